From an optimization exercise on the open Yosys and OpenROAD flow, aimed at small area; shortcuts taken in it are not production practice.
At most, simulation tests tie the RTL to the original design; equivalence was not proved.
Runs are listed by start time; runs that overlapped did not see each other's results, and the first one shown may already differ from the original design.
The series may have gaps, and a smaller design here may also do less where the tests do not look.
Function not checked in runs 3 to 7, 13, 15 and 16: the RTL went through the layout flow alone.
Power is estimated from default activity; no workload was simulated.

--- run.sh ---
#!/bin/bash
# synth_recipe.tcl (not shown) runs the flow's synth.tcl, then flattens the netlist and writes it again
# the make line also repeats each setting of config.mk as NAME=value (left out here)
make -C /OpenROAD-flow-scripts/flow DESIGN_CONFIG=/design/flow/config.mk WORK_HOME=/design/flow/orfs CLKGATE_MAP_FILE= SYNTH_SCRIPT=/design/flow/synth_recipe.tcl finish
--- design.v ---
module Mul_Add #(parameter K = 0) (
  input  [7:0] x0, x1, x2, x3, x4, x5, x6, x7, x8,
  output [15:0] S
);
generate
if (K == 0) begin : k0
    wire s1;
    assign s1 = x1[0] ^ ~x3[0] ^ x5[0];
    wire c2;
    assign c2 = (x1[0] & ~x3[0]) | (x1[0] & x5[0]) | (~x3[0] & x5[0]);
    wire s3;
    assign s3 = x0[0] ^ x1[1] ^ x2[0];
    wire c4;
    assign c4 = (x0[0] & x1[1]) | (x0[0] & x2[0]) | (x1[1] & x2[0]);
    wire s5;
    assign s5 = ~x3[1] ^ x5[1] ^ ~x7[1];
    wire c6;
    assign c6 = (~x3[1] & x5[1]) | (~x3[1] & ~x7[1]) | (x5[1] & ~x7[1]);
    wire s7;
    assign s7 = 1'b1 ^ c2 ^ s3;
    wire c8;
    assign c8 = (1'b1 & c2) | (1'b1 & s3) | (c2 & s3);
    wire s9;
    assign s9 = x0[1] ^ x1[2] ^ x1[0];
    wire c10;
    assign c10 = (x0[1] & x1[2]) | (x0[1] & x1[0]) | (x1[2] & x1[0]);
    wire s11;
    assign s11 = x2[1] ^ ~x3[2] ^ ~x3[0];
    wire c12;
    assign c12 = (x2[1] & ~x3[2]) | (x2[1] & ~x3[0]) | (~x3[2] & ~x3[0]);
    wire s13;
    assign s13 = ~x4[0] ^ x5[2] ^ x6[0];
    wire c14;
    assign c14 = (~x4[0] & x5[2]) | (~x4[0] & x6[0]) | (x5[2] & x6[0]);
    wire s15;
    assign s15 = ~x7[2] ^ x8[0] ^ c4;
    wire c16;
    assign c16 = (~x7[2] & x8[0]) | (~x7[2] & c4) | (x8[0] & c4);
    wire s17;
    assign s17 = c6 ^ s9 ^ s11;
    wire c18;
    assign c18 = (c6 & s9) | (c6 & s11) | (s9 & s11);
    wire s19;
    assign s19 = s13 ^ c8 ^ s15;
    wire c20;
    assign c20 = (s13 & c8) | (s13 & s15) | (c8 & s15);
    wire s21;
    assign s21 = x0[2] ^ ~x0[0] ^ x1[3];
    wire c22;
    assign c22 = (x0[2] & ~x0[0]) | (x0[2] & x1[3]) | (~x0[0] & x1[3]);
    wire s23;
    assign s23 = x1[1] ^ x2[2] ^ ~x3[3];
    wire c24;
    assign c24 = (x1[1] & x2[2]) | (x1[1] & ~x3[3]) | (x2[2] & ~x3[3]);
    wire s25;
    assign s25 = ~x3[1] ^ ~x4[1] ^ x5[3];
    wire c26;
    assign c26 = (~x3[1] & ~x4[1]) | (~x3[1] & x5[3]) | (~x4[1] & x5[3]);
    wire s27;
    assign s27 = ~x5[0] ^ x6[1] ^ ~x7[3];
    wire c28;
    assign c28 = (~x5[0] & x6[1]) | (~x5[0] & ~x7[3]) | (x6[1] & ~x7[3]);
    wire s29;
    assign s29 = x8[1] ^ 1'b1 ^ c10;
    wire c30;
    assign c30 = (x8[1] & 1'b1) | (x8[1] & c10) | (1'b1 & c10);
    wire s31;
    assign s31 = c12 ^ c14 ^ s21;
    wire c32;
    assign c32 = (c12 & c14) | (c12 & s21) | (c14 & s21);
    wire s33;
    assign s33 = s23 ^ s25 ^ s27;
    wire c34;
    assign c34 = (s23 & s25) | (s23 & s27) | (s25 & s27);
    wire s35;
    assign s35 = c16 ^ c18 ^ s29;
    wire c36;
    assign c36 = (c16 & c18) | (c16 & s29) | (c18 & s29);
    wire s37;
    assign s37 = s31 ^ s33 ^ c20;
    wire c38;
    assign c38 = (s31 & s33) | (s31 & c20) | (s33 & c20);
    wire s39;
    assign s39 = x0[3] ^ ~x0[1] ^ x1[4];
    wire c40;
    assign c40 = (x0[3] & ~x0[1]) | (x0[3] & x1[4]) | (~x0[1] & x1[4]);
    wire s41;
    assign s41 = x1[2] ^ ~x1[0] ^ x2[3];
    wire c42;
    assign c42 = (x1[2] & ~x1[0]) | (x1[2] & x2[3]) | (~x1[0] & x2[3]);
    wire s43;
    assign s43 = x2[0] ^ ~x3[4] ^ ~x3[2];
    wire c44;
    assign c44 = (x2[0] & ~x3[4]) | (x2[0] & ~x3[2]) | (~x3[4] & ~x3[2]);
    wire s45;
    assign s45 = ~x4[2] ^ ~x4[0] ^ x5[4];
    wire c46;
    assign c46 = (~x4[2] & ~x4[0]) | (~x4[2] & x5[4]) | (~x4[0] & x5[4]);
    wire s47;
    assign s47 = ~x5[1] ^ x6[2] ^ ~x7[4];
    wire c48;
    assign c48 = (~x5[1] & x6[2]) | (~x5[1] & ~x7[4]) | (x6[2] & ~x7[4]);
    wire s49;
    assign s49 = x8[2] ^ ~x8[0] ^ c22;
    wire c50;
    assign c50 = (x8[2] & ~x8[0]) | (x8[2] & c22) | (~x8[0] & c22);
    wire s51;
    assign s51 = c24 ^ c26 ^ c28;
    wire c52;
    assign c52 = (c24 & c26) | (c24 & c28) | (c26 & c28);
    wire s53;
    assign s53 = s39 ^ s41 ^ s43;
    wire c54;
    assign c54 = (s39 & s41) | (s39 & s43) | (s41 & s43);
    wire s55;
    assign s55 = s45 ^ s47 ^ c30;
    wire c56;
    assign c56 = (s45 & s47) | (s45 & c30) | (s47 & c30);
    wire s57;
    assign s57 = c32 ^ c34 ^ s49;
    wire c58;
    assign c58 = (c32 & c34) | (c32 & s49) | (c34 & s49);
    wire s59;
    assign s59 = s51 ^ s53 ^ c36;
    wire c60;
    assign c60 = (s51 & s53) | (s51 & c36) | (s53 & c36);
    wire s61;
    assign s61 = s55 ^ s57 ^ c38;
    wire c62;
    assign c62 = (s55 & s57) | (s55 & c38) | (s57 & c38);
    wire s63;
    assign s63 = x0[4] ^ ~x0[2] ^ x0[0];
    wire c64;
    assign c64 = (x0[4] & ~x0[2]) | (x0[4] & x0[0]) | (~x0[2] & x0[0]);
    wire s65;
    assign s65 = x1[5] ^ x1[3] ^ ~x1[1];
    wire c66;
    assign c66 = (x1[5] & x1[3]) | (x1[5] & ~x1[1]) | (x1[3] & ~x1[1]);
    wire s67;
    assign s67 = x2[4] ^ x2[1] ^ ~x3[5];
    wire c68;
    assign c68 = (x2[4] & x2[1]) | (x2[4] & ~x3[5]) | (x2[1] & ~x3[5]);
    wire s69;
    assign s69 = ~x3[3] ^ ~x4[3] ^ ~x4[1];
    wire c70;
    assign c70 = (~x3[3] & ~x4[3]) | (~x3[3] & ~x4[1]) | (~x4[3] & ~x4[1]);
    wire s71;
    assign s71 = x5[5] ^ ~x5[2] ^ x6[3];
    wire c72;
    assign c72 = (x5[5] & ~x5[2]) | (x5[5] & x6[3]) | (~x5[2] & x6[3]);
    wire s73;
    assign s73 = ~x7[5] ^ x7[0] ^ x8[3];
    wire c74;
    assign c74 = (~x7[5] & x7[0]) | (~x7[5] & x8[3]) | (x7[0] & x8[3]);
    wire s75;
    assign s75 = ~x8[1] ^ c40 ^ c42;
    wire c76;
    assign c76 = (~x8[1] & c40) | (~x8[1] & c42) | (c40 & c42);
    wire s77;
    assign s77 = c44 ^ c46 ^ c48;
    wire c78;
    assign c78 = (c44 & c46) | (c44 & c48) | (c46 & c48);
    wire s79;
    assign s79 = s63 ^ s65 ^ s67;
    wire c80;
    assign c80 = (s63 & s65) | (s63 & s67) | (s65 & s67);
    wire s81;
    assign s81 = s69 ^ s71 ^ s73;
    wire c82;
    assign c82 = (s69 & s71) | (s69 & s73) | (s71 & s73);
    wire s83;
    assign s83 = c50 ^ c52 ^ c54;
    wire c84;
    assign c84 = (c50 & c52) | (c50 & c54) | (c52 & c54);
    wire s85;
    assign s85 = s75 ^ s77 ^ s79;
    wire c86;
    assign c86 = (s75 & s77) | (s75 & s79) | (s77 & s79);
    wire s87;
    assign s87 = s81 ^ c56 ^ c58;
    wire c88;
    assign c88 = (s81 & c56) | (s81 & c58) | (c56 & c58);
    wire s89;
    assign s89 = s83 ^ s85 ^ c60;
    wire c90;
    assign c90 = (s83 & s85) | (s83 & c60) | (s85 & c60);
    wire s91;
    assign s91 = s87 ^ c62 ^ s89;
    wire c92;
    assign c92 = (s87 & c62) | (s87 & s89) | (c62 & s89);
    wire s93;
    assign s93 = x0[5] ^ ~x0[3] ^ x0[1];
    wire c94;
    assign c94 = (x0[5] & ~x0[3]) | (x0[5] & x0[1]) | (~x0[3] & x0[1]);
    wire s95;
    assign s95 = x1[6] ^ x1[4] ^ ~x1[2];
    wire c96;
    assign c96 = (x1[6] & x1[4]) | (x1[6] & ~x1[2]) | (x1[4] & ~x1[2]);
    wire s97;
    assign s97 = x1[0] ^ x2[5] ^ x2[2];
    wire c98;
    assign c98 = (x1[0] & x2[5]) | (x1[0] & x2[2]) | (x2[5] & x2[2]);
    wire s99;
    assign s99 = ~x3[6] ^ ~x3[4] ^ ~x4[4];
    wire c100;
    assign c100 = (~x3[6] & ~x3[4]) | (~x3[6] & ~x4[4]) | (~x3[4] & ~x4[4]);
    wire s101;
    assign s101 = ~x4[2] ^ x4[0] ^ x5[6];
    wire c102;
    assign c102 = (~x4[2] & x4[0]) | (~x4[2] & x5[6]) | (x4[0] & x5[6]);
    wire s103;
    assign s103 = ~x5[3] ^ x5[0] ^ x6[4];
    wire c104;
    assign c104 = (~x5[3] & x5[0]) | (~x5[3] & x6[4]) | (x5[0] & x6[4]);
    wire s105;
    assign s105 = ~x6[0] ^ ~x7[6] ^ x7[1];
    wire c106;
    assign c106 = (~x6[0] & ~x7[6]) | (~x6[0] & x7[1]) | (~x7[6] & x7[1]);
    wire s107;
    assign s107 = x8[4] ^ ~x8[2] ^ x8[0];
    wire c108;
    assign c108 = (x8[4] & ~x8[2]) | (x8[4] & x8[0]) | (~x8[2] & x8[0]);
    wire s109;
    assign s109 = c64 ^ c66 ^ c68;
    wire c110;
    assign c110 = (c64 & c66) | (c64 & c68) | (c66 & c68);
    wire s111;
    assign s111 = c70 ^ c72 ^ c74;
    wire c112;
    assign c112 = (c70 & c72) | (c70 & c74) | (c72 & c74);
    wire s113;
    assign s113 = s93 ^ s95 ^ s97;
    wire c114;
    assign c114 = (s93 & s95) | (s93 & s97) | (s95 & s97);
    wire s115;
    assign s115 = s99 ^ s101 ^ s103;
    wire c116;
    assign c116 = (s99 & s101) | (s99 & s103) | (s101 & s103);
    wire s117;
    assign s117 = s105 ^ s107 ^ c76;
    wire c118;
    assign c118 = (s105 & s107) | (s105 & c76) | (s107 & c76);
    wire s119;
    assign s119 = c78 ^ c80 ^ c82;
    wire c120;
    assign c120 = (c78 & c80) | (c78 & c82) | (c80 & c82);
    wire s121;
    assign s121 = s109 ^ s111 ^ s113;
    wire c122;
    assign c122 = (s109 & s111) | (s109 & s113) | (s111 & s113);
    wire s123;
    assign s123 = s115 ^ c84 ^ s117;
    wire c124;
    assign c124 = (s115 & c84) | (s115 & s117) | (c84 & s117);
    wire s125;
    assign s125 = c86 ^ s119 ^ s121;
    wire c126;
    assign c126 = (c86 & s119) | (c86 & s121) | (s119 & s121);
    wire s127;
    assign s127 = c88 ^ s123 ^ s125;
    wire c128;
    assign c128 = (c88 & s123) | (c88 & s125) | (s123 & s125);
    wire s129;
    assign s129 = c90 ^ s127 ^ c92;
    wire c130;
    assign c130 = (c90 & s127) | (c90 & c92) | (s127 & c92);
    wire s131;
    assign s131 = x0[6] ^ ~x0[4] ^ x0[2];
    wire c132;
    assign c132 = (x0[6] & ~x0[4]) | (x0[6] & x0[2]) | (~x0[4] & x0[2]);
    wire s133;
    assign s133 = ~x1[7] ^ x1[5] ^ ~x1[3];
    wire c134;
    assign c134 = (~x1[7] & x1[5]) | (~x1[7] & ~x1[3]) | (x1[5] & ~x1[3]);
    wire s135;
    assign s135 = x1[1] ^ x2[6] ^ x2[3];
    wire c136;
    assign c136 = (x1[1] & x2[6]) | (x1[1] & x2[3]) | (x2[6] & x2[3]);
    wire s137;
    assign s137 = x3[7] ^ ~x3[5] ^ ~x4[5];
    wire c138;
    assign c138 = (x3[7] & ~x3[5]) | (x3[7] & ~x4[5]) | (~x3[5] & ~x4[5]);
    wire s139;
    assign s139 = ~x4[3] ^ x4[1] ^ ~x5[7];
    wire c140;
    assign c140 = (~x4[3] & x4[1]) | (~x4[3] & ~x5[7]) | (x4[1] & ~x5[7]);
    wire s141;
    assign s141 = ~x5[4] ^ x5[1] ^ x6[5];
    wire c142;
    assign c142 = (~x5[4] & x5[1]) | (~x5[4] & x6[5]) | (x5[1] & x6[5]);
    wire s143;
    assign s143 = ~x6[1] ^ x7[7] ^ x7[2];
    wire c144;
    assign c144 = (~x6[1] & x7[7]) | (~x6[1] & x7[2]) | (x7[7] & x7[2]);
    wire s145;
    assign s145 = x8[5] ^ ~x8[3] ^ x8[1];
    wire c146;
    assign c146 = (x8[5] & ~x8[3]) | (x8[5] & x8[1]) | (~x8[3] & x8[1]);
    wire s147;
    assign s147 = 1'b1 ^ c94 ^ c96;
    wire c148;
    assign c148 = (1'b1 & c94) | (1'b1 & c96) | (c94 & c96);
    wire s149;
    assign s149 = c98 ^ c100 ^ c102;
    wire c150;
    assign c150 = (c98 & c100) | (c98 & c102) | (c100 & c102);
    wire s151;
    assign s151 = c104 ^ c106 ^ c108;
    wire c152;
    assign c152 = (c104 & c106) | (c104 & c108) | (c106 & c108);
    wire s153;
    assign s153 = s131 ^ s133 ^ s135;
    wire c154;
    assign c154 = (s131 & s133) | (s131 & s135) | (s133 & s135);
    wire s155;
    assign s155 = s137 ^ s139 ^ s141;
    wire c156;
    assign c156 = (s137 & s139) | (s137 & s141) | (s139 & s141);
    wire s157;
    assign s157 = s143 ^ s145 ^ c110;
    wire c158;
    assign c158 = (s143 & s145) | (s143 & c110) | (s145 & c110);
    wire s159;
    assign s159 = c112 ^ c114 ^ c116;
    wire c160;
    assign c160 = (c112 & c114) | (c112 & c116) | (c114 & c116);
    wire s161;
    assign s161 = s147 ^ s149 ^ s151;
    wire c162;
    assign c162 = (s147 & s149) | (s147 & s151) | (s149 & s151);
    wire s163;
    assign s163 = s153 ^ s155 ^ c118;
    wire c164;
    assign c164 = (s153 & s155) | (s153 & c118) | (s155 & c118);
    wire s165;
    assign s165 = c120 ^ s157 ^ c122;
    wire c166;
    assign c166 = (c120 & s157) | (c120 & c122) | (s157 & c122);
    wire s167;
    assign s167 = s159 ^ s161 ^ c124;
    wire c168;
    assign c168 = (s159 & s161) | (s159 & c124) | (s161 & c124);
    wire s169;
    assign s169 = s163 ^ c126 ^ s165;
    wire c170;
    assign c170 = (s163 & c126) | (s163 & s165) | (c126 & s165);
    wire s171;
    assign s171 = s167 ^ c128 ^ s169;
    wire c172;
    assign c172 = (s167 & c128) | (s167 & s169) | (c128 & s169);
    wire s173;
    assign s173 = ~x0[7] ^ ~x0[5] ^ x0[3];
    wire c174;
    assign c174 = (~x0[7] & ~x0[5]) | (~x0[7] & x0[3]) | (~x0[5] & x0[3]);
    wire s175;
    assign s175 = x1[6] ^ ~x1[4] ^ x1[2];
    wire c176;
    assign c176 = (x1[6] & ~x1[4]) | (x1[6] & x1[2]) | (~x1[4] & x1[2]);
    wire s177;
    assign s177 = ~x2[7] ^ x2[4] ^ ~x3[6];
    wire c178;
    assign c178 = (~x2[7] & x2[4]) | (~x2[7] & ~x3[6]) | (x2[4] & ~x3[6]);
    wire s179;
    assign s179 = ~x4[6] ^ ~x4[4] ^ x4[2];
    wire c180;
    assign c180 = (~x4[6] & ~x4[4]) | (~x4[6] & x4[2]) | (~x4[4] & x4[2]);
    wire s181;
    assign s181 = ~x5[5] ^ x5[2] ^ x6[6];
    wire c182;
    assign c182 = (~x5[5] & x5[2]) | (~x5[5] & x6[6]) | (x5[2] & x6[6]);
    wire s183;
    assign s183 = ~x6[2] ^ x7[3] ^ x8[6];
    wire c184;
    assign c184 = (~x6[2] & x7[3]) | (~x6[2] & x8[6]) | (x7[3] & x8[6]);
    wire s185;
    assign s185 = ~x8[4] ^ x8[2] ^ c132;
    wire c186;
    assign c186 = (~x8[4] & x8[2]) | (~x8[4] & c132) | (x8[2] & c132);
    wire s187;
    assign s187 = c134 ^ c136 ^ c138;
    wire c188;
    assign c188 = (c134 & c136) | (c134 & c138) | (c136 & c138);
    wire s189;
    assign s189 = c140 ^ c142 ^ c144;
    wire c190;
    assign c190 = (c140 & c142) | (c140 & c144) | (c142 & c144);
    wire s191;
    assign s191 = c146 ^ s173 ^ s175;
    wire c192;
    assign c192 = (c146 & s173) | (c146 & s175) | (s173 & s175);
    wire s193;
    assign s193 = s177 ^ s179 ^ s181;
    wire c194;
    assign c194 = (s177 & s179) | (s177 & s181) | (s179 & s181);
    wire s195;
    assign s195 = s183 ^ c148 ^ c150;
    wire c196;
    assign c196 = (s183 & c148) | (s183 & c150) | (c148 & c150);
    wire s197;
    assign s197 = c152 ^ c154 ^ c156;
    wire c198;
    assign c198 = (c152 & c154) | (c152 & c156) | (c154 & c156);
    wire s199;
    assign s199 = s185 ^ s187 ^ s189;
    wire c200;
    assign c200 = (s185 & s187) | (s185 & s189) | (s187 & s189);
    wire s201;
    assign s201 = s191 ^ s193 ^ c158;
    wire c202;
    assign c202 = (s191 & s193) | (s191 & c158) | (s193 & c158);
    wire s203;
    assign s203 = c160 ^ c162 ^ s195;
    wire c204;
    assign c204 = (c160 & c162) | (c160 & s195) | (c162 & s195);
    wire s205;
    assign s205 = s197 ^ s199 ^ c164;
    wire c206;
    assign c206 = (s197 & s199) | (s197 & c164) | (s199 & c164);
    wire s207;
    assign s207 = s201 ^ c166 ^ s203;
    wire c208;
    assign c208 = (s201 & c166) | (s201 & s203) | (c166 & s203);
    wire s209;
    assign s209 = c168 ^ s205 ^ c170;
    wire c210;
    assign c210 = (c168 & s205) | (c168 & c170) | (s205 & c170);
    wire s211;
    assign s211 = s207 ^ c172 ^ s209;
    wire c212;
    assign c212 = (s207 & c172) | (s207 & s209) | (c172 & s209);
    wire s213;
    assign s213 = ~x0[6] ^ x0[4] ^ ~x1[7];
    wire c214;
    assign c214 = (~x0[6] & x0[4]) | (~x0[6] & ~x1[7]) | (x0[4] & ~x1[7]);
    wire s215;
    assign s215 = ~x1[5] ^ x1[3] ^ x2[5];
    wire c216;
    assign c216 = (~x1[5] & x1[3]) | (~x1[5] & x2[5]) | (x1[3] & x2[5]);
    wire s217;
    assign s217 = x3[7] ^ x4[7] ^ ~x4[5];
    wire c218;
    assign c218 = (x3[7] & x4[7]) | (x3[7] & ~x4[5]) | (x4[7] & ~x4[5]);
    wire s219;
    assign s219 = x4[3] ^ ~x5[6] ^ x5[3];
    wire c220;
    assign c220 = (x4[3] & ~x5[6]) | (x4[3] & x5[3]) | (~x5[6] & x5[3]);
    wire s221;
    assign s221 = ~x6[7] ^ ~x6[3] ^ x7[4];
    wire c222;
    assign c222 = (~x6[7] & ~x6[3]) | (~x6[7] & x7[4]) | (~x6[3] & x7[4]);
    wire s223;
    assign s223 = ~x8[7] ^ ~x8[5] ^ x8[3];
    wire c224;
    assign c224 = (~x8[7] & ~x8[5]) | (~x8[7] & x8[3]) | (~x8[5] & x8[3]);
    wire s225;
    assign s225 = 1'b1 ^ c174 ^ c176;
    wire c226;
    assign c226 = (1'b1 & c174) | (1'b1 & c176) | (c174 & c176);
    wire s227;
    assign s227 = c178 ^ c180 ^ c182;
    wire c228;
    assign c228 = (c178 & c180) | (c178 & c182) | (c180 & c182);
    wire s229;
    assign s229 = c184 ^ s213 ^ s215;
    wire c230;
    assign c230 = (c184 & s213) | (c184 & s215) | (s213 & s215);
    wire s231;
    assign s231 = s217 ^ s219 ^ s221;
    wire c232;
    assign c232 = (s217 & s219) | (s217 & s221) | (s219 & s221);
    wire s233;
    assign s233 = s223 ^ c186 ^ c188;
    wire c234;
    assign c234 = (s223 & c186) | (s223 & c188) | (c186 & c188);
    wire s235;
    assign s235 = c190 ^ c192 ^ c194;
    wire c236;
    assign c236 = (c190 & c192) | (c190 & c194) | (c192 & c194);
    wire s237;
    assign s237 = s225 ^ s227 ^ s229;
    wire c238;
    assign c238 = (s225 & s227) | (s225 & s229) | (s227 & s229);
    wire s239;
    assign s239 = s231 ^ c196 ^ c198;
    wire c240;
    assign c240 = (s231 & c196) | (s231 & c198) | (c196 & c198);
    wire s241;
    assign s241 = c200 ^ s233 ^ s235;
    wire c242;
    assign c242 = (c200 & s233) | (c200 & s235) | (s233 & s235);
    wire s243;
    assign s243 = s237 ^ c202 ^ c204;
    wire c244;
    assign c244 = (s237 & c202) | (s237 & c204) | (c202 & c204);
    wire s245;
    assign s245 = s239 ^ s241 ^ c206;
    wire c246;
    assign c246 = (s239 & s241) | (s239 & c206) | (s241 & c206);
    wire s247;
    assign s247 = c208 ^ s243 ^ s245;
    wire c248;
    assign c248 = (c208 & s243) | (c208 & s245) | (s243 & s245);
    wire s249;
    assign s249 = c210 ^ s247 ^ c212;
    wire c250;
    assign c250 = (c210 & s247) | (c210 & c212) | (s247 & c212);
    wire s251;
    assign s251 = x0[7] ^ x0[5] ^ ~x1[6];
    wire c252;
    assign c252 = (x0[7] & x0[5]) | (x0[7] & ~x1[6]) | (x0[5] & ~x1[6]);
    wire s253;
    assign s253 = x1[4] ^ x2[6] ^ ~x4[6];
    wire c254;
    assign c254 = (x1[4] & x2[6]) | (x1[4] & ~x4[6]) | (x2[6] & ~x4[6]);
    wire s255;
    assign s255 = x4[4] ^ x5[7] ^ x5[4];
    wire c256;
    assign c256 = (x4[4] & x5[7]) | (x4[4] & x5[4]) | (x5[7] & x5[4]);
    wire s257;
    assign s257 = ~x6[4] ^ x7[5] ^ ~x8[6];
    wire c258;
    assign c258 = (~x6[4] & x7[5]) | (~x6[4] & ~x8[6]) | (x7[5] & ~x8[6]);
    wire s259;
    assign s259 = x8[4] ^ c214 ^ c216;
    wire c260;
    assign c260 = (x8[4] & c214) | (x8[4] & c216) | (c214 & c216);
    wire s261;
    assign s261 = c218 ^ c220 ^ c222;
    wire c262;
    assign c262 = (c218 & c220) | (c218 & c222) | (c220 & c222);
    wire s263;
    assign s263 = c224 ^ s251 ^ s253;
    wire c264;
    assign c264 = (c224 & s251) | (c224 & s253) | (s251 & s253);
    wire s265;
    assign s265 = s255 ^ s257 ^ c226;
    wire c266;
    assign c266 = (s255 & s257) | (s255 & c226) | (s257 & c226);
    wire s267;
    assign s267 = c228 ^ c230 ^ c232;
    wire c268;
    assign c268 = (c228 & c230) | (c228 & c232) | (c230 & c232);
    wire s269;
    assign s269 = s259 ^ s261 ^ s263;
    wire c270;
    assign c270 = (s259 & s261) | (s259 & s263) | (s261 & s263);
    wire s271;
    assign s271 = c234 ^ c236 ^ s265;
    wire c272;
    assign c272 = (c234 & c236) | (c234 & s265) | (c236 & s265);
    wire s273;
    assign s273 = c238 ^ s267 ^ s269;
    wire c274;
    assign c274 = (c238 & s267) | (c238 & s269) | (s267 & s269);
    wire s275;
    assign s275 = c240 ^ c242 ^ s271;
    wire c276;
    assign c276 = (c240 & c242) | (c240 & s271) | (c242 & s271);
    wire s277;
    assign s277 = s273 ^ c244 ^ s275;
    wire c278;
    assign c278 = (s273 & c244) | (s273 & s275) | (c244 & s275);
    wire s279;
    assign s279 = c246 ^ s277 ^ c248;
    wire c280;
    assign c280 = (c246 & s277) | (c246 & c248) | (s277 & c248);
    wire s281;
    assign s281 = x0[6] ^ x1[7] ^ x1[5];
    wire c282;
    assign c282 = (x0[6] & x1[7]) | (x0[6] & x1[5]) | (x1[7] & x1[5]);
    wire s283;
    assign s283 = ~x2[7] ^ x4[7] ^ x4[5];
    wire c284;
    assign c284 = (~x2[7] & x4[7]) | (~x2[7] & x4[5]) | (x4[7] & x4[5]);
    wire s285;
    assign s285 = x5[5] ^ ~x6[5] ^ x7[6];
    wire c286;
    assign c286 = (x5[5] & ~x6[5]) | (x5[5] & x7[6]) | (~x6[5] & x7[6]);
    wire s287;
    assign s287 = x8[7] ^ x8[5] ^ 1'b1;
    wire c288;
    assign c288 = (x8[7] & x8[5]) | (x8[7] & 1'b1) | (x8[5] & 1'b1);
    wire s289;
    assign s289 = c252 ^ c254 ^ c256;
    wire c290;
    assign c290 = (c252 & c254) | (c252 & c256) | (c254 & c256);
    wire s291;
    assign s291 = c258 ^ s281 ^ s283;
    wire c292;
    assign c292 = (c258 & s281) | (c258 & s283) | (s281 & s283);
    wire s293;
    assign s293 = s285 ^ s287 ^ c260;
    wire c294;
    assign c294 = (s285 & s287) | (s285 & c260) | (s287 & c260);
    wire s295;
    assign s295 = c262 ^ c264 ^ s289;
    wire c296;
    assign c296 = (c262 & c264) | (c262 & s289) | (c264 & s289);
    wire s297;
    assign s297 = s291 ^ c266 ^ c268;
    wire c298;
    assign c298 = (s291 & c266) | (s291 & c268) | (c266 & c268);
    wire s299;
    assign s299 = s293 ^ c270 ^ s295;
    wire c300;
    assign c300 = (s293 & c270) | (s293 & s295) | (c270 & s295);
    wire s301;
    assign s301 = c272 ^ s297 ^ c274;
    wire c302;
    assign c302 = (c272 & s297) | (c272 & c274) | (s297 & c274);
    wire s303;
    assign s303 = s299 ^ c276 ^ s301;
    wire c304;
    assign c304 = (s299 & c276) | (s299 & s301) | (c276 & s301);
    wire s305;
    assign s305 = c278 ^ s303 ^ c280;
    wire c306;
    assign c306 = (c278 & s303) | (c278 & c280) | (s303 & c280);
    wire s307;
    assign s307 = ~x0[7] ^ x1[6] ^ x4[6];
    wire c308;
    assign c308 = (~x0[7] & x1[6]) | (~x0[7] & x4[6]) | (x1[6] & x4[6]);
    wire s309;
    assign s309 = x5[6] ^ ~x6[6] ^ ~x7[7];
    wire c310;
    assign c310 = (x5[6] & ~x6[6]) | (x5[6] & ~x7[7]) | (~x6[6] & ~x7[7]);
    wire s311;
    assign s311 = x8[6] ^ c282 ^ c284;
    wire c312;
    assign c312 = (x8[6] & c282) | (x8[6] & c284) | (c282 & c284);
    wire s313;
    assign s313 = c286 ^ c288 ^ s307;
    wire c314;
    assign c314 = (c286 & c288) | (c286 & s307) | (c288 & s307);
    wire s315;
    assign s315 = s309 ^ c290 ^ c292;
    wire c316;
    assign c316 = (s309 & c290) | (s309 & c292) | (c290 & c292);
    wire s317;
    assign s317 = s311 ^ s313 ^ c294;
    wire c318;
    assign c318 = (s311 & s313) | (s311 & c294) | (s313 & c294);
    wire s319;
    assign s319 = c296 ^ s315 ^ c298;
    wire c320;
    assign c320 = (c296 & s315) | (c296 & c298) | (s315 & c298);
    wire s321;
    assign s321 = s317 ^ c300 ^ s319;
    wire c322;
    assign c322 = (s317 & c300) | (s317 & s319) | (c300 & s319);
    wire s323;
    assign s323 = c302 ^ s321 ^ c304;
    wire c324;
    assign c324 = (c302 & s321) | (c302 & c304) | (s321 & c304);
    wire s325;
    assign s325 = ~x1[7] ^ ~x4[7] ^ ~x5[7];
    wire c326;
    assign c326 = (~x1[7] & ~x4[7]) | (~x1[7] & ~x5[7]) | (~x4[7] & ~x5[7]);
    wire s327;
    assign s327 = x6[7] ^ ~x8[7] ^ c308;
    wire c328;
    assign c328 = (x6[7] & ~x8[7]) | (x6[7] & c308) | (~x8[7] & c308);
    wire s329;
    assign s329 = c310 ^ s325 ^ c312;
    wire c330;
    assign c330 = (c310 & s325) | (c310 & c312) | (s325 & c312);
    wire s331;
    assign s331 = c314 ^ s327 ^ c316;
    wire c332;
    assign c332 = (c314 & s327) | (c314 & c316) | (s327 & c316);
    wire s333;
    assign s333 = s329 ^ c318 ^ s331;
    wire c334;
    assign c334 = (s329 & c318) | (s329 & s331) | (c318 & s331);
    wire s335;
    assign s335 = c320 ^ s333 ^ c322;
    wire c336;
    assign c336 = (c320 & s333) | (c320 & c322) | (s333 & c322);
    wire s337;
    assign s337 = c326 ^ c328 ^ c330;
    wire c338;
    assign c338 = (c326 & c328) | (c326 & c330) | (c328 & c330);
    wire s339;
    assign s339 = c332 ^ s337 ^ c334;
    wire c340;
    assign c340 = (c332 & s337) | (c332 & c334) | (s337 & c334);
    wire [15:0] ra = {c338, c336, c324, c306, s305, c250, s249, s211, c130, s129, s91, s59, s35, s17, s5, ~x7[0]};
    wire [15:0] rb = {c340, s339, s335, s323, 1'b0, s279, 1'b0, 1'b0, s171, 1'b0, 1'b0, s61, s37, s19, s7, s1};
    assign S = ra + rb;
end
if (K == 1) begin : k1
    wire s1;
    assign s1 = ~x0[0] ^ x4[0] ^ ~x5[0];
    wire c2;
    assign c2 = (~x0[0] & x4[0]) | (~x0[0] & ~x5[0]) | (x4[0] & ~x5[0]);
    wire s3;
    assign s3 = x6[0] ^ ~x8[0] ^ 1'b1;
    wire c4;
    assign c4 = (x6[0] & ~x8[0]) | (x6[0] & 1'b1) | (~x8[0] & 1'b1);
    wire s5;
    assign s5 = ~x0[1] ^ ~x1[0] ^ x2[0];
    wire c6;
    assign c6 = (~x0[1] & ~x1[0]) | (~x0[1] & x2[0]) | (~x1[0] & x2[0]);
    wire s7;
    assign s7 = x4[1] ^ ~x5[1] ^ x6[1];
    wire c8;
    assign c8 = (x4[1] & ~x5[1]) | (x4[1] & x6[1]) | (~x5[1] & x6[1]);
    wire s9;
    assign s9 = ~x8[1] ^ c2 ^ c4;
    wire c10;
    assign c10 = (~x8[1] & c2) | (~x8[1] & c4) | (c2 & c4);
    wire s11;
    assign s11 = s5 ^ s7 ^ s9;
    wire c12;
    assign c12 = (s5 & s7) | (s5 & s9) | (s7 & s9);
    wire s13;
    assign s13 = ~x0[2] ^ ~x1[1] ^ x2[1];
    wire c14;
    assign c14 = (~x0[2] & ~x1[1]) | (~x0[2] & x2[1]) | (~x1[1] & x2[1]);
    wire s15;
    assign s15 = x4[2] ^ ~x5[2] ^ x6[2];
    wire c16;
    assign c16 = (x4[2] & ~x5[2]) | (x4[2] & x6[2]) | (~x5[2] & x6[2]);
    wire s17;
    assign s17 = ~x8[2] ^ ~x8[0] ^ c6;
    wire c18;
    assign c18 = (~x8[2] & ~x8[0]) | (~x8[2] & c6) | (~x8[0] & c6);
    wire s19;
    assign s19 = c8 ^ s13 ^ s15;
    wire c20;
    assign c20 = (c8 & s13) | (c8 & s15) | (s13 & s15);
    wire s21;
    assign s21 = c10 ^ s17 ^ s19;
    wire c22;
    assign c22 = (c10 & s17) | (c10 & s19) | (s17 & s19);
    wire s23;
    assign s23 = ~x0[3] ^ ~x0[0] ^ ~x1[2];
    wire c24;
    assign c24 = (~x0[3] & ~x0[0]) | (~x0[3] & ~x1[2]) | (~x0[0] & ~x1[2]);
    wire s25;
    assign s25 = ~x1[0] ^ x2[2] ^ ~x3[0];
    wire c26;
    assign c26 = (~x1[0] & x2[2]) | (~x1[0] & ~x3[0]) | (x2[2] & ~x3[0]);
    wire s27;
    assign s27 = x4[3] ^ x4[0] ^ ~x5[3];
    wire c28;
    assign c28 = (x4[3] & x4[0]) | (x4[3] & ~x5[3]) | (x4[0] & ~x5[3]);
    wire s29;
    assign s29 = x5[0] ^ x6[3] ^ ~x6[0];
    wire c30;
    assign c30 = (x5[0] & x6[3]) | (x5[0] & ~x6[0]) | (x6[3] & ~x6[0]);
    wire s31;
    assign s31 = ~x8[3] ^ ~x8[1] ^ 1'b1;
    wire c32;
    assign c32 = (~x8[3] & ~x8[1]) | (~x8[3] & 1'b1) | (~x8[1] & 1'b1);
    wire s33;
    assign s33 = c14 ^ c16 ^ s23;
    wire c34;
    assign c34 = (c14 & c16) | (c14 & s23) | (c16 & s23);
    wire s35;
    assign s35 = s25 ^ s27 ^ s29;
    wire c36;
    assign c36 = (s25 & s27) | (s25 & s29) | (s27 & s29);
    wire s37;
    assign s37 = s31 ^ c18 ^ c20;
    wire c38;
    assign c38 = (s31 & c18) | (s31 & c20) | (c18 & c20);
    wire s39;
    assign s39 = s33 ^ s35 ^ c22;
    wire c40;
    assign c40 = (s33 & s35) | (s33 & c22) | (s35 & c22);
    wire s41;
    assign s41 = ~x0[4] ^ ~x0[1] ^ ~x1[3];
    wire c42;
    assign c42 = (~x0[4] & ~x0[1]) | (~x0[4] & ~x1[3]) | (~x0[1] & ~x1[3]);
    wire s43;
    assign s43 = ~x1[1] ^ x2[3] ^ ~x2[0];
    wire c44;
    assign c44 = (~x1[1] & x2[3]) | (~x1[1] & ~x2[0]) | (x2[3] & ~x2[0]);
    wire s45;
    assign s45 = ~x3[1] ^ x4[4] ^ x4[1];
    wire c46;
    assign c46 = (~x3[1] & x4[4]) | (~x3[1] & x4[1]) | (x4[4] & x4[1]);
    wire s47;
    assign s47 = ~x5[4] ^ x5[1] ^ x6[4];
    wire c48;
    assign c48 = (~x5[4] & x5[1]) | (~x5[4] & x6[4]) | (x5[1] & x6[4]);
    wire s49;
    assign s49 = ~x6[1] ^ ~x8[4] ^ ~x8[2];
    wire c50;
    assign c50 = (~x6[1] & ~x8[4]) | (~x6[1] & ~x8[2]) | (~x8[4] & ~x8[2]);
    wire s51;
    assign s51 = ~x8[0] ^ c24 ^ c26;
    wire c52;
    assign c52 = (~x8[0] & c24) | (~x8[0] & c26) | (c24 & c26);
    wire s53;
    assign s53 = c28 ^ c30 ^ c32;
    wire c54;
    assign c54 = (c28 & c30) | (c28 & c32) | (c30 & c32);
    wire s55;
    assign s55 = s41 ^ s43 ^ s45;
    wire c56;
    assign c56 = (s41 & s43) | (s41 & s45) | (s43 & s45);
    wire s57;
    assign s57 = s47 ^ s49 ^ c34;
    wire c58;
    assign c58 = (s47 & s49) | (s47 & c34) | (s49 & c34);
    wire s59;
    assign s59 = c36 ^ s51 ^ s53;
    wire c60;
    assign c60 = (c36 & s51) | (c36 & s53) | (s51 & s53);
    wire s61;
    assign s61 = s55 ^ c38 ^ s57;
    wire c62;
    assign c62 = (s55 & c38) | (s55 & s57) | (c38 & s57);
    wire s63;
    assign s63 = s59 ^ c40 ^ s61;
    wire c64;
    assign c64 = (s59 & c40) | (s59 & s61) | (c40 & s61);
    wire s65;
    assign s65 = ~x0[5] ^ ~x0[2] ^ ~x1[4];
    wire c66;
    assign c66 = (~x0[5] & ~x0[2]) | (~x0[5] & ~x1[4]) | (~x0[2] & ~x1[4]);
    wire s67;
    assign s67 = ~x1[2] ^ x2[4] ^ ~x2[1];
    wire c68;
    assign c68 = (~x1[2] & x2[4]) | (~x1[2] & ~x2[1]) | (x2[4] & ~x2[1]);
    wire s69;
    assign s69 = ~x3[2] ^ x3[0] ^ x4[5];
    wire c70;
    assign c70 = (~x3[2] & x3[0]) | (~x3[2] & x4[5]) | (x3[0] & x4[5]);
    wire s71;
    assign s71 = x4[2] ^ ~x5[5] ^ x5[2];
    wire c72;
    assign c72 = (x4[2] & ~x5[5]) | (x4[2] & x5[2]) | (~x5[5] & x5[2]);
    wire s73;
    assign s73 = x6[5] ^ ~x6[2] ^ ~x8[5];
    wire c74;
    assign c74 = (x6[5] & ~x6[2]) | (x6[5] & ~x8[5]) | (~x6[2] & ~x8[5]);
    wire s75;
    assign s75 = ~x8[3] ^ ~x8[1] ^ c42;
    wire c76;
    assign c76 = (~x8[3] & ~x8[1]) | (~x8[3] & c42) | (~x8[1] & c42);
    wire s77;
    assign s77 = c44 ^ c46 ^ c48;
    wire c78;
    assign c78 = (c44 & c46) | (c44 & c48) | (c46 & c48);
    wire s79;
    assign s79 = c50 ^ s65 ^ s67;
    wire c80;
    assign c80 = (c50 & s65) | (c50 & s67) | (s65 & s67);
    wire s81;
    assign s81 = s69 ^ s71 ^ s73;
    wire c82;
    assign c82 = (s69 & s71) | (s69 & s73) | (s71 & s73);
    wire s83;
    assign s83 = c52 ^ c54 ^ c56;
    wire c84;
    assign c84 = (c52 & c54) | (c52 & c56) | (c54 & c56);
    wire s85;
    assign s85 = s75 ^ s77 ^ s79;
    wire c86;
    assign c86 = (s75 & s77) | (s75 & s79) | (s77 & s79);
    wire s87;
    assign s87 = s81 ^ c58 ^ c60;
    wire c88;
    assign c88 = (s81 & c58) | (s81 & c60) | (c58 & c60);
    wire s89;
    assign s89 = s83 ^ s85 ^ c62;
    wire c90;
    assign c90 = (s83 & s85) | (s83 & c62) | (s85 & c62);
    wire s91;
    assign s91 = s87 ^ c64 ^ s89;
    wire c92;
    assign c92 = (s87 & c64) | (s87 & s89) | (c64 & s89);
    wire s93;
    assign s93 = ~x0[6] ^ ~x0[3] ^ x0[0];
    wire c94;
    assign c94 = (~x0[6] & ~x0[3]) | (~x0[6] & x0[0]) | (~x0[3] & x0[0]);
    wire s95;
    assign s95 = ~x1[5] ^ ~x1[3] ^ x2[5];
    wire c96;
    assign c96 = (~x1[5] & ~x1[3]) | (~x1[5] & x2[5]) | (~x1[3] & x2[5]);
    wire s97;
    assign s97 = ~x2[2] ^ ~x2[0] ^ ~x3[3];
    wire c98;
    assign c98 = (~x2[2] & ~x2[0]) | (~x2[2] & ~x3[3]) | (~x2[0] & ~x3[3]);
    wire s99;
    assign s99 = x3[1] ^ x4[6] ^ x4[3];
    wire c100;
    assign c100 = (x3[1] & x4[6]) | (x3[1] & x4[3]) | (x4[6] & x4[3]);
    wire s101;
    assign s101 = ~x5[6] ^ x5[3] ^ ~x5[0];
    wire c102;
    assign c102 = (~x5[6] & x5[3]) | (~x5[6] & ~x5[0]) | (x5[3] & ~x5[0]);
    wire s103;
    assign s103 = x6[6] ^ ~x6[3] ^ ~x8[6];
    wire c104;
    assign c104 = (x6[6] & ~x6[3]) | (x6[6] & ~x8[6]) | (~x6[3] & ~x8[6]);
    wire s105;
    assign s105 = ~x8[4] ^ ~x8[2] ^ 1'b1;
    wire c106;
    assign c106 = (~x8[4] & ~x8[2]) | (~x8[4] & 1'b1) | (~x8[2] & 1'b1);
    wire s107;
    assign s107 = c66 ^ c68 ^ c70;
    wire c108;
    assign c108 = (c66 & c68) | (c66 & c70) | (c68 & c70);
    wire s109;
    assign s109 = c72 ^ c74 ^ s93;
    wire c110;
    assign c110 = (c72 & c74) | (c72 & s93) | (c74 & s93);
    wire s111;
    assign s111 = s95 ^ s97 ^ s99;
    wire c112;
    assign c112 = (s95 & s97) | (s95 & s99) | (s97 & s99);
    wire s113;
    assign s113 = s101 ^ s103 ^ s105;
    wire c114;
    assign c114 = (s101 & s103) | (s101 & s105) | (s103 & s105);
    wire s115;
    assign s115 = c76 ^ c78 ^ c80;
    wire c116;
    assign c116 = (c76 & c78) | (c76 & c80) | (c78 & c80);
    wire s117;
    assign s117 = c82 ^ s107 ^ s109;
    wire c118;
    assign c118 = (c82 & s107) | (c82 & s109) | (s107 & s109);
    wire s119;
    assign s119 = s111 ^ s113 ^ c84;
    wire c120;
    assign c120 = (s111 & s113) | (s111 & c84) | (s113 & c84);
    wire s121;
    assign s121 = c86 ^ s115 ^ s117;
    wire c122;
    assign c122 = (c86 & s115) | (c86 & s117) | (s115 & s117);
    wire s123;
    assign s123 = c88 ^ s119 ^ s121;
    wire c124;
    assign c124 = (c88 & s119) | (c88 & s121) | (s119 & s121);
    wire s125;
    assign s125 = c90 ^ s123 ^ c92;
    wire c126;
    assign c126 = (c90 & s123) | (c90 & c92) | (s123 & c92);
    wire s127;
    assign s127 = x0[7] ^ ~x0[4] ^ x0[1];
    wire c128;
    assign c128 = (x0[7] & ~x0[4]) | (x0[7] & x0[1]) | (~x0[4] & x0[1]);
    wire s129;
    assign s129 = ~x1[6] ^ ~x1[4] ^ x2[6];
    wire c130;
    assign c130 = (~x1[6] & ~x1[4]) | (~x1[6] & x2[6]) | (~x1[4] & x2[6]);
    wire s131;
    assign s131 = ~x2[3] ^ ~x2[1] ^ ~x3[4];
    wire c132;
    assign c132 = (~x2[3] & ~x2[1]) | (~x2[3] & ~x3[4]) | (~x2[1] & ~x3[4]);
    wire s133;
    assign s133 = x3[2] ^ ~x4[7] ^ x4[4];
    wire c134;
    assign c134 = (x3[2] & ~x4[7]) | (x3[2] & x4[4]) | (~x4[7] & x4[4]);
    wire s135;
    assign s135 = x5[7] ^ x5[4] ^ ~x5[1];
    wire c136;
    assign c136 = (x5[7] & x5[4]) | (x5[7] & ~x5[1]) | (x5[4] & ~x5[1]);
    wire s137;
    assign s137 = ~x6[7] ^ ~x6[4] ^ x8[7];
    wire c138;
    assign c138 = (~x6[7] & ~x6[4]) | (~x6[7] & x8[7]) | (~x6[4] & x8[7]);
    wire s139;
    assign s139 = ~x8[5] ^ ~x8[3] ^ c94;
    wire c140;
    assign c140 = (~x8[5] & ~x8[3]) | (~x8[5] & c94) | (~x8[3] & c94);
    wire s141;
    assign s141 = c96 ^ c98 ^ c100;
    wire c142;
    assign c142 = (c96 & c98) | (c96 & c100) | (c98 & c100);
    wire s143;
    assign s143 = c102 ^ c104 ^ c106;
    wire c144;
    assign c144 = (c102 & c104) | (c102 & c106) | (c104 & c106);
    wire s145;
    assign s145 = s127 ^ s129 ^ s131;
    wire c146;
    assign c146 = (s127 & s129) | (s127 & s131) | (s129 & s131);
    wire s147;
    assign s147 = s133 ^ s135 ^ s137;
    wire c148;
    assign c148 = (s133 & s135) | (s133 & s137) | (s135 & s137);
    wire s149;
    assign s149 = c108 ^ c110 ^ c112;
    wire c150;
    assign c150 = (c108 & c110) | (c108 & c112) | (c110 & c112);
    wire s151;
    assign s151 = c114 ^ s139 ^ s141;
    wire c152;
    assign c152 = (c114 & s139) | (c114 & s141) | (s139 & s141);
    wire s153;
    assign s153 = s143 ^ s145 ^ s147;
    wire c154;
    assign c154 = (s143 & s145) | (s143 & s147) | (s145 & s147);
    wire s155;
    assign s155 = c116 ^ c118 ^ s149;
    wire c156;
    assign c156 = (c116 & c118) | (c116 & s149) | (c118 & s149);
    wire s157;
    assign s157 = s151 ^ s153 ^ c120;
    wire c158;
    assign c158 = (s151 & s153) | (s151 & c120) | (s153 & c120);
    wire s159;
    assign s159 = c122 ^ s155 ^ s157;
    wire c160;
    assign c160 = (c122 & s155) | (c122 & s157) | (s155 & s157);
    wire s161;
    assign s161 = c124 ^ s159 ^ c126;
    wire c162;
    assign c162 = (c124 & s159) | (c124 & c126) | (s159 & c126);
    wire s163;
    assign s163 = ~x0[5] ^ x0[2] ^ x1[7];
    wire c164;
    assign c164 = (~x0[5] & x0[2]) | (~x0[5] & x1[7]) | (x0[2] & x1[7]);
    wire s165;
    assign s165 = ~x1[5] ^ ~x2[7] ^ ~x2[4];
    wire c166;
    assign c166 = (~x1[5] & ~x2[7]) | (~x1[5] & ~x2[4]) | (~x2[7] & ~x2[4]);
    wire s167;
    assign s167 = ~x2[2] ^ ~x3[5] ^ x3[3];
    wire c168;
    assign c168 = (~x2[2] & ~x3[5]) | (~x2[2] & x3[3]) | (~x3[5] & x3[3]);
    wire s169;
    assign s169 = x4[5] ^ x5[5] ^ ~x5[2];
    wire c170;
    assign c170 = (x4[5] & x5[5]) | (x4[5] & ~x5[2]) | (x5[5] & ~x5[2]);
    wire s171;
    assign s171 = ~x6[5] ^ ~x8[6] ^ ~x8[4];
    wire c172;
    assign c172 = (~x6[5] & ~x8[6]) | (~x6[5] & ~x8[4]) | (~x8[6] & ~x8[4]);
    wire s173;
    assign s173 = c128 ^ c130 ^ c132;
    wire c174;
    assign c174 = (c128 & c130) | (c128 & c132) | (c130 & c132);
    wire s175;
    assign s175 = c134 ^ c136 ^ c138;
    wire c176;
    assign c176 = (c134 & c136) | (c134 & c138) | (c136 & c138);
    wire s177;
    assign s177 = s163 ^ s165 ^ s167;
    wire c178;
    assign c178 = (s163 & s165) | (s163 & s167) | (s165 & s167);
    wire s179;
    assign s179 = s169 ^ s171 ^ c140;
    wire c180;
    assign c180 = (s169 & s171) | (s169 & c140) | (s171 & c140);
    wire s181;
    assign s181 = c142 ^ c144 ^ c146;
    wire c182;
    assign c182 = (c142 & c144) | (c142 & c146) | (c144 & c146);
    wire s183;
    assign s183 = c148 ^ s173 ^ s175;
    wire c184;
    assign c184 = (c148 & s173) | (c148 & s175) | (s173 & s175);
    wire s185;
    assign s185 = s177 ^ c150 ^ c152;
    wire c186;
    assign c186 = (s177 & c150) | (s177 & c152) | (c150 & c152);
    wire s187;
    assign s187 = s179 ^ c154 ^ s181;
    wire c188;
    assign c188 = (s179 & c154) | (s179 & s181) | (c154 & s181);
    wire s189;
    assign s189 = s183 ^ c156 ^ s185;
    wire c190;
    assign c190 = (s183 & c156) | (s183 & s185) | (c156 & s185);
    wire s191;
    assign s191 = s187 ^ c158 ^ s189;
    wire c192;
    assign c192 = (s187 & c158) | (s187 & s189) | (c158 & s189);
    wire s193;
    assign s193 = c160 ^ s191 ^ c162;
    wire c194;
    assign c194 = (c160 & s191) | (c160 & c162) | (s191 & c162);
    wire s195;
    assign s195 = ~x0[6] ^ x0[3] ^ ~x1[6];
    wire c196;
    assign c196 = (~x0[6] & x0[3]) | (~x0[6] & ~x1[6]) | (x0[3] & ~x1[6]);
    wire s197;
    assign s197 = ~x2[5] ^ ~x2[3] ^ ~x3[6];
    wire c198;
    assign c198 = (~x2[5] & ~x2[3]) | (~x2[5] & ~x3[6]) | (~x2[3] & ~x3[6]);
    wire s199;
    assign s199 = x3[4] ^ x4[6] ^ x5[6];
    wire c200;
    assign c200 = (x3[4] & x4[6]) | (x3[4] & x5[6]) | (x4[6] & x5[6]);
    wire s201;
    assign s201 = ~x5[3] ^ ~x6[6] ^ x8[7];
    wire c202;
    assign c202 = (~x5[3] & ~x6[6]) | (~x5[3] & x8[7]) | (~x6[6] & x8[7]);
    wire s203;
    assign s203 = ~x8[5] ^ 1'b1 ^ c164;
    wire c204;
    assign c204 = (~x8[5] & 1'b1) | (~x8[5] & c164) | (1'b1 & c164);
    wire s205;
    assign s205 = c166 ^ c168 ^ c170;
    wire c206;
    assign c206 = (c166 & c168) | (c166 & c170) | (c168 & c170);
    wire s207;
    assign s207 = c172 ^ s195 ^ s197;
    wire c208;
    assign c208 = (c172 & s195) | (c172 & s197) | (s195 & s197);
    wire s209;
    assign s209 = s199 ^ s201 ^ c174;
    wire c210;
    assign c210 = (s199 & s201) | (s199 & c174) | (s201 & c174);
    wire s211;
    assign s211 = c176 ^ c178 ^ s203;
    wire c212;
    assign c212 = (c176 & c178) | (c176 & s203) | (c178 & s203);
    wire s213;
    assign s213 = s205 ^ s207 ^ c180;
    wire c214;
    assign c214 = (s205 & s207) | (s205 & c180) | (s207 & c180);
    wire s215;
    assign s215 = c182 ^ c184 ^ s209;
    wire c216;
    assign c216 = (c182 & c184) | (c182 & s209) | (c184 & s209);
    wire s217;
    assign s217 = s211 ^ c186 ^ s213;
    wire c218;
    assign c218 = (s211 & c186) | (s211 & s213) | (c186 & s213);
    wire s219;
    assign s219 = c188 ^ s215 ^ c190;
    wire c220;
    assign c220 = (c188 & s215) | (c188 & c190) | (s215 & c190);
    wire s221;
    assign s221 = s217 ^ c192 ^ s219;
    wire c222;
    assign c222 = (s217 & c192) | (s217 & s219) | (c192 & s219);
    wire s223;
    assign s223 = x0[7] ^ x0[4] ^ x1[7];
    wire c224;
    assign c224 = (x0[7] & x0[4]) | (x0[7] & x1[7]) | (x0[4] & x1[7]);
    wire s225;
    assign s225 = ~x2[6] ^ ~x2[4] ^ x3[7];
    wire c226;
    assign c226 = (~x2[6] & ~x2[4]) | (~x2[6] & x3[7]) | (~x2[4] & x3[7]);
    wire s227;
    assign s227 = x3[5] ^ ~x4[7] ^ ~x5[7];
    wire c228;
    assign c228 = (x3[5] & ~x4[7]) | (x3[5] & ~x5[7]) | (~x4[7] & ~x5[7]);
    wire s229;
    assign s229 = ~x5[4] ^ x6[7] ^ ~x8[6];
    wire c230;
    assign c230 = (~x5[4] & x6[7]) | (~x5[4] & ~x8[6]) | (x6[7] & ~x8[6]);
    wire s231;
    assign s231 = c196 ^ c198 ^ c200;
    wire c232;
    assign c232 = (c196 & c198) | (c196 & c200) | (c198 & c200);
    wire s233;
    assign s233 = c202 ^ s223 ^ s225;
    wire c234;
    assign c234 = (c202 & s223) | (c202 & s225) | (s223 & s225);
    wire s235;
    assign s235 = s227 ^ s229 ^ c204;
    wire c236;
    assign c236 = (s227 & s229) | (s227 & c204) | (s229 & c204);
    wire s237;
    assign s237 = c206 ^ c208 ^ s231;
    wire c238;
    assign c238 = (c206 & c208) | (c206 & s231) | (c208 & s231);
    wire s239;
    assign s239 = s233 ^ c210 ^ c212;
    wire c240;
    assign c240 = (s233 & c210) | (s233 & c212) | (c210 & c212);
    wire s241;
    assign s241 = s235 ^ s237 ^ c214;
    wire c242;
    assign c242 = (s235 & s237) | (s235 & c214) | (s237 & c214);
    wire s243;
    assign s243 = c216 ^ s239 ^ c218;
    wire c244;
    assign c244 = (c216 & s239) | (c216 & c218) | (s239 & c218);
    wire s245;
    assign s245 = s241 ^ c220 ^ s243;
    wire c246;
    assign c246 = (s241 & c220) | (s241 & s243) | (c220 & s243);
    wire s247;
    assign s247 = x0[5] ^ x2[7] ^ ~x2[5];
    wire c248;
    assign c248 = (x0[5] & x2[7]) | (x0[5] & ~x2[5]) | (x2[7] & ~x2[5]);
    wire s249;
    assign s249 = x3[6] ^ ~x5[5] ^ x8[7];
    wire c250;
    assign c250 = (x3[6] & ~x5[5]) | (x3[6] & x8[7]) | (~x5[5] & x8[7]);
    wire s251;
    assign s251 = c224 ^ c226 ^ c228;
    wire c252;
    assign c252 = (c224 & c226) | (c224 & c228) | (c226 & c228);
    wire s253;
    assign s253 = c230 ^ s247 ^ s249;
    wire c254;
    assign c254 = (c230 & s247) | (c230 & s249) | (s247 & s249);
    wire s255;
    assign s255 = c232 ^ c234 ^ s251;
    wire c256;
    assign c256 = (c232 & c234) | (c232 & s251) | (c234 & s251);
    wire s257;
    assign s257 = s253 ^ c236 ^ c238;
    wire c258;
    assign c258 = (s253 & c236) | (s253 & c238) | (c236 & c238);
    wire s259;
    assign s259 = s255 ^ c240 ^ s257;
    wire c260;
    assign c260 = (s255 & c240) | (s255 & s257) | (c240 & s257);
    wire s261;
    assign s261 = c242 ^ s259 ^ c244;
    wire c262;
    assign c262 = (c242 & s259) | (c242 & c244) | (s259 & c244);
    wire s263;
    assign s263 = x0[6] ^ ~x2[6] ^ ~x3[7];
    wire c264;
    assign c264 = (x0[6] & ~x2[6]) | (x0[6] & ~x3[7]) | (~x2[6] & ~x3[7]);
    wire s265;
    assign s265 = ~x5[6] ^ c248 ^ c250;
    wire c266;
    assign c266 = (~x5[6] & c248) | (~x5[6] & c250) | (c248 & c250);
    wire s267;
    assign s267 = s263 ^ c252 ^ c254;
    wire c268;
    assign c268 = (s263 & c252) | (s263 & c254) | (c252 & c254);
    wire s269;
    assign s269 = s265 ^ c256 ^ s267;
    wire c270;
    assign c270 = (s265 & c256) | (s265 & s267) | (c256 & s267);
    wire s271;
    assign s271 = c258 ^ s269 ^ c260;
    wire c272;
    assign c272 = (c258 & s269) | (c258 & c260) | (s269 & c260);
    wire s273;
    assign s273 = ~x0[7] ^ x2[7] ^ x5[7];
    wire c274;
    assign c274 = (~x0[7] & x2[7]) | (~x0[7] & x5[7]) | (x2[7] & x5[7]);
    wire s275;
    assign s275 = 1'b1 ^ c264 ^ s273;
    wire c276;
    assign c276 = (1'b1 & c264) | (1'b1 & s273) | (c264 & s273);
    wire s277;
    assign s277 = c266 ^ s275 ^ c268;
    wire c278;
    assign c278 = (c266 & s275) | (c266 & c268) | (s275 & c268);
    wire s279;
    assign s279 = c270 ^ s277 ^ c272;
    wire c280;
    assign c280 = (c270 & s277) | (c270 & c272) | (s277 & c272);
    wire s281;
    assign s281 = 1'b1 ^ c274 ^ c276;
    wire c282;
    assign c282 = (1'b1 & c274) | (1'b1 & c276) | (c274 & c276);
    wire s283;
    assign s283 = s281 ^ c278 ^ c280;
    wire c284;
    assign c284 = (s281 & c278) | (s281 & c280) | (c278 & c280);
    wire [15:0] ra = {c282, s283, s279, c262, c246, c222, c194, s193, s161, s125, s91, s63, s37, c12, s11, s1};
    wire [15:0] rb = {c284, 1'b0, 1'b0, s271, s261, s245, s221, 1'b0, 1'b0, 1'b0, 1'b0, 1'b0, s39, s21, 1'b0, s3};
    assign S = ra + rb;
end
if (K == 2) begin : k2
    wire s1;
    assign s1 = x0[0] ^ x3[0] ^ ~x7[0];
    wire c2;
    assign c2 = (x0[0] & x3[0]) | (x0[0] & ~x7[0]) | (x3[0] & ~x7[0]);
    wire s3;
    assign s3 = x0[1] ^ ~x1[0] ^ x3[1];
    wire c4;
    assign c4 = (x0[1] & ~x1[0]) | (x0[1] & x3[1]) | (~x1[0] & x3[1]);
    wire s5;
    assign s5 = x5[0] ^ ~x6[0] ^ ~x7[1];
    wire c6;
    assign c6 = (x5[0] & ~x6[0]) | (x5[0] & ~x7[1]) | (~x6[0] & ~x7[1]);
    wire s7;
    assign s7 = ~x8[1] ^ 1'b1 ^ c2;
    wire c8;
    assign c8 = (~x8[1] & 1'b1) | (~x8[1] & c2) | (1'b1 & c2);
    wire s9;
    assign s9 = s3 ^ s5 ^ s7;
    wire c10;
    assign c10 = (s3 & s5) | (s3 & s7) | (s5 & s7);
    wire s11;
    assign s11 = x0[2] ^ ~x1[1] ^ x2[0];
    wire c12;
    assign c12 = (x0[2] & ~x1[1]) | (x0[2] & x2[0]) | (~x1[1] & x2[0]);
    wire s13;
    assign s13 = x3[2] ^ x4[0] ^ x5[1];
    wire c14;
    assign c14 = (x3[2] & x4[0]) | (x3[2] & x5[1]) | (x4[0] & x5[1]);
    wire s15;
    assign s15 = ~x6[1] ^ ~x7[2] ^ ~x7[0];
    wire c16;
    assign c16 = (~x6[1] & ~x7[2]) | (~x6[1] & ~x7[0]) | (~x7[2] & ~x7[0]);
    wire s17;
    assign s17 = ~x8[2] ^ x8[0] ^ c4;
    wire c18;
    assign c18 = (~x8[2] & x8[0]) | (~x8[2] & c4) | (x8[0] & c4);
    wire s19;
    assign s19 = c6 ^ s11 ^ s13;
    wire c20;
    assign c20 = (c6 & s11) | (c6 & s13) | (s11 & s13);
    wire s21;
    assign s21 = s15 ^ c8 ^ s17;
    wire c22;
    assign c22 = (s15 & c8) | (s15 & s17) | (c8 & s17);
    wire s23;
    assign s23 = s19 ^ c10 ^ s21;
    wire c24;
    assign c24 = (s19 & c10) | (s19 & s21) | (c10 & s21);
    wire s25;
    assign s25 = x0[3] ^ ~x1[2] ^ x1[0];
    wire c26;
    assign c26 = (x0[3] & ~x1[2]) | (x0[3] & x1[0]) | (~x1[2] & x1[0]);
    wire s27;
    assign s27 = x2[1] ^ x3[3] ^ x3[0];
    wire c28;
    assign c28 = (x2[1] & x3[3]) | (x2[1] & x3[0]) | (x3[3] & x3[0]);
    wire s29;
    assign s29 = x4[1] ^ x5[2] ^ ~x6[2];
    wire c30;
    assign c30 = (x4[1] & x5[2]) | (x4[1] & ~x6[2]) | (x5[2] & ~x6[2]);
    wire s31;
    assign s31 = ~x6[0] ^ ~x7[3] ^ ~x7[1];
    wire c32;
    assign c32 = (~x6[0] & ~x7[3]) | (~x6[0] & ~x7[1]) | (~x7[3] & ~x7[1]);
    wire s33;
    assign s33 = ~x8[3] ^ x8[1] ^ c12;
    wire c34;
    assign c34 = (~x8[3] & x8[1]) | (~x8[3] & c12) | (x8[1] & c12);
    wire s35;
    assign s35 = c14 ^ c16 ^ s25;
    wire c36;
    assign c36 = (c14 & c16) | (c14 & s25) | (c16 & s25);
    wire s37;
    assign s37 = s27 ^ s29 ^ s31;
    wire c38;
    assign c38 = (s27 & s29) | (s27 & s31) | (s29 & s31);
    wire s39;
    assign s39 = c18 ^ c20 ^ s33;
    wire c40;
    assign c40 = (c18 & c20) | (c18 & s33) | (c20 & s33);
    wire s41;
    assign s41 = s35 ^ s37 ^ c22;
    wire c42;
    assign c42 = (s35 & s37) | (s35 & c22) | (s37 & c22);
    wire s43;
    assign s43 = s39 ^ c24 ^ s41;
    wire c44;
    assign c44 = (s39 & c24) | (s39 & s41) | (c24 & s41);
    wire s45;
    assign s45 = x0[4] ^ ~x1[3] ^ x1[1];
    wire c46;
    assign c46 = (x0[4] & ~x1[3]) | (x0[4] & x1[1]) | (~x1[3] & x1[1]);
    wire s47;
    assign s47 = x2[2] ^ x3[4] ^ x3[1];
    wire c48;
    assign c48 = (x2[2] & x3[4]) | (x2[2] & x3[1]) | (x3[4] & x3[1]);
    wire s49;
    assign s49 = x4[2] ^ x5[3] ^ ~x6[3];
    wire c50;
    assign c50 = (x4[2] & x5[3]) | (x4[2] & ~x6[3]) | (x5[3] & ~x6[3]);
    wire s51;
    assign s51 = ~x6[1] ^ ~x7[4] ^ ~x7[2];
    wire c52;
    assign c52 = (~x6[1] & ~x7[4]) | (~x6[1] & ~x7[2]) | (~x7[4] & ~x7[2]);
    wire s53;
    assign s53 = ~x8[4] ^ x8[2] ^ ~x8[0];
    wire c54;
    assign c54 = (~x8[4] & x8[2]) | (~x8[4] & ~x8[0]) | (x8[2] & ~x8[0]);
    wire s55;
    assign s55 = c26 ^ c28 ^ c30;
    wire c56;
    assign c56 = (c26 & c28) | (c26 & c30) | (c28 & c30);
    wire s57;
    assign s57 = c32 ^ s45 ^ s47;
    wire c58;
    assign c58 = (c32 & s45) | (c32 & s47) | (s45 & s47);
    wire s59;
    assign s59 = s49 ^ s51 ^ s53;
    wire c60;
    assign c60 = (s49 & s51) | (s49 & s53) | (s51 & s53);
    wire s61;
    assign s61 = c34 ^ c36 ^ c38;
    wire c62;
    assign c62 = (c34 & c36) | (c34 & c38) | (c36 & c38);
    wire s63;
    assign s63 = s55 ^ s57 ^ s59;
    wire c64;
    assign c64 = (s55 & s57) | (s55 & s59) | (s57 & s59);
    wire s65;
    assign s65 = c40 ^ s61 ^ s63;
    wire c66;
    assign c66 = (c40 & s61) | (c40 & s63) | (s61 & s63);
    wire s67;
    assign s67 = c42 ^ s65 ^ c44;
    wire c68;
    assign c68 = (c42 & s65) | (c42 & c44) | (s65 & c44);
    wire s69;
    assign s69 = x0[5] ^ x0[0] ^ ~x1[4];
    wire c70;
    assign c70 = (x0[5] & x0[0]) | (x0[5] & ~x1[4]) | (x0[0] & ~x1[4]);
    wire s71;
    assign s71 = x1[2] ^ x1[0] ^ x2[3];
    wire c72;
    assign c72 = (x1[2] & x1[0]) | (x1[2] & x2[3]) | (x1[0] & x2[3]);
    wire s73;
    assign s73 = ~x2[0] ^ x3[5] ^ x3[2];
    wire c74;
    assign c74 = (~x2[0] & x3[5]) | (~x2[0] & x3[2]) | (x3[5] & x3[2]);
    wire s75;
    assign s75 = x4[3] ^ x4[0] ^ x5[4];
    wire c76;
    assign c76 = (x4[3] & x4[0]) | (x4[3] & x5[4]) | (x4[0] & x5[4]);
    wire s77;
    assign s77 = ~x6[4] ^ ~x6[2] ^ ~x7[5];
    wire c78;
    assign c78 = (~x6[4] & ~x6[2]) | (~x6[4] & ~x7[5]) | (~x6[2] & ~x7[5]);
    wire s79;
    assign s79 = ~x7[3] ^ x7[0] ^ ~x8[5];
    wire c80;
    assign c80 = (~x7[3] & x7[0]) | (~x7[3] & ~x8[5]) | (x7[0] & ~x8[5]);
    wire s81;
    assign s81 = x8[3] ^ ~x8[1] ^ c46;
    wire c82;
    assign c82 = (x8[3] & ~x8[1]) | (x8[3] & c46) | (~x8[1] & c46);
    wire s83;
    assign s83 = c48 ^ c50 ^ c52;
    wire c84;
    assign c84 = (c48 & c50) | (c48 & c52) | (c50 & c52);
    wire s85;
    assign s85 = c54 ^ s69 ^ s71;
    wire c86;
    assign c86 = (c54 & s69) | (c54 & s71) | (s69 & s71);
    wire s87;
    assign s87 = s73 ^ s75 ^ s77;
    wire c88;
    assign c88 = (s73 & s75) | (s73 & s77) | (s75 & s77);
    wire s89;
    assign s89 = s79 ^ c56 ^ c58;
    wire c90;
    assign c90 = (s79 & c56) | (s79 & c58) | (c56 & c58);
    wire s91;
    assign s91 = c60 ^ s81 ^ s83;
    wire c92;
    assign c92 = (c60 & s81) | (c60 & s83) | (s81 & s83);
    wire s93;
    assign s93 = s85 ^ s87 ^ c62;
    wire c94;
    assign c94 = (s85 & s87) | (s85 & c62) | (s87 & c62);
    wire s95;
    assign s95 = c64 ^ s89 ^ s91;
    wire c96;
    assign c96 = (c64 & s89) | (c64 & s91) | (s89 & s91);
    wire s97;
    assign s97 = s93 ^ c66 ^ s95;
    wire c98;
    assign c98 = (s93 & c66) | (s93 & s95) | (c66 & s95);
    wire s99;
    assign s99 = x0[6] ^ x0[1] ^ ~x1[5];
    wire c100;
    assign c100 = (x0[6] & x0[1]) | (x0[6] & ~x1[5]) | (x0[1] & ~x1[5]);
    wire s101;
    assign s101 = x1[3] ^ x1[1] ^ x2[4];
    wire c102;
    assign c102 = (x1[3] & x1[1]) | (x1[3] & x2[4]) | (x1[1] & x2[4]);
    wire s103;
    assign s103 = ~x2[1] ^ x3[6] ^ x3[3];
    wire c104;
    assign c104 = (~x2[1] & x3[6]) | (~x2[1] & x3[3]) | (x3[6] & x3[3]);
    wire s105;
    assign s105 = x4[4] ^ x4[1] ^ x5[5];
    wire c106;
    assign c106 = (x4[4] & x4[1]) | (x4[4] & x5[5]) | (x4[1] & x5[5]);
    wire s107;
    assign s107 = ~x6[5] ^ ~x6[3] ^ ~x7[6];
    wire c108;
    assign c108 = (~x6[5] & ~x6[3]) | (~x6[5] & ~x7[6]) | (~x6[3] & ~x7[6]);
    wire s109;
    assign s109 = ~x7[4] ^ x7[1] ^ ~x8[6];
    wire c110;
    assign c110 = (~x7[4] & x7[1]) | (~x7[4] & ~x8[6]) | (x7[1] & ~x8[6]);
    wire s111;
    assign s111 = x8[4] ^ ~x8[2] ^ x8[0];
    wire c112;
    assign c112 = (x8[4] & ~x8[2]) | (x8[4] & x8[0]) | (~x8[2] & x8[0]);
    wire s113;
    assign s113 = 1'b1 ^ c70 ^ c72;
    wire c114;
    assign c114 = (1'b1 & c70) | (1'b1 & c72) | (c70 & c72);
    wire s115;
    assign s115 = c74 ^ c76 ^ c78;
    wire c116;
    assign c116 = (c74 & c76) | (c74 & c78) | (c76 & c78);
    wire s117;
    assign s117 = c80 ^ s99 ^ s101;
    wire c118;
    assign c118 = (c80 & s99) | (c80 & s101) | (s99 & s101);
    wire s119;
    assign s119 = s103 ^ s105 ^ s107;
    wire c120;
    assign c120 = (s103 & s105) | (s103 & s107) | (s105 & s107);
    wire s121;
    assign s121 = s109 ^ s111 ^ c82;
    wire c122;
    assign c122 = (s109 & s111) | (s109 & c82) | (s111 & c82);
    wire s123;
    assign s123 = c84 ^ c86 ^ c88;
    wire c124;
    assign c124 = (c84 & c86) | (c84 & c88) | (c86 & c88);
    wire s125;
    assign s125 = s113 ^ s115 ^ s117;
    wire c126;
    assign c126 = (s113 & s115) | (s113 & s117) | (s115 & s117);
    wire s127;
    assign s127 = s119 ^ c90 ^ c92;
    wire c128;
    assign c128 = (s119 & c90) | (s119 & c92) | (c90 & c92);
    wire s129;
    assign s129 = s121 ^ s123 ^ s125;
    wire c130;
    assign c130 = (s121 & s123) | (s121 & s125) | (s123 & s125);
    wire s131;
    assign s131 = c94 ^ c96 ^ s127;
    wire c132;
    assign c132 = (c94 & c96) | (c94 & s127) | (c96 & s127);
    wire s133;
    assign s133 = s129 ^ c98 ^ s131;
    wire c134;
    assign c134 = (s129 & c98) | (s129 & s131) | (c98 & s131);
    wire s135;
    assign s135 = ~x0[7] ^ x0[2] ^ ~x1[6];
    wire c136;
    assign c136 = (~x0[7] & x0[2]) | (~x0[7] & ~x1[6]) | (x0[2] & ~x1[6]);
    wire s137;
    assign s137 = x1[4] ^ x1[2] ^ x2[5];
    wire c138;
    assign c138 = (x1[4] & x1[2]) | (x1[4] & x2[5]) | (x1[2] & x2[5]);
    wire s139;
    assign s139 = ~x2[2] ^ ~x3[7] ^ x3[4];
    wire c140;
    assign c140 = (~x2[2] & ~x3[7]) | (~x2[2] & x3[4]) | (~x3[7] & x3[4]);
    wire s141;
    assign s141 = x4[5] ^ x4[2] ^ x5[6];
    wire c142;
    assign c142 = (x4[5] & x4[2]) | (x4[5] & x5[6]) | (x4[2] & x5[6]);
    wire s143;
    assign s143 = ~x6[6] ^ ~x6[4] ^ x7[7];
    wire c144;
    assign c144 = (~x6[6] & ~x6[4]) | (~x6[6] & x7[7]) | (~x6[4] & x7[7]);
    wire s145;
    assign s145 = ~x7[5] ^ x7[2] ^ x8[7];
    wire c146;
    assign c146 = (~x7[5] & x7[2]) | (~x7[5] & x8[7]) | (x7[2] & x8[7]);
    wire s147;
    assign s147 = x8[5] ^ ~x8[3] ^ x8[1];
    wire c148;
    assign c148 = (x8[5] & ~x8[3]) | (x8[5] & x8[1]) | (~x8[3] & x8[1]);
    wire s149;
    assign s149 = c100 ^ c102 ^ c104;
    wire c150;
    assign c150 = (c100 & c102) | (c100 & c104) | (c102 & c104);
    wire s151;
    assign s151 = c106 ^ c108 ^ c110;
    wire c152;
    assign c152 = (c106 & c108) | (c106 & c110) | (c108 & c110);
    wire s153;
    assign s153 = c112 ^ s135 ^ s137;
    wire c154;
    assign c154 = (c112 & s135) | (c112 & s137) | (s135 & s137);
    wire s155;
    assign s155 = s139 ^ s141 ^ s143;
    wire c156;
    assign c156 = (s139 & s141) | (s139 & s143) | (s141 & s143);
    wire s157;
    assign s157 = s145 ^ s147 ^ c114;
    wire c158;
    assign c158 = (s145 & s147) | (s145 & c114) | (s147 & c114);
    wire s159;
    assign s159 = c116 ^ c118 ^ c120;
    wire c160;
    assign c160 = (c116 & c118) | (c116 & c120) | (c118 & c120);
    wire s161;
    assign s161 = s149 ^ s151 ^ s153;
    wire c162;
    assign c162 = (s149 & s151) | (s149 & s153) | (s151 & s153);
    wire s163;
    assign s163 = s155 ^ c122 ^ c124;
    wire c164;
    assign c164 = (s155 & c122) | (s155 & c124) | (c122 & c124);
    wire s165;
    assign s165 = s157 ^ c126 ^ s159;
    wire c166;
    assign c166 = (s157 & c126) | (s157 & s159) | (c126 & s159);
    wire s167;
    assign s167 = s161 ^ c128 ^ s163;
    wire c168;
    assign c168 = (s161 & c128) | (s161 & s163) | (c128 & s163);
    wire s169;
    assign s169 = c130 ^ s165 ^ c132;
    wire c170;
    assign c170 = (c130 & s165) | (c130 & c132) | (s165 & c132);
    wire s171;
    assign s171 = s167 ^ c134 ^ s169;
    wire c172;
    assign c172 = (s167 & c134) | (s167 & s169) | (c134 & s169);
    wire s173;
    assign s173 = x0[3] ^ x1[7] ^ x1[5];
    wire c174;
    assign c174 = (x0[3] & x1[7]) | (x0[3] & x1[5]) | (x1[7] & x1[5]);
    wire s175;
    assign s175 = x1[3] ^ x2[6] ^ ~x2[3];
    wire c176;
    assign c176 = (x1[3] & x2[6]) | (x1[3] & ~x2[3]) | (x2[6] & ~x2[3]);
    wire s177;
    assign s177 = x3[5] ^ x4[6] ^ x4[3];
    wire c178;
    assign c178 = (x3[5] & x4[6]) | (x3[5] & x4[3]) | (x4[6] & x4[3]);
    wire s179;
    assign s179 = ~x5[7] ^ x6[7] ^ ~x6[5];
    wire c180;
    assign c180 = (~x5[7] & x6[7]) | (~x5[7] & ~x6[5]) | (x6[7] & ~x6[5]);
    wire s181;
    assign s181 = ~x7[6] ^ x7[3] ^ x8[6];
    wire c182;
    assign c182 = (~x7[6] & x7[3]) | (~x7[6] & x8[6]) | (x7[3] & x8[6]);
    wire s183;
    assign s183 = ~x8[4] ^ x8[2] ^ 1'b1;
    wire c184;
    assign c184 = (~x8[4] & x8[2]) | (~x8[4] & 1'b1) | (x8[2] & 1'b1);
    wire s185;
    assign s185 = c136 ^ c138 ^ c140;
    wire c186;
    assign c186 = (c136 & c138) | (c136 & c140) | (c138 & c140);
    wire s187;
    assign s187 = c142 ^ c144 ^ c146;
    wire c188;
    assign c188 = (c142 & c144) | (c142 & c146) | (c144 & c146);
    wire s189;
    assign s189 = c148 ^ s173 ^ s175;
    wire c190;
    assign c190 = (c148 & s173) | (c148 & s175) | (s173 & s175);
    wire s191;
    assign s191 = s177 ^ s179 ^ s181;
    wire c192;
    assign c192 = (s177 & s179) | (s177 & s181) | (s179 & s181);
    wire s193;
    assign s193 = s183 ^ c150 ^ c152;
    wire c194;
    assign c194 = (s183 & c150) | (s183 & c152) | (c150 & c152);
    wire s195;
    assign s195 = c154 ^ c156 ^ s185;
    wire c196;
    assign c196 = (c154 & c156) | (c154 & s185) | (c156 & s185);
    wire s197;
    assign s197 = s187 ^ s189 ^ s191;
    wire c198;
    assign c198 = (s187 & s189) | (s187 & s191) | (s189 & s191);
    wire s199;
    assign s199 = c158 ^ c160 ^ s193;
    wire c200;
    assign c200 = (c158 & c160) | (c158 & s193) | (c160 & s193);
    wire s201;
    assign s201 = c162 ^ s195 ^ s197;
    wire c202;
    assign c202 = (c162 & s195) | (c162 & s197) | (s195 & s197);
    wire s203;
    assign s203 = c164 ^ c166 ^ s199;
    wire c204;
    assign c204 = (c164 & c166) | (c164 & s199) | (c166 & s199);
    wire s205;
    assign s205 = s201 ^ c168 ^ s203;
    wire c206;
    assign c206 = (s201 & c168) | (s201 & s203) | (c168 & s203);
    wire s207;
    assign s207 = c170 ^ s205 ^ c172;
    wire c208;
    assign c208 = (c170 & s205) | (c170 & c172) | (s205 & c172);
    wire s209;
    assign s209 = x0[4] ^ x1[6] ^ x1[4];
    wire c210;
    assign c210 = (x0[4] & x1[6]) | (x0[4] & x1[4]) | (x1[6] & x1[4]);
    wire s211;
    assign s211 = ~x2[7] ^ ~x2[4] ^ x3[6];
    wire c212;
    assign c212 = (~x2[7] & ~x2[4]) | (~x2[7] & x3[6]) | (~x2[4] & x3[6]);
    wire s213;
    assign s213 = ~x4[7] ^ x4[4] ^ ~x6[6];
    wire c214;
    assign c214 = (~x4[7] & x4[4]) | (~x4[7] & ~x6[6]) | (x4[4] & ~x6[6]);
    wire s215;
    assign s215 = x7[7] ^ x7[4] ^ ~x8[7];
    wire c216;
    assign c216 = (x7[7] & x7[4]) | (x7[7] & ~x8[7]) | (x7[4] & ~x8[7]);
    wire s217;
    assign s217 = ~x8[5] ^ x8[3] ^ 1'b1;
    wire c218;
    assign c218 = (~x8[5] & x8[3]) | (~x8[5] & 1'b1) | (x8[3] & 1'b1);
    wire s219;
    assign s219 = c174 ^ c176 ^ c178;
    wire c220;
    assign c220 = (c174 & c176) | (c174 & c178) | (c176 & c178);
    wire s221;
    assign s221 = c180 ^ c182 ^ c184;
    wire c222;
    assign c222 = (c180 & c182) | (c180 & c184) | (c182 & c184);
    wire s223;
    assign s223 = s209 ^ s211 ^ s213;
    wire c224;
    assign c224 = (s209 & s211) | (s209 & s213) | (s211 & s213);
    wire s225;
    assign s225 = s215 ^ s217 ^ c186;
    wire c226;
    assign c226 = (s215 & s217) | (s215 & c186) | (s217 & c186);
    wire s227;
    assign s227 = c188 ^ c190 ^ c192;
    wire c228;
    assign c228 = (c188 & c190) | (c188 & c192) | (c190 & c192);
    wire s229;
    assign s229 = s219 ^ s221 ^ s223;
    wire c230;
    assign c230 = (s219 & s221) | (s219 & s223) | (s221 & s223);
    wire s231;
    assign s231 = c194 ^ c196 ^ s225;
    wire c232;
    assign c232 = (c194 & c196) | (c194 & s225) | (c196 & s225);
    wire s233;
    assign s233 = c198 ^ s227 ^ s229;
    wire c234;
    assign c234 = (c198 & s227) | (c198 & s229) | (s227 & s229);
    wire s235;
    assign s235 = c200 ^ s231 ^ c202;
    wire c236;
    assign c236 = (c200 & s231) | (c200 & c202) | (s231 & c202);
    wire s237;
    assign s237 = s233 ^ c204 ^ s235;
    wire c238;
    assign c238 = (s233 & c204) | (s233 & s235) | (c204 & s235);
    wire s239;
    assign s239 = c206 ^ s237 ^ c208;
    wire c240;
    assign c240 = (c206 & s237) | (c206 & c208) | (s237 & c208);
    wire s241;
    assign s241 = x0[5] ^ ~x1[7] ^ x1[5];
    wire c242;
    assign c242 = (x0[5] & ~x1[7]) | (x0[5] & x1[5]) | (~x1[7] & x1[5]);
    wire s243;
    assign s243 = ~x2[5] ^ ~x3[7] ^ x4[5];
    wire c244;
    assign c244 = (~x2[5] & ~x3[7]) | (~x2[5] & x4[5]) | (~x3[7] & x4[5]);
    wire s245;
    assign s245 = x6[7] ^ x7[5] ^ ~x8[6];
    wire c246;
    assign c246 = (x6[7] & x7[5]) | (x6[7] & ~x8[6]) | (x7[5] & ~x8[6]);
    wire s247;
    assign s247 = x8[4] ^ 1'b1 ^ c210;
    wire c248;
    assign c248 = (x8[4] & 1'b1) | (x8[4] & c210) | (1'b1 & c210);
    wire s249;
    assign s249 = c212 ^ c214 ^ c216;
    wire c250;
    assign c250 = (c212 & c214) | (c212 & c216) | (c214 & c216);
    wire s251;
    assign s251 = c218 ^ s241 ^ s243;
    wire c252;
    assign c252 = (c218 & s241) | (c218 & s243) | (s241 & s243);
    wire s253;
    assign s253 = s245 ^ c220 ^ c222;
    wire c254;
    assign c254 = (s245 & c220) | (s245 & c222) | (c220 & c222);
    wire s255;
    assign s255 = c224 ^ s247 ^ s249;
    wire c256;
    assign c256 = (c224 & s247) | (c224 & s249) | (s247 & s249);
    wire s257;
    assign s257 = s251 ^ c226 ^ c228;
    wire c258;
    assign c258 = (s251 & c226) | (s251 & c228) | (c226 & c228);
    wire s259;
    assign s259 = s253 ^ c230 ^ s255;
    wire c260;
    assign c260 = (s253 & c230) | (s253 & s255) | (c230 & s255);
    wire s261;
    assign s261 = c232 ^ s257 ^ c234;
    wire c262;
    assign c262 = (c232 & s257) | (c232 & c234) | (s257 & c234);
    wire s263;
    assign s263 = s259 ^ c236 ^ s261;
    wire c264;
    assign c264 = (s259 & c236) | (s259 & s261) | (c236 & s261);
    wire s265;
    assign s265 = c238 ^ s263 ^ c240;
    wire c266;
    assign c266 = (c238 & s263) | (c238 & c240) | (s263 & c240);
    wire s267;
    assign s267 = x0[6] ^ x1[6] ^ ~x2[6];
    wire c268;
    assign c268 = (x0[6] & x1[6]) | (x0[6] & ~x2[6]) | (x1[6] & ~x2[6]);
    wire s269;
    assign s269 = x4[6] ^ x7[6] ^ x8[7];
    wire c270;
    assign c270 = (x4[6] & x7[6]) | (x4[6] & x8[7]) | (x7[6] & x8[7]);
    wire s271;
    assign s271 = x8[5] ^ 1'b1 ^ c242;
    wire c272;
    assign c272 = (x8[5] & 1'b1) | (x8[5] & c242) | (1'b1 & c242);
    wire s273;
    assign s273 = c244 ^ c246 ^ s267;
    wire c274;
    assign c274 = (c244 & c246) | (c244 & s267) | (c246 & s267);
    wire s275;
    assign s275 = s269 ^ c248 ^ c250;
    wire c276;
    assign c276 = (s269 & c248) | (s269 & c250) | (c248 & c250);
    wire s277;
    assign s277 = c252 ^ s271 ^ s273;
    wire c278;
    assign c278 = (c252 & s271) | (c252 & s273) | (s271 & s273);
    wire s279;
    assign s279 = c254 ^ c256 ^ s275;
    wire c280;
    assign c280 = (c254 & c256) | (c254 & s275) | (c256 & s275);
    wire s281;
    assign s281 = s277 ^ c258 ^ c260;
    wire c282;
    assign c282 = (s277 & c258) | (s277 & c260) | (c258 & c260);
    wire s283;
    assign s283 = s279 ^ c262 ^ s281;
    wire c284;
    assign c284 = (s279 & c262) | (s279 & s281) | (c262 & s281);
    wire s285;
    assign s285 = c264 ^ s283 ^ c266;
    wire c286;
    assign c286 = (c264 & s283) | (c264 & c266) | (s283 & c266);
    wire s287;
    assign s287 = ~x0[7] ^ ~x1[7] ^ x2[7];
    wire c288;
    assign c288 = (~x0[7] & ~x1[7]) | (~x0[7] & x2[7]) | (~x1[7] & x2[7]);
    wire s289;
    assign s289 = ~x4[7] ^ ~x7[7] ^ x8[6];
    wire c290;
    assign c290 = (~x4[7] & ~x7[7]) | (~x4[7] & x8[6]) | (~x7[7] & x8[6]);
    wire s291;
    assign s291 = c268 ^ c270 ^ s287;
    wire c292;
    assign c292 = (c268 & c270) | (c268 & s287) | (c270 & s287);
    wire s293;
    assign s293 = s289 ^ c272 ^ c274;
    wire c294;
    assign c294 = (s289 & c272) | (s289 & c274) | (c272 & c274);
    wire s295;
    assign s295 = s291 ^ c276 ^ c278;
    wire c296;
    assign c296 = (s291 & c276) | (s291 & c278) | (c276 & c278);
    wire s297;
    assign s297 = s293 ^ c280 ^ s295;
    wire c298;
    assign c298 = (s293 & c280) | (s293 & s295) | (c280 & s295);
    wire s299;
    assign s299 = c282 ^ s297 ^ c284;
    wire c300;
    assign c300 = (c282 & s297) | (c282 & c284) | (s297 & c284);
    wire s301;
    assign s301 = ~x8[7] ^ 1'b1 ^ c288;
    wire c302;
    assign c302 = (~x8[7] & 1'b1) | (~x8[7] & c288) | (1'b1 & c288);
    wire s303;
    assign s303 = c290 ^ c292 ^ s301;
    wire c304;
    assign c304 = (c290 & c292) | (c290 & s301) | (c292 & s301);
    wire s305;
    assign s305 = c294 ^ s303 ^ c296;
    wire c306;
    assign c306 = (c294 & s303) | (c294 & c296) | (s303 & c296);
    wire s307;
    assign s307 = c298 ^ s305 ^ c300;
    wire c308;
    assign c308 = (c298 & s305) | (c298 & c300) | (s305 & c300);
    wire s309;
    assign s309 = 1'b1 ^ c302 ^ c304;
    wire c310;
    assign c310 = (1'b1 & c302) | (1'b1 & c304) | (c302 & c304);
    wire s311;
    assign s311 = s309 ^ c306 ^ c308;
    wire c312;
    assign c312 = (s309 & c306) | (s309 & c308) | (c306 & c308);
    wire [15:0] ra = {c310, s311, s307, c286, s285, s265, s239, s207, s171, s133, c68, s67, s43, s23, s9, ~x8[0]};
    wire [15:0] rb = {c312, 1'b0, 1'b0, s299, 1'b0, 1'b0, 1'b0, 1'b0, 1'b0, 1'b0, s97, 1'b0, 1'b0, 1'b0, 1'b0, s1};
    assign S = ra + rb;
end
if (K == 3) begin : k3
    wire s1;
    assign s1 = ~x2[0] ^ ~x4[0] ^ x5[0];
    wire c2;
    assign c2 = (~x2[0] & ~x4[0]) | (~x2[0] & x5[0]) | (~x4[0] & x5[0]);
    wire s3;
    assign s3 = ~x6[0] ^ 1'b1 ^ s1;
    wire c4;
    assign c4 = (~x6[0] & 1'b1) | (~x6[0] & s1) | (1'b1 & s1);
    wire s5;
    assign s5 = ~x2[1] ^ x3[0] ^ ~x4[1];
    wire c6;
    assign c6 = (~x2[1] & x3[0]) | (~x2[1] & ~x4[1]) | (x3[0] & ~x4[1]);
    wire s7;
    assign s7 = x5[1] ^ ~x6[1] ^ x7[0];
    wire c8;
    assign c8 = (x5[1] & ~x6[1]) | (x5[1] & x7[0]) | (~x6[1] & x7[0]);
    wire s9;
    assign s9 = 1'b1 ^ c2 ^ s5;
    wire c10;
    assign c10 = (1'b1 & c2) | (1'b1 & s5) | (c2 & s5);
    wire s11;
    assign s11 = s7 ^ c4 ^ s9;
    wire c12;
    assign c12 = (s7 & c4) | (s7 & s9) | (c4 & s9);
    wire s13;
    assign s13 = ~x1[0] ^ ~x2[2] ^ x3[1];
    wire c14;
    assign c14 = (~x1[0] & ~x2[2]) | (~x1[0] & x3[1]) | (~x2[2] & x3[1]);
    wire s15;
    assign s15 = ~x4[2] ^ x5[2] ^ ~x6[2];
    wire c16;
    assign c16 = (~x4[2] & x5[2]) | (~x4[2] & ~x6[2]) | (x5[2] & ~x6[2]);
    wire s17;
    assign s17 = x7[1] ^ 1'b1 ^ c6;
    wire c18;
    assign c18 = (x7[1] & 1'b1) | (x7[1] & c6) | (1'b1 & c6);
    wire s19;
    assign s19 = c8 ^ s13 ^ s15;
    wire c20;
    assign c20 = (c8 & s13) | (c8 & s15) | (s13 & s15);
    wire s21;
    assign s21 = c10 ^ s17 ^ s19;
    wire c22;
    assign c22 = (c10 & s17) | (c10 & s19) | (s17 & s19);
    wire s23;
    assign s23 = ~x1[1] ^ ~x2[3] ^ x3[2];
    wire c24;
    assign c24 = (~x1[1] & ~x2[3]) | (~x1[1] & x3[2]) | (~x2[3] & x3[2]);
    wire s25;
    assign s25 = ~x4[3] ^ ~x4[0] ^ x5[3];
    wire c26;
    assign c26 = (~x4[3] & ~x4[0]) | (~x4[3] & x5[3]) | (~x4[0] & x5[3]);
    wire s27;
    assign s27 = x5[0] ^ ~x6[3] ^ x7[2];
    wire c28;
    assign c28 = (x5[0] & ~x6[3]) | (x5[0] & x7[2]) | (~x6[3] & x7[2]);
    wire s29;
    assign s29 = ~x8[0] ^ c14 ^ c16;
    wire c30;
    assign c30 = (~x8[0] & c14) | (~x8[0] & c16) | (c14 & c16);
    wire s31;
    assign s31 = s23 ^ s25 ^ s27;
    wire c32;
    assign c32 = (s23 & s25) | (s23 & s27) | (s25 & s27);
    wire s33;
    assign s33 = c18 ^ c20 ^ s29;
    wire c34;
    assign c34 = (c18 & c20) | (c18 & s29) | (c20 & s29);
    wire s35;
    assign s35 = s31 ^ c22 ^ s33;
    wire c36;
    assign c36 = (s31 & c22) | (s31 & s33) | (c22 & s33);
    wire s37;
    assign s37 = ~x1[2] ^ ~x2[4] ^ x3[3];
    wire c38;
    assign c38 = (~x1[2] & ~x2[4]) | (~x1[2] & x3[3]) | (~x2[4] & x3[3]);
    wire s39;
    assign s39 = ~x4[4] ^ ~x4[1] ^ x5[4];
    wire c40;
    assign c40 = (~x4[4] & ~x4[1]) | (~x4[4] & x5[4]) | (~x4[1] & x5[4]);
    wire s41;
    assign s41 = x5[1] ^ ~x6[4] ^ x6[0];
    wire c42;
    assign c42 = (x5[1] & ~x6[4]) | (x5[1] & x6[0]) | (~x6[4] & x6[0]);
    wire s43;
    assign s43 = x7[3] ^ x7[0] ^ ~x8[1];
    wire c44;
    assign c44 = (x7[3] & x7[0]) | (x7[3] & ~x8[1]) | (x7[0] & ~x8[1]);
    wire s45;
    assign s45 = 1'b1 ^ c24 ^ c26;
    wire c46;
    assign c46 = (1'b1 & c24) | (1'b1 & c26) | (c24 & c26);
    wire s47;
    assign s47 = c28 ^ s37 ^ s39;
    wire c48;
    assign c48 = (c28 & s37) | (c28 & s39) | (s37 & s39);
    wire s49;
    assign s49 = s41 ^ s43 ^ c30;
    wire c50;
    assign c50 = (s41 & s43) | (s41 & c30) | (s43 & c30);
    wire s51;
    assign s51 = c32 ^ s45 ^ s47;
    wire c52;
    assign c52 = (c32 & s45) | (c32 & s47) | (s45 & s47);
    wire s53;
    assign s53 = c34 ^ s49 ^ s51;
    wire c54;
    assign c54 = (c34 & s49) | (c34 & s51) | (s49 & s51);
    wire s55;
    assign s55 = ~x1[3] ^ x1[0] ^ ~x2[5];
    wire c56;
    assign c56 = (~x1[3] & x1[0]) | (~x1[3] & ~x2[5]) | (x1[0] & ~x2[5]);
    wire s57;
    assign s57 = ~x2[0] ^ x3[4] ^ ~x4[5];
    wire c58;
    assign c58 = (~x2[0] & x3[4]) | (~x2[0] & ~x4[5]) | (x3[4] & ~x4[5]);
    wire s59;
    assign s59 = ~x4[2] ^ x5[5] ^ x5[2];
    wire c60;
    assign c60 = (~x4[2] & x5[5]) | (~x4[2] & x5[2]) | (x5[5] & x5[2]);
    wire s61;
    assign s61 = x5[0] ^ ~x6[5] ^ x6[1];
    wire c62;
    assign c62 = (x5[0] & ~x6[5]) | (x5[0] & x6[1]) | (~x6[5] & x6[1]);
    wire s63;
    assign s63 = x7[4] ^ x7[1] ^ ~x8[2];
    wire c64;
    assign c64 = (x7[4] & x7[1]) | (x7[4] & ~x8[2]) | (x7[1] & ~x8[2]);
    wire s65;
    assign s65 = 1'b1 ^ c38 ^ c40;
    wire c66;
    assign c66 = (1'b1 & c38) | (1'b1 & c40) | (c38 & c40);
    wire s67;
    assign s67 = c42 ^ c44 ^ s55;
    wire c68;
    assign c68 = (c42 & c44) | (c42 & s55) | (c44 & s55);
    wire s69;
    assign s69 = s57 ^ s59 ^ s61;
    wire c70;
    assign c70 = (s57 & s59) | (s57 & s61) | (s59 & s61);
    wire s71;
    assign s71 = s63 ^ c46 ^ c48;
    wire c72;
    assign c72 = (s63 & c46) | (s63 & c48) | (c46 & c48);
    wire s73;
    assign s73 = s65 ^ s67 ^ s69;
    wire c74;
    assign c74 = (s65 & s67) | (s65 & s69) | (s67 & s69);
    wire s75;
    assign s75 = c50 ^ c52 ^ s71;
    wire c76;
    assign c76 = (c50 & c52) | (c50 & s71) | (c52 & s71);
    wire s77;
    assign s77 = s73 ^ c54 ^ s75;
    wire c78;
    assign c78 = (s73 & c54) | (s73 & s75) | (c54 & s75);
    wire s79;
    assign s79 = ~x1[4] ^ x1[1] ^ ~x2[6];
    wire c80;
    assign c80 = (~x1[4] & x1[1]) | (~x1[4] & ~x2[6]) | (x1[1] & ~x2[6]);
    wire s81;
    assign s81 = ~x2[1] ^ x3[5] ^ ~x4[6];
    wire c82;
    assign c82 = (~x2[1] & x3[5]) | (~x2[1] & ~x4[6]) | (x3[5] & ~x4[6]);
    wire s83;
    assign s83 = ~x4[3] ^ ~x4[0] ^ x5[6];
    wire c84;
    assign c84 = (~x4[3] & ~x4[0]) | (~x4[3] & x5[6]) | (~x4[0] & x5[6]);
    wire s85;
    assign s85 = x5[3] ^ x5[1] ^ ~x6[6];
    wire c86;
    assign c86 = (x5[3] & x5[1]) | (x5[3] & ~x6[6]) | (x5[1] & ~x6[6]);
    wire s87;
    assign s87 = x6[2] ^ x7[5] ^ x7[2];
    wire c88;
    assign c88 = (x6[2] & x7[5]) | (x6[2] & x7[2]) | (x7[5] & x7[2]);
    wire s89;
    assign s89 = ~x7[0] ^ ~x8[3] ^ ~x8[0];
    wire c90;
    assign c90 = (~x7[0] & ~x8[3]) | (~x7[0] & ~x8[0]) | (~x8[3] & ~x8[0]);
    wire s91;
    assign s91 = 1'b1 ^ c56 ^ c58;
    wire c92;
    assign c92 = (1'b1 & c56) | (1'b1 & c58) | (c56 & c58);
    wire s93;
    assign s93 = c60 ^ c62 ^ c64;
    wire c94;
    assign c94 = (c60 & c62) | (c60 & c64) | (c62 & c64);
    wire s95;
    assign s95 = s79 ^ s81 ^ s83;
    wire c96;
    assign c96 = (s79 & s81) | (s79 & s83) | (s81 & s83);
    wire s97;
    assign s97 = s85 ^ s87 ^ s89;
    wire c98;
    assign c98 = (s85 & s87) | (s85 & s89) | (s87 & s89);
    wire s99;
    assign s99 = c66 ^ c68 ^ c70;
    wire c100;
    assign c100 = (c66 & c68) | (c66 & c70) | (c68 & c70);
    wire s101;
    assign s101 = s91 ^ s93 ^ s95;
    wire c102;
    assign c102 = (s91 & s93) | (s91 & s95) | (s93 & s95);
    wire s103;
    assign s103 = s97 ^ c72 ^ c74;
    wire c104;
    assign c104 = (s97 & c72) | (s97 & c74) | (c72 & c74);
    wire s105;
    assign s105 = s99 ^ s101 ^ c76;
    wire c106;
    assign c106 = (s99 & s101) | (s99 & c76) | (s101 & c76);
    wire s107;
    assign s107 = s103 ^ c78 ^ s105;
    wire c108;
    assign c108 = (s103 & c78) | (s103 & s105) | (c78 & s105);
    wire s109;
    assign s109 = ~x1[5] ^ x1[2] ^ ~x1[0];
    wire c110;
    assign c110 = (~x1[5] & x1[2]) | (~x1[5] & ~x1[0]) | (x1[2] & ~x1[0]);
    wire s111;
    assign s111 = x2[7] ^ ~x2[2] ^ x3[6];
    wire c112;
    assign c112 = (x2[7] & ~x2[2]) | (x2[7] & x3[6]) | (~x2[2] & x3[6]);
    wire s113;
    assign s113 = x4[7] ^ ~x4[4] ^ ~x4[1];
    wire c114;
    assign c114 = (x4[7] & ~x4[4]) | (x4[7] & ~x4[1]) | (~x4[4] & ~x4[1]);
    wire s115;
    assign s115 = ~x5[7] ^ x5[4] ^ x5[2];
    wire c116;
    assign c116 = (~x5[7] & x5[4]) | (~x5[7] & x5[2]) | (x5[4] & x5[2]);
    wire s117;
    assign s117 = ~x5[0] ^ x6[7] ^ x6[3];
    wire c118;
    assign c118 = (~x5[0] & x6[7]) | (~x5[0] & x6[3]) | (x6[7] & x6[3]);
    wire s119;
    assign s119 = x7[6] ^ x7[3] ^ ~x7[1];
    wire c120;
    assign c120 = (x7[6] & x7[3]) | (x7[6] & ~x7[1]) | (x7[3] & ~x7[1]);
    wire s121;
    assign s121 = ~x8[4] ^ ~x8[1] ^ 1'b1;
    wire c122;
    assign c122 = (~x8[4] & ~x8[1]) | (~x8[4] & 1'b1) | (~x8[1] & 1'b1);
    wire s123;
    assign s123 = c80 ^ c82 ^ c84;
    wire c124;
    assign c124 = (c80 & c82) | (c80 & c84) | (c82 & c84);
    wire s125;
    assign s125 = c86 ^ c88 ^ c90;
    wire c126;
    assign c126 = (c86 & c88) | (c86 & c90) | (c88 & c90);
    wire s127;
    assign s127 = s109 ^ s111 ^ s113;
    wire c128;
    assign c128 = (s109 & s111) | (s109 & s113) | (s111 & s113);
    wire s129;
    assign s129 = s115 ^ s117 ^ s119;
    wire c130;
    assign c130 = (s115 & s117) | (s115 & s119) | (s117 & s119);
    wire s131;
    assign s131 = s121 ^ c92 ^ c94;
    wire c132;
    assign c132 = (s121 & c92) | (s121 & c94) | (c92 & c94);
    wire s133;
    assign s133 = c96 ^ c98 ^ s123;
    wire c134;
    assign c134 = (c96 & c98) | (c96 & s123) | (c98 & s123);
    wire s135;
    assign s135 = s125 ^ s127 ^ s129;
    wire c136;
    assign c136 = (s125 & s127) | (s125 & s129) | (s127 & s129);
    wire s137;
    assign s137 = c100 ^ s131 ^ c102;
    wire c138;
    assign c138 = (c100 & s131) | (c100 & c102) | (s131 & c102);
    wire s139;
    assign s139 = s133 ^ s135 ^ c104;
    wire c140;
    assign c140 = (s133 & s135) | (s133 & c104) | (s135 & c104);
    wire s141;
    assign s141 = s137 ^ c106 ^ s139;
    wire c142;
    assign c142 = (s137 & c106) | (s137 & s139) | (c106 & s139);
    wire s143;
    assign s143 = ~x1[6] ^ x1[3] ^ ~x1[1];
    wire c144;
    assign c144 = (~x1[6] & x1[3]) | (~x1[6] & ~x1[1]) | (x1[3] & ~x1[1]);
    wire s145;
    assign s145 = ~x2[3] ^ ~x3[7] ^ ~x4[5];
    wire c146;
    assign c146 = (~x2[3] & ~x3[7]) | (~x2[3] & ~x4[5]) | (~x3[7] & ~x4[5]);
    wire s147;
    assign s147 = ~x4[2] ^ x5[5] ^ x5[3];
    wire c148;
    assign c148 = (~x4[2] & x5[5]) | (~x4[2] & x5[3]) | (x5[5] & x5[3]);
    wire s149;
    assign s149 = ~x5[1] ^ x6[4] ^ ~x7[7];
    wire c150;
    assign c150 = (~x5[1] & x6[4]) | (~x5[1] & ~x7[7]) | (x6[4] & ~x7[7]);
    wire s151;
    assign s151 = x7[4] ^ ~x7[2] ^ ~x8[5];
    wire c152;
    assign c152 = (x7[4] & ~x7[2]) | (x7[4] & ~x8[5]) | (~x7[2] & ~x8[5]);
    wire s153;
    assign s153 = ~x8[2] ^ 1'b1 ^ c110;
    wire c154;
    assign c154 = (~x8[2] & 1'b1) | (~x8[2] & c110) | (1'b1 & c110);
    wire s155;
    assign s155 = c112 ^ c114 ^ c116;
    wire c156;
    assign c156 = (c112 & c114) | (c112 & c116) | (c114 & c116);
    wire s157;
    assign s157 = c118 ^ c120 ^ c122;
    wire c158;
    assign c158 = (c118 & c120) | (c118 & c122) | (c120 & c122);
    wire s159;
    assign s159 = s143 ^ s145 ^ s147;
    wire c160;
    assign c160 = (s143 & s145) | (s143 & s147) | (s145 & s147);
    wire s161;
    assign s161 = s149 ^ s151 ^ c124;
    wire c162;
    assign c162 = (s149 & s151) | (s149 & c124) | (s151 & c124);
    wire s163;
    assign s163 = c126 ^ c128 ^ c130;
    wire c164;
    assign c164 = (c126 & c128) | (c126 & c130) | (c128 & c130);
    wire s165;
    assign s165 = s153 ^ s155 ^ s157;
    wire c166;
    assign c166 = (s153 & s155) | (s153 & s157) | (s155 & s157);
    wire s167;
    assign s167 = s159 ^ c132 ^ c134;
    wire c168;
    assign c168 = (s159 & c132) | (s159 & c134) | (c132 & c134);
    wire s169;
    assign s169 = s161 ^ c136 ^ s163;
    wire c170;
    assign c170 = (s161 & c136) | (s161 & s163) | (c136 & s163);
    wire s171;
    assign s171 = s165 ^ c138 ^ s167;
    wire c172;
    assign c172 = (s165 & c138) | (s165 & s167) | (c138 & s167);
    wire s173;
    assign s173 = s169 ^ c140 ^ s171;
    wire c174;
    assign c174 = (s169 & c140) | (s169 & s171) | (c140 & s171);
    wire s175;
    assign s175 = x1[7] ^ x1[4] ^ ~x1[2];
    wire c176;
    assign c176 = (x1[7] & x1[4]) | (x1[7] & ~x1[2]) | (x1[4] & ~x1[2]);
    wire s177;
    assign s177 = ~x2[4] ^ ~x4[6] ^ ~x4[3];
    wire c178;
    assign c178 = (~x2[4] & ~x4[6]) | (~x2[4] & ~x4[3]) | (~x4[6] & ~x4[3]);
    wire s179;
    assign s179 = x5[6] ^ x5[4] ^ ~x5[2];
    wire c180;
    assign c180 = (x5[6] & x5[4]) | (x5[6] & ~x5[2]) | (x5[4] & ~x5[2]);
    wire s181;
    assign s181 = x6[5] ^ x7[5] ^ ~x7[3];
    wire c182;
    assign c182 = (x6[5] & x7[5]) | (x6[5] & ~x7[3]) | (x7[5] & ~x7[3]);
    wire s183;
    assign s183 = ~x8[6] ^ ~x8[3] ^ 1'b1;
    wire c184;
    assign c184 = (~x8[6] & ~x8[3]) | (~x8[6] & 1'b1) | (~x8[3] & 1'b1);
    wire s185;
    assign s185 = c144 ^ c146 ^ c148;
    wire c186;
    assign c186 = (c144 & c146) | (c144 & c148) | (c146 & c148);
    wire s187;
    assign s187 = c150 ^ c152 ^ s175;
    wire c188;
    assign c188 = (c150 & c152) | (c150 & s175) | (c152 & s175);
    wire s189;
    assign s189 = s177 ^ s179 ^ s181;
    wire c190;
    assign c190 = (s177 & s179) | (s177 & s181) | (s179 & s181);
    wire s191;
    assign s191 = s183 ^ c154 ^ c156;
    wire c192;
    assign c192 = (s183 & c154) | (s183 & c156) | (c154 & c156);
    wire s193;
    assign s193 = c158 ^ c160 ^ s185;
    wire c194;
    assign c194 = (c158 & c160) | (c158 & s185) | (c160 & s185);
    wire s195;
    assign s195 = s187 ^ s189 ^ c162;
    wire c196;
    assign c196 = (s187 & s189) | (s187 & c162) | (s189 & c162);
    wire s197;
    assign s197 = c164 ^ c166 ^ s191;
    wire c198;
    assign c198 = (c164 & c166) | (c164 & s191) | (c166 & s191);
    wire s199;
    assign s199 = s193 ^ c168 ^ s195;
    wire c200;
    assign c200 = (s193 & c168) | (s193 & s195) | (c168 & s195);
    wire s201;
    assign s201 = c170 ^ s197 ^ c172;
    wire c202;
    assign c202 = (c170 & s197) | (c170 & c172) | (s197 & c172);
    wire s203;
    assign s203 = s199 ^ c174 ^ s201;
    wire c204;
    assign c204 = (s199 & c174) | (s199 & s201) | (c174 & s201);
    wire s205;
    assign s205 = x1[5] ^ ~x1[3] ^ ~x2[5];
    wire c206;
    assign c206 = (x1[5] & ~x1[3]) | (x1[5] & ~x2[5]) | (~x1[3] & ~x2[5]);
    wire s207;
    assign s207 = x4[7] ^ ~x4[4] ^ ~x5[7];
    wire c208;
    assign c208 = (x4[7] & ~x4[4]) | (x4[7] & ~x5[7]) | (~x4[4] & ~x5[7]);
    wire s209;
    assign s209 = x5[5] ^ ~x5[3] ^ x6[6];
    wire c210;
    assign c210 = (x5[5] & ~x5[3]) | (x5[5] & x6[6]) | (~x5[3] & x6[6]);
    wire s211;
    assign s211 = x7[6] ^ ~x7[4] ^ x8[7];
    wire c212;
    assign c212 = (x7[6] & ~x7[4]) | (x7[6] & x8[7]) | (~x7[4] & x8[7]);
    wire s213;
    assign s213 = ~x8[4] ^ 1'b1 ^ c176;
    wire c214;
    assign c214 = (~x8[4] & 1'b1) | (~x8[4] & c176) | (1'b1 & c176);
    wire s215;
    assign s215 = c178 ^ c180 ^ c182;
    wire c216;
    assign c216 = (c178 & c180) | (c178 & c182) | (c180 & c182);
    wire s217;
    assign s217 = c184 ^ s205 ^ s207;
    wire c218;
    assign c218 = (c184 & s205) | (c184 & s207) | (s205 & s207);
    wire s219;
    assign s219 = s209 ^ s211 ^ c186;
    wire c220;
    assign c220 = (s209 & s211) | (s209 & c186) | (s211 & c186);
    wire s221;
    assign s221 = c188 ^ c190 ^ s213;
    wire c222;
    assign c222 = (c188 & c190) | (c188 & s213) | (c190 & s213);
    wire s223;
    assign s223 = s215 ^ s217 ^ c192;
    wire c224;
    assign c224 = (s215 & s217) | (s215 & c192) | (s217 & c192);
    wire s225;
    assign s225 = c194 ^ s219 ^ s221;
    wire c226;
    assign c226 = (c194 & s219) | (c194 & s221) | (s219 & s221);
    wire s227;
    assign s227 = c196 ^ c198 ^ s223;
    wire c228;
    assign c228 = (c196 & c198) | (c196 & s223) | (c198 & s223);
    wire s229;
    assign s229 = s225 ^ c200 ^ s227;
    wire c230;
    assign c230 = (s225 & c200) | (s225 & s227) | (c200 & s227);
    wire s231;
    assign s231 = c202 ^ s229 ^ c204;
    wire c232;
    assign c232 = (c202 & s229) | (c202 & c204) | (s229 & c204);
    wire s233;
    assign s233 = x1[6] ^ ~x1[4] ^ ~x2[6];
    wire c234;
    assign c234 = (x1[6] & ~x1[4]) | (x1[6] & ~x2[6]) | (~x1[4] & ~x2[6]);
    wire s235;
    assign s235 = ~x4[5] ^ x5[6] ^ ~x5[4];
    wire c236;
    assign c236 = (~x4[5] & x5[6]) | (~x4[5] & ~x5[4]) | (x5[6] & ~x5[4]);
    wire s237;
    assign s237 = ~x6[7] ^ ~x7[7] ^ ~x7[5];
    wire c238;
    assign c238 = (~x6[7] & ~x7[7]) | (~x6[7] & ~x7[5]) | (~x7[7] & ~x7[5]);
    wire s239;
    assign s239 = ~x8[5] ^ 1'b1 ^ c206;
    wire c240;
    assign c240 = (~x8[5] & 1'b1) | (~x8[5] & c206) | (1'b1 & c206);
    wire s241;
    assign s241 = c208 ^ c210 ^ c212;
    wire c242;
    assign c242 = (c208 & c210) | (c208 & c212) | (c210 & c212);
    wire s243;
    assign s243 = s233 ^ s235 ^ s237;
    wire c244;
    assign c244 = (s233 & s235) | (s233 & s237) | (s235 & s237);
    wire s245;
    assign s245 = c214 ^ c216 ^ c218;
    wire c246;
    assign c246 = (c214 & c216) | (c214 & c218) | (c216 & c218);
    wire s247;
    assign s247 = s239 ^ s241 ^ s243;
    wire c248;
    assign c248 = (s239 & s241) | (s239 & s243) | (s241 & s243);
    wire s249;
    assign s249 = c220 ^ c222 ^ s245;
    wire c250;
    assign c250 = (c220 & c222) | (c220 & s245) | (c222 & s245);
    wire s251;
    assign s251 = s247 ^ c224 ^ c226;
    wire c252;
    assign c252 = (s247 & c224) | (s247 & c226) | (c224 & c226);
    wire s253;
    assign s253 = s249 ^ c228 ^ s251;
    wire c254;
    assign c254 = (s249 & c228) | (s249 & s251) | (c228 & s251);
    wire s255;
    assign s255 = c230 ^ s253 ^ c232;
    wire c256;
    assign c256 = (c230 & s253) | (c230 & c232) | (s253 & c232);
    wire s257;
    assign s257 = ~x1[7] ^ ~x1[5] ^ x2[7];
    wire c258;
    assign c258 = (~x1[7] & ~x1[5]) | (~x1[7] & x2[7]) | (~x1[5] & x2[7]);
    wire s259;
    assign s259 = ~x4[6] ^ ~x5[7] ^ ~x5[5];
    wire c260;
    assign c260 = (~x4[6] & ~x5[7]) | (~x4[6] & ~x5[5]) | (~x5[7] & ~x5[5]);
    wire s261;
    assign s261 = ~x7[6] ^ ~x8[6] ^ c234;
    wire c262;
    assign c262 = (~x7[6] & ~x8[6]) | (~x7[6] & c234) | (~x8[6] & c234);
    wire s263;
    assign s263 = c236 ^ c238 ^ s257;
    wire c264;
    assign c264 = (c236 & c238) | (c236 & s257) | (c238 & s257);
    wire s265;
    assign s265 = s259 ^ c240 ^ c242;
    wire c266;
    assign c266 = (s259 & c240) | (s259 & c242) | (c240 & c242);
    wire s267;
    assign s267 = c244 ^ s261 ^ s263;
    wire c268;
    assign c268 = (c244 & s261) | (c244 & s263) | (s261 & s263);
    wire s269;
    assign s269 = c246 ^ s265 ^ c248;
    wire c270;
    assign c270 = (c246 & s265) | (c246 & c248) | (s265 & c248);
    wire s271;
    assign s271 = s267 ^ c250 ^ s269;
    wire c272;
    assign c272 = (s267 & c250) | (s267 & s269) | (c250 & s269);
    wire s273;
    assign s273 = c252 ^ s271 ^ c254;
    wire c274;
    assign c274 = (c252 & s271) | (c252 & c254) | (s271 & c254);
    wire s275;
    assign s275 = ~x1[6] ^ x4[7] ^ ~x5[6];
    wire c276;
    assign c276 = (~x1[6] & x4[7]) | (~x1[6] & ~x5[6]) | (x4[7] & ~x5[6]);
    wire s277;
    assign s277 = x7[7] ^ x8[7] ^ c258;
    wire c278;
    assign c278 = (x7[7] & x8[7]) | (x7[7] & c258) | (x8[7] & c258);
    wire s279;
    assign s279 = c260 ^ s275 ^ c262;
    wire c280;
    assign c280 = (c260 & s275) | (c260 & c262) | (s275 & c262);
    wire s281;
    assign s281 = c264 ^ s277 ^ c266;
    wire c282;
    assign c282 = (c264 & s277) | (c264 & c266) | (s277 & c266);
    wire s283;
    assign s283 = s279 ^ c268 ^ s281;
    wire c284;
    assign c284 = (s279 & c268) | (s279 & s281) | (c268 & s281);
    wire s285;
    assign s285 = c270 ^ s283 ^ c272;
    wire c286;
    assign c286 = (c270 & s283) | (c270 & c272) | (s283 & c272);
    wire s287;
    assign s287 = x1[7] ^ x5[7] ^ 1'b1;
    wire c288;
    assign c288 = (x1[7] & x5[7]) | (x1[7] & 1'b1) | (x5[7] & 1'b1);
    wire s289;
    assign s289 = c276 ^ s287 ^ c278;
    wire c290;
    assign c290 = (c276 & s287) | (c276 & c278) | (s287 & c278);
    wire s291;
    assign s291 = c280 ^ s289 ^ c282;
    wire c292;
    assign c292 = (c280 & s289) | (c280 & c282) | (s289 & c282);
    wire s293;
    assign s293 = c284 ^ s291 ^ c286;
    wire c294;
    assign c294 = (c284 & s291) | (c284 & c286) | (s291 & c286);
    wire s295;
    assign s295 = 1'b1 ^ c288 ^ c290;
    wire s296;
    assign s296 = s295 ^ c292 ^ c294;
    wire [15:0] ra = {s296, s293, c274, c256, s255, s231, s203, c142, c108, s107, s77, c36, s35, c12, s11, s3};
    wire [15:0] rb = {1'b0, 1'b0, s285, s273, 1'b0, 1'b0, 1'b0, s173, s141, 1'b0, 1'b0, s53, 1'b0, s21, 1'b0, 1'b0};
    assign S = ra + rb;
end
if (K == 4) begin : k4
    wire s1;
    assign s1 = ~x2[0] ^ ~x3[0] ^ x4[0];
    wire c2;
    assign c2 = (~x2[0] & ~x3[0]) | (~x2[0] & x4[0]) | (~x3[0] & x4[0]);
    wire s3;
    assign s3 = ~x6[0] ^ ~x8[0] ^ s1;
    wire c4;
    assign c4 = (~x6[0] & ~x8[0]) | (~x6[0] & s1) | (~x8[0] & s1);
    wire s5;
    assign s5 = ~x0[0] ^ ~x2[1] ^ ~x3[1];
    wire c6;
    assign c6 = (~x0[0] & ~x2[1]) | (~x0[0] & ~x3[1]) | (~x2[1] & ~x3[1]);
    wire s7;
    assign s7 = x4[1] ^ x5[0] ^ ~x6[1];
    wire c8;
    assign c8 = (x4[1] & x5[0]) | (x4[1] & ~x6[1]) | (x5[0] & ~x6[1]);
    wire s9;
    assign s9 = ~x7[0] ^ ~x8[1] ^ c2;
    wire c10;
    assign c10 = (~x7[0] & ~x8[1]) | (~x7[0] & c2) | (~x8[1] & c2);
    wire s11;
    assign s11 = s5 ^ s7 ^ c4;
    wire c12;
    assign c12 = (s5 & s7) | (s5 & c4) | (s7 & c4);
    wire s13;
    assign s13 = ~x0[1] ^ ~x2[2] ^ x2[0];
    wire c14;
    assign c14 = (~x0[1] & ~x2[2]) | (~x0[1] & x2[0]) | (~x2[2] & x2[0]);
    wire s15;
    assign s15 = ~x3[2] ^ x3[0] ^ x4[2];
    wire c16;
    assign c16 = (~x3[2] & x3[0]) | (~x3[2] & x4[2]) | (x3[0] & x4[2]);
    wire s17;
    assign s17 = x4[0] ^ x5[1] ^ ~x6[2];
    wire c18;
    assign c18 = (x4[0] & x5[1]) | (x4[0] & ~x6[2]) | (x5[1] & ~x6[2]);
    wire s19;
    assign s19 = ~x7[1] ^ ~x8[2] ^ c6;
    wire c20;
    assign c20 = (~x7[1] & ~x8[2]) | (~x7[1] & c6) | (~x8[2] & c6);
    wire s21;
    assign s21 = c8 ^ s13 ^ s15;
    wire c22;
    assign c22 = (c8 & s13) | (c8 & s15) | (s13 & s15);
    wire s23;
    assign s23 = s17 ^ c10 ^ s19;
    wire c24;
    assign c24 = (s17 & c10) | (s17 & s19) | (c10 & s19);
    wire s25;
    assign s25 = s21 ^ c12 ^ s23;
    wire c26;
    assign c26 = (s21 & c12) | (s21 & s23) | (c12 & s23);
    wire s27;
    assign s27 = ~x0[2] ^ x1[0] ^ ~x2[3];
    wire c28;
    assign c28 = (~x0[2] & x1[0]) | (~x0[2] & ~x2[3]) | (x1[0] & ~x2[3]);
    wire s29;
    assign s29 = x2[1] ^ ~x3[3] ^ x3[1];
    wire c30;
    assign c30 = (x2[1] & ~x3[3]) | (x2[1] & x3[1]) | (~x3[3] & x3[1]);
    wire s31;
    assign s31 = x4[3] ^ x4[1] ^ x5[2];
    wire c32;
    assign c32 = (x4[3] & x4[1]) | (x4[3] & x5[2]) | (x4[1] & x5[2]);
    wire s33;
    assign s33 = x5[0] ^ ~x6[3] ^ ~x6[0];
    wire c34;
    assign c34 = (x5[0] & ~x6[3]) | (x5[0] & ~x6[0]) | (~x6[3] & ~x6[0]);
    wire s35;
    assign s35 = ~x7[2] ^ ~x8[3] ^ c14;
    wire c36;
    assign c36 = (~x7[2] & ~x8[3]) | (~x7[2] & c14) | (~x8[3] & c14);
    wire s37;
    assign s37 = c16 ^ c18 ^ s27;
    wire c38;
    assign c38 = (c16 & c18) | (c16 & s27) | (c18 & s27);
    wire s39;
    assign s39 = s29 ^ s31 ^ s33;
    wire c40;
    assign c40 = (s29 & s31) | (s29 & s33) | (s31 & s33);
    wire s41;
    assign s41 = c20 ^ c22 ^ s35;
    wire c42;
    assign c42 = (c20 & c22) | (c20 & s35) | (c22 & s35);
    wire s43;
    assign s43 = s37 ^ s39 ^ c24;
    wire c44;
    assign c44 = (s37 & s39) | (s37 & c24) | (s39 & c24);
    wire s45;
    assign s45 = s41 ^ c26 ^ s43;
    wire c46;
    assign c46 = (s41 & c26) | (s41 & s43) | (c26 & s43);
    wire s47;
    assign s47 = ~x0[3] ^ ~x0[0] ^ x1[1];
    wire c48;
    assign c48 = (~x0[3] & ~x0[0]) | (~x0[3] & x1[1]) | (~x0[0] & x1[1]);
    wire s49;
    assign s49 = ~x2[4] ^ x2[2] ^ ~x3[4];
    wire c50;
    assign c50 = (~x2[4] & x2[2]) | (~x2[4] & ~x3[4]) | (x2[2] & ~x3[4]);
    wire s51;
    assign s51 = x3[2] ^ x3[0] ^ x4[4];
    wire c52;
    assign c52 = (x3[2] & x3[0]) | (x3[2] & x4[4]) | (x3[0] & x4[4]);
    wire s53;
    assign s53 = x4[2] ^ x5[3] ^ x5[1];
    wire c54;
    assign c54 = (x4[2] & x5[3]) | (x4[2] & x5[1]) | (x5[3] & x5[1]);
    wire s55;
    assign s55 = ~x6[4] ^ ~x6[1] ^ ~x7[3];
    wire c56;
    assign c56 = (~x6[4] & ~x6[1]) | (~x6[4] & ~x7[3]) | (~x6[1] & ~x7[3]);
    wire s57;
    assign s57 = ~x7[0] ^ ~x8[4] ^ x8[0];
    wire c58;
    assign c58 = (~x7[0] & ~x8[4]) | (~x7[0] & x8[0]) | (~x8[4] & x8[0]);
    wire s59;
    assign s59 = 1'b1 ^ c28 ^ c30;
    wire c60;
    assign c60 = (1'b1 & c28) | (1'b1 & c30) | (c28 & c30);
    wire s61;
    assign s61 = c32 ^ c34 ^ s47;
    wire c62;
    assign c62 = (c32 & c34) | (c32 & s47) | (c34 & s47);
    wire s63;
    assign s63 = s49 ^ s51 ^ s53;
    wire c64;
    assign c64 = (s49 & s51) | (s49 & s53) | (s51 & s53);
    wire s65;
    assign s65 = s55 ^ s57 ^ c36;
    wire c66;
    assign c66 = (s55 & s57) | (s55 & c36) | (s57 & c36);
    wire s67;
    assign s67 = c38 ^ c40 ^ s59;
    wire c68;
    assign c68 = (c38 & c40) | (c38 & s59) | (c40 & s59);
    wire s69;
    assign s69 = s61 ^ s63 ^ c42;
    wire c70;
    assign c70 = (s61 & s63) | (s61 & c42) | (s63 & c42);
    wire s71;
    assign s71 = s65 ^ s67 ^ c44;
    wire c72;
    assign c72 = (s65 & s67) | (s65 & c44) | (s67 & c44);
    wire s73;
    assign s73 = s69 ^ c46 ^ s71;
    wire c74;
    assign c74 = (s69 & c46) | (s69 & s71) | (c46 & s71);
    wire s75;
    assign s75 = ~x0[4] ^ ~x0[1] ^ x1[2];
    wire c76;
    assign c76 = (~x0[4] & ~x0[1]) | (~x0[4] & x1[2]) | (~x0[1] & x1[2]);
    wire s77;
    assign s77 = ~x1[0] ^ ~x2[5] ^ x2[3];
    wire c78;
    assign c78 = (~x1[0] & ~x2[5]) | (~x1[0] & x2[3]) | (~x2[5] & x2[3]);
    wire s79;
    assign s79 = ~x2[0] ^ ~x3[5] ^ x3[3];
    wire c80;
    assign c80 = (~x2[0] & ~x3[5]) | (~x2[0] & x3[3]) | (~x3[5] & x3[3]);
    wire s81;
    assign s81 = x3[1] ^ x4[5] ^ x4[3];
    wire c82;
    assign c82 = (x3[1] & x4[5]) | (x3[1] & x4[3]) | (x4[5] & x4[3]);
    wire s83;
    assign s83 = x4[0] ^ x5[4] ^ x5[2];
    wire c84;
    assign c84 = (x4[0] & x5[4]) | (x4[0] & x5[2]) | (x5[4] & x5[2]);
    wire s85;
    assign s85 = ~x6[5] ^ ~x6[2] ^ x6[0];
    wire c86;
    assign c86 = (~x6[5] & ~x6[2]) | (~x6[5] & x6[0]) | (~x6[2] & x6[0]);
    wire s87;
    assign s87 = ~x7[4] ^ ~x7[1] ^ ~x8[5];
    wire c88;
    assign c88 = (~x7[4] & ~x7[1]) | (~x7[4] & ~x8[5]) | (~x7[1] & ~x8[5]);
    wire s89;
    assign s89 = x8[1] ^ 1'b1 ^ c48;
    wire c90;
    assign c90 = (x8[1] & 1'b1) | (x8[1] & c48) | (1'b1 & c48);
    wire s91;
    assign s91 = c50 ^ c52 ^ c54;
    wire c92;
    assign c92 = (c50 & c52) | (c50 & c54) | (c52 & c54);
    wire s93;
    assign s93 = c56 ^ c58 ^ s75;
    wire c94;
    assign c94 = (c56 & c58) | (c56 & s75) | (c58 & s75);
    wire s95;
    assign s95 = s77 ^ s79 ^ s81;
    wire c96;
    assign c96 = (s77 & s79) | (s77 & s81) | (s79 & s81);
    wire s97;
    assign s97 = s83 ^ s85 ^ s87;
    wire c98;
    assign c98 = (s83 & s85) | (s83 & s87) | (s85 & s87);
    wire s99;
    assign s99 = c60 ^ c62 ^ c64;
    wire c100;
    assign c100 = (c60 & c62) | (c60 & c64) | (c62 & c64);
    wire s101;
    assign s101 = s89 ^ s91 ^ s93;
    wire c102;
    assign c102 = (s89 & s91) | (s89 & s93) | (s91 & s93);
    wire s103;
    assign s103 = s95 ^ s97 ^ c66;
    wire c104;
    assign c104 = (s95 & s97) | (s95 & c66) | (s97 & c66);
    wire s105;
    assign s105 = c68 ^ s99 ^ s101;
    wire c106;
    assign c106 = (c68 & s99) | (c68 & s101) | (s99 & s101);
    wire s107;
    assign s107 = c70 ^ s103 ^ s105;
    wire c108;
    assign c108 = (c70 & s103) | (c70 & s105) | (s103 & s105);
    wire s109;
    assign s109 = c72 ^ s107 ^ c74;
    wire c110;
    assign c110 = (c72 & s107) | (c72 & c74) | (s107 & c74);
    wire s111;
    assign s111 = ~x0[5] ^ ~x0[2] ^ x1[3];
    wire c112;
    assign c112 = (~x0[5] & ~x0[2]) | (~x0[5] & x1[3]) | (~x0[2] & x1[3]);
    wire s113;
    assign s113 = ~x1[1] ^ ~x2[6] ^ x2[4];
    wire c114;
    assign c114 = (~x1[1] & ~x2[6]) | (~x1[1] & x2[4]) | (~x2[6] & x2[4]);
    wire s115;
    assign s115 = ~x2[1] ^ ~x3[6] ^ x3[4];
    wire c116;
    assign c116 = (~x2[1] & ~x3[6]) | (~x2[1] & x3[4]) | (~x3[6] & x3[4]);
    wire s117;
    assign s117 = x3[2] ^ ~x3[0] ^ x4[6];
    wire c118;
    assign c118 = (x3[2] & ~x3[0]) | (x3[2] & x4[6]) | (~x3[0] & x4[6]);
    wire s119;
    assign s119 = x4[4] ^ x4[1] ^ x5[5];
    wire c120;
    assign c120 = (x4[4] & x4[1]) | (x4[4] & x5[5]) | (x4[1] & x5[5]);
    wire s121;
    assign s121 = x5[3] ^ ~x5[0] ^ ~x6[6];
    wire c122;
    assign c122 = (x5[3] & ~x5[0]) | (x5[3] & ~x6[6]) | (~x5[0] & ~x6[6]);
    wire s123;
    assign s123 = ~x6[3] ^ x6[1] ^ ~x7[5];
    wire c124;
    assign c124 = (~x6[3] & x6[1]) | (~x6[3] & ~x7[5]) | (x6[1] & ~x7[5]);
    wire s125;
    assign s125 = ~x7[2] ^ ~x8[6] ^ x8[2];
    wire c126;
    assign c126 = (~x7[2] & ~x8[6]) | (~x7[2] & x8[2]) | (~x8[6] & x8[2]);
    wire s127;
    assign s127 = ~x8[0] ^ c76 ^ c78;
    wire c128;
    assign c128 = (~x8[0] & c76) | (~x8[0] & c78) | (c76 & c78);
    wire s129;
    assign s129 = c80 ^ c82 ^ c84;
    wire c130;
    assign c130 = (c80 & c82) | (c80 & c84) | (c82 & c84);
    wire s131;
    assign s131 = c86 ^ c88 ^ s111;
    wire c132;
    assign c132 = (c86 & c88) | (c86 & s111) | (c88 & s111);
    wire s133;
    assign s133 = s113 ^ s115 ^ s117;
    wire c134;
    assign c134 = (s113 & s115) | (s113 & s117) | (s115 & s117);
    wire s135;
    assign s135 = s119 ^ s121 ^ s123;
    wire c136;
    assign c136 = (s119 & s121) | (s119 & s123) | (s121 & s123);
    wire s137;
    assign s137 = s125 ^ c90 ^ c92;
    wire c138;
    assign c138 = (s125 & c90) | (s125 & c92) | (c90 & c92);
    wire s139;
    assign s139 = c94 ^ c96 ^ c98;
    wire c140;
    assign c140 = (c94 & c96) | (c94 & c98) | (c96 & c98);
    wire s141;
    assign s141 = s127 ^ s129 ^ s131;
    wire c142;
    assign c142 = (s127 & s129) | (s127 & s131) | (s129 & s131);
    wire s143;
    assign s143 = s133 ^ s135 ^ c100;
    wire c144;
    assign c144 = (s133 & s135) | (s133 & c100) | (s135 & c100);
    wire s145;
    assign s145 = s137 ^ c102 ^ s139;
    wire c146;
    assign c146 = (s137 & c102) | (s137 & s139) | (c102 & s139);
    wire s147;
    assign s147 = s141 ^ c104 ^ s143;
    wire c148;
    assign c148 = (s141 & c104) | (s141 & s143) | (c104 & s143);
    wire s149;
    assign s149 = c106 ^ s145 ^ s147;
    wire c150;
    assign c150 = (c106 & s145) | (c106 & s147) | (s145 & s147);
    wire s151;
    assign s151 = c108 ^ s149 ^ c110;
    wire c152;
    assign c152 = (c108 & s149) | (c108 & c110) | (s149 & c110);
    wire s153;
    assign s153 = ~x0[6] ^ ~x0[3] ^ x1[4];
    wire c154;
    assign c154 = (~x0[6] & ~x0[3]) | (~x0[6] & x1[4]) | (~x0[3] & x1[4]);
    wire s155;
    assign s155 = ~x1[2] ^ x2[7] ^ x2[5];
    wire c156;
    assign c156 = (~x1[2] & x2[7]) | (~x1[2] & x2[5]) | (x2[7] & x2[5]);
    wire s157;
    assign s157 = ~x2[2] ^ x3[7] ^ x3[5];
    wire c158;
    assign c158 = (~x2[2] & x3[7]) | (~x2[2] & x3[5]) | (x3[7] & x3[5]);
    wire s159;
    assign s159 = x3[3] ^ ~x3[1] ^ ~x4[7];
    wire c160;
    assign c160 = (x3[3] & ~x3[1]) | (x3[3] & ~x4[7]) | (~x3[1] & ~x4[7]);
    wire s161;
    assign s161 = x4[5] ^ x4[2] ^ ~x4[0];
    wire c162;
    assign c162 = (x4[5] & x4[2]) | (x4[5] & ~x4[0]) | (x4[2] & ~x4[0]);
    wire s163;
    assign s163 = x5[6] ^ x5[4] ^ ~x5[1];
    wire c164;
    assign c164 = (x5[6] & x5[4]) | (x5[6] & ~x5[1]) | (x5[4] & ~x5[1]);
    wire s165;
    assign s165 = x6[7] ^ ~x6[4] ^ x6[2];
    wire c166;
    assign c166 = (x6[7] & ~x6[4]) | (x6[7] & x6[2]) | (~x6[4] & x6[2]);
    wire s167;
    assign s167 = ~x7[6] ^ ~x7[3] ^ x8[7];
    wire c168;
    assign c168 = (~x7[6] & ~x7[3]) | (~x7[6] & x8[7]) | (~x7[3] & x8[7]);
    wire s169;
    assign s169 = x8[3] ^ ~x8[1] ^ c112;
    wire c170;
    assign c170 = (x8[3] & ~x8[1]) | (x8[3] & c112) | (~x8[1] & c112);
    wire s171;
    assign s171 = c114 ^ c116 ^ c118;
    wire c172;
    assign c172 = (c114 & c116) | (c114 & c118) | (c116 & c118);
    wire s173;
    assign s173 = c120 ^ c122 ^ c124;
    wire c174;
    assign c174 = (c120 & c122) | (c120 & c124) | (c122 & c124);
    wire s175;
    assign s175 = c126 ^ s153 ^ s155;
    wire c176;
    assign c176 = (c126 & s153) | (c126 & s155) | (s153 & s155);
    wire s177;
    assign s177 = s157 ^ s159 ^ s161;
    wire c178;
    assign c178 = (s157 & s159) | (s157 & s161) | (s159 & s161);
    wire s179;
    assign s179 = s163 ^ s165 ^ s167;
    wire c180;
    assign c180 = (s163 & s165) | (s163 & s167) | (s165 & s167);
    wire s181;
    assign s181 = c128 ^ c130 ^ c132;
    wire c182;
    assign c182 = (c128 & c130) | (c128 & c132) | (c130 & c132);
    wire s183;
    assign s183 = c134 ^ c136 ^ s169;
    wire c184;
    assign c184 = (c134 & c136) | (c134 & s169) | (c136 & s169);
    wire s185;
    assign s185 = s171 ^ s173 ^ s175;
    wire c186;
    assign c186 = (s171 & s173) | (s171 & s175) | (s173 & s175);
    wire s187;
    assign s187 = s177 ^ s179 ^ c138;
    wire c188;
    assign c188 = (s177 & s179) | (s177 & c138) | (s179 & c138);
    wire s189;
    assign s189 = c140 ^ c142 ^ s181;
    wire c190;
    assign c190 = (c140 & c142) | (c140 & s181) | (c142 & s181);
    wire s191;
    assign s191 = s183 ^ s185 ^ c144;
    wire c192;
    assign c192 = (s183 & s185) | (s183 & c144) | (s185 & c144);
    wire s193;
    assign s193 = s187 ^ c146 ^ s189;
    wire c194;
    assign c194 = (s187 & c146) | (s187 & s189) | (c146 & s189);
    wire s195;
    assign s195 = c148 ^ s191 ^ s193;
    wire c196;
    assign c196 = (c148 & s191) | (c148 & s193) | (s191 & s193);
    wire s197;
    assign s197 = c150 ^ s195 ^ c152;
    wire c198;
    assign c198 = (c150 & s195) | (c150 & c152) | (s195 & c152);
    wire s199;
    assign s199 = x0[7] ^ ~x0[4] ^ x1[5];
    wire c200;
    assign c200 = (x0[7] & ~x0[4]) | (x0[7] & x1[5]) | (~x0[4] & x1[5]);
    wire s201;
    assign s201 = ~x1[3] ^ x2[6] ^ ~x2[3];
    wire c202;
    assign c202 = (~x1[3] & x2[6]) | (~x1[3] & ~x2[3]) | (x2[6] & ~x2[3]);
    wire s203;
    assign s203 = x3[6] ^ x3[4] ^ ~x3[2];
    wire c204;
    assign c204 = (x3[6] & x3[4]) | (x3[6] & ~x3[2]) | (x3[4] & ~x3[2]);
    wire s205;
    assign s205 = x4[6] ^ x4[3] ^ ~x4[1];
    wire c206;
    assign c206 = (x4[6] & x4[3]) | (x4[6] & ~x4[1]) | (x4[3] & ~x4[1]);
    wire s207;
    assign s207 = ~x5[7] ^ x5[5] ^ ~x5[2];
    wire c208;
    assign c208 = (~x5[7] & x5[5]) | (~x5[7] & ~x5[2]) | (x5[5] & ~x5[2]);
    wire s209;
    assign s209 = ~x6[5] ^ x6[3] ^ x7[7];
    wire c210;
    assign c210 = (~x6[5] & x6[3]) | (~x6[5] & x7[7]) | (x6[3] & x7[7]);
    wire s211;
    assign s211 = ~x7[4] ^ x8[4] ^ ~x8[2];
    wire c212;
    assign c212 = (~x7[4] & x8[4]) | (~x7[4] & ~x8[2]) | (x8[4] & ~x8[2]);
    wire s213;
    assign s213 = c154 ^ c156 ^ c158;
    wire c214;
    assign c214 = (c154 & c156) | (c154 & c158) | (c156 & c158);
    wire s215;
    assign s215 = c160 ^ c162 ^ c164;
    wire c216;
    assign c216 = (c160 & c162) | (c160 & c164) | (c162 & c164);
    wire s217;
    assign s217 = c166 ^ c168 ^ s199;
    wire c218;
    assign c218 = (c166 & c168) | (c166 & s199) | (c168 & s199);
    wire s219;
    assign s219 = s201 ^ s203 ^ s205;
    wire c220;
    assign c220 = (s201 & s203) | (s201 & s205) | (s203 & s205);
    wire s221;
    assign s221 = s207 ^ s209 ^ s211;
    wire c222;
    assign c222 = (s207 & s209) | (s207 & s211) | (s209 & s211);
    wire s223;
    assign s223 = c170 ^ c172 ^ c174;
    wire c224;
    assign c224 = (c170 & c172) | (c170 & c174) | (c172 & c174);
    wire s225;
    assign s225 = c176 ^ c178 ^ c180;
    wire c226;
    assign c226 = (c176 & c178) | (c176 & c180) | (c178 & c180);
    wire s227;
    assign s227 = s213 ^ s215 ^ s217;
    wire c228;
    assign c228 = (s213 & s215) | (s213 & s217) | (s215 & s217);
    wire s229;
    assign s229 = s219 ^ s221 ^ c182;
    wire c230;
    assign c230 = (s219 & s221) | (s219 & c182) | (s221 & c182);
    wire s231;
    assign s231 = c184 ^ s223 ^ c186;
    wire c232;
    assign c232 = (c184 & s223) | (c184 & c186) | (s223 & c186);
    wire s233;
    assign s233 = s225 ^ s227 ^ c188;
    wire c234;
    assign c234 = (s225 & s227) | (s225 & c188) | (s227 & c188);
    wire s235;
    assign s235 = c190 ^ s229 ^ s231;
    wire c236;
    assign c236 = (c190 & s229) | (c190 & s231) | (s229 & s231);
    wire s237;
    assign s237 = c192 ^ s233 ^ c194;
    wire c238;
    assign c238 = (c192 & s233) | (c192 & c194) | (s233 & c194);
    wire s239;
    assign s239 = s235 ^ c196 ^ s237;
    wire c240;
    assign c240 = (s235 & c196) | (s235 & s237) | (c196 & s237);
    wire s241;
    assign s241 = ~x0[5] ^ x1[6] ^ ~x1[4];
    wire c242;
    assign c242 = (~x0[5] & x1[6]) | (~x0[5] & ~x1[4]) | (x1[6] & ~x1[4]);
    wire s243;
    assign s243 = ~x2[7] ^ ~x2[4] ^ ~x3[7];
    wire c244;
    assign c244 = (~x2[7] & ~x2[4]) | (~x2[7] & ~x3[7]) | (~x2[4] & ~x3[7]);
    wire s245;
    assign s245 = x3[5] ^ ~x3[3] ^ ~x4[7];
    wire c246;
    assign c246 = (x3[5] & ~x3[3]) | (x3[5] & ~x4[7]) | (~x3[3] & ~x4[7]);
    wire s247;
    assign s247 = x4[4] ^ ~x4[2] ^ x5[6];
    wire c248;
    assign c248 = (x4[4] & ~x4[2]) | (x4[4] & x5[6]) | (~x4[2] & x5[6]);
    wire s249;
    assign s249 = ~x5[3] ^ ~x6[6] ^ x6[4];
    wire c250;
    assign c250 = (~x5[3] & ~x6[6]) | (~x5[3] & x6[4]) | (~x6[6] & x6[4]);
    wire s251;
    assign s251 = ~x7[5] ^ x8[5] ^ ~x8[3];
    wire c252;
    assign c252 = (~x7[5] & x8[5]) | (~x7[5] & ~x8[3]) | (x8[5] & ~x8[3]);
    wire s253;
    assign s253 = 1'b1 ^ c200 ^ c202;
    wire c254;
    assign c254 = (1'b1 & c200) | (1'b1 & c202) | (c200 & c202);
    wire s255;
    assign s255 = c204 ^ c206 ^ c208;
    wire c256;
    assign c256 = (c204 & c206) | (c204 & c208) | (c206 & c208);
    wire s257;
    assign s257 = c210 ^ c212 ^ s241;
    wire c258;
    assign c258 = (c210 & c212) | (c210 & s241) | (c212 & s241);
    wire s259;
    assign s259 = s243 ^ s245 ^ s247;
    wire c260;
    assign c260 = (s243 & s245) | (s243 & s247) | (s245 & s247);
    wire s261;
    assign s261 = s249 ^ s251 ^ c214;
    wire c262;
    assign c262 = (s249 & s251) | (s249 & c214) | (s251 & c214);
    wire s263;
    assign s263 = c216 ^ c218 ^ c220;
    wire c264;
    assign c264 = (c216 & c218) | (c216 & c220) | (c218 & c220);
    wire s265;
    assign s265 = c222 ^ s253 ^ s255;
    wire c266;
    assign c266 = (c222 & s253) | (c222 & s255) | (s253 & s255);
    wire s267;
    assign s267 = s257 ^ s259 ^ c224;
    wire c268;
    assign c268 = (s257 & s259) | (s257 & c224) | (s259 & c224);
    wire s269;
    assign s269 = c226 ^ s261 ^ c228;
    wire c270;
    assign c270 = (c226 & s261) | (c226 & c228) | (s261 & c228);
    wire s271;
    assign s271 = s263 ^ s265 ^ c230;
    wire c272;
    assign c272 = (s263 & s265) | (s263 & c230) | (s265 & c230);
    wire s273;
    assign s273 = s267 ^ c232 ^ s269;
    wire c274;
    assign c274 = (s267 & c232) | (s267 & s269) | (c232 & s269);
    wire s275;
    assign s275 = c234 ^ s271 ^ c236;
    wire c276;
    assign c276 = (c234 & s271) | (c234 & c236) | (s271 & c236);
    wire s277;
    assign s277 = s273 ^ c238 ^ s275;
    wire c278;
    assign c278 = (s273 & c238) | (s273 & s275) | (c238 & s275);
    wire s279;
    assign s279 = ~x0[6] ^ ~x1[7] ^ ~x1[5];
    wire c280;
    assign c280 = (~x0[6] & ~x1[7]) | (~x0[6] & ~x1[5]) | (~x1[7] & ~x1[5]);
    wire s281;
    assign s281 = ~x2[5] ^ x3[6] ^ ~x3[4];
    wire c282;
    assign c282 = (~x2[5] & x3[6]) | (~x2[5] & ~x3[4]) | (x3[6] & ~x3[4]);
    wire s283;
    assign s283 = x4[5] ^ ~x4[3] ^ ~x5[7];
    wire c284;
    assign c284 = (x4[5] & ~x4[3]) | (x4[5] & ~x5[7]) | (~x4[3] & ~x5[7]);
    wire s285;
    assign s285 = ~x5[4] ^ x6[7] ^ x6[5];
    wire c286;
    assign c286 = (~x5[4] & x6[7]) | (~x5[4] & x6[5]) | (x6[7] & x6[5]);
    wire s287;
    assign s287 = ~x7[6] ^ x8[6] ^ ~x8[4];
    wire c288;
    assign c288 = (~x7[6] & x8[6]) | (~x7[6] & ~x8[4]) | (x8[6] & ~x8[4]);
    wire s289;
    assign s289 = c242 ^ c244 ^ c246;
    wire c290;
    assign c290 = (c242 & c244) | (c242 & c246) | (c244 & c246);
    wire s291;
    assign s291 = c248 ^ c250 ^ c252;
    wire c292;
    assign c292 = (c248 & c250) | (c248 & c252) | (c250 & c252);
    wire s293;
    assign s293 = s279 ^ s281 ^ s283;
    wire c294;
    assign c294 = (s279 & s281) | (s279 & s283) | (s281 & s283);
    wire s295;
    assign s295 = s285 ^ s287 ^ c254;
    wire c296;
    assign c296 = (s285 & s287) | (s285 & c254) | (s287 & c254);
    wire s297;
    assign s297 = c256 ^ c258 ^ c260;
    wire c298;
    assign c298 = (c256 & c258) | (c256 & c260) | (c258 & c260);
    wire s299;
    assign s299 = s289 ^ s291 ^ s293;
    wire c300;
    assign c300 = (s289 & s291) | (s289 & s293) | (s291 & s293);
    wire s301;
    assign s301 = c262 ^ c264 ^ c266;
    wire c302;
    assign c302 = (c262 & c264) | (c262 & c266) | (c264 & c266);
    wire s303;
    assign s303 = s295 ^ s297 ^ s299;
    wire c304;
    assign c304 = (s295 & s297) | (s295 & s299) | (s297 & s299);
    wire s305;
    assign s305 = c268 ^ c270 ^ s301;
    wire c306;
    assign c306 = (c268 & c270) | (c268 & s301) | (c270 & s301);
    wire s307;
    assign s307 = s303 ^ c272 ^ c274;
    wire c308;
    assign c308 = (s303 & c272) | (s303 & c274) | (c272 & c274);
    wire s309;
    assign s309 = s305 ^ c276 ^ s307;
    wire c310;
    assign c310 = (s305 & c276) | (s305 & s307) | (c276 & s307);
    wire s311;
    assign s311 = x0[7] ^ ~x1[6] ^ ~x2[6];
    wire c312;
    assign c312 = (x0[7] & ~x1[6]) | (x0[7] & ~x2[6]) | (~x1[6] & ~x2[6]);
    wire s313;
    assign s313 = ~x3[7] ^ ~x3[5] ^ x4[6];
    wire c314;
    assign c314 = (~x3[7] & ~x3[5]) | (~x3[7] & x4[6]) | (~x3[5] & x4[6]);
    wire s315;
    assign s315 = ~x4[4] ^ ~x5[5] ^ x6[6];
    wire c316;
    assign c316 = (~x4[4] & ~x5[5]) | (~x4[4] & x6[6]) | (~x5[5] & x6[6]);
    wire s317;
    assign s317 = x7[7] ^ ~x8[7] ^ ~x8[5];
    wire c318;
    assign c318 = (x7[7] & ~x8[7]) | (x7[7] & ~x8[5]) | (~x8[7] & ~x8[5]);
    wire s319;
    assign s319 = 1'b1 ^ c280 ^ c282;
    wire c320;
    assign c320 = (1'b1 & c280) | (1'b1 & c282) | (c280 & c282);
    wire s321;
    assign s321 = c284 ^ c286 ^ c288;
    wire c322;
    assign c322 = (c284 & c286) | (c284 & c288) | (c286 & c288);
    wire s323;
    assign s323 = s311 ^ s313 ^ s315;
    wire c324;
    assign c324 = (s311 & s313) | (s311 & s315) | (s313 & s315);
    wire s325;
    assign s325 = s317 ^ c290 ^ c292;
    wire c326;
    assign c326 = (s317 & c290) | (s317 & c292) | (c290 & c292);
    wire s327;
    assign s327 = c294 ^ s319 ^ s321;
    wire c328;
    assign c328 = (c294 & s319) | (c294 & s321) | (s319 & s321);
    wire s329;
    assign s329 = s323 ^ c296 ^ c298;
    wire c330;
    assign c330 = (s323 & c296) | (s323 & c298) | (c296 & c298);
    wire s331;
    assign s331 = s325 ^ c300 ^ s327;
    wire c332;
    assign c332 = (s325 & c300) | (s325 & s327) | (c300 & s327);
    wire s333;
    assign s333 = c302 ^ s329 ^ c304;
    wire c334;
    assign c334 = (c302 & s329) | (c302 & c304) | (s329 & c304);
    wire s335;
    assign s335 = s331 ^ c306 ^ s333;
    wire c336;
    assign c336 = (s331 & c306) | (s331 & s333) | (c306 & s333);
    wire s337;
    assign s337 = c308 ^ s335 ^ c310;
    wire c338;
    assign c338 = (c308 & s335) | (c308 & c310) | (s335 & c310);
    wire s339;
    assign s339 = x1[7] ^ x2[7] ^ ~x3[6];
    wire c340;
    assign c340 = (x1[7] & x2[7]) | (x1[7] & ~x3[6]) | (x2[7] & ~x3[6]);
    wire s341;
    assign s341 = ~x4[7] ^ ~x4[5] ^ ~x5[6];
    wire c342;
    assign c342 = (~x4[7] & ~x4[5]) | (~x4[7] & ~x5[6]) | (~x4[5] & ~x5[6]);
    wire s343;
    assign s343 = ~x6[7] ^ ~x8[6] ^ c312;
    wire c344;
    assign c344 = (~x6[7] & ~x8[6]) | (~x6[7] & c312) | (~x8[6] & c312);
    wire s345;
    assign s345 = c314 ^ c316 ^ c318;
    wire c346;
    assign c346 = (c314 & c316) | (c314 & c318) | (c316 & c318);
    wire s347;
    assign s347 = s339 ^ s341 ^ c320;
    wire c348;
    assign c348 = (s339 & s341) | (s339 & c320) | (s341 & c320);
    wire s349;
    assign s349 = c322 ^ c324 ^ s343;
    wire c350;
    assign c350 = (c322 & c324) | (c322 & s343) | (c324 & s343);
    wire s351;
    assign s351 = s345 ^ c326 ^ c328;
    wire c352;
    assign c352 = (s345 & c326) | (s345 & c328) | (c326 & c328);
    wire s353;
    assign s353 = s347 ^ s349 ^ c330;
    wire c354;
    assign c354 = (s347 & s349) | (s347 & c330) | (s349 & c330);
    wire s355;
    assign s355 = c332 ^ s351 ^ s353;
    wire c356;
    assign c356 = (c332 & s351) | (c332 & s353) | (s351 & s353);
    wire s357;
    assign s357 = c334 ^ s355 ^ c336;
    wire c358;
    assign c358 = (c334 & s355) | (c334 & c336) | (s355 & c336);
    wire s359;
    assign s359 = x3[7] ^ ~x4[6] ^ x5[7];
    wire c360;
    assign c360 = (x3[7] & ~x4[6]) | (x3[7] & x5[7]) | (~x4[6] & x5[7]);
    wire s361;
    assign s361 = x8[7] ^ 1'b1 ^ c340;
    wire c362;
    assign c362 = (x8[7] & 1'b1) | (x8[7] & c340) | (1'b1 & c340);
    wire s363;
    assign s363 = c342 ^ s359 ^ c344;
    wire c364;
    assign c364 = (c342 & s359) | (c342 & c344) | (s359 & c344);
    wire s365;
    assign s365 = c346 ^ s361 ^ c348;
    wire c366;
    assign c366 = (c346 & s361) | (c346 & c348) | (s361 & c348);
    wire s367;
    assign s367 = c350 ^ s363 ^ c352;
    wire c368;
    assign c368 = (c350 & s363) | (c350 & c352) | (s363 & c352);
    wire s369;
    assign s369 = s365 ^ c354 ^ s367;
    wire c370;
    assign c370 = (s365 & c354) | (s365 & s367) | (c354 & s367);
    wire s371;
    assign s371 = c356 ^ s369 ^ c358;
    wire c372;
    assign c372 = (c356 & s369) | (c356 & c358) | (s369 & c358);
    wire s373;
    assign s373 = x4[7] ^ 1'b1 ^ c360;
    wire c374;
    assign c374 = (x4[7] & 1'b1) | (x4[7] & c360) | (1'b1 & c360);
    wire s375;
    assign s375 = c362 ^ s373 ^ c364;
    wire c376;
    assign c376 = (c362 & s373) | (c362 & c364) | (s373 & c364);
    wire s377;
    assign s377 = c366 ^ s375 ^ c368;
    wire c378;
    assign c378 = (c366 & s375) | (c366 & c368) | (s375 & c368);
    wire s379;
    assign s379 = c370 ^ s377 ^ c372;
    wire c380;
    assign c380 = (c370 & s377) | (c370 & c372) | (s377 & c372);
    wire s381;
    assign s381 = 1'b1 ^ c374 ^ c376;
    wire s382;
    assign s382 = s381 ^ c378 ^ c380;
    wire [15:0] ra = {s382, s379, s371, c338, s337, c278, c240, c198, s197, s151, s109, s73, s45, s25, s9, s3};
    wire [15:0] rb = {1'b0, 1'b0, 1'b0, s357, 1'b0, s309, s277, s239, 1'b0, 1'b0, 1'b0, 1'b0, 1'b0, 1'b0, s11, 1'b0};
    assign S = ra + rb;
end
if (K == 5) begin : k5
    wire s1;
    assign s1 = x0[0] ^ ~x1[0] ^ x4[0];
    wire c2;
    assign c2 = (x0[0] & ~x1[0]) | (x0[0] & x4[0]) | (~x1[0] & x4[0]);
    wire s3;
    assign s3 = x8[0] ^ 1'b1 ^ s1;
    wire c4;
    assign c4 = (x8[0] & 1'b1) | (x8[0] & s1) | (1'b1 & s1);
    wire s5;
    assign s5 = x0[1] ^ ~x1[1] ^ x2[0];
    wire c6;
    assign c6 = (x0[1] & ~x1[1]) | (x0[1] & x2[0]) | (~x1[1] & x2[0]);
    wire s7;
    assign s7 = ~x3[0] ^ x4[1] ^ ~x5[0];
    wire c8;
    assign c8 = (~x3[0] & x4[1]) | (~x3[0] & ~x5[0]) | (x4[1] & ~x5[0]);
    wire s9;
    assign s9 = x8[1] ^ c2 ^ s5;
    wire c10;
    assign c10 = (x8[1] & c2) | (x8[1] & s5) | (c2 & s5);
    wire s11;
    assign s11 = s7 ^ c4 ^ s9;
    wire c12;
    assign c12 = (s7 & c4) | (s7 & s9) | (c4 & s9);
    wire s13;
    assign s13 = x0[2] ^ ~x0[0] ^ ~x1[2];
    wire c14;
    assign c14 = (x0[2] & ~x0[0]) | (x0[2] & ~x1[2]) | (~x0[0] & ~x1[2]);
    wire s15;
    assign s15 = x2[1] ^ ~x3[1] ^ x4[2];
    wire c16;
    assign c16 = (x2[1] & ~x3[1]) | (x2[1] & x4[2]) | (~x3[1] & x4[2]);
    wire s17;
    assign s17 = x4[0] ^ ~x5[1] ^ ~x7[0];
    wire c18;
    assign c18 = (x4[0] & ~x5[1]) | (x4[0] & ~x7[0]) | (~x5[1] & ~x7[0]);
    wire s19;
    assign s19 = x8[2] ^ 1'b1 ^ c6;
    wire c20;
    assign c20 = (x8[2] & 1'b1) | (x8[2] & c6) | (1'b1 & c6);
    wire s21;
    assign s21 = c8 ^ s13 ^ s15;
    wire c22;
    assign c22 = (c8 & s13) | (c8 & s15) | (s13 & s15);
    wire s23;
    assign s23 = s17 ^ c10 ^ s19;
    wire c24;
    assign c24 = (s17 & c10) | (s17 & s19) | (c10 & s19);
    wire s25;
    assign s25 = s21 ^ c12 ^ s23;
    wire c26;
    assign c26 = (s21 & c12) | (s21 & s23) | (c12 & s23);
    wire s27;
    assign s27 = x0[3] ^ ~x0[1] ^ ~x1[3];
    wire c28;
    assign c28 = (x0[3] & ~x0[1]) | (x0[3] & ~x1[3]) | (~x0[1] & ~x1[3]);
    wire s29;
    assign s29 = x2[2] ^ ~x3[2] ^ x3[0];
    wire c30;
    assign c30 = (x2[2] & ~x3[2]) | (x2[2] & x3[0]) | (~x3[2] & x3[0]);
    wire s31;
    assign s31 = x4[3] ^ x4[1] ^ ~x5[2];
    wire c32;
    assign c32 = (x4[3] & x4[1]) | (x4[3] & ~x5[2]) | (x4[1] & ~x5[2]);
    wire s33;
    assign s33 = ~x6[0] ^ ~x7[1] ^ x8[3];
    wire c34;
    assign c34 = (~x6[0] & ~x7[1]) | (~x6[0] & x8[3]) | (~x7[1] & x8[3]);
    wire s35;
    assign s35 = x8[0] ^ c14 ^ c16;
    wire c36;
    assign c36 = (x8[0] & c14) | (x8[0] & c16) | (c14 & c16);
    wire s37;
    assign s37 = c18 ^ s27 ^ s29;
    wire c38;
    assign c38 = (c18 & s27) | (c18 & s29) | (s27 & s29);
    wire s39;
    assign s39 = s31 ^ s33 ^ c20;
    wire c40;
    assign c40 = (s31 & s33) | (s31 & c20) | (s33 & c20);
    wire s41;
    assign s41 = c22 ^ s35 ^ s37;
    wire c42;
    assign c42 = (c22 & s35) | (c22 & s37) | (s35 & s37);
    wire s43;
    assign s43 = c24 ^ s39 ^ s41;
    wire c44;
    assign c44 = (c24 & s39) | (c24 & s41) | (s39 & s41);
    wire s45;
    assign s45 = x0[4] ^ ~x0[2] ^ ~x1[4];
    wire c46;
    assign c46 = (x0[4] & ~x0[2]) | (x0[4] & ~x1[4]) | (~x0[2] & ~x1[4]);
    wire s47;
    assign s47 = x2[3] ^ x2[0] ^ ~x3[3];
    wire c48;
    assign c48 = (x2[3] & x2[0]) | (x2[3] & ~x3[3]) | (x2[0] & ~x3[3]);
    wire s49;
    assign s49 = x3[1] ^ x4[4] ^ x4[2];
    wire c50;
    assign c50 = (x3[1] & x4[4]) | (x3[1] & x4[2]) | (x4[4] & x4[2]);
    wire s51;
    assign s51 = ~x5[3] ^ ~x6[1] ^ ~x7[2];
    wire c52;
    assign c52 = (~x5[3] & ~x6[1]) | (~x5[3] & ~x7[2]) | (~x6[1] & ~x7[2]);
    wire s53;
    assign s53 = ~x7[0] ^ x8[4] ^ x8[1];
    wire c54;
    assign c54 = (~x7[0] & x8[4]) | (~x7[0] & x8[1]) | (x8[4] & x8[1]);
    wire s55;
    assign s55 = c28 ^ c30 ^ c32;
    wire c56;
    assign c56 = (c28 & c30) | (c28 & c32) | (c30 & c32);
    wire s57;
    assign s57 = c34 ^ s45 ^ s47;
    wire c58;
    assign c58 = (c34 & s45) | (c34 & s47) | (s45 & s47);
    wire s59;
    assign s59 = s49 ^ s51 ^ s53;
    wire c60;
    assign c60 = (s49 & s51) | (s49 & s53) | (s51 & s53);
    wire s61;
    assign s61 = c36 ^ c38 ^ s55;
    wire c62;
    assign c62 = (c36 & c38) | (c36 & s55) | (c38 & s55);
    wire s63;
    assign s63 = s57 ^ s59 ^ c40;
    wire c64;
    assign c64 = (s57 & s59) | (s57 & c40) | (s59 & c40);
    wire s65;
    assign s65 = c42 ^ s61 ^ s63;
    wire c66;
    assign c66 = (c42 & s61) | (c42 & s63) | (s61 & s63);
    wire s67;
    assign s67 = x0[5] ^ ~x0[3] ^ ~x1[5];
    wire c68;
    assign c68 = (x0[5] & ~x0[3]) | (x0[5] & ~x1[5]) | (~x0[3] & ~x1[5]);
    wire s69;
    assign s69 = x2[4] ^ x2[1] ^ ~x3[4];
    wire c70;
    assign c70 = (x2[4] & x2[1]) | (x2[4] & ~x3[4]) | (x2[1] & ~x3[4]);
    wire s71;
    assign s71 = x3[2] ^ x4[5] ^ x4[3];
    wire c72;
    assign c72 = (x3[2] & x4[5]) | (x3[2] & x4[3]) | (x4[5] & x4[3]);
    wire s73;
    assign s73 = ~x5[4] ^ ~x5[0] ^ ~x6[2];
    wire c74;
    assign c74 = (~x5[4] & ~x5[0]) | (~x5[4] & ~x6[2]) | (~x5[0] & ~x6[2]);
    wire s75;
    assign s75 = x6[0] ^ ~x7[3] ^ ~x7[1];
    wire c76;
    assign c76 = (x6[0] & ~x7[3]) | (x6[0] & ~x7[1]) | (~x7[3] & ~x7[1]);
    wire s77;
    assign s77 = x8[5] ^ x8[2] ^ c46;
    wire c78;
    assign c78 = (x8[5] & x8[2]) | (x8[5] & c46) | (x8[2] & c46);
    wire s79;
    assign s79 = c48 ^ c50 ^ c52;
    wire c80;
    assign c80 = (c48 & c50) | (c48 & c52) | (c50 & c52);
    wire s81;
    assign s81 = c54 ^ s67 ^ s69;
    wire c82;
    assign c82 = (c54 & s67) | (c54 & s69) | (s67 & s69);
    wire s83;
    assign s83 = s71 ^ s73 ^ s75;
    wire c84;
    assign c84 = (s71 & s73) | (s71 & s75) | (s73 & s75);
    wire s85;
    assign s85 = c56 ^ c58 ^ c60;
    wire c86;
    assign c86 = (c56 & c58) | (c56 & c60) | (c58 & c60);
    wire s87;
    assign s87 = s77 ^ s79 ^ s81;
    wire c88;
    assign c88 = (s77 & s79) | (s77 & s81) | (s79 & s81);
    wire s89;
    assign s89 = s83 ^ c62 ^ s85;
    wire c90;
    assign c90 = (s83 & c62) | (s83 & s85) | (c62 & s85);
    wire s91;
    assign s91 = s87 ^ c64 ^ s89;
    wire c92;
    assign c92 = (s87 & c64) | (s87 & s89) | (c64 & s89);
    wire s93;
    assign s93 = x0[6] ^ ~x0[4] ^ ~x1[6];
    wire c94;
    assign c94 = (x0[6] & ~x0[4]) | (x0[6] & ~x1[6]) | (~x0[4] & ~x1[6]);
    wire s95;
    assign s95 = x2[5] ^ x2[2] ^ ~x2[0];
    wire c96;
    assign c96 = (x2[5] & x2[2]) | (x2[5] & ~x2[0]) | (x2[2] & ~x2[0]);
    wire s97;
    assign s97 = ~x3[5] ^ x3[3] ^ x4[6];
    wire c98;
    assign c98 = (~x3[5] & x3[3]) | (~x3[5] & x4[6]) | (x3[3] & x4[6]);
    wire s99;
    assign s99 = x4[4] ^ ~x5[5] ^ ~x5[1];
    wire c100;
    assign c100 = (x4[4] & ~x5[5]) | (x4[4] & ~x5[1]) | (~x5[5] & ~x5[1]);
    wire s101;
    assign s101 = ~x6[3] ^ x6[1] ^ ~x7[4];
    wire c102;
    assign c102 = (~x6[3] & x6[1]) | (~x6[3] & ~x7[4]) | (x6[1] & ~x7[4]);
    wire s103;
    assign s103 = ~x7[2] ^ x7[0] ^ x8[6];
    wire c104;
    assign c104 = (~x7[2] & x7[0]) | (~x7[2] & x8[6]) | (x7[0] & x8[6]);
    wire s105;
    assign s105 = x8[3] ^ c68 ^ c70;
    wire c106;
    assign c106 = (x8[3] & c68) | (x8[3] & c70) | (c68 & c70);
    wire s107;
    assign s107 = c72 ^ c74 ^ c76;
    wire c108;
    assign c108 = (c72 & c74) | (c72 & c76) | (c74 & c76);
    wire s109;
    assign s109 = s93 ^ s95 ^ s97;
    wire c110;
    assign c110 = (s93 & s95) | (s93 & s97) | (s95 & s97);
    wire s111;
    assign s111 = s99 ^ s101 ^ s103;
    wire c112;
    assign c112 = (s99 & s101) | (s99 & s103) | (s101 & s103);
    wire s113;
    assign s113 = c78 ^ c80 ^ c82;
    wire c114;
    assign c114 = (c78 & c80) | (c78 & c82) | (c80 & c82);
    wire s115;
    assign s115 = c84 ^ s105 ^ s107;
    wire c116;
    assign c116 = (c84 & s105) | (c84 & s107) | (s105 & s107);
    wire s117;
    assign s117 = s109 ^ s111 ^ c86;
    wire c118;
    assign c118 = (s109 & s111) | (s109 & c86) | (s111 & c86);
    wire s119;
    assign s119 = c88 ^ s113 ^ s115;
    wire c120;
    assign c120 = (c88 & s113) | (c88 & s115) | (s113 & s115);
    wire s121;
    assign s121 = c90 ^ s117 ^ s119;
    wire c122;
    assign c122 = (c90 & s117) | (c90 & s119) | (s117 & s119);
    wire s123;
    assign s123 = ~x0[7] ^ ~x0[5] ^ x1[7];
    wire c124;
    assign c124 = (~x0[7] & ~x0[5]) | (~x0[7] & x1[7]) | (~x0[5] & x1[7]);
    wire s125;
    assign s125 = x2[6] ^ x2[3] ^ ~x2[1];
    wire c126;
    assign c126 = (x2[6] & x2[3]) | (x2[6] & ~x2[1]) | (x2[3] & ~x2[1]);
    wire s127;
    assign s127 = ~x3[6] ^ x3[4] ^ ~x4[7];
    wire c128;
    assign c128 = (~x3[6] & x3[4]) | (~x3[6] & ~x4[7]) | (x3[4] & ~x4[7]);
    wire s129;
    assign s129 = x4[5] ^ ~x5[6] ^ ~x5[2];
    wire c130;
    assign c130 = (x4[5] & ~x5[6]) | (x4[5] & ~x5[2]) | (~x5[6] & ~x5[2]);
    wire s131;
    assign s131 = ~x6[4] ^ x6[2] ^ ~x7[5];
    wire c132;
    assign c132 = (~x6[4] & x6[2]) | (~x6[4] & ~x7[5]) | (x6[2] & ~x7[5]);
    wire s133;
    assign s133 = ~x7[3] ^ x7[1] ^ ~x8[7];
    wire c134;
    assign c134 = (~x7[3] & x7[1]) | (~x7[3] & ~x8[7]) | (x7[1] & ~x8[7]);
    wire s135;
    assign s135 = x8[4] ^ 1'b1 ^ c94;
    wire c136;
    assign c136 = (x8[4] & 1'b1) | (x8[4] & c94) | (1'b1 & c94);
    wire s137;
    assign s137 = c96 ^ c98 ^ c100;
    wire c138;
    assign c138 = (c96 & c98) | (c96 & c100) | (c98 & c100);
    wire s139;
    assign s139 = c102 ^ c104 ^ s123;
    wire c140;
    assign c140 = (c102 & c104) | (c102 & s123) | (c104 & s123);
    wire s141;
    assign s141 = s125 ^ s127 ^ s129;
    wire c142;
    assign c142 = (s125 & s127) | (s125 & s129) | (s127 & s129);
    wire s143;
    assign s143 = s131 ^ s133 ^ c106;
    wire c144;
    assign c144 = (s131 & s133) | (s131 & c106) | (s133 & c106);
    wire s145;
    assign s145 = c108 ^ c110 ^ c112;
    wire c146;
    assign c146 = (c108 & c110) | (c108 & c112) | (c110 & c112);
    wire s147;
    assign s147 = s135 ^ s137 ^ s139;
    wire c148;
    assign c148 = (s135 & s137) | (s135 & s139) | (s137 & s139);
    wire s149;
    assign s149 = s141 ^ c114 ^ c116;
    wire c150;
    assign c150 = (s141 & c114) | (s141 & c116) | (c114 & c116);
    wire s151;
    assign s151 = s143 ^ s145 ^ s147;
    wire c152;
    assign c152 = (s143 & s145) | (s143 & s147) | (s145 & s147);
    wire s153;
    assign s153 = c118 ^ c120 ^ s149;
    wire c154;
    assign c154 = (c118 & c120) | (c118 & s149) | (c120 & s149);
    wire s155;
    assign s155 = s151 ^ c122 ^ s153;
    wire c156;
    assign c156 = (s151 & c122) | (s151 & s153) | (c122 & s153);
    wire s157;
    assign s157 = ~x0[6] ^ ~x2[7] ^ x2[4];
    wire c158;
    assign c158 = (~x0[6] & ~x2[7]) | (~x0[6] & x2[4]) | (~x2[7] & x2[4]);
    wire s159;
    assign s159 = ~x2[2] ^ x3[7] ^ x3[5];
    wire c160;
    assign c160 = (~x2[2] & x3[7]) | (~x2[2] & x3[5]) | (x3[7] & x3[5]);
    wire s161;
    assign s161 = x4[6] ^ x5[7] ^ ~x5[3];
    wire c162;
    assign c162 = (x4[6] & x5[7]) | (x4[6] & ~x5[3]) | (x5[7] & ~x5[3]);
    wire s163;
    assign s163 = ~x6[5] ^ x6[3] ^ ~x7[6];
    wire c164;
    assign c164 = (~x6[5] & x6[3]) | (~x6[5] & ~x7[6]) | (x6[3] & ~x7[6]);
    wire s165;
    assign s165 = ~x7[4] ^ x7[2] ^ x8[5];
    wire c166;
    assign c166 = (~x7[4] & x7[2]) | (~x7[4] & x8[5]) | (x7[2] & x8[5]);
    wire s167;
    assign s167 = 1'b1 ^ c124 ^ c126;
    wire c168;
    assign c168 = (1'b1 & c124) | (1'b1 & c126) | (c124 & c126);
    wire s169;
    assign s169 = c128 ^ c130 ^ c132;
    wire c170;
    assign c170 = (c128 & c130) | (c128 & c132) | (c130 & c132);
    wire s171;
    assign s171 = c134 ^ s157 ^ s159;
    wire c172;
    assign c172 = (c134 & s157) | (c134 & s159) | (s157 & s159);
    wire s173;
    assign s173 = s161 ^ s163 ^ s165;
    wire c174;
    assign c174 = (s161 & s163) | (s161 & s165) | (s163 & s165);
    wire s175;
    assign s175 = c136 ^ c138 ^ c140;
    wire c176;
    assign c176 = (c136 & c138) | (c136 & c140) | (c138 & c140);
    wire s177;
    assign s177 = c142 ^ s167 ^ s169;
    wire c178;
    assign c178 = (c142 & s167) | (c142 & s169) | (s167 & s169);
    wire s179;
    assign s179 = s171 ^ s173 ^ c144;
    wire c180;
    assign c180 = (s171 & s173) | (s171 & c144) | (s173 & c144);
    wire s181;
    assign s181 = c146 ^ c148 ^ s175;
    wire c182;
    assign c182 = (c146 & c148) | (c146 & s175) | (c148 & s175);
    wire s183;
    assign s183 = s177 ^ c150 ^ s179;
    wire c184;
    assign c184 = (s177 & c150) | (s177 & s179) | (c150 & s179);
    wire s185;
    assign s185 = c152 ^ s181 ^ c154;
    wire c186;
    assign c186 = (c152 & s181) | (c152 & c154) | (s181 & c154);
    wire s187;
    assign s187 = s183 ^ c156 ^ s185;
    wire c188;
    assign c188 = (s183 & c156) | (s183 & s185) | (c156 & s185);
    wire s189;
    assign s189 = x0[7] ^ x2[5] ^ ~x2[3];
    wire c190;
    assign c190 = (x0[7] & x2[5]) | (x0[7] & ~x2[3]) | (x2[5] & ~x2[3]);
    wire s191;
    assign s191 = x3[6] ^ ~x4[7] ^ ~x5[4];
    wire c192;
    assign c192 = (x3[6] & ~x4[7]) | (x3[6] & ~x5[4]) | (~x4[7] & ~x5[4]);
    wire s193;
    assign s193 = ~x6[6] ^ x6[4] ^ x7[7];
    wire c194;
    assign c194 = (~x6[6] & x6[4]) | (~x6[6] & x7[7]) | (x6[4] & x7[7]);
    wire s195;
    assign s195 = ~x7[5] ^ x7[3] ^ x8[6];
    wire c196;
    assign c196 = (~x7[5] & x7[3]) | (~x7[5] & x8[6]) | (x7[3] & x8[6]);
    wire s197;
    assign s197 = c158 ^ c160 ^ c162;
    wire c198;
    assign c198 = (c158 & c160) | (c158 & c162) | (c160 & c162);
    wire s199;
    assign s199 = c164 ^ c166 ^ s189;
    wire c200;
    assign c200 = (c164 & c166) | (c164 & s189) | (c166 & s189);
    wire s201;
    assign s201 = s191 ^ s193 ^ s195;
    wire c202;
    assign c202 = (s191 & s193) | (s191 & s195) | (s193 & s195);
    wire s203;
    assign s203 = c168 ^ c170 ^ c172;
    wire c204;
    assign c204 = (c168 & c170) | (c168 & c172) | (c170 & c172);
    wire s205;
    assign s205 = c174 ^ s197 ^ s199;
    wire c206;
    assign c206 = (c174 & s197) | (c174 & s199) | (s197 & s199);
    wire s207;
    assign s207 = s201 ^ c176 ^ c178;
    wire c208;
    assign c208 = (s201 & c176) | (s201 & c178) | (c176 & c178);
    wire s209;
    assign s209 = s203 ^ s205 ^ c180;
    wire c210;
    assign c210 = (s203 & s205) | (s203 & c180) | (s205 & c180);
    wire s211;
    assign s211 = c182 ^ s207 ^ c184;
    wire c212;
    assign c212 = (c182 & s207) | (c182 & c184) | (s207 & c184);
    wire s213;
    assign s213 = s209 ^ c186 ^ s211;
    wire c214;
    assign c214 = (s209 & c186) | (s209 & s211) | (c186 & s211);
    wire s215;
    assign s215 = x2[6] ^ ~x2[4] ^ ~x3[7];
    wire c216;
    assign c216 = (x2[6] & ~x2[4]) | (x2[6] & ~x3[7]) | (~x2[4] & ~x3[7]);
    wire s217;
    assign s217 = ~x5[5] ^ x6[7] ^ x6[5];
    wire c218;
    assign c218 = (~x5[5] & x6[7]) | (~x5[5] & x6[5]) | (x6[7] & x6[5]);
    wire s219;
    assign s219 = ~x7[6] ^ x7[4] ^ ~x8[7];
    wire c220;
    assign c220 = (~x7[6] & x7[4]) | (~x7[6] & ~x8[7]) | (x7[4] & ~x8[7]);
    wire s221;
    assign s221 = c190 ^ c192 ^ c194;
    wire c222;
    assign c222 = (c190 & c192) | (c190 & c194) | (c192 & c194);
    wire s223;
    assign s223 = c196 ^ s215 ^ s217;
    wire c224;
    assign c224 = (c196 & s215) | (c196 & s217) | (s215 & s217);
    wire s225;
    assign s225 = s219 ^ c198 ^ c200;
    wire c226;
    assign c226 = (s219 & c198) | (s219 & c200) | (c198 & c200);
    wire s227;
    assign s227 = c202 ^ s221 ^ s223;
    wire c228;
    assign c228 = (c202 & s221) | (c202 & s223) | (s221 & s223);
    wire s229;
    assign s229 = c204 ^ c206 ^ s225;
    wire c230;
    assign c230 = (c204 & c206) | (c204 & s225) | (c206 & s225);
    wire s231;
    assign s231 = s227 ^ c208 ^ s229;
    wire c232;
    assign c232 = (s227 & c208) | (s227 & s229) | (c208 & s229);
    wire s233;
    assign s233 = c210 ^ s231 ^ c212;
    wire c234;
    assign c234 = (c210 & s231) | (c210 & c212) | (s231 & c212);
    wire s235;
    assign s235 = ~x2[7] ^ ~x2[5] ^ ~x5[6];
    wire c236;
    assign c236 = (~x2[7] & ~x2[5]) | (~x2[7] & ~x5[6]) | (~x2[5] & ~x5[6]);
    wire s237;
    assign s237 = x6[6] ^ x7[7] ^ x7[5];
    wire c238;
    assign c238 = (x6[6] & x7[7]) | (x6[6] & x7[5]) | (x7[7] & x7[5]);
    wire s239;
    assign s239 = 1'b1 ^ c216 ^ c218;
    wire c240;
    assign c240 = (1'b1 & c216) | (1'b1 & c218) | (c216 & c218);
    wire s241;
    assign s241 = c220 ^ s235 ^ s237;
    wire c242;
    assign c242 = (c220 & s235) | (c220 & s237) | (s235 & s237);
    wire s243;
    assign s243 = c222 ^ c224 ^ s239;
    wire c244;
    assign c244 = (c222 & c224) | (c222 & s239) | (c224 & s239);
    wire s245;
    assign s245 = s241 ^ c226 ^ c228;
    wire c246;
    assign c246 = (s241 & c226) | (s241 & c228) | (c226 & c228);
    wire s247;
    assign s247 = s243 ^ c230 ^ s245;
    wire c248;
    assign c248 = (s243 & c230) | (s243 & s245) | (c230 & s245);
    wire s249;
    assign s249 = c232 ^ s247 ^ c234;
    wire c250;
    assign c250 = (c232 & s247) | (c232 & c234) | (s247 & c234);
    wire s251;
    assign s251 = ~x2[6] ^ x5[7] ^ ~x6[7];
    wire c252;
    assign c252 = (~x2[6] & x5[7]) | (~x2[6] & ~x6[7]) | (x5[7] & ~x6[7]);
    wire s253;
    assign s253 = x7[6] ^ 1'b1 ^ c236;
    wire c254;
    assign c254 = (x7[6] & 1'b1) | (x7[6] & c236) | (1'b1 & c236);
    wire s255;
    assign s255 = c238 ^ s251 ^ c240;
    wire c256;
    assign c256 = (c238 & s251) | (c238 & c240) | (s251 & c240);
    wire s257;
    assign s257 = c242 ^ s253 ^ c244;
    wire c258;
    assign c258 = (c242 & s253) | (c242 & c244) | (s253 & c244);
    wire s259;
    assign s259 = s255 ^ c246 ^ s257;
    wire c260;
    assign c260 = (s255 & c246) | (s255 & s257) | (c246 & s257);
    wire s261;
    assign s261 = c248 ^ s259 ^ c250;
    wire c262;
    assign c262 = (c248 & s259) | (c248 & c250) | (s259 & c250);
    wire s263;
    assign s263 = x2[7] ^ ~x7[7] ^ 1'b1;
    wire c264;
    assign c264 = (x2[7] & ~x7[7]) | (x2[7] & 1'b1) | (~x7[7] & 1'b1);
    wire s265;
    assign s265 = c252 ^ s263 ^ c254;
    wire c266;
    assign c266 = (c252 & s263) | (c252 & c254) | (s263 & c254);
    wire s267;
    assign s267 = c256 ^ s265 ^ c258;
    wire c268;
    assign c268 = (c256 & s265) | (c256 & c258) | (s265 & c258);
    wire s269;
    assign s269 = c260 ^ s267 ^ c262;
    wire c270;
    assign c270 = (c260 & s267) | (c260 & c262) | (s267 & c262);
    wire s271;
    assign s271 = 1'b1 ^ c264 ^ c266;
    wire c272;
    assign c272 = (1'b1 & c264) | (1'b1 & c266) | (c264 & c266);
    wire s273;
    assign s273 = s271 ^ c268 ^ c270;
    wire c274;
    assign c274 = (s271 & c268) | (s271 & c270) | (c268 & c270);
    wire [15:0] ra = {c272, s273, s269, s261, s249, c214, c188, s187, s155, c92, c66, c44, c26, s25, s11, s3};
    wire [15:0] rb = {c274, 1'b0, 1'b0, 1'b0, 1'b0, s233, s213, 1'b0, 1'b0, s121, s91, s65, s43, 1'b0, 1'b0, 1'b0};
    assign S = ra + rb;
end
if (K == 6) begin : k6
    wire s1;
    assign s1 = x0[0] ^ ~x2[0] ^ ~x3[0];
    wire c2;
    assign c2 = (x0[0] & ~x2[0]) | (x0[0] & ~x3[0]) | (~x2[0] & ~x3[0]);
    wire s3;
    assign s3 = x6[0] ^ ~x7[0] ^ 1'b1;
    wire c4;
    assign c4 = (x6[0] & ~x7[0]) | (x6[0] & 1'b1) | (~x7[0] & 1'b1);
    wire s5;
    assign s5 = x0[1] ^ ~x2[1] ^ ~x3[1];
    wire c6;
    assign c6 = (x0[1] & ~x2[1]) | (x0[1] & ~x3[1]) | (~x2[1] & ~x3[1]);
    wire s7;
    assign s7 = x6[1] ^ ~x7[1] ^ 1'b1;
    wire c8;
    assign c8 = (x6[1] & ~x7[1]) | (x6[1] & 1'b1) | (~x7[1] & 1'b1);
    wire s9;
    assign s9 = c2 ^ c4 ^ s5;
    wire c10;
    assign c10 = (c2 & c4) | (c2 & s5) | (c4 & s5);
    wire s11;
    assign s11 = x0[2] ^ ~x0[0] ^ ~x1[0];
    wire c12;
    assign c12 = (x0[2] & ~x0[0]) | (x0[2] & ~x1[0]) | (~x0[0] & ~x1[0]);
    wire s13;
    assign s13 = ~x2[2] ^ x2[0] ^ ~x3[2];
    wire c14;
    assign c14 = (~x2[2] & x2[0]) | (~x2[2] & ~x3[2]) | (x2[0] & ~x3[2]);
    wire s15;
    assign s15 = x3[0] ^ ~x4[0] ^ ~x5[0];
    wire c16;
    assign c16 = (x3[0] & ~x4[0]) | (x3[0] & ~x5[0]) | (~x4[0] & ~x5[0]);
    wire s17;
    assign s17 = x6[2] ^ ~x7[2] ^ ~x7[0];
    wire c18;
    assign c18 = (x6[2] & ~x7[2]) | (x6[2] & ~x7[0]) | (~x7[2] & ~x7[0]);
    wire s19;
    assign s19 = ~x8[0] ^ c6 ^ c8;
    wire c20;
    assign c20 = (~x8[0] & c6) | (~x8[0] & c8) | (c6 & c8);
    wire s21;
    assign s21 = s11 ^ s13 ^ s15;
    wire c22;
    assign c22 = (s11 & s13) | (s11 & s15) | (s13 & s15);
    wire s23;
    assign s23 = s17 ^ c10 ^ s19;
    wire c24;
    assign c24 = (s17 & c10) | (s17 & s19) | (c10 & s19);
    wire s25;
    assign s25 = x0[3] ^ ~x0[1] ^ ~x1[1];
    wire c26;
    assign c26 = (x0[3] & ~x0[1]) | (x0[3] & ~x1[1]) | (~x0[1] & ~x1[1]);
    wire s27;
    assign s27 = ~x2[3] ^ x2[1] ^ ~x3[3];
    wire c28;
    assign c28 = (~x2[3] & x2[1]) | (~x2[3] & ~x3[3]) | (x2[1] & ~x3[3]);
    wire s29;
    assign s29 = x3[1] ^ ~x4[1] ^ ~x5[1];
    wire c30;
    assign c30 = (x3[1] & ~x4[1]) | (x3[1] & ~x5[1]) | (~x4[1] & ~x5[1]);
    wire s31;
    assign s31 = x6[3] ^ ~x7[3] ^ ~x7[1];
    wire c32;
    assign c32 = (x6[3] & ~x7[3]) | (x6[3] & ~x7[1]) | (~x7[3] & ~x7[1]);
    wire s33;
    assign s33 = ~x8[1] ^ 1'b1 ^ c12;
    wire c34;
    assign c34 = (~x8[1] & 1'b1) | (~x8[1] & c12) | (1'b1 & c12);
    wire s35;
    assign s35 = c14 ^ c16 ^ c18;
    wire c36;
    assign c36 = (c14 & c16) | (c14 & c18) | (c16 & c18);
    wire s37;
    assign s37 = s25 ^ s27 ^ s29;
    wire c38;
    assign c38 = (s25 & s27) | (s25 & s29) | (s27 & s29);
    wire s39;
    assign s39 = s31 ^ c20 ^ c22;
    wire c40;
    assign c40 = (s31 & c20) | (s31 & c22) | (c20 & c22);
    wire s41;
    assign s41 = s33 ^ s35 ^ s37;
    wire c42;
    assign c42 = (s33 & s35) | (s33 & s37) | (s35 & s37);
    wire s43;
    assign s43 = c24 ^ s39 ^ s41;
    wire c44;
    assign c44 = (c24 & s39) | (c24 & s41) | (s39 & s41);
    wire s45;
    assign s45 = x0[4] ^ ~x0[2] ^ ~x1[2];
    wire c46;
    assign c46 = (x0[4] & ~x0[2]) | (x0[4] & ~x1[2]) | (~x0[2] & ~x1[2]);
    wire s47;
    assign s47 = ~x2[4] ^ x2[2] ^ x2[0];
    wire c48;
    assign c48 = (~x2[4] & x2[2]) | (~x2[4] & x2[0]) | (x2[2] & x2[0]);
    wire s49;
    assign s49 = ~x3[4] ^ x3[2] ^ ~x4[2];
    wire c50;
    assign c50 = (~x3[4] & x3[2]) | (~x3[4] & ~x4[2]) | (x3[2] & ~x4[2]);
    wire s51;
    assign s51 = ~x5[2] ^ x6[4] ^ ~x7[4];
    wire c52;
    assign c52 = (~x5[2] & x6[4]) | (~x5[2] & ~x7[4]) | (x6[4] & ~x7[4]);
    wire s53;
    assign s53 = ~x7[2] ^ x7[0] ^ ~x8[2];
    wire c54;
    assign c54 = (~x7[2] & x7[0]) | (~x7[2] & ~x8[2]) | (x7[0] & ~x8[2]);
    wire s55;
    assign s55 = 1'b1 ^ c26 ^ c28;
    wire c56;
    assign c56 = (1'b1 & c26) | (1'b1 & c28) | (c26 & c28);
    wire s57;
    assign s57 = c30 ^ c32 ^ s45;
    wire c58;
    assign c58 = (c30 & c32) | (c30 & s45) | (c32 & s45);
    wire s59;
    assign s59 = s47 ^ s49 ^ s51;
    wire c60;
    assign c60 = (s47 & s49) | (s47 & s51) | (s49 & s51);
    wire s61;
    assign s61 = s53 ^ c34 ^ c36;
    wire c62;
    assign c62 = (s53 & c34) | (s53 & c36) | (c34 & c36);
    wire s63;
    assign s63 = c38 ^ s55 ^ s57;
    wire c64;
    assign c64 = (c38 & s55) | (c38 & s57) | (s55 & s57);
    wire s65;
    assign s65 = s59 ^ c40 ^ s61;
    wire c66;
    assign c66 = (s59 & c40) | (s59 & s61) | (c40 & s61);
    wire s67;
    assign s67 = c42 ^ s63 ^ s65;
    wire c68;
    assign c68 = (c42 & s63) | (c42 & s65) | (s63 & s65);
    wire s69;
    assign s69 = x0[5] ^ ~x0[3] ^ ~x0[0];
    wire c70;
    assign c70 = (x0[5] & ~x0[3]) | (x0[5] & ~x0[0]) | (~x0[3] & ~x0[0]);
    wire s71;
    assign s71 = ~x1[3] ^ x1[0] ^ ~x2[5];
    wire c72;
    assign c72 = (~x1[3] & x1[0]) | (~x1[3] & ~x2[5]) | (x1[0] & ~x2[5]);
    wire s73;
    assign s73 = x2[3] ^ x2[1] ^ ~x3[5];
    wire c74;
    assign c74 = (x2[3] & x2[1]) | (x2[3] & ~x3[5]) | (x2[1] & ~x3[5]);
    wire s75;
    assign s75 = x3[3] ^ ~x3[0] ^ ~x4[3];
    wire c76;
    assign c76 = (x3[3] & ~x3[0]) | (x3[3] & ~x4[3]) | (~x3[0] & ~x4[3]);
    wire s77;
    assign s77 = x4[0] ^ ~x5[3] ^ x5[0];
    wire c78;
    assign c78 = (x4[0] & ~x5[3]) | (x4[0] & x5[0]) | (~x5[3] & x5[0]);
    wire s79;
    assign s79 = x6[5] ^ x6[0] ^ ~x7[5];
    wire c80;
    assign c80 = (x6[5] & x6[0]) | (x6[5] & ~x7[5]) | (x6[0] & ~x7[5]);
    wire s81;
    assign s81 = ~x7[3] ^ x7[1] ^ ~x8[3];
    wire c82;
    assign c82 = (~x7[3] & x7[1]) | (~x7[3] & ~x8[3]) | (x7[1] & ~x8[3]);
    wire s83;
    assign s83 = x8[0] ^ c46 ^ c48;
    wire c84;
    assign c84 = (x8[0] & c46) | (x8[0] & c48) | (c46 & c48);
    wire s85;
    assign s85 = c50 ^ c52 ^ c54;
    wire c86;
    assign c86 = (c50 & c52) | (c50 & c54) | (c52 & c54);
    wire s87;
    assign s87 = s69 ^ s71 ^ s73;
    wire c88;
    assign c88 = (s69 & s71) | (s69 & s73) | (s71 & s73);
    wire s89;
    assign s89 = s75 ^ s77 ^ s79;
    wire c90;
    assign c90 = (s75 & s77) | (s75 & s79) | (s77 & s79);
    wire s91;
    assign s91 = s81 ^ c56 ^ c58;
    wire c92;
    assign c92 = (s81 & c56) | (s81 & c58) | (c56 & c58);
    wire s93;
    assign s93 = c60 ^ s83 ^ s85;
    wire c94;
    assign c94 = (c60 & s83) | (c60 & s85) | (s83 & s85);
    wire s95;
    assign s95 = s87 ^ s89 ^ c62;
    wire c96;
    assign c96 = (s87 & s89) | (s87 & c62) | (s89 & c62);
    wire s97;
    assign s97 = c64 ^ s91 ^ s93;
    wire c98;
    assign c98 = (c64 & s91) | (c64 & s93) | (s91 & s93);
    wire s99;
    assign s99 = c66 ^ s95 ^ s97;
    wire c100;
    assign c100 = (c66 & s95) | (c66 & s97) | (s95 & s97);
    wire s101;
    assign s101 = x0[6] ^ ~x0[4] ^ ~x0[1];
    wire c102;
    assign c102 = (x0[6] & ~x0[4]) | (x0[6] & ~x0[1]) | (~x0[4] & ~x0[1]);
    wire s103;
    assign s103 = ~x1[4] ^ x1[1] ^ ~x2[6];
    wire c104;
    assign c104 = (~x1[4] & x1[1]) | (~x1[4] & ~x2[6]) | (x1[1] & ~x2[6]);
    wire s105;
    assign s105 = x2[4] ^ x2[2] ^ ~x2[0];
    wire c106;
    assign c106 = (x2[4] & x2[2]) | (x2[4] & ~x2[0]) | (x2[2] & ~x2[0]);
    wire s107;
    assign s107 = ~x3[6] ^ x3[4] ^ ~x3[1];
    wire c108;
    assign c108 = (~x3[6] & x3[4]) | (~x3[6] & ~x3[1]) | (x3[4] & ~x3[1]);
    wire s109;
    assign s109 = ~x4[4] ^ x4[1] ^ ~x5[4];
    wire c110;
    assign c110 = (~x4[4] & x4[1]) | (~x4[4] & ~x5[4]) | (x4[1] & ~x5[4]);
    wire s111;
    assign s111 = x5[1] ^ x6[6] ^ x6[1];
    wire c112;
    assign c112 = (x5[1] & x6[6]) | (x5[1] & x6[1]) | (x6[6] & x6[1]);
    wire s113;
    assign s113 = ~x7[6] ^ ~x7[4] ^ x7[2];
    wire c114;
    assign c114 = (~x7[6] & ~x7[4]) | (~x7[6] & x7[2]) | (~x7[4] & x7[2]);
    wire s115;
    assign s115 = ~x7[0] ^ ~x8[4] ^ x8[1];
    wire c116;
    assign c116 = (~x7[0] & ~x8[4]) | (~x7[0] & x8[1]) | (~x8[4] & x8[1]);
    wire s117;
    assign s117 = 1'b1 ^ c70 ^ c72;
    wire c118;
    assign c118 = (1'b1 & c70) | (1'b1 & c72) | (c70 & c72);
    wire s119;
    assign s119 = c74 ^ c76 ^ c78;
    wire c120;
    assign c120 = (c74 & c76) | (c74 & c78) | (c76 & c78);
    wire s121;
    assign s121 = c80 ^ c82 ^ s101;
    wire c122;
    assign c122 = (c80 & c82) | (c80 & s101) | (c82 & s101);
    wire s123;
    assign s123 = s103 ^ s105 ^ s107;
    wire c124;
    assign c124 = (s103 & s105) | (s103 & s107) | (s105 & s107);
    wire s125;
    assign s125 = s109 ^ s111 ^ s113;
    wire c126;
    assign c126 = (s109 & s111) | (s109 & s113) | (s111 & s113);
    wire s127;
    assign s127 = s115 ^ c84 ^ c86;
    wire c128;
    assign c128 = (s115 & c84) | (s115 & c86) | (c84 & c86);
    wire s129;
    assign s129 = c88 ^ c90 ^ s117;
    wire c130;
    assign c130 = (c88 & c90) | (c88 & s117) | (c90 & s117);
    wire s131;
    assign s131 = s119 ^ s121 ^ s123;
    wire c132;
    assign c132 = (s119 & s121) | (s119 & s123) | (s121 & s123);
    wire s133;
    assign s133 = s125 ^ c92 ^ c94;
    wire c134;
    assign c134 = (s125 & c92) | (s125 & c94) | (c92 & c94);
    wire s135;
    assign s135 = s127 ^ s129 ^ s131;
    wire c136;
    assign c136 = (s127 & s129) | (s127 & s131) | (s129 & s131);
    wire s137;
    assign s137 = c96 ^ c98 ^ s133;
    wire c138;
    assign c138 = (c96 & c98) | (c96 & s133) | (c98 & s133);
    wire s139;
    assign s139 = s135 ^ c100 ^ s137;
    wire c140;
    assign c140 = (s135 & c100) | (s135 & s137) | (c100 & s137);
    wire s141;
    assign s141 = ~x0[7] ^ ~x0[5] ^ ~x0[2];
    wire c142;
    assign c142 = (~x0[7] & ~x0[5]) | (~x0[7] & ~x0[2]) | (~x0[5] & ~x0[2]);
    wire s143;
    assign s143 = ~x1[5] ^ x1[2] ^ ~x1[0];
    wire c144;
    assign c144 = (~x1[5] & x1[2]) | (~x1[5] & ~x1[0]) | (x1[2] & ~x1[0]);
    wire s145;
    assign s145 = x2[7] ^ x2[5] ^ x2[3];
    wire c146;
    assign c146 = (x2[7] & x2[5]) | (x2[7] & x2[3]) | (x2[5] & x2[3]);
    wire s147;
    assign s147 = ~x2[1] ^ x3[7] ^ x3[5];
    wire c148;
    assign c148 = (~x2[1] & x3[7]) | (~x2[1] & x3[5]) | (x3[7] & x3[5]);
    wire s149;
    assign s149 = ~x3[2] ^ ~x4[5] ^ x4[2];
    wire c150;
    assign c150 = (~x3[2] & ~x4[5]) | (~x3[2] & x4[2]) | (~x4[5] & x4[2]);
    wire s151;
    assign s151 = ~x4[0] ^ ~x5[5] ^ x5[2];
    wire c152;
    assign c152 = (~x4[0] & ~x5[5]) | (~x4[0] & x5[2]) | (~x5[5] & x5[2]);
    wire s153;
    assign s153 = ~x5[0] ^ ~x6[7] ^ x6[2];
    wire c154;
    assign c154 = (~x5[0] & ~x6[7]) | (~x5[0] & x6[2]) | (~x6[7] & x6[2]);
    wire s155;
    assign s155 = x7[7] ^ ~x7[5] ^ x7[3];
    wire c156;
    assign c156 = (x7[7] & ~x7[5]) | (x7[7] & x7[3]) | (~x7[5] & x7[3]);
    wire s157;
    assign s157 = ~x7[1] ^ ~x8[5] ^ x8[2];
    wire c158;
    assign c158 = (~x7[1] & ~x8[5]) | (~x7[1] & x8[2]) | (~x8[5] & x8[2]);
    wire s159;
    assign s159 = ~x8[0] ^ c102 ^ c104;
    wire c160;
    assign c160 = (~x8[0] & c102) | (~x8[0] & c104) | (c102 & c104);
    wire s161;
    assign s161 = c106 ^ c108 ^ c110;
    wire c162;
    assign c162 = (c106 & c108) | (c106 & c110) | (c108 & c110);
    wire s163;
    assign s163 = c112 ^ c114 ^ c116;
    wire c164;
    assign c164 = (c112 & c114) | (c112 & c116) | (c114 & c116);
    wire s165;
    assign s165 = s141 ^ s143 ^ s145;
    wire c166;
    assign c166 = (s141 & s143) | (s141 & s145) | (s143 & s145);
    wire s167;
    assign s167 = s147 ^ s149 ^ s151;
    wire c168;
    assign c168 = (s147 & s149) | (s147 & s151) | (s149 & s151);
    wire s169;
    assign s169 = s153 ^ s155 ^ s157;
    wire c170;
    assign c170 = (s153 & s155) | (s153 & s157) | (s155 & s157);
    wire s171;
    assign s171 = c118 ^ c120 ^ c122;
    wire c172;
    assign c172 = (c118 & c120) | (c118 & c122) | (c120 & c122);
    wire s173;
    assign s173 = c124 ^ c126 ^ s159;
    wire c174;
    assign c174 = (c124 & c126) | (c124 & s159) | (c126 & s159);
    wire s175;
    assign s175 = s161 ^ s163 ^ s165;
    wire c176;
    assign c176 = (s161 & s163) | (s161 & s165) | (s163 & s165);
    wire s177;
    assign s177 = s167 ^ s169 ^ c128;
    wire c178;
    assign c178 = (s167 & s169) | (s167 & c128) | (s169 & c128);
    wire s179;
    assign s179 = c130 ^ c132 ^ s171;
    wire c180;
    assign c180 = (c130 & c132) | (c130 & s171) | (c132 & s171);
    wire s181;
    assign s181 = s173 ^ s175 ^ c134;
    wire c182;
    assign c182 = (s173 & s175) | (s173 & c134) | (s175 & c134);
    wire s183;
    assign s183 = s177 ^ c136 ^ s179;
    wire c184;
    assign c184 = (s177 & c136) | (s177 & s179) | (c136 & s179);
    wire s185;
    assign s185 = c138 ^ s181 ^ s183;
    wire c186;
    assign c186 = (c138 & s181) | (c138 & s183) | (s181 & s183);
    wire s187;
    assign s187 = ~x0[6] ^ ~x0[3] ^ ~x1[6];
    wire c188;
    assign c188 = (~x0[6] & ~x0[3]) | (~x0[6] & ~x1[6]) | (~x0[3] & ~x1[6]);
    wire s189;
    assign s189 = x1[3] ^ ~x1[1] ^ x2[6];
    wire c190;
    assign c190 = (x1[3] & ~x1[1]) | (x1[3] & x2[6]) | (~x1[1] & x2[6]);
    wire s191;
    assign s191 = x2[4] ^ ~x2[2] ^ x3[6];
    wire c192;
    assign c192 = (x2[4] & ~x2[2]) | (x2[4] & x3[6]) | (~x2[2] & x3[6]);
    wire s193;
    assign s193 = ~x3[3] ^ ~x4[6] ^ x4[3];
    wire c194;
    assign c194 = (~x3[3] & ~x4[6]) | (~x3[3] & x4[3]) | (~x4[6] & x4[3]);
    wire s195;
    assign s195 = ~x4[1] ^ ~x5[6] ^ x5[3];
    wire c196;
    assign c196 = (~x4[1] & ~x5[6]) | (~x4[1] & x5[3]) | (~x5[6] & x5[3]);
    wire s197;
    assign s197 = ~x5[1] ^ x6[3] ^ ~x7[6];
    wire c198;
    assign c198 = (~x5[1] & x6[3]) | (~x5[1] & ~x7[6]) | (x6[3] & ~x7[6]);
    wire s199;
    assign s199 = x7[4] ^ ~x7[2] ^ ~x8[6];
    wire c200;
    assign c200 = (x7[4] & ~x7[2]) | (x7[4] & ~x8[6]) | (~x7[2] & ~x8[6]);
    wire s201;
    assign s201 = x8[3] ^ ~x8[1] ^ c142;
    wire c202;
    assign c202 = (x8[3] & ~x8[1]) | (x8[3] & c142) | (~x8[1] & c142);
    wire s203;
    assign s203 = c144 ^ c146 ^ c148;
    wire c204;
    assign c204 = (c144 & c146) | (c144 & c148) | (c146 & c148);
    wire s205;
    assign s205 = c150 ^ c152 ^ c154;
    wire c206;
    assign c206 = (c150 & c152) | (c150 & c154) | (c152 & c154);
    wire s207;
    assign s207 = c156 ^ c158 ^ s187;
    wire c208;
    assign c208 = (c156 & c158) | (c156 & s187) | (c158 & s187);
    wire s209;
    assign s209 = s189 ^ s191 ^ s193;
    wire c210;
    assign c210 = (s189 & s191) | (s189 & s193) | (s191 & s193);
    wire s211;
    assign s211 = s195 ^ s197 ^ s199;
    wire c212;
    assign c212 = (s195 & s197) | (s195 & s199) | (s197 & s199);
    wire s213;
    assign s213 = c160 ^ c162 ^ c164;
    wire c214;
    assign c214 = (c160 & c162) | (c160 & c164) | (c162 & c164);
    wire s215;
    assign s215 = c166 ^ c168 ^ c170;
    wire c216;
    assign c216 = (c166 & c168) | (c166 & c170) | (c168 & c170);
    wire s217;
    assign s217 = s201 ^ s203 ^ s205;
    wire c218;
    assign c218 = (s201 & s203) | (s201 & s205) | (s203 & s205);
    wire s219;
    assign s219 = s207 ^ s209 ^ s211;
    wire c220;
    assign c220 = (s207 & s209) | (s207 & s211) | (s209 & s211);
    wire s221;
    assign s221 = c172 ^ c174 ^ s213;
    wire c222;
    assign c222 = (c172 & c174) | (c172 & s213) | (c174 & s213);
    wire s223;
    assign s223 = c176 ^ s215 ^ s217;
    wire c224;
    assign c224 = (c176 & s215) | (c176 & s217) | (s215 & s217);
    wire s225;
    assign s225 = s219 ^ c178 ^ c180;
    wire c226;
    assign c226 = (s219 & c178) | (s219 & c180) | (c178 & c180);
    wire s227;
    assign s227 = s221 ^ s223 ^ c182;
    wire c228;
    assign c228 = (s221 & s223) | (s221 & c182) | (s223 & c182);
    wire s229;
    assign s229 = c184 ^ s225 ^ s227;
    wire c230;
    assign c230 = (c184 & s225) | (c184 & s227) | (s225 & s227);
    wire s231;
    assign s231 = x0[7] ^ ~x0[4] ^ x1[7];
    wire c232;
    assign c232 = (x0[7] & ~x0[4]) | (x0[7] & x1[7]) | (~x0[4] & x1[7]);
    wire s233;
    assign s233 = x1[4] ^ ~x1[2] ^ ~x2[7];
    wire c234;
    assign c234 = (x1[4] & ~x1[2]) | (x1[4] & ~x2[7]) | (~x1[2] & ~x2[7]);
    wire s235;
    assign s235 = x2[5] ^ ~x2[3] ^ ~x3[7];
    wire c236;
    assign c236 = (x2[5] & ~x2[3]) | (x2[5] & ~x3[7]) | (~x2[3] & ~x3[7]);
    wire s237;
    assign s237 = ~x3[4] ^ x4[7] ^ x4[4];
    wire c238;
    assign c238 = (~x3[4] & x4[7]) | (~x3[4] & x4[4]) | (x4[7] & x4[4]);
    wire s239;
    assign s239 = ~x4[2] ^ x5[7] ^ x5[4];
    wire c240;
    assign c240 = (~x4[2] & x5[7]) | (~x4[2] & x5[4]) | (x5[7] & x5[4]);
    wire s241;
    assign s241 = ~x5[2] ^ x6[4] ^ x7[7];
    wire c242;
    assign c242 = (~x5[2] & x6[4]) | (~x5[2] & x7[7]) | (x6[4] & x7[7]);
    wire s243;
    assign s243 = x7[5] ^ ~x7[3] ^ x8[7];
    wire c244;
    assign c244 = (x7[5] & ~x7[3]) | (x7[5] & x8[7]) | (~x7[3] & x8[7]);
    wire s245;
    assign s245 = x8[4] ^ ~x8[2] ^ c188;
    wire c246;
    assign c246 = (x8[4] & ~x8[2]) | (x8[4] & c188) | (~x8[2] & c188);
    wire s247;
    assign s247 = c190 ^ c192 ^ c194;
    wire c248;
    assign c248 = (c190 & c192) | (c190 & c194) | (c192 & c194);
    wire s249;
    assign s249 = c196 ^ c198 ^ c200;
    wire c250;
    assign c250 = (c196 & c198) | (c196 & c200) | (c198 & c200);
    wire s251;
    assign s251 = s231 ^ s233 ^ s235;
    wire c252;
    assign c252 = (s231 & s233) | (s231 & s235) | (s233 & s235);
    wire s253;
    assign s253 = s237 ^ s239 ^ s241;
    wire c254;
    assign c254 = (s237 & s239) | (s237 & s241) | (s239 & s241);
    wire s255;
    assign s255 = s243 ^ c202 ^ c204;
    wire c256;
    assign c256 = (s243 & c202) | (s243 & c204) | (c202 & c204);
    wire s257;
    assign s257 = c206 ^ c208 ^ c210;
    wire c258;
    assign c258 = (c206 & c208) | (c206 & c210) | (c208 & c210);
    wire s259;
    assign s259 = c212 ^ s245 ^ s247;
    wire c260;
    assign c260 = (c212 & s245) | (c212 & s247) | (s245 & s247);
    wire s261;
    assign s261 = s249 ^ s251 ^ s253;
    wire c262;
    assign c262 = (s249 & s251) | (s249 & s253) | (s251 & s253);
    wire s263;
    assign s263 = c214 ^ c216 ^ c218;
    wire c264;
    assign c264 = (c214 & c216) | (c214 & c218) | (c216 & c218);
    wire s265;
    assign s265 = s255 ^ c220 ^ s257;
    wire c266;
    assign c266 = (s255 & c220) | (s255 & s257) | (c220 & s257);
    wire s267;
    assign s267 = s259 ^ s261 ^ c222;
    wire c268;
    assign c268 = (s259 & s261) | (s259 & c222) | (s261 & c222);
    wire s269;
    assign s269 = c224 ^ s263 ^ s265;
    wire c270;
    assign c270 = (c224 & s263) | (c224 & s265) | (s263 & s265);
    wire s271;
    assign s271 = c226 ^ s267 ^ s269;
    wire c272;
    assign c272 = (c226 & s267) | (c226 & s269) | (s267 & s269);
    wire s273;
    assign s273 = c228 ^ s271 ^ c230;
    wire c274;
    assign c274 = (c228 & s271) | (c228 & c230) | (s271 & c230);
    wire s275;
    assign s275 = ~x0[5] ^ x1[5] ^ ~x1[3];
    wire c276;
    assign c276 = (~x0[5] & x1[5]) | (~x0[5] & ~x1[3]) | (x1[5] & ~x1[3]);
    wire s277;
    assign s277 = x2[6] ^ ~x2[4] ^ ~x3[5];
    wire c278;
    assign c278 = (x2[6] & ~x2[4]) | (x2[6] & ~x3[5]) | (~x2[4] & ~x3[5]);
    wire s279;
    assign s279 = x4[5] ^ ~x4[3] ^ x5[5];
    wire c280;
    assign c280 = (x4[5] & ~x4[3]) | (x4[5] & x5[5]) | (~x4[3] & x5[5]);
    wire s281;
    assign s281 = ~x5[3] ^ x6[5] ^ x7[6];
    wire c282;
    assign c282 = (~x5[3] & x6[5]) | (~x5[3] & x7[6]) | (x6[5] & x7[6]);
    wire s283;
    assign s283 = ~x7[4] ^ x8[5] ^ ~x8[3];
    wire c284;
    assign c284 = (~x7[4] & x8[5]) | (~x7[4] & ~x8[3]) | (x8[5] & ~x8[3]);
    wire s285;
    assign s285 = c232 ^ c234 ^ c236;
    wire c286;
    assign c286 = (c232 & c234) | (c232 & c236) | (c234 & c236);
    wire s287;
    assign s287 = c238 ^ c240 ^ c242;
    wire c288;
    assign c288 = (c238 & c240) | (c238 & c242) | (c240 & c242);
    wire s289;
    assign s289 = c244 ^ s275 ^ s277;
    wire c290;
    assign c290 = (c244 & s275) | (c244 & s277) | (s275 & s277);
    wire s291;
    assign s291 = s279 ^ s281 ^ s283;
    wire c292;
    assign c292 = (s279 & s281) | (s279 & s283) | (s281 & s283);
    wire s293;
    assign s293 = c246 ^ c248 ^ c250;
    wire c294;
    assign c294 = (c246 & c248) | (c246 & c250) | (c248 & c250);
    wire s295;
    assign s295 = c252 ^ c254 ^ s285;
    wire c296;
    assign c296 = (c252 & c254) | (c252 & s285) | (c254 & s285);
    wire s297;
    assign s297 = s287 ^ s289 ^ s291;
    wire c298;
    assign c298 = (s287 & s289) | (s287 & s291) | (s289 & s291);
    wire s299;
    assign s299 = c256 ^ c258 ^ c260;
    wire c300;
    assign c300 = (c256 & c258) | (c256 & c260) | (c258 & c260);
    wire s301;
    assign s301 = s293 ^ c262 ^ s295;
    wire c302;
    assign c302 = (s293 & c262) | (s293 & s295) | (c262 & s295);
    wire s303;
    assign s303 = s297 ^ c264 ^ c266;
    wire c304;
    assign c304 = (s297 & c264) | (s297 & c266) | (c264 & c266);
    wire s305;
    assign s305 = s299 ^ s301 ^ c268;
    wire c306;
    assign c306 = (s299 & s301) | (s299 & c268) | (s301 & c268);
    wire s307;
    assign s307 = c270 ^ s303 ^ s305;
    wire c308;
    assign c308 = (c270 & s303) | (c270 & s305) | (s303 & s305);
    wire s309;
    assign s309 = c272 ^ s307 ^ c274;
    wire c310;
    assign c310 = (c272 & s307) | (c272 & c274) | (s307 & c274);
    wire s311;
    assign s311 = ~x0[6] ^ x1[6] ^ ~x1[4];
    wire c312;
    assign c312 = (~x0[6] & x1[6]) | (~x0[6] & ~x1[4]) | (x1[6] & ~x1[4]);
    wire s313;
    assign s313 = ~x2[7] ^ ~x2[5] ^ ~x3[6];
    wire c314;
    assign c314 = (~x2[7] & ~x2[5]) | (~x2[7] & ~x3[6]) | (~x2[5] & ~x3[6]);
    wire s315;
    assign s315 = x4[6] ^ ~x4[4] ^ x5[6];
    wire c316;
    assign c316 = (x4[6] & ~x4[4]) | (x4[6] & x5[6]) | (~x4[4] & x5[6]);
    wire s317;
    assign s317 = ~x5[4] ^ x6[6] ^ ~x7[7];
    wire c318;
    assign c318 = (~x5[4] & x6[6]) | (~x5[4] & ~x7[7]) | (x6[6] & ~x7[7]);
    wire s319;
    assign s319 = ~x7[5] ^ x8[6] ^ ~x8[4];
    wire c320;
    assign c320 = (~x7[5] & x8[6]) | (~x7[5] & ~x8[4]) | (x8[6] & ~x8[4]);
    wire s321;
    assign s321 = c276 ^ c278 ^ c280;
    wire c322;
    assign c322 = (c276 & c278) | (c276 & c280) | (c278 & c280);
    wire s323;
    assign s323 = c282 ^ c284 ^ s311;
    wire c324;
    assign c324 = (c282 & c284) | (c282 & s311) | (c284 & s311);
    wire s325;
    assign s325 = s313 ^ s315 ^ s317;
    wire c326;
    assign c326 = (s313 & s315) | (s313 & s317) | (s315 & s317);
    wire s327;
    assign s327 = s319 ^ c286 ^ c288;
    wire c328;
    assign c328 = (s319 & c286) | (s319 & c288) | (c286 & c288);
    wire s329;
    assign s329 = c290 ^ c292 ^ s321;
    wire c330;
    assign c330 = (c290 & c292) | (c290 & s321) | (c292 & s321);
    wire s331;
    assign s331 = s323 ^ s325 ^ c294;
    wire c332;
    assign c332 = (s323 & s325) | (s323 & c294) | (s325 & c294);
    wire s333;
    assign s333 = c296 ^ s327 ^ c298;
    wire c334;
    assign c334 = (c296 & s327) | (c296 & c298) | (s327 & c298);
    wire s335;
    assign s335 = s329 ^ c300 ^ s331;
    wire c336;
    assign c336 = (s329 & c300) | (s329 & s331) | (c300 & s331);
    wire s337;
    assign s337 = c302 ^ s333 ^ c304;
    wire c338;
    assign c338 = (c302 & s333) | (c302 & c304) | (s333 & c304);
    wire s339;
    assign s339 = s335 ^ c306 ^ s337;
    wire c340;
    assign c340 = (s335 & c306) | (s335 & s337) | (c306 & s337);
    wire s341;
    assign s341 = c308 ^ s339 ^ c310;
    wire c342;
    assign c342 = (c308 & s339) | (c308 & c310) | (s339 & c310);
    wire s343;
    assign s343 = x0[7] ^ ~x1[7] ^ ~x1[5];
    wire c344;
    assign c344 = (x0[7] & ~x1[7]) | (x0[7] & ~x1[5]) | (~x1[7] & ~x1[5]);
    wire s345;
    assign s345 = ~x2[6] ^ x3[7] ^ ~x4[7];
    wire c346;
    assign c346 = (~x2[6] & x3[7]) | (~x2[6] & ~x4[7]) | (x3[7] & ~x4[7]);
    wire s347;
    assign s347 = ~x4[5] ^ ~x5[7] ^ ~x5[5];
    wire c348;
    assign c348 = (~x4[5] & ~x5[7]) | (~x4[5] & ~x5[5]) | (~x5[7] & ~x5[5]);
    wire s349;
    assign s349 = ~x6[7] ^ ~x7[6] ^ ~x8[7];
    wire c350;
    assign c350 = (~x6[7] & ~x7[6]) | (~x6[7] & ~x8[7]) | (~x7[6] & ~x8[7]);
    wire s351;
    assign s351 = ~x8[5] ^ 1'b1 ^ c312;
    wire c352;
    assign c352 = (~x8[5] & 1'b1) | (~x8[5] & c312) | (1'b1 & c312);
    wire s353;
    assign s353 = c314 ^ c316 ^ c318;
    wire c354;
    assign c354 = (c314 & c316) | (c314 & c318) | (c316 & c318);
    wire s355;
    assign s355 = c320 ^ s343 ^ s345;
    wire c356;
    assign c356 = (c320 & s343) | (c320 & s345) | (s343 & s345);
    wire s357;
    assign s357 = s347 ^ s349 ^ c322;
    wire c358;
    assign c358 = (s347 & s349) | (s347 & c322) | (s349 & c322);
    wire s359;
    assign s359 = c324 ^ c326 ^ s351;
    wire c360;
    assign c360 = (c324 & c326) | (c324 & s351) | (c326 & s351);
    wire s361;
    assign s361 = s353 ^ s355 ^ c328;
    wire c362;
    assign c362 = (s353 & s355) | (s353 & c328) | (s355 & c328);
    wire s363;
    assign s363 = c330 ^ s357 ^ s359;
    wire c364;
    assign c364 = (c330 & s357) | (c330 & s359) | (s357 & s359);
    wire s365;
    assign s365 = c332 ^ s361 ^ c334;
    wire c366;
    assign c366 = (c332 & s361) | (c332 & c334) | (s361 & c334);
    wire s367;
    assign s367 = s363 ^ c336 ^ s365;
    wire c368;
    assign c368 = (s363 & c336) | (s363 & s365) | (c336 & s365);
    wire s369;
    assign s369 = c338 ^ s367 ^ c340;
    wire c370;
    assign c370 = (c338 & s367) | (c338 & c340) | (s367 & c340);
    wire s371;
    assign s371 = ~x1[6] ^ x2[7] ^ ~x4[6];
    wire c372;
    assign c372 = (~x1[6] & x2[7]) | (~x1[6] & ~x4[6]) | (x2[7] & ~x4[6]);
    wire s373;
    assign s373 = ~x5[6] ^ x7[7] ^ ~x8[6];
    wire c374;
    assign c374 = (~x5[6] & x7[7]) | (~x5[6] & ~x8[6]) | (x7[7] & ~x8[6]);
    wire s375;
    assign s375 = 1'b1 ^ c344 ^ c346;
    wire c376;
    assign c376 = (1'b1 & c344) | (1'b1 & c346) | (c344 & c346);
    wire s377;
    assign s377 = c348 ^ c350 ^ s371;
    wire c378;
    assign c378 = (c348 & c350) | (c348 & s371) | (c350 & s371);
    wire s379;
    assign s379 = s373 ^ c352 ^ c354;
    wire c380;
    assign c380 = (s373 & c352) | (s373 & c354) | (c352 & c354);
    wire s381;
    assign s381 = c356 ^ s375 ^ s377;
    wire c382;
    assign c382 = (c356 & s375) | (c356 & s377) | (s375 & s377);
    wire s383;
    assign s383 = c358 ^ c360 ^ s379;
    wire c384;
    assign c384 = (c358 & c360) | (c358 & s379) | (c360 & s379);
    wire s385;
    assign s385 = s381 ^ c362 ^ c364;
    wire c386;
    assign c386 = (s381 & c362) | (s381 & c364) | (c362 & c364);
    wire s387;
    assign s387 = s383 ^ c366 ^ s385;
    wire c388;
    assign c388 = (s383 & c366) | (s383 & s385) | (c366 & s385);
    wire s389;
    assign s389 = c368 ^ s387 ^ c370;
    wire c390;
    assign c390 = (c368 & s387) | (c368 & c370) | (s387 & c370);
    wire s391;
    assign s391 = x1[7] ^ x4[7] ^ x5[7];
    wire c392;
    assign c392 = (x1[7] & x4[7]) | (x1[7] & x5[7]) | (x4[7] & x5[7]);
    wire s393;
    assign s393 = x8[7] ^ c372 ^ c374;
    wire c394;
    assign c394 = (x8[7] & c372) | (x8[7] & c374) | (c372 & c374);
    wire s395;
    assign s395 = s391 ^ c376 ^ c378;
    wire c396;
    assign c396 = (s391 & c376) | (s391 & c378) | (c376 & c378);
    wire s397;
    assign s397 = s393 ^ c380 ^ c382;
    wire c398;
    assign c398 = (s393 & c380) | (s393 & c382) | (c380 & c382);
    wire s399;
    assign s399 = s395 ^ c384 ^ s397;
    wire c400;
    assign c400 = (s395 & c384) | (s395 & s397) | (c384 & s397);
    wire s401;
    assign s401 = c386 ^ s399 ^ c388;
    wire c402;
    assign c402 = (c386 & s399) | (c386 & c388) | (s399 & c388);
    wire s403;
    assign s403 = c392 ^ c394 ^ c396;
    wire s404;
    assign s404 = c398 ^ s403 ^ c400;
    wire [15:0] ra = {c402, c390, s389, c342, s341, s309, s273, c186, c140, s139, c68, c44, s43, s21, s7, s1};
    wire [15:0] rb = {s404, s401, 1'b0, s369, 1'b0, 1'b0, 1'b0, s229, s185, 1'b0, s99, s67, 1'b0, s23, s9, s3};
    assign S = ra + rb;
end
if (K == 7) begin : k7
    wire s1;
    assign s1 = x0[0] ^ x2[0] ^ x4[0];
    wire c2;
    assign c2 = (x0[0] & x2[0]) | (x0[0] & x4[0]) | (x2[0] & x4[0]);
    wire s3;
    assign s3 = x0[1] ^ ~x1[0] ^ x2[1];
    wire c4;
    assign c4 = (x0[1] & ~x1[0]) | (x0[1] & x2[1]) | (~x1[0] & x2[1]);
    wire s5;
    assign s5 = x4[1] ^ x6[0] ^ x7[1];
    wire c6;
    assign c6 = (x4[1] & x6[0]) | (x4[1] & x7[1]) | (x6[0] & x7[1]);
    wire s7;
    assign s7 = x8[0] ^ 1'b1 ^ c2;
    wire c8;
    assign c8 = (x8[0] & 1'b1) | (x8[0] & c2) | (1'b1 & c2);
    wire s9;
    assign s9 = s3 ^ s5 ^ s7;
    wire c10;
    assign c10 = (s3 & s5) | (s3 & s7) | (s5 & s7);
    wire s11;
    assign s11 = x0[2] ^ x0[0] ^ ~x1[1];
    wire c12;
    assign c12 = (x0[2] & x0[0]) | (x0[2] & ~x1[1]) | (x0[0] & ~x1[1]);
    wire s13;
    assign s13 = x2[2] ^ ~x3[0] ^ x4[2];
    wire c14;
    assign c14 = (x2[2] & ~x3[0]) | (x2[2] & x4[2]) | (~x3[0] & x4[2]);
    wire s15;
    assign s15 = x4[0] ^ x6[1] ^ x7[2];
    wire c16;
    assign c16 = (x4[0] & x6[1]) | (x4[0] & x7[2]) | (x6[1] & x7[2]);
    wire s17;
    assign s17 = x8[1] ^ 1'b1 ^ c4;
    wire c18;
    assign c18 = (x8[1] & 1'b1) | (x8[1] & c4) | (1'b1 & c4);
    wire s19;
    assign s19 = c6 ^ s11 ^ s13;
    wire c20;
    assign c20 = (c6 & s11) | (c6 & s13) | (s11 & s13);
    wire s21;
    assign s21 = s15 ^ c8 ^ s17;
    wire c22;
    assign c22 = (s15 & c8) | (s15 & s17) | (c8 & s17);
    wire s23;
    assign s23 = s19 ^ c10 ^ s21;
    wire c24;
    assign c24 = (s19 & c10) | (s19 & s21) | (c10 & s21);
    wire s25;
    assign s25 = x0[3] ^ x0[1] ^ ~x1[2];
    wire c26;
    assign c26 = (x0[3] & x0[1]) | (x0[3] & ~x1[2]) | (x0[1] & ~x1[2]);
    wire s27;
    assign s27 = x1[0] ^ x2[3] ^ ~x2[0];
    wire c28;
    assign c28 = (x1[0] & x2[3]) | (x1[0] & ~x2[0]) | (x2[3] & ~x2[0]);
    wire s29;
    assign s29 = ~x3[1] ^ x4[3] ^ x4[1];
    wire c30;
    assign c30 = (~x3[1] & x4[3]) | (~x3[1] & x4[1]) | (x4[3] & x4[1]);
    wire s31;
    assign s31 = ~x5[0] ^ x6[2] ^ x7[3];
    wire c32;
    assign c32 = (~x5[0] & x6[2]) | (~x5[0] & x7[3]) | (x6[2] & x7[3]);
    wire s33;
    assign s33 = x7[0] ^ x8[2] ^ c12;
    wire c34;
    assign c34 = (x7[0] & x8[2]) | (x7[0] & c12) | (x8[2] & c12);
    wire s35;
    assign s35 = c14 ^ c16 ^ s25;
    wire c36;
    assign c36 = (c14 & c16) | (c14 & s25) | (c16 & s25);
    wire s37;
    assign s37 = s27 ^ s29 ^ s31;
    wire c38;
    assign c38 = (s27 & s29) | (s27 & s31) | (s29 & s31);
    wire s39;
    assign s39 = c18 ^ c20 ^ s33;
    wire c40;
    assign c40 = (c18 & c20) | (c18 & s33) | (c20 & s33);
    wire s41;
    assign s41 = s35 ^ s37 ^ c22;
    wire c42;
    assign c42 = (s35 & s37) | (s35 & c22) | (s37 & c22);
    wire s43;
    assign s43 = s39 ^ c24 ^ s41;
    wire c44;
    assign c44 = (s39 & c24) | (s39 & s41) | (c24 & s41);
    wire s45;
    assign s45 = x0[4] ^ x0[2] ^ ~x1[3];
    wire c46;
    assign c46 = (x0[4] & x0[2]) | (x0[4] & ~x1[3]) | (x0[2] & ~x1[3]);
    wire s47;
    assign s47 = x1[1] ^ x2[4] ^ ~x2[1];
    wire c48;
    assign c48 = (x1[1] & x2[4]) | (x1[1] & ~x2[1]) | (x2[4] & ~x2[1]);
    wire s49;
    assign s49 = ~x3[2] ^ x4[4] ^ x4[2];
    wire c50;
    assign c50 = (~x3[2] & x4[4]) | (~x3[2] & x4[2]) | (x4[4] & x4[2]);
    wire s51;
    assign s51 = x4[0] ^ ~x5[1] ^ x6[3];
    wire c52;
    assign c52 = (x4[0] & ~x5[1]) | (x4[0] & x6[3]) | (~x5[1] & x6[3]);
    wire s53;
    assign s53 = x7[4] ^ x7[1] ^ x8[3];
    wire c54;
    assign c54 = (x7[4] & x7[1]) | (x7[4] & x8[3]) | (x7[1] & x8[3]);
    wire s55;
    assign s55 = 1'b1 ^ c26 ^ c28;
    wire c56;
    assign c56 = (1'b1 & c26) | (1'b1 & c28) | (c26 & c28);
    wire s57;
    assign s57 = c30 ^ c32 ^ s45;
    wire c58;
    assign c58 = (c30 & c32) | (c30 & s45) | (c32 & s45);
    wire s59;
    assign s59 = s47 ^ s49 ^ s51;
    wire c60;
    assign c60 = (s47 & s49) | (s47 & s51) | (s49 & s51);
    wire s61;
    assign s61 = s53 ^ c34 ^ c36;
    wire c62;
    assign c62 = (s53 & c34) | (s53 & c36) | (c34 & c36);
    wire s63;
    assign s63 = c38 ^ s55 ^ s57;
    wire c64;
    assign c64 = (c38 & s55) | (c38 & s57) | (s55 & s57);
    wire s65;
    assign s65 = s59 ^ c40 ^ s61;
    wire c66;
    assign c66 = (s59 & c40) | (s59 & s61) | (c40 & s61);
    wire s67;
    assign s67 = s63 ^ c42 ^ s65;
    wire c68;
    assign c68 = (s63 & c42) | (s63 & s65) | (c42 & s65);
    wire s69;
    assign s69 = x0[5] ^ x0[3] ^ ~x1[4];
    wire c70;
    assign c70 = (x0[5] & x0[3]) | (x0[5] & ~x1[4]) | (x0[3] & ~x1[4]);
    wire s71;
    assign s71 = x1[2] ^ x2[5] ^ ~x2[2];
    wire c72;
    assign c72 = (x1[2] & x2[5]) | (x1[2] & ~x2[2]) | (x2[5] & ~x2[2]);
    wire s73;
    assign s73 = ~x2[0] ^ ~x3[3] ^ x4[5];
    wire c74;
    assign c74 = (~x2[0] & ~x3[3]) | (~x2[0] & x4[5]) | (~x3[3] & x4[5]);
    wire s75;
    assign s75 = x4[3] ^ x4[1] ^ ~x5[2];
    wire c76;
    assign c76 = (x4[3] & x4[1]) | (x4[3] & ~x5[2]) | (x4[1] & ~x5[2]);
    wire s77;
    assign s77 = x6[4] ^ x7[5] ^ x7[2];
    wire c78;
    assign c78 = (x6[4] & x7[5]) | (x6[4] & x7[2]) | (x7[5] & x7[2]);
    wire s79;
    assign s79 = x7[0] ^ x8[4] ^ x8[0];
    wire c80;
    assign c80 = (x7[0] & x8[4]) | (x7[0] & x8[0]) | (x8[4] & x8[0]);
    wire s81;
    assign s81 = 1'b1 ^ c46 ^ c48;
    wire c82;
    assign c82 = (1'b1 & c46) | (1'b1 & c48) | (c46 & c48);
    wire s83;
    assign s83 = c50 ^ c52 ^ c54;
    wire c84;
    assign c84 = (c50 & c52) | (c50 & c54) | (c52 & c54);
    wire s85;
    assign s85 = s69 ^ s71 ^ s73;
    wire c86;
    assign c86 = (s69 & s71) | (s69 & s73) | (s71 & s73);
    wire s87;
    assign s87 = s75 ^ s77 ^ s79;
    wire c88;
    assign c88 = (s75 & s77) | (s75 & s79) | (s77 & s79);
    wire s89;
    assign s89 = c56 ^ c58 ^ c60;
    wire c90;
    assign c90 = (c56 & c58) | (c56 & c60) | (c58 & c60);
    wire s91;
    assign s91 = s81 ^ s83 ^ s85;
    wire c92;
    assign c92 = (s81 & s83) | (s81 & s85) | (s83 & s85);
    wire s93;
    assign s93 = s87 ^ c62 ^ c64;
    wire c94;
    assign c94 = (s87 & c62) | (s87 & c64) | (c62 & c64);
    wire s95;
    assign s95 = s89 ^ s91 ^ c66;
    wire c96;
    assign c96 = (s89 & s91) | (s89 & c66) | (s91 & c66);
    wire s97;
    assign s97 = s93 ^ c68 ^ s95;
    wire c98;
    assign c98 = (s93 & c68) | (s93 & s95) | (c68 & s95);
    wire s99;
    assign s99 = x0[6] ^ x0[4] ^ ~x1[5];
    wire c100;
    assign c100 = (x0[6] & x0[4]) | (x0[6] & ~x1[5]) | (x0[4] & ~x1[5]);
    wire s101;
    assign s101 = x1[3] ^ x2[6] ^ ~x2[3];
    wire c102;
    assign c102 = (x1[3] & x2[6]) | (x1[3] & ~x2[3]) | (x2[6] & ~x2[3]);
    wire s103;
    assign s103 = ~x2[1] ^ ~x3[4] ^ x4[6];
    wire c104;
    assign c104 = (~x2[1] & ~x3[4]) | (~x2[1] & x4[6]) | (~x3[4] & x4[6]);
    wire s105;
    assign s105 = x4[4] ^ x4[2] ^ ~x5[3];
    wire c106;
    assign c106 = (x4[4] & x4[2]) | (x4[4] & ~x5[3]) | (x4[2] & ~x5[3]);
    wire s107;
    assign s107 = x6[5] ^ x7[6] ^ x7[3];
    wire c108;
    assign c108 = (x6[5] & x7[6]) | (x6[5] & x7[3]) | (x7[6] & x7[3]);
    wire s109;
    assign s109 = x7[1] ^ x8[5] ^ x8[1];
    wire c110;
    assign c110 = (x7[1] & x8[5]) | (x7[1] & x8[1]) | (x8[5] & x8[1]);
    wire s111;
    assign s111 = c70 ^ c72 ^ c74;
    wire c112;
    assign c112 = (c70 & c72) | (c70 & c74) | (c72 & c74);
    wire s113;
    assign s113 = c76 ^ c78 ^ c80;
    wire c114;
    assign c114 = (c76 & c78) | (c76 & c80) | (c78 & c80);
    wire s115;
    assign s115 = s99 ^ s101 ^ s103;
    wire c116;
    assign c116 = (s99 & s101) | (s99 & s103) | (s101 & s103);
    wire s117;
    assign s117 = s105 ^ s107 ^ s109;
    wire c118;
    assign c118 = (s105 & s107) | (s105 & s109) | (s107 & s109);
    wire s119;
    assign s119 = c82 ^ c84 ^ c86;
    wire c120;
    assign c120 = (c82 & c84) | (c82 & c86) | (c84 & c86);
    wire s121;
    assign s121 = c88 ^ s111 ^ s113;
    wire c122;
    assign c122 = (c88 & s111) | (c88 & s113) | (s111 & s113);
    wire s123;
    assign s123 = s115 ^ s117 ^ c90;
    wire c124;
    assign c124 = (s115 & s117) | (s115 & c90) | (s117 & c90);
    wire s125;
    assign s125 = c92 ^ s119 ^ s121;
    wire c126;
    assign c126 = (c92 & s119) | (c92 & s121) | (s119 & s121);
    wire s127;
    assign s127 = c94 ^ s123 ^ s125;
    wire c128;
    assign c128 = (c94 & s123) | (c94 & s125) | (s123 & s125);
    wire s129;
    assign s129 = c96 ^ s127 ^ c98;
    wire c130;
    assign c130 = (c96 & s127) | (c96 & c98) | (s127 & c98);
    wire s131;
    assign s131 = ~x0[7] ^ x0[5] ^ ~x1[6];
    wire c132;
    assign c132 = (~x0[7] & x0[5]) | (~x0[7] & ~x1[6]) | (x0[5] & ~x1[6]);
    wire s133;
    assign s133 = x1[4] ^ ~x2[7] ^ ~x2[4];
    wire c134;
    assign c134 = (x1[4] & ~x2[7]) | (x1[4] & ~x2[4]) | (~x2[7] & ~x2[4]);
    wire s135;
    assign s135 = ~x2[2] ^ ~x3[5] ^ ~x4[7];
    wire c136;
    assign c136 = (~x2[2] & ~x3[5]) | (~x2[2] & ~x4[7]) | (~x3[5] & ~x4[7]);
    wire s137;
    assign s137 = x4[5] ^ x4[3] ^ ~x5[4];
    wire c138;
    assign c138 = (x4[5] & x4[3]) | (x4[5] & ~x5[4]) | (x4[3] & ~x5[4]);
    wire s139;
    assign s139 = x6[6] ^ ~x7[7] ^ x7[4];
    wire c140;
    assign c140 = (x6[6] & ~x7[7]) | (x6[6] & x7[4]) | (~x7[7] & x7[4]);
    wire s141;
    assign s141 = x7[2] ^ x8[6] ^ x8[2];
    wire c142;
    assign c142 = (x7[2] & x8[6]) | (x7[2] & x8[2]) | (x8[6] & x8[2]);
    wire s143;
    assign s143 = c100 ^ c102 ^ c104;
    wire c144;
    assign c144 = (c100 & c102) | (c100 & c104) | (c102 & c104);
    wire s145;
    assign s145 = c106 ^ c108 ^ c110;
    wire c146;
    assign c146 = (c106 & c108) | (c106 & c110) | (c108 & c110);
    wire s147;
    assign s147 = s131 ^ s133 ^ s135;
    wire c148;
    assign c148 = (s131 & s133) | (s131 & s135) | (s133 & s135);
    wire s149;
    assign s149 = s137 ^ s139 ^ s141;
    wire c150;
    assign c150 = (s137 & s139) | (s137 & s141) | (s139 & s141);
    wire s151;
    assign s151 = c112 ^ c114 ^ c116;
    wire c152;
    assign c152 = (c112 & c114) | (c112 & c116) | (c114 & c116);
    wire s153;
    assign s153 = c118 ^ s143 ^ s145;
    wire c154;
    assign c154 = (c118 & s143) | (c118 & s145) | (s143 & s145);
    wire s155;
    assign s155 = s147 ^ s149 ^ c120;
    wire c156;
    assign c156 = (s147 & s149) | (s147 & c120) | (s149 & c120);
    wire s157;
    assign s157 = c122 ^ s151 ^ s153;
    wire c158;
    assign c158 = (c122 & s151) | (c122 & s153) | (s151 & s153);
    wire s159;
    assign s159 = c124 ^ c126 ^ s155;
    wire c160;
    assign c160 = (c124 & c126) | (c124 & s155) | (c126 & s155);
    wire s161;
    assign s161 = s157 ^ c128 ^ s159;
    wire c162;
    assign c162 = (s157 & c128) | (s157 & s159) | (c128 & s159);
    wire s163;
    assign s163 = x0[6] ^ x1[7] ^ x1[5];
    wire c164;
    assign c164 = (x0[6] & x1[7]) | (x0[6] & x1[5]) | (x1[7] & x1[5]);
    wire s165;
    assign s165 = ~x2[5] ^ ~x2[3] ^ ~x3[6];
    wire c166;
    assign c166 = (~x2[5] & ~x2[3]) | (~x2[5] & ~x3[6]) | (~x2[3] & ~x3[6]);
    wire s167;
    assign s167 = x4[6] ^ x4[4] ^ ~x5[5];
    wire c168;
    assign c168 = (x4[6] & x4[4]) | (x4[6] & ~x5[5]) | (x4[4] & ~x5[5]);
    wire s169;
    assign s169 = ~x6[7] ^ x7[5] ^ x7[3];
    wire c170;
    assign c170 = (~x6[7] & x7[5]) | (~x6[7] & x7[3]) | (x7[5] & x7[3]);
    wire s171;
    assign s171 = ~x8[7] ^ x8[3] ^ 1'b1;
    wire c172;
    assign c172 = (~x8[7] & x8[3]) | (~x8[7] & 1'b1) | (x8[3] & 1'b1);
    wire s173;
    assign s173 = c132 ^ c134 ^ c136;
    wire c174;
    assign c174 = (c132 & c134) | (c132 & c136) | (c134 & c136);
    wire s175;
    assign s175 = c138 ^ c140 ^ c142;
    wire c176;
    assign c176 = (c138 & c140) | (c138 & c142) | (c140 & c142);
    wire s177;
    assign s177 = s163 ^ s165 ^ s167;
    wire c178;
    assign c178 = (s163 & s165) | (s163 & s167) | (s165 & s167);
    wire s179;
    assign s179 = s169 ^ s171 ^ c144;
    wire c180;
    assign c180 = (s169 & s171) | (s169 & c144) | (s171 & c144);
    wire s181;
    assign s181 = c146 ^ c148 ^ c150;
    wire c182;
    assign c182 = (c146 & c148) | (c146 & c150) | (c148 & c150);
    wire s183;
    assign s183 = s173 ^ s175 ^ s177;
    wire c184;
    assign c184 = (s173 & s175) | (s173 & s177) | (s175 & s177);
    wire s185;
    assign s185 = c152 ^ c154 ^ s179;
    wire c186;
    assign c186 = (c152 & c154) | (c152 & s179) | (c154 & s179);
    wire s187;
    assign s187 = s181 ^ s183 ^ c156;
    wire c188;
    assign c188 = (s181 & s183) | (s181 & c156) | (s183 & c156);
    wire s189;
    assign s189 = c158 ^ s185 ^ c160;
    wire c190;
    assign c190 = (c158 & s185) | (c158 & c160) | (s185 & c160);
    wire s191;
    assign s191 = s187 ^ c162 ^ s189;
    wire c192;
    assign c192 = (s187 & c162) | (s187 & s189) | (c162 & s189);
    wire s193;
    assign s193 = ~x0[7] ^ x1[6] ^ ~x2[6];
    wire c194;
    assign c194 = (~x0[7] & x1[6]) | (~x0[7] & ~x2[6]) | (x1[6] & ~x2[6]);
    wire s195;
    assign s195 = ~x2[4] ^ x3[7] ^ ~x4[7];
    wire c196;
    assign c196 = (~x2[4] & x3[7]) | (~x2[4] & ~x4[7]) | (x3[7] & ~x4[7]);
    wire s197;
    assign s197 = x4[5] ^ ~x5[6] ^ x7[6];
    wire c198;
    assign c198 = (x4[5] & ~x5[6]) | (x4[5] & x7[6]) | (~x5[6] & x7[6]);
    wire s199;
    assign s199 = x7[4] ^ x8[4] ^ c164;
    wire c200;
    assign c200 = (x7[4] & x8[4]) | (x7[4] & c164) | (x8[4] & c164);
    wire s201;
    assign s201 = c166 ^ c168 ^ c170;
    wire c202;
    assign c202 = (c166 & c168) | (c166 & c170) | (c168 & c170);
    wire s203;
    assign s203 = c172 ^ s193 ^ s195;
    wire c204;
    assign c204 = (c172 & s193) | (c172 & s195) | (s193 & s195);
    wire s205;
    assign s205 = s197 ^ c174 ^ c176;
    wire c206;
    assign c206 = (s197 & c174) | (s197 & c176) | (c174 & c176);
    wire s207;
    assign s207 = c178 ^ s199 ^ s201;
    wire c208;
    assign c208 = (c178 & s199) | (c178 & s201) | (s199 & s201);
    wire s209;
    assign s209 = s203 ^ c180 ^ c182;
    wire c210;
    assign c210 = (s203 & c180) | (s203 & c182) | (c180 & c182);
    wire s211;
    assign s211 = s205 ^ c184 ^ s207;
    wire c212;
    assign c212 = (s205 & c184) | (s205 & s207) | (c184 & s207);
    wire s213;
    assign s213 = c186 ^ s209 ^ s211;
    wire c214;
    assign c214 = (c186 & s209) | (c186 & s211) | (s209 & s211);
    wire s215;
    assign s215 = c188 ^ s213 ^ c190;
    wire c216;
    assign c216 = (c188 & s213) | (c188 & c190) | (s213 & c190);
    wire s217;
    assign s217 = ~x1[7] ^ x2[7] ^ ~x2[5];
    wire c218;
    assign c218 = (~x1[7] & x2[7]) | (~x1[7] & ~x2[5]) | (x2[7] & ~x2[5]);
    wire s219;
    assign s219 = x4[6] ^ x5[7] ^ ~x7[7];
    wire c220;
    assign c220 = (x4[6] & x5[7]) | (x4[6] & ~x7[7]) | (x5[7] & ~x7[7]);
    wire s221;
    assign s221 = x7[5] ^ x8[5] ^ 1'b1;
    wire c222;
    assign c222 = (x7[5] & x8[5]) | (x7[5] & 1'b1) | (x8[5] & 1'b1);
    wire s223;
    assign s223 = c194 ^ c196 ^ c198;
    wire c224;
    assign c224 = (c194 & c196) | (c194 & c198) | (c196 & c198);
    wire s225;
    assign s225 = s217 ^ s219 ^ s221;
    wire c226;
    assign c226 = (s217 & s219) | (s217 & s221) | (s219 & s221);
    wire s227;
    assign s227 = c200 ^ c202 ^ c204;
    wire c228;
    assign c228 = (c200 & c202) | (c200 & c204) | (c202 & c204);
    wire s229;
    assign s229 = s223 ^ s225 ^ c206;
    wire c230;
    assign c230 = (s223 & s225) | (s223 & c206) | (s225 & c206);
    wire s231;
    assign s231 = c208 ^ s227 ^ c210;
    wire c232;
    assign c232 = (c208 & s227) | (c208 & c210) | (s227 & c210);
    wire s233;
    assign s233 = s229 ^ c212 ^ s231;
    wire c234;
    assign c234 = (s229 & c212) | (s229 & s231) | (c212 & s231);
    wire s235;
    assign s235 = c214 ^ s233 ^ c216;
    wire c236;
    assign c236 = (c214 & s233) | (c214 & c216) | (s233 & c216);
    wire s237;
    assign s237 = ~x2[6] ^ ~x4[7] ^ x7[6];
    wire c238;
    assign c238 = (~x2[6] & ~x4[7]) | (~x2[6] & x7[6]) | (~x4[7] & x7[6]);
    wire s239;
    assign s239 = x8[6] ^ 1'b1 ^ c218;
    wire c240;
    assign c240 = (x8[6] & 1'b1) | (x8[6] & c218) | (1'b1 & c218);
    wire s241;
    assign s241 = c220 ^ c222 ^ s237;
    wire c242;
    assign c242 = (c220 & c222) | (c220 & s237) | (c222 & s237);
    wire s243;
    assign s243 = c224 ^ c226 ^ s239;
    wire c244;
    assign c244 = (c224 & c226) | (c224 & s239) | (c226 & s239);
    wire s245;
    assign s245 = s241 ^ c228 ^ s243;
    wire c246;
    assign c246 = (s241 & c228) | (s241 & s243) | (c228 & s243);
    wire s247;
    assign s247 = c230 ^ s245 ^ c232;
    wire c248;
    assign c248 = (c230 & s245) | (c230 & c232) | (s245 & c232);
    wire s249;
    assign s249 = c234 ^ s247 ^ c236;
    wire c250;
    assign c250 = (c234 & s247) | (c234 & c236) | (s247 & c236);
    wire s251;
    assign s251 = x2[7] ^ ~x7[7] ^ ~x8[7];
    wire c252;
    assign c252 = (x2[7] & ~x7[7]) | (x2[7] & ~x8[7]) | (~x7[7] & ~x8[7]);
    wire s253;
    assign s253 = c238 ^ s251 ^ c240;
    wire c254;
    assign c254 = (c238 & s251) | (c238 & c240) | (s251 & c240);
    wire s255;
    assign s255 = c242 ^ c244 ^ s253;
    wire c256;
    assign c256 = (c242 & c244) | (c242 & s253) | (c244 & s253);
    wire s257;
    assign s257 = c246 ^ s255 ^ c248;
    wire c258;
    assign c258 = (c246 & s255) | (c246 & c248) | (s255 & c248);
    wire s259;
    assign s259 = 1'b1 ^ c252 ^ c254;
    wire c260;
    assign c260 = (1'b1 & c252) | (1'b1 & c254) | (c252 & c254);
    wire s261;
    assign s261 = c256 ^ s259 ^ c258;
    wire c262;
    assign c262 = (c256 & s259) | (c256 & c258) | (s259 & c258);
    wire [15:0] ra = {1'b1, c260, s261, c250, s249, s235, c192, s191, c130, s129, s97, c44, s43, s23, s9, x7[0]};
    wire [15:0] rb = {1'b0, c262, 1'b0, s257, 1'b0, 1'b0, s215, 1'b0, s161, 1'b0, 1'b0, s67, 1'b0, 1'b0, 1'b0, s1};
    assign S = ra + rb;
end
endgenerate
endmodule
module Second_CNN_Sub(
    input clk,
    input rst_n,
    input Din_Valid,
    input Cal_Valid,
    input signed [7:0] Din,
    output [71:0] win
);
    reg [7:0] d1, d2, d3, d4, d5;        
    reg [5:1] v;                         
    reg [319:0] lb;                      
    reg [5:0] cnt;                       
    reg [2:0] cc;                        
    always @(posedge clk) begin
        d1 <= Din; d2 <= d1; d3 <= d2; d4 <= d3; d5 <= d4;
    end
    always @(posedge clk or negedge rst_n) begin
        if (!rst_n) begin
            v   <= 5'd0;
            cnt <= 6'd0;
            cc  <= 3'd0;
        end else begin
            v <= {v[4:1], Din_Valid};
            if (v[5] && cnt != 6'd40) cnt <= cnt + 6'd1;
            if (!Cal_Valid) cc <= 3'd0;
            else if (cc != 3'd5) cc <= cc + 3'd1;
        end
    end
    always @(posedge clk) begin
        if (v[5]) lb <= {lb[311:0], d5};
    end
    wire ok = Cal_Valid && (cc == 3'd5);
    wire m0 = ok && (cnt >= 6'd2);
    assign win[7:0] = lb[15:8] & {8{m0}};
    wire m1 = ok && (cnt >= 6'd3);
    assign win[15:8] = lb[23:16] & {8{m1}};
    wire m2 = ok && (cnt >= 6'd4);
    assign win[23:16] = lb[31:24] & {8{m2}};
    wire m3 = ok && (cnt >= 6'd20);
    assign win[31:24] = lb[159:152] & {8{m3}};
    wire m4 = ok && (cnt >= 6'd21);
    assign win[39:32] = lb[167:160] & {8{m4}};
    wire m5 = ok && (cnt >= 6'd22);
    assign win[47:40] = lb[175:168] & {8{m5}};
    wire m6 = ok && (cnt >= 6'd38);
    assign win[55:48] = lb[303:296] & {8{m6}};
    wire m7 = ok && (cnt >= 6'd39);
    assign win[63:56] = lb[311:304] & {8{m7}};
    wire m8 = ok && (cnt >= 6'd40);
    assign win[71:64] = lb[319:312] & {8{m8}};
endmodule
module Second_CNN(
clk,
rst_n,
Din_Valid,
Cal_Valid,
Din,
Dout0,
Dout1,
Dout2,
Dout3,
Dout4,
Dout5,
Dout6,
Dout7
);
parameter WIDTH = 8;
input clk;
input rst_n;
input Din_Valid;
input Cal_Valid;
input signed [WIDTH-1:0] Din;
output reg signed [2*WIDTH-1:0] Dout0,Dout1,Dout2,Dout3,Dout4,Dout5,Dout6,Dout7;
wire [71:0] win;
wire [15:0] S0, S1, S2, S3, S4, S5, S6, S7;
Second_CNN_Sub Second_CNN_Sub(.clk(clk), .rst_n(rst_n), .Din_Valid(Din_Valid),
    .Cal_Valid(Cal_Valid), .Din(Din), .win(win));
Mul_Add #(.K(0)) Mul_Add0(.x0(win[7:0]), .x1(win[15:8]), .x2(win[23:16]), .x3(win[31:24]), .x4(win[39:32]), .x5(win[47:40]), .x6(win[55:48]), .x7(win[63:56]), .x8(win[71:64]), .S(S0));
Mul_Add #(.K(1)) Mul_Add1(.x0(win[7:0]), .x1(win[15:8]), .x2(win[23:16]), .x3(win[31:24]), .x4(win[39:32]), .x5(win[47:40]), .x6(win[55:48]), .x7(win[63:56]), .x8(win[71:64]), .S(S1));
Mul_Add #(.K(2)) Mul_Add2(.x0(win[7:0]), .x1(win[15:8]), .x2(win[23:16]), .x3(win[31:24]), .x4(win[39:32]), .x5(win[47:40]), .x6(win[55:48]), .x7(win[63:56]), .x8(win[71:64]), .S(S2));
Mul_Add #(.K(3)) Mul_Add3(.x0(win[7:0]), .x1(win[15:8]), .x2(win[23:16]), .x3(win[31:24]), .x4(win[39:32]), .x5(win[47:40]), .x6(win[55:48]), .x7(win[63:56]), .x8(win[71:64]), .S(S3));
Mul_Add #(.K(4)) Mul_Add4(.x0(win[7:0]), .x1(win[15:8]), .x2(win[23:16]), .x3(win[31:24]), .x4(win[39:32]), .x5(win[47:40]), .x6(win[55:48]), .x7(win[63:56]), .x8(win[71:64]), .S(S4));
Mul_Add #(.K(5)) Mul_Add5(.x0(win[7:0]), .x1(win[15:8]), .x2(win[23:16]), .x3(win[31:24]), .x4(win[39:32]), .x5(win[47:40]), .x6(win[55:48]), .x7(win[63:56]), .x8(win[71:64]), .S(S5));
Mul_Add #(.K(6)) Mul_Add6(.x0(win[7:0]), .x1(win[15:8]), .x2(win[23:16]), .x3(win[31:24]), .x4(win[39:32]), .x5(win[47:40]), .x6(win[55:48]), .x7(win[63:56]), .x8(win[71:64]), .S(S6));
Mul_Add #(.K(7)) Mul_Add7(.x0(win[7:0]), .x1(win[15:8]), .x2(win[23:16]), .x3(win[31:24]), .x4(win[39:32]), .x5(win[47:40]), .x6(win[55:48]), .x7(win[63:56]), .x8(win[71:64]), .S(S7));
always @(posedge clk or negedge rst_n) begin
    if (!rst_n) begin
        Dout0 <= 16'd0; Dout1 <= 16'd0; Dout2 <= 16'd0; Dout3 <= 16'd0;
        Dout4 <= 16'd0; Dout5 <= 16'd0; Dout6 <= 16'd0; Dout7 <= 16'd0;
    end else begin
        Dout0 <= S0; Dout1 <= S1; Dout2 <= S2; Dout3 <= S3;
        Dout4 <= S4; Dout5 <= S5; Dout6 <= S6; Dout7 <= S7;
    end
end
endmodule
--- constraint.sdc ---
create_clock -name core_clock -period 8.0 [get_ports {clk}]
set_input_delay 1.6000 -clock core_clock [delete_from_list [all_inputs] [get_ports {clk}]]
set_output_delay 1.6000 -clock core_clock [all_outputs]
set_load 0.01 [all_outputs]
--- config.mk ---
export PLATFORM = sky130hd
export DESIGN_NAME = Second_CNN
export DESIGN_NICKNAME = Second_CNN
export VERILOG_FILES = /design/flow/design.v
export SDC_FILE = /design/flow/constraint.sdc
export NUM_CORES = 4
export LEC_CHECK = 0
export CAP_MARGIN = 20
export CORE_MARGIN = 2
export CORE_UTILIZATION = 40
export SLEW_MARGIN = 20
==> impl_metrics.env, run 1 <==
export IMPL_synth_top_cells_by_count="inv_1, fa_1, edfxtp_1, dfrtp_1, ha_1"
export IMPL_power_share_sequential_pct=26.1
export IMPL_clkSlewWorstSetupHoldPaths_ps=60
export IMPL_track_usage_pct=29.2
export IMPL_wl_um=170000
export IMPL_wl_per_cell_um=27.9
export IMPL_drive_gt1_share_pct=17.4
export IMPL_setup_viol=0
export IMPL_cts_tree="done"
export IMPL_intPower_w=0.00792
export IMPL_syn_inst=3665
export IMPL_p_clk_share_pct=20.3
export IMPL_drt_iter0_markers=2783
export IMPL_cts_root_buf="clkbuf_16"
export IMPL_yosysMostFrequentCell="inv_1"
export IMPL_routabilityCongestion=1.05
export IMPL_antenna_found_initial=3
export IMPL_synth_area_leader_cell="fa_1"
export IMPL_setup_worst_path_end_class="flop"
export IMPL_synth_edff_count=320
export IMPL_drv_cap=0
export IMPL_grt_overflow_total=0
export IMPL_crit_type="input port to flop"
export IMPL_clock_latency_ps=690
export IMPL_switching_share_pct=36.6
export IMPL_p_per_area_nw_per_um2=214
export IMPL_hold_path_depth=0
export IMPL_fmax_mhz=130
export IMPL_worst_setup_path_start_kind="input port"
export IMPL_synthDistinctLibCells=70
export IMPL_min_period_over_period_pct=96.3
export IMPL_cts_max_path_buffers=3
export IMPL_worst_r2r_setup_slack_ps=620
export IMPL_critPathMaxStageDelay_ps=530
export IMPL_viasPerCell=4.87
export IMPL_worst_hold_startpoint="Second_CNN_Sub.d4[5]$_DFF_P_"
export IMPL_antenna_left=0
export IMPL_pwr_share_comb_pct=53.6
export IMPL_worst_pin_slew_ps=1040
export IMPL_vdd_drop_max_uv=217
export IMPL_outcome="complete, no violations"
export IMPL_leakage_nw=27.9
export IMPL_avgSynthCellArea_sq_um=13.0
export IMPL_yosysTopAreaCellShare_pct=49.8
export IMPL_whs_endpoint="Second_CNN_Sub.d5[5]$_DFF_P_"
export IMPL_ctsHoldBuffers=0
export IMPL_finalHoldViolations=0
export IMPL_yosys_top_cells_area="fa_1, edfxtp_1, inv_1"
export IMPL_die_height_um=350
export IMPL_ys_warn_count=2
export IMPL_cp_common_cell="fa_1"
export IMPL_syn2layout_area_growth_pct=22.2
export IMPL_p_sw_w=0.00457
export IMPL_syn_cell_area_sq_um=47800
export IMPL_grt_setup_unrepaired="false"
export IMPL_r2r_cells=23
export IMPL_synth_seq_area_share_pct=29.2
export IMPL_max_slew_margin_rel_pct=30.8
export IMPL_cts_made_buffers=54
export IMPL_slowest_stage="fa_1"
export IMPL_fin_nets=5824
export IMPL_worstPathMaxFanout=8
export IMPL_cts_sinks=502
export IMPL_die_w_um=350
export IMPL_io_pins=140
export IMPL_syn_nets=5005
export IMPL_h_tree_depth=2
export IMPL_dr_total_vias=29500
export IMPL_min_period_ps=7700
export IMPL_worst_ep_arrival_time_ps=8270
export IMPL_grt_pass1_vias=32500
export IMPL_holdWs_ps=318
export IMPL_row_count=126
export IMPL_post_dp_hpwl_um=146000
export IMPL_grt_pass1_wl_um=243000
export IMPL_synthFlopType="edfxtp_1"
export IMPL_start_util_pct=40.4
export IMPL_grt_max_degree=160
export IMPL_ys_ff_latch=502
export IMPL_hold_path_class="flop to flop"
export IMPL_portBuffers=139
export IMPL_drcViolationCount=0
export IMPL_firstDrtPassIters=5
export IMPL_crit_required_ps=8570
export IMPL_timing_rr_start="Second_CNN_Sub.cnt[3]$_DFFE_PN0P_"
export IMPL_fin_skew_ps=73.7
export IMPL_total_power_w=0.0125
export IMPL_dieArea_sq_um=122000
export IMPL_async_reset_ff_share_pct=28.3
export IMPL_final_max_slew_violation_count=0
export IMPL_core_sq_um=118000
export IMPL_rr_endpoint="Dout4[15]$_DFF_PN0_"
-- cells by family after synthesis --
group                      share of synthesized area [%]
AOI/OAI and AO/OA                                   1.86
muxes                                             0.0628
DFF                                                 29.2
xor gates and xnor gates                            2.27
buffers and inverters                               10.3
and+or+nand+nor                                     2.86
adders and majority gates                           53.4
-- power groups by stage --
stage,Combinational (W),Sequential [W],Clock (W)
final,0.00669,0.00326,0.00254
after global routing,0.00738,0.00329,0.00272
after CTS,0.00675,0.00327,0.00263
after detailed placement,0.00668,0.00332,0
after global placement,0.00664,0.00332,0
after floorplan,0.00354,0.00343,0
-- layer usage --
| layer | wire (um) | global-route usage, % | vias to the layer above | share of wire, % |
|---|---|---|---|---|
| met3 | 12100 | 4.93 | 339 | 7.1 |
| met1 | 70500 | 40.5 | 15900 | 42 |
| met5 | 11 | 0 | - | 0.0065 |
| met2 | 77600 | 45.3 | 1165 | 46 |
| met4 | 9310 | 13.1 | 2 | 5.5 |
| li1 | - | - | 12200 | - |
-- per-stage QoR --
stage / utilization [%] / setup slack [ps] / setup TNS, ps / instances / cell area [sq um]
3_3_place_gp: 47.8 / -737 / -19360 / 5964 / 56500
5_1_grt: 49.4 / 67.3 / 0 / 6066 / 58400
6_report: 49.4 / 299 / 0 / 6068 / 58400
2_1_floorplan: - / -11.6 / -11.6 / 3665 / 47900
4_1_cts: 49.4 / 18.8 / 0 / 6066 / 58400
3_5_place_dp: 47.8 / -822 / -23630 / 5964 / 56500
-- cell type report --
cell class / instances / area [sq um]
inverters: 1299 / 4920
clock inverters: 30 / 330
well taps: 1536 / 1920
flip-flops and latches: 502 / 14000
repair buffers: 769 / 6730
clock buffers: 72 / 1500
multi-input cells: 1858 / 29000
diodes: 2 / 5.00
fillers: 10500 / 59800
-- sequential cells by signal, indices dropped and copies added, names as in the netlist --
register	count
Second_CNN_Sub.lb	320
Dout0	16
Dout1	16
Dout2	16
Dout3	16
Dout4	16
Dout5	16
Dout6	16
Dout7	16
Second_CNN_Sub.d1	8
Second_CNN_Sub.d2	8
Second_CNN_Sub.d3	8
Second_CNN_Sub.d4	8
Second_CNN_Sub.d5	8
Second_CNN_Sub.cnt	6
Second_CNN_Sub.v	5
Second_CNN_Sub.cc	3
-- repair_timing --
item                       CTS  global route
setup endpoints to repair    5            27
buffers inserted             0             0
gates resized for setup      3             2
-- cell usage in the layout, fill, tap and decap left out, types with 13 or more instances in the layout --
master,n
clkbuf_16,54
edfxtp_1,320
dfxtp_1,40
a21oi_1,29
xor2_1,47
ha_1,138
nand2_2,16
nand2_1,95
nor2_1,36
clkdlybuf4s50_1,137
dfrtp_1,141
nand3_1,19
o21ai_0,28
buf_12,48
clkinvlp_4,13
fa_1,1182
xnor2_1,77
buf_4,582
inv_1,1285
-- worst max path at each step --
stage | start | endpoint | depth (start not counted)
global placement | Cal_Valid | Dout5[15]$_DFF_PN0_ | 24
finish | Cal_Valid | Dout6[14]$_DFF_PN0_ | 25
global route | Cal_Valid | Dout6[14]$_DFF_PN0_ | 25
floorplan | Cal_Valid | Dout2[14]$_DFF_PN0_ | 21
detailed placement | Cal_Valid | Dout6[14]$_DFF_PN0_ | 25
CTS | Cal_Valid | Dout4[15]$_DFF_PN0_ | 25
-- critical path, delay by kind of cell --
family	cells	cell delay (ps)
adders and majority gates	9	4220
buffers and inverters	9	1200
and+or+nand+nor	4	900
AOI/OAI and AO/OA	2	230
muxes	1	100
==> run 2, diff against run 1 <==
--- a/config.mk
+++ b/config.mk
@@ -5,7 +5,8 @@
 export SDC_FILE = /design/flow/constraint.sdc
 export NUM_CORES = 4
 export LEC_CHECK = 0
-export CAP_MARGIN = 20
+export CAP_MARGIN = 0
 export CORE_MARGIN = 2
-export CORE_UTILIZATION = 40
-export SLEW_MARGIN = 20
+export CORE_UTILIZATION = 55
+export GPL_TIMING_DRIVEN = 0
+export SLEW_MARGIN = 0
==> run 2 against run 1 <==
Still clean on timing, DRC and antenna; sequential share of layout area grew 0.87 points; routed wire length shrank 11%; count of clock-buffer cells in the layout shrank 6; die area shrank 27%; sequential power shrank 1%; final area shrank 3.5%; worst hold slack lost 1.7 ps; final cell count shrank 12%; synthesized area is the same; critical path type unchanged; highest routed layer unchanged.
==> impl_metrics.env, run 2 <==
export IMPL_worstPathMaxFanout=7
export IMPL_outcome="complete, no violations"
export IMPL_pwr_share_comb_pct=50.6
export IMPL_clock_latency_ps=680
export IMPL_syn_nets=5005
export IMPL_cts_sinks=502
export IMPL_worst_ep_arrival_time_ps=8390
export IMPL_setup_viol=0
export IMPL_drive_gt1_share_pct=13.7
export IMPL_finalHoldViolations=0
export IMPL_synthSimpleGateAreaFrac_pct=2.86
export IMPL_cts_tree="done"
export IMPL_ctsHoldBuffers=0
export IMPL_fmax_mhz=128
export IMPL_antenna_found_initial=1
export IMPL_routabilityCongestion=0.973
export IMPL_critPathLaunch="Cal_Valid"
export IMPL_start_util_pct=55.3
export IMPL_track_usage_pct=35.7
export IMPL_core_sq_um=86500
export IMPL_worst_r2r_setup_slack_ps=240
export IMPL_row_count=108
export IMPL_final_max_slew_violation_count=0
export IMPL_drv_cap=0
export IMPL_avgSynthCellArea_sq_um=13.0
export IMPL_fin_nets=5493
export IMPL_largest_register="Second_CNN_Sub.lb"
export IMPL_clkSlewWorstSetupHoldPaths_ps=60
export IMPL_num_fill_cells=6711
export IMPL_fin_tns_setup_ps=0
export IMPL_portBuffers=139
export IMPL_yosysMostFrequentCell="inv_1"
export IMPL_cts_root_buf="clkbuf_16"
export IMPL_cts_max_path_buffers=3
export IMPL_max_slew_margin_rel_pct=8.58
export IMPL_r2r_cells=26
export IMPL_worst_pin_slew_ps=1360
export IMPL_instances_no_fill=5353
export IMPL_cp_endpoint="Dout6[14]$_DFF_PN0_"
export IMPL_final_cell_mix="inv_1, fa_1, edfxtp_1, buf_4, dfrtp_1"
export IMPL_io_pins=140
export IMPL_hold_path_class="flop to flop"
export IMPL_min_period_over_period_pct=97.9
export IMPL_die_height_um=299
export IMPL_placedCellCount=4968
export IMPL_syn_cell_area_sq_um=47800
export IMPL_mostFrequentLayoutCell="inv_1"
export IMPL_wl_per_cell_um=28.2
export IMPL_drcViolationCount=0
export IMPL_synthFlopType="edfxtp_1"
export IMPL_intPower_w=0.00725
export IMPL_muxShareOfSynthArea_pct=0.0628
export IMPL_syn2layout_area_growth_pct=17.9
export IMPL_crit_type="input port to flop"
export IMPL_p_clk_share_pct=22.1
export IMPL_rr_endpoint="Dout4[14]$_DFF_PN0_"
export IMPL_power_share_sequential_pct=27.3
export IMPL_synth_area_leader_cell="fa_1"
export IMPL_grt_max_degree=91
export IMPL_timing_rr_start="Second_CNN_Sub.cnt[3]$_DFFE_PN0P_"
export IMPL_final_seq_area_sq_um=14000
export IMPL_largest_register_ffs=320
export IMPL_leakage_nw=26.3
export IMPL_grt_pass1_wl_um=218000
export IMPL_drt_iter0_markers=2656
export IMPL_post_dp_hpwl_um=106000
export IMPL_worst_setup_path_start_kind="input port"
export IMPL_ys_warn_count=2
export IMPL_yosys_top_cells_area="fa_1, edfxtp_1, inv_1"
export IMPL_grt_setup_unrepaired="false"
export IMPL_multi_input_area_sq_um=29800
export IMPL_cp_cell_sequence="buf_2, nand3_4, nor2_4, nand2_2, clkinvlp_4, buf_4, fa_1, fa_1, fa_1, fa_1, inv_1, fa_1, fa_1, inv_1, fa_1, fa_1, inv_1, fa_1, nand4b_1, nor3b_1, mux2i_1, o2111ai_2"
export IMPL_viasPerCell=5.28
export IMPL_yosysTopAreaCellShare_pct=49.8
export IMPL_min_period_ps=7830
export IMPL_critPathMaxStageDelay_ps=530
export IMPL_dr_total_vias=28300
export IMPL_async_reset_ff_share_pct=28.3
export IMPL_vdd_drop_max_uv=279
export IMPL_ys_ff_latch=502
export IMPL_synthDistinctLibCells=70
export IMPL_fin_skew_ps=55.1
export IMPL_setup_worst_path_end_class="flop"
export IMPL_switching_share_pct=38.5
export IMPL_synth_compound_area_share_pct=1.86
export IMPL_dieArea_sq_um=89300
export IMPL_synth_edff_count=320
export IMPL_worst_hold_startpoint="Second_CNN_Sub.d3[7]$_DFF_P_"
export IMPL_p_per_area_nw_per_um2=209
export IMPL_crit_required_ps=8550
export IMPL_cp_common_cell="fa_1"
export IMPL_yosys_area_share_xor_xnor_pct=2.27
export IMPL_syn_inst=3665
export IMPL_grt_overflow_total=0
export IMPL_synth_adder_area_share_pct=53.4
export IMPL_antenna_left=0
export IMPL_slowest_stage="fa_1"
export IMPL_cts_made_buffers=52
export IMPL_synth_seq_area_share_pct=29.2
export IMPL_synth_top_cells_by_count="inv_1, fa_1, edfxtp_1, dfrtp_1, ha_1"
export IMPL_firstDrtPassIters=5
export IMPL_wl_um=151000
export IMPL_synth_top_family_by_area="adder cells"
export IMPL_h_tree_depth=2
export IMPL_die_w_um=299
export IMPL_p_sw_w=0.00455
export IMPL_grt_pass1_vias=30600
[run 2: cell counts after synthesis]
No cell type changed its count.
[run 2: worst min-delay path by stage]
stage / end / depth (start not counted)
floorplan: Second_CNN_Sub.d2[0]$_DFF_P_ / 0
global placement: Second_CNN_Sub.d3[3]$_DFF_P_ / 0
detailed placement: Second_CNN_Sub.d5[1]$_DFF_P_ / 0
CTS: Second_CNN_Sub.d4[7]$_DFF_P_ / 0
global route: Second_CNN_Sub.d5[0]$_DFF_P_ / 0
finish: Second_CNN_Sub.d4[7]$_DFF_P_ / 0
[run 2: what timing repair did]
item	in CTS	in global routing
setup endpoints to repair	81	26
setup buffers	214	72
pin swaps	8	15
gates resized for setup	195	34
[run 2: kinds of logic (layout without fill, tap and decap cells)]
kind of cell | after synthesis | count (layout)
fa+ha+maj | 1328 | 1328
buf+inv | 1305 | 1837
flops | 502 | 502
simple gates | 272 | 272
compound gates | 131 | 131
xor+xnor | 124 | 124
mux | 3 | 3
other cells | 0 | 1
[run 2: final cells by class]
cell class | instances | share of cell area (%)
flip-flops and latches | 502 | 24.8
multi-input cells | 1858 | 52.8
inverters | 1299 | 9.07
diodes | 1 | 0.00444
well taps | 1155 | 2.56
clock inverters | 32 | 0.835
plain buffers | 6 | 0.0844
repair buffers | 434 | 7.34
clock buffers | 66 | 2.49
[run 2: worst max-delay path, delay by kind of cell]
family	cells	cell delay, ps
fa+ha+maj	9	4230
simple gates	5	1510
buf+inv	6	750
compound gates	1	180
mux	1	120
[run 2: power groups by stage]
| stage | Combinational (W) | Clock [W] | Sequential [W] |
|---|---|---|---|
| finish | 0.00598 | 0.00261 | 0.00322 |
| global route | 0.00653 | 0.00279 | 0.00325 |
| CTS | 0.00585 | 0.00269 | 0.00322 |
| detailed placement | 0.00573 | 0 | 0.00327 |
| global placement | 0.00567 | 0 | 0.00332 |
| floorplan | 0.00354 | 0 | 0.00343 |
[run 2: per-layer routing]
layer	routed length [um]	vias up	track usage (%)	part of all wire (%)
met5	195	-	0	0.13
li1	-	11500	-	-
met2	66900	1436	52.6	44
met3	17300	435	11.6	11
met1	55800	14900	47.5	37
met4	10700	4	19.8	7.1
[run 2: stage by stage]
| step | hold slack, ps | power (W) | utilization [%] | instance area (sq um) | worst slack (ps) |
|---|---|---|---|---|---|
| finish | 317 | 0.0118 | 65.2 | 56300 | 168 |
| global route | 330 | 0.0126 | 65.1 | 56300 | 3.43 |
| CTS | 320 | 0.0118 | 64.3 | 55600 | 49.4 |
| detailed placement | 312 | 0.00901 | 59.0 | 51000 | -3130 |
| global placement | 310 | 0.00899 | 58.7 | 50800 | -3550 |
| floorplan | 310 | 0.00697 | - | 47900 | -11.6 |
## Run 3: large edit since run 2, in outline
design.v: 5250 -> 3649 lines; modules unchanged: 0
  Mul_Add: edited, 5155 -> 3558 lines, shown in part
  Second_CNN_Sub: edited, 51 -> 45 lines
  Second_CNN: edited, 44 -> 46 lines
==> module Mul_Add, changes in run 3, first 38 of 7390 lines <==
@@ -1,5155 +1,3558 @@
-module Mul_Add #(parameter K = 0) (
+module Mul_Add (
   input  [7:0] x0, x1, x2, x3, x4, x5, x6, x7, x8,
-  output [15:0] S
+  output [15:0] S0, S1, S2, S3, S4, S5, S6, S7
 );
-generate
-if (K == 0) begin : k0
+  wire [8:0] y0;
+  wire [9:0] y0_c;
+  assign y0_c[0] = 1'b0;
+  assign y0[0] = x4[0] ^ x8[0] ^ y0_c[0];
+  assign y0_c[1] = (x4[0] & x8[0]) | (x4[0] & y0_c[0]) | (x8[0] & y0_c[0]);
+  assign y0[1] = x4[1] ^ x8[1] ^ y0_c[1];
+  assign y0_c[2] = (x4[1] & x8[1]) | (x4[1] & y0_c[1]) | (x8[1] & y0_c[1]);
+  assign y0[2] = x4[2] ^ x8[2] ^ y0_c[2];
+  assign y0_c[3] = (x4[2] & x8[2]) | (x4[2] & y0_c[2]) | (x8[2] & y0_c[2]);
+  assign y0[3] = x4[3] ^ x8[3] ^ y0_c[3];
+  assign y0_c[4] = (x4[3] & x8[3]) | (x4[3] & y0_c[3]) | (x8[3] & y0_c[3]);
+  assign y0[4] = x4[4] ^ x8[4] ^ y0_c[4];
+  assign y0_c[5] = (x4[4] & x8[4]) | (x4[4] & y0_c[4]) | (x8[4] & y0_c[4]);
+  assign y0[5] = x4[5] ^ x8[5] ^ y0_c[5];
+  assign y0_c[6] = (x4[5] & x8[5]) | (x4[5] & y0_c[5]) | (x8[5] & y0_c[5]);
+  assign y0[6] = x4[6] ^ x8[6] ^ y0_c[6];
+  assign y0_c[7] = (x4[6] & x8[6]) | (x4[6] & y0_c[6]) | (x8[6] & y0_c[6]);
+  assign y0[7] = x4[7] ^ x8[7] ^ y0_c[7];
+  assign y0_c[8] = (x4[7] & x8[7]) | (x4[7] & y0_c[7]) | (x8[7] & y0_c[7]);
+  assign y0[8] = x4[7] ^ x8[7] ^ y0_c[8];
+  assign y0_c[9] = (x4[7] & x8[7]) | (x4[7] & y0_c[8]) | (x8[7] & y0_c[8]);
+  wire [8:0] y1;
+  wire [9:0] y1_c;
+  assign y1_c[0] = 1'b0;
+  assign y1[0] = x1[0] ^ x5[0] ^ y1_c[0];
+  assign y1_c[1] = (x1[0] & x5[0]) | (x1[0] & y1_c[0]) | (x5[0] & y1_c[0]);
+  assign y1[1] = x1[1] ^ x5[1] ^ y1_c[1];
+  assign y1_c[2] = (x1[1] & x5[1]) | (x1[1] & y1_c[1]) | (x5[1] & y1_c[1]);
+  assign y1[2] = x1[2] ^ x5[2] ^ y1_c[2];
==> module Second_CNN_Sub as of run 3 <==
module Second_CNN_Sub(
    input clk,
    input rst_n,
    input Din_Valid,
    input signed [7:0] Din,
    output [71:0] win
);
    reg [7:0] d1, d2, d3, d4, d5;        
    reg [5:1] v;                         
    reg [319:0] lb;                      
    reg [5:0] cnt;                       
    always @(posedge clk) begin
        d1 <= Din; d2 <= d1; d3 <= d2; d4 <= d3; d5 <= d4;
    end
    always @(posedge clk or negedge rst_n) begin
        if (!rst_n) begin
            v   <= 5'd0;
            cnt <= 6'd0;
        end else begin
            v <= {v[4:1], Din_Valid};
            if (v[5] && cnt != 6'd40) cnt <= cnt + 6'd1;
        end
    end
    always @(posedge clk) begin
        if (v[5]) lb <= {lb[311:0], d5};
    end
    wire m0 = (cnt >= 6'd2);
    assign win[7:0] = lb[15:8] & {8{m0}};
    wire m1 = (cnt >= 6'd3);
    assign win[15:8] = lb[23:16] & {8{m1}};
    wire m2 = (cnt >= 6'd4);
    assign win[23:16] = lb[31:24] & {8{m2}};
    wire m3 = (cnt >= 6'd20);
    assign win[31:24] = lb[159:152] & {8{m3}};
    wire m4 = (cnt >= 6'd21);
    assign win[39:32] = lb[167:160] & {8{m4}};
    wire m5 = (cnt >= 6'd22);
    assign win[47:40] = lb[175:168] & {8{m5}};
    wire m6 = (cnt >= 6'd38);
    assign win[55:48] = lb[303:296] & {8{m6}};
    wire m7 = (cnt >= 6'd39);
    assign win[63:56] = lb[311:304] & {8{m7}};
    wire m8 = (cnt >= 6'd40);
    assign win[71:64] = lb[319:312] & {8{m8}};
endmodule
==> module Second_CNN as of run 3 <==
module Second_CNN(
clk,
rst_n,
Din_Valid,
Cal_Valid,
Din,
Dout0,
Dout1,
Dout2,
Dout3,
Dout4,
Dout5,
Dout6,
Dout7
);
parameter WIDTH = 8;
input clk;
input rst_n;
input Din_Valid;
input Cal_Valid;
input signed [WIDTH-1:0] Din;
output reg signed [2*WIDTH-1:0] Dout0,Dout1,Dout2,Dout3,Dout4,Dout5,Dout6,Dout7;
wire [71:0] win;
wire [15:0] S0, S1, S2, S3, S4, S5, S6, S7;
reg [2:0] cc;    
wire ok = Cal_Valid && (cc == 3'd5);
Second_CNN_Sub Second_CNN_Sub(.clk(clk), .rst_n(rst_n), .Din_Valid(Din_Valid),
    .Din(Din), .win(win));
Mul_Add Mul_Add(.x0(win[7:0]), .x1(win[15:8]), .x2(win[23:16]), .x3(win[31:24]),
    .x4(win[39:32]), .x5(win[47:40]), .x6(win[55:48]), .x7(win[63:56]), .x8(win[71:64]),
    .S0(S0), .S1(S1), .S2(S2), .S3(S3), .S4(S4), .S5(S5), .S6(S6), .S7(S7));
always @(posedge clk or negedge rst_n) begin
    if (!rst_n) begin
        cc <= 3'd0;
        Dout0 <= 16'd0; Dout1 <= 16'd0; Dout2 <= 16'd0; Dout3 <= 16'd0;
        Dout4 <= 16'd0; Dout5 <= 16'd0; Dout6 <= 16'd0; Dout7 <= 16'd0;
    end else begin
        if (!Cal_Valid) cc <= 3'd0;
        else if (cc != 3'd5) cc <= cc + 3'd1;
        Dout0 <= ok ? S0 : 16'd0; Dout1 <= ok ? S1 : 16'd0;
        Dout2 <= ok ? S2 : 16'd0; Dout3 <= ok ? S3 : 16'd0;
        Dout4 <= ok ? S4 : 16'd0; Dout5 <= ok ? S5 : 16'd0;
        Dout6 <= ok ? S6 : 16'd0; Dout7 <= ok ? S7 : 16'd0;
    end
end
endmodule
==> run 3 against run 2 <==
The layout now fails its checks (setup timing); final area is 20% lower; sequential cell count stayed put; first-iteration DRC count is 36% lower; largest cell class unchanged; highest routed layer is now met4.
==> impl_metrics.env, run 3 <==
export IMPL_postPlaceCellArea_sq_um=40900
export IMPL_cts_made_buffers=48
export IMPL_async_reset_ff_share_pct=28.3
export IMPL_drive_gt1_share_pct=20.2
export IMPL_yosysTopAreaCellShare_pct=42.9
export IMPL_syn_nets=3810
export IMPL_setup_viol=38
export IMPL_core_sq_um=68600
export IMPL_grt_pass1_vias=23700
export IMPL_finalHoldViolations=0
export IMPL_critPathMaxStageDelay_ps=640
export IMPL_wl_um=119000
export IMPL_grt_setup_unrepaired="true"
export IMPL_use_met1_pct=47.7
export IMPL_max_slew_margin_rel_pct=14.0
export IMPL_ys_ff_latch=502
export IMPL_cts_max_path_buffers=3
export IMPL_ys_warn_count=2
export IMPL_cts_tree="done"
export IMPL_whs_endpoint="Second_CNN_Sub.d5[1]$_DFF_P_"
export IMPL_worst_hold_startpoint="Second_CNN_Sub.d4[1]$_DFF_P_"
export IMPL_firstDrtPassIters=6
export IMPL_antenna_diode_count=0
export IMPL_hold_path_class="flop to flop"
export IMPL_use_met2_pct=54.3
export IMPL_drv_cap=0
export IMPL_track_usage_pct=34.8
export IMPL_routabilityCongestion=1.03
export IMPL_timing_rr_start="Second_CNN_Sub.cnt[1]$_DFFE_PN0P_"
export IMPL_synth_edff_count=320
export IMPL_antenna_found_initial=3
export IMPL_r2r_cells=36
export IMPL_final_cell_mix="inv_1, fa_1, edfxtp_1, fa_2, buf_4"
export IMPL_fmax_mhz=103
export IMPL_min_period_ps=9710
export IMPL_ctsHoldBuffers=0
export IMPL_grt_max_degree=87
export IMPL_placedCellCount=3905
export IMPL_worst_ep_arrival_time_ps=10170
export IMPL_min_period_over_period_pct=121
export IMPL_rr_endpoint="Dout6[15]$_DFF_PN0_"
export IMPL_synth_seq_area_share_pct=36.7
export IMPL_syn2layout_area_growth_pct=18.7
export IMPL_dr_total_vias=21700
export IMPL_cts_root_buf="clkbuf_16"
export IMPL_largest_register="Second_CNN_Sub.lb"
export IMPL_crit_type="flop to flop"
export IMPL_busiest_layer="met2"
export IMPL_viasPerCell=5.21
export IMPL_die_height_um=267
export IMPL_h_tree_depth=2
export IMPL_mostFrequentLayoutCell="inv_1"
export IMPL_synth_area_leader_cell="fa_1"
export IMPL_grt_overflow_total=0
export IMPL_worst_r2r_setup_slack_ps=-1710
export IMPL_syn_inst=2830
export IMPL_cts_sinks=502
export IMPL_synthFlopType="edfxtp_1"
export IMPL_clock_latency_ps=640
export IMPL_avgSynthCellArea_sq_um=13.4
export IMPL_yosysMostFrequentCell="inv_1"
export IMPL_finish_instance_area_sq_um=45200
export IMPL_drcViolationCount=0
export IMPL_num_fill_cells=5048
export IMPL_setup_worst_path_end_class="flop"
export IMPL_cp_common_cell="fa_2"
export IMPL_io_pins=140
export IMPL_die_w_um=267
export IMPL_grt_pass1_wl_um=166000
export IMPL_portBuffers=139
export IMPL_fin_skew_ps=49.5
export IMPL_worst_pin_slew_ps=1290
export IMPL_worstPathMaxFanout=4
export IMPL_dieArea_sq_um=71300
export IMPL_dp_slack_ps=-2970
export IMPL_final_max_slew_violation_count=0
export IMPL_drt_iter0_markers=1691
export IMPL_post_dp_hpwl_um=98000
export IMPL_wl_per_cell_um=28.5
export IMPL_clkSlewWorstSetupHoldPaths_ps=70
export IMPL_fin_nets=4166
export IMPL_slowest_stage="fa_2"
export IMPL_row_count=96
export IMPL_synth_top_cells_by_count="inv_1, fa_1, edfxtp_1, ha_1, dfrtp_1"
export IMPL_largest_register_ffs=320
export IMPL_failed_checks="setup timing"
export IMPL_yosys_top_cells_area="fa_1, edfxtp_1, inv_1"
export IMPL_use_met3_pct=8.37
export IMPL_antenna_left=0
export IMPL_setup_slack_ps=-1710
export IMPL_hold_path_depth=0
export IMPL_syn_cell_area_sq_um=38000
export IMPL_crit_required_ps=8460
export IMPL_synthDistinctLibCells=42
export IMPL_worst_setup_path_start_kind="flop"
export IMPL_instances_no_fill=4156
export IMPL_outcome="failed layout checks"
export IMPL_start_util_pct=55.5
-- run 3: cell count changes in the layout (fill, tap and decap cells not counted), moves of 40 or more --
cell | before | now
buf_4 | 253 | 147
and2_1 | 3 | 77
xnor2_1 | 77 | 35
xor2_1 | 47 | 7
inv_2 | 1 | 77
inv_1 | 1236 | 872
fa_2 | 10 | 161
fa_1 | 1179 | 654
-- run 3: layout make-up --
| class | count | area, sq um | share of cell area (%) |
|---|---|---|---|
| buffer | 20 | 130 | 0.288 |
| clock buffer | 58 | 1260 | 2.79 |
| clock inverter | 31 | 378 | 0.837 |
| inverter | 985 | 3840 | 8.51 |
| multi-input combinational | 1318 | 21500 | 47.6 |
| sequential | 502 | 14000 | 30.9 |
| tap | 931 | 1160 | 2.58 |
| timing repair buffer | 311 | 2890 | 6.41 |
-- run 3: worst max path at each step --
stage                                           start  cells after the start  slack, ps                   to
floorplan           Second_CNN_Sub.cnt[3]$_DFFE_PN0P_                     36      -1380  Dout6[15]$_DFF_PN0_
global placement    Second_CNN_Sub.cnt[1]$_DFFE_PN0P_                     33      -2930  Dout6[15]$_DFF_PN0_
detailed placement  Second_CNN_Sub.cnt[1]$_DFFE_PN0P_                     33      -2970  Dout6[15]$_DFF_PN0_
CTS                 Second_CNN_Sub.cnt[3]$_DFFE_PN0P_                     34      -1770  Dout6[15]$_DFF_PN0_
global route        Second_CNN_Sub.cnt[5]$_DFFE_PN0P_                     36      -1920  Dout4[15]$_DFF_PN0_
finish              Second_CNN_Sub.cnt[1]$_DFFE_PN0P_                     36      -1710  Dout6[15]$_DFF_PN0_
-- run 3: layer usage --
metal	share of wire (%)	up-vias
met5	0	-
met4	4.7	0
met3	8.4	222
met2	47	925
met1	40	11700
li1	-	8821
-- run 3: critical path: cells and delay by family, from the launching register on --
kind	cells	cell delay [ps]
and+or+nand+nor	3	260
buffers and inverters	11	760
xor gates and xnor gates	3	440
DFF	1	420
adders and majority gates	18	7420
AOI/OAI and AO/OA	1	240
-- run 3: what timing repair did --
action,in CTS,in global routing
cloned,0,0
pin swaps,40,108
gates resized for setup,179,246
buffers inserted,86,83
endpoints found under the setup margin,61,48
-- run 3: metrics by stage --
step | setup TNS [ps] | utilization, % | hold slack, ps
floorplan | -15380 | - | 310
global placement | -87640 | 59.4 | 310
detailed placement | -76880 | 59.7 | 312
CTS | -36340 | 63.9 | 324
global route | -34740 | 65.8 | 331
finish | -28470 | 65.8 | 322
-- run 3: cell families after synthesis --
logic type,synth area share [%]
adders and majority gates,48.0
and+or+nand+nor,3.15
DFF,36.7
buffers and inverters,10.0
xor gates and xnor gates,1.38
AOI/OAI and AO/OA,0.704
Power of run 3 is left out: the tool's default activity adds up to more than one toggle a clock period on the data nets, which glitch-free logic cannot reach.
==> run 4, diff against run 3 <==
==> flow/run.sh (new file) <==
#!/bin/bash
# Standard layout, with one extra netlist step between synthesis and floorplan:
# flow/polarity.py removes the inverters Yosys's full-adder extraction leaves
# around the sky130 fa cells (registers and their names are untouched).
set -euo pipefail
R=orfs/results/${FLOW_PLATFORM}/Second_CNN/base
bash standard.sh synth > synth.log 2>&1
cp $R/1_2_yosys.v yosys_netlist_orig.v
python3 flow/polarity.py yosys_netlist_orig.v $R/1_2_yosys.v > polarity.log 2>&1
rm -f $R/1_synth.odb $R/1_synth.sdc
bash standard.sh > layout.log 2>&1
==> flow/polarity.py (new file) <==
#!/usr/bin/env python3
"""Remove inverters around full adders in a Yosys netlist.

A full adder is self-dual: FA(~a, ~b, ~c) = (~sum, ~cout).  Yosys's
extract_fa leaves an inverter on most adder pins.  This pass collapses every
inverter, chooses for each sky130 fa cell whether it computes its signals in
true or complemented form, and then puts back one inverter for each signal
that some reader needs in the other polarity.  The function of every output
and register input is unchanged; no register is touched.

usage: polarity.py IN.v OUT.v
"""
import re, sys, random

src = open(sys.argv[1]).read()

INV_RE = re.compile(r'^sky130_fd_sc_hd__(inv|clkinv)_\d+$')
FA_RE = re.compile(r'^sky130_fd_sc_hd__fa_\d+$')
OUT_PINS = {'X', 'Y', 'Q', 'Q_N', 'SUM', 'COUT', 'HI', 'LO'}

m = re.search(r'^module\s+(\S+)\s*\(', src, re.M)
body_start = src.index(';', m.end()) + 1
end = src.rindex('endmodule')

# instances: "  TYPE NAME (\n    .PIN(NET),\n ... );"
inst_re = re.compile(r'^  (sky130_fd_sc_hd__\w+)\s+(\S+)\s*\((.*?)\);\n', re.M | re.S)
pin_re = re.compile(r'\.(\w+)\(\s*(.*?)\s*\)\s*(?:,|$)', re.S)
cells = []
for mm in inst_re.finditer(src, body_start, end):
    pins = {}
    for p, n in pin_re.findall(mm.group(3)):
        pins[p] = n
    cells.append({'type': mm.group(1), 'name': mm.group(2), 'pins': pins,
                  'span': (mm.start(), mm.end())})

ports = set()
for mm in re.finditer(r'^\s*(input|output|inout)\s+(\[[^\]]*\]\s*)?(\S+);', src[:end], re.M):
    ports.add(mm.group(3))
assigns = re.findall(r'^\s*assign\s+(.*?)\s*=\s*(.*?);', src[body_start:end], re.M)
assign_nets = set()
for a, b in assigns:
    for x in (a, b):
        assign_nets.add(x.strip())

def is_port_net(n):
    base = n.split('[')[0].strip()
    return base in ports or n in assign_nets or base in assign_nets

def is_const(n):
    return "'" in n

drv = {}
for c in cells:
    for p, n in c['pins'].items():
        if p in OUT_PINS:
            drv[n] = c

# collapsible inverters: input a plain net, output not a port / assign
invs = {}
for c in cells:
    if INV_RE.match(c['type']):
        a, y = c['pins'].get('A'), c['pins'].get('Y')
        if a is None or y is None or is_const(a) or is_port_net(y):
            continue
        invs[y] = c

def root(n):
    par = 0
    seen = 0
    while n in invs and seen < 100:
        n = invs[n]['pins']['A']; par ^= 1; seen += 1
    return n, par

# consumers: (cell, pin, base, parity) for every non-removed input pin
fas = [c for c in cells if FA_RE.match(c['type'])]
fa_idx = {id(c): i for i, c in enumerate(fas)}
cons = []           # list of [cellid or None, pin, base, parity, fa index or -1]
sig_cons = {}       # base -> list of consumer indices
for c in cells:
    if INV_RE.match(c['type']) and c['pins'].get('Y') in invs:
        continue
    for p, n in c['pins'].items():
        if p in OUT_PINS or is_const(n):
            continue
        b, par = root(n)
        fi = fa_idx.get(id(c), -1)
        cons.append((c, p, b, par, fi))
        sig_cons.setdefault(b, []).append(len(cons) - 1)
# a flipped adder output read by a port or an assign would change it: never flip those
fixed_fa = set()
for n in list(drv):
    if is_port_net(n) and id(drv[n]) in fa_idx:
        fixed_fa.add(fa_idx[id(drv[n])])

# FA-driven bases: which fa drives the base
base_drv_fa = {}
for b in sig_cons:
    d = drv.get(b)
    if d is not None and id(d) in fa_idx:
        base_drv_fa[b] = fa_idx[id(d)]

f = [0] * len(fas)
fa_in = [[] for _ in fas]     # bases read by fa
fa_out = [[] for _ in fas]    # bases driven by fa (in sig_cons)
for b, lst in sig_cons.items():
    for ci in lst:
        fi = cons[ci][4]
        if fi >= 0 and b not in fa_in[fi]:
            fa_in[fi].append(b)
    if b in base_drv_fa:
        fa_out[base_drv_fa[b]].append(b)

def cost(b):
    pd = f[base_drv_fa[b]] if b in base_drv_fa else 0
    for ci in sig_cons[b]:
        _, _, _, par, fi = cons[ci]
        r = par ^ (f[fi] if fi >= 0 else 0)
        if r != pd:
            return 1
    return 0

def local_cost(i):
    bs = set(fa_in[i]) | set(fa_out[i])
    return sum(cost(b) for b in bs)

before = sum(cost(b) for b in sig_cons)
random.seed(1)
for it in range(50):
    changed = 0
    order = list(range(len(fas)))
    random.shuffle(order)
    for i in order:
        if i in fixed_fa:
            continue
        c0 = local_cost(i)
        f[i] ^= 1
        c1 = local_cost(i)
        if c1 < c0 or (c1 == c0 and random.random() < 0.1 and it < 30):
            changed += (c1 < c0)
        else:
            f[i] ^= 1
    if changed == 0 and it >= 30:
        break
after = sum(cost(b) for b in sig_cons)
sys.stderr.write(f'polarity: {len(invs)} inverters collapsed, {len(fas)} adders, '
                 f'{sum(f)} flipped, inverters needed {before} -> {after}\n')

# rebuild
newpins = {}        # (id(cell), pin) -> net
new_inv = []
new_wires = []
k = 0
for b, lst in sig_cons.items():
    pd = f[base_drv_fa[b]] if b in base_drv_fa else 0
    inv_net = None
    for ci in lst:
        c, p, _, par, fi = cons[ci]
        r = par ^ (f[fi] if fi >= 0 else 0)
        if r == pd:
            newpins[(id(c), p)] = b
        else:
            if inv_net is None:
                k += 1
                inv_net = f'pol_n{k}'
                new_wires.append(inv_net)
                new_inv.append((f'pol_inv{k}', b, inv_net))
            newpins[(id(c), p)] = inv_net

removed = set(id(c) for c in invs.values())
out = []
pos = 0
for c in cells:
    s, e = c['span']
    out.append(src[pos:s]); pos = e
    if id(c) in removed:
        continue
    pins = c['pins']
    lines = [f"  {c['type']} {c['name']} ("]
    items = []
    for p, n in pins.items():
        nn = newpins.get((id(c), p), n)
        if nn.startswith('\\'):
            nn += ' '
        items.append(f'    .{p}({nn})')
    lines.append(',\n'.join(items))
    lines.append('  );\n')
    out.append('\n'.join(lines))
rest = src[pos:]
ei = rest.rindex('endmodule')
add = ''.join(f'  wire {w};\n' for w in new_wires)
add += ''.join(f'  sky130_fd_sc_hd__inv_1 {n} (\n    .A({a}{" " if a.startswith(chr(92)) else ""}),\n    .Y({y})\n  );\n' for n, a, y in new_inv)
out.append(rest[:ei] + add + rest[ei:])
open(sys.argv[2], 'w').write(''.join(out))
==> standard.sh (new file) <==
#!/bin/bash
# synth_recipe.tcl (not shown) runs the flow's synth.tcl, then flattens the netlist and writes it again
# the make line also repeats each setting of config.mk as NAME=value (left out here)
make -C /OpenROAD-flow-scripts/flow DESIGN_CONFIG=/design/flow/config.mk WORK_HOME=/design/flow/orfs CLKGATE_MAP_FILE= SYNTH_SCRIPT=/design/flow/synth_recipe.tcl "${@:-finish}"
removed: run.sh
==> run 4 against run 3 <==
Die area is 5.4% lower; worst hold slack improved by 8.9 ps; critical path depth fell by 9; synthesized area is 5.5% lower; via count decreased by 2.1%; final area shrank 2.4%; sequential cell count is the same; still fails the layout checks on setup timing.
==> impl_metrics.env, run 4 <==
export IMPL_outcome="failed layout checks"
export IMPL_crit_type="flop to flop"
export IMPL_worst_setup_path_start_kind="flop"
export IMPL_hold_path_depth=0
export IMPL_worst_pin_slew_ps=1360
export IMPL_portBuffers=139
export IMPL_worst_r2r_setup_slack_ps=-1830
export IMPL_cts_made_buffers=49
export IMPL_cts_sinks=502
export IMPL_final_max_slew_violation_count=0
export IMPL_routabilityCongestion=0.997
export IMPL_track_usage_pct=41.3
export IMPL_hold_path_class="flop to flop"
export IMPL_drt_iter0_markers=2773
export IMPL_grt_pass1_wl_um=184000
export IMPL_syn2layout_area_growth_pct=22.5
export IMPL_core_sq_um=64600
export IMPL_max_slew_margin_rel_pct=9.58
export IMPL_final_cell_mix="fa_1, inv_1, edfxtp_1, fa_2, buf_4"
export IMPL_finalHoldViolations=0
export IMPL_drv_cap=0
export IMPL_grt_max_degree=83
export IMPL_largest_register="Second_CNN_Sub.lb"
export IMPL_rr_endpoint="Dout4[15]$_DFF_PN0_"
export IMPL_dr_total_vias=21200
export IMPL_die_w_um=260
export IMPL_grt_pass1_vias=23500
export IMPL_ctsHoldBuffers=0
export IMPL_cts_root_buf="clkbuf_16"
export IMPL_cts_tree="done"
export IMPL_syn_nets=3251
export IMPL_clock_latency_ps=650
export IMPL_viasPerCell=5.94
export IMPL_fin_nets=3648
export IMPL_min_period_ps=9830
export IMPL_syn_inst=2271
export IMPL_drive_gt1_share_pct=28.5
export IMPL_worst_ep_arrival_time_ps=10250
export IMPL_failed_checks="setup timing"
export IMPL_drcViolationCount=0
export IMPL_io_pins=140
export IMPL_firstDrtPassIters=7
export IMPL_setup_viol=41
export IMPL_finish_instance_area_sq_um=44000
export IMPL_wl_per_cell_um=38.1
export IMPL_antenna_found_initial=10
export IMPL_min_period_over_period_pct=123
export IMPL_h_tree_depth=2
export IMPL_worstPathMaxFanout=6
export IMPL_cts_max_path_buffers=3
export IMPL_worst_hold_startpoint="Second_CNN_Sub.d3[5]$_DFF_P_"
export IMPL_dieArea_sq_um=67400
export IMPL_slowest_stage="fa_1"
export IMPL_mostFrequentLayoutCell="fa_1"
export IMPL_syn_cell_area_sq_um=35900
export IMPL_cp_common_cell="fa_1"
export IMPL_largest_register_ffs=320
export IMPL_grt_overflow_total=0
export IMPL_timing_rr_start="Second_CNN_Sub.cnt[2]$_DFFE_PN0P_"
export IMPL_antenna_left=0
export IMPL_critPathMaxStageDelay_ps=590
export IMPL_fmax_mhz=102
export IMPL_fin_skew_ps=52.0
export IMPL_r2r_cells=27
export IMPL_start_util_pct=55.7
export IMPL_crit_required_ps=8420
export IMPL_row_count=93
export IMPL_wl_um=136000
export IMPL_avgSynthCellArea_sq_um=15.8
export IMPL_grt_setup_unrepaired="true"
export IMPL_postPlaceCellArea_sq_um=38800
export IMPL_post_dp_hpwl_um=102000
export IMPL_clkSlewWorstSetupHoldPaths_ps=80
export IMPL_die_height_um=260
export IMPL_setup_slack_ps=-1830
export IMPL_whs_endpoint="Second_CNN_Sub.d4[5]$_DFF_P_"
export IMPL_setup_worst_path_end_class="flop"
export IMPL_ys_warn_count=2
run 4: cell count changes in the layout (fill, tap and decap cells not counted), moves of 6 or more:
cell     delta
fa_1       -85
fa_2       +85
buf_4      +22
ha_4        +7
nand2_2     -6
buf_12      +6
nand2_4     +8
nand2_1     -7
inv_2      -42
diode_2     +6
ha_1        -7
buf_6       +8
inv_1     -525
run 4: metrics by stage:
step | hold WS [ps] | util [%] | setup slack [ps] | setup TNS (ps) | cells
detailed placement | 313 | 60.1 | -2980 | -77800 | 3270
CTS | 330 | 67.1 | -1880 | -31870 | 3520
global route | 335 | 68.2 | -1960 | -38300 | 3563
finish | 331 | 68.2 | -1830 | -35060 | 3569
global placement | 313 | 59.9 | -2640 | -74640 | 3265
floorplan | 310 | - | -1320 | -12130 | 2271
run 4: routing by layer:
metal | track usage (%) | share of wire (%) | vias up
met5 | 0 | 0.036 | -
met1 | 55.4 | 37 | 11400
met4 | 17.5 | 6.4 | 8
met3 | 11.5 | 10 | 442
met2 | 64.5 | 46 | 1514
li1 | - | - | 7804
run 4: critical path: cells and delay by family (launching register included):
family,cells,cell delay (ps)
xor+xnor,3,550
fa+ha+maj,16,7160
buf+inv,5,740
flops,1,430
simple gates,3,730
run 4: final cells by class:
| cell class | count | area, sq um |
|---|---|---|
| diodes | 6 | 15.0 |
| plain buffers | 20 | 133 |
| clock buffers | 63 | 1350 |
| clock inverters | 28 | 367 |
| fillers | 4091 | 20500 |
| inverters | 426 | 1770 |
| multi-input cells | 1318 | 22000 |
| flip-flops and latches | 502 | 14000 |
| well taps | 855 | 1070 |
| repair buffers | 351 | 3340 |
run 4: worst max-delay path by stage:
stage                                            startpoint             endpoint  slack [ps]
after floorplan           Second_CNN_Sub.cnt[3]$_DFFE_PN0P_  Dout6[15]$_DFF_PN0_       -1320
after global placement    Second_CNN_Sub.cnt[1]$_DFFE_PN0P_  Dout4[15]$_DFF_PN0_       -2640
after detailed placement  Second_CNN_Sub.cnt[0]$_DFFE_PN0P_  Dout4[15]$_DFF_PN0_       -2980
after CTS                 Second_CNN_Sub.cnt[3]$_DFFE_PN0P_  Dout6[15]$_DFF_PN0_       -1880
after global routing      Second_CNN_Sub.cnt[0]$_DFFE_PN0P_  Dout6[15]$_DFF_PN0_       -1960
final                     Second_CNN_Sub.cnt[2]$_DFFE_PN0P_  Dout4[15]$_DFF_PN0_       -1830
run 4: repair_timing:
item	4_1_cts	5_1_grt
gates resized for setup	418	110
pin swaps	165	115
gates cloned	0	0
setup endpoints to repair	62	45
setup buffers	162	48
Power of run 4 is left out for the same reason.
==> run 5, diff against run 4 <==
--- a/design.v
+++ b/design.v
@@ -913,40 +913,7 @@
     assign c160 = (c154 & y6[8]) | (c154 & c156) | (y6[8] & c156);
     wire [15:0] ra = {~y6[9], c158, c152, c142, c130, c116, c100, s97, s81, s61, s43, s27, s17, s9, s3, s1};
     wire [15:0] rb = {c160, s159, s157, s151, s141, s129, s115, s99, 1'b0, 1'b0, 1'b0, s29, s19, s11, s5, 1'b0};
-    wire [16:0] cy;
-    assign cy[0] = 1'b0;
-    assign S[0] = ra[0] ^ rb[0] ^ cy[0];
-    assign cy[1] = (ra[0] & rb[0]) | (ra[0] & cy[0]) | (rb[0] & cy[0]);
-    assign S[1] = ra[1] ^ rb[1] ^ cy[1];
-    assign cy[2] = (ra[1] & rb[1]) | (ra[1] & cy[1]) | (rb[1] & cy[1]);
-    assign S[2] = ra[2] ^ rb[2] ^ cy[2];
-    assign cy[3] = (ra[2] & rb[2]) | (ra[2] & cy[2]) | (rb[2] & cy[2]);
-    assign S[3] = ra[3] ^ rb[3] ^ cy[3];
-    assign cy[4] = (ra[3] & rb[3]) | (ra[3] & cy[3]) | (rb[3] & cy[3]);
-    assign S[4] = ra[4] ^ rb[4] ^ cy[4];
-    assign cy[5] = (ra[4] & rb[4]) | (ra[4] & cy[4]) | (rb[4] & cy[4]);
-    assign S[5] = ra[5] ^ rb[5] ^ cy[5];
-    assign cy[6] = (ra[5] & rb[5]) | (ra[5] & cy[5]) | (rb[5] & cy[5]);
-    assign S[6] = ra[6] ^ rb[6] ^ cy[6];
-    assign cy[7] = (ra[6] & rb[6]) | (ra[6] & cy[6]) | (rb[6] & cy[6]);
-    assign S[7] = ra[7] ^ rb[7] ^ cy[7];
-    assign cy[8] = (ra[7] & rb[7]) | (ra[7] & cy[7]) | (rb[7] & cy[7]);
-    assign S[8] = ra[8] ^ rb[8] ^ cy[8];
-    assign cy[9] = (ra[8] & rb[8]) | (ra[8] & cy[8]) | (rb[8] & cy[8]);
-    assign S[9] = ra[9] ^ rb[9] ^ cy[9];
-    assign cy[10] = (ra[9] & rb[9]) | (ra[9] & cy[9]) | (rb[9] & cy[9]);
-    assign S[10] = ra[10] ^ rb[10] ^ cy[10];
-    assign cy[11] = (ra[10] & rb[10]) | (ra[10] & cy[10]) | (rb[10] & cy[10]);
-    assign S[11] = ra[11] ^ rb[11] ^ cy[11];
-    assign cy[12] = (ra[11] & rb[11]) | (ra[11] & cy[11]) | (rb[11] & cy[11]);
-    assign S[12] = ra[12] ^ rb[12] ^ cy[12];
-    assign cy[13] = (ra[12] & rb[12]) | (ra[12] & cy[12]) | (rb[12] & cy[12]);
-    assign S[13] = ra[13] ^ rb[13] ^ cy[13];
-    assign cy[14] = (ra[13] & rb[13]) | (ra[13] & cy[13]) | (rb[13] & cy[13]);
-    assign S[14] = ra[14] ^ rb[14] ^ cy[14];
-    assign cy[15] = (ra[14] & rb[14]) | (ra[14] & cy[14]) | (rb[14] & cy[14]);
-    assign S[15] = ra[15] ^ rb[15] ^ cy[15];
-    assign cy[16] = (ra[15] & rb[15]) | (ra[15] & cy[15]) | (rb[15] & cy[15]);
+    assign S = ra + rb;
   assign S0 = S;
   end endgenerate
   generate if (1) begin : k1
@@ -1285,40 +1252,7 @@
     assign c166 = (c160 & s163) | (c160 & c162) | (s163 & c162);
     wire [15:0] ra = {c164, s165, c156, c146, c134, c120, s119, c84, s81, s65, s47, s31, s21, s9, s3, s1};
     wire [15:0] rb = {c166, 1'b0, s161, s155, s145, s133, 1'b0, s101, s83, 1'b0, 1'b0, s33, 1'b0, s11, s5, 1'b0};
-    wire [16:0] cy;
-    assign cy[0] = 1'b0;
-    assign S[0] = ra[0] ^ rb[0] ^ cy[0];
-    assign cy[1] = (ra[0] & rb[0]) | (ra[0] & cy[0]) | (rb[0] & cy[0]);
-    assign S[1] = ra[1] ^ rb[1] ^ cy[1];
-    assign cy[2] = (ra[1] & rb[1]) | (ra[1] & cy[1]) | (rb[1] & cy[1]);
-    assign S[2] = ra[2] ^ rb[2] ^ cy[2];
-    assign cy[3] = (ra[2] & rb[2]) | (ra[2] & cy[2]) | (rb[2] & cy[2]);
-    assign S[3] = ra[3] ^ rb[3] ^ cy[3];
-    assign cy[4] = (ra[3] & rb[3]) | (ra[3] & cy[3]) | (rb[3] & cy[3]);
-    assign S[4] = ra[4] ^ rb[4] ^ cy[4];
-    assign cy[5] = (ra[4] & rb[4]) | (ra[4] & cy[4]) | (rb[4] & cy[4]);
-    assign S[5] = ra[5] ^ rb[5] ^ cy[5];
-    assign cy[6] = (ra[5] & rb[5]) | (ra[5] & cy[5]) | (rb[5] & cy[5]);
-    assign S[6] = ra[6] ^ rb[6] ^ cy[6];
-    assign cy[7] = (ra[6] & rb[6]) | (ra[6] & cy[6]) | (rb[6] & cy[6]);
-    assign S[7] = ra[7] ^ rb[7] ^ cy[7];
-    assign cy[8] = (ra[7] & rb[7]) | (ra[7] & cy[7]) | (rb[7] & cy[7]);
-    assign S[8] = ra[8] ^ rb[8] ^ cy[8];
-    assign cy[9] = (ra[8] & rb[8]) | (ra[8] & cy[8]) | (rb[8] & cy[8]);
-    assign S[9] = ra[9] ^ rb[9] ^ cy[9];
-    assign cy[10] = (ra[9] & rb[9]) | (ra[9] & cy[9]) | (rb[9] & cy[9]);
-    assign S[10] = ra[10] ^ rb[10] ^ cy[10];
-    assign cy[11] = (ra[10] & rb[10]) | (ra[10] & cy[10]) | (rb[10] & cy[10]);
-    assign S[11] = ra[11] ^ rb[11] ^ cy[11];
-    assign cy[12] = (ra[11] & rb[11]) | (ra[11] & cy[11]) | (rb[11] & cy[11]);
-    assign S[12] = ra[12] ^ rb[12] ^ cy[12];
-    assign cy[13] = (ra[12] & rb[12]) | (ra[12] & cy[12]) | (rb[12] & cy[12]);
-    assign S[13] = ra[13] ^ rb[13] ^ cy[13];
-    assign cy[14] = (ra[13] & rb[13]) | (ra[13] & cy[13]) | (rb[13] & cy[13]);
-    assign S[14] = ra[14] ^ rb[14] ^ cy[14];
-    assign cy[15] = (ra[14] & rb[14]) | (ra[14] & cy[14]) | (rb[14] & cy[14]);
-    assign S[15] = ra[15] ^ rb[15] ^ cy[15];
-    assign cy[16] = (ra[15] & rb[15]) | (ra[15] & cy[15]) | (rb[15] & cy[15]);
+    assign S = ra + rb;
   assign S1 = S;
   end endgenerate
   generate if (1) begin : k2
@@ -1621,40 +1555,7 @@
     assign c148 = (s145 & ~y16[11]) | (s145 & c144) | (~y16[11] & c144);
     wire [15:0] ra = {c146, s147, c140, s139, s129, c110, s107, s95, c64, s63, s45, s33, s19, s11, s7, y22[0]};
     wire [15:0] rb = {c148, 1'b0, s143, 1'b0, s131, s121, s109, 1'b0, s79, 1'b0, s47, 1'b0, s21, s13, 1'b0, s1};
-    wire [16:0] cy;
-    assign cy[0] = 1'b0;
-    assign S[0] = ra[0] ^ rb[0] ^ cy[0];
-    assign cy[1] = (ra[0] & rb[0]) | (ra[0] & cy[0]) | (rb[0] & cy[0]);
-    assign S[1] = ra[1] ^ rb[1] ^ cy[1];
-    assign cy[2] = (ra[1] & rb[1]) | (ra[1] & cy[1]) | (rb[1] & cy[1]);
-    assign S[2] = ra[2] ^ rb[2] ^ cy[2];
-    assign cy[3] = (ra[2] & rb[2]) | (ra[2] & cy[2]) | (rb[2] & cy[2]);
-    assign S[3] = ra[3] ^ rb[3] ^ cy[3];
-    assign cy[4] = (ra[3] & rb[3]) | (ra[3] & cy[3]) | (rb[3] & cy[3]);
-    assign S[4] = ra[4] ^ rb[4] ^ cy[4];
-    assign cy[5] = (ra[4] & rb[4]) | (ra[4] & cy[4]) | (rb[4] & cy[4]);
-    assign S[5] = ra[5] ^ rb[5] ^ cy[5];
-    assign cy[6] = (ra[5] & rb[5]) | (ra[5] & cy[5]) | (rb[5] & cy[5]);
-    assign S[6] = ra[6] ^ rb[6] ^ cy[6];
-    assign cy[7] = (ra[6] & rb[6]) | (ra[6] & cy[6]) | (rb[6] & cy[6]);
-    assign S[7] = ra[7] ^ rb[7] ^ cy[7];
-    assign cy[8] = (ra[7] & rb[7]) | (ra[7] & cy[7]) | (rb[7] & cy[7]);
-    assign S[8] = ra[8] ^ rb[8] ^ cy[8];
-    assign cy[9] = (ra[8] & rb[8]) | (ra[8] & cy[8]) | (rb[8] & cy[8]);
-    assign S[9] = ra[9] ^ rb[9] ^ cy[9];
-    assign cy[10] = (ra[9] & rb[9]) | (ra[9] & cy[9]) | (rb[9] & cy[9]);
-    assign S[10] = ra[10] ^ rb[10] ^ cy[10];
-    assign cy[11] = (ra[10] & rb[10]) | (ra[10] & cy[10]) | (rb[10] & cy[10]);
-    assign S[11] = ra[11] ^ rb[11] ^ cy[11];
-    assign cy[12] = (ra[11] & rb[11]) | (ra[11] & cy[11]) | (rb[11] & cy[11]);
-    assign S[12] = ra[12] ^ rb[12] ^ cy[12];
-    assign cy[13] = (ra[12] & rb[12]) | (ra[12] & cy[12]) | (rb[12] & cy[12]);
-    assign S[13] = ra[13] ^ rb[13] ^ cy[13];
-    assign cy[14] = (ra[13] & rb[13]) | (ra[13] & cy[13]) | (rb[13] & cy[13]);
-    assign S[14] = ra[14] ^ rb[14] ^ cy[14];
-    assign cy[15] = (ra[14] & rb[14]) | (ra[14] & cy[14]) | (rb[14] & cy[14]);
-    assign S[15] = ra[15] ^ rb[15] ^ cy[15];
-    assign cy[16] = (ra[15] & rb[15]) | (ra[15] & cy[15]) | (rb[15] & cy[15]);
+    assign S = ra + rb;
   assign S2 = S;
   end endgenerate
   generate if (1) begin : k3
@@ -2021,40 +1922,7 @@
     assign s180 = s179 ^ ~y15[11] ^ c178;
     wire [15:0] ra = {s180, c174, c166, c154, s153, s137, s119, c84, s81, s63, s43, s29, s21, s11, s7, s1};
     wire [15:0] rb = {1'b0, s177, s173, s165, 1'b0, 1'b0, 1'b0, s101, s83, 1'b0, s45, s31, 1'b0, s13, 1'b0, 1'b0};
-    wire [16:0] cy;
-    assign cy[0] = 1'b0;
-    assign S[0] = ra[0] ^ rb[0] ^ cy[0];
-    assign cy[1] = (ra[0] & rb[0]) | (ra[0] & cy[0]) | (rb[0] & cy[0]);
-    assign S[1] = ra[1] ^ rb[1] ^ cy[1];
-    assign cy[2] = (ra[1] & rb[1]) | (ra[1] & cy[1]) | (rb[1] & cy[1]);
-    assign S[2] = ra[2] ^ rb[2] ^ cy[2];
-    assign cy[3] = (ra[2] & rb[2]) | (ra[2] & cy[2]) | (rb[2] & cy[2]);
-    assign S[3] = ra[3] ^ rb[3] ^ cy[3];
-    assign cy[4] = (ra[3] & rb[3]) | (ra[3] & cy[3]) | (rb[3] & cy[3]);
-    assign S[4] = ra[4] ^ rb[4] ^ cy[4];
-    assign cy[5] = (ra[4] & rb[4]) | (ra[4] & cy[4]) | (rb[4] & cy[4]);
-    assign S[5] = ra[5] ^ rb[5] ^ cy[5];
-    assign cy[6] = (ra[5] & rb[5]) | (ra[5] & cy[5]) | (rb[5] & cy[5]);
-    assign S[6] = ra[6] ^ rb[6] ^ cy[6];
-    assign cy[7] = (ra[6] & rb[6]) | (ra[6] & cy[6]) | (rb[6] & cy[6]);
-    assign S[7] = ra[7] ^ rb[7] ^ cy[7];
-    assign cy[8] = (ra[7] & rb[7]) | (ra[7] & cy[7]) | (rb[7] & cy[7]);
-    assign S[8] = ra[8] ^ rb[8] ^ cy[8];
-    assign cy[9] = (ra[8] & rb[8]) | (ra[8] & cy[8]) | (rb[8] & cy[8]);
-    assign S[9] = ra[9] ^ rb[9] ^ cy[9];
-    assign cy[10] = (ra[9] & rb[9]) | (ra[9] & cy[9]) | (rb[9] & cy[9]);
-    assign S[10] = ra[10] ^ rb[10] ^ cy[10];
-    assign cy[11] = (ra[10] & rb[10]) | (ra[10] & cy[10]) | (rb[10] & cy[10]);
-    assign S[11] = ra[11] ^ rb[11] ^ cy[11];
-    assign cy[12] = (ra[11] & rb[11]) | (ra[11] & cy[11]) | (rb[11] & cy[11]);
-    assign S[12] = ra[12] ^ rb[12] ^ cy[12];
-    assign cy[13] = (ra[12] & rb[12]) | (ra[12] & cy[12]) | (rb[12] & cy[12]);
-    assign S[13] = ra[13] ^ rb[13] ^ cy[13];
-    assign cy[14] = (ra[13] & rb[13]) | (ra[13] & cy[13]) | (rb[13] & cy[13]);
-    assign S[14] = ra[14] ^ rb[14] ^ cy[14];
-    assign cy[15] = (ra[14] & rb[14]) | (ra[14] & cy[14]) | (rb[14] & cy[14]);
-    assign S[15] = ra[15] ^ rb[15] ^ cy[15];
-    assign cy[16] = (ra[15] & rb[15]) | (ra[15] & cy[15]) | (rb[15] & cy[15]);
+    assign S = ra + rb;
   assign S3 = S;
   end endgenerate
   generate if (1) begin : k4
@@ -2493,40 +2361,7 @@
     assign s216 = c210 ^ s215 ^ c212;
     wire [15:0] ra = {c214, s213, s203, s191, s177, s159, s139, s117, s95, s73, s51, s35, s25, s13, s9, s3};
     wire [15:0] rb = {s216, 1'b0, 1'b0, 1'b0, 1'b0, 1'b0, 1'b0, 1'b0, 1'b0, 1'b0, s53, s37, 1'b0, s15, 1'b0, 1'b0};
-    wire [16:0] cy;
-    assign cy[0] = 1'b0;
-    assign S[0] = ra[0] ^ rb[0] ^ cy[0];
-    assign cy[1] = (ra[0] & rb[0]) | (ra[0] & cy[0]) | (rb[0] & cy[0]);
-    assign S[1] = ra[1] ^ rb[1] ^ cy[1];
-    assign cy[2] = (ra[1] & rb[1]) | (ra[1] & cy[1]) | (rb[1] & cy[1]);
-    assign S[2] = ra[2] ^ rb[2] ^ cy[2];
-    assign cy[3] = (ra[2] & rb[2]) | (ra[2] & cy[2]) | (rb[2] & cy[2]);
-    assign S[3] = ra[3] ^ rb[3] ^ cy[3];
-    assign cy[4] = (ra[3] & rb[3]) | (ra[3] & cy[3]) | (rb[3] & cy[3]);
-    assign S[4] = ra[4] ^ rb[4] ^ cy[4];
-    assign cy[5] = (ra[4] & rb[4]) | (ra[4] & cy[4]) | (rb[4] & cy[4]);
-    assign S[5] = ra[5] ^ rb[5] ^ cy[5];
-    assign cy[6] = (ra[5] & rb[5]) | (ra[5] & cy[5]) | (rb[5] & cy[5]);
-    assign S[6] = ra[6] ^ rb[6] ^ cy[6];
-    assign cy[7] = (ra[6] & rb[6]) | (ra[6] & cy[6]) | (rb[6] & cy[6]);
-    assign S[7] = ra[7] ^ rb[7] ^ cy[7];
-    assign cy[8] = (ra[7] & rb[7]) | (ra[7] & cy[7]) | (rb[7] & cy[7]);
-    assign S[8] = ra[8] ^ rb[8] ^ cy[8];
-    assign cy[9] = (ra[8] & rb[8]) | (ra[8] & cy[8]) | (rb[8] & cy[8]);
-    assign S[9] = ra[9] ^ rb[9] ^ cy[9];
-    assign cy[10] = (ra[9] & rb[9]) | (ra[9] & cy[9]) | (rb[9] & cy[9]);
-    assign S[10] = ra[10] ^ rb[10] ^ cy[10];
-    assign cy[11] = (ra[10] & rb[10]) | (ra[10] & cy[10]) | (rb[10] & cy[10]);
-    assign S[11] = ra[11] ^ rb[11] ^ cy[11];
-    assign cy[12] = (ra[11] & rb[11]) | (ra[11] & cy[11]) | (rb[11] & cy[11]);
-    assign S[12] = ra[12] ^ rb[12] ^ cy[12];
-    assign cy[13] = (ra[12] & rb[12]) | (ra[12] & cy[12]) | (rb[12] & cy[12]);
-    assign S[13] = ra[13] ^ rb[13] ^ cy[13];
-    assign cy[14] = (ra[13] & rb[13]) | (ra[13] & cy[13]) | (rb[13] & cy[13]);
-    assign S[14] = ra[14] ^ rb[14] ^ cy[14];
-    assign cy[15] = (ra[14] & rb[14]) | (ra[14] & cy[14]) | (rb[14] & cy[14]);
-    assign S[15] = ra[15] ^ rb[15] ^ cy[15];
-    assign cy[16] = (ra[15] & rb[15]) | (ra[15] & cy[15]) | (rb[15] & cy[15]);
+    assign S = ra + rb;
   assign S4 = S;
   end endgenerate
   generate if (1) begin : k5
@@ -2809,40 +2644,7 @@
     assign c138 = (1'b1 & ~y20[9]) | (1'b1 & c136) | (~y20[9] & c136);
     wire [15:0] ra = {y20[10], s137, c134, s133, c120, s119, s107, c80, s79, s61, s47, s35, s23, s13, s3, y13[0]};
     wire [15:0] rb = {c138, 1'b0, s135, 1'b0, s127, 1'b0, 1'b0, s93, 1'b0, s63, s49, 1'b0, 1'b0, 1'b0, s5, s1};
-    wire [16:0] cy;
-    assign cy[0] = 1'b0;
-    assign S[0] = ra[0] ^ rb[0] ^ cy[0];
-    assign cy[1] = (ra[0] & rb[0]) | (ra[0] & cy[0]) | (rb[0] & cy[0]);
-    assign S[1] = ra[1] ^ rb[1] ^ cy[1];
-    assign cy[2] = (ra[1] & rb[1]) | (ra[1] & cy[1]) | (rb[1] & cy[1]);
-    assign S[2] = ra[2] ^ rb[2] ^ cy[2];
-    assign cy[3] = (ra[2] & rb[2]) | (ra[2] & cy[2]) | (rb[2] & cy[2]);
-    assign S[3] = ra[3] ^ rb[3] ^ cy[3];
-    assign cy[4] = (ra[3] & rb[3]) | (ra[3] & cy[3]) | (rb[3] & cy[3]);
-    assign S[4] = ra[4] ^ rb[4] ^ cy[4];
-    assign cy[5] = (ra[4] & rb[4]) | (ra[4] & cy[4]) | (rb[4] & cy[4]);
-    assign S[5] = ra[5] ^ rb[5] ^ cy[5];
-    assign cy[6] = (ra[5] & rb[5]) | (ra[5] & cy[5]) | (rb[5] & cy[5]);
-    assign S[6] = ra[6] ^ rb[6] ^ cy[6];
-    assign cy[7] = (ra[6] & rb[6]) | (ra[6] & cy[6]) | (rb[6] & cy[6]);
-    assign S[7] = ra[7] ^ rb[7] ^ cy[7];
-    assign cy[8] = (ra[7] & rb[7]) | (ra[7] & cy[7]) | (rb[7] & cy[7]);
-    assign S[8] = ra[8] ^ rb[8] ^ cy[8];
-    assign cy[9] = (ra[8] & rb[8]) | (ra[8] & cy[8]) | (rb[8] & cy[8]);
-    assign S[9] = ra[9] ^ rb[9] ^ cy[9];
-    assign cy[10] = (ra[9] & rb[9]) | (ra[9] & cy[9]) | (rb[9] & cy[9]);
-    assign S[10] = ra[10] ^ rb[10] ^ cy[10];
-    assign cy[11] = (ra[10] & rb[10]) | (ra[10] & cy[10]) | (rb[10] & cy[10]);
-    assign S[11] = ra[11] ^ rb[11] ^ cy[11];
-    assign cy[12] = (ra[11] & rb[11]) | (ra[11] & cy[11]) | (rb[11] & cy[11]);
-    assign S[12] = ra[12] ^ rb[12] ^ cy[12];
-    assign cy[13] = (ra[12] & rb[12]) | (ra[12] & cy[12]) | (rb[12] & cy[12]);
-    assign S[13] = ra[13] ^ rb[13] ^ cy[13];
-    assign cy[14] = (ra[13] & rb[13]) | (ra[13] & cy[13]) | (rb[13] & cy[13]);
-    assign S[14] = ra[14] ^ rb[14] ^ cy[14];
-    assign cy[15] = (ra[14] & rb[14]) | (ra[14] & cy[14]) | (rb[14] & cy[14]);
-    assign S[15] = ra[15] ^ rb[15] ^ cy[15];
-    assign cy[16] = (ra[15] & rb[15]) | (ra[15] & cy[15]) | (rb[15] & cy[15]);
+    assign S = ra + rb;
   assign S5 = S;
   end endgenerate
   generate if (1) begin : k6
@@ -3159,40 +2961,7 @@
     assign s155 = ~y24[9] ^ c152 ^ ~y24[11];
     wire [15:0] ra = {c154, c150, c144, c136, c124, c110, s109, s93, c62, c48, c36, s35, s25, s17, s9, s3};
     wire [15:0] rb = {s155, s153, s149, s143, s135, s123, 1'b0, 1'b0, s77, s61, s47, 1'b0, 1'b0, 1'b0, 1'b0, 1'b0};
-    wire [16:0] cy;
-    assign cy[0] = 1'b0;
-    assign S[0] = ra[0] ^ rb[0] ^ cy[0];
-    assign cy[1] = (ra[0] & rb[0]) | (ra[0] & cy[0]) | (rb[0] & cy[0]);
-    assign S[1] = ra[1] ^ rb[1] ^ cy[1];
-    assign cy[2] = (ra[1] & rb[1]) | (ra[1] & cy[1]) | (rb[1] & cy[1]);
-    assign S[2] = ra[2] ^ rb[2] ^ cy[2];
-    assign cy[3] = (ra[2] & rb[2]) | (ra[2] & cy[2]) | (rb[2] & cy[2]);
-    assign S[3] = ra[3] ^ rb[3] ^ cy[3];
-    assign cy[4] = (ra[3] & rb[3]) | (ra[3] & cy[3]) | (rb[3] & cy[3]);
-    assign S[4] = ra[4] ^ rb[4] ^ cy[4];
-    assign cy[5] = (ra[4] & rb[4]) | (ra[4] & cy[4]) | (rb[4] & cy[4]);
-    assign S[5] = ra[5] ^ rb[5] ^ cy[5];
-    assign cy[6] = (ra[5] & rb[5]) | (ra[5] & cy[5]) | (rb[5] & cy[5]);
-    assign S[6] = ra[6] ^ rb[6] ^ cy[6];
-    assign cy[7] = (ra[6] & rb[6]) | (ra[6] & cy[6]) | (rb[6] & cy[6]);
-    assign S[7] = ra[7] ^ rb[7] ^ cy[7];
-    assign cy[8] = (ra[7] & rb[7]) | (ra[7] & cy[7]) | (rb[7] & cy[7]);
-    assign S[8] = ra[8] ^ rb[8] ^ cy[8];
-    assign cy[9] = (ra[8] & rb[8]) | (ra[8] & cy[8]) | (rb[8] & cy[8]);
-    assign S[9] = ra[9] ^ rb[9] ^ cy[9];
-    assign cy[10] = (ra[9] & rb[9]) | (ra[9] & cy[9]) | (rb[9] & cy[9]);
-    assign S[10] = ra[10] ^ rb[10] ^ cy[10];
-    assign cy[11] = (ra[10] & rb[10]) | (ra[10] & cy[10]) | (rb[10] & cy[10]);
-    assign S[11] = ra[11] ^ rb[11] ^ cy[11];
-    assign cy[12] = (ra[11] & rb[11]) | (ra[11] & cy[11]) | (rb[11] & cy[11]);
-    assign S[12] = ra[12] ^ rb[12] ^ cy[12];
-    assign cy[13] = (ra[12] & rb[12]) | (ra[12] & cy[12]) | (rb[12] & cy[12]);
-    assign S[13] = ra[13] ^ rb[13] ^ cy[13];
-    assign cy[14] = (ra[13] & rb[13]) | (ra[13] & cy[13]) | (rb[13] & cy[13]);
-    assign S[14] = ra[14] ^ rb[14] ^ cy[14];
-    assign cy[15] = (ra[14] & rb[14]) | (ra[14] & cy[14]) | (rb[14] & cy[14]);
-    assign S[15] = ra[15] ^ rb[15] ^ cy[15];
-    assign cy[16] = (ra[15] & rb[15]) | (ra[15] & cy[15]) | (rb[15] & cy[15]);
+    assign S = ra + rb;
   assign S6 = S;
   end endgenerate
   generate if (1) begin : k7
@@ -3519,40 +3288,7 @@
     assign c160 = (c152 & s157) | (c152 & c154) | (s157 & c154);
     wire [15:0] ra = {1'b1, c158, c156, s155, s147, s135, s121, s105, s85, s69, s53, s39, s23, s15, s7, s1};
     wire [15:0] rb = {1'b0, c160, s159, 1'b0, 1'b0, 1'b0, 1'b0, 1'b0, s87, s71, s55, 1'b0, s25, 1'b0, 1'b0, 1'b0};
-    wire [16:0] cy;
-    assign cy[0] = 1'b0;
-    assign S[0] = ra[0] ^ rb[0] ^ cy[0];
-    assign cy[1] = (ra[0] & rb[0]) | (ra[0] & cy[0]) | (rb[0] & cy[0]);
-    assign S[1] = ra[1] ^ rb[1] ^ cy[1];
-    assign cy[2] = (ra[1] & rb[1]) | (ra[1] & cy[1]) | (rb[1] & cy[1]);
-    assign S[2] = ra[2] ^ rb[2] ^ cy[2];
-    assign cy[3] = (ra[2] & rb[2]) | (ra[2] & cy[2]) | (rb[2] & cy[2]);
-    assign S[3] = ra[3] ^ rb[3] ^ cy[3];
-    assign cy[4] = (ra[3] & rb[3]) | (ra[3] & cy[3]) | (rb[3] & cy[3]);
-    assign S[4] = ra[4] ^ rb[4] ^ cy[4];
-    assign cy[5] = (ra[4] & rb[4]) | (ra[4] & cy[4]) | (rb[4] & cy[4]);
-    assign S[5] = ra[5] ^ rb[5] ^ cy[5];
-    assign cy[6] = (ra[5] & rb[5]) | (ra[5] & cy[5]) | (rb[5] & cy[5]);
-    assign S[6] = ra[6] ^ rb[6] ^ cy[6];
-    assign cy[7] = (ra[6] & rb[6]) | (ra[6] & cy[6]) | (rb[6] & cy[6]);
-    assign S[7] = ra[7] ^ rb[7] ^ cy[7];
-    assign cy[8] = (ra[7] & rb[7]) | (ra[7] & cy[7]) | (rb[7] & cy[7]);
-    assign S[8] = ra[8] ^ rb[8] ^ cy[8];
-    assign cy[9] = (ra[8] & rb[8]) | (ra[8] & cy[8]) | (rb[8] & cy[8]);
-    assign S[9] = ra[9] ^ rb[9] ^ cy[9];
-    assign cy[10] = (ra[9] & rb[9]) | (ra[9] & cy[9]) | (rb[9] & cy[9]);
-    assign S[10] = ra[10] ^ rb[10] ^ cy[10];
-    assign cy[11] = (ra[10] & rb[10]) | (ra[10] & cy[10]) | (rb[10] & cy[10]);
-    assign S[11] = ra[11] ^ rb[11] ^ cy[11];
-    assign cy[12] = (ra[11] & rb[11]) | (ra[11] & cy[11]) | (rb[11] & cy[11]);
-    assign S[12] = ra[12] ^ rb[12] ^ cy[12];
-    assign cy[13] = (ra[12] & rb[12]) | (ra[12] & cy[12]) | (rb[12] & cy[12]);
-    assign S[13] = ra[13] ^ rb[13] ^ cy[13];
-    assign cy[14] = (ra[13] & rb[13]) | (ra[13] & cy[13]) | (rb[13] & cy[13]);
-    assign S[14] = ra[14] ^ rb[14] ^ cy[14];
-    assign cy[15] = (ra[14] & rb[14]) | (ra[14] & cy[14]) | (rb[14] & cy[14]);
-    assign S[15] = ra[15] ^ rb[15] ^ cy[15];
-    assign cy[16] = (ra[15] & rb[15]) | (ra[15] & cy[15]) | (rb[15] & cy[15]);
+    assign S = ra + rb;
   assign S7 = S;
   end endgenerate
 endmodule
@@ -3567,6 +3303,8 @@
     reg [5:1] v;                         
     reg [319:0] lb;                      
     reg [5:0] cnt;                       
+    reg [8:0] m;                         
+    wire [5:0] cnt_n = (v[5] && cnt != 6'd40) ? cnt + 6'd1 : cnt;
     always @(posedge clk) begin
         d1 <= Din; d2 <= d1; d3 <= d2; d4 <= d3; d5 <= d4;
     end
@@ -3574,32 +3312,33 @@
         if (!rst_n) begin
             v   <= 5'd0;
             cnt <= 6'd0;
+            m   <= 9'd0;
         end else begin
             v <= {v[4:1], Din_Valid};
-            if (v[5] && cnt != 6'd40) cnt <= cnt + 6'd1;
+            cnt <= cnt_n;
+            m[0] <= (cnt_n >= 6'd2);
+            m[1] <= (cnt_n >= 6'd3);
+            m[2] <= (cnt_n >= 6'd4);
+            m[3] <= (cnt_n >= 6'd20);
+            m[4] <= (cnt_n >= 6'd21);
+            m[5] <= (cnt_n >= 6'd22);
+            m[6] <= (cnt_n >= 6'd38);
+            m[7] <= (cnt_n >= 6'd39);
+            m[8] <= (cnt_n >= 6'd40);
         end
     end
     always @(posedge clk) begin
         if (v[5]) lb <= {lb[311:0], d5};
     end
-    wire m0 = (cnt >= 6'd2);
-    assign win[7:0] = lb[15:8] & {8{m0}};
-    wire m1 = (cnt >= 6'd3);
-    assign win[15:8] = lb[23:16] & {8{m1}};
-    wire m2 = (cnt >= 6'd4);
-    assign win[23:16] = lb[31:24] & {8{m2}};
-    wire m3 = (cnt >= 6'd20);
-    assign win[31:24] = lb[159:152] & {8{m3}};
-    wire m4 = (cnt >= 6'd21);
-    assign win[39:32] = lb[167:160] & {8{m4}};
-    wire m5 = (cnt >= 6'd22);
-    assign win[47:40] = lb[175:168] & {8{m5}};
-    wire m6 = (cnt >= 6'd38);
-    assign win[55:48] = lb[303:296] & {8{m6}};
-    wire m7 = (cnt >= 6'd39);
-    assign win[63:56] = lb[311:304] & {8{m7}};
-    wire m8 = (cnt >= 6'd40);
-    assign win[71:64] = lb[319:312] & {8{m8}};
+    assign win[7:0] = lb[15:8] & {8{m[0]}};
+    assign win[15:8] = lb[23:16] & {8{m[1]}};
+    assign win[23:16] = lb[31:24] & {8{m[2]}};
+    assign win[31:24] = lb[159:152] & {8{m[3]}};
+    assign win[39:32] = lb[167:160] & {8{m[4]}};
+    assign win[47:40] = lb[175:168] & {8{m[5]}};
+    assign win[55:48] = lb[303:296] & {8{m[6]}};
+    assign win[63:56] = lb[311:304] & {8{m[7]}};
+    assign win[71:64] = lb[319:312] & {8{m[8]}};
 endmodule
 module Second_CNN(
 clk,
==> run 5 against run 4 <==
Still fails the layout checks on setup timing; critical path depth increased by 3; clock skew up 14 ps; final cell count increased by 5.7%; global-route usage is 1.2 points lower; worst hold slack got worse by 38 ps; sequential share of layout area grew 0.42 points; synthesized cell count grew 11%; synthesized area grew 3.7%; die area up 3.6%; routed wire length grew 0.14%; sequential cell count rose by 9; first-iteration DRC count down 16%.
==> impl_metrics.env, run 5 <==
export IMPL_dr_total_vias=22400
export IMPL_rr_endpoint="Dout4[15]$_DFF_PN0_"
export IMPL_fmax_mhz=119
export IMPL_antenna_found_initial=0
export IMPL_firstDrtPassIters=5
export IMPL_avgSynthCellArea_sq_um=14.8
export IMPL_syn2layout_area_growth_pct=18.6
export IMPL_crit_required_ps=8420
export IMPL_final_cell_mix="fa_1, inv_1, edfxtp_1, fa_2, dfrtp_1"
export IMPL_grt_pass1_vias=24500
export IMPL_grt_overflow_total=0
export IMPL_crit_type="flop to flop"
export IMPL_portBuffers=139
export IMPL_setup_worst_path_end_class="flop"
export IMPL_grt_pass1_wl_um=187000
export IMPL_min_period_over_period_pct=105
export IMPL_ctsHoldBuffers=0
export IMPL_drcViolationCount=0
export IMPL_clock_latency_ps=650
export IMPL_r2r_cells=30
export IMPL_slowest_stage="fa_2"
export IMPL_drt_iter0_markers=2332
export IMPL_syn_inst=2526
export IMPL_setup_slack_ps=-427
export IMPL_wl_per_cell_um=36.1
export IMPL_track_usage_pct=40.2
export IMPL_min_period_ps=8430
export IMPL_die_height_um=264
export IMPL_dieArea_sq_um=69900
export IMPL_ys_warn_count=2
export IMPL_syn_nets=3474
export IMPL_cts_made_buffers=48
export IMPL_post_dp_hpwl_um=109000
export IMPL_viasPerCell=5.94
export IMPL_whs_endpoint="Second_CNN_Sub.d4[1]$_DFF_P_"
export IMPL_fin_skew_ps=66.0
export IMPL_drive_gt1_share_pct=20.3
export IMPL_finalHoldViolations=0
export IMPL_final_seq_area_sq_um=14200
export IMPL_instances_no_fill=3772
export IMPL_grt_setup_unrepaired="true"
export IMPL_timing_rr_start="Second_CNN_Sub.m[8]$_DFF_PN0_"
export IMPL_antenna_left=0
export IMPL_h_tree_depth=2
export IMPL_holdWs_ps=293
export IMPL_hold_path_depth=0
export IMPL_outcome="failed layout checks"
export IMPL_largest_register="Second_CNN_Sub.lb"
export IMPL_largest_register_ffs=320
export IMPL_dp_slack_ps=-1900
export IMPL_cts_max_path_buffers=3
export IMPL_worst_ep_arrival_time_ps=8850
export IMPL_setup_viol=8
export IMPL_cp_common_cell="fa_2"
export IMPL_critPathMaxStageDelay_ps=630
export IMPL_die_w_um=264
export IMPL_worstPathMaxFanout=5
export IMPL_cts_sinks=511
export IMPL_path_delay_family="adder cells"
export IMPL_max_slew_margin_rel_pct=11.1
export IMPL_core_sq_um=67200
export IMPL_multi_input_area_sq_um=22600
export IMPL_fin_nets=3807
export IMPL_fin_tns_setup_ps=-1330
export IMPL_wl_um=136000
export IMPL_syn_cell_area_sq_um=37300
export IMPL_io_pins=140
export IMPL_worst_hold_startpoint="Second_CNN_Sub.d3[1]$_DFF_P_"
export IMPL_path_buf_inv=4
export IMPL_hold_path_class="flop to flop"
export IMPL_start_util_pct=55.5
export IMPL_final_max_slew_violation_count=0
export IMPL_cts_root_buf="clkbuf_16"
export IMPL_routabilityCongestion=1.01
export IMPL_cts_tree="done"
export IMPL_worst_pin_slew_ps=1330
export IMPL_drv_cap=0
export IMPL_placedCellCount=3543
export IMPL_worst_setup_path_start_kind="flop"
export IMPL_grt_max_degree=83
export IMPL_antenna_diode_count=0
export IMPL_mostFrequentLayoutCell="fa_1"
export IMPL_failed_checks="setup timing"
export IMPL_num_fill_cells=4625
export IMPL_clkSlewWorstSetupHoldPaths_ps=70
export IMPL_row_count=95
export IMPL_worst_r2r_setup_slack_ps=-430
run 5: worst max-delay path by stage:
stage	depth (start not counted)	end	slack (ps)	startpoint
final	30	Dout4[15]$_DFF_PN0_	-430	Second_CNN_Sub.m[8]$_DFF_PN0_
after global routing	29	Dout4[15]$_DFF_PN0_	-500	Second_CNN_Sub.m[8]$_DFF_PN0_
after CTS	30	Dout4[15]$_DFF_PN0_	-400	Second_CNN_Sub.m[8]$_DFF_PN0_
after detailed placement	25	Dout6[15]$_DFF_PN0_	-1900	Second_CNN_Sub.m[6]$_DFF_PN0_
after global placement	25	Dout6[15]$_DFF_PN0_	-1940	Second_CNN_Sub.m[6]$_DFF_PN0_
after floorplan	28	Dout4[15]$_DFF_PN0_	30	Second_CNN_Sub.m[8]$_DFF_PN0_
run 5: metrics by stage:
stage          util (%)  instance area (sq um)
6_report           65.8                  44200
5_1_grt            65.8                  44200
4_1_cts            64.5                  43300
3_5_place_dp       59.5                  40000
3_3_place_gp       59.3                  39800
2_1_floorplan         -                  37300
run 5: cell type report:
class | count | area share, %
Multi-Input combinational cell | 1570 | 51.2
Inverter | 420 | 3.85
Clock buffer | 64 | 3.08
Timing Repair Buffer | 286 | 6.15
Sequential cell | 511 | 32.1
Buffer | 22 | 0.405
Clock inverter | 26 | 0.680
Tap cell | 873 | 2.47
run 5: repair_timing:
item	in CTS	in global routing
gates resized for setup	275	132
endpoints found under the hold margin	0	0
buffers inserted	90	56
setup endpoints to repair	55	26
pin swaps	86	109
run 5: routing by layer:
| metal | GRT usage, % | share of wire [%] |
|---|---|---|
| met5 | 0 | 0 |
| met2 | 63.5 | 47 |
| met3 | 8.59 | 8.4 |
| met1 | 55.1 | 39 |
| met4 | 16.3 | 5.3 |
Power of run 5 is left out for the same reason.
--- run 6: outline of the changes from run 5 ---
design.v: 3388 -> 3733 lines; modules unchanged: 2
  Mul_Add: edited, 3294 -> 3639 lines, shown in part
==> module Mul_Add as of run 6, first 36 of 3639 lines <==
module Mul_Add (
  input  [7:0] x0, x1, x2, x3, x4, x5, x6, x7, x8,
  output [15:0] S0, S1, S2, S3, S4, S5, S6, S7
);
  wire [8:0] y0;
  wire [9:0] y0_c;
  assign y0_c[0] = 1'b0;
  assign y0[0] = x4[0] ^ x8[0] ^ y0_c[0];
  assign y0_c[1] = (x4[0] & x8[0]) | (x4[0] & y0_c[0]) | (x8[0] & y0_c[0]);
  assign y0[1] = x4[1] ^ x8[1] ^ y0_c[1];
  assign y0_c[2] = (x4[1] & x8[1]) | (x4[1] & y0_c[1]) | (x8[1] & y0_c[1]);
  assign y0[2] = x4[2] ^ x8[2] ^ y0_c[2];
  assign y0_c[3] = (x4[2] & x8[2]) | (x4[2] & y0_c[2]) | (x8[2] & y0_c[2]);
  assign y0[3] = x4[3] ^ x8[3] ^ y0_c[3];
  assign y0_c[4] = (x4[3] & x8[3]) | (x4[3] & y0_c[3]) | (x8[3] & y0_c[3]);
  assign y0[4] = x4[4] ^ x8[4] ^ y0_c[4];
  assign y0_c[5] = (x4[4] & x8[4]) | (x4[4] & y0_c[4]) | (x8[4] & y0_c[4]);
  assign y0[5] = x4[5] ^ x8[5] ^ y0_c[5];
  assign y0_c[6] = (x4[5] & x8[5]) | (x4[5] & y0_c[5]) | (x8[5] & y0_c[5]);
  assign y0[6] = x4[6] ^ x8[6] ^ y0_c[6];
  assign y0_c[7] = (x4[6] & x8[6]) | (x4[6] & y0_c[6]) | (x8[6] & y0_c[6]);
  assign y0[7] = x4[7] ^ x8[7] ^ y0_c[7];
  assign y0_c[8] = (x4[7] & x8[7]) | (x4[7] & y0_c[7]) | (x8[7] & y0_c[7]);
  assign y0[8] = x4[7] ^ x8[7] ^ y0_c[8];
  assign y0_c[9] = (x4[7] & x8[7]) | (x4[7] & y0_c[8]) | (x8[7] & y0_c[8]);
  wire [8:0] y1;
  wire [9:0] y1_c;
  assign y1_c[0] = 1'b0;
  assign y1[0] = x1[0] ^ x5[0] ^ y1_c[0];
  assign y1_c[1] = (x1[0] & x5[0]) | (x1[0] & y1_c[0]) | (x5[0] & y1_c[0]);
  assign y1[1] = x1[1] ^ x5[1] ^ y1_c[1];
  assign y1_c[2] = (x1[1] & x5[1]) | (x1[1] & y1_c[1]) | (x5[1] & y1_c[1]);
  assign y1[2] = x1[2] ^ x5[2] ^ y1_c[2];
  assign y1_c[3] = (x1[2] & x5[2]) | (x1[2] & y1_c[2]) | (x5[2] & y1_c[2]);
  assign y1[3] = x1[3] ^ x5[3] ^ y1_c[3];
  assign y1_c[4] = (x1[3] & x5[3]) | (x1[3] & y1_c[3]) | (x5[3] & y1_c[3]);
==> run 6 against run 5 <==
The layout still fails its checks (setup timing); maximum frequency is 4.9% higher; critical path type unchanged; worst hold slack better by 34 ps; critical path depth is 6 lower; setup slack better by 400 ps.
==> impl_metrics.env, run 6 <==
export IMPL_firstDrtPassIters=5
export IMPL_rr_endpoint="Dout2[15]$_DFF_PN0_"
export IMPL_finalHoldViolations=0
export IMPL_track_usage_pct=41.0
export IMPL_io_pins=140
export IMPL_max_slew_margin_rel_pct=9.28
export IMPL_final_seq_area_sq_um=14200
export IMPL_final_max_slew_violation_count=0
export IMPL_grt_max_degree=85
export IMPL_hold_path_class="flop to flop"
export IMPL_antenna_found_initial=6
export IMPL_crit_type="flop to flop"
export IMPL_fmax_mhz=125
export IMPL_viasPerCell=6.07
export IMPL_grt_overflow_total=0
export IMPL_antenna_left=0
export IMPL_drcViolationCount=0
export IMPL_row_count=97
export IMPL_cts_max_path_buffers=3
export IMPL_dr_total_vias=24500
export IMPL_ctsHoldBuffers=0
export IMPL_largest_register_ffs=320
export IMPL_syn2layout_area_growth_pct=17.5
export IMPL_cts_root_buf="clkbuf_16"
export IMPL_timing_rr_start="Second_CNN_Sub.m[8]$_DFF_PN0_"
export IMPL_num_fill_cells=4905
export IMPL_r2r_cells=24
export IMPL_wl_um=146000
export IMPL_drv_cap=0
export IMPL_fin_nets=4067
export IMPL_wl_per_cell_um=36.2
export IMPL_worst_pin_slew_ps=1360
export IMPL_outcome="failed layout checks"
export IMPL_dieArea_sq_um=73300
export IMPL_failed_checks="setup timing"
export IMPL_syn_inst=2700
export IMPL_syn_nets=3711
export IMPL_portBuffers=139
export IMPL_worst_r2r_setup_slack_ps=-30
export IMPL_use_met1_pct=55.8
export IMPL_multi_input_area_sq_um=24100
export IMPL_worst_setup_path_start_kind="flop"
export IMPL_syn_cell_area_sq_um=39200
export IMPL_use_met2_pct=63.0
export IMPL_clkSlewWorstSetupHoldPaths_ps=70
export IMPL_use_met3_pct=9.15
export IMPL_worstPathMaxFanout=7
export IMPL_ys_warn_count=2
export IMPL_worst_hold_startpoint="Second_CNN_Sub.d2[1]$_DFF_P_"
export IMPL_h_tree_depth=2
export IMPL_final_cell_mix="fa_1, inv_1, edfxtp_1, buf_4, ha_1"
export IMPL_cts_sinks=511
export IMPL_largest_register="Second_CNN_Sub.lb"
export IMPL_drt_iter0_markers=2595
export IMPL_start_util_pct=55.7
export IMPL_min_period_ps=8030
export IMPL_holdWs_ps=327
export IMPL_die_w_um=271
export IMPL_busiest_layer="met2"
export IMPL_cts_made_buffers=49
export IMPL_drive_gt1_share_pct=17.3
export IMPL_setup_slack_ps=-30.7
export IMPL_post_dp_hpwl_um=118000
export IMPL_whs_endpoint="Second_CNN_Sub.d3[1]$_DFF_P_"
export IMPL_grt_pass1_vias=26600
export IMPL_routabilityCongestion=1.04
export IMPL_worst_ep_arrival_time_ps=8510
export IMPL_clock_latency_ps=650
export IMPL_grt_pass1_wl_um=202000
export IMPL_min_period_over_period_pct=100
export IMPL_mostFrequentLayoutCell="fa_1"
export IMPL_grt_setup_unrepaired="true"
export IMPL_die_height_um=271
export IMPL_core_sq_um=70300
export IMPL_fin_skew_ps=51.4
export IMPL_crit_required_ps=8480
export IMPL_avgSynthCellArea_sq_um=14.5
export IMPL_cts_tree="done"
export IMPL_hold_path_depth=0
export IMPL_setup_viol=1
export IMPL_setup_worst_path_end_class="flop"
[run 6: worst max-delay path: stages, from the launching register on]
cell and delay, ps:
dfrtp_4 630, nand2_8 140, clkinvlp_4 160, ha_2 240
fa_2 690, clkinvlp_4 110, buf_4 180, fa_1 380
inv_1 90, fa_2 450, fa_1 400, fa_2 400
fa_2 380, fa_2 370, fa_2 370, fa_1 470
fa_2 380, fa_2 350, fa_2 350, fa_2 380
ha_4 290, and3_4 210, nor4_4 50, a311oi_2 280
nand3_1 100
[run 6: metrics by stage]
stage                     instances  worst slack (ps)  util [%]  instance area, sq um  TNS [ps]
after floorplan                2700              23.0         -                 39200         0
after global placement         3779             -2070      59.4                 41700    -97970
after detailed placement       3784             -2160      59.6                 41900    -58390
after CTS                      4000             -45.4      64.6                 45400     -66.9
after global routing           4037              -133      65.4                 46000      -374
final                          4040             -30.7      65.5                 46000     -30.7
[run 6: area by class of cell]
class,instances,share of cell area [%]
timing repair buffer,315,6.30
inverter,432,3.91
antenna,3,0.0163
sequential,511,30.9
tap,940,2.56
multi-input combinational,1723,52.3
clock inverter,35,0.909
clock buffer,57,2.84
buffer,24,0.269
[run 6: how the worst max path moves through the flow]
stage | start | to | slack, ps | cells past startpoint
after floorplan | Second_CNN_Sub.m[4]$_DFF_PN0_ | Dout2[14]$_DFF_PN0_ | 20 | 24
after detailed placement | Second_CNN_Sub.m[6]$_DFF_PN0_ | Dout1[12]$_DFF_PN0_ | -2160 | 23
final | Second_CNN_Sub.m[8]$_DFF_PN0_ | Dout2[15]$_DFF_PN0_ | -30 | 24
after CTS | Second_CNN_Sub.m[2]$_DFF_PN0_ | Dout4[15]$_DFF_PN0_ | -50 | 21
after global routing | Second_CNN_Sub.m[8]$_DFF_PN0_ | Dout2[15]$_DFF_PN0_ | -130 | 21
after global placement | Second_CNN_Sub.m[6]$_DFF_PN0_ | Dout1[12]$_DFF_PN0_ | -2070 | 23
[run 6: repair_timing]
| item | CTS | global route |
|---|---|---|
| setup endpoints to repair | 60 | 24 |
| pin swaps | 46 | 30 |
| resized for setup | 222 | 79 |
| setup buffers | 133 | 38 |
[run 6: routing by layer]
layer	wire length (um)	share of wire, %	vias up
met5	55	0.038	-
met4	9230	6.3	8
met3	14400	9.8	416
met2	67300	46	1623
met1	55200	38	13100
li1	-	-	9388
Power of run 6 is left out for the same reason.
--- run 7: outline of the changes from run 6 ---
design.v: 3733 -> 3433 lines; modules unchanged: 2
  Mul_Add: edited, 3639 -> 3339 lines, shown in part
==> module Mul_Add as of run 7, first 36 of 3339 lines <==
module Mul_Add (
  input  [7:0] x0, x1, x2, x3, x4, x5, x6, x7, x8,
  output [15:0] S0, S1, S2, S3, S4, S5, S6, S7
);
  wire [8:0] y0;
  wire [9:0] y0_c;
  assign y0_c[0] = 1'b0;
  assign y0[0] = x4[0] ^ x8[0] ^ y0_c[0];
  assign y0_c[1] = (x4[0] & x8[0]) | (x4[0] & y0_c[0]) | (x8[0] & y0_c[0]);
  assign y0[1] = x4[1] ^ x8[1] ^ y0_c[1];
  assign y0_c[2] = (x4[1] & x8[1]) | (x4[1] & y0_c[1]) | (x8[1] & y0_c[1]);
  assign y0[2] = x4[2] ^ x8[2] ^ y0_c[2];
  assign y0_c[3] = (x4[2] & x8[2]) | (x4[2] & y0_c[2]) | (x8[2] & y0_c[2]);
  assign y0[3] = x4[3] ^ x8[3] ^ y0_c[3];
  assign y0_c[4] = (x4[3] & x8[3]) | (x4[3] & y0_c[3]) | (x8[3] & y0_c[3]);
  assign y0[4] = x4[4] ^ x8[4] ^ y0_c[4];
  assign y0_c[5] = (x4[4] & x8[4]) | (x4[4] & y0_c[4]) | (x8[4] & y0_c[4]);
  assign y0[5] = x4[5] ^ x8[5] ^ y0_c[5];
  assign y0_c[6] = (x4[5] & x8[5]) | (x4[5] & y0_c[5]) | (x8[5] & y0_c[5]);
  assign y0[6] = x4[6] ^ x8[6] ^ y0_c[6];
  assign y0_c[7] = (x4[6] & x8[6]) | (x4[6] & y0_c[6]) | (x8[6] & y0_c[6]);
  assign y0[7] = x4[7] ^ x8[7] ^ y0_c[7];
  assign y0_c[8] = (x4[7] & x8[7]) | (x4[7] & y0_c[7]) | (x8[7] & y0_c[7]);
  assign y0[8] = x4[7] ^ x8[7] ^ y0_c[8];
  assign y0_c[9] = (x4[7] & x8[7]) | (x4[7] & y0_c[8]) | (x8[7] & y0_c[8]);
  wire [8:0] y1;
  wire [9:0] y1_c;
  assign y1_c[0] = 1'b0;
  assign y1[0] = x1[0] ^ x5[0] ^ y1_c[0];
  assign y1_c[1] = (x1[0] & x5[0]) | (x1[0] & y1_c[0]) | (x5[0] & y1_c[0]);
  assign y1[1] = x1[1] ^ x5[1] ^ y1_c[1];
  assign y1_c[2] = (x1[1] & x5[1]) | (x1[1] & y1_c[1]) | (x5[1] & y1_c[1]);
  assign y1[2] = x1[2] ^ x5[2] ^ y1_c[2];
  assign y1_c[3] = (x1[2] & x5[2]) | (x1[2] & y1_c[2]) | (x5[2] & y1_c[2]);
  assign y1[3] = x1[3] ^ x5[3] ^ y1_c[3];
  assign y1_c[4] = (x1[3] & x5[3]) | (x1[3] & y1_c[3]) | (x5[3] & y1_c[3]);
==> run 7 against run 6 <==
The layout still fails its checks (setup timing); via count down 5.6%; routed wire length down 8.6%; core utilization down 0.56 points.
==> impl_metrics.env, run 7 <==
export IMPL_outcome="failed layout checks"
export IMPL_failed_checks="setup timing"
export IMPL_wl_per_cell_um=34.0
export IMPL_antenna_diode_count=0
export IMPL_routabilityCongestion=1.03
export IMPL_syn2layout_area_growth_pct=16.6
export IMPL_whs_endpoint="Second_CNN_Sub.d2[5]$_DFF_P_"
export IMPL_syn_nets=3639
export IMPL_drcViolationCount=0
export IMPL_antenna_left=0
export IMPL_grt_pass1_vias=25400
export IMPL_crit_required_ps=8460
export IMPL_fmax_mhz=125
export IMPL_drv_cap=0
export IMPL_final_max_slew_violation_count=0
export IMPL_fin_tns_setup_ps=-7.69
export IMPL_setup_slack_ps=-7.69
export IMPL_die_height_um=268
export IMPL_largest_register_ffs=320
export IMPL_avgSynthCellArea_sq_um=14.4
export IMPL_hold_path_depth=0
export IMPL_r2r_cells=23
export IMPL_clkSlewWorstSetupHoldPaths_ps=70
export IMPL_track_usage_pct=38.7
export IMPL_ys_warn_count=2
export IMPL_setup_viol=1
export IMPL_hold_path_class="flop to flop"
export IMPL_syn_cell_area_sq_um=38200
export IMPL_viasPerCell=5.89
export IMPL_antenna_found_initial=3
export IMPL_io_pins=140
export IMPL_portBuffers=139
export IMPL_fin_skew_ps=50.3
export IMPL_clock_latency_ps=660
export IMPL_rr_endpoint="Dout6[14]$_DFF_PN0_"
export IMPL_worst_pin_slew_ps=1420
export IMPL_grt_setup_unrepaired="true"
export IMPL_cts_root_buf="clkbuf_16"
export IMPL_fin_nets=3935
export IMPL_worstPathMaxFanout=4
export IMPL_h_tree_depth=2
export IMPL_worst_setup_path_start_kind="flop"
export IMPL_cts_made_buffers=51
export IMPL_holdWs_ps=291
export IMPL_wl_um=134000
export IMPL_die_w_um=268
export IMPL_worst_r2r_setup_slack_ps=-8
export IMPL_setup_worst_path_end_class="flop"
export IMPL_cts_tree="done"
export IMPL_row_count=96
export IMPL_dr_total_vias=23200
export IMPL_cts_max_path_buffers=3
export IMPL_drive_gt1_share_pct=15.1
export IMPL_final_cell_mix="fa_1, inv_1, edfxtp_1, ha_1, dfrtp_1"
export IMPL_max_slew_margin_rel_pct=5.35
export IMPL_cts_sinks=511
export IMPL_mostFrequentLayoutCell="fa_1"
export IMPL_start_util_pct=55.7
export IMPL_dieArea_sq_um=71700
export IMPL_grt_pass1_wl_um=186000
export IMPL_grt_overflow_total=0
export IMPL_min_period_over_period_pct=100
export IMPL_grt_max_degree=82
export IMPL_crit_type="flop to flop"
export IMPL_timing_rr_start="Second_CNN_Sub.m[8]$_DFF_PN0_"
export IMPL_drt_iter0_markers=2086
export IMPL_worst_ep_arrival_time_ps=8470
export IMPL_finalHoldViolations=0
export IMPL_post_dp_hpwl_um=110000
export IMPL_firstDrtPassIters=5
export IMPL_syn_inst=2661
export IMPL_worst_hold_startpoint="Second_CNN_Sub.d1[5]$_DFF_P_"
export IMPL_largest_register="Second_CNN_Sub.lb"
export IMPL_min_period_ps=8010
export IMPL_core_sq_um=68700
run 7: cell type report:
cell class              count  area, sq um
clock inverters            33          423
flip-flops and latches    511        14200
inverters                 412         1650
fillers                  4962        24100
well taps                 931         1160
plain buffers              17         67.6
clock buffers              63         1390
repair buffers            253         2440
multi-input cells        1711        23200
run 7: critical path, stage by stage, from the launching register on:
cell and delay, ps:
dfrtp_4 550, nand2_4 110, clkinvlp_4 200, ha_4 230, fa_2 540, fa_2 420, fa_2 370, fa_2 590
buf_12 120, clkinvlp_4 120, fa_1 490, fa_2 370, fa_2 410, fa_2 380, fa_2 490, fa_2 370
fa_2 380, fa_2 550, ha_4 200, and3_4 150, and4_4 200, a221oi_4 320, xor2_1 200, nor2_2 70
run 7: per-layer routing:
metal	global-route usage, %	vias to the layer above	wire length (um)
li1	-	9178	-
met5	0	-	113
met2	60.6	1173	62200
met1	51.7	12500	51900
met3	10.6	286	12200
met4	16.0	6	7110
run 7: worst max-delay path by stage:
stage	start	endpoint	slack [ps]	cells after the start
final	Second_CNN_Sub.m[8]$_DFF_PN0_	Dout6[14]$_DFF_PN0_	-8	23
after floorplan	Second_CNN_Sub.m[0]$_DFF_PN0_	Dout4[15]$_DFF_PN0_	5	24
after CTS	Second_CNN_Sub.m[0]$_DFF_PN0_	Dout6[14]$_DFF_PN0_	-20	24
after detailed placement	Second_CNN_Sub.m[7]$_DFF_PN0_	Dout6[14]$_DFF_PN0_	-2180	23
after global routing	Second_CNN_Sub.m[8]$_DFF_PN0_	Dout4[15]$_DFF_PN0_	-110	24
after global placement	Second_CNN_Sub.m[7]$_DFF_PN0_	Dout4[15]$_DFF_PN0_	-2170	24
run 7: repair_timing:
item                       4_1_cts  5_1_grt
hold buffers                     0        0
setup buffers                   71       38
hold endpoints to repair         0        0
resized for setup              183       95
setup endpoints to repair       62       24
pin swaps                       35       49
run 7: per-stage QoR:
step / cell area (sq um) / std cells / setup slack (ps) / utilization, %
2_1_floorplan: 38300 / 2661 / 4.84 / -
3_3_place_gp: 40800 / 3731 / -2170 / 59.4
3_5_place_dp: 41000 / 3736 / -2180 / 59.6
4_1_cts: 43900 / 3894 / -15.7 / 63.9
5_1_grt: 44600 / 3931 / -110 / 64.9
6_report: 44600 / 3931 / -7.69 / 64.9
Power of run 7 is left out for the same reason.
==> run 8, diff against run 7 <==
--- a/design.v
+++ b/design.v
@@ -1132,9 +1132,9 @@
     wire c148;
     assign c148 = (y8[9] & c128) | (y8[9] & s145) | (c128 & s145);
     wire s149;
-    assign s149 = s147 ^ c130;
+    assign s149 = s147 ^ c130 ^ c132;
     wire c150;
-    assign c150 = s147 & c130;
+    assign c150 = (s147 & c130) | (s147 & c132) | (c130 & c132);
     wire s151;
     assign s151 = x0[5] ^ ~x5[5] ^ c134;
     wire c152;
@@ -1200,11 +1200,11 @@
     wire c182;
     assign c182 = (1'b1 & c176) | (1'b1 & ~y11[9]) | (c176 & ~y11[9]);
     wire s183;
-    assign s183 = c178 ^ s181;
+    assign s183 = c178 ^ s181 ^ c180;
     wire c184;
-    assign c184 = c178 & s181;
-    wire [15:0] ra = {c182, c180, c174, c164, c150, c132, s131, s109, c72, s71, s51, s35, s19, s9, s3, s1};
-    wire [15:0] rb = {c184, s183, s179, s173, s163, s149, 1'b0, s111, s91, 1'b0, 1'b0, 1'b0, s21, s11, s5, 1'b0};
+    assign c184 = (c178 & s181) | (c178 & c180) | (s181 & c180);
+    wire [15:0] ra = {c182, s183, c174, c164, c150, s149, s131, s109, c72, s71, s51, s35, s19, s9, s3, s1};
+    wire [15:0] rb = {c184, 1'b0, s179, s173, s163, 1'b0, 1'b0, s111, s91, 1'b0, 1'b0, 1'b0, s21, s11, s5, 1'b0};
     assign S = ra + rb;
   assign S1 = S;
   end endgenerate
@@ -1223,21 +1223,21 @@
     wire c6;
     assign c6 = (s3 & ~y15[1]) | (s3 & y19[1]) | (~y15[1] & y19[1]);
     wire s7;
-    assign s7 = c2 ^ y17[0];
+    assign s7 = c2 ^ y17[0] ^ s5;
     wire c8;
-    assign c8 = c2 & y17[0];
+    assign c8 = (c2 & y17[0]) | (c2 & s5) | (y17[0] & s5);
     wire s9;
     assign s9 = x0[2] ^ ~x8[2] ^ c4;
     wire c10;
     assign c10 = (x0[2] & ~x8[2]) | (x0[2] & c4) | (~x8[2] & c4);
     wire s11;
-    assign s11 = s9 ^ c8 ^ ~y15[2];
+    assign s11 = s9 ^ ~y15[2] ^ y19[2];
     wire c12;
-    assign c12 = (s9 & c8) | (s9 & ~y15[2]) | (c8 & ~y15[2]);
+    assign c12 = (s9 & ~y15[2]) | (s9 & y19[2]) | (~y15[2] & y19[2]);
     wire s13;
-    assign s13 = y19[2] ^ c6 ^ y17[1];
+    assign s13 = c6 ^ y17[1] ^ c8;
     wire c14;
-    assign c14 = (y19[2] & c6) | (y19[2] & y17[1]) | (c6 & y17[1]);
+    assign c14 = (c6 & y17[1]) | (c6 & c8) | (y17[1] & c8);
     wire s15;
     assign s15 = x0[3] ^ x1[0] ^ ~x8[3];
     wire c16;
@@ -1251,9 +1251,9 @@
     wire c20;
     assign c20 = (s17 & ~y15[3]) | (s17 & y19[3]) | (~y15[3] & y19[3]);
     wire s21;
-    assign s21 = c12 ^ c14 ^ y17[2];
+    assign s21 = c12 ^ y17[2] ^ c14;
     wire c22;
-    assign c22 = (c12 & c14) | (c12 & y17[2]) | (c14 & y17[2]);
+    assign c22 = (c12 & y17[2]) | (c12 & c14) | (y17[2] & c14);
     wire s23;
     assign s23 = 1'b1 ^ x0[4] ^ x1[1];
     wire c24;
@@ -1487,9 +1487,9 @@
     wire c138;
     assign c138 = (s135 & y10[9]) | (s135 & c128) | (y10[9] & c128);
     wire s139;
-    assign s139 = s137 ^ c130;
+    assign s139 = s137 ^ c130 ^ c132;
     wire c140;
-    assign c140 = s137 & c130;
+    assign c140 = (s137 & c130) | (s137 & c132) | (c130 & c132);
     wire s141;
     assign s141 = 1'b1 ^ c134 ^ y20[8];
     wire c142;
@@ -1499,36 +1499,36 @@
     wire c144;
     assign c144 = (c136 & s141) | (c136 & ~y10[10]) | (s141 & ~y10[10]);
     wire s145;
-    assign s145 = c138 ^ s143 ^ c140;
+    assign s145 = c138 ^ s143;
     wire c146;
-    assign c146 = (c138 & s143) | (c138 & c140) | (s143 & c140);
+    assign c146 = c138 & s143;
     wire s147;
     assign s147 = y20[9] ^ c142 ^ c144;
     wire c148;
     assign c148 = (y20[9] & c142) | (y20[9] & c144) | (c142 & c144);
-    wire [15:0] ra = {~y20[10], c146, s145, c132, c122, c110, c96, s95, s77, s63, s45, s33, s19, s11, s5, y19[0]};
-    wire [15:0] rb = {c148, s147, 1'b0, s139, s131, s121, s109, 1'b0, s79, 1'b0, s47, 1'b0, s21, s13, s7, s1};
+    wire [15:0] ra = {~y20[10], c146, c140, s139, c122, c110, c96, s95, s77, s63, s45, s33, s19, s11, s7, y19[0]};
+    wire [15:0] rb = {c148, s147, s145, 1'b0, s131, s121, s109, 1'b0, s79, 1'b0, s47, 1'b0, s21, s13, 1'b0, s1};
     assign S = ra + rb;
   assign S2 = S;
   end endgenerate
   generate if (1) begin : k3
   wire [15:0] S;
     wire s1;
-    assign s1 = ~x2[0] ^ ~x4[0];
+    assign s1 = ~x2[0] ^ ~x4[0] ^ y4[0];
     wire c2;
-    assign c2 = ~x2[0] & ~x4[0];
+    assign c2 = (~x2[0] & ~x4[0]) | (~x2[0] & y4[0]) | (~x4[0] & y4[0]);
     wire s3;
     assign s3 = 1'b1 ^ ~x2[1] ^ ~x4[1];
     wire c4;
     assign c4 = (1'b1 & ~x2[1]) | (1'b1 & ~x4[1]) | (~x2[1] & ~x4[1]);
     wire s5;
-    assign s5 = c2 ^ y15[0] ^ y19[0];
+    assign s5 = y15[0] ^ y19[0] ^ s3;
     wire c6;
-    assign c6 = (c2 & y15[0]) | (c2 & y19[0]) | (y15[0] & y19[0]);
+    assign c6 = (y15[0] & y19[0]) | (y15[0] & s3) | (y19[0] & s3);
     wire s7;
-    assign s7 = s3 ^ y4[1] ^ s5;
+    assign s7 = y4[1] ^ c2 ^ s5;
     wire c8;
-    assign c8 = (s3 & y4[1]) | (s3 & s5) | (y4[1] & s5);
+    assign c8 = (y4[1] & c2) | (y4[1] & s5) | (c2 & s5);
     wire s9;
     assign s9 = ~x2[2] ^ ~x4[2] ^ c4;
     wire c10;
@@ -1554,9 +1554,9 @@
     wire c20;
     assign c20 = (y19[2] & c12) | (y19[2] & y4[3]) | (c12 & y4[3]);
     wire s21;
-    assign s21 = c14 ^ s17;
+    assign s21 = c14 ^ s17 ^ s19;
     wire c22;
-    assign c22 = c14 & s17;
+    assign c22 = (c14 & s17) | (c14 & s19) | (s17 & s19);
     wire s23;
     assign s23 = ~x2[4] ^ ~x4[4] ^ x5[1];
     wire c24;
@@ -1570,13 +1570,13 @@
     wire c28;
     assign c28 = (s23 & s25) | (s23 & y15[3]) | (s25 & y15[3]);
     wire s29;
-    assign s29 = y19[3] ^ c18 ^ c22;
+    assign s29 = y19[3] ^ c18 ^ y4[4];
     wire c30;
-    assign c30 = (y19[3] & c18) | (y19[3] & c22) | (c18 & c22);
+    assign c30 = (y19[3] & c18) | (y19[3] & y4[4]) | (c18 & y4[4]);
     wire s31;
-    assign s31 = y4[4] ^ c20 ^ s27;
+    assign s31 = c20 ^ s27 ^ c22;
     wire c32;
-    assign c32 = (y4[4] & c20) | (y4[4] & s27) | (c20 & s27);
+    assign c32 = (c20 & s27) | (c20 & c22) | (s27 & c22);
     wire s33;
     assign s33 = 1'b1 ^ ~x2[5] ^ ~x2[0];
     wire c34;
@@ -1598,13 +1598,13 @@
     wire c42;
     assign c42 = (s37 & s39) | (s37 & y15[4]) | (s39 & y15[4]);
     wire s43;
-    assign s43 = y19[4] ^ c28 ^ c30;
+    assign s43 = y19[4] ^ c28 ^ y4[5];
     wire c44;
-    assign c44 = (y19[4] & c28) | (y19[4] & c30) | (c28 & c30);
+    assign c44 = (y19[4] & c28) | (y19[4] & y4[5]) | (c28 & y4[5]);
     wire s45;
-    assign s45 = y4[5] ^ c32 ^ s41;
+    assign s45 = c30 ^ s41 ^ c32;
     wire c46;
-    assign c46 = (y4[5] & c32) | (y4[5] & s41) | (c32 & s41);
+    assign c46 = (c30 & s41) | (c30 & c32) | (s41 & c32);
     wire s47;
     assign s47 = 1'b1 ^ ~x2[6] ^ ~x2[1];
     wire c48;
@@ -1634,13 +1634,13 @@
     wire c60;
     assign c60 = (s57 & y15[5]) | (s57 & y19[5]) | (y15[5] & y19[5]);
     wire s61;
-    assign s61 = c42 ^ c44 ^ y4[6];
+    assign s61 = c42 ^ y4[6] ^ c44;
     wire c62;
-    assign c62 = (c42 & c44) | (c42 & y4[6]) | (c44 & y4[6]);
+    assign c62 = (c42 & y4[6]) | (c42 & c44) | (y4[6] & c44);
     wire s63;
-    assign s63 = c46 ^ s59;
+    assign s63 = s59 ^ c46 ^ s61;
     wire c64;
-    assign c64 = c46 & s59;
+    assign c64 = (s59 & c46) | (s59 & s61) | (c46 & s61);
     wire s65;
     assign s65 = 1'b1 ^ x2[7] ^ ~x2[2];
     wire c66;
@@ -1674,13 +1674,13 @@
     wire c80;
     assign c80 = (c58 & s77) | (c58 & y15[6]) | (s77 & y15[6]);
     wire s81;
-    assign s81 = y19[6] ^ c60 ^ c64;
+    assign s81 = y19[6] ^ c60 ^ y4[7];
     wire c82;
-    assign c82 = (y19[6] & c60) | (y19[6] & c64) | (c60 & c64);
+    assign c82 = (y19[6] & c60) | (y19[6] & y4[7]) | (c60 & y4[7]);
     wire s83;
-    assign s83 = y4[7] ^ c62 ^ s79;
+    assign s83 = c62 ^ s79 ^ c64;
     wire c84;
-    assign c84 = (y4[7] & c62) | (y4[7] & s79) | (c62 & s79);
+    assign c84 = (c62 & s79) | (c62 & c64) | (s79 & c64);
     wire s85;
     assign s85 = ~x2[3] ^ x5[5] ^ x6[4];
     wire c86;
@@ -1710,13 +1710,13 @@
     wire c98;
     assign c98 = (s93 & s95) | (s93 & y15[7]) | (s95 & y15[7]);
     wire s99;
-    assign s99 = y19[7] ^ c80 ^ c82;
+    assign s99 = y19[7] ^ c80 ^ ~y4[8];
     wire c100;
-    assign c100 = (y19[7] & c80) | (y19[7] & c82) | (c80 & c82);
+    assign c100 = (y19[7] & c80) | (y19[7] & ~y4[8]) | (c80 & ~y4[8]);
     wire s101;
-    assign s101 = ~y4[8] ^ c84 ^ s97;
+    assign s101 = c82 ^ s97 ^ s99;
     wire c102;
-    assign c102 = (~y4[8] & c84) | (~y4[8] & s97) | (c84 & s97);
+    assign c102 = (c82 & s97) | (c82 & s99) | (s97 & s99);
     wire s103;
     assign s103 = 1'b1 ^ ~x2[4] ^ x5[6];
     wire c104;
@@ -1750,9 +1750,9 @@
     wire c118;
     assign c118 = (y19[8] & c98) | (y19[8] & c100) | (c98 & c100);
     wire s119;
-    assign s119 = s115 ^ c102;
+    assign s119 = s115 ^ c102 ^ s117;
     wire c120;
-    assign c120 = s115 & c102;
+    assign c120 = (s115 & c102) | (s115 & s117) | (c102 & s117);
     wire s121;
     assign s121 = 1'b1 ^ ~x2[5] ^ ~x5[7];
     wire c122;
@@ -1786,9 +1786,9 @@
     wire c136;
     assign c136 = (~y19[9] & c116) | (~y19[9] & c118) | (c116 & c118);
     wire s137;
-    assign s137 = c120 ^ s133;
+    assign s137 = s133 ^ c120 ^ s135;
     wire c138;
-    assign c138 = c120 & s133;
+    assign c138 = (s133 & c120) | (s133 & s135) | (c120 & s135);
     wire s139;
     assign s139 = 1'b1 ^ ~x2[6] ^ ~x6[7];
     wire c140;
@@ -1818,9 +1818,9 @@
     wire c152;
     assign c152 = (s149 & y15[10]) | (s149 & c134) | (y15[10] & c134);
     wire s153;
-    assign s153 = c138 ^ c136 ^ s151;
+    assign s153 = c136 ^ s151 ^ c138;
     wire c154;
-    assign c154 = (c138 & c136) | (c138 & s151) | (c136 & s151);
+    assign c154 = (c136 & s151) | (c136 & c138) | (s151 & c138);
     wire s155;
     assign s155 = x2[7] ^ ~x7[6] ^ c140;
     wire c156;
@@ -1873,8 +1873,8 @@
     assign s179 = 1'b1 ^ y1[8] ^ c176;
     wire s180;
     assign s180 = s179 ^ ~y15[11] ^ c178;
-    wire [15:0] ra = {s180, c174, c166, c154, s153, s135, s117, s99, s81, s61, s43, s29, s19, s11, s7, y4[0]};
-    wire [15:0] rb = {1'b0, s177, s173, s165, 1'b0, s137, s119, s101, s83, s63, s45, s31, s21, s13, 1'b0, s1};
+    wire [15:0] ra = {s180, c174, c166, c154, s153, s137, s119, c84, s81, s63, s43, s29, s21, s11, s7, s1};
+    wire [15:0] rb = {1'b0, s177, s173, s165, 1'b0, 1'b0, 1'b0, s101, s83, 1'b0, s45, s31, 1'b0, s13, 1'b0, 1'b0};
     assign S = ra + rb;
   assign S3 = S;
   end endgenerate
@@ -1897,9 +1897,9 @@
     wire c8;
     assign c8 = (~y14[1] & c2) | (~y14[1] & y16[1]) | (c2 & y16[1]);
     wire s9;
-    assign s9 = c4 ^ s5;
+    assign s9 = c4 ^ s5 ^ s7;
     wire c10;
-    assign c10 = c4 & s5;
+    assign c10 = (c4 & s5) | (c4 & s7) | (s5 & s7);
     wire s11;
     assign s11 = 1'b1 ^ x2[0] ^ ~x3[2];
     wire c12;
@@ -1909,13 +1909,13 @@
     wire c14;
     assign c14 = (s11 & ~y2[1]) | (s11 & ~y8[2]) | (~y2[1] & ~y8[2]);
     wire s15;
-    assign s15 = ~y14[2] ^ c6 ^ c10;
+    assign s15 = ~y14[2] ^ c6 ^ c8;
     wire c16;
-    assign c16 = (~y14[2] & c6) | (~y14[2] & c10) | (c6 & c10);
+    assign c16 = (~y14[2] & c6) | (~y14[2] & c8) | (c6 & c8);
     wire s17;
-    assign s17 = c8 ^ y16[2] ^ s13;
+    assign s17 = y16[2] ^ s13 ^ c10;
     wire c18;
-    assign c18 = (c8 & y16[2]) | (c8 & s13) | (y16[2] & s13);
+    assign c18 = (y16[2] & s13) | (y16[2] & c10) | (s13 & c10);
     wire s19;
     assign s19 = 1'b1 ^ x2[1] ^ ~x3[3];
     wire c20;
@@ -1937,9 +1937,9 @@
     wire c28;
     assign c28 = (s23 & c16) | (s23 & y16[3]) | (c16 & y16[3]);
     wire s29;
-    assign s29 = c18 ^ s25;
+    assign s29 = s25 ^ c18 ^ s27;
     wire c30;
-    assign c30 = c18 & s25;
+    assign c30 = (s25 & c18) | (s25 & s27) | (c18 & s27);
     wire s31;
     assign s31 = 1'b1 ^ x2[2] ^ ~x3[4];
     wire c32;
@@ -1965,13 +1965,13 @@
     wire c42;
     assign c42 = (c24 & ~y8[4]) | (c24 & ~y14[4]) | (~y8[4] & ~y14[4]);
     wire s43;
-    assign s43 = c26 ^ s39 ^ c30;
+    assign s43 = c26 ^ s39 ^ y16[4];
     wire c44;
-    assign c44 = (c26 & s39) | (c26 & c30) | (s39 & c30);
+    assign c44 = (c26 & s39) | (c26 & y16[4]) | (s39 & y16[4]);
     wire s45;
-    assign s45 = y16[4] ^ c28 ^ s41;
+    assign s45 = c28 ^ s41 ^ c30;
     wire c46;
-    assign c46 = (y16[4] & c28) | (y16[4] & s41) | (c28 & s41);
+    assign c46 = (c28 & s41) | (c28 & c30) | (s41 & c30);
     wire s47;
     assign s47 = 1'b1 ^ x2[3] ^ ~x3[5];
     wire c48;
@@ -2005,13 +2005,13 @@
     wire c62;
     assign c62 = (c40 & ~y8[5]) | (c40 & ~y14[5]) | (~y8[5] & ~y14[5]);
     wire s63;
-    assign s63 = c42 ^ s59 ^ c44;
+    assign s63 = c42 ^ s59 ^ y16[5];
     wire c64;
-    assign c64 = (c42 & s59) | (c42 & c44) | (s59 & c44);
+    assign c64 = (c42 & s59) | (c42 & y16[5]) | (s59 & y16[5]);
     wire s65;
-    assign s65 = y16[5] ^ c46 ^ s61;
+    assign s65 = c44 ^ s61 ^ c46;
     wire c66;
-    assign c66 = (y16[5] & c46) | (y16[5] & s61) | (c46 & s61);
+    assign c66 = (c44 & s61) | (c44 & c46) | (s61 & c46);
     wire s67;
     assign s67 = 1'b1 ^ x2[4] ^ ~x3[6];
     wire c68;
@@ -2053,13 +2053,13 @@
     wire c86;
     assign c86 = (~y14[6] & c62) | (~y14[6] & s81) | (c62 & s81);
     wire s87;
-    assign s87 = c64 ^ y16[6] ^ c66;
+    assign s87 = y16[6] ^ c64 ^ s83;
     wire c88;
-    assign c88 = (c64 & y16[6]) | (c64 & c66) | (y16[6] & c66);
+    assign c88 = (y16[6] & c64) | (y16[6] & s83) | (c64 & s83);
     wire s89;
-    assign s89 = s83 ^ s85;
+    assign s89 = s85 ^ c66 ^ s87;
     wire c90;
-    assign c90 = s83 & s85;
+    assign c90 = (s85 & c66) | (s85 & s87) | (c66 & s87);
     wire s91;
     assign s91 = 1'b1 ^ x2[5] ^ x3[7];
     wire c92;
@@ -2105,13 +2105,13 @@
     wire c112;
     assign c112 = (c84 & c86) | (c84 & s107) | (c86 & s107);
     wire s113;
-    assign s113 = c90 ^ y16[7] ^ c88;
+    assign s113 = y16[7] ^ c88 ^ s109;
     wire c114;
-    assign c114 = (c90 & y16[7]) | (c90 & c88) | (y16[7] & c88);
+    assign c114 = (y16[7] & c88) | (y16[7] & s109) | (c88 & s109);
     wire s115;
-    assign s115 = s109 ^ s111;
+    assign s115 = s111 ^ c90 ^ s113;
     wire c116;
-    assign c116 = s109 & s111;
+    assign c116 = (s111 & c90) | (s111 & s113) | (c90 & s113);
     wire s117;
     assign s117 = 1'b1 ^ x2[6] ^ x8[4];
     wire c118;
@@ -2157,13 +2157,13 @@
     wire c138;
     assign c138 = (c110 & c112) | (c110 & s133) | (c112 & s133);
     wire s139;
-    assign s139 = c116 ^ y16[8] ^ s135;
+    assign s139 = y16[8] ^ s135 ^ c114;
     wire c140;
-    assign c140 = (c116 & y16[8]) | (c116 & s135) | (y16[8] & s135);
+    assign c140 = (y16[8] & s135) | (y16[8] & c114) | (s135 & c114);
     wire s141;
-    assign s141 = c114 ^ s137;
+    assign s141 = s137 ^ c116 ^ s139;
     wire c142;
-    assign c142 = c114 & s137;
+    assign c142 = (s137 & c116) | (s137 & s139) | (c116 & s139);
     wire s143;
     assign s143 = ~x2[7] ^ x8[5] ^ c118;
     wire c144;
@@ -2205,13 +2205,13 @@
     wire c162;
     assign c162 = (~y14[9] & c136) | (~y14[9] & s157) | (c136 & s157);
     wire s163;
-    assign s163 = c138 ^ c142 ^ ~y16[9];
+    assign s163 = c138 ^ ~y16[9] ^ s159;
     wire c164;
-    assign c164 = (c138 & c142) | (c138 & ~y16[9]) | (c142 & ~y16[9]);
+    assign c164 = (c138 & ~y16[9]) | (c138 & s159) | (~y16[9] & s159);
     wire s165;
-    assign s165 = c140 ^ s159 ^ s161;
+    assign s165 = s161 ^ c140 ^ s163;
     wire c166;
-    assign c166 = (c140 & s159) | (c140 & s161) | (s159 & s161);
+    assign c166 = (s161 & c140) | (s161 & s163) | (c140 & s163);
     wire s167;
     assign s167 = x8[6] ^ c144 ^ ~y21[4];
     wire c168;
@@ -2249,9 +2249,9 @@
     wire c184;
     assign c184 = (c160 & c162) | (c160 & s179) | (c162 & s179);
     wire s185;
-    assign s185 = c164 ^ c166 ^ s181;
+    assign s185 = c164 ^ s181 ^ s183;
     wire c186;
-    assign c186 = (c164 & c166) | (c164 & s181) | (c166 & s181);
+    assign c186 = (c164 & s181) | (c164 & s183) | (s181 & s183);
     wire s187;
     assign s187 = ~x8[7] ^ ~y21[5] ^ c168;
     wire c188;
@@ -2348,8 +2348,8 @@
     assign s233 = 1'b1 ^ ~y14[10] ^ c228;
     wire s234;
     assign s234 = c230 ^ s233 ^ c232;
-    wire [15:0] ra = {s234, c226, c216, s215, c186, s183, s163, s139, s113, s87, s63, s43, s27, s15, s7, s3};
-    wire [15:0] rb = {1'b0, s231, s225, 1'b0, s201, s185, s165, s141, s115, s89, s65, s45, s29, s17, s9, 1'b0};
+    wire [15:0] ra = {s234, c226, c216, s215, c186, c166, c142, s141, s115, s89, s63, s43, s29, s15, s9, s3};
+    wire [15:0] rb = {1'b0, s231, s225, 1'b0, s201, s185, s165, 1'b0, 1'b0, 1'b0, s65, s45, 1'b0, s17, 1'b0, 1'b0};
     assign S = ra + rb;
   assign S4 = S;
   end endgenerate
@@ -2380,9 +2380,9 @@
     wire c12;
     assign c12 = (s7 & y0[2]) | (s7 & y13[2]) | (y0[2] & y13[2]);
     wire s13;
-    assign s13 = c6 ^ s9;
+    assign s13 = c6 ^ s9 ^ s11;
     wire c14;
-    assign c14 = c6 & s9;
+    assign c14 = (c6 & s9) | (c6 & s11) | (s9 & s11);
     wire s15;
     assign s15 = ~x1[3] ^ y3[0] ^ ~y2[1];
     wire c16;
@@ -2392,17 +2392,17 @@
     wire c18;
     assign c18 = (y9[1] & c8) | (y9[1] & ~y21[2]) | (c8 & ~y21[2]);
     wire s19;
-    assign s19 = c10 ^ s15 ^ c14;
+    assign s19 = c10 ^ s15 ^ y0[3];
     wire c20;
-    assign c20 = (c10 & s15) | (c10 & c14) | (s15 & c14);
+    assign c20 = (c10 & s15) | (c10 & y0[3]) | (s15 & y0[3]);
     wire s21;
-    assign s21 = y0[3] ^ y13[3] ^ c12;
+    assign s21 = y13[3] ^ c12 ^ s17;
     wire c22;
-    assign c22 = (y0[3] & y13[3]) | (y0[3] & c12) | (y13[3] & c12);
+    assign c22 = (y13[3] & c12) | (y13[3] & s17) | (c12 & s17);
     wire s23;
-    assign s23 = s17 ^ s19 ^ s21;
+    assign s23 = c14 ^ s19 ^ s21;
     wire c24;
-    assign c24 = (s17 & s19) | (s17 & s21) | (s19 & s21);
+    assign c24 = (c14 & s19) | (c14 & s21) | (s19 & s21);
     wire s25;
     assign s25 = ~x1[4] ^ y5[0] ^ y3[1];
     wire c26;
@@ -2416,17 +2416,17 @@
     wire c30;
     assign c30 = (s25 & ~y21[3]) | (s25 & c18) | (~y21[3] & c18);
     wire s31;
-    assign s31 = s27 ^ c20 ^ y0[4];
+    assign s31 = s27 ^ y0[4] ^ y13[4];
     wire c32;
-    assign c32 = (s27 & c20) | (s27 & y0[4]) | (c20 & y0[4]);
+    assign c32 = (s27 & y0[4]) | (s27 & y13[4]) | (y0[4] & y13[4]);
     wire s33;
-    assign s33 = y13[4] ^ c22 ^ s29;
+    assign s33 = c20 ^ c22 ^ s29;
     wire c34;
-    assign c34 = (y13[4] & c22) | (y13[4] & s29) | (c22 & s29);
+    assign c34 = (c20 & c22) | (c20 & s29) | (c22 & s29);
     wire s35;
-    assign s35 = c24 ^ s31 ^ s33;
+    assign s35 = s31 ^ c24 ^ s33;
     wire c36;
-    assign c36 = (c24 & s31) | (c24 & s33) | (s31 & s33);
+    assign c36 = (s31 & c24) | (s31 & s33) | (c24 & s33);
     wire s37;
     assign s37 = 1'b1 ^ ~x1[5] ^ y5[1];
     wire c38;
@@ -2620,19 +2620,19 @@
     wire c132;
     assign c132 = (c122 & c124) | (c122 & s129) | (c124 & s129);
     wire s133;
-    assign s133 = s131 ^ c126;
+    assign s133 = s131 ^ c126 ^ c128;
     wire c134;
-    assign c134 = s131 & c126;
+    assign c134 = (s131 & c126) | (s131 & c128) | (c126 & c128);
     wire s135;
     assign s135 = ~y17[8] ^ c130 ^ c132;
     wire c136;
     assign c136 = (~y17[8] & c130) | (~y17[8] & c132) | (c130 & c132);
     wire s137;
-    assign s137 = 1'b1 ^ ~y17[9];
+    assign s137 = 1'b1 ^ ~y17[9] ^ c136;
     wire c138;
-    assign c138 = 1'b1 & ~y17[9];
-    wire [15:0] ra = {y17[10], c136, c134, c128, c120, s119, s107, c80, s79, s61, s47, s35, s23, s11, s3, y13[0]};
-    wire [15:0] rb = {c138, s137, s135, s133, s127, 1'b0, 1'b0, s93, 1'b0, s63, s49, 1'b0, 1'b0, s13, s5, s1};
+    assign c138 = (1'b1 & ~y17[9]) | (1'b1 & c136) | (~y17[9] & c136);
+    wire [15:0] ra = {y17[10], s137, c134, s133, c120, s119, s107, c80, s79, s61, s47, s35, s23, s13, s3, y13[0]};
+    wire [15:0] rb = {c138, 1'b0, s135, 1'b0, s127, 1'b0, 1'b0, s93, 1'b0, s63, s49, 1'b0, 1'b0, 1'b0, s5, s1};
     assign S = ra + rb;
   assign S5 = S;
   end endgenerate
@@ -2643,21 +2643,21 @@
     wire c2;
     assign c2 = (1'b1 & x0[0]) | (1'b1 & ~x7[0]) | (x0[0] & ~x7[0]);
     wire s3;
-    assign s3 = ~y8[0] ^ s1;
+    assign s3 = ~y8[0] ^ s1 ^ ~y10[0];
     wire c4;
-    assign c4 = ~y8[0] & s1;
+    assign c4 = (~y8[0] & s1) | (~y8[0] & ~y10[0]) | (s1 & ~y10[0]);
     wire s5;
     assign s5 = 1'b1 ^ x0[1] ^ ~x7[1];
     wire c6;
     assign c6 = (1'b1 & x0[1]) | (1'b1 & ~x7[1]) | (x0[1] & ~x7[1]);
     wire s7;
-    assign s7 = c2 ^ s5 ^ c4;
+    assign s7 = c2 ^ s5 ^ ~y8[1];
     wire c8;
-    assign c8 = (c2 & s5) | (c2 & c4) | (s5 & c4);
+    assign c8 = (c2 & s5) | (c2 & ~y8[1]) | (s5 & ~y8[1]);
     wire s9;
-    assign s9 = ~y8[1] ^ s7 ^ ~y10[1];
+    assign s9 = ~y10[1] ^ c4 ^ s7;
     wire c10;
-    assign c10 = (~y8[1] & s7) | (~y8[1] & ~y10[1]) | (s7 & ~y10[1]);
+    assign c10 = (~y10[1] & c4) | (~y10[1] & s7) | (c4 & s7);
     wire s11;
     assign s11 = x0[2] ^ ~x7[2] ^ c6;
     wire c12;
@@ -2667,9 +2667,9 @@
     wire c14;
     assign c14 = (~y2[0] & s11) | (~y2[0] & ~y6[0]) | (s11 & ~y6[0]);
     wire s15;
-    assign s15 = c8 ^ ~y8[2] ^ s13;
+    assign s15 = ~y8[2] ^ c8 ^ s13;
     wire c16;
-    assign c16 = (c8 & ~y8[2]) | (c8 & s13) | (~y8[2] & s13);
+    assign c16 = (~y8[2] & c8) | (~y8[2] & s13) | (c8 & s13);
     wire s17;
     assign s17 = c10 ^ ~y10[2] ^ s15;
     wire c18;
@@ -2979,9 +2979,9 @@
     wire c170;
     assign c170 = (y6[9] & c150) | (y6[9] & s167) | (c150 & s167);
     wire s171;
-    assign s171 = c152 ^ s169;
+    assign s171 = c152 ^ s169 ^ c154;
     wire c172;
-    assign c172 = c152 & s169;
+    assign c172 = (c152 & s169) | (c152 & c154) | (s169 & c154);
     wire s173;
     assign s173 = 1'b1 ^ ~x7[6] ^ c156;
     wire c174;
@@ -3044,8 +3044,8 @@
     assign c202 = (s197 & c194) | (s197 & s199) | (c194 & s199);
     wire s203;
     assign s203 = ~y6[8] ^ c198 ^ c200;
-    wire [15:0] ra = {c202, c196, c186, c172, c154, s151, s133, s113, c74, s71, s55, s39, s27, s17, s9, ~y10[0]};
-    wire [15:0] rb = {s203, s201, s195, s185, s171, s153, 1'b0, 1'b0, s93, s73, 1'b0, 1'b0, 1'b0, 1'b0, 1'b0, s3};
+    wire [15:0] ra = {c202, c196, c186, c172, s171, s151, s133, s113, c74, s71, s55, s39, s27, s17, s9, s3};
+    wire [15:0] rb = {s203, s201, s195, s185, 1'b0, s153, 1'b0, 1'b0, s93, s73, 1'b0, 1'b0, 1'b0, 1'b0, 1'b0, 1'b0};
     assign S = ra + rb;
   assign S6 = S;
   end endgenerate
@@ -3056,9 +3056,9 @@
     wire c2;
     assign c2 = (1'b1 & ~x1[0]) | (1'b1 & x6[0]) | (~x1[0] & x6[0]);
     wire s3;
-    assign s3 = s1 ^ y8[1];
+    assign s3 = s1 ^ y8[1] ^ y20[1];
     wire c4;
-    assign c4 = s1 & y8[1];
+    assign c4 = (s1 & y8[1]) | (s1 & y20[1]) | (y8[1] & y20[1]);
     wire s5;
     assign s5 = ~x1[1] ^ x4[0] ^ x6[1];
     wire c6;
@@ -3068,9 +3068,9 @@
     wire c8;
     assign c8 = (c2 & y7[0]) | (c2 & s5) | (y7[0] & s5);
     wire s9;
-    assign s9 = s7 ^ c4 ^ y8[2];
+    assign s9 = s7 ^ y8[2] ^ c4;
     wire c10;
-    assign c10 = (s7 & c4) | (s7 & y8[2]) | (c4 & y8[2]);
+    assign c10 = (s7 & y8[2]) | (s7 & c4) | (y8[2] & c4);
     wire s11;
     assign s11 = ~x1[2] ^ x4[1] ^ ~x5[0];
     wire c12;
@@ -3328,11 +3328,11 @@
     wire c138;
     assign c138 = (1'b1 & y5[8]) | (1'b1 & ~y9[9]) | (y5[8] & ~y9[9]);
     wire s139;
-    assign s139 = c134 ^ s137;
+    assign s139 = c134 ^ s137 ^ c136;
     wire c140;
-    assign c140 = c134 & s137;
-    wire [15:0] ra = {1'b1, c138, c136, c132, c124, s121, s109, c82, c66, c50, s47, s33, s19, y20[2], y20[1], y8[0]};
-    wire [15:0] rb = {1'b0, c140, s139, s135, s131, s123, s111, s97, s81, s65, s49, 1'b0, 1'b0, s9, s3, y20[0]};
+    assign c140 = (c134 & s137) | (c134 & c136) | (s137 & c136);
+    wire [15:0] ra = {1'b1, c138, s139, c132, c124, s121, s109, c82, c66, c50, s47, s33, s19, y20[2], s3, y8[0]};
+    wire [15:0] rb = {1'b0, c140, 1'b0, s135, s131, s123, s111, s97, s81, s65, s49, 1'b0, 1'b0, s9, 1'b0, y20[0]};
     assign S = ra + rb;
   assign S7 = S;
   end endgenerate
--- a/config.mk
+++ b/config.mk
@@ -5,8 +5,8 @@
 export SDC_FILE = /design/flow/constraint.sdc
 export NUM_CORES = 4
 export LEC_CHECK = 0
-export CAP_MARGIN = 0
+export CAP_MARGIN = 20
 export CORE_MARGIN = 2
 export CORE_UTILIZATION = 55
-export GPL_TIMING_DRIVEN = 0
-export SLEW_MARGIN = 0
+export SETUP_SLACK_MARGIN = 0.2
+export SLEW_MARGIN = 20
==> run 8 against run 7 <==
Now clean on timing, DRC and antenna; core utilization up 1.2 points; maximum frequency up 2.1%; clock skew is 6.3 ps higher; synthesized cell count down 1.4%; critical path type unchanged; critical endpoint unchanged; largest cell class unchanged.
==> impl_metrics.env, run 8 <==
export IMPL_worst_pin_slew_ps=1080
export IMPL_largest_register="Second_CNN_Sub.lb"
export IMPL_final_max_slew_violation_count=0
export IMPL_multi_input_area_sq_um=22600
export IMPL_placedCellCount=3932
export IMPL_syn_cell_area_sq_um=38000
export IMPL_post_dp_hpwl_um=118000
export IMPL_track_usage_pct=41.3
export IMPL_max_slew_margin_rel_pct=27.9
export IMPL_die_height_um=267
export IMPL_postPlaceCellArea_sq_um=42900
export IMPL_syn_nets=3586
export IMPL_mostFrequentLayoutCell="fa_1"
export IMPL_outcome="complete, no violations"
export IMPL_antenna_found_initial=5
export IMPL_dieArea_sq_um=71200
export IMPL_grt_pass1_wl_um=196000
export IMPL_start_util_pct=55.5
export IMPL_grt_max_degree=207
export IMPL_grt_setup_unrepaired="true"
export IMPL_clock_latency_ps=650
export IMPL_num_fill_cells=4722
export IMPL_syn_inst=2625
export IMPL_cp_common_cell="fa_2"
export IMPL_fin_skew_ps=56.6
export IMPL_cts_sinks=511
export IMPL_core_sq_um=68500
export IMPL_setup_worst_path_end_class="flop"
export IMPL_cts_max_path_buffers=3
export IMPL_cts_tree="done"
export IMPL_clkSlewWorstSetupHoldPaths_ps=70
export IMPL_drive_gt1_share_pct=18.9
export IMPL_syn2layout_area_growth_pct=19.0
export IMPL_portBuffers=139
export IMPL_final_cell_mix="fa_1, inv_1, buf_4, edfxtp_1, ha_1"
export IMPL_instances_no_fill=4057
export IMPL_finish_instance_area_sq_um=45200
export IMPL_grt_overflow_total=0
export IMPL_grt_pass1_vias=26400
export IMPL_slowest_stage="fa_2"
export IMPL_cts_made_buffers=51
export IMPL_crit_type="flop to flop"
export IMPL_wl_per_cell_um=35.1
export IMPL_fin_nets=4093
export IMPL_ys_warn_count=2
export IMPL_viasPerCell=5.98
export IMPL_critPathMaxStageDelay_ps=580
export IMPL_hold_path_class="flop to flop"
export IMPL_min_period_over_period_pct=98.0
export IMPL_cp_cell_sequence="nand2_4, inv_2, fa_1, fa_2, fa_1, inv_1, fa_1, fa_1, fa_1, fa_2, fa_2, fa_2, fa_2, fa_1, fa_2, fa_2, ha_4, a41o_1, a31o_2, a21oi_2, xor2_1, nor2_1"
export IMPL_antenna_left=0
export IMPL_die_w_um=267
export IMPL_finalHoldViolations=0
export IMPL_drv_cap=0
export IMPL_cts_root_buf="clkbuf_16"
export IMPL_routabilityCongestion=1.08
export IMPL_io_pins=140
export IMPL_dr_total_vias=24300
export IMPL_avgSynthCellArea_sq_um=14.5
export IMPL_worst_ep_arrival_time_ps=8290
export IMPL_largest_register_ffs=320
export IMPL_crit_required_ps=8450
export IMPL_h_tree_depth=2
export IMPL_worst_setup_path_start_kind="flop"
export IMPL_path_buf_inv=2
export IMPL_min_period_ps=7840
export IMPL_worstPathMaxFanout=2
export IMPL_wl_um=142000
export IMPL_drcViolationCount=0
export IMPL_row_count=96
export IMPL_setup_viol=0
export IMPL_path_delay_family="adder cells"
export IMPL_fmax_mhz=128
export IMPL_firstDrtPassIters=6
export IMPL_final_seq_area_sq_um=14200
export IMPL_drt_iter0_markers=2908
-- run 8: area by class of cell --
cell class	count	area share (%)
Multi-Input combinational cell	1653	49.9
Inverter	433	3.64
Tap cell	882	2.44
Clock inverter	29	0.611
Timing Repair Buffer	482	9.01
Clock buffer	66	3.01
Sequential cell	511	31.4
Antenna cell	1	0.00553
-- run 8: final timing paths --
kind,startpoint,cells after the start,to,slack [ps]
min reg2reg,Second_CNN_Sub.d4[7]$_DFF_P_,0,Second_CNN_Sub.d5[7]$_DFF_P_,290
max in group asynchronous,rst_n,2,Second_CNN_Sub.v[5]$_DFF_PN0_,5410
min,Second_CNN_Sub.d4[7]$_DFF_P_,0,Second_CNN_Sub.d5[7]$_DFF_P_,290
max,Second_CNN_Sub.lb[308]$_DFFE_PP_,22,Dout6[14]$_DFF_PN0_,160
min in group asynchronous,rst_n,1,Dout2[2]$_DFF_PN0_,1020
max reg2reg,Second_CNN_Sub.lb[308]$_DFFE_PP_,22,Dout6[14]$_DFF_PN0_,160
-- run 8: worst register-to-register path, stage by stage (launching register included) --
cell	delay (ps)
edfxtp_1	450
nand2_4	120
inv_2	50
fa_1	510
fa_2	360
fa_1	500
inv_1	60
fa_1	460
fa_1	540
fa_1	450
fa_2	430
fa_2	410
fa_2	370
fa_2	380
fa_1	470
fa_2	370
fa_2	580
ha_4	210
a41o_1	200
a31o_2	280
a21oi_2	140
xor2_1	250
nor2_1	110
-- run 8: through the flow --
stage	utilization, %	TNS [ps]	hold WS (ps)	setup slack [ps]
CTS	65.4	0	304	186
global route	66.1	0	309	48.9
floorplan	-	0	310	226
global placement	62.6	-118	313	-71.1
finish	66.1	0	291	160
detailed placement	62.6	-934	312	-230
-- run 8: layer usage --
metal  GRT usage, %  vias up  share of wire (%)
li1               -     9420                  -
met1           55.9    13000                 38
met2           65.8     1489                 47
met3           9.34      354                9.3
met4           15.7        6                5.2
met5              0        -              0.026
-- run 8: repair_timing --
| action | in CTS | in global routing |
|---|---|---|
| pin swaps | 15 | 48 |
| hold buffers | 0 | 0 |
| gates cloned | 0 | 0 |
| gates resized for setup | 61 | 112 |
| endpoints found under the setup margin | 22 | 23 |
| setup buffers | 10 | 19 |
Power of run 8 is left out for the same reason.
==> run 9, diff against run 8 <==
==> flow/run.sh (replaced) <==
#!/bin/bash
# Standard layout, with one extra netlist step between synthesis and floorplan:
# flow/polarity.py removes the inverters Yosys's full-adder extraction leaves
# around the sky130 fa cells (registers and their names are untouched).
# Port buffers are the small buf_1 instead of the default choice.
set -euo pipefail
R=orfs/results/${FLOW_PLATFORM}/Second_CNN/base
bash standard.sh synth > synth.log 2>&1
cp $R/1_2_yosys.v yosys_netlist_orig.v
python3 flow/polarity.py yosys_netlist_orig.v $R/1_2_yosys.v > polarity.log 2>&1
rm -f $R/1_synth.odb $R/1_synth.sdc
export BUFFER_PORTS_ARGS="-buffer_cell sky130_fd_sc_hd__buf_1"
bash standard.sh > layout.log 2>&1
--- a/flow/polarity.py
+++ b/flow/polarity.py
@@ -141,6 +141,26 @@
             f[i] ^= 1
     if changed == 0 and it >= 30:
         break
+# simulated annealing on top of the greedy result
+import math
+cur = sum(cost(b) for b in sig_cons)
+best_f, best_c = list(f), cur
+free = [i for i in range(len(fas)) if i not in fixed_fa]
+steps = 3000000
+for st in range(steps):
+    T = 1.5 * (1 - st / steps) + 0.02
+    i = random.choice(free)
+    c0 = local_cost(i)
+    f[i] ^= 1
+    c1 = local_cost(i)
+    dlt = c1 - c0
+    if dlt <= 0 or random.random() < math.exp(-dlt / T):
+        cur += dlt
+        if cur < best_c:
+            best_c, best_f = cur, list(f)
+    else:
+        f[i] ^= 1
+f[:] = best_f
 after = sum(cost(b) for b in sig_cons)
 sys.stderr.write(f'polarity: {len(invs)} inverters collapsed, {len(fas)} adders, '
                  f'{sum(f)} flipped, inverters needed {before} -> {after}\n')
--- a/config.mk
+++ b/config.mk
@@ -8,5 +8,6 @@
 export CAP_MARGIN = 20
 export CORE_MARGIN = 2
 export CORE_UTILIZATION = 55
+export CTS_BUF_LIST = sky130_fd_sc_hd__clkbuf_4 sky130_fd_sc_hd__clkbuf_8
 export SETUP_SLACK_MARGIN = 0.2
 export SLEW_MARGIN = 20
==> run 9 against run 8 <==
Still clean on timing, DRC and antenna; global-route usage fell by 1.2 points; worst hold slack gained 29 ps; synthesized area down 0.89%; core utilization decreased by 0.34 points; synthesized cell count decreased by 3.4%; final area decreased by 1.9%; critical path depth increased by 2; clock skew down 10 ps; count of clock-buffer cells in the layout rose by 57; register-to-register slack improved by 110 ps; critical path type unchanged; largest cell class unchanged; highest routed layer unchanged.
==> impl_metrics.env, run 9 <==
export IMPL_outcome="complete, no violations"
export IMPL_route_met2_wl_um=63700
export IMPL_finalHoldViolations=0
export IMPL_wl_met1_um=52500
export IMPL_grt_pass1_vias=26100
export IMPL_worst_ep_arrival_time_ps=8310
export IMPL_die_height_um=266
export IMPL_syn_inst=2535
export IMPL_num_fill_cells=4739
export IMPL_row_count=95
export IMPL_drive_gt1_share_pct=21.7
export IMPL_largest_register="Second_CNN_Sub.lb"
export IMPL_crit_type="flop to flop"
export IMPL_wl_per_cell_um=33.6
export IMPL_min_period_ps=7730
export IMPL_drcViolationCount=0
export IMPL_cts_root_buf="clkbuf_8"
export IMPL_highest_layer="met5"
export IMPL_crit_required_ps=8570
export IMPL_viasPerCell=5.91
export IMPL_antenna_left=0
export IMPL_track_usage_pct=40.1
export IMPL_setup_viol=0
export IMPL_cts_max_path_buffers=3
export IMPL_max_slew_margin_rel_pct=22.7
export IMPL_syn2layout_area_growth_pct=17.8
export IMPL_drt_iter0_markers=2748
export IMPL_cts_tree="done"
export IMPL_min_period_over_period_pct=96.7
export IMPL_clkSlewWorstSetupHoldPaths_ps=70
export IMPL_final_cell_mix="fa_1, buf_4, inv_1, edfxtp_1, ha_1"
export IMPL_dr_total_vias=24000
export IMPL_ys_warn_count=2
export IMPL_fin_skew_ps=46.2
export IMPL_start_util_pct=55.8
export IMPL_critPathMaxStageDelay_ps=570
export IMPL_finish_instance_area_sq_um=44400
export IMPL_firstDrtPassIters=5
export IMPL_dr_wl_met3_um=13000
export IMPL_grt_max_degree=77
export IMPL_clock_latency_ps=740
export IMPL_grt_setup_unrepaired="true"
export IMPL_h_tree_depth=3
export IMPL_multi_input_area_sq_um=22500
export IMPL_cp_common_cell="fa_2"
export IMPL_hold_path_class="flop to flop"
export IMPL_final_seq_area_sq_um=14200
export IMPL_portBuffers=139
export IMPL_wl_um=136000
export IMPL_fin_tns_setup_ps=0
export IMPL_worst_setup_path_start_kind="flop"
export IMPL_fin_nets=4075
export IMPL_fmax_mhz=129
export IMPL_avgSynthCellArea_sq_um=14.9
export IMPL_routabilityCongestion=1.07
export IMPL_worst_r2r_setup_slack_ps=270
export IMPL_post_dp_hpwl_um=116000
export IMPL_syn_nets=3496
export IMPL_cts_made_buffers=80
export IMPL_antenna_found_initial=4
export IMPL_syn_cell_area_sq_um=37700
export IMPL_grt_pass1_wl_um=190000
export IMPL_dieArea_sq_um=70600
export IMPL_cts_sinks=511
export IMPL_grt_overflow_total=0
export IMPL_holdWs_ps=320
export IMPL_final_max_slew_violation_count=0
export IMPL_worst_pin_slew_ps=1160
export IMPL_slowest_stage="fa_2"
export IMPL_cp_cell_sequence="nand2_4, inv_4, ha_1, fa_2, fa_2, fa_2, buf_6, clkinvlp_4, buf_4, fa_1, fa_1, fa_2, fa_2, fa_2, fa_1, fa_2, fa_2, fa_1, ha_4, a41o_1, a31o_2, a21oi_2, xor2_1, nor2_1"
export IMPL_setup_worst_path_end_class="flop"
export IMPL_drv_cap=0
export IMPL_postPlaceCellArea_sq_um=42000
export IMPL_worstPathMaxFanout=4
export IMPL_largest_register_ffs=320
export IMPL_io_pins=140
export IMPL_core_sq_um=67500
export IMPL_mostFrequentLayoutCell="fa_1"
export IMPL_die_w_um=266
==> run 9: changes by cell type in the layout (fill, tap and decap cells not counted), sizes merged <==
cell / delta
diode: +2
inv: -86
clkinv: -9
clkinvlp: +1
bufinv: -1
clkdlybuf4s50: -138
clkbuf: +58
buf: +180
==> run 9: layout make-up <==
class,count,area share [%]
inverter,343,2.96
sequential,511,32.0
timing repair buffer,525,7.79
multi-input combinational,1653,50.7
tap,873,2.46
clock inverter,24,0.634
antenna,3,0.0169
clock buffer,123,3.50
==> run 9: critical path, delay by kind of cell (launching register included) <==
kind | cells | cell delay (ps)
and+or+nand+nor | 2 | 180
DFF | 1 | 430
AOI/OAI and AO/OA | 3 | 620
adders and majority gates | 14 | 5790
xor gates and xnor gates | 1 | 170
buffers and inverters | 4 | 420
==> run 9: final timing paths <==
kind,start,to,cells past startpoint
min in group asynchronous,rst_n,cc[0]$_DFFE_PN0N_,1
worst min-delay path,Second_CNN_Sub.d3[2]$_DFF_P_,Second_CNN_Sub.d4[2]$_DFF_P_,0
max in group asynchronous,rst_n,Second_CNN_Sub.m[8]$_DFF_PN0_,2
worst max register to register,Second_CNN_Sub.lb[304]$_DFFE_PP_,Dout6[14]$_DFF_PN0_,24
worst min register to register,Second_CNN_Sub.d3[2]$_DFF_P_,Second_CNN_Sub.d4[2]$_DFF_P_,0
worst max-delay path,Second_CNN_Sub.lb[304]$_DFFE_PP_,Dout6[14]$_DFF_PN0_,24
==> run 9: per-layer routing <==
metal / vias up / global-route usage, %
li1: 9403 / -
met1: 12900 / 54.7
met5: - / 0
met2: 1379 / 62.6
met3: 328 / 9.66
met4: 4 / 16.8
==> run 9: metrics by stage <==
stage	std cells	setup WS, ps	utilization, %
after CTS	4033	193	65.1
after global placement	3885	22.5	62.2
after detailed placement	3885	-168	62.2
after global routing	4053	108	65.7
final	4055	268	65.7
after floorplan	2535	205	-
==> run 9: timing repair <==
item	CTS	global route
pin swaps	6	43
setup buffers	1	19
cloned	0	0
hold buffers	0	0
endpoints found under the setup margin	16	25
endpoints found under the hold margin	0	0
gates resized for setup	45	90
Power of run 9 is left out for the same reason.
==> run 10, diff against run 9 <==
--- a/config.mk
+++ b/config.mk
@@ -7,7 +7,8 @@
 export LEC_CHECK = 0
 export CAP_MARGIN = 20
 export CORE_MARGIN = 2
-export CORE_UTILIZATION = 55
-export CTS_BUF_LIST = sky130_fd_sc_hd__clkbuf_4 sky130_fd_sc_hd__clkbuf_8
+export CORE_UTILIZATION = 65
+export CTS_BUF_LIST = sky130_fd_sc_hd__clkbuf_4
+export GPL_TIMING_DRIVEN = 1
 export SETUP_SLACK_MARGIN = 0.2
 export SLEW_MARGIN = 20
==> run 10 against run 9 <==
Sequential share of layout area is 0.84 points higher; register-to-register slack better by 30 ps; maximum frequency is 0.42% higher; global-route usage is 5.9 points higher; largest cell class unchanged; synthesized cell count stayed put; clock skew is 140 ps higher; die area is 15% lower; critical path type unchanged; non-clock buffer count is 89 lower; critical path depth is 4 lower; sequential cell count stayed put.
==> impl_metrics.env, run 10 <==
export IMPL_placedCellCount=3689
export IMPL_instances_no_fill=3937
export IMPL_worst_pin_slew_ps=1190
export IMPL_slowest_stage="fa_1"
export IMPL_viasPerCell=6.25
export IMPL_cp_cell_sequence="nand2_1, clkinvlp_4, fa_1, fa_1, fa_1, fa_1, fa_1, fa_1, fa_1, fa_2, fa_1, fa_1, inv_1, fa_1, ha_1, a211o_1, a311o_1, o22ai_1, xnor2_1, nor2_1"
export IMPL_postPlaceCellArea_sq_um=41200
export IMPL_cts_made_buffers=117
export IMPL_avgSynthCellArea_sq_um=14.9
export IMPL_cts_tree="done"
export IMPL_wl_um=132000
export IMPL_clkSlewWorstSetupHoldPaths_ps=80
export IMPL_die_height_um=245
export IMPL_dieArea_sq_um=59900
export IMPL_die_w_um=245
export IMPL_setup_worst_path_end_class="flop"
export IMPL_wl_per_cell_um=33.6
export IMPL_finalHoldViolations=0
export IMPL_worst_setup_path_start_kind="flop"
export IMPL_finish_instance_area_sq_um=43300
export IMPL_largest_register="Second_CNN_Sub.lb"
export IMPL_largest_register_ffs=320
export IMPL_ys_warn_count=2
export IMPL_min_period_ps=7700
export IMPL_grt_max_degree=178
export IMPL_hold_path_class="flop to flop"
export IMPL_critPathLaunch="Second_CNN_Sub.lb[10]$_DFFE_PP_"
export IMPL_syn_nets=3496
export IMPL_h_tree_depth=3
export IMPL_routabilityCongestion=1.12
export IMPL_cts_sinks=511
export IMPL_grt_pass1_vias=27000
export IMPL_cp_common_cell="fa_1"
export IMPL_final_max_slew_violation_count=0
export IMPL_dr_total_vias=24600
export IMPL_fmax_mhz=130
export IMPL_grt_pass1_wl_um=186000
export IMPL_track_usage_pct=46.0
export IMPL_ctsHoldBuffers=0
export IMPL_r2r_cells=20
export IMPL_antenna_found_initial=7
export IMPL_mostFrequentLayoutCell="fa_1"
export IMPL_min_period_over_period_pct=96.3
export IMPL_syn_cell_area_sq_um=37700
export IMPL_grt_overflow_total=0
export IMPL_worst_hold_startpoint="Second_CNN_Sub.lb[201]$_DFFE_PP_"
export IMPL_io_pins=140
export IMPL_hold_path_depth=0
export IMPL_grt_setup_unrepaired="true"
export IMPL_worstPathMaxFanout=5
export IMPL_drv_cap=0
export IMPL_crit_type="flop to flop"
export IMPL_drive_gt1_share_pct=19.7
export IMPL_syn2layout_area_growth_pct=14.9
export IMPL_fin_skew_ps=191
export IMPL_syn_inst=2535
export IMPL_cts_max_path_buffers=3
export IMPL_antenna_left=0
export IMPL_setup_viol=0
export IMPL_post_dp_hpwl_um=109000
export IMPL_timing_rr_start="Second_CNN_Sub.lb[10]$_DFFE_PP_"
export IMPL_drt_iter0_markers=2875
export IMPL_fin_nets=4023
export IMPL_max_slew_margin_rel_pct=20.9
export IMPL_firstDrtPassIters=6
export IMPL_start_util_pct=65.5
export IMPL_core_sq_um=57500
export IMPL_num_fill_cells=3467
export IMPL_clock_latency_ps=1120
export IMPL_cts_root_buf="clkbuf_4"
export IMPL_portBuffers=139
export IMPL_drcViolationCount=0
export IMPL_outcome="complete, no violations"
export IMPL_critPathMaxStageDelay_ps=560
export IMPL_crit_required_ps=8830
export IMPL_worst_ep_arrival_time_ps=8530
export IMPL_row_count=88
export IMPL_final_cell_mix="fa_1, inv_1, edfxtp_1, buf_4, clkbuf_4"
## run 10: worst paths after layout
path / endpoint / slack [ps]
max: Dout0[15]$_DFF_PN0_ / 300
max reg2reg: Dout0[15]$_DFF_PN0_ / 300
min in group asynchronous: Dout7[6]$_DFF_PN0_ / 380
min reg2reg: Second_CNN_Sub.lb[209]$_DFFE_PP_ / 280
min: Second_CNN_Sub.lb[209]$_DFFE_PP_ / 280
max in group asynchronous: Second_CNN_Sub.m[0]$_DFF_PN0_ / 6170
## run 10: worst max-delay path: cells and delay by family, from the launching register on
family                   cells  cell delay, ps
buffers and inverters        2             450
AND/OR/NAND/NOR              2             310
AO/OA/AOI/OAI                3             830
XOR/XNOR                     1             140
adder cells (fa/ha/maj)     12            5430
flip-flops                   1             440
## run 10: timing repair
action / 4_1_cts / 5_1_grt
setup buffers: 7 / 12
gates cloned: 0 / 0
pin swaps: 20 / 14
resized for setup: 47 / 62
setup endpoints to repair: 16 / 25
## run 10: layout make-up
class	instances	area (sq um)	share of cell area (%)
clock inverters	52	315	0.729
flip-flops and latches	511	14200	32.8
well taps	765	957	2.21
inverters	343	1310	3.02
diodes	6	15.0	0.0347
multi-input cells	1653	22400	51.8
repair buffers	436	2800	6.47
clock buffers	171	1280	2.97
## run 10: per-stage QoR
| step | util [%] | hold WS [ps] | setup TNS [ps] | setup slack [ps] |
|---|---|---|---|---|
| final | 75.3 | 277 | 0 | 300 |
| after global routing | 75.3 | 309 | 0 | 175 |
| after CTS | 74.8 | 272 | 0 | 204 |
| after detailed placement | 71.7 | 313 | -235 | -114 |
| after global placement | 71.7 | 311 | 0 | 38.4 |
| after floorplan | - | 310 | 0 | 205 |
## run 10: metal layers
layer / vias up / wire length, um / track usage, % / share of wire (%)
met5: - / 175 / 0 / 0.13
met4: 8 / 8440 / 23.3 / 6.4
met3: 483 / 17500 / 17.9 / 13
met2: 1882 / 59900 / 69.1 / 45
met1: 12800 / 46200 / 59.2 / 35
li1: 9390 / - / - / -
Power of run 10 is left out for the same reason.
==> run 11, diff against run 10 <==
--- a/config.mk
+++ b/config.mk
@@ -7,7 +7,7 @@
 export LEC_CHECK = 0
 export CAP_MARGIN = 20
 export CORE_MARGIN = 2
-export CORE_UTILIZATION = 65
+export CORE_UTILIZATION = 75
 export CTS_BUF_LIST = sky130_fd_sc_hd__clkbuf_4
 export GPL_TIMING_DRIVEN = 1
 export SETUP_SLACK_MARGIN = 0.2
==> run 11 against run 10 <==
Clock skew down 99 ps; still clean; setup slack worse by 110 ps; largest cell class unchanged; sequential share of layout area up 0.51 points; via count up 0.30%; worst hold slack better by 52 ps; synthesized area unchanged; count of clock-buffer cells in the layout unchanged; synthesized cell count unchanged; critical endpoint is now Dout2[14]$_DFF_PN0_.
==> impl_metrics.env, run 11 <==
export IMPL_antenna_found_initial=6
export IMPL_holdWs_ps=329
export IMPL_multi_input_area_sq_um=22500
export IMPL_setup_worst_path_end_class="flop"
export IMPL_antenna_left=0
export IMPL_fin_skew_ps=91.4
export IMPL_syn_nets=3496
export IMPL_grt_pass1_vias=26600
export IMPL_largest_register="Second_CNN_Sub.lb"
export IMPL_wl_per_cell_um=31.0
export IMPL_portBuffers=139
export IMPL_placedCellCount=3509
export IMPL_start_util_pct=75.5
export IMPL_min_period_over_period_pct=97.6
export IMPL_die_height_um=228
export IMPL_row_count=82
export IMPL_mostFrequentLayoutCell="fa_1"
export IMPL_track_usage_pct=46.2
export IMPL_drt_iter0_markers=3595
export IMPL_h_tree_depth=3
export IMPL_crit_required_ps=8850
export IMPL_wl_um=116000
export IMPL_cts_max_path_buffers=3
export IMPL_io_pins=140
export IMPL_worstPathMaxFanout=3
export IMPL_routabilityCongestion=1.30
export IMPL_cts_sinks=511
export IMPL_grt_overflow_total=0
export IMPL_grt_pass1_wl_um=167000
export IMPL_cts_root_buf="clkbuf_4"
export IMPL_firstDrtPassIters=12
export IMPL_final_seq_area_sq_um=14200
export IMPL_hold_path_class="flop to flop"
export IMPL_syn_inst=2535
export IMPL_dr_total_vias=24700
export IMPL_drive_gt1_share_pct=17.9
export IMPL_syn2layout_area_growth_pct=13.1
export IMPL_cts_tree="done"
export IMPL_largest_register_ffs=320
export IMPL_final_max_slew_violation_count=0
export IMPL_max_slew_margin_rel_pct=25.9
export IMPL_finalHoldViolations=0
export IMPL_clkSlewWorstSetupHoldPaths_ps=80
export IMPL_syn_cell_area_sq_um=37700
export IMPL_outcome="complete, no violations"
export IMPL_instances_no_fill=3757
export IMPL_worst_pin_slew_ps=1110
export IMPL_ctsHoldBuffers=0
export IMPL_worst_setup_path_start_kind="flop"
export IMPL_min_period_ps=7810
export IMPL_num_fill_cells=2409
export IMPL_setup_viol=0
export IMPL_die_w_um=228
export IMPL_clock_latency_ps=1010
export IMPL_dp_slack_ps=-51.7
export IMPL_ys_warn_count=2
export IMPL_viasPerCell=6.57
export IMPL_crit_type="flop to flop"
export IMPL_post_dp_hpwl_um=92600
export IMPL_grt_max_degree=158
export IMPL_grt_setup_unrepaired="true"
export IMPL_drcViolationCount=0
export IMPL_cts_made_buffers=118
export IMPL_fin_nets=3939
export IMPL_dieArea_sq_um=52000
export IMPL_final_cell_mix="fa_1, inv_1, edfxtp_1, buf_4, clkbuf_4"
export IMPL_worst_ep_arrival_time_ps=8660
export IMPL_core_sq_um=49900
export IMPL_drv_cap=0
export IMPL_post_route_util_pct=85.4
export IMPL_setup_slack_ps=191
export IMPL_fmax_mhz=128
export IMPL_avgSynthCellArea_sq_um=14.9
## run 11: cell types whose count changed in the layout (fill, tap and decap cells not counted), moves of 2 or more
cell      delta
inv_8        +2
o21ai_1      -2
a21oi_1      +3
fa_2         +6
ha_4         +4
o21ai_0      +2
clkinv_8     -2
a21oi_2      -3
buf_4       -86
ha_1         -3
buf_6        +2
fa_1         -6
clkinv_1     -4
## run 11: what timing repair did
item                                    CTS  global route
buffers inserted                          2            19
resized for setup                        22           101
pin swaps                                 2            30
endpoints found under the setup margin   10            26
## run 11: metal layers
metal / track usage (%) / up-vias / routed length [um]
met5: 6.71 / - / 491
met4: 31.5 / 18 / 10900
met3: 25.9 / 823 / 19200
met2: 64.0 / 2261 / 49400
met1: 54.7 / 12400 / 36500
li1: - / 9195 / -
## run 11: worst max-delay path: stages (launching register included)
cell	delay (ps)
edfxtp_1	420
nand2_2	130
inv_1	70
ha_1	240
fa_1	520
buf_4	200
fa_1	470
fa_1	410
fa_1	400
fa_1	410
fa_1	420
fa_1	420
fa_1	440
fa_1	630
fa_1	590
fa_2	610
ha_4	210
and2_4	130
a22o_1	200
a31o_2	230
and4b_1	200
or3_1	350
## run 11: metrics by stage
| step | TNS (ps) | cell area [sq um] |
|---|---|---|
| 2_1_floorplan | 0 | 37700 |
| 3_3_place_gp | 0 | 40400 |
| 3_5_place_dp | -51.7 | 40400 |
| 4_1_cts | 0 | 42100 |
| 5_1_grt | 0 | 42600 |
| 6_report | 0 | 42600 |
## run 11: final timing paths
check                                                 start                       endpoint  slack, ps  cells after the start
setup reg to reg           Second_CNN_Sub.lb[312]$_DFFE_PP_            Dout2[14]$_DFF_PN0_        190                     21
max in group asynchronous                             rst_n  Second_CNN_Sub.v[5]$_DFF_PN0_       6230                      2
setup / recovery           Second_CNN_Sub.lb[312]$_DFFE_PP_            Dout2[14]$_DFF_PN0_        190                     21
min in group asynchronous                             rst_n            Dout2[15]$_DFF_PN0_        490                      1
hold / removal                 Second_CNN_Sub.d2[1]$_DFF_P_   Second_CNN_Sub.d3[1]$_DFF_P_        330                      0
hold reg to reg                Second_CNN_Sub.d2[1]$_DFF_P_   Second_CNN_Sub.d3[1]$_DFF_P_        330                      0
## run 11: area by class of cell
type / count / area share, %
multi-input combinational: 1653 / 52.8
sequential: 511 / 33.3
timing repair buffer: 351 / 5.06
inverter: 343 / 3.06
clock buffer: 171 / 3.01
tap: 672 / 1.97
clock inverter: 50 / 0.764
antenna: 6 / 0.0352
Power of run 11 is left out for the same reason.
==> run 12, diff against run 11 <==
--- a/config.mk
+++ b/config.mk
@@ -8,7 +8,9 @@
 export CAP_MARGIN = 20
 export CORE_MARGIN = 2
 export CORE_UTILIZATION = 75
-export CTS_BUF_LIST = sky130_fd_sc_hd__clkbuf_4
+export CTS_BUF_LIST = sky130_fd_sc_hd__clkbuf_16
+export CTS_CLUSTER_DIAMETER = 60
+export CTS_CLUSTER_SIZE = 24
 export GPL_TIMING_DRIVEN = 1
 export SETUP_SLACK_MARGIN = 0.2
 export SLEW_MARGIN = 20
==> run 12 against run 11 <==
Setup slack better by 7.5 ps; routed wire length is 1.0% higher; first-iteration DRC count is 3.5% lower; largest cell class unchanged.
==> impl_metrics.env, run 12 <==
export IMPL_outcome="complete, no violations"
export IMPL_grt_setup_unrepaired="true"
export IMPL_final_max_slew_violation_count=0
export IMPL_io_pins=140
export IMPL_mostFrequentLayoutCell="fa_1"
export IMPL_timing_rr_start="Second_CNN_Sub.m[4]$_DFF_PN0_"
export IMPL_syn_nets=3496
export IMPL_portBuffers=139
export IMPL_drt_iter0_markers=3470
export IMPL_viasPerCell=6.71
export IMPL_cp_common_cell="fa_1"
export IMPL_slowest_stage="fa_1"
export IMPL_instances_no_fill=3591
export IMPL_syn2layout_area_growth_pct=11.7
export IMPL_hold_path_class="flop to flop"
export IMPL_postPlaceCellArea_sq_um=40400
export IMPL_start_util_pct=75.5
export IMPL_critPathLaunch="Second_CNN_Sub.m[4]$_DFF_PN0_"
export IMPL_routabilityCongestion=1.30
export IMPL_worst_ep_arrival_time_ps=8310
export IMPL_dieArea_sq_um=52000
export IMPL_h_tree_depth=1
export IMPL_cp_endpoint="Dout7[15]$_DFF_PN0_"
export IMPL_ctsHoldBuffers=0
export IMPL_clock_latency_ps=660
export IMPL_min_period_over_period_pct=97.5
export IMPL_antenna_found_initial=1
export IMPL_fin_skew_ps=37.7
export IMPL_finalHoldViolations=0
export IMPL_max_slew_margin_rel_pct=27.2
export IMPL_cts_sinks=511
export IMPL_grt_pass1_vias=25700
export IMPL_core_sq_um=49900
export IMPL_largest_register="Second_CNN_Sub.lb"
export IMPL_track_usage_pct=45.9
export IMPL_holdWs_ps=308
export IMPL_rr_endpoint="Dout7[15]$_DFF_PN0_"
export IMPL_path_depth=19
export IMPL_crit_required_ps=8510
export IMPL_antenna_left=0
export IMPL_critPathMaxStageDelay_ps=610
export IMPL_crit_type="flop to flop"
export IMPL_clkSlewWorstSetupHoldPaths_ps=120
export IMPL_die_height_um=228
export IMPL_syn_inst=2535
export IMPL_path_buf_inv=1
export IMPL_drv_cap=0
export IMPL_worst_setup_path_start_kind="flop"
export IMPL_cp_cell_sequence="nand2_1, inv_1, fa_1, fa_1, fa_1, fa_1, fa_1, fa_1, fa_1, fa_1, fa_1, fa_1, fa_1, ha_1, and3_1, and3_1, o21ai_0, nand2_1, a311oi_1"
export IMPL_die_w_um=228
export IMPL_cts_root_buf="clkbuf_16"
export IMPL_wl_um=118000
export IMPL_worst_pin_slew_ps=1090
export IMPL_grt_overflow_total=0
export IMPL_dr_total_vias=24100
export IMPL_path_delay_family="adder cells"
export IMPL_wl_per_cell_um=32.8
export IMPL_drive_gt1_share_pct=14.8
export IMPL_cts_tree="done"
export IMPL_worstPathMaxFanout=8
export IMPL_grt_pass1_wl_um=166000
export IMPL_finish_instance_area_sq_um=42100
export IMPL_cts_max_path_buffers=3
export IMPL_row_count=82
export IMPL_ys_warn_count=2
export IMPL_r2r_cells=19
export IMPL_firstDrtPassIters=7
export IMPL_largest_register_ffs=320
export IMPL_fmax_mhz=128
export IMPL_drcViolationCount=0
export IMPL_cts_made_buffers=30
export IMPL_placedCellCount=3509
export IMPL_syn_cell_area_sq_um=37700
export IMPL_fin_nets=3855
export IMPL_worst_r2r_setup_slack_ps=200
export IMPL_min_period_ps=7800
export IMPL_post_dp_hpwl_um=92600
export IMPL_avgSynthCellArea_sq_um=14.9
export IMPL_setup_viol=0
export IMPL_final_cell_mix="fa_1, inv_1, edfxtp_1, buf_4, ha_1"
export IMPL_grt_max_degree=158
export IMPL_setup_worst_path_end_class="flop"
run 12: worst register-to-register path: cells and delay by family, from the launching register on:
family | cells | cell delay [ps]
AO/OA/AOI/OAI | 2 | 460
adder cells (fa/ha/maj) | 12 | 5530
buffers and inverters | 1 | 260
flip-flops | 1 | 480
AND/OR/NAND/NOR | 4 | 950
run 12: worst min path at each step:
stage / slack, ps / startpoint / endpoint / cells after the start
final: 310 / Second_CNN_Sub.d2[0]$_DFF_P_ / Second_CNN_Sub.d3[0]$_DFF_P_ / 0
after global routing: 320 / Second_CNN_Sub.d2[0]$_DFF_P_ / Second_CNN_Sub.d3[0]$_DFF_P_ / 0
after floorplan: 310 / Second_CNN_Sub.d1[0]$_DFF_P_ / Second_CNN_Sub.d2[0]$_DFF_P_ / 0
after global placement: 310 / Second_CNN_Sub.d2[2]$_DFF_P_ / Second_CNN_Sub.d3[2]$_DFF_P_ / 0
after CTS: 330 / Second_CNN_Sub.d3[2]$_DFF_P_ / Second_CNN_Sub.d4[2]$_DFF_P_ / 0
after detailed placement: 310 / Second_CNN_Sub.d1[0]$_DFF_P_ / Second_CNN_Sub.d2[0]$_DFF_P_ / 0
run 12: area by class of cell:
| class | instances | area (sq um) |
|---|---|---|
| timing repair buffer | 355 | 2190 |
| fill | 2428 | 7800 |
| multi-input combinational | 1653 | 22500 |
| inverter | 343 | 1320 |
| clock inverter | 26 | 244 |
| clock buffer | 30 | 751 |
| sequential | 511 | 14200 |
| antenna | 1 | 2.50 |
| tap | 672 | 841 |
run 12: timing repair:
item,4_1_cts,5_1_grt
resized for setup,30,116
endpoints found under the hold margin,0,0
pin swaps,8,31
endpoints found under the setup margin,12,29
buffers inserted,4,21
run 12: stage by stage:
stage / TNS, ps / setup WS, ps / utilization, %
2_1_floorplan: 0 / 205 / -
3_5_place_dp: -51.7 / -51.7 / 81.1
4_1_cts: 0 / 135 / 83.3
3_3_place_gp: 0 / 129 / 81.1
5_1_grt: 0 / 69.6 / 84.4
6_report: 0 / 198 / 84.4
run 12: metal layers:
layer	routed length [um]	GRT usage, %	share of wire, %	vias to the layer above
met5	180	5.51	0.15	-
met4	11100	27.8	9.4	7
met3	20100	25.5	17	782
met1	36000	55.1	31	12200
met2	50300	64.8	43	2212
li1	-	-	-	8931
Power of run 12 is left out for the same reason.
==> run 13, diff against run 12 <==
--- a/design.v
+++ b/design.v
@@ -830,7 +830,27 @@
     assign c160 = (c154 & y6[8]) | (c154 & c156) | (y6[8] & c156);
     wire [15:0] ra = {~y6[9], c158, c152, c142, c130, c116, c100, s97, s81, s61, s43, s27, s17, s9, s3, s1};
     wire [15:0] rb = {c160, s159, s157, s151, s141, s129, s115, s99, 1'b0, 1'b0, 1'b0, s29, s19, s11, s5, 1'b0};
-    assign S = ra + rb;
+    wire [9:0] cy;
+    assign cy[0] = 1'b0;
+    assign S[0] = ra[0] ^ rb[0] ^ cy[0];
+    assign cy[1] = (ra[0] & rb[0]) | (ra[0] & cy[0]) | (rb[0] & cy[0]);
+    assign S[1] = ra[1] ^ rb[1] ^ cy[1];
+    assign cy[2] = (ra[1] & rb[1]) | (ra[1] & cy[1]) | (rb[1] & cy[1]);
+    assign S[2] = ra[2] ^ rb[2] ^ cy[2];
+    assign cy[3] = (ra[2] & rb[2]) | (ra[2] & cy[2]) | (rb[2] & cy[2]);
+    assign S[3] = ra[3] ^ rb[3] ^ cy[3];
+    assign cy[4] = (ra[3] & rb[3]) | (ra[3] & cy[3]) | (rb[3] & cy[3]);
+    assign S[4] = ra[4] ^ rb[4] ^ cy[4];
+    assign cy[5] = (ra[4] & rb[4]) | (ra[4] & cy[4]) | (rb[4] & cy[4]);
+    assign S[5] = ra[5] ^ rb[5] ^ cy[5];
+    assign cy[6] = (ra[5] & rb[5]) | (ra[5] & cy[5]) | (rb[5] & cy[5]);
+    assign S[6] = ra[6] ^ rb[6] ^ cy[6];
+    assign cy[7] = (ra[6] & rb[6]) | (ra[6] & cy[6]) | (rb[6] & cy[6]);
+    assign S[7] = ra[7] ^ rb[7] ^ cy[7];
+    assign cy[8] = (ra[7] & rb[7]) | (ra[7] & cy[7]) | (rb[7] & cy[7]);
+    assign S[8] = ra[8] ^ rb[8] ^ cy[8];
+    assign cy[9] = (ra[8] & rb[8]) | (ra[8] & cy[8]) | (rb[8] & cy[8]);
+    assign S[15:9] = ra[15:9] + rb[15:9] + cy[9];
   assign S0 = S;
   end endgenerate
   generate if (1) begin : k1
@@ -1205,7 +1225,27 @@
     assign c184 = (c178 & s181) | (c178 & c180) | (s181 & c180);
     wire [15:0] ra = {c182, s183, c174, c164, c150, s149, s131, s109, c72, s71, s51, s35, s19, s9, s3, s1};
     wire [15:0] rb = {c184, 1'b0, s179, s173, s163, 1'b0, 1'b0, s111, s91, 1'b0, 1'b0, 1'b0, s21, s11, s5, 1'b0};
-    assign S = ra + rb;
+    wire [9:0] cy;
+    assign cy[0] = 1'b0;
+    assign S[0] = ra[0] ^ rb[0] ^ cy[0];
+    assign cy[1] = (ra[0] & rb[0]) | (ra[0] & cy[0]) | (rb[0] & cy[0]);
+    assign S[1] = ra[1] ^ rb[1] ^ cy[1];
+    assign cy[2] = (ra[1] & rb[1]) | (ra[1] & cy[1]) | (rb[1] & cy[1]);
+    assign S[2] = ra[2] ^ rb[2] ^ cy[2];
+    assign cy[3] = (ra[2] & rb[2]) | (ra[2] & cy[2]) | (rb[2] & cy[2]);
+    assign S[3] = ra[3] ^ rb[3] ^ cy[3];
+    assign cy[4] = (ra[3] & rb[3]) | (ra[3] & cy[3]) | (rb[3] & cy[3]);
+    assign S[4] = ra[4] ^ rb[4] ^ cy[4];
+    assign cy[5] = (ra[4] & rb[4]) | (ra[4] & cy[4]) | (rb[4] & cy[4]);
+    assign S[5] = ra[5] ^ rb[5] ^ cy[5];
+    assign cy[6] = (ra[5] & rb[5]) | (ra[5] & cy[5]) | (rb[5] & cy[5]);
+    assign S[6] = ra[6] ^ rb[6] ^ cy[6];
+    assign cy[7] = (ra[6] & rb[6]) | (ra[6] & cy[6]) | (rb[6] & cy[6]);
+    assign S[7] = ra[7] ^ rb[7] ^ cy[7];
+    assign cy[8] = (ra[7] & rb[7]) | (ra[7] & cy[7]) | (rb[7] & cy[7]);
+    assign S[8] = ra[8] ^ rb[8] ^ cy[8];
+    assign cy[9] = (ra[8] & rb[8]) | (ra[8] & cy[8]) | (rb[8] & cy[8]);
+    assign S[15:9] = ra[15:9] + rb[15:9] + cy[9];
   assign S1 = S;
   end endgenerate
   generate if (1) begin : k2
@@ -1508,7 +1548,27 @@
     assign c148 = (y20[9] & c142) | (y20[9] & c144) | (c142 & c144);
     wire [15:0] ra = {~y20[10], c146, c140, s139, c122, c110, c96, s95, s77, s63, s45, s33, s19, s11, s7, y19[0]};
     wire [15:0] rb = {c148, s147, s145, 1'b0, s131, s121, s109, 1'b0, s79, 1'b0, s47, 1'b0, s21, s13, 1'b0, s1};
-    assign S = ra + rb;
+    wire [9:0] cy;
+    assign cy[0] = 1'b0;
+    assign S[0] = ra[0] ^ rb[0] ^ cy[0];
+    assign cy[1] = (ra[0] & rb[0]) | (ra[0] & cy[0]) | (rb[0] & cy[0]);
+    assign S[1] = ra[1] ^ rb[1] ^ cy[1];
+    assign cy[2] = (ra[1] & rb[1]) | (ra[1] & cy[1]) | (rb[1] & cy[1]);
+    assign S[2] = ra[2] ^ rb[2] ^ cy[2];
+    assign cy[3] = (ra[2] & rb[2]) | (ra[2] & cy[2]) | (rb[2] & cy[2]);
+    assign S[3] = ra[3] ^ rb[3] ^ cy[3];
+    assign cy[4] = (ra[3] & rb[3]) | (ra[3] & cy[3]) | (rb[3] & cy[3]);
+    assign S[4] = ra[4] ^ rb[4] ^ cy[4];
+    assign cy[5] = (ra[4] & rb[4]) | (ra[4] & cy[4]) | (rb[4] & cy[4]);
+    assign S[5] = ra[5] ^ rb[5] ^ cy[5];
+    assign cy[6] = (ra[5] & rb[5]) | (ra[5] & cy[5]) | (rb[5] & cy[5]);
+    assign S[6] = ra[6] ^ rb[6] ^ cy[6];
+    assign cy[7] = (ra[6] & rb[6]) | (ra[6] & cy[6]) | (rb[6] & cy[6]);
+    assign S[7] = ra[7] ^ rb[7] ^ cy[7];
+    assign cy[8] = (ra[7] & rb[7]) | (ra[7] & cy[7]) | (rb[7] & cy[7]);
+    assign S[8] = ra[8] ^ rb[8] ^ cy[8];
+    assign cy[9] = (ra[8] & rb[8]) | (ra[8] & cy[8]) | (rb[8] & cy[8]);
+    assign S[15:9] = ra[15:9] + rb[15:9] + cy[9];
   assign S2 = S;
   end endgenerate
   generate if (1) begin : k3
@@ -1875,7 +1935,27 @@
     assign s180 = s179 ^ ~y15[11] ^ c178;
     wire [15:0] ra = {s180, c174, c166, c154, s153, s137, s119, c84, s81, s63, s43, s29, s21, s11, s7, s1};
     wire [15:0] rb = {1'b0, s177, s173, s165, 1'b0, 1'b0, 1'b0, s101, s83, 1'b0, s45, s31, 1'b0, s13, 1'b0, 1'b0};
-    assign S = ra + rb;
+    wire [9:0] cy;
+    assign cy[0] = 1'b0;
+    assign S[0] = ra[0] ^ rb[0] ^ cy[0];
+    assign cy[1] = (ra[0] & rb[0]) | (ra[0] & cy[0]) | (rb[0] & cy[0]);
+    assign S[1] = ra[1] ^ rb[1] ^ cy[1];
+    assign cy[2] = (ra[1] & rb[1]) | (ra[1] & cy[1]) | (rb[1] & cy[1]);
+    assign S[2] = ra[2] ^ rb[2] ^ cy[2];
+    assign cy[3] = (ra[2] & rb[2]) | (ra[2] & cy[2]) | (rb[2] & cy[2]);
+    assign S[3] = ra[3] ^ rb[3] ^ cy[3];
+    assign cy[4] = (ra[3] & rb[3]) | (ra[3] & cy[3]) | (rb[3] & cy[3]);
+    assign S[4] = ra[4] ^ rb[4] ^ cy[4];
+    assign cy[5] = (ra[4] & rb[4]) | (ra[4] & cy[4]) | (rb[4] & cy[4]);
+    assign S[5] = ra[5] ^ rb[5] ^ cy[5];
+    assign cy[6] = (ra[5] & rb[5]) | (ra[5] & cy[5]) | (rb[5] & cy[5]);
+    assign S[6] = ra[6] ^ rb[6] ^ cy[6];
+    assign cy[7] = (ra[6] & rb[6]) | (ra[6] & cy[6]) | (rb[6] & cy[6]);
+    assign S[7] = ra[7] ^ rb[7] ^ cy[7];
+    assign cy[8] = (ra[7] & rb[7]) | (ra[7] & cy[7]) | (rb[7] & cy[7]);
+    assign S[8] = ra[8] ^ rb[8] ^ cy[8];
+    assign cy[9] = (ra[8] & rb[8]) | (ra[8] & cy[8]) | (rb[8] & cy[8]);
+    assign S[15:9] = ra[15:9] + rb[15:9] + cy[9];
   assign S3 = S;
   end endgenerate
   generate if (1) begin : k4
@@ -2350,7 +2430,27 @@
     assign s234 = c230 ^ s233 ^ c232;
     wire [15:0] ra = {s234, c226, c216, s215, c186, c166, c142, s141, s115, s89, s63, s43, s29, s15, s9, s3};
     wire [15:0] rb = {1'b0, s231, s225, 1'b0, s201, s185, s165, 1'b0, 1'b0, 1'b0, s65, s45, 1'b0, s17, 1'b0, 1'b0};
-    assign S = ra + rb;
+    wire [9:0] cy;
+    assign cy[0] = 1'b0;
+    assign S[0] = ra[0] ^ rb[0] ^ cy[0];
+    assign cy[1] = (ra[0] & rb[0]) | (ra[0] & cy[0]) | (rb[0] & cy[0]);
+    assign S[1] = ra[1] ^ rb[1] ^ cy[1];
+    assign cy[2] = (ra[1] & rb[1]) | (ra[1] & cy[1]) | (rb[1] & cy[1]);
+    assign S[2] = ra[2] ^ rb[2] ^ cy[2];
+    assign cy[3] = (ra[2] & rb[2]) | (ra[2] & cy[2]) | (rb[2] & cy[2]);
+    assign S[3] = ra[3] ^ rb[3] ^ cy[3];
+    assign cy[4] = (ra[3] & rb[3]) | (ra[3] & cy[3]) | (rb[3] & cy[3]);
+    assign S[4] = ra[4] ^ rb[4] ^ cy[4];
+    assign cy[5] = (ra[4] & rb[4]) | (ra[4] & cy[4]) | (rb[4] & cy[4]);
+    assign S[5] = ra[5] ^ rb[5] ^ cy[5];
+    assign cy[6] = (ra[5] & rb[5]) | (ra[5] & cy[5]) | (rb[5] & cy[5]);
+    assign S[6] = ra[6] ^ rb[6] ^ cy[6];
+    assign cy[7] = (ra[6] & rb[6]) | (ra[6] & cy[6]) | (rb[6] & cy[6]);
+    assign S[7] = ra[7] ^ rb[7] ^ cy[7];
+    assign cy[8] = (ra[7] & rb[7]) | (ra[7] & cy[7]) | (rb[7] & cy[7]);
+    assign S[8] = ra[8] ^ rb[8] ^ cy[8];
+    assign cy[9] = (ra[8] & rb[8]) | (ra[8] & cy[8]) | (rb[8] & cy[8]);
+    assign S[15:9] = ra[15:9] + rb[15:9] + cy[9];
   assign S4 = S;
   end endgenerate
   generate if (1) begin : k5
@@ -2633,7 +2733,27 @@
     assign c138 = (1'b1 & ~y17[9]) | (1'b1 & c136) | (~y17[9] & c136);
     wire [15:0] ra = {y17[10], s137, c134, s133, c120, s119, s107, c80, s79, s61, s47, s35, s23, s13, s3, y13[0]};
     wire [15:0] rb = {c138, 1'b0, s135, 1'b0, s127, 1'b0, 1'b0, s93, 1'b0, s63, s49, 1'b0, 1'b0, 1'b0, s5, s1};
-    assign S = ra + rb;
+    wire [9:0] cy;
+    assign cy[0] = 1'b0;
+    assign S[0] = ra[0] ^ rb[0] ^ cy[0];
+    assign cy[1] = (ra[0] & rb[0]) | (ra[0] & cy[0]) | (rb[0] & cy[0]);
+    assign S[1] = ra[1] ^ rb[1] ^ cy[1];
+    assign cy[2] = (ra[1] & rb[1]) | (ra[1] & cy[1]) | (rb[1] & cy[1]);
+    assign S[2] = ra[2] ^ rb[2] ^ cy[2];
+    assign cy[3] = (ra[2] & rb[2]) | (ra[2] & cy[2]) | (rb[2] & cy[2]);
+    assign S[3] = ra[3] ^ rb[3] ^ cy[3];
+    assign cy[4] = (ra[3] & rb[3]) | (ra[3] & cy[3]) | (rb[3] & cy[3]);
+    assign S[4] = ra[4] ^ rb[4] ^ cy[4];
+    assign cy[5] = (ra[4] & rb[4]) | (ra[4] & cy[4]) | (rb[4] & cy[4]);
+    assign S[5] = ra[5] ^ rb[5] ^ cy[5];
+    assign cy[6] = (ra[5] & rb[5]) | (ra[5] & cy[5]) | (rb[5] & cy[5]);
+    assign S[6] = ra[6] ^ rb[6] ^ cy[6];
+    assign cy[7] = (ra[6] & rb[6]) | (ra[6] & cy[6]) | (rb[6] & cy[6]);
+    assign S[7] = ra[7] ^ rb[7] ^ cy[7];
+    assign cy[8] = (ra[7] & rb[7]) | (ra[7] & cy[7]) | (rb[7] & cy[7]);
+    assign S[8] = ra[8] ^ rb[8] ^ cy[8];
+    assign cy[9] = (ra[8] & rb[8]) | (ra[8] & cy[8]) | (rb[8] & cy[8]);
+    assign S[15:9] = ra[15:9] + rb[15:9] + cy[9];
   assign S5 = S;
   end endgenerate
   generate if (1) begin : k6
@@ -3046,7 +3166,27 @@
     assign s203 = ~y6[8] ^ c198 ^ c200;
     wire [15:0] ra = {c202, c196, c186, c172, s171, s151, s133, s113, c74, s71, s55, s39, s27, s17, s9, s3};
     wire [15:0] rb = {s203, s201, s195, s185, 1'b0, s153, 1'b0, 1'b0, s93, s73, 1'b0, 1'b0, 1'b0, 1'b0, 1'b0, 1'b0};
-    assign S = ra + rb;
+    wire [9:0] cy;
+    assign cy[0] = 1'b0;
+    assign S[0] = ra[0] ^ rb[0] ^ cy[0];
+    assign cy[1] = (ra[0] & rb[0]) | (ra[0] & cy[0]) | (rb[0] & cy[0]);
+    assign S[1] = ra[1] ^ rb[1] ^ cy[1];
+    assign cy[2] = (ra[1] & rb[1]) | (ra[1] & cy[1]) | (rb[1] & cy[1]);
+    assign S[2] = ra[2] ^ rb[2] ^ cy[2];
+    assign cy[3] = (ra[2] & rb[2]) | (ra[2] & cy[2]) | (rb[2] & cy[2]);
+    assign S[3] = ra[3] ^ rb[3] ^ cy[3];
+    assign cy[4] = (ra[3] & rb[3]) | (ra[3] & cy[3]) | (rb[3] & cy[3]);
+    assign S[4] = ra[4] ^ rb[4] ^ cy[4];
+    assign cy[5] = (ra[4] & rb[4]) | (ra[4] & cy[4]) | (rb[4] & cy[4]);
+    assign S[5] = ra[5] ^ rb[5] ^ cy[5];
+    assign cy[6] = (ra[5] & rb[5]) | (ra[5] & cy[5]) | (rb[5] & cy[5]);
+    assign S[6] = ra[6] ^ rb[6] ^ cy[6];
+    assign cy[7] = (ra[6] & rb[6]) | (ra[6] & cy[6]) | (rb[6] & cy[6]);
+    assign S[7] = ra[7] ^ rb[7] ^ cy[7];
+    assign cy[8] = (ra[7] & rb[7]) | (ra[7] & cy[7]) | (rb[7] & cy[7]);
+    assign S[8] = ra[8] ^ rb[8] ^ cy[8];
+    assign cy[9] = (ra[8] & rb[8]) | (ra[8] & cy[8]) | (rb[8] & cy[8]);
+    assign S[15:9] = ra[15:9] + rb[15:9] + cy[9];
   assign S6 = S;
   end endgenerate
   generate if (1) begin : k7
@@ -3333,7 +3473,27 @@
     assign c140 = (c134 & s137) | (c134 & c136) | (s137 & c136);
     wire [15:0] ra = {1'b1, c138, s139, c132, c124, s121, s109, c82, c66, c50, s47, s33, s19, y20[2], s3, y8[0]};
     wire [15:0] rb = {1'b0, c140, 1'b0, s135, s131, s123, s111, s97, s81, s65, s49, 1'b0, 1'b0, s9, 1'b0, y20[0]};
-    assign S = ra + rb;
+    wire [9:0] cy;
+    assign cy[0] = 1'b0;
+    assign S[0] = ra[0] ^ rb[0] ^ cy[0];
+    assign cy[1] = (ra[0] & rb[0]) | (ra[0] & cy[0]) | (rb[0] & cy[0]);
+    assign S[1] = ra[1] ^ rb[1] ^ cy[1];
+    assign cy[2] = (ra[1] & rb[1]) | (ra[1] & cy[1]) | (rb[1] & cy[1]);
+    assign S[2] = ra[2] ^ rb[2] ^ cy[2];
+    assign cy[3] = (ra[2] & rb[2]) | (ra[2] & cy[2]) | (rb[2] & cy[2]);
+    assign S[3] = ra[3] ^ rb[3] ^ cy[3];
+    assign cy[4] = (ra[3] & rb[3]) | (ra[3] & cy[3]) | (rb[3] & cy[3]);
+    assign S[4] = ra[4] ^ rb[4] ^ cy[4];
+    assign cy[5] = (ra[4] & rb[4]) | (ra[4] & cy[4]) | (rb[4] & cy[4]);
+    assign S[5] = ra[5] ^ rb[5] ^ cy[5];
+    assign cy[6] = (ra[5] & rb[5]) | (ra[5] & cy[5]) | (rb[5] & cy[5]);
+    assign S[6] = ra[6] ^ rb[6] ^ cy[6];
+    assign cy[7] = (ra[6] & rb[6]) | (ra[6] & cy[6]) | (rb[6] & cy[6]);
+    assign S[7] = ra[7] ^ rb[7] ^ cy[7];
+    assign cy[8] = (ra[7] & rb[7]) | (ra[7] & cy[7]) | (rb[7] & cy[7]);
+    assign S[8] = ra[8] ^ rb[8] ^ cy[8];
+    assign cy[9] = (ra[8] & rb[8]) | (ra[8] & cy[8]) | (rb[8] & cy[8]);
+    assign S[15:9] = ra[15:9] + rb[15:9] + cy[9];
   assign S7 = S;
   end endgenerate
 endmodule
==> run 13 against run 12 <==
Now fails the layout checks on setup timing; core utilization rose by 0.29 points; sequential cell count is the same; die area fell by 2.4%; critical path depth rose by 1; maximum frequency shrank 4.1%; count of clock-buffer cells in the layout unchanged; routed wire length rose by 10%; critical endpoint is now Dout6[13]$_DFF_PN0_.
==> impl_metrics.env, run 13 <==
export IMPL_syn_nets=3321
export IMPL_wl_um=130000
export IMPL_die_height_um=225
export IMPL_portBuffers=139
export IMPL_min_period_ps=8130
export IMPL_post_dp_hpwl_um=99900
export IMPL_drive_gt1_share_pct=16.6
export IMPL_failed_checks="setup timing"
export IMPL_io_pins=140
export IMPL_crit_required_ps=8510
export IMPL_cts_made_buffers=30
export IMPL_mostFrequentLayoutCell="fa_1"
export IMPL_min_period_over_period_pct=102
export IMPL_syn2layout_area_growth_pct=12.1
export IMPL_antenna_found_initial=9
export IMPL_worst_pin_slew_ps=1150
export IMPL_syn_cell_area_sq_um=36700
export IMPL_grt_pass1_wl_um=176000
export IMPL_num_fill_cells=2184
export IMPL_finalHoldViolations=0
export IMPL_cts_max_path_buffers=3
export IMPL_timing_rr_start="Second_CNN_Sub.lb[17]$_DFFE_PP_"
export IMPL_rr_endpoint="Dout6[13]$_DFF_PN0_"
export IMPL_setup_worst_path_end_class="flop"
export IMPL_hold_path_depth=0
export IMPL_worst_hold_startpoint="Second_CNN_Sub.d4[1]$_DFF_P_"
export IMPL_clkSlewWorstSetupHoldPaths_ps=110
export IMPL_drcViolationCount=0
export IMPL_fin_tns_setup_ps=-175
export IMPL_cts_sinks=511
export IMPL_track_usage_pct=52.4
export IMPL_final_cell_mix="fa_1, inv_1, edfxtp_1, buf_4"
export IMPL_die_w_um=225
export IMPL_multi_input_area_sq_um=21500
export IMPL_viasPerCell=6.95
export IMPL_h_tree_depth=1
export IMPL_whs_endpoint="Second_CNN_Sub.d5[1]$_DFF_P_"
export IMPL_drv_cap=0
export IMPL_dp_slack_ps=-188
export IMPL_drt_iter0_markers=3527
export IMPL_placedCellCount=3275
export IMPL_syn_inst=2333
export IMPL_r2r_cells=20
export IMPL_dieArea_sq_um=50800
export IMPL_holdWs_ps=331
export IMPL_largest_register="Second_CNN_Sub.lb"
export IMPL_clock_latency_ps=670
export IMPL_largest_register_ffs=320
export IMPL_worst_ep_arrival_time_ps=8640
export IMPL_worstPathMaxFanout=3
export IMPL_final_seq_area_sq_um=14200
export IMPL_setup_viol=3
export IMPL_worst_setup_path_start_kind="flop"
export IMPL_routabilityCongestion=1.19
export IMPL_start_util_pct=75.5
export IMPL_instances_no_fill=3361
export IMPL_critPathLaunch="Second_CNN_Sub.lb[17]$_DFFE_PP_"
export IMPL_ys_warn_count=2
export IMPL_worst_r2r_setup_slack_ps=-130
export IMPL_avgSynthCellArea_sq_um=15.7
export IMPL_fin_nets=3700
export IMPL_hold_path_class="flop to flop"
export IMPL_fin_skew_ps=64.0
export IMPL_max_slew_margin_rel_pct=23.6
export IMPL_grt_overflow_total=0
export IMPL_grt_max_degree=82
export IMPL_wl_per_cell_um=38.6
export IMPL_grt_pass1_vias=25200
export IMPL_core_sq_um=48600
export IMPL_fmax_mhz=123
export IMPL_grt_setup_unrepaired="true"
export IMPL_cts_tree="done"
export IMPL_crit_type="flop to flop"
export IMPL_firstDrtPassIters=8
export IMPL_dr_total_vias=23400
export IMPL_antenna_left=0
export IMPL_row_count=81
export IMPL_setup_slack_ps=-133
export IMPL_final_max_slew_violation_count=0
export IMPL_outcome="failed layout checks"
export IMPL_cts_root_buf="clkbuf_16"
## run 13: layer usage
metal | track usage, % | wire length, um | up-vias
met5 | 0 | 347 | -
met4 | 40.3 | 14500 | 18
met3 | 22.8 | 21100 | 947
met2 | 74.8 | 55800 | 2610
met1 | 63.5 | 37900 | 11700
li1 | - | - | 8072
## run 13: worst max-delay path by stage
stage | to | slack [ps]
floorplan | Dout6[15]$_DFF_PN0_ | 220
global placement | Dout4[13]$_DFF_PN0_ | -120
detailed placement | Dout1[15]$_DFF_PN0_ | -190
CTS | Dout1[15]$_DFF_PN0_ | 160
global route | Dout1[15]$_DFF_PN0_ | -120
finish | Dout6[13]$_DFF_PN0_ | -130
## run 13: layout make-up
type,count,area share (%)
repair buffers,375,5.60
inverters,362,3.31
clock inverters,26,0.641
flip-flops and latches,511,34.5
multi-input cells,1432,52.2
clock buffers,30,1.82
well taps,622,1.89
diodes,3,0.0182
## run 13: worst max-delay path: stages, from the launching register on
cell and delay [ps]:
edfxtp_1 460, nand2_1 250, inv_1 120, fa_2 370, fa_1 390, fa_1 440
fa_1 420, fa_1 580, inv_1 170, fa_1 780, inv_1 230, fa_1 500
fa_1 850, fa_1 530, fa_1 500, fa_2 390, ha_4 240, a31oi_2 250
buf_4 170, xor2_1 210, nor2_1 110
## run 13: stage by stage
step	utilization (%)	instance area, sq um
finish	84.7	41200
global route	84.6	41200
CTS	83.7	40700
detailed placement	81.2	39500
global placement	81.2	39500
floorplan	-	36700
## run 13: timing repair
item                                    in CTS  in global routing
endpoints found under the setup margin      23                 20
setup buffers                                9                 18
gates cloned                                 0                  0
gates resized for setup                     57                109
pin swaps                                   10                 48
hold buffers                                 0                  0
Power of run 13 is left out for the same reason.
==> run 14, diff against run 13 <==
==> design.v: back to that of run 8 <==
--- a/config.mk
+++ b/config.mk
@@ -8,9 +8,9 @@
 export CAP_MARGIN = 20
 export CORE_MARGIN = 2
 export CORE_UTILIZATION = 75
-export CTS_BUF_LIST = sky130_fd_sc_hd__clkbuf_16
-export CTS_CLUSTER_DIAMETER = 60
-export CTS_CLUSTER_SIZE = 24
+export CTS_BUF_LIST = sky130_fd_sc_hd__clkbuf_8
+export CTS_CLUSTER_DIAMETER = 50
+export CTS_CLUSTER_SIZE = 14
 export GPL_TIMING_DRIVEN = 1
 export SETUP_SLACK_MARGIN = 0.2
 export SLEW_MARGIN = 20
==> run 14 against run 13 <==
Critical endpoint is now Dout5[15]$_DFF_PN0_; synthesized area is 2.6% higher; maximum frequency is 4.7% higher; core utilization is 0.69 points lower; global-route usage is 7.7 points lower; clock skew is 27 ps higher; largest cell class unchanged; synthesized cell count is 8.7% higher; die area is 2.5% higher; sequential share of layout area is 0.56 points lower; now clean on timing, DRC and antenna; critical path depth is 1 higher.
==> impl_metrics.env, run 14 <==
export IMPL_min_period_ps=7760
export IMPL_max_slew_margin_rel_pct=27.2
export IMPL_drive_gt1_share_pct=14.3
export IMPL_setup_worst_path_end_class="flop"
export IMPL_worst_setup_path_start_kind="flop"
export IMPL_num_fill_cells=2527
export IMPL_r2r_cells=21
export IMPL_grt_max_degree=158
export IMPL_die_height_um=228
export IMPL_syn_nets=3496
export IMPL_largest_register_ffs=320
export IMPL_highest_layer="met5"
export IMPL_antenna_found_initial=3
export IMPL_antenna_left=0
export IMPL_wl_met1_um=35500
export IMPL_syn_cell_area_sq_um=37700
export IMPL_start_util_pct=75.5
export IMPL_cts_sinks=511
export IMPL_grt_setup_unrepaired="true"
export IMPL_outcome="complete, no violations"
export IMPL_fin_skew_ps=91.2
export IMPL_cts_max_path_buffers=3
export IMPL_fmax_mhz=129
export IMPL_firstDrtPassIters=14
export IMPL_grt_overflow_total=0
export IMPL_die_w_um=228
export IMPL_portBuffers=139
export IMPL_dr_total_vias=23800
export IMPL_final_max_slew_violation_count=0
export IMPL_track_usage_pct=44.7
export IMPL_timing_rr_start="Second_CNN_Sub.lb[296]$_DFFE_PP_"
export IMPL_io_pins=140
export IMPL_crit_required_ps=8610
export IMPL_fin_nets=3868
export IMPL_worst_hold_startpoint="Second_CNN_Sub.d3[4]$_DFF_P_"
export IMPL_drt_iter0_markers=3128
export IMPL_core_sq_um=49900
export IMPL_drv_cap=0
export IMPL_hold_path_depth=0
export IMPL_worst_r2r_setup_slack_ps=240
export IMPL_routabilityCongestion=1.30
export IMPL_cp_common_cell="fa_1"
export IMPL_syn_inst=2535
export IMPL_syn2layout_area_growth_pct=11.2
export IMPL_whs_endpoint="Second_CNN_Sub.d4[4]$_DFF_P_"
export IMPL_mostFrequentLayoutCell="fa_1"
export IMPL_clock_latency_ps=740
export IMPL_final_cell_mix="fa_1, inv_1, edfxtp_1, buf_4, ha_1"
export IMPL_post_dp_hpwl_um=92600
export IMPL_ctsHoldBuffers=0
export IMPL_crit_type="flop to flop"
export IMPL_h_tree_depth=2
export IMPL_cts_tree="done"
export IMPL_finalHoldViolations=0
export IMPL_drcViolationCount=0
export IMPL_avgSynthCellArea_sq_um=14.9
export IMPL_clkSlewWorstSetupHoldPaths_ps=100
export IMPL_viasPerCell=6.59
export IMPL_rr_endpoint="Dout5[15]$_DFF_PN0_"
export IMPL_wl_per_cell_um=31.2
export IMPL_worst_pin_slew_ps=1090
export IMPL_largest_register="Second_CNN_Sub.lb"
export IMPL_dr_wl_met3_um=18900
export IMPL_cp_cell_sequence="and2_4, ha_1, fa_1, fa_2, inv_1, fa_1, fa_2, fa_2, inv_1, xnor2_1, xnor2_1, fa_1, fa_1, fa_1, fa_1, fa_1, ha_1, and3b_1, a31oi_2, nor4b_1, a211o_1"
export IMPL_grt_pass1_wl_um=161000
export IMPL_dieArea_sq_um=52000
export IMPL_min_period_over_period_pct=97.1
export IMPL_grt_pass1_vias=25400
export IMPL_route_met2_wl_um=47900
export IMPL_setup_viol=0
export IMPL_hold_path_class="flop to flop"
export IMPL_ys_warn_count=2
export IMPL_wl_um=113000
export IMPL_worst_ep_arrival_time_ps=8380
export IMPL_fin_tns_setup_ps=0
export IMPL_slowest_stage="fa_2"
export IMPL_critPathMaxStageDelay_ps=650
export IMPL_cts_made_buffers=46
export IMPL_worstPathMaxFanout=5
export IMPL_cts_root_buf="clkbuf_8"
export IMPL_row_count=82
## run 14: worst max-delay path, delay by kind of cell (launching register included)
kind,cells,cell delay (ps)
AOI/OAI and AO/OA,2,560
xor gates and xnor gates,2,430
adders and majority gates,12,5450
buffers and inverters,2,250
DFF,1,410
and+or+nand+nor,3,540
## run 14: final cells by class
type	count	area, sq um	share of cell area, %
Multi-Input combinational cell	1653	22500	53.7
Sequential cell	511	14200	33.9
Timing Repair Buffer	352	2160	5.15
Inverter	343	1310	3.12
Tap cell	672	841	2.01
Clock buffer	50	688	1.64
Clock inverter	36	201	0.481
Antenna cell	2	5.00	0.0120
## run 14: worst max path at each step
stage | slack [ps] | from | cells past startpoint | endpoint
after floorplan | 210 | Second_CNN_Sub.m[5]$_DFF_PN0_ | 24 | Dout4[15]$_DFF_PN0_
after global placement | 130 | Second_CNN_Sub.lb[168]$_DFFE_PP_ | 23 | Dout4[15]$_DFF_PN0_
after detailed placement | -50 | Second_CNN_Sub.m[6]$_DFF_PN0_ | 26 | Dout6[14]$_DFF_PN0_
after CTS | 150 | Second_CNN_Sub.lb[16]$_DFFE_PP_ | 23 | Dout6[14]$_DFF_PN0_
after global routing | 50 | Second_CNN_Sub.lb[304]$_DFFE_PP_ | 24 | Dout0[14]$_DFF_PN0_
final | 240 | Second_CNN_Sub.lb[296]$_DFFE_PP_ | 21 | Dout5[15]$_DFF_PN0_
## run 14: repair_timing
action                                  4_1_cts  5_1_grt
pin swaps                                     2       26
endpoints found under the setup margin       11       26
hold endpoints to repair                      0        0
resized for setup                            20       97
buffers inserted                              3       19
## run 14: metrics by stage
stage	util, %	cells	area, sq um	hold slack [ps]	worst slack, ps
2_1_floorplan	-	2535	37700	310	205
3_3_place_gp	81.1	3509	40400	310	129
3_5_place_dp	81.1	3509	40400	312	-51.7
4_1_cts	83.0	3598	41400	314	151
5_1_grt	84.0	3617	41900	336	49.5
6_report	84.0	3619	41900	305	236
## run 14: routing by layer
| metal | vias to the layer above | global-route usage, % |
|---|---|---|
| met5 | - | 5.15 |
| met3 | 720 | 25.2 |
| met4 | 12 | 28.5 |
| li1 | 8972 | - |
| met2 | 2127 | 61.9 |
| met1 | 12000 | 53.9 |
Power of run 14 is left out for the same reason.
==> run 15, diff against run 14 <==
==> design.v: back to that of run 13 <==
==> run 15 against run 14 <==
Now fails the layout checks on setup timing; synthesized cell count fell by 8.0%; synthesized area fell by 2.5%; count of clock-buffer cells in the layout rose by 1; register-to-register slack got worse by 260 ps; largest cell class unchanged; global-route usage rose by 5.5 points; critical path type unchanged; die area fell by 2.4%; clock skew rose by 18 ps; core utilization rose by 0.47 points; setup slack got worse by 260 ps; sequential cell count did not move; via count fell by 2.7%; first-iteration DRC count rose by 12%.
==> impl_metrics.env, run 15 <==
export IMPL_outcome="failed layout checks"
export IMPL_failed_checks="setup timing"
export IMPL_instances_no_fill=3403
export IMPL_routabilityCongestion=1.19
export IMPL_final_cell_mix="fa_1, inv_1, edfxtp_1, buf_4, ha_1"
export IMPL_die_w_um=225
export IMPL_viasPerCell=6.82
export IMPL_worst_ep_arrival_time_ps=8660
export IMPL_cts_made_buffers=48
export IMPL_syn_nets=3321
export IMPL_placedCellCount=3275
export IMPL_dr_total_vias=23200
export IMPL_firstDrtPassIters=14
export IMPL_io_pins=140
export IMPL_drive_gt1_share_pct=16.4
export IMPL_setup_worst_path_end_class="flop"
export IMPL_cts_sinks=511
export IMPL_syn2layout_area_growth_pct=11.8
export IMPL_fin_skew_ps=109
export IMPL_syn_cell_area_sq_um=36700
export IMPL_wl_per_cell_um=36.8
export IMPL_post_dp_hpwl_um=99900
export IMPL_mostFrequentLayoutCell="fa_1"
export IMPL_clkSlewWorstSetupHoldPaths_ps=100
export IMPL_setup_slack_ps=-24.8
export IMPL_syn_inst=2333
export IMPL_avgSynthCellArea_sq_um=15.7
export IMPL_setup_viol=1
export IMPL_grt_pass1_vias=24900
export IMPL_dieArea_sq_um=50800
export IMPL_wl_met1_um=37600
export IMPL_fmax_mhz=125
export IMPL_worst_pin_slew_ps=1110
export IMPL_ys_warn_count=2
export IMPL_num_fill_cells=2240
export IMPL_min_period_ps=8020
export IMPL_grt_pass1_wl_um=170000
export IMPL_r2r_cells=24
export IMPL_portBuffers=139
export IMPL_hold_path_class="flop to flop"
export IMPL_core_sq_um=48600
export IMPL_drv_cap=0
export IMPL_grt_overflow_total=0
export IMPL_worstPathMaxFanout=5
export IMPL_dr_wl_met3_um=20500
export IMPL_ctsHoldBuffers=0
export IMPL_finalHoldViolations=0
export IMPL_largest_register="Second_CNN_Sub.lb"
export IMPL_min_period_over_period_pct=100
export IMPL_crit_type="flop to flop"
export IMPL_clock_latency_ps=740
export IMPL_highest_layer="met5"
export IMPL_crit_required_ps=8630
export IMPL_worst_setup_path_start_kind="flop"
export IMPL_fin_tns_setup_ps=-24.8
export IMPL_grt_setup_unrepaired="true"
export IMPL_cts_tree="done"
export IMPL_h_tree_depth=2
export IMPL_wl_um=125000
export IMPL_row_count=81
export IMPL_final_max_slew_violation_count=0
export IMPL_holdWs_ps=287
export IMPL_max_slew_margin_rel_pct=26.0
export IMPL_drt_iter0_markers=3514
export IMPL_dp_slack_ps=-188
export IMPL_start_util_pct=75.5
export IMPL_route_met2_wl_um=53800
export IMPL_track_usage_pct=50.2
export IMPL_antenna_left=0
export IMPL_cts_root_buf="clkbuf_8"
export IMPL_drcViolationCount=0
export IMPL_antenna_found_initial=13
export IMPL_die_height_um=225
export IMPL_cts_max_path_buffers=3
export IMPL_fin_nets=3719
export IMPL_largest_register_ffs=320
export IMPL_hold_path_depth=0
export IMPL_grt_max_degree=82
## run 15: cell types whose count changed in the layout (fill, tap and decap cells not counted), sizes merged, moves of 24 or more
cell   before  now
a21oi      62   21
nor2      103   75
and2       34   71
fa        788  820
nand2     119   93
buf       351  375
xor2       51   26
## run 15: final timing paths
check                                                 startpoint                           end  slack, ps
worst max-delay path            Second_CNN_Sub.lb[304]$_DFFE_PP_           Dout5[15]$_DFF_PN0_        -20
worst min-delay path                Second_CNN_Sub.d1[3]$_DFF_P_  Second_CNN_Sub.d2[3]$_DFF_P_        290
worst max register to register  Second_CNN_Sub.lb[304]$_DFFE_PP_           Dout5[15]$_DFF_PN0_        -20
worst min register to register      Second_CNN_Sub.d1[3]$_DFF_P_  Second_CNN_Sub.d2[3]$_DFF_P_        290
max in group asynchronous                                  rst_n           Dout1[15]$_DFF_PN0_       6030
min in group asynchronous                                  rst_n             cc[0]$_DFFE_PN0N_        760
## run 15: area by class of cell
cell class	instances	area [sq um]	area share [%]
inverters	362	1360	3.32
well taps	622	778	1.89
clock buffers	51	702	1.71
multi-input cells	1432	21500	52.2
diodes	10	25.0	0.0609
clock inverters	39	244	0.594
flip-flops and latches	511	14200	34.6
repair buffers	376	2310	5.62
## run 15: per-layer routing
layer  GRT usage, %  vias to the layer above
met5              0                        -
met4           37.1                       12
met3           21.7                      868
met2           71.9                     2581
met1           61.5                    11600
li1               -                     8130
## run 15: repair_timing
item                       4_1_cts  5_1_grt
setup buffers                    9       19
resized for setup               58       86
setup endpoints to repair       23       19
pin swaps                        9       35
cloned                           0        0
## run 15: worst max-delay path, cell delays in order, from the launching register on
cell and delay, ps:
edfxtp_1 420, nand2_2 80, inv_1 90, buf_4 210, ha_1 180, inv_1 70
fa_1 410, fa_2 420, fa_1 410, fa_2 400, fa_1 410, fa_1 460
fa_2 650, inv_1 80, fa_1 500, fa_1 590, fa_1 510, fa_1 450
fa_1 390, inv_1 80, ha_1 280, nor2b_2 210, a21oi_1 290, o21ai_0 220
a21oi_1 170
## run 15: per-stage QoR
stage,cell area [sq um],util [%]
final,41100,84.4
after global routing,41000,84.4
after CTS,40600,83.5
after detailed placement,39500,81.2
after global placement,39500,81.2
after floorplan,36700,-
Power of run 15 is left out for the same reason.
==> run 16, diff against run 15 <==
--- a/config.mk
+++ b/config.mk
@@ -12,5 +12,5 @@
 export CTS_CLUSTER_DIAMETER = 50
 export CTS_CLUSTER_SIZE = 14
 export GPL_TIMING_DRIVEN = 1
-export SETUP_SLACK_MARGIN = 0.2
+export SETUP_SLACK_MARGIN = 0.4
 export SLEW_MARGIN = 20
==> run 16 against run 15 <==
Synthesized cell count is the same; the flow now stops in 5_1_grt; synthesized area unchanged.
==> impl_metrics.env, run 16 <==
export IMPL_outcome="did not finish"
export IMPL_die_height_um=225
export IMPL_lastStage="5_1_grt"
export IMPL_cts_max_path_buffers=3
export IMPL_cts_root_buf="clkbuf_8"
export IMPL_worst_ep_kind="sequential cell input"
export IMPL_placedCellCount=3266
export IMPL_tool_error="[ERROR GRT-0232] Routing congestion too high. Check the congestion heatmap in the GUI."
export IMPL_portBuffers=139
export IMPL_ctsHoldBuffers=0
export IMPL_syn_nets=3321
export IMPL_start_util_pct=75.5
export IMPL_h_tree_depth=2
export IMPL_ys_warn_count=2
export IMPL_post_dp_hpwl_um=103000
export IMPL_syn_cell_area_sq_um=36700
export IMPL_io_pins=140
export IMPL_worst_endpoint="Dout6[15]$_DFF_PN0_/D"
export IMPL_die_w_um=225
export IMPL_row_count=81
export IMPL_grt_max_degree=94
export IMPL_routabilityCongestion=1.16
export IMPL_syn_inst=2333
export IMPL_avgSynthCellArea_sq_um=15.7
export IMPL_cts_made_buffers=49
## run 16: what timing repair did
item / CTS
cloned: 0
gates resized for setup: 108
setup endpoints to repair: 31
setup buffers: 17
endpoints found under the hold margin: 0
pin swaps: 27
## run 16: worst min path at each step
| stage | from | to | slack [ps] |
|---|---|---|---|
| floorplan | Second_CNN_Sub.d1[0]$_DFF_P_ | Second_CNN_Sub.d2[0]$_DFF_P_ | 310 |
| global placement | Second_CNN_Sub.d3[3]$_DFF_P_ | Second_CNN_Sub.d4[3]$_DFF_P_ | 310 |
| detailed placement | Second_CNN_Sub.d4[0]$_DFF_P_ | Second_CNN_Sub.d5[0]$_DFF_P_ | 310 |
| CTS | Second_CNN_Sub.d1[3]$_DFF_P_ | Second_CNN_Sub.d2[3]$_DFF_P_ | 320 |
## run 16: stage by stage
stage | utilization [%] | worst slack (ps) | instance area, sq um | setup TNS, ps
2_1_floorplan | - | 408 | 36800 | 0
3_5_place_dp | 81.1 | -315 | 39500 | -515
4_1_cts | 84.0 | 355 | 40800 | 0
3_3_place_gp | 81.1 | -215 | 39500 | -284
==> run 17, diff against run 16 <==
--- a/design.v
+++ b/design.v
@@ -830,7 +830,7 @@
     assign c160 = (c154 & y6[8]) | (c154 & c156) | (y6[8] & c156);
     wire [15:0] ra = {~y6[9], c158, c152, c142, c130, c116, c100, s97, s81, s61, s43, s27, s17, s9, s3, s1};
     wire [15:0] rb = {c160, s159, s157, s151, s141, s129, s115, s99, 1'b0, 1'b0, 1'b0, s29, s19, s11, s5, 1'b0};
-    wire [9:0] cy;
+    wire [6:0] cy;
     assign cy[0] = 1'b0;
     assign S[0] = ra[0] ^ rb[0] ^ cy[0];
     assign cy[1] = (ra[0] & rb[0]) | (ra[0] & cy[0]) | (rb[0] & cy[0]);
@@ -844,13 +844,7 @@
     assign cy[5] = (ra[4] & rb[4]) | (ra[4] & cy[4]) | (rb[4] & cy[4]);
     assign S[5] = ra[5] ^ rb[5] ^ cy[5];
     assign cy[6] = (ra[5] & rb[5]) | (ra[5] & cy[5]) | (rb[5] & cy[5]);
-    assign S[6] = ra[6] ^ rb[6] ^ cy[6];
-    assign cy[7] = (ra[6] & rb[6]) | (ra[6] & cy[6]) | (rb[6] & cy[6]);
-    assign S[7] = ra[7] ^ rb[7] ^ cy[7];
-    assign cy[8] = (ra[7] & rb[7]) | (ra[7] & cy[7]) | (rb[7] & cy[7]);
-    assign S[8] = ra[8] ^ rb[8] ^ cy[8];
-    assign cy[9] = (ra[8] & rb[8]) | (ra[8] & cy[8]) | (rb[8] & cy[8]);
-    assign S[15:9] = ra[15:9] + rb[15:9] + cy[9];
+    assign S[15:6] = ra[15:6] + rb[15:6] + cy[6];
   assign S0 = S;
   end endgenerate
   generate if (1) begin : k1
@@ -1225,7 +1219,7 @@
     assign c184 = (c178 & s181) | (c178 & c180) | (s181 & c180);
     wire [15:0] ra = {c182, s183, c174, c164, c150, s149, s131, s109, c72, s71, s51, s35, s19, s9, s3, s1};
     wire [15:0] rb = {c184, 1'b0, s179, s173, s163, 1'b0, 1'b0, s111, s91, 1'b0, 1'b0, 1'b0, s21, s11, s5, 1'b0};
-    wire [9:0] cy;
+    wire [6:0] cy;
     assign cy[0] = 1'b0;
     assign S[0] = ra[0] ^ rb[0] ^ cy[0];
     assign cy[1] = (ra[0] & rb[0]) | (ra[0] & cy[0]) | (rb[0] & cy[0]);
@@ -1239,13 +1233,7 @@
     assign cy[5] = (ra[4] & rb[4]) | (ra[4] & cy[4]) | (rb[4] & cy[4]);
     assign S[5] = ra[5] ^ rb[5] ^ cy[5];
     assign cy[6] = (ra[5] & rb[5]) | (ra[5] & cy[5]) | (rb[5] & cy[5]);
-    assign S[6] = ra[6] ^ rb[6] ^ cy[6];
-    assign cy[7] = (ra[6] & rb[6]) | (ra[6] & cy[6]) | (rb[6] & cy[6]);
-    assign S[7] = ra[7] ^ rb[7] ^ cy[7];
-    assign cy[8] = (ra[7] & rb[7]) | (ra[7] & cy[7]) | (rb[7] & cy[7]);
-    assign S[8] = ra[8] ^ rb[8] ^ cy[8];
-    assign cy[9] = (ra[8] & rb[8]) | (ra[8] & cy[8]) | (rb[8] & cy[8]);
-    assign S[15:9] = ra[15:9] + rb[15:9] + cy[9];
+    assign S[15:6] = ra[15:6] + rb[15:6] + cy[6];
   assign S1 = S;
   end endgenerate
   generate if (1) begin : k2
@@ -1548,7 +1536,7 @@
     assign c148 = (y20[9] & c142) | (y20[9] & c144) | (c142 & c144);
     wire [15:0] ra = {~y20[10], c146, c140, s139, c122, c110, c96, s95, s77, s63, s45, s33, s19, s11, s7, y19[0]};
     wire [15:0] rb = {c148, s147, s145, 1'b0, s131, s121, s109, 1'b0, s79, 1'b0, s47, 1'b0, s21, s13, 1'b0, s1};
-    wire [9:0] cy;
+    wire [6:0] cy;
     assign cy[0] = 1'b0;
     assign S[0] = ra[0] ^ rb[0] ^ cy[0];
     assign cy[1] = (ra[0] & rb[0]) | (ra[0] & cy[0]) | (rb[0] & cy[0]);
@@ -1562,13 +1550,7 @@
     assign cy[5] = (ra[4] & rb[4]) | (ra[4] & cy[4]) | (rb[4] & cy[4]);
     assign S[5] = ra[5] ^ rb[5] ^ cy[5];
     assign cy[6] = (ra[5] & rb[5]) | (ra[5] & cy[5]) | (rb[5] & cy[5]);
-    assign S[6] = ra[6] ^ rb[6] ^ cy[6];
-    assign cy[7] = (ra[6] & rb[6]) | (ra[6] & cy[6]) | (rb[6] & cy[6]);
-    assign S[7] = ra[7] ^ rb[7] ^ cy[7];
-    assign cy[8] = (ra[7] & rb[7]) | (ra[7] & cy[7]) | (rb[7] & cy[7]);
-    assign S[8] = ra[8] ^ rb[8] ^ cy[8];
-    assign cy[9] = (ra[8] & rb[8]) | (ra[8] & cy[8]) | (rb[8] & cy[8]);
-    assign S[15:9] = ra[15:9] + rb[15:9] + cy[9];
+    assign S[15:6] = ra[15:6] + rb[15:6] + cy[6];
   assign S2 = S;
   end endgenerate
   generate if (1) begin : k3
@@ -1935,7 +1917,7 @@
     assign s180 = s179 ^ ~y15[11] ^ c178;
     wire [15:0] ra = {s180, c174, c166, c154, s153, s137, s119, c84, s81, s63, s43, s29, s21, s11, s7, s1};
     wire [15:0] rb = {1'b0, s177, s173, s165, 1'b0, 1'b0, 1'b0, s101, s83, 1'b0, s45, s31, 1'b0, s13, 1'b0, 1'b0};
-    wire [9:0] cy;
+    wire [6:0] cy;
     assign cy[0] = 1'b0;
     assign S[0] = ra[0] ^ rb[0] ^ cy[0];
     assign cy[1] = (ra[0] & rb[0]) | (ra[0] & cy[0]) | (rb[0] & cy[0]);
@@ -1949,13 +1931,7 @@
     assign cy[5] = (ra[4] & rb[4]) | (ra[4] & cy[4]) | (rb[4] & cy[4]);
     assign S[5] = ra[5] ^ rb[5] ^ cy[5];
     assign cy[6] = (ra[5] & rb[5]) | (ra[5] & cy[5]) | (rb[5] & cy[5]);
-    assign S[6] = ra[6] ^ rb[6] ^ cy[6];
-    assign cy[7] = (ra[6] & rb[6]) | (ra[6] & cy[6]) | (rb[6] & cy[6]);
-    assign S[7] = ra[7] ^ rb[7] ^ cy[7];
-    assign cy[8] = (ra[7] & rb[7]) | (ra[7] & cy[7]) | (rb[7] & cy[7]);
-    assign S[8] = ra[8] ^ rb[8] ^ cy[8];
-    assign cy[9] = (ra[8] & rb[8]) | (ra[8] & cy[8]) | (rb[8] & cy[8]);
-    assign S[15:9] = ra[15:9] + rb[15:9] + cy[9];
+    assign S[15:6] = ra[15:6] + rb[15:6] + cy[6];
   assign S3 = S;
   end endgenerate
   generate if (1) begin : k4
@@ -2430,7 +2406,7 @@
     assign s234 = c230 ^ s233 ^ c232;
     wire [15:0] ra = {s234, c226, c216, s215, c186, c166, c142, s141, s115, s89, s63, s43, s29, s15, s9, s3};
     wire [15:0] rb = {1'b0, s231, s225, 1'b0, s201, s185, s165, 1'b0, 1'b0, 1'b0, s65, s45, 1'b0, s17, 1'b0, 1'b0};
-    wire [9:0] cy;
+    wire [6:0] cy;
     assign cy[0] = 1'b0;
     assign S[0] = ra[0] ^ rb[0] ^ cy[0];
     assign cy[1] = (ra[0] & rb[0]) | (ra[0] & cy[0]) | (rb[0] & cy[0]);
@@ -2444,13 +2420,7 @@
     assign cy[5] = (ra[4] & rb[4]) | (ra[4] & cy[4]) | (rb[4] & cy[4]);
     assign S[5] = ra[5] ^ rb[5] ^ cy[5];
     assign cy[6] = (ra[5] & rb[5]) | (ra[5] & cy[5]) | (rb[5] & cy[5]);
-    assign S[6] = ra[6] ^ rb[6] ^ cy[6];
-    assign cy[7] = (ra[6] & rb[6]) | (ra[6] & cy[6]) | (rb[6] & cy[6]);
-    assign S[7] = ra[7] ^ rb[7] ^ cy[7];
-    assign cy[8] = (ra[7] & rb[7]) | (ra[7] & cy[7]) | (rb[7] & cy[7]);
-    assign S[8] = ra[8] ^ rb[8] ^ cy[8];
-    assign cy[9] = (ra[8] & rb[8]) | (ra[8] & cy[8]) | (rb[8] & cy[8]);
-    assign S[15:9] = ra[15:9] + rb[15:9] + cy[9];
+    assign S[15:6] = ra[15:6] + rb[15:6] + cy[6];
   assign S4 = S;
   end endgenerate
   generate if (1) begin : k5
@@ -2733,7 +2703,7 @@
     assign c138 = (1'b1 & ~y17[9]) | (1'b1 & c136) | (~y17[9] & c136);
     wire [15:0] ra = {y17[10], s137, c134, s133, c120, s119, s107, c80, s79, s61, s47, s35, s23, s13, s3, y13[0]};
     wire [15:0] rb = {c138, 1'b0, s135, 1'b0, s127, 1'b0, 1'b0, s93, 1'b0, s63, s49, 1'b0, 1'b0, 1'b0, s5, s1};
-    wire [9:0] cy;
+    wire [6:0] cy;
     assign cy[0] = 1'b0;
     assign S[0] = ra[0] ^ rb[0] ^ cy[0];
     assign cy[1] = (ra[0] & rb[0]) | (ra[0] & cy[0]) | (rb[0] & cy[0]);
@@ -2747,13 +2717,7 @@
     assign cy[5] = (ra[4] & rb[4]) | (ra[4] & cy[4]) | (rb[4] & cy[4]);
     assign S[5] = ra[5] ^ rb[5] ^ cy[5];
     assign cy[6] = (ra[5] & rb[5]) | (ra[5] & cy[5]) | (rb[5] & cy[5]);
-    assign S[6] = ra[6] ^ rb[6] ^ cy[6];
-    assign cy[7] = (ra[6] & rb[6]) | (ra[6] & cy[6]) | (rb[6] & cy[6]);
-    assign S[7] = ra[7] ^ rb[7] ^ cy[7];
-    assign cy[8] = (ra[7] & rb[7]) | (ra[7] & cy[7]) | (rb[7] & cy[7]);
-    assign S[8] = ra[8] ^ rb[8] ^ cy[8];
-    assign cy[9] = (ra[8] & rb[8]) | (ra[8] & cy[8]) | (rb[8] & cy[8]);
-    assign S[15:9] = ra[15:9] + rb[15:9] + cy[9];
+    assign S[15:6] = ra[15:6] + rb[15:6] + cy[6];
   assign S5 = S;
   end endgenerate
   generate if (1) begin : k6
@@ -3166,7 +3130,7 @@
     assign s203 = ~y6[8] ^ c198 ^ c200;
     wire [15:0] ra = {c202, c196, c186, c172, s171, s151, s133, s113, c74, s71, s55, s39, s27, s17, s9, s3};
     wire [15:0] rb = {s203, s201, s195, s185, 1'b0, s153, 1'b0, 1'b0, s93, s73, 1'b0, 1'b0, 1'b0, 1'b0, 1'b0, 1'b0};
-    wire [9:0] cy;
+    wire [6:0] cy;
     assign cy[0] = 1'b0;
     assign S[0] = ra[0] ^ rb[0] ^ cy[0];
     assign cy[1] = (ra[0] & rb[0]) | (ra[0] & cy[0]) | (rb[0] & cy[0]);
@@ -3180,13 +3144,7 @@
     assign cy[5] = (ra[4] & rb[4]) | (ra[4] & cy[4]) | (rb[4] & cy[4]);
     assign S[5] = ra[5] ^ rb[5] ^ cy[5];
     assign cy[6] = (ra[5] & rb[5]) | (ra[5] & cy[5]) | (rb[5] & cy[5]);
-    assign S[6] = ra[6] ^ rb[6] ^ cy[6];
-    assign cy[7] = (ra[6] & rb[6]) | (ra[6] & cy[6]) | (rb[6] & cy[6]);
-    assign S[7] = ra[7] ^ rb[7] ^ cy[7];
-    assign cy[8] = (ra[7] & rb[7]) | (ra[7] & cy[7]) | (rb[7] & cy[7]);
-    assign S[8] = ra[8] ^ rb[8] ^ cy[8];
-    assign cy[9] = (ra[8] & rb[8]) | (ra[8] & cy[8]) | (rb[8] & cy[8]);
-    assign S[15:9] = ra[15:9] + rb[15:9] + cy[9];
+    assign S[15:6] = ra[15:6] + rb[15:6] + cy[6];
   assign S6 = S;
   end endgenerate
   generate if (1) begin : k7
@@ -3473,7 +3431,7 @@
     assign c140 = (c134 & s137) | (c134 & c136) | (s137 & c136);
     wire [15:0] ra = {1'b1, c138, s139, c132, c124, s121, s109, c82, c66, c50, s47, s33, s19, y20[2], s3, y8[0]};
     wire [15:0] rb = {1'b0, c140, 1'b0, s135, s131, s123, s111, s97, s81, s65, s49, 1'b0, 1'b0, s9, 1'b0, y20[0]};
-    wire [9:0] cy;
+    wire [6:0] cy;
     assign cy[0] = 1'b0;
     assign S[0] = ra[0] ^ rb[0] ^ cy[0];
     assign cy[1] = (ra[0] & rb[0]) | (ra[0] & cy[0]) | (rb[0] & cy[0]);
@@ -3487,13 +3445,7 @@
     assign cy[5] = (ra[4] & rb[4]) | (ra[4] & cy[4]) | (rb[4] & cy[4]);
     assign S[5] = ra[5] ^ rb[5] ^ cy[5];
     assign cy[6] = (ra[5] & rb[5]) | (ra[5] & cy[5]) | (rb[5] & cy[5]);
-    assign S[6] = ra[6] ^ rb[6] ^ cy[6];
-    assign cy[7] = (ra[6] & rb[6]) | (ra[6] & cy[6]) | (rb[6] & cy[6]);
-    assign S[7] = ra[7] ^ rb[7] ^ cy[7];
-    assign cy[8] = (ra[7] & rb[7]) | (ra[7] & cy[7]) | (rb[7] & cy[7]);
-    assign S[8] = ra[8] ^ rb[8] ^ cy[8];
-    assign cy[9] = (ra[8] & rb[8]) | (ra[8] & cy[8]) | (rb[8] & cy[8]);
-    assign S[15:9] = ra[15:9] + rb[15:9] + cy[9];
+    assign S[15:6] = ra[15:6] + rb[15:6] + cy[6];
   assign S7 = S;
   end endgenerate
 endmodule
--- a/config.mk
+++ b/config.mk
@@ -12,5 +12,5 @@
 export CTS_CLUSTER_DIAMETER = 50
 export CTS_CLUSTER_SIZE = 14
 export GPL_TIMING_DRIVEN = 1
-export SETUP_SLACK_MARGIN = 0.4
+export SETUP_SLACK_MARGIN = 0.3
 export SLEW_MARGIN = 20
==> run 17 against run 16 <==
The run now finishes clean; synthesized area up 0.71%; synthesized cell count is 2.6% higher.
==> impl_metrics.env, run 17 <==
export IMPL_wl_um=108000
export IMPL_final_seq_area_sq_um=14200
export IMPL_fin_skew_ps=46.3
export IMPL_firstDrtPassIters=10
export IMPL_routabilityCongestion=1.34
export IMPL_h_tree_depth=2
export IMPL_wl_per_cell_um=31.4
export IMPL_crit_required_ps=8560
export IMPL_cts_max_path_buffers=3
export IMPL_hold_path_class="flop to flop"
export IMPL_start_util_pct=75.7
export IMPL_antenna_found_initial=3
export IMPL_drive_gt1_share_pct=14.1
export IMPL_die_height_um=226
export IMPL_dieArea_sq_um=51100
export IMPL_r2r_cells=22
export IMPL_fmax_mhz=131
export IMPL_core_sq_um=48800
export IMPL_dr_wl_met3_um=17800
export IMPL_track_usage_pct=44.9
export IMPL_grt_setup_unrepaired="true"
export IMPL_setup_slack_ps=343
export IMPL_fin_nets=3706
export IMPL_worstPathMaxFanout=5
export IMPL_grt_pass1_vias=23900
export IMPL_post_dp_hpwl_um=87500
export IMPL_highest_layer="met5"
export IMPL_max_slew_margin_rel_pct=30.9
export IMPL_final_max_slew_violation_count=0
export IMPL_ctsHoldBuffers=0
export IMPL_viasPerCell=6.44
export IMPL_cts_tree="done"
export IMPL_row_count=81
export IMPL_worst_setup_path_start_kind="flop"
export IMPL_setup_viol=0
export IMPL_setup_worst_path_end_class="flop"
export IMPL_wl_met1_um=34600
export IMPL_largest_register_ffs=320
export IMPL_min_period_over_period_pct=95.7
export IMPL_dr_total_vias=22100
export IMPL_syn_cell_area_sq_um=37000
export IMPL_worst_ep_arrival_time_ps=8220
export IMPL_antenna_left=0
export IMPL_dp_slack_ps=-25.7
export IMPL_cts_made_buffers=47
export IMPL_route_met2_wl_um=45300
export IMPL_drcViolationCount=0
export IMPL_finalHoldViolations=0
export IMPL_min_period_ps=7660
export IMPL_clock_latency_ps=730
export IMPL_die_w_um=226
export IMPL_mostFrequentLayoutCell="fa_1"
export IMPL_grt_max_degree=172
export IMPL_io_pins=140
export IMPL_portBuffers=139
export IMPL_drt_iter0_markers=2897
export IMPL_num_fill_cells=2415
export IMPL_grt_overflow_total=0
export IMPL_cts_sinks=511
export IMPL_syn_inst=2394
export IMPL_final_cell_mix="fa_1, inv_1, edfxtp_1, buf_4, ha_1"
export IMPL_cts_root_buf="clkbuf_8"
export IMPL_worst_r2r_setup_slack_ps=340
export IMPL_ys_warn_count=2
export IMPL_largest_register="Second_CNN_Sub.lb"
export IMPL_grt_pass1_wl_um=154000
export IMPL_syn_nets=3371
export IMPL_worst_pin_slew_ps=1030
export IMPL_drv_cap=0
export IMPL_fin_tns_setup_ps=0
export IMPL_hold_path_depth=0
export IMPL_syn2layout_area_growth_pct=10.9
export IMPL_multi_input_area_sq_um=21800
export IMPL_clkSlewWorstSetupHoldPaths_ps=90
export IMPL_avgSynthCellArea_sq_um=15.4
export IMPL_outcome="complete, no violations"
export IMPL_crit_type="flop to flop"
run 17: through the flow:
step	std cells	utilization, %	hold slack [ps]	instance area [sq um]
floorplan	2394	-	310	37100
global placement	3319	80.7	311	39400
detailed placement	3319	80.7	312	39400
CTS	3414	83.0	331	40600
global route	3430	84.0	326	41000
finish	3432	84.0	327	41000
run 17: path summary, 6_finish.rpt:
| check | from | endpoint |
|---|---|---|
| hold / removal | Second_CNN_Sub.d2[7]$_DFF_P_ | Second_CNN_Sub.d3[7]$_DFF_P_ |
| setup / recovery | Second_CNN_Sub.m[7]$_DFF_PN0_ | Dout0[15]$_DFF_PN0_ |
| max in group asynchronous | rst_n | Second_CNN_Sub.v[5]$_DFF_PN0_ |
| setup reg to reg | Second_CNN_Sub.m[7]$_DFF_PN0_ | Dout0[15]$_DFF_PN0_ |
| hold reg to reg | Second_CNN_Sub.d2[7]$_DFF_P_ | Second_CNN_Sub.d3[7]$_DFF_P_ |
| min in group asynchronous | rst_n | Dout2[11]$_DFF_PN0_ |
run 17: layout make-up:
type,instances,area share [%]
clock inverters,39,0.823
repair buffers,311,4.47
well taps,664,2.03
multi-input cells,1499,53.1
clock buffers,47,1.58
inverters,359,3.34
flip-flops and latches,511,34.6
diodes,2,0.0122
run 17: worst max-delay path, cell delays in order, from the launching register on:
cell and delay [ps]:
dfrtp_1 440, buf_4 170, nand2_1 100, buf_4 200, inv_1 460, ha_1 360, fa_1 470, fa_1 480
fa_1 500, fa_1 390, fa_2 380, fa_1 450, fa_1 460, fa_1 390, fa_1 520, inv_1 60
fa_1 440, ha_1 320, a21o_1 200, a221o_1 310, a41oi_2 180, xnor2_1 150, nor2_1 60
run 17: routing by layer:
metal	up-vias	global-route usage, %
met1	11200	53.2
met3	687	28.2
met5	-	4.59
met4	18	27.7
li1	8257	-
met2	1933	61.5
run 17: what timing repair did:
action | in CTS | in global routing
pin swaps | 12 | 30
resized for setup | 27 | 91
endpoints found under the setup margin | 18 | 27
buffers inserted | 9 | 16
Power of run 17 is left out for the same reason.
==> run 18, diff against run 17 <==
--- a/config.mk
+++ b/config.mk
@@ -12,5 +12,5 @@
 export CTS_CLUSTER_DIAMETER = 50
 export CTS_CLUSTER_SIZE = 14
 export GPL_TIMING_DRIVEN = 1
-export SETUP_SLACK_MARGIN = 0.3
+export SETUP_SLACK_MARGIN = 0.15
 export SLEW_MARGIN = 20
==> run 18 against run 17 <==
Still clean; register-to-register slack lost 120 ps; die area is the same; final area shrank 1.0%; sequential cell count is the same; first-iteration DRC count shrank 10%; setup slack lost 120 ps; synthesized area is the same; critical path type unchanged; highest routed layer unchanged.
==> impl_metrics.env, run 18 <==
export IMPL_outcome="complete, no violations"
export IMPL_mostFrequentLayoutCell="fa_1"
export IMPL_start_util_pct=75.7
export IMPL_path_delay_family="adder cells"
export IMPL_timing_rr_start="Second_CNN_Sub.m[8]$_DFF_PN0_"
export IMPL_worst_r2r_setup_slack_ps=220
export IMPL_hold_path_depth=0
export IMPL_cts_root_buf="clkbuf_8"
export IMPL_min_period_ps=7780
export IMPL_clock_latency_ps=740
export IMPL_crit_type="flop to flop"
export IMPL_fmax_mhz=129
export IMPL_cts_tree="done"
export IMPL_worst_pin_slew_ps=1030
export IMPL_whs_endpoint="Second_CNN_Sub.d5[6]$_DFF_P_"
export IMPL_worst_setup_path_start_kind="flop"
export IMPL_final_cell_mix="fa_1, inv_1, edfxtp_1, buf_4, ha_1"
export IMPL_syn_cell_area_sq_um=37000
export IMPL_drt_iter0_markers=2601
export IMPL_drive_gt1_share_pct=11.0
export IMPL_setup_viol=0
export IMPL_worst_hold_startpoint="Second_CNN_Sub.d4[6]$_DFF_P_"
export IMPL_max_slew_margin_rel_pct=30.8
export IMPL_grt_max_degree=90
export IMPL_row_count=81
export IMPL_post_dp_hpwl_um=86900
export IMPL_antenna_left=0
export IMPL_worst_ep_arrival_time_ps=8300
export IMPL_syn_nets=3371
export IMPL_holdWs_ps=329
export IMPL_fin_tns_setup_ps=0
export IMPL_dr_total_vias=21700
export IMPL_largest_register="Second_CNN_Sub.lb"
export IMPL_critPathMaxStageDelay_ps=590
export IMPL_track_usage_pct=43.9
export IMPL_cp_common_cell="fa_1"
export IMPL_hold_path_class="flop to flop"
export IMPL_clkSlewWorstSetupHoldPaths_ps=90
export IMPL_fin_skew_ps=79.0
export IMPL_cp_cell_sequence="buf_4, nand2_1, buf_4, fa_1, fa_1, fa_1, fa_1, fa_1, fa_1, fa_1, fa_2, fa_1, fa_1, fa_1, inv_1, ha_1, o21ai_0, a22oi_1, buf_4, buf_4, a31oi_1, xor2_1, nor2_1"
export IMPL_die_height_um=226
export IMPL_viasPerCell=6.34
export IMPL_drcViolationCount=0
export IMPL_min_period_over_period_pct=97.2
export IMPL_syn_inst=2394
export IMPL_fin_nets=3702
export IMPL_wl_um=105000
export IMPL_setup_worst_path_end_class="flop"
export IMPL_cts_max_path_buffers=3
export IMPL_routabilityCongestion=1.30
export IMPL_drv_cap=0
export IMPL_avgSynthCellArea_sq_um=15.4
export IMPL_slowest_stage="fa_1"
export IMPL_r2r_cells=23
export IMPL_io_pins=140
export IMPL_wl_per_cell_um=30.6
export IMPL_largest_register_ffs=320
export IMPL_path_buf_inv=5
export IMPL_crit_required_ps=8520
export IMPL_grt_pass1_wl_um=152000
export IMPL_dieArea_sq_um=51100
export IMPL_rr_endpoint="Dout0[13]$_DFF_PN0_"
export IMPL_finalHoldViolations=0
export IMPL_cts_sinks=511
export IMPL_ys_warn_count=2
export IMPL_finish_instance_area_sq_um=40600
export IMPL_grt_setup_unrepaired="true"
export IMPL_core_sq_um=48800
export IMPL_grt_overflow_total=0
export IMPL_final_max_slew_violation_count=0
export IMPL_h_tree_depth=2
export IMPL_cts_made_buffers=45
export IMPL_portBuffers=139
export IMPL_placedCellCount=3331
export IMPL_firstDrtPassIters=8
export IMPL_worstPathMaxFanout=7
export IMPL_grt_pass1_vias=23700
export IMPL_antenna_found_initial=0
export IMPL_postPlaceCellArea_sq_um=39400
export IMPL_num_fill_cells=2523
export IMPL_die_w_um=226
export IMPL_ctsHoldBuffers=0
export IMPL_instances_no_fill=3426
export IMPL_syn2layout_area_growth_pct=9.80
==> run 18: layout make-up <==
type | count | area, sq um | share of cell area, %
antenna | 1 | 2.50 | 0.00616
clock buffer | 47 | 647 | 1.59
clock inverter | 36 | 218 | 0.536
inverter | 359 | 1350 | 3.33
multi-input combinational | 1499 | 21600 | 53.1
sequential | 511 | 14200 | 35.0
tap | 664 | 831 | 2.05
timing repair buffer | 309 | 1810 | 4.45
==> run 18: worst reg2reg max path: stages, from the launching register on <==
cell	delay [ps]
dfrtp_1	370
buf_4	170
nand2_1	80
buf_4	200
fa_1	510
fa_1	420
fa_1	400
fa_1	490
fa_1	450
fa_1	460
fa_1	600
fa_2	500
fa_1	530
fa_1	490
fa_1	520
inv_1	50
ha_1	350
o21ai_0	200
a22oi_1	110
buf_4	180
buf_4	140
a31oi_1	190
xor2_1	160
nor2_1	50
==> run 18: layer usage <==
layer	part of all wire, %	track usage, %
met2	43	61.3
met3	16	23.7
met1	33	53.9
met5	0.32	5.67
met4	8.3	26.5
==> run 18: metrics by stage <==
step / setup WS [ps] / util, %
2_1_floorplan: 174 / -
3_3_place_gp: 161 / 80.7
3_5_place_dp: -94.0 / 80.7
4_1_cts: 152 / 82.6
5_1_grt: 86.3 / 83.1
6_report: 224 / 83.1
==> run 18: timing repair <==
item	in CTS	in global routing
pin swaps	0	10
cloned	0	0
gates resized for setup	10	50
buffers inserted	0	11
setup endpoints to repair	9	23
==> run 18: worst max path at each step <==
| stage | start | to | slack [ps] | depth (start not counted) |
|---|---|---|---|---|
| floorplan | Second_CNN_Sub.m[8]$_DFF_PN0_ | Dout6[15]$_DFF_PN0_ | 170 | 24 |
| global placement | Second_CNN_Sub.m[6]$_DFF_PN0_ | Dout1[13]$_DFF_PN0_ | 160 | 21 |
| detailed placement | Second_CNN_Sub.m[6]$_DFF_PN0_ | Dout1[13]$_DFF_PN0_ | -90 | 21 |
| CTS | Second_CNN_Sub.lb[168]$_DFFE_PP_ | Dout6[15]$_DFF_PN0_ | 150 | 23 |
| global route | Second_CNN_Sub.m[0]$_DFF_PN0_ | Dout0[15]$_DFF_PN0_ | 90 | 23 |
| finish | Second_CNN_Sub.m[8]$_DFF_PN0_ | Dout0[13]$_DFF_PN0_ | 220 | 23 |
Power of run 18 is left out for the same reason.

==> re-timing with driven ports <==
Ports are ideal in the flow. The routed layouts listed here were re-timed in OpenROAD. Step 1: set_driving_cell puts a clkbuf_16 on clk and a buf_2 on each other input, an assumption about the parent block. Step 2 times the ports against the registers' clock, not the clock port: input delays grow and output delays shrink by t, the midpoint of the rising clock arrivals with the driver on. Three values: ideal, step 1, step 2; two values: the first two.
| run | t (ns) | setup WS [ns] | worst register clock-pin slew, ns |
|---|---|---|---|
| run 1 | 0.731 | 0.299 / 0.319 / -0.412 | 0.07 / 0.07 |
| run 2 | 0.718 | 0.168 / 0.211 / -0.506 | 0.08 / 0.08 |
| run 3 | 0.679 | -1.710 / -1.710 / -1.710 | 0.08 / 0.08 |
| run 4 | 0.694 | -1.831 / -1.831 / -1.831 | 0.09 / 0.09 |
| run 5 | 0.688 | -0.427 / -0.427 / -0.427 | 0.08 / 0.08 |
| run 6 | 0.690 | -0.031 / -0.031 / -0.031 | 0.08 / 0.08 |
| run 7 | 0.703 | -0.008 / -0.008 / -0.008 | 0.07 / 0.07 |
| run 8 | 0.689 | 0.160 / 0.160 / 0.160 | 0.08 / 0.08 |
| run 9 | 0.780 | 0.268 / 0.268 / 0.268 | 0.08 / 0.08 |
| run 10 | 1.082 | 0.300 / 0.300 / 0.300 | 0.10 / 0.10 |
| run 11 | 1.021 | 0.191 / 0.191 / 0.191 | 0.11 / 0.11 |
| run 12 | 0.696 | 0.198 / 0.198 / 0.198 | 0.12 / 0.12 |
| run 13 | 0.711 | -0.133 / -0.133 / -0.133 | 0.11 / 0.11 |
| run 14 | 0.754 | 0.236 / 0.236 / 0.236 | 0.10 / 0.10 |
| run 15 | 0.749 | -0.025 / -0.025 / -0.025 | 0.12 / 0.12 |
| run 17 | 0.763 | 0.343 / 0.343 / 0.343 | 0.10 / 0.10 |
| run 18 | 0.760 | 0.224 / 0.224 / 0.224 | 0.11 / 0.11 |
With both steps, setup timing fails in run 1 and run 2, where it was met with ideal ports. The setup slack of run 1, which loses most, moves by +0.020 ns with the drivers and by -0.711 ns with both steps.
